Source: an optimization exercise on an open RTL-to-GDS flow (aim: a short achievable clock period and few clock cycles). Production flows keep margins and buffers that such runs may drop.
Function was checked by simulation only, so behaviour that the tests miss may differ from the original.
The runs stand in the order in which they began. Some may have run side by side, so a run need not build on the results above it, and the first need not be the original design.
Some runs may be left out. An edit can pass the tests and still lose a function that they never use.

`flow/config.mk`:
```
export PLATFORM = sky130hd
export DESIGN_NAME = vexriscv_core
export DESIGN_NICKNAME = vexriscv_core
export VERILOG_FILES = /design/flow/design.v
export SDC_FILE = /design/flow/constraint.sdc
export NUM_CORES = 4
export LEC_CHECK = 0
export CAP_MARGIN = 30
export CORE_MARGIN = 2
export CORE_UTILIZATION = 30
export PLACE_DENSITY = 0.5
export SLEW_MARGIN = 40
```
`flow/constraint.sdc`:
```
create_clock -name core_clock -period 10.0 [get_ports {clk}]
set_input_delay 2.0000 -clock core_clock [delete_from_list [all_inputs] [get_ports {clk}]]
set_output_delay 2.0000 -clock core_clock [all_outputs]
set_load 0.01 [all_outputs]
```
`flow/design.v`:
```
module VexRiscv (
  output              iBus_cmd_valid,
  input               iBus_cmd_ready,
  output     [31:0]   iBus_cmd_payload_pc,
  input               iBus_rsp_valid,
  input               iBus_rsp_payload_error,
  input      [31:0]   iBus_rsp_payload_inst,
  input               timerInterrupt,
  input               externalInterrupt,
  input               softwareInterrupt,
  input               debug_bus_cmd_valid,
  output reg          debug_bus_cmd_ready,
  input               debug_bus_cmd_payload_wr,
  input      [7:0]    debug_bus_cmd_payload_address,
  input      [31:0]   debug_bus_cmd_payload_data,
  output reg [31:0]   debug_bus_rsp_data,
  output              debug_resetOut,
  output              dBus_cmd_valid,
  input               dBus_cmd_ready,
  output              dBus_cmd_payload_wr,
  output     [31:0]   dBus_cmd_payload_address,
  output     [31:0]   dBus_cmd_payload_data,
  output     [1:0]    dBus_cmd_payload_size,
  input               dBus_rsp_ready,
  input               dBus_rsp_error,
  input      [31:0]   dBus_rsp_data,
  input               clk,
  input               reset
);
  wire                _zz_VexRiscv_145;
  wire                _zz_VexRiscv_146;
  reg        [31:0]   _zz_VexRiscv_147;
  reg        [31:0]   _zz_VexRiscv_148;
  wire                IBusSimplePlugin_rspJoin_rspBuffer_c_io_push_ready;
  wire                IBusSimplePlugin_rspJoin_rspBuffer_c_io_pop_valid;
  wire                IBusSimplePlugin_rspJoin_rspBuffer_c_io_pop_payload_error;
  wire       [31:0]   IBusSimplePlugin_rspJoin_rspBuffer_c_io_pop_payload_inst;
  wire       [0:0]    IBusSimplePlugin_rspJoin_rspBuffer_c_io_occupancy;
  wire                _zz_VexRiscv_149;
  wire                _zz_VexRiscv_150;
  wire                _zz_VexRiscv_151;
  wire                _zz_VexRiscv_152;
  wire                _zz_VexRiscv_153;
  wire                _zz_VexRiscv_154;
  wire                _zz_VexRiscv_155;
  wire                _zz_VexRiscv_156;
  wire                _zz_VexRiscv_157;
  wire                _zz_VexRiscv_158;
  wire                _zz_VexRiscv_159;
  wire       [1:0]    _zz_VexRiscv_160;
  wire                _zz_VexRiscv_161;
  wire                _zz_VexRiscv_162;
  wire                _zz_VexRiscv_163;
  wire                _zz_VexRiscv_164;
  wire                _zz_VexRiscv_165;
  wire                _zz_VexRiscv_166;
  wire                _zz_VexRiscv_167;
  wire                _zz_VexRiscv_168;
  wire                _zz_VexRiscv_169;
  wire       [5:0]    _zz_VexRiscv_170;
  wire                _zz_VexRiscv_171;
  wire                _zz_VexRiscv_172;
  wire                _zz_VexRiscv_173;
  wire                _zz_VexRiscv_174;
  wire                _zz_VexRiscv_175;
  wire                _zz_VexRiscv_176;
  wire       [4:0]    _zz_VexRiscv_177;
  wire       [1:0]    _zz_VexRiscv_178;
  wire       [1:0]    _zz_VexRiscv_179;
  wire       [1:0]    _zz_VexRiscv_180;
  wire                _zz_VexRiscv_181;
  wire       [0:0]    _zz_VexRiscv_182;
  wire       [0:0]    _zz_VexRiscv_183;
  wire       [0:0]    _zz_VexRiscv_184;
  wire       [0:0]    _zz_VexRiscv_185;
  wire       [0:0]    _zz_VexRiscv_186;
  wire       [0:0]    _zz_VexRiscv_187;
  wire       [2:0]    _zz_VexRiscv_188;
  wire       [31:0]   _zz_VexRiscv_189;
  wire       [0:0]    _zz_VexRiscv_190;
  wire       [0:0]    _zz_VexRiscv_191;
  wire       [0:0]    _zz_VexRiscv_192;
  wire       [0:0]    _zz_VexRiscv_193;
  wire       [0:0]    _zz_VexRiscv_194;
  wire       [0:0]    _zz_VexRiscv_195;
  wire       [1:0]    _zz_VexRiscv_196;
  wire       [1:0]    _zz_VexRiscv_197;
  wire       [2:0]    _zz_VexRiscv_198;
  wire       [31:0]   _zz_VexRiscv_199;
  wire       [2:0]    _zz_VexRiscv_200;
  wire       [31:0]   _zz_VexRiscv_201;
  wire       [31:0]   _zz_VexRiscv_202;
  wire       [11:0]   _zz_VexRiscv_203;
  wire       [11:0]   _zz_VexRiscv_204;
  wire       [2:0]    _zz_VexRiscv_205;
  wire       [0:0]    _zz_VexRiscv_206;
  wire       [2:0]    _zz_VexRiscv_207;
  wire       [0:0]    _zz_VexRiscv_208;
  wire       [2:0]    _zz_VexRiscv_209;
  wire       [0:0]    _zz_VexRiscv_210;
  wire       [2:0]    _zz_VexRiscv_211;
  wire       [0:0]    _zz_VexRiscv_212;
  wire       [2:0]    _zz_VexRiscv_213;
  wire       [0:0]    _zz_VexRiscv_214;
  wire       [2:0]    _zz_VexRiscv_215;
  wire       [4:0]    _zz_VexRiscv_216;
  wire       [11:0]   _zz_VexRiscv_217;
  wire       [11:0]   _zz_VexRiscv_218;
  wire       [31:0]   _zz_VexRiscv_219;
  wire       [31:0]   _zz_VexRiscv_220;
  wire       [31:0]   _zz_VexRiscv_221;
  wire       [31:0]   _zz_VexRiscv_222;
  wire       [31:0]   _zz_VexRiscv_223;
  wire       [31:0]   _zz_VexRiscv_224;
  wire       [31:0]   _zz_VexRiscv_225;
  wire       [31:0]   _zz_VexRiscv_226;
  wire       [32:0]   _zz_VexRiscv_227;
  wire       [19:0]   _zz_VexRiscv_228;
  wire       [11:0]   _zz_VexRiscv_229;
  wire       [11:0]   _zz_VexRiscv_230;
  wire       [0:0]    _zz_VexRiscv_231;
  wire       [0:0]    _zz_VexRiscv_232;
  wire       [0:0]    _zz_VexRiscv_233;
  wire       [0:0]    _zz_VexRiscv_234;
  wire       [0:0]    _zz_VexRiscv_235;
  wire       [0:0]    _zz_VexRiscv_236;
  wire                _zz_VexRiscv_237;
  wire                _zz_VexRiscv_238;
  wire                _zz_VexRiscv_239;
  wire                _zz_VexRiscv_240;
  wire       [6:0]    _zz_VexRiscv_241;
  wire       [4:0]    _zz_VexRiscv_242;
  wire                _zz_VexRiscv_243;
  wire       [4:0]    _zz_VexRiscv_244;
  wire       [31:0]   _zz_VexRiscv_245;
  wire       [31:0]   _zz_VexRiscv_246;
  wire       [31:0]   _zz_VexRiscv_247;
  wire       [31:0]   _zz_VexRiscv_248;
  wire                _zz_VexRiscv_249;
  wire       [1:0]    _zz_VexRiscv_250;
  wire       [1:0]    _zz_VexRiscv_251;
  wire                _zz_VexRiscv_252;
  wire       [0:0]    _zz_VexRiscv_253;
  wire       [20:0]   _zz_VexRiscv_254;
  wire       [31:0]   _zz_VexRiscv_255;
  wire       [31:0]   _zz_VexRiscv_256;
  wire       [31:0]   _zz_VexRiscv_257;
  wire       [31:0]   _zz_VexRiscv_258;
  wire                _zz_VexRiscv_259;
  wire                _zz_VexRiscv_260;
  wire                _zz_VexRiscv_261;
  wire       [0:0]    _zz_VexRiscv_262;
  wire       [0:0]    _zz_VexRiscv_263;
  wire                _zz_VexRiscv_264;
  wire       [0:0]    _zz_VexRiscv_265;
  wire       [17:0]   _zz_VexRiscv_266;
  wire       [31:0]   _zz_VexRiscv_267;
  wire                _zz_VexRiscv_268;
  wire                _zz_VexRiscv_269;
  wire       [0:0]    _zz_VexRiscv_270;
  wire       [0:0]    _zz_VexRiscv_271;
  wire       [0:0]    _zz_VexRiscv_272;
  wire       [0:0]    _zz_VexRiscv_273;
  wire                _zz_VexRiscv_274;
  wire       [0:0]    _zz_VexRiscv_275;
  wire       [14:0]   _zz_VexRiscv_276;
  wire       [31:0]   _zz_VexRiscv_277;
  wire       [31:0]   _zz_VexRiscv_278;
  wire       [0:0]    _zz_VexRiscv_279;
  wire       [0:0]    _zz_VexRiscv_280;
  wire       [0:0]    _zz_VexRiscv_281;
  wire       [0:0]    _zz_VexRiscv_282;
  wire                _zz_VexRiscv_283;
  wire       [0:0]    _zz_VexRiscv_284;
  wire       [11:0]   _zz_VexRiscv_285;
  wire       [31:0]   _zz_VexRiscv_286;
  wire                _zz_VexRiscv_287;
  wire                _zz_VexRiscv_288;
  wire       [0:0]    _zz_VexRiscv_289;
  wire       [0:0]    _zz_VexRiscv_290;
  wire       [0:0]    _zz_VexRiscv_291;
  wire       [0:0]    _zz_VexRiscv_292;
  wire                _zz_VexRiscv_293;
  wire       [0:0]    _zz_VexRiscv_294;
  wire       [7:0]    _zz_VexRiscv_295;
  wire       [31:0]   _zz_VexRiscv_296;
  wire       [31:0]   _zz_VexRiscv_297;
  wire       [31:0]   _zz_VexRiscv_298;
  wire       [31:0]   _zz_VexRiscv_299;
  wire       [31:0]   _zz_VexRiscv_300;
  wire       [5:0]    _zz_VexRiscv_301;
  wire       [5:0]    _zz_VexRiscv_302;
  wire                _zz_VexRiscv_303;
  wire       [0:0]    _zz_VexRiscv_304;
  wire       [4:0]    _zz_VexRiscv_305;
  wire       [31:0]   _zz_VexRiscv_306;
  wire       [31:0]   _zz_VexRiscv_307;
  wire                _zz_VexRiscv_308;
  wire       [0:0]    _zz_VexRiscv_309;
  wire       [1:0]    _zz_VexRiscv_310;
  wire       [31:0]   _zz_VexRiscv_311;
  wire       [31:0]   _zz_VexRiscv_312;
  wire                _zz_VexRiscv_313;
  wire       [0:0]    _zz_VexRiscv_314;
  wire       [2:0]    _zz_VexRiscv_315;
  wire       [0:0]    _zz_VexRiscv_316;
  wire       [0:0]    _zz_VexRiscv_317;
  wire                _zz_VexRiscv_318;
  wire       [0:0]    _zz_VexRiscv_319;
  wire       [0:0]    _zz_VexRiscv_320;
  wire       [31:0]   _zz_VexRiscv_321;
  wire                _zz_VexRiscv_322;
  wire                _zz_VexRiscv_323;
  wire       [31:0]   _zz_VexRiscv_324;
  wire       [31:0]   _zz_VexRiscv_325;
  wire       [31:0]   _zz_VexRiscv_326;
  wire                _zz_VexRiscv_327;
  wire       [0:0]    _zz_VexRiscv_328;
  wire       [0:0]    _zz_VexRiscv_329;
  wire       [31:0]   _zz_VexRiscv_330;
  wire       [31:0]   _zz_VexRiscv_331;
  wire       [0:0]    _zz_VexRiscv_332;
  wire       [1:0]    _zz_VexRiscv_333;
  wire       [1:0]    _zz_VexRiscv_334;
  wire       [1:0]    _zz_VexRiscv_335;
  wire       [1:0]    _zz_VexRiscv_336;
  wire       [1:0]    _zz_VexRiscv_337;
  wire       [31:0]   _zz_VexRiscv_338;
  wire       [31:0]   _zz_VexRiscv_339;
  wire       [31:0]   _zz_VexRiscv_340;
  wire       [31:0]   _zz_VexRiscv_341;
  wire       [31:0]   _zz_VexRiscv_342;
  wire       [31:0]   _zz_VexRiscv_343;
  wire       [31:0]   _zz_VexRiscv_344;
  wire       [31:0]   _zz_VexRiscv_345;
  wire       [31:0]   _zz_VexRiscv_346;
  wire       [31:0]   _zz_VexRiscv_347;
  wire       [31:0]   memory_MEMORY_READ_DATA;
  wire       [31:0]   execute_BRANCH_CALC;
  wire                execute_BRANCH_DO;
  wire       [31:0]   writeBack_REGFILE_WRITE_DATA;
  wire       [31:0]   execute_REGFILE_WRITE_DATA;
  wire       [1:0]    memory_MEMORY_ADDRESS_LOW;
  wire       [1:0]    execute_MEMORY_ADDRESS_LOW;
  wire                decode_DO_EBREAK;
  wire       [31:0]   decode_SRC2;
  wire       [31:0]   decode_SRC1;
  wire                decode_SRC2_FORCE_ZERO;
  wire       [1:0] decode_BRANCH_CTRL;
  wire       [1:0] _zz_VexRiscv_1;
  wire       [1:0] _zz_VexRiscv_2;
  wire       [1:0] _zz_VexRiscv_3;
  wire       [1:0] decode_SHIFT_CTRL;
  wire       [1:0] _zz_VexRiscv_4;
  wire       [1:0] _zz_VexRiscv_5;
  wire       [1:0] _zz_VexRiscv_6;
  wire       [1:0] decode_ALU_BITWISE_CTRL;
  wire       [1:0] _zz_VexRiscv_7;
  wire       [1:0] _zz_VexRiscv_8;
  wire       [1:0] _zz_VexRiscv_9;
  wire                decode_SRC_LESS_UNSIGNED;
  wire       [1:0] decode_ALU_CTRL;
  wire       [1:0] _zz_VexRiscv_10;
  wire       [1:0] _zz_VexRiscv_11;
  wire       [1:0] _zz_VexRiscv_12;
  wire       [1:0] _zz_VexRiscv_13;
  wire       [1:0] _zz_VexRiscv_14;
  wire       [1:0] _zz_VexRiscv_15;
  wire       [1:0] _zz_VexRiscv_16;
  wire       [1:0] decode_ENV_CTRL;
  wire       [1:0] _zz_VexRiscv_17;
  wire       [1:0] _zz_VexRiscv_18;
  wire       [1:0] _zz_VexRiscv_19;
  wire                decode_IS_CSR;
  wire                decode_MEMORY_STORE;
  wire                execute_BYPASSABLE_MEMORY_STAGE;
  wire                decode_BYPASSABLE_MEMORY_STAGE;
  wire                decode_BYPASSABLE_EXECUTE_STAGE;
  wire                decode_MEMORY_ENABLE;
  wire                decode_CSR_READ_OPCODE;
  wire                decode_CSR_WRITE_OPCODE;
  wire       [31:0]   writeBack_FORMAL_PC_NEXT;
  wire       [31:0]   memory_FORMAL_PC_NEXT;
  wire       [31:0]   execute_FORMAL_PC_NEXT;
  wire       [31:0]   decode_FORMAL_PC_NEXT;
  wire       [31:0]   memory_PC;
  wire                execute_DO_EBREAK;
  wire                decode_IS_EBREAK;
  wire       [31:0]   memory_BRANCH_CALC;
  wire                memory_BRANCH_DO;
  wire       [31:0]   execute_PC;
  wire       [31:0]   execute_RS1;
  wire       [1:0] execute_BRANCH_CTRL;
  wire       [1:0] _zz_VexRiscv_20;
  wire                decode_RS2_USE;
  wire                decode_RS1_USE;
  wire                execute_REGFILE_WRITE_VALID;
  wire                execute_BYPASSABLE_EXECUTE_STAGE;
  wire       [31:0]   _zz_VexRiscv_21;
  wire                memory_REGFILE_WRITE_VALID;
  wire       [31:0]   memory_INSTRUCTION;
  wire                memory_BYPASSABLE_MEMORY_STAGE;
  wire                writeBack_REGFILE_WRITE_VALID;
  reg        [31:0]   decode_RS2;
  reg        [31:0]   decode_RS1;
  wire       [31:0]   memory_REGFILE_WRITE_DATA;
  wire       [1:0] execute_SHIFT_CTRL;
  wire       [1:0] _zz_VexRiscv_22;
  wire                execute_SRC_LESS_UNSIGNED;
  wire                execute_SRC2_FORCE_ZERO;
  wire                execute_SRC_USE_SUB_LESS;
  wire       [31:0]   _zz_VexRiscv_23;
  wire       [31:0]   _zz_VexRiscv_24;
  wire       [1:0] decode_SRC2_CTRL;
  wire       [1:0] _zz_VexRiscv_25;
  wire       [31:0]   _zz_VexRiscv_26;
  wire       [1:0] decode_SRC1_CTRL;
  wire       [1:0] _zz_VexRiscv_27;
  wire                decode_SRC_USE_SUB_LESS;
  wire                decode_SRC_ADD_ZERO;
  wire       [31:0]   execute_SRC_ADD_SUB;
  wire                execute_SRC_LESS;
  wire       [1:0] execute_ALU_CTRL;
  wire       [1:0] _zz_VexRiscv_28;
  wire       [31:0]   execute_SRC2;
  wire       [1:0] execute_ALU_BITWISE_CTRL;
  wire       [1:0] _zz_VexRiscv_29;
  wire       [31:0]   _zz_VexRiscv_30;
  wire                _zz_VexRiscv_31;
  reg                 _zz_VexRiscv_32;
  wire       [31:0]   decode_INSTRUCTION_ANTICIPATED;
  reg                 decode_REGFILE_WRITE_VALID;
  wire       [1:0] _zz_VexRiscv_33;
  wire       [1:0] _zz_VexRiscv_34;
  wire       [1:0] _zz_VexRiscv_35;
  wire       [1:0] _zz_VexRiscv_36;
  wire       [1:0] _zz_VexRiscv_37;
  wire       [1:0] _zz_VexRiscv_38;
  wire       [1:0] _zz_VexRiscv_39;
  reg        [31:0]   _zz_VexRiscv_40;
  wire       [31:0]   execute_SRC1;
  wire                execute_CSR_READ_OPCODE;
  wire                execute_CSR_WRITE_OPCODE;
  wire                execute_IS_CSR;
  wire       [1:0] memory_ENV_CTRL;
  wire       [1:0] _zz_VexRiscv_41;
  wire       [1:0] execute_ENV_CTRL;
  wire       [1:0] _zz_VexRiscv_42;
  wire       [1:0] writeBack_ENV_CTRL;
  wire       [1:0] _zz_VexRiscv_43;
  wire                writeBack_MEMORY_STORE;
  reg        [31:0]   _zz_VexRiscv_44;
  wire                writeBack_MEMORY_ENABLE;
  wire       [1:0]    writeBack_MEMORY_ADDRESS_LOW;
  wire       [31:0]   writeBack_MEMORY_READ_DATA;
  wire                memory_MEMORY_STORE;
  wire                memory_MEMORY_ENABLE;
  wire       [31:0]   execute_SRC_ADD;
  wire       [31:0]   execute_RS2;
  wire       [31:0]   execute_INSTRUCTION;
  wire                execute_MEMORY_STORE;
  wire                execute_MEMORY_ENABLE;
  wire                execute_ALIGNEMENT_FAULT;
  reg        [31:0]   _zz_VexRiscv_45;
  wire       [31:0]   decode_PC;
  wire       [31:0]   decode_INSTRUCTION;
  wire                decode_IS_RVC;
  wire       [31:0]   writeBack_PC;
  wire       [31:0]   writeBack_INSTRUCTION;
  reg                 decode_arbitration_haltItself;
  reg                 decode_arbitration_haltByOther;
  reg                 decode_arbitration_removeIt;
  wire                decode_arbitration_flushIt;
  wire                decode_arbitration_flushNext;
  reg                 decode_arbitration_isValid;
  wire                decode_arbitration_isStuck;
  wire                decode_arbitration_isStuckByOthers;
  wire                decode_arbitration_isFlushed;
  wire                decode_arbitration_isMoving;
  wire                decode_arbitration_isFiring;
  reg                 execute_arbitration_haltItself;
  reg                 execute_arbitration_haltByOther;
  reg                 execute_arbitration_removeIt;
  reg                 execute_arbitration_flushIt;
  reg                 execute_arbitration_flushNext;
  reg                 execute_arbitration_isValid;
  wire                execute_arbitration_isStuck;
  wire                execute_arbitration_isStuckByOthers;
  wire                execute_arbitration_isFlushed;
  wire                execute_arbitration_isMoving;
  wire                execute_arbitration_isFiring;
  reg                 memory_arbitration_haltItself;
  wire                memory_arbitration_haltByOther;
  reg                 memory_arbitration_removeIt;
  wire                memory_arbitration_flushIt;
  reg                 memory_arbitration_flushNext;
  reg                 memory_arbitration_isValid;
  wire                memory_arbitration_isStuck;
  wire                memory_arbitration_isStuckByOthers;
  wire                memory_arbitration_isFlushed;
  wire                memory_arbitration_isMoving;
  wire                memory_arbitration_isFiring;
  wire                writeBack_arbitration_haltItself;
  wire                writeBack_arbitration_haltByOther;
  reg                 writeBack_arbitration_removeIt;
  wire                writeBack_arbitration_flushIt;
  reg                 writeBack_arbitration_flushNext;
  reg                 writeBack_arbitration_isValid;
  wire                writeBack_arbitration_isStuck;
  wire                writeBack_arbitration_isStuckByOthers;
  wire                writeBack_arbitration_isFlushed;
  wire                writeBack_arbitration_isMoving;
  wire                writeBack_arbitration_isFiring;
  wire       [31:0]   lastStageInstruction ;
  wire       [31:0]   lastStagePc ;
  wire                lastStageIsValid ;
  wire                lastStageIsFiring ;
  reg                 IBusSimplePlugin_fetcherHalt;
  reg                 IBusSimplePlugin_incomingInstruction;
  wire                IBusSimplePlugin_pcValids_0;
  wire                IBusSimplePlugin_pcValids_1;
  wire                IBusSimplePlugin_pcValids_2;
  wire                IBusSimplePlugin_pcValids_3;
  wire                CsrPlugin_inWfi ;
  reg                 CsrPlugin_thirdPartyWake;
  reg                 CsrPlugin_jumpInterface_valid;
  reg        [31:0]   CsrPlugin_jumpInterface_payload;
  wire                CsrPlugin_exceptionPendings_0;
  wire                CsrPlugin_exceptionPendings_1;
  wire                CsrPlugin_exceptionPendings_2;
  wire                CsrPlugin_exceptionPendings_3;
  wire                contextSwitching;
  reg        [1:0]    CsrPlugin_privilege;
  reg                 CsrPlugin_forceMachineWire;
  reg                 CsrPlugin_selfException_valid;
  reg        [3:0]    CsrPlugin_selfException_payload_code;
  wire       [31:0]   CsrPlugin_selfException_payload_badAddr;
  reg                 CsrPlugin_allowInterrupts;
  reg                 CsrPlugin_allowException;
  reg                 CsrPlugin_allowEbreakException;
  wire                BranchPlugin_jumpInterface_valid;
  wire       [31:0]   BranchPlugin_jumpInterface_payload;
  reg                 IBusSimplePlugin_injectionPort_valid;
  reg                 IBusSimplePlugin_injectionPort_ready;
  wire       [31:0]   IBusSimplePlugin_injectionPort_payload;
  wire                IBusSimplePlugin_externalFlush;
  wire                IBusSimplePlugin_jump_pcLoad_valid;
  wire       [31:0]   IBusSimplePlugin_jump_pcLoad_payload;
  wire       [1:0]    _zz_VexRiscv_46;
  wire                IBusSimplePlugin_fetchPc_output_valid;
  wire                IBusSimplePlugin_fetchPc_output_ready;
  wire       [31:0]   IBusSimplePlugin_fetchPc_output_payload;
  reg        [31:0]   IBusSimplePlugin_fetchPc_pcReg ;
  reg                 IBusSimplePlugin_fetchPc_correction;
  reg                 IBusSimplePlugin_fetchPc_correctionReg;
  wire                IBusSimplePlugin_fetchPc_corrected;
  reg                 IBusSimplePlugin_fetchPc_pcRegPropagate;
  reg                 IBusSimplePlugin_fetchPc_booted;
  reg                 IBusSimplePlugin_fetchPc_inc;
  reg        [31:0]   IBusSimplePlugin_fetchPc_pc;
  reg                 IBusSimplePlugin_fetchPc_flushed;
  reg                 IBusSimplePlugin_decodePc_flushed;
  reg        [31:0]   IBusSimplePlugin_decodePc_pcReg ;
  wire       [31:0]   IBusSimplePlugin_decodePc_pcPlus;
  reg                 IBusSimplePlugin_decodePc_injectedDecode;
  wire                IBusSimplePlugin_iBusRsp_redoFetch;
  wire                IBusSimplePlugin_iBusRsp_stages_0_input_valid;
  wire                IBusSimplePlugin_iBusRsp_stages_0_input_ready;
  wire       [31:0]   IBusSimplePlugin_iBusRsp_stages_0_input_payload;
  wire                IBusSimplePlugin_iBusRsp_stages_0_output_valid;
  wire                IBusSimplePlugin_iBusRsp_stages_0_output_ready;
  wire       [31:0]   IBusSimplePlugin_iBusRsp_stages_0_output_payload;
  reg                 IBusSimplePlugin_iBusRsp_stages_0_halt;
  wire                IBusSimplePlugin_iBusRsp_stages_1_input_valid;
  wire                IBusSimplePlugin_iBusRsp_stages_1_input_ready;
  wire       [31:0]   IBusSimplePlugin_iBusRsp_stages_1_input_payload;
  wire                IBusSimplePlugin_iBusRsp_stages_1_output_valid;
  wire                IBusSimplePlugin_iBusRsp_stages_1_output_ready;
  wire       [31:0]   IBusSimplePlugin_iBusRsp_stages_1_output_payload;
  wire                IBusSimplePlugin_iBusRsp_stages_1_halt;
  wire                _zz_VexRiscv_47;
  wire                _zz_VexRiscv_48;
  wire                IBusSimplePlugin_iBusRsp_flush;
  wire                _zz_VexRiscv_49;
  wire                _zz_VexRiscv_50;
  reg                 _zz_VexRiscv_51;
  reg                 IBusSimplePlugin_iBusRsp_readyForError;
  wire                IBusSimplePlugin_iBusRsp_output_valid;
  wire                IBusSimplePlugin_iBusRsp_output_ready;
  wire       [31:0]   IBusSimplePlugin_iBusRsp_output_payload_pc;
  wire                IBusSimplePlugin_iBusRsp_output_payload_rsp_error;
  wire       [31:0]   IBusSimplePlugin_iBusRsp_output_payload_rsp_inst;
  wire                IBusSimplePlugin_iBusRsp_output_payload_isRvc;
  wire                IBusSimplePlugin_decompressor_input_valid;
  wire                IBusSimplePlugin_decompressor_input_ready;
  wire       [31:0]   IBusSimplePlugin_decompressor_input_payload_pc;
  wire                IBusSimplePlugin_decompressor_input_payload_rsp_error;
  wire       [31:0]   IBusSimplePlugin_decompressor_input_payload_rsp_inst;
  wire                IBusSimplePlugin_decompressor_input_payload_isRvc;
  wire                IBusSimplePlugin_decompressor_output_valid;
  wire                IBusSimplePlugin_decompressor_output_ready;
  wire       [31:0]   IBusSimplePlugin_decompressor_output_payload_pc;
  wire                IBusSimplePlugin_decompressor_output_payload_rsp_error;
  wire       [31:0]   IBusSimplePlugin_decompressor_output_payload_rsp_inst;
  wire                IBusSimplePlugin_decompressor_output_payload_isRvc;
  wire                IBusSimplePlugin_decompressor_flushNext;
  wire                IBusSimplePlugin_decompressor_consumeCurrent;
  reg                 IBusSimplePlugin_decompressor_bufferValid;
  reg        [15:0]   IBusSimplePlugin_decompressor_bufferData;
  wire                IBusSimplePlugin_decompressor_isInputLowRvc;
  wire                IBusSimplePlugin_decompressor_isInputHighRvc;
  reg                 IBusSimplePlugin_decompressor_throw2BytesReg;
  wire                IBusSimplePlugin_decompressor_throw2Bytes;
  wire                IBusSimplePlugin_decompressor_unaligned;
  reg                 IBusSimplePlugin_decompressor_bufferValidLatch;
  reg                 IBusSimplePlugin_decompressor_throw2BytesLatch;
  wire                IBusSimplePlugin_decompressor_bufferValidPatched;
  wire                IBusSimplePlugin_decompressor_throw2BytesPatched;
  wire       [31:0]   IBusSimplePlugin_decompressor_raw;
  wire                IBusSimplePlugin_decompressor_isRvc;
  wire       [15:0]   _zz_VexRiscv_52;
  reg        [31:0]   IBusSimplePlugin_decompressor_decompressed;
  wire       [4:0]    _zz_VexRiscv_53;
  wire       [4:0]    _zz_VexRiscv_54;
  wire       [11:0]   _zz_VexRiscv_55;
  wire                _zz_VexRiscv_56;
  reg        [11:0]   _zz_VexRiscv_57;
  wire                _zz_VexRiscv_58;
  reg        [9:0]    _zz_VexRiscv_59;
  wire       [20:0]   _zz_VexRiscv_60;
  wire                _zz_VexRiscv_61;
  reg        [14:0]   _zz_VexRiscv_62;
  wire                _zz_VexRiscv_63;
  reg        [2:0]    _zz_VexRiscv_64;
  wire                _zz_VexRiscv_65;
  reg        [9:0]    _zz_VexRiscv_66;
  wire       [20:0]   _zz_VexRiscv_67;
  wire                _zz_VexRiscv_68;
  reg        [4:0]    _zz_VexRiscv_69;
  wire       [12:0]   _zz_VexRiscv_70;
  wire       [4:0]    _zz_VexRiscv_71;
  wire       [4:0]    _zz_VexRiscv_72;
  wire       [4:0]    _zz_VexRiscv_73;
  wire                _zz_VexRiscv_74;
  reg        [2:0]    _zz_VexRiscv_75;
  reg        [2:0]    _zz_VexRiscv_76;
  wire                _zz_VexRiscv_77;
  reg        [6:0]    _zz_VexRiscv_78;
  wire                IBusSimplePlugin_decompressor_bufferFill;
  wire                IBusSimplePlugin_injector_decodeInput_valid;
  wire                IBusSimplePlugin_injector_decodeInput_ready;
  wire       [31:0]   IBusSimplePlugin_injector_decodeInput_payload_pc;
  wire                IBusSimplePlugin_injector_decodeInput_payload_rsp_error;
  wire       [31:0]   IBusSimplePlugin_injector_decodeInput_payload_rsp_inst;
  wire                IBusSimplePlugin_injector_decodeInput_payload_isRvc;
  reg                 _zz_VexRiscv_79;
  reg        [31:0]   _zz_VexRiscv_80;
  reg                 _zz_VexRiscv_81;
  reg        [31:0]   _zz_VexRiscv_82;
  reg                 _zz_VexRiscv_83;
  reg                 IBusSimplePlugin_injector_nextPcCalc_valids_0;
  reg                 IBusSimplePlugin_injector_nextPcCalc_valids_1;
  reg                 IBusSimplePlugin_injector_nextPcCalc_valids_2;
  reg                 IBusSimplePlugin_injector_nextPcCalc_valids_3;
  reg        [31:0]   IBusSimplePlugin_injector_formal_rawInDecode;
  wire                IBusSimplePlugin_cmd_valid;
  wire                IBusSimplePlugin_cmd_ready;
  wire       [31:0]   IBusSimplePlugin_cmd_payload_pc;
  wire                IBusSimplePlugin_pending_inc;
  wire                IBusSimplePlugin_pending_dec;
  reg        [2:0]    IBusSimplePlugin_pending_value;
  wire       [2:0]    IBusSimplePlugin_pending_next;
  wire                IBusSimplePlugin_cmdFork_canEmit;
  wire                IBusSimplePlugin_rspJoin_rspBuffer_output_valid;
  wire                IBusSimplePlugin_rspJoin_rspBuffer_output_ready;
  wire                IBusSimplePlugin_rspJoin_rspBuffer_output_payload_error;
  wire       [31:0]   IBusSimplePlugin_rspJoin_rspBuffer_output_payload_inst;
  reg        [2:0]    IBusSimplePlugin_rspJoin_rspBuffer_discardCounter;
  wire                IBusSimplePlugin_rspJoin_rspBuffer_flush;
  wire       [31:0]   IBusSimplePlugin_rspJoin_fetchRsp_pc;
  reg                 IBusSimplePlugin_rspJoin_fetchRsp_rsp_error;
  wire       [31:0]   IBusSimplePlugin_rspJoin_fetchRsp_rsp_inst;
  wire                IBusSimplePlugin_rspJoin_fetchRsp_isRvc;
  wire                IBusSimplePlugin_rspJoin_join_valid;
  wire                IBusSimplePlugin_rspJoin_join_ready;
  wire       [31:0]   IBusSimplePlugin_rspJoin_join_payload_pc;
  wire                IBusSimplePlugin_rspJoin_join_payload_rsp_error;
  wire       [31:0]   IBusSimplePlugin_rspJoin_join_payload_rsp_inst;
  wire                IBusSimplePlugin_rspJoin_join_payload_isRvc;
  wire                IBusSimplePlugin_rspJoin_exceptionDetected;
  wire                _zz_VexRiscv_84;
  wire                _zz_VexRiscv_85;
  reg                 execute_DBusSimplePlugin_skipCmd;
  reg        [31:0]   _zz_VexRiscv_86;
  reg        [3:0]    _zz_VexRiscv_87;
  wire       [3:0]    execute_DBusSimplePlugin_formalMask;
  reg        [31:0]   writeBack_DBusSimplePlugin_rspShifted;
  wire                _zz_VexRiscv_88;
  reg        [31:0]   _zz_VexRiscv_89;
  wire                _zz_VexRiscv_90;
  reg        [31:0]   _zz_VexRiscv_91;
  reg        [31:0]   writeBack_DBusSimplePlugin_rspFormated;
  wire       [1:0]    CsrPlugin_misa_base;
  wire       [25:0]   CsrPlugin_misa_extensions;
  wire       [1:0]    CsrPlugin_mtvec_mode;
  wire       [29:0]   CsrPlugin_mtvec_base;
  reg        [31:0]   CsrPlugin_mepc;
  reg                 CsrPlugin_mstatus_MIE;
  reg                 CsrPlugin_mstatus_MPIE;
  reg        [1:0]    CsrPlugin_mstatus_MPP;
  reg                 CsrPlugin_mip_MEIP;
  reg                 CsrPlugin_mip_MTIP;
  reg                 CsrPlugin_mip_MSIP;
  reg                 CsrPlugin_mie_MEIE;
  reg                 CsrPlugin_mie_MTIE;
  reg                 CsrPlugin_mie_MSIE;
  reg                 CsrPlugin_mcause_interrupt;
  reg        [3:0]    CsrPlugin_mcause_exceptionCode;
  reg        [31:0]   CsrPlugin_mtval;
  reg        [63:0]   CsrPlugin_mcycle;
  reg        [63:0]   CsrPlugin_minstret;
  wire                _zz_VexRiscv_92;
  wire                _zz_VexRiscv_93;
  wire                _zz_VexRiscv_94;
  wire                CsrPlugin_exceptionPortCtrl_exceptionValids_decode;
  reg                 CsrPlugin_exceptionPortCtrl_exceptionValids_execute;
  reg                 CsrPlugin_exceptionPortCtrl_exceptionValids_memory;
  reg                 CsrPlugin_exceptionPortCtrl_exceptionValids_writeBack;
  wire                CsrPlugin_exceptionPortCtrl_exceptionValidsRegs_decode;
  reg                 CsrPlugin_exceptionPortCtrl_exceptionValidsRegs_execute;
  reg                 CsrPlugin_exceptionPortCtrl_exceptionValidsRegs_memory;
  reg                 CsrPlugin_exceptionPortCtrl_exceptionValidsRegs_writeBack;
  reg        [3:0]    CsrPlugin_exceptionPortCtrl_exceptionContext_code;
  reg        [31:0]   CsrPlugin_exceptionPortCtrl_exceptionContext_badAddr;
  wire       [1:0]    CsrPlugin_exceptionPortCtrl_exceptionTargetPrivilegeUncapped;
  wire       [1:0]    CsrPlugin_exceptionPortCtrl_exceptionTargetPrivilege;
  reg                 CsrPlugin_interrupt_valid;
  reg        [3:0]    CsrPlugin_interrupt_code ;
  reg        [1:0]    CsrPlugin_interrupt_targetPrivilege;
  wire                CsrPlugin_exception;
  wire                CsrPlugin_lastStageWasWfi;
  reg                 CsrPlugin_pipelineLiberator_pcValids_0;
  reg                 CsrPlugin_pipelineLiberator_pcValids_1;
  reg                 CsrPlugin_pipelineLiberator_pcValids_2;
  wire                CsrPlugin_pipelineLiberator_active;
  reg                 CsrPlugin_pipelineLiberator_done;
  wire                CsrPlugin_interruptJump ;
  reg                 CsrPlugin_hadException ;
  reg        [1:0]    CsrPlugin_targetPrivilege;
  reg        [3:0]    CsrPlugin_trapCause;
  reg        [1:0]    CsrPlugin_xtvec_mode;
  reg        [29:0]   CsrPlugin_xtvec_base;
  reg                 execute_CsrPlugin_wfiWake;
  wire                execute_CsrPlugin_blockedBySideEffects;
  reg                 execute_CsrPlugin_illegalAccess;
  reg                 execute_CsrPlugin_illegalInstruction;
  wire       [31:0]   execute_CsrPlugin_readData;
  reg                 execute_CsrPlugin_writeInstruction;
  reg                 execute_CsrPlugin_readInstruction;
  wire                execute_CsrPlugin_writeEnable;
  wire                execute_CsrPlugin_readEnable;
  wire       [31:0]   execute_CsrPlugin_readToWriteData;
  reg        [31:0]   execute_CsrPlugin_writeData;
  wire       [11:0]   execute_CsrPlugin_csrAddress;
  wire       [26:0]   _zz_VexRiscv_95;
  wire                _zz_VexRiscv_96;
  wire                _zz_VexRiscv_97;
  wire                _zz_VexRiscv_98;
  wire                _zz_VexRiscv_99;
  wire                _zz_VexRiscv_100;
  wire                _zz_VexRiscv_101;
  wire       [1:0] _zz_VexRiscv_102;
  wire       [1:0] _zz_VexRiscv_103;
  wire       [1:0] _zz_VexRiscv_104;
  wire       [1:0] _zz_VexRiscv_105;
  wire       [1:0] _zz_VexRiscv_106;
  wire       [1:0] _zz_VexRiscv_107;
  wire       [1:0] _zz_VexRiscv_108;
  wire       [4:0]    decode_RegFilePlugin_regFileReadAddress1;
  wire       [4:0]    decode_RegFilePlugin_regFileReadAddress2;
  wire       [31:0]   decode_RegFilePlugin_rs1Data;
  wire       [31:0]   decode_RegFilePlugin_rs2Data;
  reg                 lastStageRegFileWrite_valid ;
  reg        [4:0]    lastStageRegFileWrite_payload_address ;
  reg        [31:0]   lastStageRegFileWrite_payload_data ;
  reg                 _zz_VexRiscv_109;
  reg        [31:0]   execute_IntAluPlugin_bitwise;
  reg        [31:0]   _zz_VexRiscv_110;
  reg        [31:0]   _zz_VexRiscv_111;
  wire                _zz_VexRiscv_112;
  reg        [19:0]   _zz_VexRiscv_113;
  wire                _zz_VexRiscv_114;
  reg        [19:0]   _zz_VexRiscv_115;
  reg        [31:0]   _zz_VexRiscv_116;
  reg        [31:0]   execute_SrcPlugin_addSub;
  wire                execute_SrcPlugin_less;
  reg                 execute_LightShifterPlugin_isActive;
  wire                execute_LightShifterPlugin_isShift;
  reg        [4:0]    execute_LightShifterPlugin_amplitudeReg;
  wire       [4:0]    execute_LightShifterPlugin_amplitude;
  wire       [31:0]   execute_LightShifterPlugin_shiftInput;
  wire                execute_LightShifterPlugin_done;
  reg        [31:0]   _zz_VexRiscv_117;
  reg                 HazardSimplePlugin_src0Hazard;
  reg                 HazardSimplePlugin_src1Hazard;
  wire                HazardSimplePlugin_writeBackWrites_valid;
  wire       [4:0]    HazardSimplePlugin_writeBackWrites_payload_address;
  wire       [31:0]   HazardSimplePlugin_writeBackWrites_payload_data;
  reg                 HazardSimplePlugin_writeBackBuffer_valid;
  reg        [4:0]    HazardSimplePlugin_writeBackBuffer_payload_address;
  reg        [31:0]   HazardSimplePlugin_writeBackBuffer_payload_data;
  wire                HazardSimplePlugin_addr0Match;
  wire                HazardSimplePlugin_addr1Match;
  wire                _zz_VexRiscv_118;
  wire                _zz_VexRiscv_119;
  wire                _zz_VexRiscv_120;
  wire                _zz_VexRiscv_121;
  wire                _zz_VexRiscv_122;
  wire                _zz_VexRiscv_123;
  wire                execute_BranchPlugin_eq;
  wire       [2:0]    _zz_VexRiscv_124;
  reg                 _zz_VexRiscv_125;
  reg                 _zz_VexRiscv_126;
  wire       [31:0]   execute_BranchPlugin_branch_src1;
  wire                _zz_VexRiscv_127;
  reg        [10:0]   _zz_VexRiscv_128;
  wire                _zz_VexRiscv_129;
  reg        [19:0]   _zz_VexRiscv_130;
  wire                _zz_VexRiscv_131;
  reg        [18:0]   _zz_VexRiscv_132;
  reg        [31:0]   _zz_VexRiscv_133;
  wire       [31:0]   execute_BranchPlugin_branch_src2;
  wire       [31:0]   execute_BranchPlugin_branchAdder;
  reg                 DebugPlugin_firstCycle;
  reg                 DebugPlugin_secondCycle;
  reg                 DebugPlugin_resetIt;
  reg                 DebugPlugin_haltIt;
  reg                 DebugPlugin_stepIt;
  reg                 DebugPlugin_isPipBusy;
  reg                 DebugPlugin_godmode;
  reg                 DebugPlugin_haltedByBreak;
  reg                 DebugPlugin_debugUsed ;
  reg                 DebugPlugin_disableEbreak;
  wire                DebugPlugin_allowEBreak;
  reg        [31:0]   DebugPlugin_busReadDataReg;
  reg                 _zz_VexRiscv_134;
  reg                 _zz_VexRiscv_135;
  reg                 DebugPlugin_resetIt_regNext;
  reg        [31:0]   decode_to_execute_PC;
  reg        [31:0]   execute_to_memory_PC;
  reg        [31:0]   memory_to_writeBack_PC;
  reg        [31:0]   decode_to_execute_INSTRUCTION;
  reg        [31:0]   execute_to_memory_INSTRUCTION;
  reg        [31:0]   memory_to_writeBack_INSTRUCTION;
  reg        [31:0]   decode_to_execute_FORMAL_PC_NEXT;
  reg        [31:0]   execute_to_memory_FORMAL_PC_NEXT;
  reg        [31:0]   memory_to_writeBack_FORMAL_PC_NEXT;
  reg                 decode_to_execute_CSR_WRITE_OPCODE;
  reg                 decode_to_execute_CSR_READ_OPCODE;
  reg                 decode_to_execute_SRC_USE_SUB_LESS;
  reg                 decode_to_execute_MEMORY_ENABLE;
  reg                 execute_to_memory_MEMORY_ENABLE;
  reg                 memory_to_writeBack_MEMORY_ENABLE;
  reg                 decode_to_execute_REGFILE_WRITE_VALID;
  reg                 execute_to_memory_REGFILE_WRITE_VALID;
  reg                 memory_to_writeBack_REGFILE_WRITE_VALID;
  reg                 decode_to_execute_BYPASSABLE_EXECUTE_STAGE;
  reg                 decode_to_execute_BYPASSABLE_MEMORY_STAGE;
  reg                 execute_to_memory_BYPASSABLE_MEMORY_STAGE;
  reg                 decode_to_execute_MEMORY_STORE;
  reg                 execute_to_memory_MEMORY_STORE;
  reg                 memory_to_writeBack_MEMORY_STORE;
  reg                 decode_to_execute_IS_CSR;
  reg        [1:0] decode_to_execute_ENV_CTRL;
  reg        [1:0] execute_to_memory_ENV_CTRL;
  reg        [1:0] memory_to_writeBack_ENV_CTRL;
  reg        [1:0] decode_to_execute_ALU_CTRL;
  reg                 decode_to_execute_SRC_LESS_UNSIGNED;
  reg        [1:0] decode_to_execute_ALU_BITWISE_CTRL;
  reg        [1:0] decode_to_execute_SHIFT_CTRL;
  reg        [1:0] decode_to_execute_BRANCH_CTRL;
  reg        [31:0]   decode_to_execute_RS1;
  reg        [31:0]   decode_to_execute_RS2;
  reg                 decode_to_execute_SRC2_FORCE_ZERO;
  reg        [31:0]   decode_to_execute_SRC1;
  reg        [31:0]   decode_to_execute_SRC2;
  reg                 decode_to_execute_DO_EBREAK;
  reg        [1:0]    execute_to_memory_MEMORY_ADDRESS_LOW;
  reg        [1:0]    memory_to_writeBack_MEMORY_ADDRESS_LOW;
  reg        [31:0]   execute_to_memory_REGFILE_WRITE_DATA;
  reg        [31:0]   memory_to_writeBack_REGFILE_WRITE_DATA;
  reg                 execute_to_memory_BRANCH_DO;
  reg        [31:0]   execute_to_memory_BRANCH_CALC;
  reg        [31:0]   memory_to_writeBack_MEMORY_READ_DATA;
  reg        [2:0]    _zz_VexRiscv_136;
  reg                 execute_CsrPlugin_csr_768;
  reg                 execute_CsrPlugin_csr_836;
  reg                 execute_CsrPlugin_csr_772;
  reg                 execute_CsrPlugin_csr_833;
  reg                 execute_CsrPlugin_csr_834;
  reg                 execute_CsrPlugin_csr_835;
  reg                 execute_CsrPlugin_csr_3072;
  reg                 execute_CsrPlugin_csr_3200;
  reg        [31:0]   _zz_VexRiscv_137;
  reg        [31:0]   _zz_VexRiscv_138;
  reg        [31:0]   _zz_VexRiscv_139;
  reg        [31:0]   _zz_VexRiscv_140;
  reg        [31:0]   _zz_VexRiscv_141;
  reg        [31:0]   _zz_VexRiscv_142;
  reg        [31:0]   _zz_VexRiscv_143;
  reg        [31:0]   _zz_VexRiscv_144;
  reg [31:0] RegFilePlugin_regFile [0:31] ;
  assign _zz_VexRiscv_149 = (writeBack_arbitration_isValid && writeBack_REGFILE_WRITE_VALID);
  assign _zz_VexRiscv_150 = 1'b1;
  assign _zz_VexRiscv_151 = (memory_arbitration_isValid && memory_REGFILE_WRITE_VALID);
  assign _zz_VexRiscv_152 = (execute_arbitration_isValid && execute_REGFILE_WRITE_VALID);
  assign _zz_VexRiscv_153 = (execute_arbitration_isValid && execute_IS_CSR);
  assign _zz_VexRiscv_154 = ((execute_arbitration_isValid && execute_LightShifterPlugin_isShift) && (execute_SRC2[4 : 0] != 5'h0));
  assign _zz_VexRiscv_155 = (execute_arbitration_isValid && execute_DO_EBREAK);
  assign _zz_VexRiscv_156 = (({writeBack_arbitration_isValid,memory_arbitration_isValid} != 2'b00) == 1'b0);
  assign _zz_VexRiscv_157 = (CsrPlugin_hadException || CsrPlugin_interruptJump);
  assign _zz_VexRiscv_158 = (writeBack_arbitration_isValid && (writeBack_ENV_CTRL == 2'b01));
  assign _zz_VexRiscv_159 = (DebugPlugin_stepIt && IBusSimplePlugin_incomingInstruction);
  assign _zz_VexRiscv_160 = writeBack_INSTRUCTION[29 : 28];
  assign _zz_VexRiscv_161 = (IBusSimplePlugin_jump_pcLoad_valid && ((! decode_arbitration_isStuck) || decode_arbitration_removeIt));
  assign _zz_VexRiscv_162 = (CsrPlugin_privilege < execute_CsrPlugin_csrAddress[9 : 8]);
  assign _zz_VexRiscv_163 = ((execute_arbitration_isValid && (execute_ENV_CTRL == 2'b10)) && CsrPlugin_allowEbreakException);
  assign _zz_VexRiscv_164 = (writeBack_arbitration_isValid && writeBack_REGFILE_WRITE_VALID);
  assign _zz_VexRiscv_165 = (1'b0 || (! 1'b1));
  assign _zz_VexRiscv_166 = (memory_arbitration_isValid && memory_REGFILE_WRITE_VALID);
  assign _zz_VexRiscv_167 = (1'b0 || (! memory_BYPASSABLE_MEMORY_STAGE));
  assign _zz_VexRiscv_168 = (execute_arbitration_isValid && execute_REGFILE_WRITE_VALID);
  assign _zz_VexRiscv_169 = (1'b0 || (! execute_BYPASSABLE_EXECUTE_STAGE));
  assign _zz_VexRiscv_170 = debug_bus_cmd_payload_address[7 : 2];
  assign _zz_VexRiscv_171 = (IBusSimplePlugin_decompressor_output_ready && IBusSimplePlugin_decompressor_input_valid);
  assign _zz_VexRiscv_172 = (CsrPlugin_mstatus_MIE || (CsrPlugin_privilege < 2'b11));
  assign _zz_VexRiscv_173 = ((_zz_VexRiscv_92 && 1'b1) && (! 1'b0));
  assign _zz_VexRiscv_174 = ((_zz_VexRiscv_93 && 1'b1) && (! 1'b0));
  assign _zz_VexRiscv_175 = ((_zz_VexRiscv_94 && 1'b1) && (! 1'b0));
  assign _zz_VexRiscv_176 = (! execute_arbitration_isStuckByOthers);
  assign _zz_VexRiscv_177 = {_zz_VexRiscv_52[1 : 0],_zz_VexRiscv_52[15 : 13]};
  assign _zz_VexRiscv_178 = _zz_VexRiscv_52[6 : 5];
  assign _zz_VexRiscv_179 = _zz_VexRiscv_52[11 : 10];
  assign _zz_VexRiscv_180 = writeBack_INSTRUCTION[13 : 12];
  assign _zz_VexRiscv_181 = execute_INSTRUCTION[13];
  assign _zz_VexRiscv_182 = _zz_VexRiscv_95[19 : 19];
  assign _zz_VexRiscv_183 = _zz_VexRiscv_95[12 : 12];
  assign _zz_VexRiscv_184 = _zz_VexRiscv_95[10 : 10];
  assign _zz_VexRiscv_185 = _zz_VexRiscv_95[9 : 9];
  assign _zz_VexRiscv_186 = _zz_VexRiscv_95[8 : 8];
  assign _zz_VexRiscv_187 = _zz_VexRiscv_95[3 : 3];
  assign _zz_VexRiscv_188 = (decode_IS_RVC ? 3'b010 : 3'b100);
  assign _zz_VexRiscv_189 = {29'd0, _zz_VexRiscv_188};
  assign _zz_VexRiscv_190 = _zz_VexRiscv_95[16 : 16];
  assign _zz_VexRiscv_191 = _zz_VexRiscv_95[11 : 11];
  assign _zz_VexRiscv_192 = _zz_VexRiscv_95[4 : 4];
  assign _zz_VexRiscv_193 = _zz_VexRiscv_95[2 : 2];
  assign _zz_VexRiscv_194 = _zz_VexRiscv_95[22 : 22];
  assign _zz_VexRiscv_195 = _zz_VexRiscv_95[7 : 7];
  assign _zz_VexRiscv_196 = (_zz_VexRiscv_46 & (~ _zz_VexRiscv_197));
  assign _zz_VexRiscv_197 = (_zz_VexRiscv_46 - 2'b01);
  assign _zz_VexRiscv_198 = {IBusSimplePlugin_fetchPc_inc,2'b00};
  assign _zz_VexRiscv_199 = {29'd0, _zz_VexRiscv_198};
  assign _zz_VexRiscv_200 = (decode_IS_RVC ? 3'b010 : 3'b100);
  assign _zz_VexRiscv_201 = {29'd0, _zz_VexRiscv_200};
  assign _zz_VexRiscv_202 = {{_zz_VexRiscv_62,_zz_VexRiscv_52[6 : 2]},12'h0};
  assign _zz_VexRiscv_203 = {{{4'b0000,_zz_VexRiscv_52[8 : 7]},_zz_VexRiscv_52[12 : 9]},2'b00};
  assign _zz_VexRiscv_204 = {{{4'b0000,_zz_VexRiscv_52[8 : 7]},_zz_VexRiscv_52[12 : 9]},2'b00};
  assign _zz_VexRiscv_205 = (IBusSimplePlugin_pending_value + _zz_VexRiscv_207);
  assign _zz_VexRiscv_206 = IBusSimplePlugin_pending_inc;
  assign _zz_VexRiscv_207 = {2'd0, _zz_VexRiscv_206};
  assign _zz_VexRiscv_208 = IBusSimplePlugin_pending_dec;
  assign _zz_VexRiscv_209 = {2'd0, _zz_VexRiscv_208};
  assign _zz_VexRiscv_210 = (IBusSimplePlugin_rspJoin_rspBuffer_c_io_pop_valid && (IBusSimplePlugin_rspJoin_rspBuffer_discardCounter != 3'b000));
  assign _zz_VexRiscv_211 = {2'd0, _zz_VexRiscv_210};
  assign _zz_VexRiscv_212 = IBusSimplePlugin_pending_dec;
  assign _zz_VexRiscv_213 = {2'd0, _zz_VexRiscv_212};
  assign _zz_VexRiscv_214 = execute_SRC_LESS;
  assign _zz_VexRiscv_215 = (decode_IS_RVC ? 3'b010 : 3'b100);
  assign _zz_VexRiscv_216 = decode_INSTRUCTION[19 : 15];
  assign _zz_VexRiscv_217 = decode_INSTRUCTION[31 : 20];
  assign _zz_VexRiscv_218 = {decode_INSTRUCTION[31 : 25],decode_INSTRUCTION[11 : 7]};
  assign _zz_VexRiscv_219 = ($signed(_zz_VexRiscv_220) + $signed(_zz_VexRiscv_223));
  assign _zz_VexRiscv_220 = ($signed(_zz_VexRiscv_221) + $signed(_zz_VexRiscv_222));
  assign _zz_VexRiscv_221 = execute_SRC1;
  assign _zz_VexRiscv_222 = (execute_SRC_USE_SUB_LESS ? (~ execute_SRC2) : execute_SRC2);
  assign _zz_VexRiscv_223 = (execute_SRC_USE_SUB_LESS ? _zz_VexRiscv_224 : _zz_VexRiscv_225);
  assign _zz_VexRiscv_224 = 32'h00000001;
  assign _zz_VexRiscv_225 = 32'h0;
  assign _zz_VexRiscv_226 = (_zz_VexRiscv_227 >>> 1);
  assign _zz_VexRiscv_227 = {((execute_SHIFT_CTRL == 2'b11) && execute_LightShifterPlugin_shiftInput[31]),execute_LightShifterPlugin_shiftInput};
  assign _zz_VexRiscv_228 = {{{execute_INSTRUCTION[31],execute_INSTRUCTION[19 : 12]},execute_INSTRUCTION[20]},execute_INSTRUCTION[30 : 21]};
  assign _zz_VexRiscv_229 = execute_INSTRUCTION[31 : 20];
  assign _zz_VexRiscv_230 = {{{execute_INSTRUCTION[31],execute_INSTRUCTION[7]},execute_INSTRUCTION[30 : 25]},execute_INSTRUCTION[11 : 8]};
  assign _zz_VexRiscv_231 = execute_CsrPlugin_writeData[7 : 7];
  assign _zz_VexRiscv_232 = execute_CsrPlugin_writeData[3 : 3];
  assign _zz_VexRiscv_233 = execute_CsrPlugin_writeData[3 : 3];
  assign _zz_VexRiscv_234 = execute_CsrPlugin_writeData[11 : 11];
  assign _zz_VexRiscv_235 = execute_CsrPlugin_writeData[7 : 7];
  assign _zz_VexRiscv_236 = execute_CsrPlugin_writeData[3 : 3];
  assign _zz_VexRiscv_237 = 1'b1;
  assign _zz_VexRiscv_238 = 1'b1;
  assign _zz_VexRiscv_239 = (_zz_VexRiscv_52[11 : 10] == 2'b01);
  assign _zz_VexRiscv_240 = ((_zz_VexRiscv_52[11 : 10] == 2'b11) && (_zz_VexRiscv_52[6 : 5] == 2'b00));
  assign _zz_VexRiscv_241 = 7'h0;
  assign _zz_VexRiscv_242 = _zz_VexRiscv_52[6 : 2];
  assign _zz_VexRiscv_243 = _zz_VexRiscv_52[12];
  assign _zz_VexRiscv_244 = _zz_VexRiscv_52[11 : 7];
  assign _zz_VexRiscv_245 = (decode_INSTRUCTION & 32'h0000001c);
  assign _zz_VexRiscv_246 = 32'h00000004;
  assign _zz_VexRiscv_247 = (decode_INSTRUCTION & 32'h00000058);
  assign _zz_VexRiscv_248 = 32'h00000040;
  assign _zz_VexRiscv_249 = ((decode_INSTRUCTION & 32'h00007054) == 32'h00005010);
  assign _zz_VexRiscv_250 = {(_zz_VexRiscv_255 == _zz_VexRiscv_256),(_zz_VexRiscv_257 == _zz_VexRiscv_258)};
  assign _zz_VexRiscv_251 = 2'b00;
  assign _zz_VexRiscv_252 = ({_zz_VexRiscv_259,_zz_VexRiscv_260} != 2'b00);
  assign _zz_VexRiscv_253 = (_zz_VexRiscv_261 != 1'b0);
  assign _zz_VexRiscv_254 = {(_zz_VexRiscv_262 != _zz_VexRiscv_263),{_zz_VexRiscv_264,{_zz_VexRiscv_265,_zz_VexRiscv_266}}};
  assign _zz_VexRiscv_255 = (decode_INSTRUCTION & 32'h40003054);
  assign _zz_VexRiscv_256 = 32'h40001010;
  assign _zz_VexRiscv_257 = (decode_INSTRUCTION & 32'h00007054);
  assign _zz_VexRiscv_258 = 32'h00001010;
  assign _zz_VexRiscv_259 = ((decode_INSTRUCTION & 32'h00000064) == 32'h00000024);
  assign _zz_VexRiscv_260 = ((decode_INSTRUCTION & 32'h00003054) == 32'h00001010);
  assign _zz_VexRiscv_261 = ((decode_INSTRUCTION & 32'h00001000) == 32'h00001000);
  assign _zz_VexRiscv_262 = ((decode_INSTRUCTION & _zz_VexRiscv_267) == 32'h00002000);
  assign _zz_VexRiscv_263 = 1'b0;
  assign _zz_VexRiscv_264 = ({_zz_VexRiscv_268,_zz_VexRiscv_269} != 2'b00);
  assign _zz_VexRiscv_265 = ({_zz_VexRiscv_270,_zz_VexRiscv_271} != 2'b00);
  assign _zz_VexRiscv_266 = {(_zz_VexRiscv_272 != _zz_VexRiscv_273),{_zz_VexRiscv_274,{_zz_VexRiscv_275,_zz_VexRiscv_276}}};
  assign _zz_VexRiscv_267 = 32'h00003000;
  assign _zz_VexRiscv_268 = ((decode_INSTRUCTION & 32'h00002010) == 32'h00002000);
  assign _zz_VexRiscv_269 = ((decode_INSTRUCTION & 32'h00005000) == 32'h00001000);
  assign _zz_VexRiscv_270 = ((decode_INSTRUCTION & _zz_VexRiscv_277) == 32'h00006000);
  assign _zz_VexRiscv_271 = ((decode_INSTRUCTION & _zz_VexRiscv_278) == 32'h00004000);
  assign _zz_VexRiscv_272 = _zz_VexRiscv_97;
  assign _zz_VexRiscv_273 = 1'b0;
  assign _zz_VexRiscv_274 = (_zz_VexRiscv_101 != 1'b0);
  assign _zz_VexRiscv_275 = ({_zz_VexRiscv_279,_zz_VexRiscv_280} != 2'b00);
  assign _zz_VexRiscv_276 = {(_zz_VexRiscv_281 != _zz_VexRiscv_282),{_zz_VexRiscv_283,{_zz_VexRiscv_284,_zz_VexRiscv_285}}};
  assign _zz_VexRiscv_277 = 32'h00006004;
  assign _zz_VexRiscv_278 = 32'h00005004;
  assign _zz_VexRiscv_279 = ((decode_INSTRUCTION & 32'h00000050) == 32'h00000040);
  assign _zz_VexRiscv_280 = ((decode_INSTRUCTION & 32'h00003040) == 32'h00000040);
  assign _zz_VexRiscv_281 = _zz_VexRiscv_101;
  assign _zz_VexRiscv_282 = 1'b0;
  assign _zz_VexRiscv_283 = (((decode_INSTRUCTION & _zz_VexRiscv_286) == 32'h00000050) != 1'b0);
  assign _zz_VexRiscv_284 = ({_zz_VexRiscv_287,_zz_VexRiscv_288} != 2'b00);
  assign _zz_VexRiscv_285 = {({_zz_VexRiscv_289,_zz_VexRiscv_290} != 2'b00),{(_zz_VexRiscv_291 != _zz_VexRiscv_292),{_zz_VexRiscv_293,{_zz_VexRiscv_294,_zz_VexRiscv_295}}}};
  assign _zz_VexRiscv_286 = 32'h00103050;
  assign _zz_VexRiscv_287 = ((decode_INSTRUCTION & 32'h00001050) == 32'h00001050);
  assign _zz_VexRiscv_288 = ((decode_INSTRUCTION & 32'h00002050) == 32'h00002050);
  assign _zz_VexRiscv_289 = ((decode_INSTRUCTION & _zz_VexRiscv_296) == 32'h00000020);
  assign _zz_VexRiscv_290 = ((decode_INSTRUCTION & _zz_VexRiscv_297) == 32'h00000020);
  assign _zz_VexRiscv_291 = ((decode_INSTRUCTION & _zz_VexRiscv_298) == 32'h00000020);
  assign _zz_VexRiscv_292 = 1'b0;
  assign _zz_VexRiscv_293 = ((_zz_VexRiscv_299 == _zz_VexRiscv_300) != 1'b0);
  assign _zz_VexRiscv_294 = (_zz_VexRiscv_99 != 1'b0);
  assign _zz_VexRiscv_295 = {(_zz_VexRiscv_301 != _zz_VexRiscv_302),{_zz_VexRiscv_303,{_zz_VexRiscv_304,_zz_VexRiscv_305}}};
  assign _zz_VexRiscv_296 = 32'h00000034;
  assign _zz_VexRiscv_297 = 32'h00000064;
  assign _zz_VexRiscv_298 = 32'h00000020;
  assign _zz_VexRiscv_299 = (decode_INSTRUCTION & 32'h00000010);
  assign _zz_VexRiscv_300 = 32'h00000010;
  assign _zz_VexRiscv_301 = {_zz_VexRiscv_100,{(_zz_VexRiscv_306 == _zz_VexRiscv_307),{_zz_VexRiscv_308,{_zz_VexRiscv_309,_zz_VexRiscv_310}}}};
  assign _zz_VexRiscv_302 = 6'h0;
  assign _zz_VexRiscv_303 = ({_zz_VexRiscv_98,(_zz_VexRiscv_311 == _zz_VexRiscv_312)} != 2'b00);
  assign _zz_VexRiscv_304 = ({_zz_VexRiscv_98,_zz_VexRiscv_313} != 2'b00);
  assign _zz_VexRiscv_305 = {({_zz_VexRiscv_314,_zz_VexRiscv_315} != 4'b0000),{(_zz_VexRiscv_316 != _zz_VexRiscv_317),{_zz_VexRiscv_318,{_zz_VexRiscv_319,_zz_VexRiscv_320}}}};
  assign _zz_VexRiscv_306 = (decode_INSTRUCTION & 32'h00001010);
  assign _zz_VexRiscv_307 = 32'h00001010;
  assign _zz_VexRiscv_308 = ((decode_INSTRUCTION & _zz_VexRiscv_321) == 32'h00002010);
  assign _zz_VexRiscv_309 = _zz_VexRiscv_99;
  assign _zz_VexRiscv_310 = {_zz_VexRiscv_322,_zz_VexRiscv_323};
  assign _zz_VexRiscv_311 = (decode_INSTRUCTION & 32'h00000070);
  assign _zz_VexRiscv_312 = 32'h00000020;
  assign _zz_VexRiscv_313 = ((decode_INSTRUCTION & _zz_VexRiscv_324) == 32'h0);
  assign _zz_VexRiscv_314 = (_zz_VexRiscv_325 == _zz_VexRiscv_326);
  assign _zz_VexRiscv_315 = {_zz_VexRiscv_327,{_zz_VexRiscv_328,_zz_VexRiscv_329}};
  assign _zz_VexRiscv_316 = (_zz_VexRiscv_330 == _zz_VexRiscv_331);
  assign _zz_VexRiscv_317 = 1'b0;
  assign _zz_VexRiscv_318 = ({_zz_VexRiscv_332,_zz_VexRiscv_333} != 3'b000);
  assign _zz_VexRiscv_319 = (_zz_VexRiscv_334 != _zz_VexRiscv_335);
  assign _zz_VexRiscv_320 = (_zz_VexRiscv_336 != _zz_VexRiscv_337);
  assign _zz_VexRiscv_321 = 32'h00002010;
  assign _zz_VexRiscv_322 = ((decode_INSTRUCTION & 32'h0000000c) == 32'h00000004);
  assign _zz_VexRiscv_323 = ((decode_INSTRUCTION & 32'h00000028) == 32'h0);
  assign _zz_VexRiscv_324 = 32'h00000020;
  assign _zz_VexRiscv_325 = (decode_INSTRUCTION & 32'h00000044);
  assign _zz_VexRiscv_326 = 32'h0;
  assign _zz_VexRiscv_327 = ((decode_INSTRUCTION & 32'h00000018) == 32'h0);
  assign _zz_VexRiscv_328 = _zz_VexRiscv_97;
  assign _zz_VexRiscv_329 = ((decode_INSTRUCTION & _zz_VexRiscv_338) == 32'h00001000);
  assign _zz_VexRiscv_330 = (decode_INSTRUCTION & 32'h00000058);
  assign _zz_VexRiscv_331 = 32'h0;
  assign _zz_VexRiscv_332 = ((decode_INSTRUCTION & _zz_VexRiscv_339) == 32'h00000040);
  assign _zz_VexRiscv_333 = {(_zz_VexRiscv_340 == _zz_VexRiscv_341),(_zz_VexRiscv_342 == _zz_VexRiscv_343)};
  assign _zz_VexRiscv_334 = {(_zz_VexRiscv_344 == _zz_VexRiscv_345),_zz_VexRiscv_96};
  assign _zz_VexRiscv_335 = 2'b00;
  assign _zz_VexRiscv_336 = {(_zz_VexRiscv_346 == _zz_VexRiscv_347),_zz_VexRiscv_96};
  assign _zz_VexRiscv_337 = 2'b00;
  assign _zz_VexRiscv_338 = 32'h00005004;
  assign _zz_VexRiscv_339 = 32'h00000044;
  assign _zz_VexRiscv_340 = (decode_INSTRUCTION & 32'h00002014);
  assign _zz_VexRiscv_341 = 32'h00002010;
  assign _zz_VexRiscv_342 = (decode_INSTRUCTION & 32'h40004034);
  assign _zz_VexRiscv_343 = 32'h40000030;
  assign _zz_VexRiscv_344 = (decode_INSTRUCTION & 32'h00000014);
  assign _zz_VexRiscv_345 = 32'h00000004;
  assign _zz_VexRiscv_346 = (decode_INSTRUCTION & 32'h00000044);
  assign _zz_VexRiscv_347 = 32'h00000004;
  always @ (posedge clk) begin
    if(_zz_VexRiscv_237) begin
      _zz_VexRiscv_147 <= RegFilePlugin_regFile[decode_RegFilePlugin_regFileReadAddress1];
    end
  end
  always @ (posedge clk) begin
    if(_zz_VexRiscv_238) begin
      _zz_VexRiscv_148 <= RegFilePlugin_regFile[decode_RegFilePlugin_regFileReadAddress2];
    end
  end
  always @ (posedge clk) begin
    if(_zz_VexRiscv_32) begin
      RegFilePlugin_regFile[lastStageRegFileWrite_payload_address] <= lastStageRegFileWrite_payload_data;
    end
  end
  StreamFifoLowLatency IBusSimplePlugin_rspJoin_rspBuffer_c (
    .io_push_valid            (iBus_rsp_valid                                                  ),  
    .io_push_ready            (IBusSimplePlugin_rspJoin_rspBuffer_c_io_push_ready              ),  
    .io_push_payload_error    (iBus_rsp_payload_error                                          ),  
    .io_push_payload_inst     (iBus_rsp_payload_inst[31:0]                                     ),  
    .io_pop_valid             (IBusSimplePlugin_rspJoin_rspBuffer_c_io_pop_valid               ),  
    .io_pop_ready             (_zz_VexRiscv_145                                                ),  
    .io_pop_payload_error     (IBusSimplePlugin_rspJoin_rspBuffer_c_io_pop_payload_error       ),  
    .io_pop_payload_inst      (IBusSimplePlugin_rspJoin_rspBuffer_c_io_pop_payload_inst[31:0]  ),  
    .io_flush                 (_zz_VexRiscv_146                                                ),  
    .io_occupancy             (IBusSimplePlugin_rspJoin_rspBuffer_c_io_occupancy               ),  
    .clk                      (clk                                                             ),  
    .reset                    (reset                                                           )   
  );
  assign memory_MEMORY_READ_DATA = dBus_rsp_data;
  assign execute_BRANCH_CALC = {execute_BranchPlugin_branchAdder[31 : 1],1'b0};
  assign execute_BRANCH_DO = _zz_VexRiscv_126;
  assign writeBack_REGFILE_WRITE_DATA = memory_to_writeBack_REGFILE_WRITE_DATA;
  assign execute_REGFILE_WRITE_DATA = _zz_VexRiscv_110;
  assign memory_MEMORY_ADDRESS_LOW = execute_to_memory_MEMORY_ADDRESS_LOW;
  assign execute_MEMORY_ADDRESS_LOW = dBus_cmd_payload_address[1 : 0];
  assign decode_DO_EBREAK = (((! DebugPlugin_haltIt) && (decode_IS_EBREAK || 1'b0)) && DebugPlugin_allowEBreak);
  assign decode_SRC2 = _zz_VexRiscv_116;
  assign decode_SRC1 = _zz_VexRiscv_111;
  assign decode_SRC2_FORCE_ZERO = (decode_SRC_ADD_ZERO && (! decode_SRC_USE_SUB_LESS));
  assign decode_BRANCH_CTRL = _zz_VexRiscv_1;
  assign _zz_VexRiscv_2 = _zz_VexRiscv_3;
  assign decode_SHIFT_CTRL = _zz_VexRiscv_4;
  assign _zz_VexRiscv_5 = _zz_VexRiscv_6;
  assign decode_ALU_BITWISE_CTRL = _zz_VexRiscv_7;
  assign _zz_VexRiscv_8 = _zz_VexRiscv_9;
  assign decode_SRC_LESS_UNSIGNED = _zz_VexRiscv_182[0];
  assign decode_ALU_CTRL = _zz_VexRiscv_10;
  assign _zz_VexRiscv_11 = _zz_VexRiscv_12;
  assign _zz_VexRiscv_13 = _zz_VexRiscv_14;
  assign _zz_VexRiscv_15 = _zz_VexRiscv_16;
  assign decode_ENV_CTRL = _zz_VexRiscv_17;
  assign _zz_VexRiscv_18 = _zz_VexRiscv_19;
  assign decode_IS_CSR = _zz_VexRiscv_183[0];
  assign decode_MEMORY_STORE = _zz_VexRiscv_184[0];
  assign execute_BYPASSABLE_MEMORY_STAGE = decode_to_execute_BYPASSABLE_MEMORY_STAGE;
  assign decode_BYPASSABLE_MEMORY_STAGE = _zz_VexRiscv_185[0];
  assign decode_BYPASSABLE_EXECUTE_STAGE = _zz_VexRiscv_186[0];
  assign decode_MEMORY_ENABLE = _zz_VexRiscv_187[0];
  assign decode_CSR_READ_OPCODE = (decode_INSTRUCTION[13 : 7] != 7'h20);
  assign decode_CSR_WRITE_OPCODE = (! (((decode_INSTRUCTION[14 : 13] == 2'b01) && (decode_INSTRUCTION[19 : 15] == 5'h0)) || ((decode_INSTRUCTION[14 : 13] == 2'b11) && (decode_INSTRUCTION[19 : 15] == 5'h0))));
  assign writeBack_FORMAL_PC_NEXT = memory_to_writeBack_FORMAL_PC_NEXT;
  assign memory_FORMAL_PC_NEXT = execute_to_memory_FORMAL_PC_NEXT;
  assign execute_FORMAL_PC_NEXT = decode_to_execute_FORMAL_PC_NEXT;
  assign decode_FORMAL_PC_NEXT = (decode_PC + _zz_VexRiscv_189);
  assign memory_PC = execute_to_memory_PC;
  assign execute_DO_EBREAK = decode_to_execute_DO_EBREAK;
  assign decode_IS_EBREAK = _zz_VexRiscv_190[0];
  assign memory_BRANCH_CALC = execute_to_memory_BRANCH_CALC;
  assign memory_BRANCH_DO = execute_to_memory_BRANCH_DO;
  assign execute_PC = decode_to_execute_PC;
  assign execute_RS1 = decode_to_execute_RS1;
  assign execute_BRANCH_CTRL = _zz_VexRiscv_20;
  assign decode_RS2_USE = _zz_VexRiscv_191[0];
  assign decode_RS1_USE = _zz_VexRiscv_192[0];
  assign execute_REGFILE_WRITE_VALID = decode_to_execute_REGFILE_WRITE_VALID;
  assign execute_BYPASSABLE_EXECUTE_STAGE = decode_to_execute_BYPASSABLE_EXECUTE_STAGE;
  assign _zz_VexRiscv_21 = memory_REGFILE_WRITE_DATA;
  assign memory_REGFILE_WRITE_VALID = execute_to_memory_REGFILE_WRITE_VALID;
  assign memory_INSTRUCTION = execute_to_memory_INSTRUCTION;
  assign memory_BYPASSABLE_MEMORY_STAGE = execute_to_memory_BYPASSABLE_MEMORY_STAGE;
  assign writeBack_REGFILE_WRITE_VALID = memory_to_writeBack_REGFILE_WRITE_VALID;
  always @ (*) begin
    decode_RS2 = decode_RegFilePlugin_rs2Data;
    if(HazardSimplePlugin_writeBackBuffer_valid)begin
      if(HazardSimplePlugin_addr1Match)begin
        decode_RS2 = HazardSimplePlugin_writeBackBuffer_payload_data;
      end
    end
    if(_zz_VexRiscv_149)begin
      if(_zz_VexRiscv_150)begin
        if(_zz_VexRiscv_119)begin
          decode_RS2 = _zz_VexRiscv_44;
        end
      end
    end
    if(_zz_VexRiscv_151)begin
      if(memory_BYPASSABLE_MEMORY_STAGE)begin
        if(_zz_VexRiscv_121)begin
          decode_RS2 = _zz_VexRiscv_21;
        end
      end
    end
    if(_zz_VexRiscv_152)begin
      if(execute_BYPASSABLE_EXECUTE_STAGE)begin
        if(_zz_VexRiscv_123)begin
          decode_RS2 = _zz_VexRiscv_40;
        end
      end
    end
  end
  always @ (*) begin
    decode_RS1 = decode_RegFilePlugin_rs1Data;
    if(HazardSimplePlugin_writeBackBuffer_valid)begin
      if(HazardSimplePlugin_addr0Match)begin
        decode_RS1 = HazardSimplePlugin_writeBackBuffer_payload_data;
      end
    end
    if(_zz_VexRiscv_149)begin
      if(_zz_VexRiscv_150)begin
        if(_zz_VexRiscv_118)begin
          decode_RS1 = _zz_VexRiscv_44;
        end
      end
    end
    if(_zz_VexRiscv_151)begin
      if(memory_BYPASSABLE_MEMORY_STAGE)begin
        if(_zz_VexRiscv_120)begin
          decode_RS1 = _zz_VexRiscv_21;
        end
      end
    end
    if(_zz_VexRiscv_152)begin
      if(execute_BYPASSABLE_EXECUTE_STAGE)begin
        if(_zz_VexRiscv_122)begin
          decode_RS1 = _zz_VexRiscv_40;
        end
      end
    end
  end
  assign memory_REGFILE_WRITE_DATA = execute_to_memory_REGFILE_WRITE_DATA;
  assign execute_SHIFT_CTRL = _zz_VexRiscv_22;
  assign execute_SRC_LESS_UNSIGNED = decode_to_execute_SRC_LESS_UNSIGNED;
  assign execute_SRC2_FORCE_ZERO = decode_to_execute_SRC2_FORCE_ZERO;
  assign execute_SRC_USE_SUB_LESS = decode_to_execute_SRC_USE_SUB_LESS;
  assign _zz_VexRiscv_23 = decode_PC;
  assign _zz_VexRiscv_24 = decode_RS2;
  assign decode_SRC2_CTRL = _zz_VexRiscv_25;
  assign _zz_VexRiscv_26 = decode_RS1;
  assign decode_SRC1_CTRL = _zz_VexRiscv_27;
  assign decode_SRC_USE_SUB_LESS = _zz_VexRiscv_193[0];
  assign decode_SRC_ADD_ZERO = _zz_VexRiscv_194[0];
  assign execute_SRC_ADD_SUB = execute_SrcPlugin_addSub;
  assign execute_SRC_LESS = execute_SrcPlugin_less;
  assign execute_ALU_CTRL = _zz_VexRiscv_28;
  assign execute_SRC2 = decode_to_execute_SRC2;
  assign execute_ALU_BITWISE_CTRL = _zz_VexRiscv_29;
  assign _zz_VexRiscv_30 = writeBack_INSTRUCTION;
  assign _zz_VexRiscv_31 = writeBack_REGFILE_WRITE_VALID;
  always @ (*) begin
    _zz_VexRiscv_32 = 1'b0;
    if(lastStageRegFileWrite_valid)begin
      _zz_VexRiscv_32 = 1'b1;
    end
  end
  assign decode_INSTRUCTION_ANTICIPATED = (decode_arbitration_isStuck ? decode_INSTRUCTION : IBusSimplePlugin_decompressor_output_payload_rsp_inst);
  always @ (*) begin
    decode_REGFILE_WRITE_VALID = _zz_VexRiscv_195[0];
    if((decode_INSTRUCTION[11 : 7] == 5'h0))begin
      decode_REGFILE_WRITE_VALID = 1'b0;
    end
  end
  always @ (*) begin
    _zz_VexRiscv_40 = execute_REGFILE_WRITE_DATA;
    if(_zz_VexRiscv_153)begin
      _zz_VexRiscv_40 = execute_CsrPlugin_readData;
    end
    if(_zz_VexRiscv_154)begin
      _zz_VexRiscv_40 = _zz_VexRiscv_117;
    end
  end
  assign execute_SRC1 = decode_to_execute_SRC1;
  assign execute_CSR_READ_OPCODE = decode_to_execute_CSR_READ_OPCODE;
  assign execute_CSR_WRITE_OPCODE = decode_to_execute_CSR_WRITE_OPCODE;
  assign execute_IS_CSR = decode_to_execute_IS_CSR;
  assign memory_ENV_CTRL = _zz_VexRiscv_41;
  assign execute_ENV_CTRL = _zz_VexRiscv_42;
  assign writeBack_ENV_CTRL = _zz_VexRiscv_43;
  assign writeBack_MEMORY_STORE = memory_to_writeBack_MEMORY_STORE;
  always @ (*) begin
    _zz_VexRiscv_44 = writeBack_REGFILE_WRITE_DATA;
    if((writeBack_arbitration_isValid && writeBack_MEMORY_ENABLE))begin
      _zz_VexRiscv_44 = writeBack_DBusSimplePlugin_rspFormated;
    end
  end
  assign writeBack_MEMORY_ENABLE = memory_to_writeBack_MEMORY_ENABLE;
  assign writeBack_MEMORY_ADDRESS_LOW = memory_to_writeBack_MEMORY_ADDRESS_LOW;
  assign writeBack_MEMORY_READ_DATA = memory_to_writeBack_MEMORY_READ_DATA;
  assign memory_MEMORY_STORE = execute_to_memory_MEMORY_STORE;
  assign memory_MEMORY_ENABLE = execute_to_memory_MEMORY_ENABLE;
  assign execute_SRC_ADD = execute_SrcPlugin_addSub;
  assign execute_RS2 = decode_to_execute_RS2;
  assign execute_INSTRUCTION = decode_to_execute_INSTRUCTION;
  assign execute_MEMORY_STORE = decode_to_execute_MEMORY_STORE;
  assign execute_MEMORY_ENABLE = decode_to_execute_MEMORY_ENABLE;
  assign execute_ALIGNEMENT_FAULT = 1'b0;
  always @ (*) begin
    _zz_VexRiscv_45 = memory_FORMAL_PC_NEXT;
    if(BranchPlugin_jumpInterface_valid)begin
      _zz_VexRiscv_45 = BranchPlugin_jumpInterface_payload;
    end
  end
  assign decode_PC = IBusSimplePlugin_decodePc_pcReg;
  assign decode_INSTRUCTION = IBusSimplePlugin_injector_decodeInput_payload_rsp_inst;
  assign decode_IS_RVC = IBusSimplePlugin_injector_decodeInput_payload_isRvc;
  assign writeBack_PC = memory_to_writeBack_PC;
  assign writeBack_INSTRUCTION = memory_to_writeBack_INSTRUCTION;
  always @ (*) begin
    decode_arbitration_haltItself = 1'b0;
    case(_zz_VexRiscv_136)
      3'b010 : begin
        decode_arbitration_haltItself = 1'b1;
      end
      default : begin
      end
    endcase
  end
  always @ (*) begin
    decode_arbitration_haltByOther = 1'b0;
    if(CsrPlugin_pipelineLiberator_active)begin
      decode_arbitration_haltByOther = 1'b1;
    end
    if(({(writeBack_arbitration_isValid && (writeBack_ENV_CTRL == 2'b01)),{(memory_arbitration_isValid && (memory_ENV_CTRL == 2'b01)),(execute_arbitration_isValid && (execute_ENV_CTRL == 2'b01))}} != 3'b000))begin
      decode_arbitration_haltByOther = 1'b1;
    end
    if((decode_arbitration_isValid && (HazardSimplePlugin_src0Hazard || HazardSimplePlugin_src1Hazard)))begin
      decode_arbitration_haltByOther = 1'b1;
    end
  end
  always @ (*) begin
    decode_arbitration_removeIt = 1'b0;
    if(decode_arbitration_isFlushed)begin
      decode_arbitration_removeIt = 1'b1;
    end
  end
  assign decode_arbitration_flushIt = 1'b0;
  assign decode_arbitration_flushNext = 1'b0;
  always @ (*) begin
    execute_arbitration_haltItself = 1'b0;
    if(((((execute_arbitration_isValid && execute_MEMORY_ENABLE) && (! dBus_cmd_ready)) && (! execute_DBusSimplePlugin_skipCmd)) && (! _zz_VexRiscv_85)))begin
      execute_arbitration_haltItself = 1'b1;
    end
    if(_zz_VexRiscv_153)begin
      if(execute_CsrPlugin_blockedBySideEffects)begin
        execute_arbitration_haltItself = 1'b1;
      end
    end
    if(_zz_VexRiscv_154)begin
      if((! execute_LightShifterPlugin_done))begin
        execute_arbitration_haltItself = 1'b1;
      end
    end
  end
  always @ (*) begin
    execute_arbitration_haltByOther = 1'b0;
    if(_zz_VexRiscv_155)begin
      execute_arbitration_haltByOther = 1'b1;
    end
  end
  always @ (*) begin
    execute_arbitration_removeIt = 1'b0;
    if(CsrPlugin_selfException_valid)begin
      execute_arbitration_removeIt = 1'b1;
    end
    if(execute_arbitration_isFlushed)begin
      execute_arbitration_removeIt = 1'b1;
    end
  end
  always @ (*) begin
    execute_arbitration_flushIt = 1'b0;
    if(_zz_VexRiscv_155)begin
      if(_zz_VexRiscv_156)begin
        execute_arbitration_flushIt = 1'b1;
      end
    end
  end
  always @ (*) begin
    execute_arbitration_flushNext = 1'b0;
    if(CsrPlugin_selfException_valid)begin
      execute_arbitration_flushNext = 1'b1;
    end
    if(_zz_VexRiscv_155)begin
      if(_zz_VexRiscv_156)begin
        execute_arbitration_flushNext = 1'b1;
      end
    end
    if(_zz_VexRiscv_135)begin
      execute_arbitration_flushNext = 1'b1;
    end
  end
  always @ (*) begin
    memory_arbitration_haltItself = 1'b0;
    if((((memory_arbitration_isValid && memory_MEMORY_ENABLE) && (! memory_MEMORY_STORE)) && ((! dBus_rsp_ready) || 1'b0)))begin
      memory_arbitration_haltItself = 1'b1;
    end
  end
  assign memory_arbitration_haltByOther = 1'b0;
  always @ (*) begin
    memory_arbitration_removeIt = 1'b0;
    if(memory_arbitration_isFlushed)begin
      memory_arbitration_removeIt = 1'b1;
    end
  end
  assign memory_arbitration_flushIt = 1'b0;
  always @ (*) begin
    memory_arbitration_flushNext = 1'b0;
    if(BranchPlugin_jumpInterface_valid)begin
      memory_arbitration_flushNext = 1'b1;
    end
  end
  assign writeBack_arbitration_haltItself = 1'b0;
  assign writeBack_arbitration_haltByOther = 1'b0;
  always @ (*) begin
    writeBack_arbitration_removeIt = 1'b0;
    if(writeBack_arbitration_isFlushed)begin
      writeBack_arbitration_removeIt = 1'b1;
    end
  end
  assign writeBack_arbitration_flushIt = 1'b0;
  always @ (*) begin
    writeBack_arbitration_flushNext = 1'b0;
    if(_zz_VexRiscv_157)begin
      writeBack_arbitration_flushNext = 1'b1;
    end
    if(_zz_VexRiscv_158)begin
      writeBack_arbitration_flushNext = 1'b1;
    end
  end
  assign lastStageInstruction = writeBack_INSTRUCTION;
  assign lastStagePc = writeBack_PC;
  assign lastStageIsValid = writeBack_arbitration_isValid;
  assign lastStageIsFiring = writeBack_arbitration_isFiring;
  always @ (*) begin
    IBusSimplePlugin_fetcherHalt = 1'b0;
    if(({CsrPlugin_exceptionPortCtrl_exceptionValids_writeBack,{CsrPlugin_exceptionPortCtrl_exceptionValids_memory,{CsrPlugin_exceptionPortCtrl_exceptionValids_execute,CsrPlugin_exceptionPortCtrl_exceptionValids_decode}}} != 4'b0000))begin
      IBusSimplePlugin_fetcherHalt = 1'b1;
    end
    if(_zz_VexRiscv_157)begin
      IBusSimplePlugin_fetcherHalt = 1'b1;
    end
    if(_zz_VexRiscv_158)begin
      IBusSimplePlugin_fetcherHalt = 1'b1;
    end
    if(_zz_VexRiscv_155)begin
      if(_zz_VexRiscv_156)begin
        IBusSimplePlugin_fetcherHalt = 1'b1;
      end
    end
    if(DebugPlugin_haltIt)begin
      IBusSimplePlugin_fetcherHalt = 1'b1;
    end
    if(_zz_VexRiscv_159)begin
      IBusSimplePlugin_fetcherHalt = 1'b1;
    end
  end
  always @ (*) begin
    IBusSimplePlugin_incomingInstruction = 1'b0;
    if(IBusSimplePlugin_iBusRsp_stages_1_input_valid)begin
      IBusSimplePlugin_incomingInstruction = 1'b1;
    end
    if(IBusSimplePlugin_injector_decodeInput_valid)begin
      IBusSimplePlugin_incomingInstruction = 1'b1;
    end
  end
  assign CsrPlugin_inWfi = 1'b0;
  always @ (*) begin
    CsrPlugin_thirdPartyWake = 1'b0;
    if(DebugPlugin_haltIt)begin
      CsrPlugin_thirdPartyWake = 1'b1;
    end
  end
  always @ (*) begin
    CsrPlugin_jumpInterface_valid = 1'b0;
    if(_zz_VexRiscv_157)begin
      CsrPlugin_jumpInterface_valid = 1'b1;
    end
    if(_zz_VexRiscv_158)begin
      CsrPlugin_jumpInterface_valid = 1'b1;
    end
  end
  always @ (*) begin
    CsrPlugin_jumpInterface_payload = 32'bxxxxxxxxxxxxxxxxxxxxxxxxxxxxxxxx;
    if(_zz_VexRiscv_157)begin
      CsrPlugin_jumpInterface_payload = {CsrPlugin_xtvec_base,2'b00};
    end
    if(_zz_VexRiscv_158)begin
      case(_zz_VexRiscv_160)
        2'b11 : begin
          CsrPlugin_jumpInterface_payload = CsrPlugin_mepc;
        end
        default : begin
        end
      endcase
    end
  end
  always @ (*) begin
    CsrPlugin_forceMachineWire = 1'b0;
    if(DebugPlugin_godmode)begin
      CsrPlugin_forceMachineWire = 1'b1;
    end
  end
  always @ (*) begin
    CsrPlugin_allowInterrupts = 1'b1;
    if((DebugPlugin_haltIt || DebugPlugin_stepIt))begin
      CsrPlugin_allowInterrupts = 1'b0;
    end
  end
  always @ (*) begin
    CsrPlugin_allowException = 1'b1;
    if(DebugPlugin_godmode)begin
      CsrPlugin_allowException = 1'b0;
    end
  end
  always @ (*) begin
    CsrPlugin_allowEbreakException = 1'b1;
    if(DebugPlugin_allowEBreak)begin
      CsrPlugin_allowEbreakException = 1'b0;
    end
  end
  assign IBusSimplePlugin_externalFlush = ({writeBack_arbitration_flushNext,{memory_arbitration_flushNext,{execute_arbitration_flushNext,decode_arbitration_flushNext}}} != 4'b0000);
  assign IBusSimplePlugin_jump_pcLoad_valid = ({BranchPlugin_jumpInterface_valid,CsrPlugin_jumpInterface_valid} != 2'b00);
  assign _zz_VexRiscv_46 = {BranchPlugin_jumpInterface_valid,CsrPlugin_jumpInterface_valid};
  assign IBusSimplePlugin_jump_pcLoad_payload = (_zz_VexRiscv_196[0] ? CsrPlugin_jumpInterface_payload : BranchPlugin_jumpInterface_payload);
  always @ (*) begin
    IBusSimplePlugin_fetchPc_correction = 1'b0;
    if(IBusSimplePlugin_jump_pcLoad_valid)begin
      IBusSimplePlugin_fetchPc_correction = 1'b1;
    end
  end
  assign IBusSimplePlugin_fetchPc_corrected = (IBusSimplePlugin_fetchPc_correction || IBusSimplePlugin_fetchPc_correctionReg);
  always @ (*) begin
    IBusSimplePlugin_fetchPc_pcRegPropagate = 1'b0;
    if(IBusSimplePlugin_iBusRsp_stages_1_input_ready)begin
      IBusSimplePlugin_fetchPc_pcRegPropagate = 1'b1;
    end
  end
  always @ (*) begin
    IBusSimplePlugin_fetchPc_pc = (IBusSimplePlugin_fetchPc_pcReg + _zz_VexRiscv_199);
    if(IBusSimplePlugin_fetchPc_inc)begin
      IBusSimplePlugin_fetchPc_pc[1] = 1'b0;
    end
    if(IBusSimplePlugin_jump_pcLoad_valid)begin
      IBusSimplePlugin_fetchPc_pc = IBusSimplePlugin_jump_pcLoad_payload;
    end
    IBusSimplePlugin_fetchPc_pc[0] = 1'b0;
  end
  always @ (*) begin
    IBusSimplePlugin_fetchPc_flushed = 1'b0;
    if(IBusSimplePlugin_jump_pcLoad_valid)begin
      IBusSimplePlugin_fetchPc_flushed = 1'b1;
    end
  end
  assign IBusSimplePlugin_fetchPc_output_valid = ((! IBusSimplePlugin_fetcherHalt) && IBusSimplePlugin_fetchPc_booted);
  assign IBusSimplePlugin_fetchPc_output_payload = IBusSimplePlugin_fetchPc_pc;
  always @ (*) begin
    IBusSimplePlugin_decodePc_flushed = 1'b0;
    if(_zz_VexRiscv_161)begin
      IBusSimplePlugin_decodePc_flushed = 1'b1;
    end
  end
  assign IBusSimplePlugin_decodePc_pcPlus = (IBusSimplePlugin_decodePc_pcReg + _zz_VexRiscv_201);
  always @ (*) begin
    IBusSimplePlugin_decodePc_injectedDecode = 1'b0;
    if((_zz_VexRiscv_136 != 3'b000))begin
      IBusSimplePlugin_decodePc_injectedDecode = 1'b1;
    end
  end
  assign IBusSimplePlugin_iBusRsp_redoFetch = 1'b0;
  assign IBusSimplePlugin_iBusRsp_stages_0_input_valid = IBusSimplePlugin_fetchPc_output_valid;
  assign IBusSimplePlugin_fetchPc_output_ready = IBusSimplePlugin_iBusRsp_stages_0_input_ready;
  assign IBusSimplePlugin_iBusRsp_stages_0_input_payload = IBusSimplePlugin_fetchPc_output_payload;
  always @ (*) begin
    IBusSimplePlugin_iBusRsp_stages_0_halt = 1'b0;
    if((IBusSimplePlugin_iBusRsp_stages_0_input_valid && ((! IBusSimplePlugin_cmdFork_canEmit) || (! IBusSimplePlugin_cmd_ready))))begin
      IBusSimplePlugin_iBusRsp_stages_0_halt = 1'b1;
    end
  end
  assign _zz_VexRiscv_47 = (! IBusSimplePlugin_iBusRsp_stages_0_halt);
  assign IBusSimplePlugin_iBusRsp_stages_0_input_ready = (IBusSimplePlugin_iBusRsp_stages_0_output_ready && _zz_VexRiscv_47);
  assign IBusSimplePlugin_iBusRsp_stages_0_output_valid = (IBusSimplePlugin_iBusRsp_stages_0_input_valid && _zz_VexRiscv_47);
  assign IBusSimplePlugin_iBusRsp_stages_0_output_payload = IBusSimplePlugin_iBusRsp_stages_0_input_payload;
  assign IBusSimplePlugin_iBusRsp_stages_1_halt = 1'b0;
  assign _zz_VexRiscv_48 = (! IBusSimplePlugin_iBusRsp_stages_1_halt);
  assign IBusSimplePlugin_iBusRsp_stages_1_input_ready = (IBusSimplePlugin_iBusRsp_stages_1_output_ready && _zz_VexRiscv_48);
  assign IBusSimplePlugin_iBusRsp_stages_1_output_valid = (IBusSimplePlugin_iBusRsp_stages_1_input_valid && _zz_VexRiscv_48);
  assign IBusSimplePlugin_iBusRsp_stages_1_output_payload = IBusSimplePlugin_iBusRsp_stages_1_input_payload;
  assign IBusSimplePlugin_iBusRsp_flush = (IBusSimplePlugin_externalFlush || IBusSimplePlugin_iBusRsp_redoFetch);
  assign IBusSimplePlugin_iBusRsp_stages_0_output_ready = _zz_VexRiscv_49;
  assign _zz_VexRiscv_49 = ((1'b0 && (! _zz_VexRiscv_50)) || IBusSimplePlugin_iBusRsp_stages_1_input_ready);
  assign _zz_VexRiscv_50 = _zz_VexRiscv_51;
  assign IBusSimplePlugin_iBusRsp_stages_1_input_valid = _zz_VexRiscv_50;
  assign IBusSimplePlugin_iBusRsp_stages_1_input_payload = IBusSimplePlugin_fetchPc_pcReg;
  always @ (*) begin
    IBusSimplePlugin_iBusRsp_readyForError = 1'b1;
    if(IBusSimplePlugin_injector_decodeInput_valid)begin
      IBusSimplePlugin_iBusRsp_readyForError = 1'b0;
    end
  end
  assign IBusSimplePlugin_decompressor_input_valid = (IBusSimplePlugin_iBusRsp_output_valid && (! IBusSimplePlugin_iBusRsp_redoFetch));
  assign IBusSimplePlugin_decompressor_input_payload_pc = IBusSimplePlugin_iBusRsp_output_payload_pc;
  assign IBusSimplePlugin_decompressor_input_payload_rsp_error = IBusSimplePlugin_iBusRsp_output_payload_rsp_error;
  assign IBusSimplePlugin_decompressor_input_payload_rsp_inst = IBusSimplePlugin_iBusRsp_output_payload_rsp_inst;
  assign IBusSimplePlugin_decompressor_input_payload_isRvc = IBusSimplePlugin_iBusRsp_output_payload_isRvc;
  assign IBusSimplePlugin_iBusRsp_output_ready = IBusSimplePlugin_decompressor_input_ready;
  assign IBusSimplePlugin_decompressor_flushNext = 1'b0;
  assign IBusSimplePlugin_decompressor_consumeCurrent = 1'b0;
  assign IBusSimplePlugin_decompressor_isInputLowRvc = (IBusSimplePlugin_decompressor_input_payload_rsp_inst[1 : 0] != 2'b11);
  assign IBusSimplePlugin_decompressor_isInputHighRvc = (IBusSimplePlugin_decompressor_input_payload_rsp_inst[17 : 16] != 2'b11);
  assign IBusSimplePlugin_decompressor_throw2Bytes = (IBusSimplePlugin_decompressor_throw2BytesReg || IBusSimplePlugin_decompressor_input_payload_pc[1]);
  assign IBusSimplePlugin_decompressor_unaligned = (IBusSimplePlugin_decompressor_throw2Bytes || IBusSimplePlugin_decompressor_bufferValid);
  assign IBusSimplePlugin_decompressor_bufferValidPatched = (IBusSimplePlugin_decompressor_input_valid ? IBusSimplePlugin_decompressor_bufferValid : IBusSimplePlugin_decompressor_bufferValidLatch);
  assign IBusSimplePlugin_decompressor_throw2BytesPatched = (IBusSimplePlugin_decompressor_input_valid ? IBusSimplePlugin_decompressor_throw2Bytes : IBusSimplePlugin_decompressor_throw2BytesLatch);
  assign IBusSimplePlugin_decompressor_raw = (IBusSimplePlugin_decompressor_bufferValidPatched ? {IBusSimplePlugin_decompressor_input_payload_rsp_inst[15 : 0],IBusSimplePlugin_decompressor_bufferData} : {IBusSimplePlugin_decompressor_input_payload_rsp_inst[31 : 16],(IBusSimplePlugin_decompressor_throw2BytesPatched ? IBusSimplePlugin_decompressor_input_payload_rsp_inst[31 : 16] : IBusSimplePlugin_decompressor_input_payload_rsp_inst[15 : 0])});
  assign IBusSimplePlugin_decompressor_isRvc = (IBusSimplePlugin_decompressor_raw[1 : 0] != 2'b11);
  assign _zz_VexRiscv_52 = IBusSimplePlugin_decompressor_raw[15 : 0];
  always @ (*) begin
    IBusSimplePlugin_decompressor_decompressed = 32'bxxxxxxxxxxxxxxxxxxxxxxxxxxxxxxxx;
    case(_zz_VexRiscv_177)
      5'h0 : begin
        IBusSimplePlugin_decompressor_decompressed = {{{{{{{{{2'b00,_zz_VexRiscv_52[10 : 7]},_zz_VexRiscv_52[12 : 11]},_zz_VexRiscv_52[5]},_zz_VexRiscv_52[6]},2'b00},5'h02},3'b000},_zz_VexRiscv_54},7'h13};
      end
      5'h02 : begin
        IBusSimplePlugin_decompressor_decompressed = {{{{_zz_VexRiscv_55,_zz_VexRiscv_53},3'b010},_zz_VexRiscv_54},7'h03};
      end
      5'h06 : begin
        IBusSimplePlugin_decompressor_decompressed = {{{{{_zz_VexRiscv_55[11 : 5],_zz_VexRiscv_54},_zz_VexRiscv_53},3'b010},_zz_VexRiscv_55[4 : 0]},7'h23};
      end
      5'h08 : begin
        IBusSimplePlugin_decompressor_decompressed = {{{{_zz_VexRiscv_57,_zz_VexRiscv_52[11 : 7]},3'b000},_zz_VexRiscv_52[11 : 7]},7'h13};
      end
      5'h09 : begin
        IBusSimplePlugin_decompressor_decompressed = {{{{{_zz_VexRiscv_60[20],_zz_VexRiscv_60[10 : 1]},_zz_VexRiscv_60[11]},_zz_VexRiscv_60[19 : 12]},_zz_VexRiscv_72},7'h6f};
      end
      5'h0a : begin
        IBusSimplePlugin_decompressor_decompressed = {{{{_zz_VexRiscv_57,5'h0},3'b000},_zz_VexRiscv_52[11 : 7]},7'h13};
      end
      5'h0b : begin
        IBusSimplePlugin_decompressor_decompressed = ((_zz_VexRiscv_52[11 : 7] == 5'h02) ? {{{{{{{{{_zz_VexRiscv_64,_zz_VexRiscv_52[4 : 3]},_zz_VexRiscv_52[5]},_zz_VexRiscv_52[2]},_zz_VexRiscv_52[6]},4'b0000},_zz_VexRiscv_52[11 : 7]},3'b000},_zz_VexRiscv_52[11 : 7]},7'h13} : {{_zz_VexRiscv_202[31 : 12],_zz_VexRiscv_52[11 : 7]},7'h37});
      end
      5'h0c : begin
        IBusSimplePlugin_decompressor_decompressed = {{{{{((_zz_VexRiscv_52[11 : 10] == 2'b10) ? _zz_VexRiscv_78 : {{1'b0,(_zz_VexRiscv_239 || _zz_VexRiscv_240)},5'h0}),(((! _zz_VexRiscv_52[11]) || _zz_VexRiscv_74) ? _zz_VexRiscv_52[6 : 2] : _zz_VexRiscv_54)},_zz_VexRiscv_53},_zz_VexRiscv_76},_zz_VexRiscv_53},(_zz_VexRiscv_74 ? 7'h13 : 7'h33)};
      end
      5'h0d : begin
        IBusSimplePlugin_decompressor_decompressed = {{{{{_zz_VexRiscv_67[20],_zz_VexRiscv_67[10 : 1]},_zz_VexRiscv_67[11]},_zz_VexRiscv_67[19 : 12]},_zz_VexRiscv_71},7'h6f};
      end
      5'h0e : begin
        IBusSimplePlugin_decompressor_decompressed = {{{{{{{_zz_VexRiscv_70[12],_zz_VexRiscv_70[10 : 5]},_zz_VexRiscv_71},_zz_VexRiscv_53},3'b000},_zz_VexRiscv_70[4 : 1]},_zz_VexRiscv_70[11]},7'h63};
      end
      5'h0f : begin
        IBusSimplePlugin_decompressor_decompressed = {{{{{{{_zz_VexRiscv_70[12],_zz_VexRiscv_70[10 : 5]},_zz_VexRiscv_71},_zz_VexRiscv_53},3'b001},_zz_VexRiscv_70[4 : 1]},_zz_VexRiscv_70[11]},7'h63};
      end
      5'h10 : begin
        IBusSimplePlugin_decompressor_decompressed = {{{{{7'h0,_zz_VexRiscv_52[6 : 2]},_zz_VexRiscv_52[11 : 7]},3'b001},_zz_VexRiscv_52[11 : 7]},7'h13};
      end
      5'h12 : begin
        IBusSimplePlugin_decompressor_decompressed = {{{{{{{{4'b0000,_zz_VexRiscv_52[3 : 2]},_zz_VexRiscv_52[12]},_zz_VexRiscv_52[6 : 4]},2'b00},_zz_VexRiscv_73},3'b010},_zz_VexRiscv_52[11 : 7]},7'h03};
      end
      5'h14 : begin
        IBusSimplePlugin_decompressor_decompressed = ((_zz_VexRiscv_52[12 : 2] == 11'h400) ? 32'h00100073 : ((_zz_VexRiscv_52[6 : 2] == 5'h0) ? {{{{12'h0,_zz_VexRiscv_52[11 : 7]},3'b000},(_zz_VexRiscv_52[12] ? _zz_VexRiscv_72 : _zz_VexRiscv_71)},7'h67} : {{{{{_zz_VexRiscv_241,_zz_VexRiscv_242},(_zz_VexRiscv_243 ? _zz_VexRiscv_244 : _zz_VexRiscv_71)},3'b000},_zz_VexRiscv_52[11 : 7]},7'h33}));
      end
      5'h16 : begin
        IBusSimplePlugin_decompressor_decompressed = {{{{{_zz_VexRiscv_203[11 : 5],_zz_VexRiscv_52[6 : 2]},_zz_VexRiscv_73},3'b010},_zz_VexRiscv_204[4 : 0]},7'h23};
      end
      default : begin
      end
    endcase
  end
  assign _zz_VexRiscv_53 = {2'b01,_zz_VexRiscv_52[9 : 7]};
  assign _zz_VexRiscv_54 = {2'b01,_zz_VexRiscv_52[4 : 2]};
  assign _zz_VexRiscv_55 = {{{{5'h0,_zz_VexRiscv_52[5]},_zz_VexRiscv_52[12 : 10]},_zz_VexRiscv_52[6]},2'b00};
  assign _zz_VexRiscv_56 = _zz_VexRiscv_52[12];
  always @ (*) begin
    _zz_VexRiscv_57[11] = _zz_VexRiscv_56;
    _zz_VexRiscv_57[10] = _zz_VexRiscv_56;
    _zz_VexRiscv_57[9] = _zz_VexRiscv_56;
    _zz_VexRiscv_57[8] = _zz_VexRiscv_56;
    _zz_VexRiscv_57[7] = _zz_VexRiscv_56;
    _zz_VexRiscv_57[6] = _zz_VexRiscv_56;
    _zz_VexRiscv_57[5] = _zz_VexRiscv_56;
    _zz_VexRiscv_57[4 : 0] = _zz_VexRiscv_52[6 : 2];
  end
  assign _zz_VexRiscv_58 = _zz_VexRiscv_52[12];
  always @ (*) begin
    _zz_VexRiscv_59[9] = _zz_VexRiscv_58;
    _zz_VexRiscv_59[8] = _zz_VexRiscv_58;
    _zz_VexRiscv_59[7] = _zz_VexRiscv_58;
    _zz_VexRiscv_59[6] = _zz_VexRiscv_58;
    _zz_VexRiscv_59[5] = _zz_VexRiscv_58;
    _zz_VexRiscv_59[4] = _zz_VexRiscv_58;
    _zz_VexRiscv_59[3] = _zz_VexRiscv_58;
    _zz_VexRiscv_59[2] = _zz_VexRiscv_58;
    _zz_VexRiscv_59[1] = _zz_VexRiscv_58;
    _zz_VexRiscv_59[0] = _zz_VexRiscv_58;
  end
  assign _zz_VexRiscv_60 = {{{{{{{{_zz_VexRiscv_59,_zz_VexRiscv_52[8]},_zz_VexRiscv_52[10 : 9]},_zz_VexRiscv_52[6]},_zz_VexRiscv_52[7]},_zz_VexRiscv_52[2]},_zz_VexRiscv_52[11]},_zz_VexRiscv_52[5 : 3]},1'b0};
  assign _zz_VexRiscv_61 = _zz_VexRiscv_52[12];
  always @ (*) begin
    _zz_VexRiscv_62[14] = _zz_VexRiscv_61;
    _zz_VexRiscv_62[13] = _zz_VexRiscv_61;
    _zz_VexRiscv_62[12] = _zz_VexRiscv_61;
    _zz_VexRiscv_62[11] = _zz_VexRiscv_61;
    _zz_VexRiscv_62[10] = _zz_VexRiscv_61;
    _zz_VexRiscv_62[9] = _zz_VexRiscv_61;
    _zz_VexRiscv_62[8] = _zz_VexRiscv_61;
    _zz_VexRiscv_62[7] = _zz_VexRiscv_61;
    _zz_VexRiscv_62[6] = _zz_VexRiscv_61;
    _zz_VexRiscv_62[5] = _zz_VexRiscv_61;
    _zz_VexRiscv_62[4] = _zz_VexRiscv_61;
    _zz_VexRiscv_62[3] = _zz_VexRiscv_61;
    _zz_VexRiscv_62[2] = _zz_VexRiscv_61;
    _zz_VexRiscv_62[1] = _zz_VexRiscv_61;
    _zz_VexRiscv_62[0] = _zz_VexRiscv_61;
  end
  assign _zz_VexRiscv_63 = _zz_VexRiscv_52[12];
  always @ (*) begin
    _zz_VexRiscv_64[2] = _zz_VexRiscv_63;
    _zz_VexRiscv_64[1] = _zz_VexRiscv_63;
    _zz_VexRiscv_64[0] = _zz_VexRiscv_63;
  end
  assign _zz_VexRiscv_65 = _zz_VexRiscv_52[12];
  always @ (*) begin
    _zz_VexRiscv_66[9] = _zz_VexRiscv_65;
    _zz_VexRiscv_66[8] = _zz_VexRiscv_65;
    _zz_VexRiscv_66[7] = _zz_VexRiscv_65;
    _zz_VexRiscv_66[6] = _zz_VexRiscv_65;
    _zz_VexRiscv_66[5] = _zz_VexRiscv_65;
    _zz_VexRiscv_66[4] = _zz_VexRiscv_65;
    _zz_VexRiscv_66[3] = _zz_VexRiscv_65;
    _zz_VexRiscv_66[2] = _zz_VexRiscv_65;
    _zz_VexRiscv_66[1] = _zz_VexRiscv_65;
    _zz_VexRiscv_66[0] = _zz_VexRiscv_65;
  end
  assign _zz_VexRiscv_67 = {{{{{{{{_zz_VexRiscv_66,_zz_VexRiscv_52[8]},_zz_VexRiscv_52[10 : 9]},_zz_VexRiscv_52[6]},_zz_VexRiscv_52[7]},_zz_VexRiscv_52[2]},_zz_VexRiscv_52[11]},_zz_VexRiscv_52[5 : 3]},1'b0};
  assign _zz_VexRiscv_68 = _zz_VexRiscv_52[12];
  always @ (*) begin
    _zz_VexRiscv_69[4] = _zz_VexRiscv_68;
    _zz_VexRiscv_69[3] = _zz_VexRiscv_68;
    _zz_VexRiscv_69[2] = _zz_VexRiscv_68;
    _zz_VexRiscv_69[1] = _zz_VexRiscv_68;
    _zz_VexRiscv_69[0] = _zz_VexRiscv_68;
  end
  assign _zz_VexRiscv_70 = {{{{{_zz_VexRiscv_69,_zz_VexRiscv_52[6 : 5]},_zz_VexRiscv_52[2]},_zz_VexRiscv_52[11 : 10]},_zz_VexRiscv_52[4 : 3]},1'b0};
  assign _zz_VexRiscv_71 = 5'h0;
  assign _zz_VexRiscv_72 = 5'h01;
  assign _zz_VexRiscv_73 = 5'h02;
  assign _zz_VexRiscv_74 = (_zz_VexRiscv_52[11 : 10] != 2'b11);
  always @ (*) begin
    case(_zz_VexRiscv_178)
      2'b00 : begin
        _zz_VexRiscv_75 = 3'b000;
      end
      2'b01 : begin
        _zz_VexRiscv_75 = 3'b100;
      end
      2'b10 : begin
        _zz_VexRiscv_75 = 3'b110;
      end
      default : begin
        _zz_VexRiscv_75 = 3'b111;
      end
    endcase
  end
  always @ (*) begin
    case(_zz_VexRiscv_179)
      2'b00 : begin
        _zz_VexRiscv_76 = 3'b101;
      end
      2'b01 : begin
        _zz_VexRiscv_76 = 3'b101;
      end
      2'b10 : begin
        _zz_VexRiscv_76 = 3'b111;
      end
      default : begin
        _zz_VexRiscv_76 = _zz_VexRiscv_75;
      end
    endcase
  end
  assign _zz_VexRiscv_77 = _zz_VexRiscv_52[12];
  always @ (*) begin
    _zz_VexRiscv_78[6] = _zz_VexRiscv_77;
    _zz_VexRiscv_78[5] = _zz_VexRiscv_77;
    _zz_VexRiscv_78[4] = _zz_VexRiscv_77;
    _zz_VexRiscv_78[3] = _zz_VexRiscv_77;
    _zz_VexRiscv_78[2] = _zz_VexRiscv_77;
    _zz_VexRiscv_78[1] = _zz_VexRiscv_77;
    _zz_VexRiscv_78[0] = _zz_VexRiscv_77;
  end
  assign IBusSimplePlugin_decompressor_output_valid = (IBusSimplePlugin_decompressor_input_valid && (! ((IBusSimplePlugin_decompressor_throw2Bytes && (! IBusSimplePlugin_decompressor_bufferValid)) && (! IBusSimplePlugin_decompressor_isInputHighRvc))));
  assign IBusSimplePlugin_decompressor_output_payload_pc = IBusSimplePlugin_decompressor_input_payload_pc;
  assign IBusSimplePlugin_decompressor_output_payload_isRvc = IBusSimplePlugin_decompressor_isRvc;
  assign IBusSimplePlugin_decompressor_output_payload_rsp_inst = (IBusSimplePlugin_decompressor_isRvc ? IBusSimplePlugin_decompressor_decompressed : IBusSimplePlugin_decompressor_raw);
  assign IBusSimplePlugin_decompressor_input_ready = (IBusSimplePlugin_decompressor_output_ready && (((! IBusSimplePlugin_iBusRsp_stages_1_input_valid) || IBusSimplePlugin_decompressor_flushNext) || ((! (IBusSimplePlugin_decompressor_bufferValid && IBusSimplePlugin_decompressor_isInputHighRvc)) && (! (((! IBusSimplePlugin_decompressor_unaligned) && IBusSimplePlugin_decompressor_isInputLowRvc) && IBusSimplePlugin_decompressor_isInputHighRvc)))));
  assign IBusSimplePlugin_decompressor_bufferFill = (((((! IBusSimplePlugin_decompressor_unaligned) && IBusSimplePlugin_decompressor_isInputLowRvc) && (! IBusSimplePlugin_decompressor_isInputHighRvc)) || (IBusSimplePlugin_decompressor_bufferValid && (! IBusSimplePlugin_decompressor_isInputHighRvc))) || ((IBusSimplePlugin_decompressor_throw2Bytes && (! IBusSimplePlugin_decompressor_isRvc)) && (! IBusSimplePlugin_decompressor_isInputHighRvc)));
  assign IBusSimplePlugin_decompressor_output_ready = ((1'b0 && (! IBusSimplePlugin_injector_decodeInput_valid)) || IBusSimplePlugin_injector_decodeInput_ready);
  assign IBusSimplePlugin_injector_decodeInput_valid = _zz_VexRiscv_79;
  assign IBusSimplePlugin_injector_decodeInput_payload_pc = _zz_VexRiscv_80;
  assign IBusSimplePlugin_injector_decodeInput_payload_rsp_error = _zz_VexRiscv_81;
  assign IBusSimplePlugin_injector_decodeInput_payload_rsp_inst = _zz_VexRiscv_82;
  assign IBusSimplePlugin_injector_decodeInput_payload_isRvc = _zz_VexRiscv_83;
  assign IBusSimplePlugin_pcValids_0 = IBusSimplePlugin_injector_nextPcCalc_valids_0;
  assign IBusSimplePlugin_pcValids_1 = IBusSimplePlugin_injector_nextPcCalc_valids_1;
  assign IBusSimplePlugin_pcValids_2 = IBusSimplePlugin_injector_nextPcCalc_valids_2;
  assign IBusSimplePlugin_pcValids_3 = IBusSimplePlugin_injector_nextPcCalc_valids_3;
  assign IBusSimplePlugin_injector_decodeInput_ready = (! decode_arbitration_isStuck);
  always @ (*) begin
    decode_arbitration_isValid = IBusSimplePlugin_injector_decodeInput_valid;
    case(_zz_VexRiscv_136)
      3'b010 : begin
        decode_arbitration_isValid = 1'b1;
      end
      3'b011 : begin
        decode_arbitration_isValid = 1'b1;
      end
      default : begin
      end
    endcase
  end
  assign iBus_cmd_valid = IBusSimplePlugin_cmd_valid;
  assign IBusSimplePlugin_cmd_ready = iBus_cmd_ready;
  assign iBus_cmd_payload_pc = IBusSimplePlugin_cmd_payload_pc;
  assign IBusSimplePlugin_pending_next = (_zz_VexRiscv_205 - _zz_VexRiscv_209);
  assign IBusSimplePlugin_cmdFork_canEmit = (IBusSimplePlugin_iBusRsp_stages_0_output_ready && (IBusSimplePlugin_pending_value != 3'b111));
  assign IBusSimplePlugin_cmd_valid = (IBusSimplePlugin_iBusRsp_stages_0_input_valid && IBusSimplePlugin_cmdFork_canEmit);
  assign IBusSimplePlugin_pending_inc = (IBusSimplePlugin_cmd_valid && IBusSimplePlugin_cmd_ready);
  assign IBusSimplePlugin_cmd_payload_pc = {IBusSimplePlugin_iBusRsp_stages_0_input_payload[31 : 2],2'b00};
  assign IBusSimplePlugin_rspJoin_rspBuffer_flush = ((IBusSimplePlugin_rspJoin_rspBuffer_discardCounter != 3'b000) || IBusSimplePlugin_iBusRsp_flush);
  assign IBusSimplePlugin_rspJoin_rspBuffer_output_valid = (IBusSimplePlugin_rspJoin_rspBuffer_c_io_pop_valid && (IBusSimplePlugin_rspJoin_rspBuffer_discardCounter == 3'b000));
  assign IBusSimplePlugin_rspJoin_rspBuffer_output_payload_error = IBusSimplePlugin_rspJoin_rspBuffer_c_io_pop_payload_error;
  assign IBusSimplePlugin_rspJoin_rspBuffer_output_payload_inst = IBusSimplePlugin_rspJoin_rspBuffer_c_io_pop_payload_inst;
  assign _zz_VexRiscv_145 = (IBusSimplePlugin_rspJoin_rspBuffer_output_ready || IBusSimplePlugin_rspJoin_rspBuffer_flush);
  assign IBusSimplePlugin_pending_dec = (IBusSimplePlugin_rspJoin_rspBuffer_c_io_pop_valid && _zz_VexRiscv_145);
  assign IBusSimplePlugin_rspJoin_fetchRsp_pc = IBusSimplePlugin_iBusRsp_stages_1_output_payload;
  always @ (*) begin
    IBusSimplePlugin_rspJoin_fetchRsp_rsp_error = IBusSimplePlugin_rspJoin_rspBuffer_output_payload_error;
    if((! IBusSimplePlugin_rspJoin_rspBuffer_output_valid))begin
      IBusSimplePlugin_rspJoin_fetchRsp_rsp_error = 1'b0;
    end
  end
  assign IBusSimplePlugin_rspJoin_fetchRsp_rsp_inst = IBusSimplePlugin_rspJoin_rspBuffer_output_payload_inst;
  assign IBusSimplePlugin_rspJoin_exceptionDetected = 1'b0;
  assign IBusSimplePlugin_rspJoin_join_valid = (IBusSimplePlugin_iBusRsp_stages_1_output_valid && IBusSimplePlugin_rspJoin_rspBuffer_output_valid);
  assign IBusSimplePlugin_rspJoin_join_payload_pc = IBusSimplePlugin_rspJoin_fetchRsp_pc;
  assign IBusSimplePlugin_rspJoin_join_payload_rsp_error = IBusSimplePlugin_rspJoin_fetchRsp_rsp_error;
  assign IBusSimplePlugin_rspJoin_join_payload_rsp_inst = IBusSimplePlugin_rspJoin_fetchRsp_rsp_inst;
  assign IBusSimplePlugin_rspJoin_join_payload_isRvc = IBusSimplePlugin_rspJoin_fetchRsp_isRvc;
  assign IBusSimplePlugin_iBusRsp_stages_1_output_ready = (IBusSimplePlugin_iBusRsp_stages_1_output_valid ? (IBusSimplePlugin_rspJoin_join_valid && IBusSimplePlugin_rspJoin_join_ready) : IBusSimplePlugin_rspJoin_join_ready);
  assign IBusSimplePlugin_rspJoin_rspBuffer_output_ready = (IBusSimplePlugin_rspJoin_join_valid && IBusSimplePlugin_rspJoin_join_ready);
  assign _zz_VexRiscv_84 = (! IBusSimplePlugin_rspJoin_exceptionDetected);
  assign IBusSimplePlugin_rspJoin_join_ready = (IBusSimplePlugin_iBusRsp_output_ready && _zz_VexRiscv_84);
  assign IBusSimplePlugin_iBusRsp_output_valid = (IBusSimplePlugin_rspJoin_join_valid && _zz_VexRiscv_84);
  assign IBusSimplePlugin_iBusRsp_output_payload_pc = IBusSimplePlugin_rspJoin_join_payload_pc;
  assign IBusSimplePlugin_iBusRsp_output_payload_rsp_error = IBusSimplePlugin_rspJoin_join_payload_rsp_error;
  assign IBusSimplePlugin_iBusRsp_output_payload_rsp_inst = IBusSimplePlugin_rspJoin_join_payload_rsp_inst;
  assign IBusSimplePlugin_iBusRsp_output_payload_isRvc = IBusSimplePlugin_rspJoin_join_payload_isRvc;
  assign _zz_VexRiscv_85 = 1'b0;
  always @ (*) begin
    execute_DBusSimplePlugin_skipCmd = 1'b0;
    if(execute_ALIGNEMENT_FAULT)begin
      execute_DBusSimplePlugin_skipCmd = 1'b1;
    end
  end
  assign dBus_cmd_valid = (((((execute_arbitration_isValid && execute_MEMORY_ENABLE) && (! execute_arbitration_isStuckByOthers)) && (! execute_arbitration_isFlushed)) && (! execute_DBusSimplePlugin_skipCmd)) && (! _zz_VexRiscv_85));
  assign dBus_cmd_payload_wr = execute_MEMORY_STORE;
  assign dBus_cmd_payload_size = execute_INSTRUCTION[13 : 12];
  always @ (*) begin
    case(dBus_cmd_payload_size)
      2'b00 : begin
        _zz_VexRiscv_86 = {{{execute_RS2[7 : 0],execute_RS2[7 : 0]},execute_RS2[7 : 0]},execute_RS2[7 : 0]};
      end
      2'b01 : begin
        _zz_VexRiscv_86 = {execute_RS2[15 : 0],execute_RS2[15 : 0]};
      end
      default : begin
        _zz_VexRiscv_86 = execute_RS2[31 : 0];
      end
    endcase
  end
  assign dBus_cmd_payload_data = _zz_VexRiscv_86;
  always @ (*) begin
    case(dBus_cmd_payload_size)
      2'b00 : begin
        _zz_VexRiscv_87 = 4'b0001;
      end
      2'b01 : begin
        _zz_VexRiscv_87 = 4'b0011;
      end
      default : begin
        _zz_VexRiscv_87 = 4'b1111;
      end
    endcase
  end
  assign execute_DBusSimplePlugin_formalMask = (_zz_VexRiscv_87 <<< dBus_cmd_payload_address[1 : 0]);
  assign dBus_cmd_payload_address = execute_SRC_ADD;
  always @ (*) begin
    writeBack_DBusSimplePlugin_rspShifted = writeBack_MEMORY_READ_DATA;
    case(writeBack_MEMORY_ADDRESS_LOW)
      2'b01 : begin
        writeBack_DBusSimplePlugin_rspShifted[7 : 0] = writeBack_MEMORY_READ_DATA[15 : 8];
      end
      2'b10 : begin
        writeBack_DBusSimplePlugin_rspShifted[15 : 0] = writeBack_MEMORY_READ_DATA[31 : 16];
      end
      2'b11 : begin
        writeBack_DBusSimplePlugin_rspShifted[7 : 0] = writeBack_MEMORY_READ_DATA[31 : 24];
      end
      default : begin
      end
    endcase
  end
  assign _zz_VexRiscv_88 = (writeBack_DBusSimplePlugin_rspShifted[7] && (! writeBack_INSTRUCTION[14]));
  always @ (*) begin
    _zz_VexRiscv_89[31] = _zz_VexRiscv_88;
    _zz_VexRiscv_89[30] = _zz_VexRiscv_88;
    _zz_VexRiscv_89[29] = _zz_VexRiscv_88;
    _zz_VexRiscv_89[28] = _zz_VexRiscv_88;
    _zz_VexRiscv_89[27] = _zz_VexRiscv_88;
    _zz_VexRiscv_89[26] = _zz_VexRiscv_88;
    _zz_VexRiscv_89[25] = _zz_VexRiscv_88;
    _zz_VexRiscv_89[24] = _zz_VexRiscv_88;
    _zz_VexRiscv_89[23] = _zz_VexRiscv_88;
    _zz_VexRiscv_89[22] = _zz_VexRiscv_88;
    _zz_VexRiscv_89[21] = _zz_VexRiscv_88;
    _zz_VexRiscv_89[20] = _zz_VexRiscv_88;
    _zz_VexRiscv_89[19] = _zz_VexRiscv_88;
    _zz_VexRiscv_89[18] = _zz_VexRiscv_88;
    _zz_VexRiscv_89[17] = _zz_VexRiscv_88;
    _zz_VexRiscv_89[16] = _zz_VexRiscv_88;
    _zz_VexRiscv_89[15] = _zz_VexRiscv_88;
    _zz_VexRiscv_89[14] = _zz_VexRiscv_88;
    _zz_VexRiscv_89[13] = _zz_VexRiscv_88;
    _zz_VexRiscv_89[12] = _zz_VexRiscv_88;
    _zz_VexRiscv_89[11] = _zz_VexRiscv_88;
    _zz_VexRiscv_89[10] = _zz_VexRiscv_88;
    _zz_VexRiscv_89[9] = _zz_VexRiscv_88;
    _zz_VexRiscv_89[8] = _zz_VexRiscv_88;
    _zz_VexRiscv_89[7 : 0] = writeBack_DBusSimplePlugin_rspShifted[7 : 0];
  end
  assign _zz_VexRiscv_90 = (writeBack_DBusSimplePlugin_rspShifted[15] && (! writeBack_INSTRUCTION[14]));
  always @ (*) begin
    _zz_VexRiscv_91[31] = _zz_VexRiscv_90;
    _zz_VexRiscv_91[30] = _zz_VexRiscv_90;
    _zz_VexRiscv_91[29] = _zz_VexRiscv_90;
    _zz_VexRiscv_91[28] = _zz_VexRiscv_90;
    _zz_VexRiscv_91[27] = _zz_VexRiscv_90;
    _zz_VexRiscv_91[26] = _zz_VexRiscv_90;
    _zz_VexRiscv_91[25] = _zz_VexRiscv_90;
    _zz_VexRiscv_91[24] = _zz_VexRiscv_90;
    _zz_VexRiscv_91[23] = _zz_VexRiscv_90;
    _zz_VexRiscv_91[22] = _zz_VexRiscv_90;
    _zz_VexRiscv_91[21] = _zz_VexRiscv_90;
    _zz_VexRiscv_91[20] = _zz_VexRiscv_90;
    _zz_VexRiscv_91[19] = _zz_VexRiscv_90;
    _zz_VexRiscv_91[18] = _zz_VexRiscv_90;
    _zz_VexRiscv_91[17] = _zz_VexRiscv_90;
    _zz_VexRiscv_91[16] = _zz_VexRiscv_90;
    _zz_VexRiscv_91[15 : 0] = writeBack_DBusSimplePlugin_rspShifted[15 : 0];
  end
  always @ (*) begin
    case(_zz_VexRiscv_180)
      2'b00 : begin
        writeBack_DBusSimplePlugin_rspFormated = _zz_VexRiscv_89;
      end
      2'b01 : begin
        writeBack_DBusSimplePlugin_rspFormated = _zz_VexRiscv_91;
      end
      default : begin
        writeBack_DBusSimplePlugin_rspFormated = writeBack_DBusSimplePlugin_rspShifted;
      end
    endcase
  end
  always @ (*) begin
    CsrPlugin_privilege = 2'b11;
    if(CsrPlugin_forceMachineWire)begin
      CsrPlugin_privilege = 2'b11;
    end
  end
  assign CsrPlugin_misa_base = 2'b01;
  assign CsrPlugin_misa_extensions = 26'h0000042;
  assign CsrPlugin_mtvec_mode = 2'b00;
  assign CsrPlugin_mtvec_base = 30'h00000008;
  assign _zz_VexRiscv_92 = (CsrPlugin_mip_MTIP && CsrPlugin_mie_MTIE);
  assign _zz_VexRiscv_93 = (CsrPlugin_mip_MSIP && CsrPlugin_mie_MSIE);
  assign _zz_VexRiscv_94 = (CsrPlugin_mip_MEIP && CsrPlugin_mie_MEIE);
  assign CsrPlugin_exceptionPortCtrl_exceptionValidsRegs_decode = 1'b0;
  assign CsrPlugin_exceptionPortCtrl_exceptionTargetPrivilegeUncapped = 2'b11;
  assign CsrPlugin_exceptionPortCtrl_exceptionTargetPrivilege = ((CsrPlugin_privilege < CsrPlugin_exceptionPortCtrl_exceptionTargetPrivilegeUncapped) ? CsrPlugin_exceptionPortCtrl_exceptionTargetPrivilegeUncapped : CsrPlugin_privilege);
  assign CsrPlugin_exceptionPortCtrl_exceptionValids_decode = CsrPlugin_exceptionPortCtrl_exceptionValidsRegs_decode;
  always @ (*) begin
    CsrPlugin_exceptionPortCtrl_exceptionValids_execute = CsrPlugin_exceptionPortCtrl_exceptionValidsRegs_execute;
    if(CsrPlugin_selfException_valid)begin
      CsrPlugin_exceptionPortCtrl_exceptionValids_execute = 1'b1;
    end
    if(execute_arbitration_isFlushed)begin
      CsrPlugin_exceptionPortCtrl_exceptionValids_execute = 1'b0;
    end
  end
  always @ (*) begin
    CsrPlugin_exceptionPortCtrl_exceptionValids_memory = CsrPlugin_exceptionPortCtrl_exceptionValidsRegs_memory;
    if(memory_arbitration_isFlushed)begin
      CsrPlugin_exceptionPortCtrl_exceptionValids_memory = 1'b0;
    end
  end
  always @ (*) begin
    CsrPlugin_exceptionPortCtrl_exceptionValids_writeBack = CsrPlugin_exceptionPortCtrl_exceptionValidsRegs_writeBack;
    if(writeBack_arbitration_isFlushed)begin
      CsrPlugin_exceptionPortCtrl_exceptionValids_writeBack = 1'b0;
    end
  end
  assign CsrPlugin_exceptionPendings_0 = CsrPlugin_exceptionPortCtrl_exceptionValidsRegs_decode;
  assign CsrPlugin_exceptionPendings_1 = CsrPlugin_exceptionPortCtrl_exceptionValidsRegs_execute;
  assign CsrPlugin_exceptionPendings_2 = CsrPlugin_exceptionPortCtrl_exceptionValidsRegs_memory;
  assign CsrPlugin_exceptionPendings_3 = CsrPlugin_exceptionPortCtrl_exceptionValidsRegs_writeBack;
  assign CsrPlugin_exception = (CsrPlugin_exceptionPortCtrl_exceptionValids_writeBack && CsrPlugin_allowException);
  assign CsrPlugin_lastStageWasWfi = 1'b0;
  assign CsrPlugin_pipelineLiberator_active = ((CsrPlugin_interrupt_valid && CsrPlugin_allowInterrupts) && decode_arbitration_isValid);
  always @ (*) begin
    CsrPlugin_pipelineLiberator_done = CsrPlugin_pipelineLiberator_pcValids_2;
    if(({CsrPlugin_exceptionPortCtrl_exceptionValidsRegs_writeBack,{CsrPlugin_exceptionPortCtrl_exceptionValidsRegs_memory,CsrPlugin_exceptionPortCtrl_exceptionValidsRegs_execute}} != 3'b000))begin
      CsrPlugin_pipelineLiberator_done = 1'b0;
    end
    if(CsrPlugin_hadException)begin
      CsrPlugin_pipelineLiberator_done = 1'b0;
    end
  end
  assign CsrPlugin_interruptJump = ((CsrPlugin_interrupt_valid && CsrPlugin_pipelineLiberator_done) && CsrPlugin_allowInterrupts);
  always @ (*) begin
    CsrPlugin_targetPrivilege = CsrPlugin_interrupt_targetPrivilege;
    if(CsrPlugin_hadException)begin
      CsrPlugin_targetPrivilege = CsrPlugin_exceptionPortCtrl_exceptionTargetPrivilege;
    end
  end
  always @ (*) begin
    CsrPlugin_trapCause = CsrPlugin_interrupt_code;
    if(CsrPlugin_hadException)begin
      CsrPlugin_trapCause = CsrPlugin_exceptionPortCtrl_exceptionContext_code;
    end
  end
  always @ (*) begin
    CsrPlugin_xtvec_mode = 2'bxx;
    case(CsrPlugin_targetPrivilege)
      2'b11 : begin
        CsrPlugin_xtvec_mode = CsrPlugin_mtvec_mode;
      end
      default : begin
      end
    endcase
  end
  always @ (*) begin
    CsrPlugin_xtvec_base = 30'bxxxxxxxxxxxxxxxxxxxxxxxxxxxxxx;
    case(CsrPlugin_targetPrivilege)
      2'b11 : begin
        CsrPlugin_xtvec_base = CsrPlugin_mtvec_base;
      end
      default : begin
      end
    endcase
  end
  assign contextSwitching = CsrPlugin_jumpInterface_valid;
  assign execute_CsrPlugin_blockedBySideEffects = (({writeBack_arbitration_isValid,memory_arbitration_isValid} != 2'b00) || 1'b0);
  always @ (*) begin
    execute_CsrPlugin_illegalAccess = 1'b1;
    if(execute_CsrPlugin_csr_768)begin
      execute_CsrPlugin_illegalAccess = 1'b0;
    end
    if(execute_CsrPlugin_csr_836)begin
      execute_CsrPlugin_illegalAccess = 1'b0;
    end
    if(execute_CsrPlugin_csr_772)begin
      execute_CsrPlugin_illegalAccess = 1'b0;
    end
    if(execute_CsrPlugin_csr_833)begin
      execute_CsrPlugin_illegalAccess = 1'b0;
    end
    if(execute_CsrPlugin_csr_834)begin
      if(execute_CSR_READ_OPCODE)begin
        execute_CsrPlugin_illegalAccess = 1'b0;
      end
    end
    if(execute_CsrPlugin_csr_835)begin
      if(execute_CSR_READ_OPCODE)begin
        execute_CsrPlugin_illegalAccess = 1'b0;
      end
    end
    if(execute_CsrPlugin_csr_3072)begin
      if(execute_CSR_READ_OPCODE)begin
        execute_CsrPlugin_illegalAccess = 1'b0;
      end
    end
    if(execute_CsrPlugin_csr_3200)begin
      if(execute_CSR_READ_OPCODE)begin
        execute_CsrPlugin_illegalAccess = 1'b0;
      end
    end
    if(_zz_VexRiscv_162)begin
      execute_CsrPlugin_illegalAccess = 1'b1;
    end
    if(((! execute_arbitration_isValid) || (! execute_IS_CSR)))begin
      execute_CsrPlugin_illegalAccess = 1'b0;
    end
  end
  always @ (*) begin
    execute_CsrPlugin_illegalInstruction = 1'b0;
    if((execute_arbitration_isValid && (execute_ENV_CTRL == 2'b01)))begin
      if((CsrPlugin_privilege < execute_INSTRUCTION[29 : 28]))begin
        execute_CsrPlugin_illegalInstruction = 1'b1;
      end
    end
  end
  always @ (*) begin
    CsrPlugin_selfException_valid = 1'b0;
    if(_zz_VexRiscv_163)begin
      CsrPlugin_selfException_valid = 1'b1;
    end
  end
  always @ (*) begin
    CsrPlugin_selfException_payload_code = 4'bxxxx;
    if(_zz_VexRiscv_163)begin
      CsrPlugin_selfException_payload_code = 4'b0011;
    end
  end
  assign CsrPlugin_selfException_payload_badAddr = execute_INSTRUCTION;
  always @ (*) begin
    execute_CsrPlugin_writeInstruction = ((execute_arbitration_isValid && execute_IS_CSR) && execute_CSR_WRITE_OPCODE);
    if(_zz_VexRiscv_162)begin
      execute_CsrPlugin_writeInstruction = 1'b0;
    end
  end
  always @ (*) begin
    execute_CsrPlugin_readInstruction = ((execute_arbitration_isValid && execute_IS_CSR) && execute_CSR_READ_OPCODE);
    if(_zz_VexRiscv_162)begin
      execute_CsrPlugin_readInstruction = 1'b0;
    end
  end
  assign execute_CsrPlugin_writeEnable = (execute_CsrPlugin_writeInstruction && (! execute_arbitration_isStuck));
  assign execute_CsrPlugin_readEnable = (execute_CsrPlugin_readInstruction && (! execute_arbitration_isStuck));
  assign execute_CsrPlugin_readToWriteData = execute_CsrPlugin_readData;
  always @ (*) begin
    case(_zz_VexRiscv_181)
      1'b0 : begin
        execute_CsrPlugin_writeData = execute_SRC1;
      end
      default : begin
        execute_CsrPlugin_writeData = (execute_INSTRUCTION[12] ? (execute_CsrPlugin_readToWriteData & (~ execute_SRC1)) : (execute_CsrPlugin_readToWriteData | execute_SRC1));
      end
    endcase
  end
  assign execute_CsrPlugin_csrAddress = execute_INSTRUCTION[31 : 20];
  assign _zz_VexRiscv_96 = ((decode_INSTRUCTION & 32'h00004050) == 32'h00004050);
  assign _zz_VexRiscv_97 = ((decode_INSTRUCTION & 32'h00006004) == 32'h00002000);
  assign _zz_VexRiscv_98 = ((decode_INSTRUCTION & 32'h00000004) == 32'h00000004);
  assign _zz_VexRiscv_99 = ((decode_INSTRUCTION & 32'h00000050) == 32'h00000010);
  assign _zz_VexRiscv_100 = ((decode_INSTRUCTION & 32'h00000048) == 32'h00000048);
  assign _zz_VexRiscv_101 = ((decode_INSTRUCTION & 32'h10003050) == 32'h00000050);
  assign _zz_VexRiscv_95 = {({_zz_VexRiscv_100,(_zz_VexRiscv_245 == _zz_VexRiscv_246)} != 2'b00),{((_zz_VexRiscv_247 == _zz_VexRiscv_248) != 1'b0),{(_zz_VexRiscv_249 != 1'b0),{(_zz_VexRiscv_250 != _zz_VexRiscv_251),{_zz_VexRiscv_252,{_zz_VexRiscv_253,_zz_VexRiscv_254}}}}}};
  assign _zz_VexRiscv_102 = _zz_VexRiscv_95[1 : 0];
  assign _zz_VexRiscv_39 = _zz_VexRiscv_102;
  assign _zz_VexRiscv_103 = _zz_VexRiscv_95[6 : 5];
  assign _zz_VexRiscv_38 = _zz_VexRiscv_103;
  assign _zz_VexRiscv_104 = _zz_VexRiscv_95[14 : 13];
  assign _zz_VexRiscv_37 = _zz_VexRiscv_104;
  assign _zz_VexRiscv_105 = _zz_VexRiscv_95[18 : 17];
  assign _zz_VexRiscv_36 = _zz_VexRiscv_105;
  assign _zz_VexRiscv_106 = _zz_VexRiscv_95[21 : 20];
  assign _zz_VexRiscv_35 = _zz_VexRiscv_106;
  assign _zz_VexRiscv_107 = _zz_VexRiscv_95[24 : 23];
  assign _zz_VexRiscv_34 = _zz_VexRiscv_107;
  assign _zz_VexRiscv_108 = _zz_VexRiscv_95[26 : 25];
  assign _zz_VexRiscv_33 = _zz_VexRiscv_108;
  assign decode_RegFilePlugin_regFileReadAddress1 = decode_INSTRUCTION_ANTICIPATED[19 : 15];
  assign decode_RegFilePlugin_regFileReadAddress2 = decode_INSTRUCTION_ANTICIPATED[24 : 20];
  assign decode_RegFilePlugin_rs1Data = _zz_VexRiscv_147;
  assign decode_RegFilePlugin_rs2Data = _zz_VexRiscv_148;
  always @ (*) begin
    lastStageRegFileWrite_valid = (_zz_VexRiscv_31 && writeBack_arbitration_isFiring);
    if(_zz_VexRiscv_109)begin
      lastStageRegFileWrite_valid = 1'b1;
    end
  end
  always @ (*) begin
    lastStageRegFileWrite_payload_address = _zz_VexRiscv_30[11 : 7];
    if(_zz_VexRiscv_109)begin
      lastStageRegFileWrite_payload_address = 5'h0;
    end
  end
  always @ (*) begin
    lastStageRegFileWrite_payload_data = _zz_VexRiscv_44;
    if(_zz_VexRiscv_109)begin
      lastStageRegFileWrite_payload_data = 32'h0;
    end
  end
  always @ (*) begin
    case(execute_ALU_BITWISE_CTRL)
      2'b10 : begin
        execute_IntAluPlugin_bitwise = (execute_SRC1 & execute_SRC2);
      end
      2'b01 : begin
        execute_IntAluPlugin_bitwise = (execute_SRC1 | execute_SRC2);
      end
      default : begin
        execute_IntAluPlugin_bitwise = (execute_SRC1 ^ execute_SRC2);
      end
    endcase
  end
  always @ (*) begin
    case(execute_ALU_CTRL)
      2'b10 : begin
        _zz_VexRiscv_110 = execute_IntAluPlugin_bitwise;
      end
      2'b01 : begin
        _zz_VexRiscv_110 = {31'd0, _zz_VexRiscv_214};
      end
      default : begin
        _zz_VexRiscv_110 = execute_SRC_ADD_SUB;
      end
    endcase
  end
  always @ (*) begin
    case(decode_SRC1_CTRL)
      2'b00 : begin
        _zz_VexRiscv_111 = _zz_VexRiscv_26;
      end
      2'b10 : begin
        _zz_VexRiscv_111 = {29'd0, _zz_VexRiscv_215};
      end
      2'b01 : begin
        _zz_VexRiscv_111 = {decode_INSTRUCTION[31 : 12],12'h0};
      end
      default : begin
        _zz_VexRiscv_111 = {27'd0, _zz_VexRiscv_216};
      end
    endcase
  end
  assign _zz_VexRiscv_112 = _zz_VexRiscv_217[11];
  always @ (*) begin
    _zz_VexRiscv_113[19] = _zz_VexRiscv_112;
    _zz_VexRiscv_113[18] = _zz_VexRiscv_112;
    _zz_VexRiscv_113[17] = _zz_VexRiscv_112;
    _zz_VexRiscv_113[16] = _zz_VexRiscv_112;
    _zz_VexRiscv_113[15] = _zz_VexRiscv_112;
    _zz_VexRiscv_113[14] = _zz_VexRiscv_112;
    _zz_VexRiscv_113[13] = _zz_VexRiscv_112;
    _zz_VexRiscv_113[12] = _zz_VexRiscv_112;
    _zz_VexRiscv_113[11] = _zz_VexRiscv_112;
    _zz_VexRiscv_113[10] = _zz_VexRiscv_112;
    _zz_VexRiscv_113[9] = _zz_VexRiscv_112;
    _zz_VexRiscv_113[8] = _zz_VexRiscv_112;
    _zz_VexRiscv_113[7] = _zz_VexRiscv_112;
    _zz_VexRiscv_113[6] = _zz_VexRiscv_112;
    _zz_VexRiscv_113[5] = _zz_VexRiscv_112;
    _zz_VexRiscv_113[4] = _zz_VexRiscv_112;
    _zz_VexRiscv_113[3] = _zz_VexRiscv_112;
    _zz_VexRiscv_113[2] = _zz_VexRiscv_112;
    _zz_VexRiscv_113[1] = _zz_VexRiscv_112;
    _zz_VexRiscv_113[0] = _zz_VexRiscv_112;
  end
  assign _zz_VexRiscv_114 = _zz_VexRiscv_218[11];
  always @ (*) begin
    _zz_VexRiscv_115[19] = _zz_VexRiscv_114;
    _zz_VexRiscv_115[18] = _zz_VexRiscv_114;
    _zz_VexRiscv_115[17] = _zz_VexRiscv_114;
    _zz_VexRiscv_115[16] = _zz_VexRiscv_114;
    _zz_VexRiscv_115[15] = _zz_VexRiscv_114;
    _zz_VexRiscv_115[14] = _zz_VexRiscv_114;
    _zz_VexRiscv_115[13] = _zz_VexRiscv_114;
    _zz_VexRiscv_115[12] = _zz_VexRiscv_114;
    _zz_VexRiscv_115[11] = _zz_VexRiscv_114;
    _zz_VexRiscv_115[10] = _zz_VexRiscv_114;
    _zz_VexRiscv_115[9] = _zz_VexRiscv_114;
    _zz_VexRiscv_115[8] = _zz_VexRiscv_114;
    _zz_VexRiscv_115[7] = _zz_VexRiscv_114;
    _zz_VexRiscv_115[6] = _zz_VexRiscv_114;
    _zz_VexRiscv_115[5] = _zz_VexRiscv_114;
    _zz_VexRiscv_115[4] = _zz_VexRiscv_114;
    _zz_VexRiscv_115[3] = _zz_VexRiscv_114;
    _zz_VexRiscv_115[2] = _zz_VexRiscv_114;
    _zz_VexRiscv_115[1] = _zz_VexRiscv_114;
    _zz_VexRiscv_115[0] = _zz_VexRiscv_114;
  end
  always @ (*) begin
    case(decode_SRC2_CTRL)
      2'b00 : begin
        _zz_VexRiscv_116 = _zz_VexRiscv_24;
      end
      2'b01 : begin
        _zz_VexRiscv_116 = {_zz_VexRiscv_113,decode_INSTRUCTION[31 : 20]};
      end
      2'b10 : begin
        _zz_VexRiscv_116 = {_zz_VexRiscv_115,{decode_INSTRUCTION[31 : 25],decode_INSTRUCTION[11 : 7]}};
      end
      default : begin
        _zz_VexRiscv_116 = _zz_VexRiscv_23;
      end
    endcase
  end
  always @ (*) begin
    execute_SrcPlugin_addSub = _zz_VexRiscv_219;
    if(execute_SRC2_FORCE_ZERO)begin
      execute_SrcPlugin_addSub = execute_SRC1;
    end
  end
  assign execute_SrcPlugin_less = ((execute_SRC1[31] == execute_SRC2[31]) ? execute_SrcPlugin_addSub[31] : (execute_SRC_LESS_UNSIGNED ? execute_SRC2[31] : execute_SRC1[31]));
  assign execute_LightShifterPlugin_isShift = (execute_SHIFT_CTRL != 2'b00);
  assign execute_LightShifterPlugin_amplitude = (execute_LightShifterPlugin_isActive ? execute_LightShifterPlugin_amplitudeReg : execute_SRC2[4 : 0]);
  assign execute_LightShifterPlugin_shiftInput = (execute_LightShifterPlugin_isActive ? memory_REGFILE_WRITE_DATA : execute_SRC1);
  assign execute_LightShifterPlugin_done = (execute_LightShifterPlugin_amplitude[4 : 1] == 4'b0000);
  always @ (*) begin
    case(execute_SHIFT_CTRL)
      2'b01 : begin
        _zz_VexRiscv_117 = (execute_LightShifterPlugin_shiftInput <<< 1);
      end
      default : begin
        _zz_VexRiscv_117 = _zz_VexRiscv_226;
      end
    endcase
  end
  always @ (*) begin
    HazardSimplePlugin_src0Hazard = 1'b0;
    if(_zz_VexRiscv_164)begin
      if(_zz_VexRiscv_165)begin
        if(_zz_VexRiscv_118)begin
          HazardSimplePlugin_src0Hazard = 1'b1;
        end
      end
    end
    if(_zz_VexRiscv_166)begin
      if(_zz_VexRiscv_167)begin
        if(_zz_VexRiscv_120)begin
          HazardSimplePlugin_src0Hazard = 1'b1;
        end
      end
    end
    if(_zz_VexRiscv_168)begin
      if(_zz_VexRiscv_169)begin
        if(_zz_VexRiscv_122)begin
          HazardSimplePlugin_src0Hazard = 1'b1;
        end
      end
    end
    if((! decode_RS1_USE))begin
      HazardSimplePlugin_src0Hazard = 1'b0;
    end
  end
  always @ (*) begin
    HazardSimplePlugin_src1Hazard = 1'b0;
    if(_zz_VexRiscv_164)begin
      if(_zz_VexRiscv_165)begin
        if(_zz_VexRiscv_119)begin
          HazardSimplePlugin_src1Hazard = 1'b1;
        end
      end
    end
    if(_zz_VexRiscv_166)begin
      if(_zz_VexRiscv_167)begin
        if(_zz_VexRiscv_121)begin
          HazardSimplePlugin_src1Hazard = 1'b1;
        end
      end
    end
    if(_zz_VexRiscv_168)begin
      if(_zz_VexRiscv_169)begin
        if(_zz_VexRiscv_123)begin
          HazardSimplePlugin_src1Hazard = 1'b1;
        end
      end
    end
    if((! decode_RS2_USE))begin
      HazardSimplePlugin_src1Hazard = 1'b0;
    end
  end
  assign HazardSimplePlugin_writeBackWrites_valid = (_zz_VexRiscv_31 && writeBack_arbitration_isFiring);
  assign HazardSimplePlugin_writeBackWrites_payload_address = _zz_VexRiscv_30[11 : 7];
  assign HazardSimplePlugin_writeBackWrites_payload_data = _zz_VexRiscv_44;
  assign HazardSimplePlugin_addr0Match = (HazardSimplePlugin_writeBackBuffer_payload_address == decode_INSTRUCTION[19 : 15]);
  assign HazardSimplePlugin_addr1Match = (HazardSimplePlugin_writeBackBuffer_payload_address == decode_INSTRUCTION[24 : 20]);
  assign _zz_VexRiscv_118 = (writeBack_INSTRUCTION[11 : 7] == decode_INSTRUCTION[19 : 15]);
  assign _zz_VexRiscv_119 = (writeBack_INSTRUCTION[11 : 7] == decode_INSTRUCTION[24 : 20]);
  assign _zz_VexRiscv_120 = (memory_INSTRUCTION[11 : 7] == decode_INSTRUCTION[19 : 15]);
  assign _zz_VexRiscv_121 = (memory_INSTRUCTION[11 : 7] == decode_INSTRUCTION[24 : 20]);
  assign _zz_VexRiscv_122 = (execute_INSTRUCTION[11 : 7] == decode_INSTRUCTION[19 : 15]);
  assign _zz_VexRiscv_123 = (execute_INSTRUCTION[11 : 7] == decode_INSTRUCTION[24 : 20]);
  assign execute_BranchPlugin_eq = (execute_SRC1 == execute_SRC2);
  assign _zz_VexRiscv_124 = execute_INSTRUCTION[14 : 12];
  always @ (*) begin
    if((_zz_VexRiscv_124 == 3'b000)) begin
        _zz_VexRiscv_125 = execute_BranchPlugin_eq;
    end else if((_zz_VexRiscv_124 == 3'b001)) begin
        _zz_VexRiscv_125 = (! execute_BranchPlugin_eq);
    end else if((((_zz_VexRiscv_124 & 3'b101) == 3'b101))) begin
        _zz_VexRiscv_125 = (! execute_SRC_LESS);
    end else begin
        _zz_VexRiscv_125 = execute_SRC_LESS;
    end
  end
  always @ (*) begin
    case(execute_BRANCH_CTRL)
      2'b00 : begin
        _zz_VexRiscv_126 = 1'b0;
      end
      2'b10 : begin
        _zz_VexRiscv_126 = 1'b1;
      end
      2'b11 : begin
        _zz_VexRiscv_126 = 1'b1;
      end
      default : begin
        _zz_VexRiscv_126 = _zz_VexRiscv_125;
      end
    endcase
  end
  assign execute_BranchPlugin_branch_src1 = ((execute_BRANCH_CTRL == 2'b11) ? execute_RS1 : execute_PC);
  assign _zz_VexRiscv_127 = _zz_VexRiscv_228[19];
  always @ (*) begin
    _zz_VexRiscv_128[10] = _zz_VexRiscv_127;
    _zz_VexRiscv_128[9] = _zz_VexRiscv_127;
    _zz_VexRiscv_128[8] = _zz_VexRiscv_127;
    _zz_VexRiscv_128[7] = _zz_VexRiscv_127;
    _zz_VexRiscv_128[6] = _zz_VexRiscv_127;
    _zz_VexRiscv_128[5] = _zz_VexRiscv_127;
    _zz_VexRiscv_128[4] = _zz_VexRiscv_127;
    _zz_VexRiscv_128[3] = _zz_VexRiscv_127;
    _zz_VexRiscv_128[2] = _zz_VexRiscv_127;
    _zz_VexRiscv_128[1] = _zz_VexRiscv_127;
    _zz_VexRiscv_128[0] = _zz_VexRiscv_127;
  end
  assign _zz_VexRiscv_129 = _zz_VexRiscv_229[11];
  always @ (*) begin
    _zz_VexRiscv_130[19] = _zz_VexRiscv_129;
    _zz_VexRiscv_130[18] = _zz_VexRiscv_129;
    _zz_VexRiscv_130[17] = _zz_VexRiscv_129;
    _zz_VexRiscv_130[16] = _zz_VexRiscv_129;
    _zz_VexRiscv_130[15] = _zz_VexRiscv_129;
    _zz_VexRiscv_130[14] = _zz_VexRiscv_129;
    _zz_VexRiscv_130[13] = _zz_VexRiscv_129;
    _zz_VexRiscv_130[12] = _zz_VexRiscv_129;
    _zz_VexRiscv_130[11] = _zz_VexRiscv_129;
    _zz_VexRiscv_130[10] = _zz_VexRiscv_129;
    _zz_VexRiscv_130[9] = _zz_VexRiscv_129;
    _zz_VexRiscv_130[8] = _zz_VexRiscv_129;
    _zz_VexRiscv_130[7] = _zz_VexRiscv_129;
    _zz_VexRiscv_130[6] = _zz_VexRiscv_129;
    _zz_VexRiscv_130[5] = _zz_VexRiscv_129;
    _zz_VexRiscv_130[4] = _zz_VexRiscv_129;
    _zz_VexRiscv_130[3] = _zz_VexRiscv_129;
    _zz_VexRiscv_130[2] = _zz_VexRiscv_129;
    _zz_VexRiscv_130[1] = _zz_VexRiscv_129;
    _zz_VexRiscv_130[0] = _zz_VexRiscv_129;
  end
  assign _zz_VexRiscv_131 = _zz_VexRiscv_230[11];
  always @ (*) begin
    _zz_VexRiscv_132[18] = _zz_VexRiscv_131;
    _zz_VexRiscv_132[17] = _zz_VexRiscv_131;
    _zz_VexRiscv_132[16] = _zz_VexRiscv_131;
    _zz_VexRiscv_132[15] = _zz_VexRiscv_131;
    _zz_VexRiscv_132[14] = _zz_VexRiscv_131;
    _zz_VexRiscv_132[13] = _zz_VexRiscv_131;
    _zz_VexRiscv_132[12] = _zz_VexRiscv_131;
    _zz_VexRiscv_132[11] = _zz_VexRiscv_131;
    _zz_VexRiscv_132[10] = _zz_VexRiscv_131;
    _zz_VexRiscv_132[9] = _zz_VexRiscv_131;
    _zz_VexRiscv_132[8] = _zz_VexRiscv_131;
    _zz_VexRiscv_132[7] = _zz_VexRiscv_131;
    _zz_VexRiscv_132[6] = _zz_VexRiscv_131;
    _zz_VexRiscv_132[5] = _zz_VexRiscv_131;
    _zz_VexRiscv_132[4] = _zz_VexRiscv_131;
    _zz_VexRiscv_132[3] = _zz_VexRiscv_131;
    _zz_VexRiscv_132[2] = _zz_VexRiscv_131;
    _zz_VexRiscv_132[1] = _zz_VexRiscv_131;
    _zz_VexRiscv_132[0] = _zz_VexRiscv_131;
  end
  always @ (*) begin
    case(execute_BRANCH_CTRL)
      2'b10 : begin
        _zz_VexRiscv_133 = {{_zz_VexRiscv_128,{{{execute_INSTRUCTION[31],execute_INSTRUCTION[19 : 12]},execute_INSTRUCTION[20]},execute_INSTRUCTION[30 : 21]}},1'b0};
      end
      2'b11 : begin
        _zz_VexRiscv_133 = {_zz_VexRiscv_130,execute_INSTRUCTION[31 : 20]};
      end
      default : begin
        _zz_VexRiscv_133 = {{_zz_VexRiscv_132,{{{execute_INSTRUCTION[31],execute_INSTRUCTION[7]},execute_INSTRUCTION[30 : 25]},execute_INSTRUCTION[11 : 8]}},1'b0};
      end
    endcase
  end
  assign execute_BranchPlugin_branch_src2 = _zz_VexRiscv_133;
  assign execute_BranchPlugin_branchAdder = (execute_BranchPlugin_branch_src1 + execute_BranchPlugin_branch_src2);
  assign BranchPlugin_jumpInterface_valid = ((memory_arbitration_isValid && memory_BRANCH_DO) && (! 1'b0));
  assign BranchPlugin_jumpInterface_payload = memory_BRANCH_CALC;
  assign DebugPlugin_allowEBreak = (DebugPlugin_debugUsed && (! DebugPlugin_disableEbreak));
  always @ (*) begin
    debug_bus_cmd_ready = 1'b1;
    if(debug_bus_cmd_valid)begin
      case(_zz_VexRiscv_170)
        6'h01 : begin
          if(debug_bus_cmd_payload_wr)begin
            debug_bus_cmd_ready = IBusSimplePlugin_injectionPort_ready;
          end
        end
        default : begin
        end
      endcase
    end
  end
  always @ (*) begin
    debug_bus_rsp_data = DebugPlugin_busReadDataReg;
    if((! _zz_VexRiscv_134))begin
      debug_bus_rsp_data[0] = DebugPlugin_resetIt;
      debug_bus_rsp_data[1] = DebugPlugin_haltIt;
      debug_bus_rsp_data[2] = DebugPlugin_isPipBusy;
      debug_bus_rsp_data[3] = DebugPlugin_haltedByBreak;
      debug_bus_rsp_data[4] = DebugPlugin_stepIt;
    end
  end
  always @ (*) begin
    IBusSimplePlugin_injectionPort_valid = 1'b0;
    if(debug_bus_cmd_valid)begin
      case(_zz_VexRiscv_170)
        6'h01 : begin
          if(debug_bus_cmd_payload_wr)begin
            IBusSimplePlugin_injectionPort_valid = 1'b1;
          end
        end
        default : begin
        end
      endcase
    end
  end
  assign IBusSimplePlugin_injectionPort_payload = debug_bus_cmd_payload_data;
  assign debug_resetOut = DebugPlugin_resetIt_regNext;
  assign _zz_VexRiscv_27 = _zz_VexRiscv_39;
  assign _zz_VexRiscv_25 = _zz_VexRiscv_38;
  assign _zz_VexRiscv_19 = decode_ENV_CTRL;
  assign _zz_VexRiscv_16 = execute_ENV_CTRL;
  assign _zz_VexRiscv_14 = memory_ENV_CTRL;
  assign _zz_VexRiscv_17 = _zz_VexRiscv_37;
  assign _zz_VexRiscv_42 = decode_to_execute_ENV_CTRL;
  assign _zz_VexRiscv_41 = execute_to_memory_ENV_CTRL;
  assign _zz_VexRiscv_43 = memory_to_writeBack_ENV_CTRL;
  assign _zz_VexRiscv_12 = decode_ALU_CTRL;
  assign _zz_VexRiscv_10 = _zz_VexRiscv_36;
  assign _zz_VexRiscv_28 = decode_to_execute_ALU_CTRL;
  assign _zz_VexRiscv_9 = decode_ALU_BITWISE_CTRL;
  assign _zz_VexRiscv_7 = _zz_VexRiscv_35;
  assign _zz_VexRiscv_29 = decode_to_execute_ALU_BITWISE_CTRL;
  assign _zz_VexRiscv_6 = decode_SHIFT_CTRL;
  assign _zz_VexRiscv_4 = _zz_VexRiscv_34;
  assign _zz_VexRiscv_22 = decode_to_execute_SHIFT_CTRL;
  assign _zz_VexRiscv_3 = decode_BRANCH_CTRL;
  assign _zz_VexRiscv_1 = _zz_VexRiscv_33;
  assign _zz_VexRiscv_20 = decode_to_execute_BRANCH_CTRL;
  assign decode_arbitration_isFlushed = (({writeBack_arbitration_flushNext,{memory_arbitration_flushNext,execute_arbitration_flushNext}} != 3'b000) || ({writeBack_arbitration_flushIt,{memory_arbitration_flushIt,{execute_arbitration_flushIt,decode_arbitration_flushIt}}} != 4'b0000));
  assign execute_arbitration_isFlushed = (({writeBack_arbitration_flushNext,memory_arbitration_flushNext} != 2'b00) || ({writeBack_arbitration_flushIt,{memory_arbitration_flushIt,execute_arbitration_flushIt}} != 3'b000));
  assign memory_arbitration_isFlushed = ((writeBack_arbitration_flushNext != 1'b0) || ({writeBack_arbitration_flushIt,memory_arbitration_flushIt} != 2'b00));
  assign writeBack_arbitration_isFlushed = (1'b0 || (writeBack_arbitration_flushIt != 1'b0));
  assign decode_arbitration_isStuckByOthers = (decode_arbitration_haltByOther || (((1'b0 || execute_arbitration_isStuck) || memory_arbitration_isStuck) || writeBack_arbitration_isStuck));
  assign decode_arbitration_isStuck = (decode_arbitration_haltItself || decode_arbitration_isStuckByOthers);
  assign decode_arbitration_isMoving = ((! decode_arbitration_isStuck) && (! decode_arbitration_removeIt));
  assign decode_arbitration_isFiring = ((decode_arbitration_isValid && (! decode_arbitration_isStuck)) && (! decode_arbitration_removeIt));
  assign execute_arbitration_isStuckByOthers = (execute_arbitration_haltByOther || ((1'b0 || memory_arbitration_isStuck) || writeBack_arbitration_isStuck));
  assign execute_arbitration_isStuck = (execute_arbitration_haltItself || execute_arbitration_isStuckByOthers);
  assign execute_arbitration_isMoving = ((! execute_arbitration_isStuck) && (! execute_arbitration_removeIt));
  assign execute_arbitration_isFiring = ((execute_arbitration_isValid && (! execute_arbitration_isStuck)) && (! execute_arbitration_removeIt));
  assign memory_arbitration_isStuckByOthers = (memory_arbitration_haltByOther || (1'b0 || writeBack_arbitration_isStuck));
  assign memory_arbitration_isStuck = (memory_arbitration_haltItself || memory_arbitration_isStuckByOthers);
  assign memory_arbitration_isMoving = ((! memory_arbitration_isStuck) && (! memory_arbitration_removeIt));
  assign memory_arbitration_isFiring = ((memory_arbitration_isValid && (! memory_arbitration_isStuck)) && (! memory_arbitration_removeIt));
  assign writeBack_arbitration_isStuckByOthers = (writeBack_arbitration_haltByOther || 1'b0);
  assign writeBack_arbitration_isStuck = (writeBack_arbitration_haltItself || writeBack_arbitration_isStuckByOthers);
  assign writeBack_arbitration_isMoving = ((! writeBack_arbitration_isStuck) && (! writeBack_arbitration_removeIt));
  assign writeBack_arbitration_isFiring = ((writeBack_arbitration_isValid && (! writeBack_arbitration_isStuck)) && (! writeBack_arbitration_removeIt));
  always @ (*) begin
    IBusSimplePlugin_injectionPort_ready = 1'b0;
    case(_zz_VexRiscv_136)
      3'b100 : begin
        IBusSimplePlugin_injectionPort_ready = 1'b1;
      end
      default : begin
      end
    endcase
  end
  always @ (*) begin
    _zz_VexRiscv_137 = 32'h0;
    if(execute_CsrPlugin_csr_768)begin
      _zz_VexRiscv_137[12 : 11] = CsrPlugin_mstatus_MPP;
      _zz_VexRiscv_137[7 : 7] = CsrPlugin_mstatus_MPIE;
      _zz_VexRiscv_137[3 : 3] = CsrPlugin_mstatus_MIE;
    end
  end
  always @ (*) begin
    _zz_VexRiscv_138 = 32'h0;
    if(execute_CsrPlugin_csr_836)begin
      _zz_VexRiscv_138[11 : 11] = CsrPlugin_mip_MEIP;
      _zz_VexRiscv_138[7 : 7] = CsrPlugin_mip_MTIP;
      _zz_VexRiscv_138[3 : 3] = CsrPlugin_mip_MSIP;
    end
  end
  always @ (*) begin
    _zz_VexRiscv_139 = 32'h0;
    if(execute_CsrPlugin_csr_772)begin
      _zz_VexRiscv_139[11 : 11] = CsrPlugin_mie_MEIE;
      _zz_VexRiscv_139[7 : 7] = CsrPlugin_mie_MTIE;
      _zz_VexRiscv_139[3 : 3] = CsrPlugin_mie_MSIE;
    end
  end
  always @ (*) begin
    _zz_VexRiscv_140 = 32'h0;
    if(execute_CsrPlugin_csr_833)begin
      _zz_VexRiscv_140[31 : 0] = CsrPlugin_mepc;
    end
  end
  always @ (*) begin
    _zz_VexRiscv_141 = 32'h0;
    if(execute_CsrPlugin_csr_834)begin
      _zz_VexRiscv_141[31 : 31] = CsrPlugin_mcause_interrupt;
      _zz_VexRiscv_141[3 : 0] = CsrPlugin_mcause_exceptionCode;
    end
  end
  always @ (*) begin
    _zz_VexRiscv_142 = 32'h0;
    if(execute_CsrPlugin_csr_835)begin
      _zz_VexRiscv_142[31 : 0] = CsrPlugin_mtval;
    end
  end
  always @ (*) begin
    _zz_VexRiscv_143 = 32'h0;
    if(execute_CsrPlugin_csr_3072)begin
      _zz_VexRiscv_143[31 : 0] = CsrPlugin_mcycle[31 : 0];
    end
  end
  always @ (*) begin
    _zz_VexRiscv_144 = 32'h0;
    if(execute_CsrPlugin_csr_3200)begin
      _zz_VexRiscv_144[31 : 0] = CsrPlugin_mcycle[63 : 32];
    end
  end
  assign execute_CsrPlugin_readData = (((_zz_VexRiscv_137 | _zz_VexRiscv_138) | (_zz_VexRiscv_139 | _zz_VexRiscv_140)) | ((_zz_VexRiscv_141 | _zz_VexRiscv_142) | (_zz_VexRiscv_143 | _zz_VexRiscv_144)));
  assign _zz_VexRiscv_146 = 1'b0;
  always @ (posedge clk or posedge reset) begin
    if (reset) begin
      IBusSimplePlugin_fetchPc_pcReg <= 32'h0;
      IBusSimplePlugin_fetchPc_correctionReg <= 1'b0;
      IBusSimplePlugin_fetchPc_booted <= 1'b0;
      IBusSimplePlugin_fetchPc_inc <= 1'b0;
      IBusSimplePlugin_decodePc_pcReg <= 32'h0;
      _zz_VexRiscv_51 <= 1'b0;
      IBusSimplePlugin_decompressor_bufferValid <= 1'b0;
      IBusSimplePlugin_decompressor_throw2BytesReg <= 1'b0;
      _zz_VexRiscv_79 <= 1'b0;
      IBusSimplePlugin_injector_nextPcCalc_valids_0 <= 1'b0;
      IBusSimplePlugin_injector_nextPcCalc_valids_1 <= 1'b0;
      IBusSimplePlugin_injector_nextPcCalc_valids_2 <= 1'b0;
      IBusSimplePlugin_injector_nextPcCalc_valids_3 <= 1'b0;
      IBusSimplePlugin_pending_value <= 3'b000;
      IBusSimplePlugin_rspJoin_rspBuffer_discardCounter <= 3'b000;
      CsrPlugin_mstatus_MIE <= 1'b0;
      CsrPlugin_mstatus_MPIE <= 1'b0;
      CsrPlugin_mstatus_MPP <= 2'b11;
      CsrPlugin_mie_MEIE <= 1'b0;
      CsrPlugin_mie_MTIE <= 1'b0;
      CsrPlugin_mie_MSIE <= 1'b0;
      CsrPlugin_exceptionPortCtrl_exceptionValidsRegs_execute <= 1'b0;
      CsrPlugin_exceptionPortCtrl_exceptionValidsRegs_memory <= 1'b0;
      CsrPlugin_exceptionPortCtrl_exceptionValidsRegs_writeBack <= 1'b0;
      CsrPlugin_interrupt_valid <= 1'b0;
      CsrPlugin_pipelineLiberator_pcValids_0 <= 1'b0;
      CsrPlugin_pipelineLiberator_pcValids_1 <= 1'b0;
      CsrPlugin_pipelineLiberator_pcValids_2 <= 1'b0;
      CsrPlugin_hadException <= 1'b0;
      execute_CsrPlugin_wfiWake <= 1'b0;
      _zz_VexRiscv_109 <= 1'b1;
      execute_LightShifterPlugin_isActive <= 1'b0;
      HazardSimplePlugin_writeBackBuffer_valid <= 1'b0;
      DebugPlugin_resetIt <= 1'b0;
      DebugPlugin_haltIt <= 1'b0;
      DebugPlugin_stepIt <= 1'b0;
      DebugPlugin_godmode <= 1'b0;
      DebugPlugin_haltedByBreak <= 1'b0;
      DebugPlugin_debugUsed <= 1'b0;
      DebugPlugin_disableEbreak <= 1'b0;
      _zz_VexRiscv_135 <= 1'b0;
      execute_arbitration_isValid <= 1'b0;
      memory_arbitration_isValid <= 1'b0;
      writeBack_arbitration_isValid <= 1'b0;
      _zz_VexRiscv_136 <= 3'b000;
      CsrPlugin_mcycle <= 64'h0;
    end else begin
      CsrPlugin_mcycle <= (CsrPlugin_mcycle + 64'h0000000000000001);
      if(IBusSimplePlugin_fetchPc_correction)begin
        IBusSimplePlugin_fetchPc_correctionReg <= 1'b1;
      end
      if((IBusSimplePlugin_fetchPc_output_valid && IBusSimplePlugin_fetchPc_output_ready))begin
        IBusSimplePlugin_fetchPc_correctionReg <= 1'b0;
      end
      IBusSimplePlugin_fetchPc_booted <= 1'b1;
      if((IBusSimplePlugin_fetchPc_correction || IBusSimplePlugin_fetchPc_pcRegPropagate))begin
        IBusSimplePlugin_fetchPc_inc <= 1'b0;
      end
      if((IBusSimplePlugin_fetchPc_output_valid && IBusSimplePlugin_fetchPc_output_ready))begin
        IBusSimplePlugin_fetchPc_inc <= 1'b1;
      end
      if(((! IBusSimplePlugin_fetchPc_output_valid) && IBusSimplePlugin_fetchPc_output_ready))begin
        IBusSimplePlugin_fetchPc_inc <= 1'b0;
      end
      if((IBusSimplePlugin_fetchPc_booted && ((IBusSimplePlugin_fetchPc_output_ready || IBusSimplePlugin_fetchPc_correction) || IBusSimplePlugin_fetchPc_pcRegPropagate)))begin
        IBusSimplePlugin_fetchPc_pcReg <= IBusSimplePlugin_fetchPc_pc;
      end
      if((decode_arbitration_isFiring && (! IBusSimplePlugin_decodePc_injectedDecode)))begin
        IBusSimplePlugin_decodePc_pcReg <= IBusSimplePlugin_decodePc_pcPlus;
      end
      if(_zz_VexRiscv_161)begin
        IBusSimplePlugin_decodePc_pcReg <= IBusSimplePlugin_jump_pcLoad_payload;
      end
      if(IBusSimplePlugin_iBusRsp_flush)begin
        _zz_VexRiscv_51 <= 1'b0;
      end
      if(_zz_VexRiscv_49)begin
        _zz_VexRiscv_51 <= (IBusSimplePlugin_iBusRsp_stages_0_output_valid && (! 1'b0));
      end
      if((IBusSimplePlugin_decompressor_output_valid && IBusSimplePlugin_decompressor_output_ready))begin
        IBusSimplePlugin_decompressor_throw2BytesReg <= ((((! IBusSimplePlugin_decompressor_unaligned) && IBusSimplePlugin_decompressor_isInputLowRvc) && IBusSimplePlugin_decompressor_isInputHighRvc) || (IBusSimplePlugin_decompressor_bufferValid && IBusSimplePlugin_decompressor_isInputHighRvc));
      end
      if((IBusSimplePlugin_decompressor_output_ready && IBusSimplePlugin_decompressor_input_valid))begin
        IBusSimplePlugin_decompressor_bufferValid <= 1'b0;
      end
      if(_zz_VexRiscv_171)begin
        if(IBusSimplePlugin_decompressor_bufferFill)begin
          IBusSimplePlugin_decompressor_bufferValid <= 1'b1;
        end
      end
      if((IBusSimplePlugin_externalFlush || IBusSimplePlugin_decompressor_consumeCurrent))begin
        IBusSimplePlugin_decompressor_throw2BytesReg <= 1'b0;
        IBusSimplePlugin_decompressor_bufferValid <= 1'b0;
      end
      if(decode_arbitration_removeIt)begin
        _zz_VexRiscv_79 <= 1'b0;
      end
      if(IBusSimplePlugin_decompressor_output_ready)begin
        _zz_VexRiscv_79 <= (IBusSimplePlugin_decompressor_output_valid && (! IBusSimplePlugin_externalFlush));
      end
      if((! 1'b0))begin
        IBusSimplePlugin_injector_nextPcCalc_valids_0 <= 1'b1;
      end
      if(IBusSimplePlugin_decodePc_flushed)begin
        IBusSimplePlugin_injector_nextPcCalc_valids_0 <= 1'b0;
      end
      if((! execute_arbitration_isStuck))begin
        IBusSimplePlugin_injector_nextPcCalc_valids_1 <= IBusSimplePlugin_injector_nextPcCalc_valids_0;
      end
      if(IBusSimplePlugin_decodePc_flushed)begin
        IBusSimplePlugin_injector_nextPcCalc_valids_1 <= 1'b0;
      end
      if((! memory_arbitration_isStuck))begin
        IBusSimplePlugin_injector_nextPcCalc_valids_2 <= IBusSimplePlugin_injector_nextPcCalc_valids_1;
      end
      if(IBusSimplePlugin_decodePc_flushed)begin
        IBusSimplePlugin_injector_nextPcCalc_valids_2 <= 1'b0;
      end
      if((! writeBack_arbitration_isStuck))begin
        IBusSimplePlugin_injector_nextPcCalc_valids_3 <= IBusSimplePlugin_injector_nextPcCalc_valids_2;
      end
      if(IBusSimplePlugin_decodePc_flushed)begin
        IBusSimplePlugin_injector_nextPcCalc_valids_3 <= 1'b0;
      end
      IBusSimplePlugin_pending_value <= IBusSimplePlugin_pending_next;
      IBusSimplePlugin_rspJoin_rspBuffer_discardCounter <= (IBusSimplePlugin_rspJoin_rspBuffer_discardCounter - _zz_VexRiscv_211);
      if(IBusSimplePlugin_iBusRsp_flush)begin
        IBusSimplePlugin_rspJoin_rspBuffer_discardCounter <= (IBusSimplePlugin_pending_value - _zz_VexRiscv_213);
      end
      if((! execute_arbitration_isStuck))begin
        CsrPlugin_exceptionPortCtrl_exceptionValidsRegs_execute <= 1'b0;
      end else begin
        CsrPlugin_exceptionPortCtrl_exceptionValidsRegs_execute <= CsrPlugin_exceptionPortCtrl_exceptionValids_execute;
      end
      if((! memory_arbitration_isStuck))begin
        CsrPlugin_exceptionPortCtrl_exceptionValidsRegs_memory <= (CsrPlugin_exceptionPortCtrl_exceptionValids_execute && (! execute_arbitration_isStuck));
      end else begin
        CsrPlugin_exceptionPortCtrl_exceptionValidsRegs_memory <= CsrPlugin_exceptionPortCtrl_exceptionValids_memory;
      end
      if((! writeBack_arbitration_isStuck))begin
        CsrPlugin_exceptionPortCtrl_exceptionValidsRegs_writeBack <= (CsrPlugin_exceptionPortCtrl_exceptionValids_memory && (! memory_arbitration_isStuck));
      end else begin
        CsrPlugin_exceptionPortCtrl_exceptionValidsRegs_writeBack <= 1'b0;
      end
      CsrPlugin_interrupt_valid <= 1'b0;
      if(_zz_VexRiscv_172)begin
        if(_zz_VexRiscv_173)begin
          CsrPlugin_interrupt_valid <= 1'b1;
        end
        if(_zz_VexRiscv_174)begin
          CsrPlugin_interrupt_valid <= 1'b1;
        end
        if(_zz_VexRiscv_175)begin
          CsrPlugin_interrupt_valid <= 1'b1;
        end
      end
      if(CsrPlugin_pipelineLiberator_active)begin
        if((! execute_arbitration_isStuck))begin
          CsrPlugin_pipelineLiberator_pcValids_0 <= 1'b1;
        end
        if((! memory_arbitration_isStuck))begin
          CsrPlugin_pipelineLiberator_pcValids_1 <= CsrPlugin_pipelineLiberator_pcValids_0;
        end
        if((! writeBack_arbitration_isStuck))begin
          CsrPlugin_pipelineLiberator_pcValids_2 <= CsrPlugin_pipelineLiberator_pcValids_1;
        end
      end
      if(((! CsrPlugin_pipelineLiberator_active) || decode_arbitration_removeIt))begin
        CsrPlugin_pipelineLiberator_pcValids_0 <= 1'b0;
        CsrPlugin_pipelineLiberator_pcValids_1 <= 1'b0;
        CsrPlugin_pipelineLiberator_pcValids_2 <= 1'b0;
      end
      if(CsrPlugin_interruptJump)begin
        CsrPlugin_interrupt_valid <= 1'b0;
      end
      CsrPlugin_hadException <= CsrPlugin_exception;
      if(_zz_VexRiscv_157)begin
        case(CsrPlugin_targetPrivilege)
          2'b11 : begin
            CsrPlugin_mstatus_MIE <= 1'b0;
            CsrPlugin_mstatus_MPIE <= CsrPlugin_mstatus_MIE;
            CsrPlugin_mstatus_MPP <= CsrPlugin_privilege;
          end
          default : begin
          end
        endcase
      end
      if(_zz_VexRiscv_158)begin
        case(_zz_VexRiscv_160)
          2'b11 : begin
            CsrPlugin_mstatus_MPP <= 2'b00;
            CsrPlugin_mstatus_MIE <= CsrPlugin_mstatus_MPIE;
            CsrPlugin_mstatus_MPIE <= 1'b1;
          end
          default : begin
          end
        endcase
      end
      execute_CsrPlugin_wfiWake <= (({_zz_VexRiscv_94,{_zz_VexRiscv_93,_zz_VexRiscv_92}} != 3'b000) || CsrPlugin_thirdPartyWake);
      _zz_VexRiscv_109 <= 1'b0;
      if(_zz_VexRiscv_154)begin
        if(_zz_VexRiscv_176)begin
          execute_LightShifterPlugin_isActive <= 1'b1;
          if(execute_LightShifterPlugin_done)begin
            execute_LightShifterPlugin_isActive <= 1'b0;
          end
        end
      end
      if(execute_arbitration_removeIt)begin
        execute_LightShifterPlugin_isActive <= 1'b0;
      end
      HazardSimplePlugin_writeBackBuffer_valid <= HazardSimplePlugin_writeBackWrites_valid;
      if((DebugPlugin_haltIt && (! DebugPlugin_isPipBusy)))begin
        DebugPlugin_godmode <= 1'b1;
      end
      if(debug_bus_cmd_valid)begin
        DebugPlugin_debugUsed <= 1'b1;
      end
      if(debug_bus_cmd_valid)begin
        case(_zz_VexRiscv_170)
          6'h0 : begin
            if(debug_bus_cmd_payload_wr)begin
              DebugPlugin_stepIt <= debug_bus_cmd_payload_data[4];
              if(debug_bus_cmd_payload_data[16])begin
                DebugPlugin_resetIt <= 1'b1;
              end
              if(debug_bus_cmd_payload_data[24])begin
                DebugPlugin_resetIt <= 1'b0;
              end
              if(debug_bus_cmd_payload_data[17])begin
                DebugPlugin_haltIt <= 1'b1;
              end
              if(debug_bus_cmd_payload_data[25])begin
                DebugPlugin_haltIt <= 1'b0;
              end
              if(debug_bus_cmd_payload_data[25])begin
                DebugPlugin_haltedByBreak <= 1'b0;
              end
              if(debug_bus_cmd_payload_data[25])begin
                DebugPlugin_godmode <= 1'b0;
              end
              if(debug_bus_cmd_payload_data[18])begin
                DebugPlugin_disableEbreak <= 1'b1;
              end
              if(debug_bus_cmd_payload_data[26])begin
                DebugPlugin_disableEbreak <= 1'b0;
              end
            end
          end
          default : begin
          end
        endcase
      end
      if(_zz_VexRiscv_155)begin
        if(_zz_VexRiscv_156)begin
          DebugPlugin_haltIt <= 1'b1;
          DebugPlugin_haltedByBreak <= 1'b1;
        end
      end
      if(_zz_VexRiscv_159)begin
        if(decode_arbitration_isValid)begin
          DebugPlugin_haltIt <= 1'b1;
        end
      end
      _zz_VexRiscv_135 <= (DebugPlugin_stepIt && decode_arbitration_isFiring);
      if(((! execute_arbitration_isStuck) || execute_arbitration_removeIt))begin
        execute_arbitration_isValid <= 1'b0;
      end
      if(((! decode_arbitration_isStuck) && (! decode_arbitration_removeIt)))begin
        execute_arbitration_isValid <= decode_arbitration_isValid;
      end
      if(((! memory_arbitration_isStuck) || memory_arbitration_removeIt))begin
        memory_arbitration_isValid <= 1'b0;
      end
      if(((! execute_arbitration_isStuck) && (! execute_arbitration_removeIt)))begin
        memory_arbitration_isValid <= execute_arbitration_isValid;
      end
      if(((! writeBack_arbitration_isStuck) || writeBack_arbitration_removeIt))begin
        writeBack_arbitration_isValid <= 1'b0;
      end
      if(((! memory_arbitration_isStuck) && (! memory_arbitration_removeIt)))begin
        writeBack_arbitration_isValid <= memory_arbitration_isValid;
      end
      case(_zz_VexRiscv_136)
        3'b000 : begin
          if(IBusSimplePlugin_injectionPort_valid)begin
            _zz_VexRiscv_136 <= 3'b001;
          end
        end
        3'b001 : begin
          _zz_VexRiscv_136 <= 3'b010;
        end
        3'b010 : begin
          _zz_VexRiscv_136 <= 3'b011;
        end
        3'b011 : begin
          if((! decode_arbitration_isStuck))begin
            _zz_VexRiscv_136 <= 3'b100;
          end
        end
        3'b100 : begin
          _zz_VexRiscv_136 <= 3'b000;
        end
        default : begin
        end
      endcase
      if(execute_CsrPlugin_csr_768)begin
        if(execute_CsrPlugin_writeEnable)begin
          CsrPlugin_mstatus_MPP <= execute_CsrPlugin_writeData[12 : 11];
          CsrPlugin_mstatus_MPIE <= _zz_VexRiscv_231[0];
          CsrPlugin_mstatus_MIE <= _zz_VexRiscv_232[0];
        end
      end
      if(execute_CsrPlugin_csr_772)begin
        if(execute_CsrPlugin_writeEnable)begin
          CsrPlugin_mie_MEIE <= _zz_VexRiscv_234[0];
          CsrPlugin_mie_MTIE <= _zz_VexRiscv_235[0];
          CsrPlugin_mie_MSIE <= _zz_VexRiscv_236[0];
        end
      end
    end
  end
  always @ (posedge clk) begin
    if(IBusSimplePlugin_decompressor_input_valid)begin
      IBusSimplePlugin_decompressor_bufferValidLatch <= IBusSimplePlugin_decompressor_bufferValid;
    end
    if(IBusSimplePlugin_decompressor_input_valid)begin
      IBusSimplePlugin_decompressor_throw2BytesLatch <= IBusSimplePlugin_decompressor_throw2Bytes;
    end
    if(_zz_VexRiscv_171)begin
      IBusSimplePlugin_decompressor_bufferData <= IBusSimplePlugin_decompressor_input_payload_rsp_inst[31 : 16];
    end
    if(IBusSimplePlugin_decompressor_output_ready)begin
      _zz_VexRiscv_80 <= IBusSimplePlugin_decompressor_output_payload_pc;
      _zz_VexRiscv_81 <= IBusSimplePlugin_decompressor_output_payload_rsp_error;
      _zz_VexRiscv_82 <= IBusSimplePlugin_decompressor_output_payload_rsp_inst;
      _zz_VexRiscv_83 <= IBusSimplePlugin_decompressor_output_payload_isRvc;
    end
    if(IBusSimplePlugin_injector_decodeInput_ready)begin
      IBusSimplePlugin_injector_formal_rawInDecode <= IBusSimplePlugin_decompressor_raw;
    end
    CsrPlugin_mip_MEIP <= externalInterrupt;
    CsrPlugin_mip_MTIP <= timerInterrupt;
    CsrPlugin_mip_MSIP <= softwareInterrupt;
    if(writeBack_arbitration_isFiring)begin
      CsrPlugin_minstret <= (CsrPlugin_minstret + 64'h0000000000000001);
    end
    if(CsrPlugin_selfException_valid)begin
      CsrPlugin_exceptionPortCtrl_exceptionContext_code <= CsrPlugin_selfException_payload_code;
      CsrPlugin_exceptionPortCtrl_exceptionContext_badAddr <= CsrPlugin_selfException_payload_badAddr;
    end
    if(_zz_VexRiscv_172)begin
      if(_zz_VexRiscv_173)begin
        CsrPlugin_interrupt_code <= 4'b0111;
        CsrPlugin_interrupt_targetPrivilege <= 2'b11;
      end
      if(_zz_VexRiscv_174)begin
        CsrPlugin_interrupt_code <= 4'b0011;
        CsrPlugin_interrupt_targetPrivilege <= 2'b11;
      end
      if(_zz_VexRiscv_175)begin
        CsrPlugin_interrupt_code <= 4'b1011;
        CsrPlugin_interrupt_targetPrivilege <= 2'b11;
      end
    end
    if(_zz_VexRiscv_157)begin
      case(CsrPlugin_targetPrivilege)
        2'b11 : begin
          CsrPlugin_mcause_interrupt <= (! CsrPlugin_hadException);
          CsrPlugin_mcause_exceptionCode <= CsrPlugin_trapCause;
          CsrPlugin_mepc <= writeBack_PC;
          if(CsrPlugin_hadException)begin
            CsrPlugin_mtval <= CsrPlugin_exceptionPortCtrl_exceptionContext_badAddr;
          end
        end
        default : begin
        end
      endcase
    end
    if(_zz_VexRiscv_154)begin
      if(_zz_VexRiscv_176)begin
        execute_LightShifterPlugin_amplitudeReg <= (execute_LightShifterPlugin_amplitude - 5'h01);
      end
    end
    HazardSimplePlugin_writeBackBuffer_payload_address <= HazardSimplePlugin_writeBackWrites_payload_address;
    HazardSimplePlugin_writeBackBuffer_payload_data <= HazardSimplePlugin_writeBackWrites_payload_data;
    DebugPlugin_firstCycle <= 1'b0;
    if(debug_bus_cmd_ready)begin
      DebugPlugin_firstCycle <= 1'b1;
    end
    DebugPlugin_secondCycle <= DebugPlugin_firstCycle;
    DebugPlugin_isPipBusy <= (({writeBack_arbitration_isValid,{memory_arbitration_isValid,{execute_arbitration_isValid,decode_arbitration_isValid}}} != 4'b0000) || IBusSimplePlugin_incomingInstruction);
    if(writeBack_arbitration_isValid)begin
      DebugPlugin_busReadDataReg <= _zz_VexRiscv_44;
    end
    _zz_VexRiscv_134 <= debug_bus_cmd_payload_address[2];
    if(_zz_VexRiscv_155)begin
      DebugPlugin_busReadDataReg <= execute_PC;
    end
    DebugPlugin_resetIt_regNext <= DebugPlugin_resetIt;
    if((! execute_arbitration_isStuck))begin
      decode_to_execute_PC <= _zz_VexRiscv_23;
    end
    if((! memory_arbitration_isStuck))begin
      execute_to_memory_PC <= execute_PC;
    end
    if(((! writeBack_arbitration_isStuck) && (! CsrPlugin_exceptionPortCtrl_exceptionValids_writeBack)))begin
      memory_to_writeBack_PC <= memory_PC;
    end
    if((! execute_arbitration_isStuck))begin
      decode_to_execute_INSTRUCTION <= decode_INSTRUCTION;
    end
    if((! memory_arbitration_isStuck))begin
      execute_to_memory_INSTRUCTION <= execute_INSTRUCTION;
    end
    if((! writeBack_arbitration_isStuck))begin
      memory_to_writeBack_INSTRUCTION <= memory_INSTRUCTION;
    end
    if((! execute_arbitration_isStuck))begin
      decode_to_execute_FORMAL_PC_NEXT <= decode_FORMAL_PC_NEXT;
    end
    if((! memory_arbitration_isStuck))begin
      execute_to_memory_FORMAL_PC_NEXT <= execute_FORMAL_PC_NEXT;
    end
    if((! writeBack_arbitration_isStuck))begin
      memory_to_writeBack_FORMAL_PC_NEXT <= _zz_VexRiscv_45;
    end
    if((! execute_arbitration_isStuck))begin
      decode_to_execute_CSR_WRITE_OPCODE <= decode_CSR_WRITE_OPCODE;
    end
    if((! execute_arbitration_isStuck))begin
      decode_to_execute_CSR_READ_OPCODE <= decode_CSR_READ_OPCODE;
    end
    if((! execute_arbitration_isStuck))begin
      decode_to_execute_SRC_USE_SUB_LESS <= decode_SRC_USE_SUB_LESS;
    end
    if((! execute_arbitration_isStuck))begin
      decode_to_execute_MEMORY_ENABLE <= decode_MEMORY_ENABLE;
    end
    if((! memory_arbitration_isStuck))begin
      execute_to_memory_MEMORY_ENABLE <= execute_MEMORY_ENABLE;
    end
    if((! writeBack_arbitration_isStuck))begin
      memory_to_writeBack_MEMORY_ENABLE <= memory_MEMORY_ENABLE;
    end
    if((! execute_arbitration_isStuck))begin
      decode_to_execute_REGFILE_WRITE_VALID <= decode_REGFILE_WRITE_VALID;
    end
    if((! memory_arbitration_isStuck))begin
      execute_to_memory_REGFILE_WRITE_VALID <= execute_REGFILE_WRITE_VALID;
    end
    if((! writeBack_arbitration_isStuck))begin
      memory_to_writeBack_REGFILE_WRITE_VALID <= memory_REGFILE_WRITE_VALID;
    end
    if((! execute_arbitration_isStuck))begin
      decode_to_execute_BYPASSABLE_EXECUTE_STAGE <= decode_BYPASSABLE_EXECUTE_STAGE;
    end
    if((! execute_arbitration_isStuck))begin
      decode_to_execute_BYPASSABLE_MEMORY_STAGE <= decode_BYPASSABLE_MEMORY_STAGE;
    end
    if((! memory_arbitration_isStuck))begin
      execute_to_memory_BYPASSABLE_MEMORY_STAGE <= execute_BYPASSABLE_MEMORY_STAGE;
    end
    if((! execute_arbitration_isStuck))begin
      decode_to_execute_MEMORY_STORE <= decode_MEMORY_STORE;
    end
    if((! memory_arbitration_isStuck))begin
      execute_to_memory_MEMORY_STORE <= execute_MEMORY_STORE;
    end
    if((! writeBack_arbitration_isStuck))begin
      memory_to_writeBack_MEMORY_STORE <= memory_MEMORY_STORE;
    end
    if((! execute_arbitration_isStuck))begin
      decode_to_execute_IS_CSR <= decode_IS_CSR;
    end
    if((! execute_arbitration_isStuck))begin
      decode_to_execute_ENV_CTRL <= _zz_VexRiscv_18;
    end
    if((! memory_arbitration_isStuck))begin
      execute_to_memory_ENV_CTRL <= _zz_VexRiscv_15;
    end
    if((! writeBack_arbitration_isStuck))begin
      memory_to_writeBack_ENV_CTRL <= _zz_VexRiscv_13;
    end
    if((! execute_arbitration_isStuck))begin
      decode_to_execute_ALU_CTRL <= _zz_VexRiscv_11;
    end
    if((! execute_arbitration_isStuck))begin
      decode_to_execute_SRC_LESS_UNSIGNED <= decode_SRC_LESS_UNSIGNED;
    end
    if((! execute_arbitration_isStuck))begin
      decode_to_execute_ALU_BITWISE_CTRL <= _zz_VexRiscv_8;
    end
    if((! execute_arbitration_isStuck))begin
      decode_to_execute_SHIFT_CTRL <= _zz_VexRiscv_5;
    end
    if((! execute_arbitration_isStuck))begin
      decode_to_execute_BRANCH_CTRL <= _zz_VexRiscv_2;
    end
    if((! execute_arbitration_isStuck))begin
      decode_to_execute_RS1 <= _zz_VexRiscv_26;
    end
    if((! execute_arbitration_isStuck))begin
      decode_to_execute_RS2 <= _zz_VexRiscv_24;
    end
    if((! execute_arbitration_isStuck))begin
      decode_to_execute_SRC2_FORCE_ZERO <= decode_SRC2_FORCE_ZERO;
    end
    if((! execute_arbitration_isStuck))begin
      decode_to_execute_SRC1 <= decode_SRC1;
    end
    if((! execute_arbitration_isStuck))begin
      decode_to_execute_SRC2 <= decode_SRC2;
    end
    if((! execute_arbitration_isStuck))begin
      decode_to_execute_DO_EBREAK <= decode_DO_EBREAK;
    end
    if((! memory_arbitration_isStuck))begin
      execute_to_memory_MEMORY_ADDRESS_LOW <= execute_MEMORY_ADDRESS_LOW;
    end
    if((! writeBack_arbitration_isStuck))begin
      memory_to_writeBack_MEMORY_ADDRESS_LOW <= memory_MEMORY_ADDRESS_LOW;
    end
    if(((! memory_arbitration_isStuck) && (! execute_arbitration_isStuckByOthers)))begin
      execute_to_memory_REGFILE_WRITE_DATA <= _zz_VexRiscv_40;
    end
    if((! writeBack_arbitration_isStuck))begin
      memory_to_writeBack_REGFILE_WRITE_DATA <= _zz_VexRiscv_21;
    end
    if((! memory_arbitration_isStuck))begin
      execute_to_memory_BRANCH_DO <= execute_BRANCH_DO;
    end
    if((! memory_arbitration_isStuck))begin
      execute_to_memory_BRANCH_CALC <= execute_BRANCH_CALC;
    end
    if((! writeBack_arbitration_isStuck))begin
      memory_to_writeBack_MEMORY_READ_DATA <= memory_MEMORY_READ_DATA;
    end
    if((_zz_VexRiscv_136 != 3'b000))begin
      _zz_VexRiscv_82 <= IBusSimplePlugin_injectionPort_payload;
    end
    if((! execute_arbitration_isStuck))begin
      execute_CsrPlugin_csr_768 <= (decode_INSTRUCTION[31 : 20] == 12'h300);
    end
    if((! execute_arbitration_isStuck))begin
      execute_CsrPlugin_csr_836 <= (decode_INSTRUCTION[31 : 20] == 12'h344);
    end
    if((! execute_arbitration_isStuck))begin
      execute_CsrPlugin_csr_772 <= (decode_INSTRUCTION[31 : 20] == 12'h304);
    end
    if((! execute_arbitration_isStuck))begin
      execute_CsrPlugin_csr_833 <= (decode_INSTRUCTION[31 : 20] == 12'h341);
    end
    if((! execute_arbitration_isStuck))begin
      execute_CsrPlugin_csr_834 <= (decode_INSTRUCTION[31 : 20] == 12'h342);
    end
    if((! execute_arbitration_isStuck))begin
      execute_CsrPlugin_csr_835 <= (decode_INSTRUCTION[31 : 20] == 12'h343);
    end
    if((! execute_arbitration_isStuck))begin
      execute_CsrPlugin_csr_3072 <= (decode_INSTRUCTION[31 : 20] == 12'hc00);
    end
    if((! execute_arbitration_isStuck))begin
      execute_CsrPlugin_csr_3200 <= (decode_INSTRUCTION[31 : 20] == 12'hc80);
    end
    if(execute_CsrPlugin_csr_836)begin
      if(execute_CsrPlugin_writeEnable)begin
        CsrPlugin_mip_MSIP <= _zz_VexRiscv_233[0];
      end
    end
    if(execute_CsrPlugin_csr_833)begin
      if(execute_CsrPlugin_writeEnable)begin
        CsrPlugin_mepc <= execute_CsrPlugin_writeData[31 : 0];
      end
    end
  end
endmodule
module StreamFifoLowLatency (
  input               io_push_valid,
  output              io_push_ready,
  input               io_push_payload_error,
  input      [31:0]   io_push_payload_inst,
  output reg          io_pop_valid,
  input               io_pop_ready,
  output reg          io_pop_payload_error,
  output reg [31:0]   io_pop_payload_inst,
  input               io_flush,
  output     [0:0]    io_occupancy,
  input               clk,
  input               reset
);
  wire                _zz_StreamFifoLowLatency_4;
  wire       [0:0]    _zz_StreamFifoLowLatency_5;
  reg                 _zz_StreamFifoLowLatency_1;
  reg                 pushPtr_willIncrement;
  reg                 pushPtr_willClear;
  wire                pushPtr_willOverflowIfInc;
  wire                pushPtr_willOverflow;
  reg                 popPtr_willIncrement;
  reg                 popPtr_willClear;
  wire                popPtr_willOverflowIfInc;
  wire                popPtr_willOverflow;
  wire                ptrMatch;
  reg                 risingOccupancy;
  wire                empty;
  wire                full;
  wire                pushing;
  wire                popping;
  wire       [32:0]   _zz_StreamFifoLowLatency_2;
  reg        [32:0]   _zz_StreamFifoLowLatency_3;
  assign _zz_StreamFifoLowLatency_4 = (! empty);
  assign _zz_StreamFifoLowLatency_5 = _zz_StreamFifoLowLatency_2[0 : 0];
  always @ (*) begin
    _zz_StreamFifoLowLatency_1 = 1'b0;
    if(pushing)begin
      _zz_StreamFifoLowLatency_1 = 1'b1;
    end
  end
  always @ (*) begin
    pushPtr_willIncrement = 1'b0;
    if(pushing)begin
      pushPtr_willIncrement = 1'b1;
    end
  end
  always @ (*) begin
    pushPtr_willClear = 1'b0;
    if(io_flush)begin
      pushPtr_willClear = 1'b1;
    end
  end
  assign pushPtr_willOverflowIfInc = 1'b1;
  assign pushPtr_willOverflow = (pushPtr_willOverflowIfInc && pushPtr_willIncrement);
  always @ (*) begin
    popPtr_willIncrement = 1'b0;
    if(popping)begin
      popPtr_willIncrement = 1'b1;
    end
  end
  always @ (*) begin
    popPtr_willClear = 1'b0;
    if(io_flush)begin
      popPtr_willClear = 1'b1;
    end
  end
  assign popPtr_willOverflowIfInc = 1'b1;
  assign popPtr_willOverflow = (popPtr_willOverflowIfInc && popPtr_willIncrement);
  assign ptrMatch = 1'b1;
  assign empty = (ptrMatch && (! risingOccupancy));
  assign full = (ptrMatch && risingOccupancy);
  assign pushing = (io_push_valid && io_push_ready);
  assign popping = (io_pop_valid && io_pop_ready);
  assign io_push_ready = (! full);
  always @ (*) begin
    if(_zz_StreamFifoLowLatency_4)begin
      io_pop_valid = 1'b1;
    end else begin
      io_pop_valid = io_push_valid;
    end
  end
  assign _zz_StreamFifoLowLatency_2 = _zz_StreamFifoLowLatency_3;
  always @ (*) begin
    if(_zz_StreamFifoLowLatency_4)begin
      io_pop_payload_error = _zz_StreamFifoLowLatency_5[0];
    end else begin
      io_pop_payload_error = io_push_payload_error;
    end
  end
  always @ (*) begin
    if(_zz_StreamFifoLowLatency_4)begin
      io_pop_payload_inst = _zz_StreamFifoLowLatency_2[32 : 1];
    end else begin
      io_pop_payload_inst = io_push_payload_inst;
    end
  end
  assign io_occupancy = (risingOccupancy && ptrMatch);
  always @ (posedge clk or posedge reset) begin
    if (reset) begin
      risingOccupancy <= 1'b0;
    end else begin
      if((pushing != popping))begin
        risingOccupancy <= pushing;
      end
      if(io_flush)begin
        risingOccupancy <= 1'b0;
      end
    end
  end
  always @ (posedge clk) begin
    if(_zz_StreamFifoLowLatency_1)begin
      _zz_StreamFifoLowLatency_3 <= {io_push_payload_inst,io_push_payload_error};
    end
  end
endmodule
module vexriscv_core (
  input               clk,
  input               reset,
  output              iBus_cmd_valid,
  input               iBus_cmd_ready,
  output     [31:0]   iBus_cmd_payload_pc,
  input               iBus_rsp_valid,
  input      [31:0]   iBus_rsp_payload_inst,
  output              dBus_cmd_valid,
  input               dBus_cmd_ready,
  output              dBus_cmd_payload_wr,
  output     [31:0]   dBus_cmd_payload_address,
  output     [31:0]   dBus_cmd_payload_data,
  output     [1:0]    dBus_cmd_payload_size,
  input               dBus_rsp_ready,
  input      [31:0]   dBus_rsp_data
);
  wire          debug_bus_cmd_ready;
  wire [31:0]   debug_bus_rsp_data;
  wire          debug_resetOut;
  VexRiscv cpu (
    .iBus_cmd_valid                (iBus_cmd_valid),
    .iBus_cmd_ready                (iBus_cmd_ready),
    .iBus_cmd_payload_pc           (iBus_cmd_payload_pc),
    .iBus_rsp_valid                (iBus_rsp_valid),
    .iBus_rsp_payload_error        (1'b0),
    .iBus_rsp_payload_inst         (iBus_rsp_payload_inst),
    .timerInterrupt                (1'b0),
    .externalInterrupt             (1'b0),
    .softwareInterrupt             (1'b0),
    .debug_bus_cmd_valid           (1'b0),
    .debug_bus_cmd_ready           (debug_bus_cmd_ready),
    .debug_bus_cmd_payload_wr      (1'b0),
    .debug_bus_cmd_payload_address (8'h00),
    .debug_bus_cmd_payload_data    (32'h00000000),
    .debug_bus_rsp_data            (debug_bus_rsp_data),
    .debug_resetOut                (debug_resetOut),
    .dBus_cmd_valid                (dBus_cmd_valid),
    .dBus_cmd_ready                (dBus_cmd_ready),
    .dBus_cmd_payload_wr           (dBus_cmd_payload_wr),
    .dBus_cmd_payload_address      (dBus_cmd_payload_address),
    .dBus_cmd_payload_data         (dBus_cmd_payload_data),
    .dBus_cmd_payload_size         (dBus_cmd_payload_size),
    .dBus_rsp_ready                (dBus_rsp_ready),
    .dBus_rsp_error                (1'b0),
    .dBus_rsp_data                 (dBus_rsp_data),
    .clk                           (clk),
    .reset                         (reset)
  );
endmodule
```
`flow/run.sh`:
```
#!/bin/bash
# synth_recipe.tcl (not shown) runs the flow's synth.tcl, then flattens the netlist and writes it again
# the make line also repeats each setting of config.mk as NAME=value (left out here)
make -C /OpenROAD-flow-scripts/flow DESIGN_CONFIG=/design/flow/config.mk WORK_HOME=/design/flow/orfs CLKGATE_MAP_FILE= SYNTH_SCRIPT=/design/flow/synth_recipe.tcl finish
```
==> results by group, run 1 <==
Worst setup path
  – Largest fanout of any net on the critical path: 31
  – Biggest cell delay along the critical path: 680 ps
  – Critical path type: reg -> out
  – Crit path launch: cpu.decode_to_execute_SRC_USE_SUB_LESS
  – RR Endpoint: cpu._zz_VexRiscv_147[27]
  – Crit path cell chain: buf_4 -> xor2_1 -> fa_1 -> a21o_1 -> a21oi_1 -> o21bai_1 -> a2111oi_1 -> o31ai_1 -> buf_4 -> a21oi_1 -> o211ai_1 -> and2_1 -> xnor2_1 -> o21ai_1 -> clkdlybuf4s50_1
  – Data arrival at the endpoint of the critical path: 6540 ps
  – CP Capture Type: primary output
  – Register-to-register setup slack: 3400 ps
  – Setup crit start kind: register
  – Slowest stage cell, crit path: a2111oi_1
  – Critical path data required time: 8000 ps
  – Cell count of the worst reg-to-reg path: 16

Timing
  – Setup tns final: 0 ps
  – Final hold vios: 0
  – Final worst path period need: 8540 ps
  – Setup repair after global routing missed its margin: no
  – Hold WS: 340 ps
  – Actual transition at the worst max-transition pin: 995 ps
  – Highest achievable clock rate: 117 MHz
  – Setup-failing EPs final: 0
  – Worst clock skew on the final layout: 73.3 ps
  – Share of the clock period used by the worst path after layout: 85.4%
  – Final slew viol count: 0
  – Headroom to the max-slew limit: 32.9%

Layout
  – Flip-flop count of the largest register after layout: 1024
  – Top reg by flops: cpu.RegFilePlugin_regFile
  – Number of nets in the layout: 8718
  – Layout Area Growth over Synthesis: 14.6%
  – Fraction of final layout cells sized beyond drive strength 1: 13.1%
  – Number of standard cells in the final layout excluding fillers: 13100
  – Top Registers: cpu.RegFilePlugin_regFile: 1024 flops, cpu.CsrPlugin_mcycle: 64 flops

Clock tree
  – Sinks on the clock net: 1918
  – Number of buffers created by CTS: 213
  – Setup Fix Bufs, Post-CTS: 0
  – CTS resizes: 0
  – Hold buffer count at cts: 0
  – Clk pin slew, worst setup/hold paths: 60 ps
  – Root buffer cell: clkbuf_16
  – TritonCTS clock tree: done
  – Number of levels in the clock H-tree: 4
  – Insertion delay of the later-clocked pin in the worst-skew pair: 920 ps
  – Maximum buffer depth of the clock tree: 4

Synth
  – Leading post-synthesis cells by cell area: edfxtp_1 (45%), dfxtp_1 (5.0%), dfrtp_1 (4.0%), mux4_2 (3.8%), mux2i_1 (3.8%)
  – Most common cell in the synthesized netlist: edfxtp_1
  – Most instantiated flip-flop cell in the synthesis netlist: edfxtp_1
  – YS warnings: 2
  – Distinct cell type count of the synthesized netlist: 105
  – Share of the synthesized area in the top cell type: 45.5%
  – Synthesized instance count: 8622
  – Post-synthesis sequential area ratio: 54.6%
  – Top cell type by total area after synthesis: edfxtp_1
  – Async set-reset flop share out of synthesis: 8.55%
  – Commonest cells post-synth: edfxtp_1 (1506), a21oi_1 (672), nand2_1 (543), clkbuf_1 (530), nand3_1 (386)
  – Area of the mapped netlist: 99500 µm²
  – Mean instance size in the synthesized netlist: 11.5 µm²
  – Flop and latch count out of synthesis: 1918
  – Number of flops mapped to enable cells by yosys: 1506

Route
  – Vias/cell: 6.13
  – Overall via count from detail_route: 80100
  – Wirelength, routed: 426000 µm
  – Count of unresolved DRC violations after routing: 0
  – Detailed router's first-iteration violation count: 11100
  – Number of iterations in the first detailed-routing pass: 7
  – Routed wire per std cell: 32.6 µm
  – Antenna viol nets, final: 0

Die
  – Starting density of the core: 30.1%
  – Placeable Area: 330000 µm²
  – Vert. Die Dim: 580 µm
  – Width of the die: 580 µm
  – Total Die Area: 336000 µm²
  – Cell row count: 211
  – Count of pins on the block boundary: 171

Worst hold path
  – Number of cells traversed by the worst hold path: 0
  – Hold Path End: cpu.memory_to_writeBack_INSTRUCTION[13]
  – Beginning of the worst hold path: cpu.execute_to_memory_INSTRUCTION[13]
  – Hold/Removal Path Class: reg -> reg

Run
  – Number of max-cap violations: 0

Global routing
  – Aggregate global routing overflow: 0
  – Antenna violations before repair: 23
  – Largest net degree at the start of global routing: 135
  – Global-route wire length before repair: 594000 µm
  – Via count of the first global-routing pass: 76300
  – Global Route Usage Sum: 24.3%

Placed design
  – Port Buffer Count: 168
  – DP HPWL: 272000 µm
  – Number of placed cells counting well taps: 12700
  – Placer congestion estimate: 0.944

Run status
  – Status: complete, no violations
==> cell families (layout without fill, tap and decap cells) <==
| kind of cell | count (synthesis) | in the layout | share of synthesized area [%] |
|---|---|---|---|
| and+or+nand+nor | 1903 | 1903 | 8.97 |
| DFF | 1918 | 1918 | 54.6 |
| adders and majority gates | 144 | 144 | 1.84 |
| AOI/OAI and AO/OA | 2627 | 2627 | 18.4 |
| muxes | 722 | 722 | 9.60 |
| xor gates and xnor gates | 252 | 252 | 2.22 |
| buffers and inverters | 1054 | 1118 | 4.42 |
| other | 2 | 17 | 0.00755 |
==> stage by stage <==
step | cell area, µm² | util (%) | setup WS [ps]
floorplan | 99700 | - | -1230
global placement | 106000 | 32.2 | 1610
detailed placement | 107000 | 32.4 | 1770
CTS | 114000 | 34.5 | 1400
global route | 114000 | 34.5 | 1380
finish | 114000 | 34.5 | 1460
==> layout by cell type, fill, tap and decap left out, types with 167 or more instances in the layout <==
master,synthesis,layout
a22oi_1,183,183
dfxtp_1,248,245
a21oi_1,672,664
buf_4,66,178
inv_1,284,281
mux4_2,167,167
nand3_1,386,379
edfxtp_1,1506,1506
mux2i_1,374,374
mux2_2,179,179
clkdlybuf4s50_1,0,168
o21ai_0,283,258
nor3_1,279,274
nand2_1,543,538
nor2_1,363,314
clkbuf_16,0,221
a211oi_1,254,253
==> cell type report <==
cell class / count / area (µm²)
tap: 4366 / 5460
antenna: 13 / 32.5
fill: 32300 / 216000
timing repair buffer: 432 / 4380
multi-input combinational: 5652 / 41800
clock inverter: 110 / 978
inverter: 287 / 1100
clock buffer: 289 / 5980
sequential: 1918 / 54300
==> critical path, delay by kind of cell, from the launching register on <==
kind / cells / cell delay (ps)
AOI/OAI and AO/OA: 8 / 2810
xor gates and xnor gates: 2 / 380
adders and majority gates: 1 / 450
buffers and inverters: 3 / 1360
DFF: 1 / 340
and+or+nand+nor: 1 / 290
==> worst max path at each step <==
stage	endpoint	slack (ps)	depth (start not counted)
global placement	cpu._zz_VexRiscv_148[7]	1610	15
CTS	dBus_cmd_payload_address[26]	1400	15
detailed placement	cpu._zz_VexRiscv_148[3]	1770	16
global route	dBus_cmd_payload_address[26]	1380	15
floorplan	iBus_cmd_valid	-1230	12
finish	dBus_cmd_payload_address[26]	1460	15
==> per-layer routing <==
metal	vias to the layer above	wire length, µm	GRT usage [%]
met4	4	21900	11.2
met1	40600	172000	33.0
met2	5039	188000	37.1
met5	-	23	0
li1	33500	-	-
met3	923	43600	4.91
Testbench counts, summed over its fixed seeds: cycles 308,386.
Power of run 1 is left out: the tool's default activity adds up to more than one toggle a clock period on the data nets, which glitch-free logic cannot reach.
==> run 2: changes to the inputs <==
==> flow/design.v (replaced) <==
module VexRiscv (
  input               clk,
  input               reset,
  output              iBus_cmd_valid,
  input               iBus_cmd_ready,
  output     [31:0]   iBus_cmd_payload_pc,
  input               iBus_rsp_valid,
  input      [31:0]   iBus_rsp_payload_inst,
  output              dBus_cmd_valid,
  input               dBus_cmd_ready,
  output              dBus_cmd_payload_wr,
  output     [31:0]   dBus_cmd_payload_address,
  output     [31:0]   dBus_cmd_payload_data,
  output     [1:0]    dBus_cmd_payload_size,
  input               dBus_rsp_ready,
  input      [31:0]   dBus_rsp_data
);
  localparam BI = 5;               
  localparam NB = 1 << BI;
  localparam TW = 10;              
  localparam R_ADD  = 4'd0;
  localparam R_SLT  = 4'd1;
  localparam R_SLTU = 4'd2;
  localparam R_XOR  = 4'd3;
  localparam R_OR   = 4'd4;
  localparam R_AND  = 4'd5;
  localparam R_SLL  = 4'd6;
  localparam R_SRL  = 4'd7;
  localparam R_SRA  = 4'd8;
  localparam R_LINK = 4'd9;
  localparam R_CSR  = 4'd10;
  function [31:0] cexp;
    input [15:0] c;
    reg [4:0] rdp, rs2p;
    begin
      rdp  = {2'b01, c[4:2]};
      rs2p = {2'b01, c[9:7]};
      cexp = 32'h0;
      case ({c[15:13], c[1:0]})
        5'b000_00: cexp = {2'b0, c[10:7], c[12:11], c[5], c[6], 2'b00, 5'd2, 3'b000, rdp, 7'h13};            
        5'b010_00: cexp = {5'b0, c[5], c[12:10], c[6], 2'b00, rs2p, 3'b010, rdp, 7'h03};                     
        5'b110_00: cexp = {5'b0, c[5], c[12], rdp, rs2p, 3'b010, c[11:10], c[6], 2'b00, 7'h23};              
        5'b000_01: cexp = {{7{c[12]}}, c[6:2], c[11:7], 3'b000, c[11:7], 7'h13};                               
        5'b001_01: cexp = {c[12], c[8], c[10:9], c[6], c[7], c[2], c[11], c[5:3], {9{c[12]}}, 5'd1, 7'h6F};   
        5'b010_01: cexp = {{7{c[12]}}, c[6:2], 5'd0, 3'b000, c[11:7], 7'h13};                                  
        5'b011_01: begin
          if (c[11:7] == 5'd2)
            cexp = {{3{c[12]}}, c[4:3], c[5], c[2], c[6], 4'b0, 5'd2, 3'b000, 5'd2, 7'h13};                    
          else
            cexp = {{15{c[12]}}, c[6:2], c[11:7], 7'h37};                                                      
        end
        5'b100_01: begin
          case (c[11:10])
            2'b00: cexp = {7'b0000000, c[6:2], rs2p, 3'b101, rs2p, 7'h13};                                     
            2'b01: cexp = {7'b0100000, c[6:2], rs2p, 3'b101, rs2p, 7'h13};                                     
            2'b10: cexp = {{7{c[12]}}, c[6:2], rs2p, 3'b111, rs2p, 7'h13};                                     
            default: begin
              case (c[6:5])
                2'b00: cexp = {7'b0100000, rdp, rs2p, 3'b000, rs2p, 7'h33};                                    
                2'b01: cexp = {7'b0000000, rdp, rs2p, 3'b100, rs2p, 7'h33};                                    
                2'b10: cexp = {7'b0000000, rdp, rs2p, 3'b110, rs2p, 7'h33};                                    
                default: cexp = {7'b0000000, rdp, rs2p, 3'b111, rs2p, 7'h33};                                  
              endcase
            end
          endcase
        end
        5'b101_01: cexp = {c[12], c[8], c[10:9], c[6], c[7], c[2], c[11], c[5:3], {9{c[12]}}, 5'd0, 7'h6F};   
        5'b110_01: cexp = {{4{c[12]}}, c[6:5], c[2], 5'd0, rs2p, 3'b000, c[11:10], c[4:3], c[12], 7'h63};     
        5'b111_01: cexp = {{4{c[12]}}, c[6:5], c[2], 5'd0, rs2p, 3'b001, c[11:10], c[4:3], c[12], 7'h63};     
        5'b000_10: cexp = {7'b0000000, c[6:2], c[11:7], 3'b001, c[11:7], 7'h13};                               
        5'b010_10: cexp = {4'b0, c[3:2], c[12], c[6:4], 2'b00, 5'd2, 3'b010, c[11:7], 7'h03};                 
        5'b110_10: cexp = {4'b0, c[8:7], c[12], c[6:2], 5'd2, 3'b010, c[11:9], 2'b00, 7'h23};                 
        5'b100_10: begin
          if (c[12] == 1'b0) begin
            if (c[6:2] == 5'd0) cexp = {12'b0, c[11:7], 3'b000, 5'd0, 7'h67};                                  
            else                cexp = {7'b0, c[6:2], 5'd0, 3'b000, c[11:7], 7'h33};                           
          end else begin
            if (c[11:2] == 10'd0)    cexp = 32'h00100073;                                                      
            else if (c[6:2] == 5'd0) cexp = {12'b0, c[11:7], 3'b000, 5'd1, 7'h67};                             
            else                     cexp = {7'b0, c[6:2], c[11:7], 3'b000, c[11:7], 7'h33};                   
          end
        end
        default: cexp = 32'h00000013;
      endcase
    end
  endfunction
  wire        flush;               
  wire [31:1] rpc;                 
  wire        hold_w, hold_m, hold_e;
  reg  [NB-1:0] btb_v;
  reg  [TW-1:0] btb_tag [0:NB-1];
  reg           btb_e   [0:NB-1];
  reg  [1:0]    btb_ctr [0:NB-1];
  reg  [31:1]   btb_tgt [0:NB-1];
  wire          btb_we;
  wire [BI-1:0] btb_widx;
  wire          btb_wv;
  wire [TW-1:0] btb_wtag;
  wire          btb_we_e;
  wire [1:0]    btb_wctr;
  wire [31:1]   btb_wtgt;
  reg  [31:2] f_pc;
  reg         f_start;             
  reg         f_valid;
  reg  [4:0]  f_live;              
  reg  [4:0]  f_drop;              
  reg  [1:0]  mq_h, mq_t;
  reg         mq_start [0:3];
  reg         mq_hit   [0:3];
  reg         mq_e     [0:3];
  reg  [1:0]  mq_ctr   [0:3];
  reg  [31:1] mq_tgt   [0:3];
  localparam QN = 10;
  localparam QW = 50;
  reg  [QN*QW-1:0] qv;
  reg  [3:0]       q_cnt;
  wire [BI-1:0] f_idx = f_pc[BI+1:2];
  reg           bu_we;
  reg  [BI-1:0] bu_idx;
  reg           bu_v;
  reg  [TW-1:0] bu_tag;
  reg           bu_e;
  reg  [1:0]    bu_ctr;
  reg  [31:1]   bu_tgt;
  wire f_hit  = btb_v[f_idx] && (btb_tag[f_idx] == f_pc[BI+1+TW:BI+2]) && !(!btb_e[f_idx] && f_start) &&
                !(bu_we && (bu_idx == f_idx));
  wire f_take = f_hit && btb_ctr[f_idx][1];
  wire f_acc   = f_valid && iBus_cmd_ready;
  wire r_stale = (f_drop != 5'd0);
  wire r_live  = iBus_rsp_valid && !r_stale;
  assign iBus_cmd_valid      = f_valid;
  assign iBus_cmd_payload_pc = {f_pc, 2'b00};
  wire        m_st  = mq_start[mq_h];
  wire        m_ht  = mq_hit[mq_h];
  wire        m_e   = mq_e[mq_h];
  wire [1:0]  m_ct  = mq_ctr[mq_h];
  wire [31:1] m_tg  = mq_tgt[mq_h];
  wire        m_end = (m_ht && m_ct[1]) ? m_e : 1'b1;
  wire        push  = r_live && !flush;
  wire [1:0]  npush = !push ? 2'd0 : ((m_st || !m_end) ? 2'd1 : 2'd2);
  wire [15:0] p0_hw = m_st ? iBus_rsp_payload_inst[31:16] : iBus_rsp_payload_inst[15:0];
  wire        p0_bh = m_ht && (m_e == m_st);
  wire [15:0] p1_hw = iBus_rsp_payload_inst[31:16];
  wire        p1_bh = m_ht && m_e;
  wire [QW-1:0] qe0 = qv[0 +: QW];
  wire [QW-1:0] qe1 = qv[QW +: QW];
  wire [15:0] hw0 = qe0[15:0];
  wire [15:0] hw1 = qe1[15:0];
  wire        is16 = (hw0[1:0] != 2'b11);
  wire        d_avail = (q_cnt != 4'd0) && (is16 || (q_cnt >= 4'd2));
  wire        d_take;              
  wire        d_go;                
  wire [1:0]  npop = d_take ? (is16 ? 2'd1 : 2'd2) : 2'd0;
  wire [4:0] tot_next  = f_live + f_drop + {4'd0, f_acc} - {4'd0, iBus_rsp_valid};
  wire [4:0] live_next = flush ? 5'd0 : (f_live + {4'd0, f_acc} - {4'd0, r_live});
  wire [4:0] drop_next = flush ? tot_next : (f_drop - {4'd0, (iBus_rsp_valid && r_stale)});
  wire [3:0] qcnt_next = flush ? 4'd0 : (q_cnt + {2'd0, npush} - {2'd0, npop});
  wire [4:0] live_nf   = f_live + {4'd0, f_acc} - {4'd0, r_live};
  wire [6:0] room      = {3'd0, q_cnt} + {5'd0, npush} + {1'b0, live_nf, 1'b0};
  wire       valid_next = (flush || ((room <= QN - 2) && (live_nf < 5'd3))) && (tot_next < 5'd14);
  wire [QW-1:0] pe0 = {m_tg, m_ct, p0_bh, p0_hw};
  wire [QW-1:0] pe1 = {m_tg, m_ct, p1_bh, p1_hw};
  reg  [QN*QW-1:0] qv_n;
  integer qi, qb;
  reg [QW-1:0] c0, c1, c2;
  always @(*) begin
    for (qi = 0; qi < QN; qi = qi + 1) begin
      qb = q_cnt;
      c0 = (qi < qb) ? qv[qi*QW +: QW] : (qi == qb) ? pe0 : pe1;
      c1 = (qi < qb - 1) ? qv[((qi+1 < QN) ? qi+1 : qi)*QW +: QW] : (qi == qb - 1) ? pe0 : pe1;
      c2 = (qi < qb - 2) ? qv[((qi+2 < QN) ? qi+2 : qi)*QW +: QW] : (qi == qb - 2) ? pe0 : pe1;
      qv_n[qi*QW +: QW] = (npop == 2'd0) ? c0 : (npop == 2'd1) ? c1 : c2;
    end
  end
  always @(posedge clk or posedge reset) begin
    if (reset) begin
      f_pc    <= 30'd0;
      f_start <= 1'b0;
      f_valid <= 1'b1;
      f_live  <= 5'd0;
      f_drop  <= 5'd0;
      mq_h    <= 2'd0;
      mq_t    <= 2'd0;
      q_cnt   <= 4'd0;
    end else begin
      f_valid <= valid_next;
      f_live  <= live_next;
      f_drop  <= drop_next;
      q_cnt   <= qcnt_next;
      if (flush) begin
        f_pc    <= rpc[31:2];
        f_start <= rpc[1];
        mq_h    <= 2'd0;
        mq_t    <= 2'd0;
      end else begin
        if (f_acc) begin
          f_pc    <= f_take ? btb_tgt[f_idx][31:2] : (f_pc + 30'd1);
          f_start <= f_take ? btb_tgt[f_idx][1] : 1'b0;
          mq_t    <= mq_t + 2'd1;
        end
        if (r_live) mq_h <= mq_h + 2'd1;
      end
    end
  end
  always @(posedge clk) begin
    if (f_acc && !flush) begin
      mq_start[mq_t] <= f_start;
      mq_hit[mq_t]   <= f_hit;
      mq_e[mq_t]     <= btb_e[f_idx];
      mq_ctr[mq_t]   <= btb_ctr[f_idx];
      mq_tgt[mq_t]   <= btb_tgt[f_idx];
    end
    qv <= qv_n;
  end
  reg  [31:1] d_pc;
  wire [31:0] ins = is16 ? cexp(hw0) : {hw1, hw0};
  wire        x_bh  = is16 ? qe0[16]    : qe1[16];
  wire [1:0]  x_bc  = is16 ? qe0[18:17] : qe1[18:17];
  wire [31:1] x_tgt = is16 ? qe0[49:19] : qe1[49:19];
  wire        x_pt  = x_bh && x_bc[1];
  wire        x_bad = !is16 && qe0[16] && qe0[18];
  wire [6:0] op  = ins[6:0];
  wire [4:0] rd  = ins[11:7];
  wire [2:0] f3  = ins[14:12];
  wire [4:0] rs1 = ins[19:15];
  wire [4:0] rs2 = ins[24:20];
  wire       f7b = ins[30];
  wire i_lui   = (op == 7'h37);
  wire i_auipc = (op == 7'h17);
  wire i_jal   = (op == 7'h6F);
  wire i_jalr  = (op == 7'h67);
  wire i_br    = (op == 7'h63);
  wire i_load  = (op == 7'h03);
  wire i_store = (op == 7'h23);
  wire i_opi   = (op == 7'h13);
  wire i_op    = (op == 7'h33);
  wire i_sys   = (op == 7'h73);
  wire i_csr   = i_sys && (f3 != 3'b000);
  wire i_ebrk  = i_sys && (f3 == 3'b000) && (ins[31:20] == 12'h001);
  wire i_mret  = i_sys && (f3 == 3'b000) && (ins[31:20] == 12'h302);
  wire [31:0] imm_i = {{20{ins[31]}}, ins[31:20]};
  wire [31:0] imm_s = {{20{ins[31]}}, ins[31:25], ins[11:7]};
  wire [31:0] imm_b = {{19{ins[31]}}, ins[31], ins[7], ins[30:25], ins[11:8], 1'b0};
  wire [31:0] imm_u = {ins[31:12], 12'b0};
  wire [31:0] imm_j = {{11{ins[31]}}, ins[31], ins[19:12], ins[20], ins[30:21], 1'b0};
  wire use1 = !(i_lui || i_auipc || i_jal || (i_csr && f3[2]));
  wire use2 = i_br || i_store || i_op;
  wire wr_rd = (i_lui || i_auipc || i_jal || i_jalr || i_load || i_opi || i_op || i_csr) && (rd != 5'd0) && !x_bad;
  reg  [31:0] rf [1:31];
  reg         e_valid, e_we, e_load, e_store, e_br, e_jal, e_jalr, e_csr, e_csrw, e_ebrk, e_mret, e_bad;
  reg         e_sub, e_pt, e_bh;
  reg  [1:0]  e_bc;
  reg  [3:0]  e_rsel;
  reg  [4:0]  e_rd;
  reg  [2:0]  e_f3;
  reg  [31:0] e_a, e_b, e_sd;
  reg  [31:1] e_pc, e_nseq, e_boff, e_poff, e_ptgt;
  reg  [BI-1:0] e_eidx;
  reg  [TW-1:0] e_etag;
  reg         e_ehw;
  reg  [7:0]  e_csel;
  reg         m_valid, m_we, m_load, m_mem, m_wr, m_issued, m_sgn;
  reg  [1:0]  m_size;
  reg  [4:0]  m_rd;
  reg  [31:0] m_res, m_sd;
  reg         w_valid, w_we, w_load, w_sgn;
  reg  [1:0]  w_size, w_alo;
  reg  [4:0]  w_rd;
  reg  [31:0] w_res;
  wire [31:0] e_res;
  wire [31:0] ld_sh = dBus_rsp_data >> {w_alo, 3'b000};
  wire [31:0] ld_val = (w_size == 2'd0) ? {{24{w_sgn && ld_sh[7]}}, ld_sh[7:0]} :
                       (w_size == 2'd1) ? {{16{w_sgn && ld_sh[15]}}, ld_sh[15:0]} : dBus_rsp_data;
  wire [31:0] w_val = w_load ? ld_val : w_res;
  reg [31:0] v1, v2;
  always @(*) begin
    if (rs1 == 5'd0)                              v1 = 32'd0;
    else if (e_valid && e_we && (e_rd == rs1))    v1 = e_res;
    else if (m_valid && m_we && (m_rd == rs1))    v1 = m_res;
    else if (w_valid && w_we && (w_rd == rs1))    v1 = w_val;
    else                                          v1 = rf[rs1];
  end
  always @(*) begin
    if (rs2 == 5'd0)                              v2 = 32'd0;
    else if (e_valid && e_we && (e_rd == rs2))    v2 = e_res;
    else if (m_valid && m_we && (m_rd == rs2))    v2 = m_res;
    else if (w_valid && w_we && (w_rd == rs2))    v2 = w_val;
    else                                          v2 = rf[rs2];
  end
  wire haz = (e_valid && e_load && (e_rd != 5'd0) && ((use1 && e_rd == rs1) || (use2 && e_rd == rs2))) ||
             (m_valid && m_load && (m_rd != 5'd0) && ((use1 && m_rd == rs1) || (use2 && m_rd == rs2)));
  assign d_take = d_avail && !haz && !hold_e;
  assign d_go = d_take && !flush;
  wire [31:1] d_p1 = d_pc + 31'd1;
  wire [31:1] d_p2 = d_pc + 31'd2;
  wire [31:1] d_nseq = is16 ? d_p1 : d_p2;
  wire [31:1] d_end  = is16 ? d_pc : d_p1;       
  wire [31:0] d_boff = i_jal ? imm_j : imm_b;
  wire [31:1] d_poff = x_tgt - d_pc;
  wire [31:0] d_a = (i_auipc) ? {d_pc, 1'b0} : i_lui ? 32'd0 : (i_csr && f3[2]) ? {27'd0, rs1} : v1;
  wire [31:0] d_b = (i_op || i_br) ? v2 : i_store ? imm_s : (i_lui || i_auipc) ? imm_u : imm_i;
  reg [3:0] d_rsel;
  always @(*) begin
    d_rsel = R_ADD;
    if (i_op || i_opi) begin
      case (f3)
        3'b010: d_rsel = R_SLT;
        3'b011: d_rsel = R_SLTU;
        3'b100: d_rsel = R_XOR;
        3'b110: d_rsel = R_OR;
        3'b111: d_rsel = R_AND;
        3'b001: d_rsel = R_SLL;
        3'b101: d_rsel = f7b ? R_SRA : R_SRL;
        default: d_rsel = R_ADD;
      endcase
    end
    if (i_jal || i_jalr) d_rsel = R_LINK;
    if (i_csr) d_rsel = R_CSR;
  end
  wire [11:0] csra = ins[31:20];
  wire [7:0]  d_csel = {csra == 12'hC80, csra == 12'hC00, csra == 12'h343, csra == 12'h342,
                        csra == 12'h341, csra == 12'h344, csra == 12'h304, csra == 12'h300};
  always @(posedge clk or posedge reset) begin
    if (reset) begin
      e_valid <= 1'b0;
      d_pc    <= 31'd0;
    end else begin
      if (flush) d_pc <= rpc;
      else if (d_go) d_pc <= x_pt ? x_tgt : d_nseq;
      if (!hold_e) e_valid <= d_go;
    end
  end
  always @(posedge clk) begin
    if (!hold_e) begin
      e_we    <= wr_rd;
      e_load  <= i_load && !x_bad;
      e_store <= i_store && !x_bad;
      e_br    <= i_br && !x_bad;
      e_jal   <= i_jal && !x_bad;
      e_jalr  <= i_jalr && !x_bad;
      e_csr   <= i_csr && !x_bad;
      e_csrw  <= (f3[1:0] == 2'b01) || (rs1 != 5'd0);
      e_ebrk  <= i_ebrk && !x_bad;
      e_mret  <= i_mret && !x_bad;
      e_bad   <= x_bad;
      e_sub   <= i_op && f7b && (f3 == 3'b000);
      e_pt    <= x_pt;
      e_bh    <= x_bh;
      e_bc    <= x_bc;
      e_rsel  <= d_rsel;
      e_rd    <= rd;
      e_f3    <= f3;
      e_a     <= d_a;
      e_b     <= d_b;
      e_sd    <= v2;
      e_pc    <= d_pc;
      e_nseq  <= d_nseq;
      e_boff  <= d_boff[31:1];
      e_poff  <= d_poff;
      e_ptgt  <= x_tgt;
      e_eidx  <= d_end[BI+1:2];
      e_etag  <= d_end[BI+1+TW:BI+2];
      e_ehw   <= d_end[1];
      e_csel  <= d_csel;
    end
  end
  reg         st_mie, st_mpie;
  reg  [1:0]  st_mpp;
  reg         ie_meie, ie_mtie, ie_msie;
  reg  [31:0] mepc, mtval;
  reg         mc_int;
  reg  [3:0]  mc_code;
  reg  [63:0] mcycle;
  wire [31:0] bx   = e_sub ? ~e_b : e_b;
  wire [31:0] sum  = e_a + bx + {31'd0, e_sub};
  wire        c_eq  = (e_a == e_b);
  wire        c_lt  = ($signed(e_a) < $signed(e_b));
  wire        c_ltu = (e_a < e_b);
  wire [31:0] sll  = e_a << e_b[4:0];
  wire [31:0] srl  = e_a >> e_b[4:0];
  wire [31:0] sra  = $signed(e_a) >>> e_b[4:0];
  wire [31:0] csr_r =
      ({32{e_csel[0]}} & {19'd0, st_mpp, 3'd0, st_mpie, 3'd0, st_mie, 3'd0}) |
      ({32{e_csel[1]}} & {20'd0, ie_meie, 3'd0, ie_mtie, 3'd0, ie_msie, 3'd0}) |
      ({32{e_csel[3]}} & mepc) |
      ({32{e_csel[4]}} & {mc_int, 27'd0, mc_code}) |
      ({32{e_csel[5]}} & mtval) |
      ({32{e_csel[6]}} & mcycle[31:0]) |
      ({32{e_csel[7]}} & mcycle[63:32]);
  wire [31:0] csr_w = (e_f3[1:0] == 2'b01) ? e_a : (e_f3[1:0] == 2'b10) ? (csr_r | e_a) : (csr_r & ~e_a);
  reg [31:0] res;
  always @(*) begin
    case (e_rsel)
      R_SLT:  res = {31'd0, c_lt};
      R_SLTU: res = {31'd0, c_ltu};
      R_XOR:  res = e_a ^ e_b;
      R_OR:   res = e_a | e_b;
      R_AND:  res = e_a & e_b;
      R_SLL:  res = sll;
      R_SRL:  res = srl;
      R_SRA:  res = sra;
      R_LINK: res = {e_nseq, 1'b0};
      R_CSR:  res = csr_r;
      default: res = sum;
    endcase
  end
  assign e_res = res;
  reg cond;
  always @(*) begin
    case (e_f3)
      3'b000: cond = c_eq;
      3'b001: cond = !c_eq;
      3'b100: cond = c_lt;
      3'b101: cond = !c_lt;
      3'b110: cond = c_ltu;
      default: cond = !c_ltu;
    endcase
  end
  wire [31:1] e_btgt = e_pc + e_boff;
  wire tgt_ok = (e_poff == e_boff);
  wire [31:0] jr_p  = {e_ptgt, 1'b0};
  wire [31:0] jr_k  = e_a ^ e_b ^ jr_p;
  wire [31:0] jr_g  = (e_a & e_b) | ((e_a ^ e_b) & ~jr_p);
  wire [31:0] jr_c  = {jr_g[30:1], e_a[0] & e_b[0], 1'b0};
  wire jr_ok  = (jr_k[31:1] == jr_c[31:1]);
  wire is_cti = e_br || e_jal || e_jalr;
  wire mis = (e_br && (cond ? !(e_pt && tgt_ok) : e_pt)) ||
             (e_jal && !(e_pt && tgt_ok)) ||
             (e_jalr && !(e_pt && jr_ok)) ||
             (!is_cti && e_pt) || e_ebrk || e_mret || e_bad;
  wire e_fire = e_valid && !hold_e;
  assign flush = e_valid && mis;
  assign rpc = e_bad ? e_pc :
               e_ebrk ? 31'h10 :
               e_mret ? mepc[31:1] :
               e_jalr ? sum[31:1] :
               ((e_br && cond) || e_jal) ? e_btgt : e_nseq;
  assign btb_we   = e_valid && ((e_br && (e_bh || cond)) || e_jal || e_jalr || (!is_cti && e_bh) || e_bad);
  assign btb_widx = e_bad ? e_pc[BI+1:2] : e_eidx;
  assign btb_wv   = is_cti;
  assign btb_wtag = e_etag;
  assign btb_we_e = e_ehw;
  assign btb_wctr = !e_br ? 2'b11 :
                    !e_bh ? 2'b10 :
                    cond ? ((e_bc == 2'b11) ? 2'b11 : e_bc + 2'd1) :
                           ((e_bc == 2'b00) ? 2'b00 : e_bc - 2'd1);
  assign btb_wtgt = e_jalr ? sum[31:1] : e_btgt;
  always @(posedge clk or posedge reset) begin
    if (reset) begin
      btb_v <= {NB{1'b0}};
      bu_we <= 1'b0;
    end else begin
      bu_we <= btb_we;
      if (bu_we) btb_v[bu_idx] <= bu_v;
    end
  end
  always @(posedge clk) begin
    bu_idx <= btb_widx;
    bu_v   <= btb_wv;
    bu_tag <= btb_wtag;
    bu_e   <= btb_we_e;
    bu_ctr <= btb_wctr;
    bu_tgt <= btb_wtgt;
    if (bu_we) begin
      btb_tag[bu_idx] <= bu_tag;
      btb_e[bu_idx]   <= bu_e;
      btb_ctr[bu_idx] <= bu_ctr;
      btb_tgt[bu_idx] <= bu_tgt;
    end
  end
  always @(posedge clk or posedge reset) begin
    if (reset) begin
      st_mie  <= 1'b0;
      st_mpie <= 1'b0;
      st_mpp  <= 2'b11;
      ie_meie <= 1'b0;
      ie_mtie <= 1'b0;
      ie_msie <= 1'b0;
      mcycle  <= 64'd0;
    end else begin
      mcycle <= mcycle + 64'd1;
      if (e_fire) begin
        if (e_csr && e_csrw && e_csel[0]) begin
          st_mpp  <= csr_w[12:11];
          st_mpie <= csr_w[7];
          st_mie  <= csr_w[3];
        end
        if (e_csr && e_csrw && e_csel[1]) begin
          ie_meie <= csr_w[11];
          ie_mtie <= csr_w[7];
          ie_msie <= csr_w[3];
        end
        if (e_ebrk) begin
          st_mie  <= 1'b0;
          st_mpie <= st_mie;
          st_mpp  <= 2'b11;
        end
        if (e_mret) begin
          st_mpp  <= 2'b00;
          st_mie  <= st_mpie;
          st_mpie <= 1'b1;
        end
      end
    end
  end
  always @(posedge clk) begin
    if (e_fire) begin
      if (e_csr && e_csrw && e_csel[3]) mepc <= csr_w;
      if (e_ebrk) begin
        mepc    <= {e_pc, 1'b0};
        mc_int  <= 1'b0;
        mc_code <= 4'd3;
        mtval   <= 32'h00100073;
      end
    end
  end
  wire m_stall = m_valid && m_mem && !m_issued && !dBus_cmd_ready;
  wire w_stall = w_valid && w_load && !dBus_rsp_ready;
  assign hold_w = w_stall;
  assign hold_m = hold_w || m_stall;
  assign hold_e = hold_m;
  assign dBus_cmd_valid           = m_valid && m_mem && !m_issued;
  assign dBus_cmd_payload_wr      = m_wr;
  assign dBus_cmd_payload_address = m_res;
  assign dBus_cmd_payload_data    = m_sd;
  assign dBus_cmd_payload_size    = m_size;
  always @(posedge clk or posedge reset) begin
    if (reset) begin
      m_valid  <= 1'b0;
      m_issued <= 1'b0;
      w_valid  <= 1'b0;
    end else begin
      if (!hold_m) begin
        m_valid  <= e_valid;
        m_issued <= 1'b0;
      end else if (dBus_cmd_valid && dBus_cmd_ready) begin
        m_issued <= 1'b1;
      end
      if (!hold_w) w_valid <= m_valid && !hold_m;
    end
  end
  always @(posedge clk) begin
    if (!hold_m) begin
      m_we   <= e_we;
      m_load <= e_load;
      m_mem  <= e_load || e_store;
      m_wr   <= e_store;
      m_sgn  <= !e_f3[2];
      m_size <= e_f3[1:0];
      m_rd   <= e_rd;
      m_res  <= e_res;
      m_sd   <= (e_f3[1:0] == 2'd0) ? {4{e_sd[7:0]}} : (e_f3[1:0] == 2'd1) ? {2{e_sd[15:0]}} : e_sd;
    end
    if (!hold_w) begin
      w_we   <= m_we;
      w_load <= m_load;
      w_sgn  <= m_sgn;
      w_size <= m_size;
      w_alo  <= m_res[1:0];
      w_rd   <= m_rd;
      w_res  <= m_res;
    end
    if (w_valid && w_we && !hold_w) rf[w_rd] <= w_val;
  end
endmodule
module vexriscv_core (
  input               clk,
  input               reset,
  output              iBus_cmd_valid,
  input               iBus_cmd_ready,
  output     [31:0]   iBus_cmd_payload_pc,
  input               iBus_rsp_valid,
  input      [31:0]   iBus_rsp_payload_inst,
  output              dBus_cmd_valid,
  input               dBus_cmd_ready,
  output              dBus_cmd_payload_wr,
  output     [31:0]   dBus_cmd_payload_address,
  output     [31:0]   dBus_cmd_payload_data,
  output     [1:0]    dBus_cmd_payload_size,
  input               dBus_rsp_ready,
  input      [31:0]   dBus_rsp_data
);
  VexRiscv cpu (
    .clk                           (clk),
    .reset                         (reset),
    .iBus_cmd_valid                (iBus_cmd_valid),
    .iBus_cmd_ready                (iBus_cmd_ready),
    .iBus_cmd_payload_pc           (iBus_cmd_payload_pc),
    .iBus_rsp_valid                (iBus_rsp_valid),
    .iBus_rsp_payload_inst         (iBus_rsp_payload_inst),
    .dBus_cmd_valid                (dBus_cmd_valid),
    .dBus_cmd_ready                (dBus_cmd_ready),
    .dBus_cmd_payload_wr           (dBus_cmd_payload_wr),
    .dBus_cmd_payload_address      (dBus_cmd_payload_address),
    .dBus_cmd_payload_data         (dBus_cmd_payload_data),
    .dBus_cmd_payload_size         (dBus_cmd_payload_size),
    .dBus_rsp_ready                (dBus_rsp_ready),
    .dBus_rsp_data                 (dBus_rsp_data)
  );
endmodule
--- a/flow/config.mk
+++ b/flow/config.mk
@@ -5,8 +5,10 @@
 export SDC_FILE = /design/flow/constraint.sdc
 export NUM_CORES = 4
 export LEC_CHECK = 0
+export ABC_CLOCK_PERIOD_IN_PS = 4000
 export CAP_MARGIN = 30
 export CORE_MARGIN = 2
 export CORE_UTILIZATION = 30
 export PLACE_DENSITY = 0.5
+export SETUP_SLACK_MARGIN = 5
 export SLEW_MARGIN = 40
==> run 2 against run 1 <==
First-iteration DRC count rose by 96%. Via count rose by 84%. Fmax rose by 58%. Cell count rose by 89%. Area after synthesis rose by 90%. Design area rose by 94%. Clock-buffer cell count rose by 248. Critical endpoint is now cpu.f_valid. Largest cell class unchanged.
==> results by group, run 2 <==
Run status
  – Status: complete, no violations

Route
  – Count of unresolved DRC violations after routing: 0
  – Routed wire per std cell: 33.5 µm
  – Antenna viol nets, final: 0
  – Vias/cell: 5.98
  – Overall via count from detail_route: 147000
  – Number of iterations in the first detailed-routing pass: 10
  – Wirelength, routed: 825000 µm
  – Detailed router's first-iteration violation count: 21800

Worst setup path
  – CP Capture Type: register
  – Gate family responsible for the most delay along the worst path: compound AO/OA/AOI/OAI gates
  – Slowest stage cell, crit path: edfxtp_1
  – Largest fanout of any net on the critical path: 12
  – Worst path bufs/invs: 3
  – Data arrival at the endpoint of the critical path: 6400 ps
  – Crit path cell chain: inv_1 -> ha_1 -> o21bai_1 -> a2111oi_4 -> a2111oi_4 -> nor4_4 -> o21a_1 -> nor2_1 -> o41a_1 -> a31oi_4 -> buf_12 -> and3_4 -> xnor2_2 -> ha_4 -> a21oi_2 -> xnor2_1 -> buf_4 -> ha_4 -> a21oi_2 -> nor2b_1 -> mux2i_1 -> o2111ai_1 -> a21oi_1
  – Biggest cell delay along the critical path: 870 ps
  – Critical path data required time: 11010 ps
  – Setup crit start kind: register
  – Critical path type: reg -> reg

Placed design
  – DP Worst Slack: 3440 ps
  – Post-DP Area: 202000 µm²
  – Placer congestion estimate: 1.00
  – DP HPWL: 510000 µm
  – Port Buffer Count: 168

Die
  – Width of the die: 797 µm
  – Vert. Die Dim: 797 µm
  – Cell row count: 291
  – Count of pins on the block boundary: 171
  – Total Die Area: 635000 µm²
  – Starting density of the core: 30.1%
  – Placeable Area: 627000 µm²

Clock tree
  – Insertion delay of the later-clocked pin in the worst-skew pair: 1100 ps
  – Root buffer cell: clkbuf_16
  – Sinks on the clock net: 3724
  – Number of levels in the clock H-tree: 5
  – Clk pin slew, worst setup/hold paths: 60 ps
  – TritonCTS clock tree: done
  – Maximum buffer depth of the clock tree: 4
  – Number of buffers created by CTS: 417

Layout
  – Layout Area Growth over Synthesis: 17.2%
  – Fraction of final layout cells sized beyond drive strength 1: 15.6%
  – Final Cell Area: 221000 µm²
  – Top Registers: cpu.btb_tgt: 992 flops, cpu.rf: 992 flops, cpu.qv: 500 flops
  – Most frequent cells in the layout: edfxtp_1 (3485), nand2_1 (2325), a21oi_1 (893)
  – Number of nets in the layout: 16200
  – Most common cell after layout, fill and taps aside: edfxtp_1
  – Final core utilization: 35.2%

Timing
  – Setup-failing EPs final: 0
  – Actual transition at the worst max-transition pin: 1020 ps
  – Headroom to the max-slew limit: 31.9%
  – Worst clock skew on the final layout: 187 ps
  – Final slew viol count: 0
  – Setup repair after global routing missed its margin: yes
  – Highest achievable clock rate: 185 MHz
  – Minimum setup slack in the final design: 4610 ps
  – Final hold vios: 0
  – Hold WS: 470 ps
  – Share of the clock period used by the worst path after layout: 53.9%
  – Final worst path period need: 5390 ps

Global routing
  – Largest net degree at the start of global routing: 135
  – Via count of the first global-routing pass: 137000
  – Aggregate global routing overflow: 0
  – Global Route Usage Sum: 24.7%
  – Antenna violations before repair: 61
  – Global-route wire length before repair: 1130000 µm

Synth
  – Async set-reset flop share out of synthesis: 5.08%
  – Synthesized instance count: 15900
  – YS warnings: 1
  – Post-synthesis sequential area ratio: 58.5%
  – Simple logic cell fraction of the synthesized area: 10.6%
  – Top cell type by total area after synthesis: edfxtp_1
  – Share of the synthesized area in the top cell type: 55.5%
  – Number of flops mapped to enable cells by yosys: 3485
  – Mux contribution to synthesized area: 8.49%
  – Distinct cell type count of the synthesized netlist: 116
  – Flop and latch count out of synthesis: 3724
  – Adder-Cell Fraction of Synth Area: 2.02%
  – Most instantiated flip-flop cell in the synthesis netlist: edfxtp_1
  – Mean instance size in the synthesized netlist: 11.9 µm²
  – Commonest cells post-synth: edfxtp_1 (3485), nand2_1 (2355), a21oi_1 (934), clkbuf_1 (927), nor2_1 (881)
  – Post-Synth XOR/XNOR Area: 1.62%
  – Fraction of the mapped netlist area in compound gates: 15.1%
  – Leading post-synthesis cells by cell area: edfxtp_1 (55%), mux4_2 (5.2%), nand2_1 (4.7%), mux2i_1 (2.7%), a211oi_1 (2.5%)
  – Area of the mapped netlist: 189000 µm²
  – Most common cell in the synthesized netlist: edfxtp_1
  – Main combinational cell family by area after synthesis: compound AO/OA/AOI/OAI gates

Run
  – Number of max-cap violations: 0

Worst hold path
  – Hold/Removal Path Class: reg -> reg
-- run 2: area by class of cell --
type                       instances  area (µm²)
fill                           60900      406000
clock buffer                     537       11300
multi-input combinational      10400       74700
antenna                           34        85.1
sequential                      3724      110000
timing repair buffer             955       10300
tap                             8350       10400
clock inverter                   239        2510
inverter                         359        1370
-- run 2: metal layers --
metal / GRT usage [%] / up-vias / wire length [µm]
met1: 33.5 / 75400 / 329000
li1: - / 61500 / -
met3: 5.16 / 1628 / 84200
met2: 38.1 / 8902 / 366000
met4: 11.0 / 24 / 45100
met5: 0 / - / 243
-- run 2: cells by family after synthesis --
family,count (synthesis)
fa+ha+maj,283
buf+inv,1715
mux,1047
simple gates,4608
compound gates,4139
flops,3724
xor+xnor,348
other cells,1
-- run 2: repair_timing --
action                                   CTS  global route
hold buffers                               0             0
endpoints found under the setup margin  1535           620
gates cloned                              30            14
buffers inserted                         124            64
gates resized for setup                  284           145
pin swaps                                 54            31
-- run 2: final timing paths --
check,endpoint,slack (ps),start,depth (start not counted)
setup reg to reg,cpu.f_valid,4610,cpu.e_a[1],23
min in group asynchronous,cpu.mcycle[58],1700,reset,2
setup / recovery,cpu.f_valid,4610,cpu.e_a[1],23
hold / removal,cpu.w_we,470,cpu.m_we,0
hold reg to reg,cpu.w_we,470,cpu.m_we,0
max in group asynchronous,cpu.mq_h[1],6850,reset,3
-- run 2: per-stage QoR --
stage / setup TNS [ps] / cells
2_1_floorplan: -618160 / 15900
3_3_place_gp: 0 / 23500
3_5_place_dp: 0 / 23600
4_1_cts: 0 / 24500
5_1_grt: 0 / 24600
6_report: 0 / 24600
Testbench counts for the RTL of run 2, summed over its fixed seeds: cycles 140,018.
Power of run 2 is left out for the same reason.
==> run 3: changes to the inputs <==
--- a/flow/design.v
+++ b/flow/design.v
@@ -111,8 +111,8 @@
   reg  [1:0]  mq_ctr   [0:3];
   reg  [31:1] mq_tgt   [0:3];
   localparam QN = 10;
-  localparam QW = 50;
-  reg  [QN*QW-1:0] qv;
+  localparam QW = 60;
+  reg  [QN*QW-1:0] qv;               
   reg  [3:0]       q_cnt;
   wire [BI-1:0] f_idx = f_pc[BI+1:2];
   reg           bu_we;
@@ -137,20 +137,23 @@
   wire [31:1] m_tg  = mq_tgt[mq_h];
   wire        m_end = (m_ht && m_ct[1]) ? m_e : 1'b1;
   wire        push  = r_live && !flush;
-  wire [1:0]  npush = !push ? 2'd0 : ((m_st || !m_end) ? 2'd1 : 2'd2);
+  wire [1:0]  npush = !r_live ? 2'd0 : ((m_st || !m_end) ? 2'd1 : 2'd2);    
   wire [15:0] p0_hw = m_st ? iBus_rsp_payload_inst[31:16] : iBus_rsp_payload_inst[15:0];
   wire        p0_bh = m_ht && (m_e == m_st);
   wire [15:0] p1_hw = iBus_rsp_payload_inst[31:16];
   wire        p1_bh = m_ht && m_e;
+  wire [QW-1:0] pe0, pe1;
   wire [QW-1:0] qe0 = qv[0 +: QW];
   wire [QW-1:0] qe1 = qv[QW +: QW];
-  wire [15:0] hw0 = qe0[15:0];
-  wire [15:0] hw1 = qe1[15:0];
+  wire [QW-1:0] h0 = (q_cnt != 4'd0) ? qe0 : pe0;
+  wire [QW-1:0] h1 = (q_cnt >= 4'd2) ? qe1 : (q_cnt == 4'd1) ? pe0 : pe1;
+  wire [4:0]  q_avail = {1'b0, q_cnt} + {3'd0, npush};
+  wire [15:0] hw0 = h0[15:0];
+  wire [15:0] hw1 = h1[15:0];
   wire        is16 = (hw0[1:0] != 2'b11);
-  wire        d_avail = (q_cnt != 4'd0) && (is16 || (q_cnt >= 4'd2));
-  wire        d_take;              
-  wire        d_go;                
-  wire [1:0]  npop = d_take ? (is16 ? 2'd1 : 2'd2) : 2'd0;
+  wire        i_avail = (q_avail != 5'd0) && (is16 || (q_avail >= 5'd2));
+  wire        i_take;              
+  wire [1:0]  npop = i_take ? (is16 ? 2'd1 : 2'd2) : 2'd0;
   wire [4:0] tot_next  = f_live + f_drop + {4'd0, f_acc} - {4'd0, iBus_rsp_valid};
   wire [4:0] live_next = flush ? 5'd0 : (f_live + {4'd0, f_acc} - {4'd0, r_live});
   wire [4:0] drop_next = flush ? tot_next : (f_drop - {4'd0, (iBus_rsp_valid && r_stale)});
@@ -158,8 +161,10 @@
   wire [4:0] live_nf   = f_live + {4'd0, f_acc} - {4'd0, r_live};
   wire [6:0] room      = {3'd0, q_cnt} + {5'd0, npush} + {1'b0, live_nf, 1'b0};
   wire       valid_next = (flush || ((room <= QN - 2) && (live_nf < 5'd3))) && (tot_next < 5'd14);
-  wire [QW-1:0] pe0 = {m_tg, m_ct, p0_bh, p0_hw};
-  wire [QW-1:0] pe1 = {m_tg, m_ct, p1_bh, p1_hw};
+  wire [31:0] p0_x = cexp(p0_hw);
+  wire [31:0] p1_x = cexp(p1_hw);
+  assign pe0 = {p0_x[24:20], p0_x[19:15], m_tg, m_ct, p0_bh, p0_hw};
+  assign pe1 = {p1_x[24:20], p1_x[19:15], m_tg, m_ct, p1_bh, p1_hw};
   reg  [QN*QW-1:0] qv_n;
   integer qi, qb;
   reg [QW-1:0] c0, c1, c2;
@@ -203,7 +208,7 @@
     end
   end
   always @(posedge clk) begin
-    if (f_acc && !flush) begin
+    if (f_acc) begin
       mq_start[mq_t] <= f_start;
       mq_hit[mq_t]   <= f_hit;
       mq_e[mq_t]     <= btb_e[f_idx];
@@ -212,18 +217,18 @@
     end
     qv <= qv_n;
   end
-  reg  [31:1] d_pc;
+  reg  [31:1] i_pc;
   wire [31:0] ins = is16 ? cexp(hw0) : {hw1, hw0};
-  wire        x_bh  = is16 ? qe0[16]    : qe1[16];
-  wire [1:0]  x_bc  = is16 ? qe0[18:17] : qe1[18:17];
-  wire [31:1] x_tgt = is16 ? qe0[49:19] : qe1[49:19];
+  wire        x_bh  = is16 ? h0[16]    : h1[16];
+  wire [1:0]  x_bc  = is16 ? h0[18:17] : h1[18:17];
+  wire [31:1] x_tgt = is16 ? h0[49:19] : h1[49:19];
   wire        x_pt  = x_bh && x_bc[1];
-  wire        x_bad = !is16 && qe0[16] && qe0[18];
+  wire        x_bad = !is16 && h0[16] && h0[18];
   wire [6:0] op  = ins[6:0];
   wire [4:0] rd  = ins[11:7];
   wire [2:0] f3  = ins[14:12];
-  wire [4:0] rs1 = ins[19:15];
-  wire [4:0] rs2 = ins[24:20];
+  wire [4:0] rs1 = is16 ? h0[54:50] : {hw1[3:0], hw0[15]};
+  wire [4:0] rs2 = is16 ? h0[59:55] : hw1[8:4];
   wire       f7b = ins[30];
   wire i_lui   = (op == 7'h37);
   wire i_auipc = (op == 7'h17);
@@ -246,6 +251,101 @@
   wire use1 = !(i_lui || i_auipc || i_jal || (i_csr && f3[2]));
   wire use2 = i_br || i_store || i_op;
   wire wr_rd = (i_lui || i_auipc || i_jal || i_jalr || i_load || i_opi || i_op || i_csr) && (rd != 5'd0) && !x_bad;
+  wire [31:1] i_p1 = i_pc + 31'd1;
+  wire [31:1] i_p2 = i_pc + 31'd2;
+  wire [31:1] i_nseq = is16 ? i_p1 : i_p2;
+  wire [31:1] i_end  = is16 ? i_pc : i_p1;       
+  wire [31:0] i_boff = i_jal ? imm_j : imm_b;
+  wire [31:1] i_poff0 = h0[49:19] - i_pc;
+  wire [31:1] i_poff1 = h1[49:19] - i_pc;
+  wire [31:1] i_poff = is16 ? i_poff0 : i_poff1;   
+  wire [31:0] i_imm  = i_store ? imm_s : (i_lui || i_auipc) ? imm_u : imm_i;
+  wire [1:0]  i_asel = i_auipc ? 2'd1 : i_lui ? 2'd2 : (i_csr && f3[2]) ? 2'd3 : 2'd0;
+  reg [3:0] i_rsel;
+  always @(*) begin
+    i_rsel = R_ADD;
+    if (i_op || i_opi) begin
+      case (f3)
+        3'b010: i_rsel = R_SLT;
+        3'b011: i_rsel = R_SLTU;
+        3'b100: i_rsel = R_XOR;
+        3'b110: i_rsel = R_OR;
+        3'b111: i_rsel = R_AND;
+        3'b001: i_rsel = R_SLL;
+        3'b101: i_rsel = f7b ? R_SRA : R_SRL;
+        default: i_rsel = R_ADD;
+      endcase
+    end
+    if (i_jal || i_jalr) i_rsel = R_LINK;
+    if (i_csr) i_rsel = R_CSR;
+  end
+  wire [11:0] csra = ins[31:20];
+  wire [7:0]  i_csel = {csra == 12'hC80, csra == 12'hC00, csra == 12'h343, csra == 12'h342,
+                        csra == 12'h341, csra == 12'h344, csra == 12'h304, csra == 12'h300};
+  reg         dd_valid, dd_we, dd_load, dd_store, dd_br, dd_jal, dd_jalr, dd_csr, dd_csrw, dd_ebrk, dd_mret, dd_bad;
+  reg         dd_sub, dd_pt, dd_bh, dd_use1, dd_use2, dd_bimm;
+  reg  [1:0]  dd_bc, dd_asel;
+  reg  [3:0]  dd_rsel;
+  reg  [4:0]  dd_rd, dd_rs1, dd_rs2;
+  reg  [2:0]  dd_f3;
+  reg  [31:0] dd_imm;
+  reg  [31:1] dd_pc, dd_nseq, dd_boff, dd_poff, dd_ptgt;
+  reg  [BI-1:0] dd_eidx;
+  reg  [TW-1:0] dd_etag;
+  reg         dd_ehw;
+  reg  [7:0]  dd_csel;
+  wire d_go_nf;                    
+  wire dd_free = !dd_valid || d_go_nf;
+  assign i_take = i_avail && dd_free;
+  always @(posedge clk or posedge reset) begin
+    if (reset) begin
+      i_pc     <= 31'd0;
+      dd_valid <= 1'b0;
+    end else begin
+      if (flush) i_pc <= rpc;
+      else if (i_take) i_pc <= x_pt ? x_tgt : i_nseq;
+      if (flush) dd_valid <= 1'b0;
+      else if (dd_free) dd_valid <= i_avail;
+    end
+  end
+  always @(posedge clk) begin
+    if (dd_free) begin
+      dd_we    <= wr_rd;
+      dd_load  <= i_load && !x_bad;
+      dd_store <= i_store && !x_bad;
+      dd_br    <= i_br && !x_bad;
+      dd_jal   <= i_jal && !x_bad;
+      dd_jalr  <= i_jalr && !x_bad;
+      dd_csr   <= i_csr && !x_bad;
+      dd_csrw  <= (f3[1:0] == 2'b01) || (rs1 != 5'd0);
+      dd_ebrk  <= i_ebrk && !x_bad;
+      dd_mret  <= i_mret && !x_bad;
+      dd_bad   <= x_bad;
+      dd_sub   <= i_op && f7b && (f3 == 3'b000);
+      dd_pt    <= x_pt;
+      dd_bh    <= x_bh;
+      dd_bc    <= x_bc;
+      dd_use1  <= use1;
+      dd_use2  <= use2;
+      dd_bimm  <= !(i_op || i_br);
+      dd_asel  <= i_asel;
+      dd_rsel  <= i_rsel;
+      dd_rd    <= rd;
+      dd_rs1   <= rs1;
+      dd_rs2   <= rs2;
+      dd_f3    <= f3;
+      dd_imm   <= i_imm;
+      dd_pc    <= i_pc;
+      dd_nseq  <= i_nseq;
+      dd_boff  <= i_boff[31:1];
+      dd_poff  <= i_poff;
+      dd_ptgt  <= x_tgt;
+      dd_eidx  <= i_end[BI+1:2];
+      dd_etag  <= i_end[BI+1+TW:BI+2];
+      dd_ehw   <= i_end[1];
+      dd_csel  <= i_csel;
+    end
+  end
   reg  [31:0] rf [1:31];
   reg         e_valid, e_we, e_load, e_store, e_br, e_jal, e_jalr, e_csr, e_csrw, e_ebrk, e_mret, e_bad;
   reg         e_sub, e_pt, e_bh;
@@ -274,94 +374,64 @@
   wire [31:0] w_val = w_load ? ld_val : w_res;
   reg [31:0] v1, v2;
   always @(*) begin
-    if (rs1 == 5'd0)                              v1 = 32'd0;
-    else if (e_valid && e_we && (e_rd == rs1))    v1 = e_res;
-    else if (m_valid && m_we && (m_rd == rs1))    v1 = m_res;
-    else if (w_valid && w_we && (w_rd == rs1))    v1 = w_val;
-    else                                          v1 = rf[rs1];
-  end
-  always @(*) begin
-    if (rs2 == 5'd0)                              v2 = 32'd0;
-    else if (e_valid && e_we && (e_rd == rs2))    v2 = e_res;
-    else if (m_valid && m_we && (m_rd == rs2))    v2 = m_res;
-    else if (w_valid && w_we && (w_rd == rs2))    v2 = w_val;
-    else                                          v2 = rf[rs2];
+    if (dd_rs1 == 5'd0)                              v1 = 32'd0;
+    else if (e_valid && e_we && (e_rd == dd_rs1))    v1 = e_res;
+    else if (m_valid && m_we && (m_rd == dd_rs1))    v1 = m_res;
+    else if (w_valid && w_we && (w_rd == dd_rs1))    v1 = w_val;
+    else                                             v1 = rf[dd_rs1];
   end
-  wire haz = (e_valid && e_load && (e_rd != 5'd0) && ((use1 && e_rd == rs1) || (use2 && e_rd == rs2))) ||
-             (m_valid && m_load && (m_rd != 5'd0) && ((use1 && m_rd == rs1) || (use2 && m_rd == rs2)));
-  assign d_take = d_avail && !haz && !hold_e;
-  assign d_go = d_take && !flush;
-  wire [31:1] d_p1 = d_pc + 31'd1;
-  wire [31:1] d_p2 = d_pc + 31'd2;
-  wire [31:1] d_nseq = is16 ? d_p1 : d_p2;
-  wire [31:1] d_end  = is16 ? d_pc : d_p1;       
-  wire [31:0] d_boff = i_jal ? imm_j : imm_b;
-  wire [31:1] d_poff = x_tgt - d_pc;
-  wire [31:0] d_a = (i_auipc) ? {d_pc, 1'b0} : i_lui ? 32'd0 : (i_csr && f3[2]) ? {27'd0, rs1} : v1;
-  wire [31:0] d_b = (i_op || i_br) ? v2 : i_store ? imm_s : (i_lui || i_auipc) ? imm_u : imm_i;
-  reg [3:0] d_rsel;
   always @(*) begin
-    d_rsel = R_ADD;
-    if (i_op || i_opi) begin
-      case (f3)
-        3'b010: d_rsel = R_SLT;
-        3'b011: d_rsel = R_SLTU;
-        3'b100: d_rsel = R_XOR;
-        3'b110: d_rsel = R_OR;
-        3'b111: d_rsel = R_AND;
-        3'b001: d_rsel = R_SLL;
-        3'b101: d_rsel = f7b ? R_SRA : R_SRL;
-        default: d_rsel = R_ADD;
-      endcase
-    end
-    if (i_jal || i_jalr) d_rsel = R_LINK;
-    if (i_csr) d_rsel = R_CSR;
+    if (dd_rs2 == 5'd0)                              v2 = 32'd0;
+    else if (e_valid && e_we && (e_rd == dd_rs2))    v2 = e_res;
+    else if (m_valid && m_we && (m_rd == dd_rs2))    v2 = m_res;
+    else if (w_valid && w_we && (w_rd == dd_rs2))    v2 = w_val;
+    else                                             v2 = rf[dd_rs2];
   end
-  wire [11:0] csra = ins[31:20];
-  wire [7:0]  d_csel = {csra == 12'hC80, csra == 12'hC00, csra == 12'h343, csra == 12'h342,
-                        csra == 12'h341, csra == 12'h344, csra == 12'h304, csra == 12'h300};
+  wire haz = (e_valid && e_load && (e_rd != 5'd0) && ((dd_use1 && e_rd == dd_rs1) || (dd_use2 && e_rd == dd_rs2))) ||
+             (m_valid && m_load && (m_rd != 5'd0) && ((dd_use1 && m_rd == dd_rs1) || (dd_use2 && m_rd == dd_rs2)));
+  assign d_go_nf = dd_valid && !haz && !hold_e;
+  wire   d_go    = d_go_nf && !flush;
+  wire [31:0] d_a = (dd_asel == 2'd1) ? {dd_pc, 1'b0} : (dd_asel == 2'd2) ? 32'd0 : (dd_asel == 2'd3) ? {27'd0, dd_rs1} : v1;
+  wire [31:0] d_b = dd_bimm ? dd_imm : v2;
   always @(posedge clk or posedge reset) begin
     if (reset) begin
       e_valid <= 1'b0;
-      d_pc    <= 31'd0;
     end else begin
-      if (flush) d_pc <= rpc;
-      else if (d_go) d_pc <= x_pt ? x_tgt : d_nseq;
       if (!hold_e) e_valid <= d_go;
     end
   end
   always @(posedge clk) begin
     if (!hold_e) begin
-      e_we    <= wr_rd;
-      e_load  <= i_load && !x_bad;
-      e_store <= i_store && !x_bad;
-      e_br    <= i_br && !x_bad;
-      e_jal   <= i_jal && !x_bad;
-      e_jalr  <= i_jalr && !x_bad;
-      e_csr   <= i_csr && !x_bad;
-      e_csrw  <= (f3[1:0] == 2'b01) || (rs1 != 5'd0);
-      e_ebrk  <= i_ebrk && !x_bad;
-      e_mret  <= i_mret && !x_bad;
-      e_bad   <= x_bad;
-      e_sub   <= i_op && f7b && (f3 == 3'b000);
-      e_pt    <= x_pt;
-      e_bh    <= x_bh;
-      e_bc    <= x_bc;
-      e_rsel  <= d_rsel;
-      e_rd    <= rd;
-      e_f3    <= f3;
+      e_we    <= dd_we;
+      e_load  <= dd_load;
+      e_store <= dd_store;
+      e_br    <= dd_br;
+      e_jal   <= dd_jal;
+      e_jalr  <= dd_jalr;
+      e_csr   <= dd_csr;
+      e_csrw  <= dd_csrw;
+      e_ebrk  <= dd_ebrk;
+      e_mret  <= dd_mret;
+      e_bad   <= dd_bad;
+      e_sub   <= dd_sub;
+      e_pt    <= dd_pt;
+      e_bh    <= dd_bh;
+      e_bc    <= dd_bc;
+      e_rsel  <= dd_rsel;
+      e_rd    <= dd_rd;
+      e_f3    <= dd_f3;
       e_a     <= d_a;
       e_b     <= d_b;
       e_sd    <= v2;
-      e_pc    <= d_pc;
-      e_nseq  <= d_nseq;
-      e_boff  <= d_boff[31:1];
-      e_poff  <= d_poff;
-      e_ptgt  <= x_tgt;
-      e_eidx  <= d_end[BI+1:2];
-      e_etag  <= d_end[BI+1+TW:BI+2];
-      e_ehw   <= d_end[1];
-      e_csel  <= d_csel;
+      e_pc    <= dd_pc;
+      e_nseq  <= dd_nseq;
+      e_boff  <= dd_boff;
+      e_poff  <= dd_poff;
+      e_ptgt  <= dd_ptgt;
+      e_eidx  <= dd_eidx;
+      e_etag  <= dd_etag;
+      e_ehw   <= dd_ehw;
+      e_csel  <= dd_csel;
     end
   end
   reg         st_mie, st_mpie;
==> run 3 against run 2 <==
Design area is 6.8% higher. Fmax is 5.1% higher. Still clean. Critical path type is now in -> reg. Sequential cell count is 352 higher. Clock skew is 71 ps lower. Hold slack worse by 58 ps.
==> results by group, run 3 <==
Run status
  – Status: complete, no violations

Run
  – Number of max-cap violations: 0

Timing
  – Highest achievable clock rate: 195 MHz
  – Setup-failing EPs final: 0
  – Worst clock skew on the final layout: 116 ps
  – Headroom to the max-slew limit: 36.3%
  – Actual transition at the worst max-transition pin: 950 ps
  – Setup repair after global routing missed its margin: yes
  – Final hold vios: 0
  – Final slew viol count: 0
  – Share of the clock period used by the worst path after layout: 51.3%
  – Hold WS: 412 ps
  – Final worst path period need: 5130 ps

Die
  – Placeable Area: 673000 µm²
  – Count of pins on the block boundary: 171
  – Starting density of the core: 30.1%
  – Total Die Area: 682000 µm²
  – Cell row count: 301
  – Vert. Die Dim: 826 µm
  – Width of the die: 826 µm

Global routing
  – Aggregate global routing overflow: 0
  – Antenna violations before repair: 48
  – Via count of the first global-routing pass: 133000
  – Global Route Usage Sum: 21.5%
  – Largest net degree at the start of global routing: 133
  – Global-route wire length before repair: 1060000 µm

Route
  – Routed wire per std cell: 30.9 µm
  – Wirelength, routed: 762000 µm
  – Detailed router's first-iteration violation count: 17700
  – Count of unresolved DRC violations after routing: 0
  – Vias/cell: 5.70
  – Antenna viol nets, final: 0
  – Overall via count from detail_route: 141000
  – Number of iterations in the first detailed-routing pass: 8

Clock tree
  – Number of buffers created by CTS: 433
  – Clk pin slew, worst setup/hold paths: 70 ps
  – Insertion delay of the later-clocked pin in the worst-skew pair: 1110 ps
  – Sinks on the clock net: 4076
  – TritonCTS clock tree: done
  – Maximum buffer depth of the clock tree: 4
  – Root buffer cell: clkbuf_16
  – Number of levels in the clock H-tree: 5

Synth
  – Commonest cells post-synth: edfxtp_1 (3826), nand2_1 (1605), nor2_1 (1177), mux4_2 (1063), clkbuf_1 (1019)
  – Leading post-synthesis cells by cell area: edfxtp_1 (57%), mux4_2 (12%), nand2_1 (3.0%), a21oi_1 (2.5%), dfrtp_1 (2.3%)
  – Post-synthesis sequential area ratio: 59.6%
  – Most common cell in the synthesized netlist: edfxtp_1
  – Top cell type by total area after synthesis: edfxtp_1
  – YS warnings: 1
  – Mean instance size in the synthesized netlist: 13.3 µm²
  – Most instantiated flip-flop cell in the synthesis netlist: edfxtp_1
  – Distinct cell type count of the synthesized netlist: 111
  – Flop and latch count out of synthesis: 4076
  – Area of the mapped netlist: 203000 µm²
  – Number of flops mapped to enable cells by yosys: 3826
  – Share of the synthesized area in the top cell type: 56.7%
  – Synthesized instance count: 15300
  – Async set-reset flop share out of synthesis: 4.66%

Layout
  – Number of nets in the layout: 15700
  – Final Cell Area: 236000 µm²
  – Most frequent cells in the layout: edfxtp_1 (3826), nand2_1 (1569), nor2_1 (1075)
  – Top Registers: cpu.btb_tgt: 992 flops, cpu.rf: 992 flops, cpu.qv: 600 flops
  – # fillers: 64900
  – Combined flip-flop and latch cell area: 121000 µm²
  – Final core utilization: 35.1%
  – Most common cell after layout, fill and taps aside: edfxtp_1
  – Multi-input gate area: 78900 µm²
  – Layout Area Growth over Synthesis: 16.5%
  – Fraction of final layout cells sized beyond drive strength 1: 20.3%

Worst setup path
  – CP Capture Type: register
  – Slowest stage cell, crit path: clkdlybuf4s50_1
  – Critical path type: in -> reg
  – Biggest cell delay along the critical path: 580 ps
  – Critical path data required time: 10740 ps
  – Setup crit start kind: input pin
  – Crit path cell chain: clkdlybuf4s50_1 -> buf_6 -> nand2b_1 -> mux2i_1 -> nand4_1 -> o31ai_2 -> buf_4 -> a31oi_2 -> buf_6 -> nand2_1 -> o211ai_1 -> nand2_1 -> or3_1 -> or4_1
  – Data arrival at the endpoint of the critical path: 5870 ps
  – Largest fanout of any net on the critical path: 31

Placed design
  – Post-DP Area: 217000 µm²
  – DP HPWL: 495000 µm
  – Placer congestion estimate: 0.945
  – Port Buffer Count: 168

Worst hold path
  – Hold/Removal Path Class: reg -> reg
[run 3: cell types whose count changed in the layout (fill, tap and decap cells not counted), sizes merged, moves of 208 or more]
cell    before   now
nand2     2361  1611
mux4       433  1063
edfxtp    3485  3826
nand3      504   202
o221ai     374    79
nor2       891  1177
a22oi       80   288
[run 3: cells by family after synthesis]
family,share of synthesized area (%)
flip-flops,59.6
AO/OA/AOI/OAI,11.9
AND/OR/NAND/NOR,7.85
buffers and inverters,3.01
multiplexers,14.3
XOR/XNOR,1.50
adder cells (fa/ha/maj),1.89
other,0.00185
[run 3: worst max-delay path: cells and delay by family]
kind | cells | cell delay [ps]
compound gates | 3 | 590
buf+inv | 4 | 1380
mux | 1 | 250
simple gates | 6 | 1610
[run 3: metal layers]
layer / global-route usage, % / wire length [µm]
met1: 29.5 / 314000
met2: 33.9 / 348000
met3: 3.12 / 59900
met4: 9.41 / 40600
met5: 0 / 64
[run 3: worst paths after layout]
| check | from | to | slack, ps | depth (start not counted) |
|---|---|---|---|---|
| max in group asynchronous | reset | cpu.q_cnt[0] | 6980 | 3 |
| min reg2reg | cpu.dd_nseq[10] | cpu.e_nseq[10] | 410 | 0 |
| min in group asynchronous | reset | cpu.btb_v[11] | 1740 | 2 |
| max | iBus_rsp_payload_inst[17] | cpu.dd_csrw | 4870 | 14 |
| max reg2reg | cpu.mq_h[0] | cpu.dd_poff[31] | 4970 | 22 |
| min | cpu.dd_nseq[10] | cpu.e_nseq[10] | 410 | 0 |
[run 3: final cells by class]
class,count,area share [%]
Multi-Input combinational cell,9598,33.4
Timing Repair Buffer,908,3.99
Tap cell,8938,4.74
Sequential cell,4076,51.2
Inverter,328,0.535
Antenna cell,26,0.0276
Clock buffer,556,4.92
Clock inverter,251,1.14
[run 3: through the flow]
stage | std cells | setup WS (ps) | TNS (ps)
after detailed placement | 23600 | 2680 | 0
after CTS | 24600 | 4810 | 0
after global routing | 24700 | 4810 | 0
after global placement | 23600 | 2510 | 0
final | 24700 | 4870 | 0
after floorplan | 15300 | -314 | -3750
[run 3: repair_timing]
| item | CTS | global route |
|---|---|---|
| setup buffers | 92 | 75 |
| endpoints found under the setup margin | 1513 | 956 |
| pin swaps | 44 | 44 |
| hold buffers | 0 | 0 |
| gates resized for setup | 268 | 178 |
| gates cloned | 24 | 8 |
Testbench counts for the RTL of run 3, summed over its fixed seeds: cycles 139,793.
Power of run 3 is not shown: the default activity estimate is doubtful for this run.
==> run 4: changes to the inputs <==
--- a/flow/design.v
+++ b/flow/design.v
@@ -17,7 +17,8 @@
 );
   localparam BI = 5;               
   localparam NB = 1 << BI;
-  localparam TW = 10;              
+  localparam TW = 8;               
+  localparam GW = 16;              
   localparam R_ADD  = 4'd0;
   localparam R_SLT  = 4'd1;
   localparam R_SLTU = 4'd2;
@@ -86,12 +87,12 @@
   endfunction
   wire        flush;               
   wire [31:1] rpc;                 
-  wire        hold_w, hold_m, hold_e;
+  wire        hold_w, hold_x, hold_m, hold_e;
   reg  [NB-1:0] btb_v;
   reg  [TW-1:0] btb_tag [0:NB-1];
   reg           btb_e   [0:NB-1];
   reg  [1:0]    btb_ctr [0:NB-1];
-  reg  [31:1]   btb_tgt [0:NB-1];
+  reg  [GW:1]   btb_tgt [0:NB-1];
   wire          btb_we;
   wire [BI-1:0] btb_widx;
   wire          btb_wv;
@@ -110,7 +111,7 @@
   reg         mq_e     [0:3];
   reg  [1:0]  mq_ctr   [0:3];
   reg  [31:1] mq_tgt   [0:3];
-  localparam QN = 10;
+  localparam QN = 12;
   localparam QW = 60;
   reg  [QN*QW-1:0] qv;               
   reg  [3:0]       q_cnt;
@@ -121,15 +122,17 @@
   reg  [TW-1:0] bu_tag;
   reg           bu_e;
   reg  [1:0]    bu_ctr;
-  reg  [31:1]   bu_tgt;
-  wire f_hit  = btb_v[f_idx] && (btb_tag[f_idx] == f_pc[BI+1+TW:BI+2]) && !(!btb_e[f_idx] && f_start) &&
-                !(bu_we && (bu_idx == f_idx));
+  reg  [GW:1]   bu_tgt;
+  reg  f_nopred;
+  wire f_hit  = btb_v[f_idx] && (btb_tag[f_idx] == f_pc[BI+1+TW:BI+2]) && !(!btb_e[f_idx] && f_start) && !f_nopred;
   wire f_take = f_hit && btb_ctr[f_idx][1];
+  wire [31:1] f_tgt = {f_pc[31:GW+1], btb_tgt[f_idx]};
   wire f_acc   = f_valid && iBus_cmd_ready;
   wire r_stale = (f_drop != 5'd0);
   wire r_live  = iBus_rsp_valid && !r_stale;
   assign iBus_cmd_valid      = f_valid;
-  assign iBus_cmd_payload_pc = {f_pc, 2'b00};
+  reg  [31:2] o_pc;                
+  assign iBus_cmd_payload_pc = {o_pc, 2'b00};
   wire        m_st  = mq_start[mq_h];
   wire        m_ht  = mq_hit[mq_h];
   wire        m_e   = mq_e[mq_h];
@@ -145,22 +148,21 @@
   wire [QW-1:0] pe0, pe1;
   wire [QW-1:0] qe0 = qv[0 +: QW];
   wire [QW-1:0] qe1 = qv[QW +: QW];
-  wire [QW-1:0] h0 = (q_cnt != 4'd0) ? qe0 : pe0;
-  wire [QW-1:0] h1 = (q_cnt >= 4'd2) ? qe1 : (q_cnt == 4'd1) ? pe0 : pe1;
-  wire [4:0]  q_avail = {1'b0, q_cnt} + {3'd0, npush};
+  wire [QW-1:0] h0 = qe0;
+  wire [QW-1:0] h1 = qe1;
   wire [15:0] hw0 = h0[15:0];
   wire [15:0] hw1 = h1[15:0];
   wire        is16 = (hw0[1:0] != 2'b11);
-  wire        i_avail = (q_avail != 5'd0) && (is16 || (q_avail >= 5'd2));
+  wire        i_avail = (q_cnt >= 4'd2) || ((q_cnt == 4'd1) && is16);
   wire        i_take;              
   wire [1:0]  npop = i_take ? (is16 ? 2'd1 : 2'd2) : 2'd0;
   wire [4:0] tot_next  = f_live + f_drop + {4'd0, f_acc} - {4'd0, iBus_rsp_valid};
   wire [4:0] live_next = flush ? 5'd0 : (f_live + {4'd0, f_acc} - {4'd0, r_live});
   wire [4:0] drop_next = flush ? tot_next : (f_drop - {4'd0, (iBus_rsp_valid && r_stale)});
   wire [3:0] qcnt_next = flush ? 4'd0 : (q_cnt + {2'd0, npush} - {2'd0, npop});
-  wire [4:0] live_nf   = f_live + {4'd0, f_acc} - {4'd0, r_live};
-  wire [6:0] room      = {3'd0, q_cnt} + {5'd0, npush} + {1'b0, live_nf, 1'b0};
-  wire       valid_next = (flush || ((room <= QN - 2) && (live_nf < 5'd3))) && (tot_next < 5'd14);
+  wire [4:0] live_w    = f_live + {4'd0, f_valid};
+  wire [6:0] room      = {3'd0, q_cnt} + {1'b0, live_w, 1'b0};
+  wire       valid_next = (flush || ((room <= QN - 2) && (live_w < 5'd3))) && ((live_w + f_drop) < 5'd14);
   wire [31:0] p0_x = cexp(p0_hw);
   wire [31:0] p1_x = cexp(p1_hw);
   assign pe0 = {p0_x[24:20], p0_x[19:15], m_tg, m_ct, p0_bh, p0_hw};
@@ -177,6 +179,16 @@
       qv_n[qi*QW +: QW] = (npop == 2'd0) ? c0 : (npop == 2'd1) ? c1 : c2;
     end
   end
+  wire [31:2] f_pc_n = flush ? rpc[31:2] : f_acc ? (f_take ? f_tgt[31:2] : (f_pc + 30'd1)) : f_pc;
+  always @(posedge clk or posedge reset) begin
+    if (reset) o_pc <= 30'd0;
+    else if (flush || f_acc || !f_valid) o_pc <= f_pc_n;
+  end
+  always @(posedge clk or posedge reset) begin
+    if (reset)      f_nopred <= 1'b1;
+    else if (flush) f_nopred <= 1'b1;
+    else if (f_acc) f_nopred <= 1'b0;
+  end
   always @(posedge clk or posedge reset) begin
     if (reset) begin
       f_pc    <= 30'd0;
@@ -193,14 +205,14 @@
       f_drop  <= drop_next;
       q_cnt   <= qcnt_next;
       if (flush) begin
-        f_pc    <= rpc[31:2];
+        f_pc    <= f_pc_n;
         f_start <= rpc[1];
         mq_h    <= 2'd0;
         mq_t    <= 2'd0;
       end else begin
         if (f_acc) begin
-          f_pc    <= f_take ? btb_tgt[f_idx][31:2] : (f_pc + 30'd1);
-          f_start <= f_take ? btb_tgt[f_idx][1] : 1'b0;
+          f_pc    <= f_pc_n;
+          f_start <= f_take ? f_tgt[1] : 1'b0;
           mq_t    <= mq_t + 2'd1;
         end
         if (r_live) mq_h <= mq_h + 2'd1;
@@ -213,7 +225,7 @@
       mq_hit[mq_t]   <= f_hit;
       mq_e[mq_t]     <= btb_e[f_idx];
       mq_ctr[mq_t]   <= btb_ctr[f_idx];
-      mq_tgt[mq_t]   <= btb_tgt[f_idx];
+      mq_tgt[mq_t]   <= f_tgt;
     end
     qv <= qv_n;
   end
@@ -321,7 +333,7 @@
       dd_ebrk  <= i_ebrk && !x_bad;
       dd_mret  <= i_mret && !x_bad;
       dd_bad   <= x_bad;
-      dd_sub   <= i_op && f7b && (f3 == 3'b000);
+      dd_sub   <= (i_op && f7b && (f3 == 3'b000)) || ((i_op || i_opi) && (f3[2:1] == 2'b01));
       dd_pt    <= x_pt;
       dd_bh    <= x_bh;
       dd_bc    <= x_bc;
@@ -348,35 +360,46 @@
   end
   reg  [31:0] rf [1:31];
   reg         e_valid, e_we, e_load, e_store, e_br, e_jal, e_jalr, e_csr, e_csrw, e_ebrk, e_mret, e_bad;
-  reg         e_sub, e_pt, e_bh;
+  reg         e_sub, e_pt, e_bh, e_mis_t, e_mis_s;
+  reg  [31:0] e_ca, e_cb;          
+  reg  [31:1] e_btgt, e_alt;
   reg  [1:0]  e_bc;
   reg  [3:0]  e_rsel;
   reg  [4:0]  e_rd;
   reg  [2:0]  e_f3;
   reg  [31:0] e_a, e_b, e_sd;
-  reg  [31:1] e_pc, e_nseq, e_boff, e_poff, e_ptgt;
+  reg  [31:1] e_pc, e_nseq, e_ptgt;
   reg  [BI-1:0] e_eidx;
   reg  [TW-1:0] e_etag;
   reg         e_ehw;
   reg  [7:0]  e_csel;
-  reg         m_valid, m_we, m_load, m_mem, m_wr, m_issued, m_sgn;
+  reg         m_valid, m_we, m_load, m_sgn;
   reg  [1:0]  m_size;
   reg  [4:0]  m_rd;
-  reg  [31:0] m_res, m_sd;
+  reg  [31:0] m_res;
+  reg         x_valid, x_we, x_load, x_sgn;
+  reg  [1:0]  x_size, x_alo;
+  reg  [4:0]  x_rd;
+  reg  [31:0] x_res;
   reg         w_valid, w_we, w_load, w_sgn;
   reg  [1:0]  w_size, w_alo;
   reg  [4:0]  w_rd;
   reg  [31:0] w_res;
   wire [31:0] e_res;
-  wire [31:0] ld_sh = dBus_rsp_data >> {w_alo, 3'b000};
+  reg  [31:0] rq_d [0:3];
+  reg  [1:0]  rq_h, rq_t;
+  reg  [2:0]  rq_n;
+  wire [31:0] rq_top = rq_d[rq_h];
+  wire [31:0] ld_sh = rq_top >> {w_alo, 3'b000};
   wire [31:0] ld_val = (w_size == 2'd0) ? {{24{w_sgn && ld_sh[7]}}, ld_sh[7:0]} :
-                       (w_size == 2'd1) ? {{16{w_sgn && ld_sh[15]}}, ld_sh[15:0]} : dBus_rsp_data;
+                       (w_size == 2'd1) ? {{16{w_sgn && ld_sh[15]}}, ld_sh[15:0]} : rq_top;
   wire [31:0] w_val = w_load ? ld_val : w_res;
   reg [31:0] v1, v2;
   always @(*) begin
     if (dd_rs1 == 5'd0)                              v1 = 32'd0;
     else if (e_valid && e_we && (e_rd == dd_rs1))    v1 = e_res;
     else if (m_valid && m_we && (m_rd == dd_rs1))    v1 = m_res;
+    else if (x_valid && x_we && (x_rd == dd_rs1))    v1 = x_res;
     else if (w_valid && w_we && (w_rd == dd_rs1))    v1 = w_val;
     else                                             v1 = rf[dd_rs1];
   end
@@ -384,15 +407,23 @@
     if (dd_rs2 == 5'd0)                              v2 = 32'd0;
     else if (e_valid && e_we && (e_rd == dd_rs2))    v2 = e_res;
     else if (m_valid && m_we && (m_rd == dd_rs2))    v2 = m_res;
+    else if (x_valid && x_we && (x_rd == dd_rs2))    v2 = x_res;
     else if (w_valid && w_we && (w_rd == dd_rs2))    v2 = w_val;
     else                                             v2 = rf[dd_rs2];
   end
   wire haz = (e_valid && e_load && (e_rd != 5'd0) && ((dd_use1 && e_rd == dd_rs1) || (dd_use2 && e_rd == dd_rs2))) ||
-             (m_valid && m_load && (m_rd != 5'd0) && ((dd_use1 && m_rd == dd_rs1) || (dd_use2 && m_rd == dd_rs2)));
+             (m_valid && m_load && (m_rd != 5'd0) && ((dd_use1 && m_rd == dd_rs1) || (dd_use2 && m_rd == dd_rs2))) ||
+             (x_valid && x_load && (x_rd != 5'd0) && ((dd_use1 && x_rd == dd_rs1) || (dd_use2 && x_rd == dd_rs2)));
   assign d_go_nf = dd_valid && !haz && !hold_e;
   wire   d_go    = d_go_nf && !flush;
   wire [31:0] d_a = (dd_asel == 2'd1) ? {dd_pc, 1'b0} : (dd_asel == 2'd2) ? 32'd0 : (dd_asel == 2'd3) ? {27'd0, dd_rs1} : v1;
   wire [31:0] d_b = dd_bimm ? dd_imm : v2;
+  wire        d_tgtok = (dd_poff == dd_boff);
+  wire [31:1] d_btgt  = dd_pc + dd_boff;
+  wire        d_mis_t = !(dd_pt && d_tgtok);
+  wire        d_mis_s = (dd_jal && !(dd_pt && d_tgtok)) || (!(dd_br || dd_jal || dd_jalr) && dd_pt) ||
+                        dd_ebrk || dd_mret || dd_bad;
+  wire [31:1] d_alt   = dd_bad ? dd_pc : dd_ebrk ? 31'h10 : dd_jal ? d_btgt : dd_nseq;
   always @(posedge clk or posedge reset) begin
     if (reset) begin
       e_valid <= 1'b0;
@@ -414,6 +445,14 @@
       e_mret  <= dd_mret;
       e_bad   <= dd_bad;
       e_sub   <= dd_sub;
+      e_mis_t <= d_mis_t;
+      e_mis_s <= d_mis_s;
+      e_btgt  <= d_btgt;
+      e_alt   <= d_alt;
+      if (dd_br) begin
+        e_ca  <= d_a;
+        e_cb  <= d_b;
+      end
       e_pt    <= dd_pt;
       e_bh    <= dd_bh;
       e_bc    <= dd_bc;
@@ -425,8 +464,6 @@
       e_sd    <= v2;
       e_pc    <= dd_pc;
       e_nseq  <= dd_nseq;
-      e_boff  <= dd_boff;
-      e_poff  <= dd_poff;
       e_ptgt  <= dd_ptgt;
       e_eidx  <= dd_eidx;
       e_etag  <= dd_etag;
@@ -442,10 +479,13 @@
   reg  [3:0]  mc_code;
   reg  [63:0] mcycle;
   wire [31:0] bx   = e_sub ? ~e_b : e_b;
-  wire [31:0] sum  = e_a + bx + {31'd0, e_sub};
-  wire        c_eq  = (e_a == e_b);
-  wire        c_lt  = ($signed(e_a) < $signed(e_b));
-  wire        c_ltu = (e_a < e_b);
+  wire [32:0] sum33 = {1'b0, e_a} + {1'b0, bx} + {32'd0, e_sub};
+  wire [31:0] sum  = sum33[31:0];
+  wire        a_lt  = (e_a[31] ^ e_b[31]) ? e_a[31] : sum[31];
+  wire        a_ltu = !sum33[32];
+  wire        c_eq  = (e_ca == e_cb);
+  wire        c_lt  = ($signed(e_ca) < $signed(e_cb));
+  wire        c_ltu = (e_ca < e_cb);
   wire [31:0] sll  = e_a << e_b[4:0];
   wire [31:0] srl  = e_a >> e_b[4:0];
   wire [31:0] sra  = $signed(e_a) >>> e_b[4:0];
@@ -461,8 +501,8 @@
   reg [31:0] res;
   always @(*) begin
     case (e_rsel)
-      R_SLT:  res = {31'd0, c_lt};
-      R_SLTU: res = {31'd0, c_ltu};
+      R_SLT:  res = {31'd0, a_lt};
+      R_SLTU: res = {31'd0, a_ltu};
       R_XOR:  res = e_a ^ e_b;
       R_OR:   res = e_a | e_b;
       R_AND:  res = e_a & e_b;
@@ -486,25 +526,18 @@
       default: cond = !c_ltu;
     endcase
   end
-  wire [31:1] e_btgt = e_pc + e_boff;
-  wire tgt_ok = (e_poff == e_boff);
   wire [31:0] jr_p  = {e_ptgt, 1'b0};
   wire [31:0] jr_k  = e_a ^ e_b ^ jr_p;
   wire [31:0] jr_g  = (e_a & e_b) | ((e_a ^ e_b) & ~jr_p);
   wire [31:0] jr_c  = {jr_g[30:1], e_a[0] & e_b[0], 1'b0};
   wire jr_ok  = (jr_k[31:1] == jr_c[31:1]);
   wire is_cti = e_br || e_jal || e_jalr;
-  wire mis = (e_br && (cond ? !(e_pt && tgt_ok) : e_pt)) ||
-             (e_jal && !(e_pt && tgt_ok)) ||
-             (e_jalr && !(e_pt && jr_ok)) ||
-             (!is_cti && e_pt) || e_ebrk || e_mret || e_bad;
+  wire mis = e_mis_s || (e_br && (cond ? e_mis_t : e_pt)) || (e_jalr && !(e_pt && jr_ok));
   wire e_fire = e_valid && !hold_e;
   assign flush = e_valid && mis;
-  assign rpc = e_bad ? e_pc :
-               e_ebrk ? 31'h10 :
-               e_mret ? mepc[31:1] :
+  assign rpc = e_mret ? mepc[31:1] :
                e_jalr ? sum[31:1] :
-               ((e_br && cond) || e_jal) ? e_btgt : e_nseq;
+               e_br ? (cond ? e_btgt : e_nseq) : e_alt;
   assign btb_we   = e_valid && ((e_br && (e_bh || cond)) || e_jal || e_jalr || (!is_cti && e_bh) || e_bad);
   assign btb_widx = e_bad ? e_pc[BI+1:2] : e_eidx;
   assign btb_wv   = is_cti;
@@ -530,7 +563,7 @@
     bu_tag <= btb_wtag;
     bu_e   <= btb_we_e;
     bu_ctr <= btb_wctr;
-    bu_tgt <= btb_wtgt;
+    bu_tgt <= btb_wtgt[GW:1];
     if (bu_we) begin
       btb_tag[bu_idx] <= bu_tag;
       btb_e[bu_idx]   <= bu_e;
@@ -584,51 +617,94 @@
       end
     end
   end
-  wire m_stall = m_valid && m_mem && !m_issued && !dBus_cmd_ready;
-  wire w_stall = w_valid && w_load && !dBus_rsp_ready;
+  reg         c_v0, c_v1;
+  reg         c0_wr, c1_wr;
+  reg  [1:0]  c0_size, c1_size;
+  reg  [31:0] c0_addr, c0_data, c1_addr, c1_data;
+  assign dBus_cmd_valid           = c_v0;
+  assign dBus_cmd_payload_wr      = c0_wr;
+  assign dBus_cmd_payload_address = c0_addr;
+  assign dBus_cmd_payload_data    = c0_data;
+  assign dBus_cmd_payload_size    = c0_size;
+  wire        e_mem   = e_load || e_store;
+  wire        e_stall = e_valid && e_mem && c_v1;
+  wire        w_stall = w_valid && w_load && (rq_n == 3'd0);
   assign hold_w = w_stall;
-  assign hold_m = hold_w || m_stall;
-  assign hold_e = hold_m;
-  assign dBus_cmd_valid           = m_valid && m_mem && !m_issued;
-  assign dBus_cmd_payload_wr      = m_wr;
-  assign dBus_cmd_payload_address = m_res;
-  assign dBus_cmd_payload_data    = m_sd;
-  assign dBus_cmd_payload_size    = m_size;
+  assign hold_x = hold_w;
+  assign hold_m = hold_x;
+  assign hold_e = hold_m || e_stall;
+  wire        c_pop  = c_v0 && dBus_cmd_ready;
+  wire        c_push = e_valid && e_mem && !hold_e;
+  wire [31:0] c_data = (e_f3[1:0] == 2'd0) ? {4{e_sd[7:0]}} : (e_f3[1:0] == 2'd1) ? {2{e_sd[15:0]}} : e_sd;
+  wire        c0_new = c_push && (c_v1 ? 1'b0 : (!c_v0 || c_pop));
+  wire        c0_sh  = c_pop && c_v1;
+  wire        c1_new = c_push && !c0_new;
+  wire rq_pop = w_valid && w_load && !w_stall;
   always @(posedge clk or posedge reset) begin
     if (reset) begin
       m_valid  <= 1'b0;
-      m_issued <= 1'b0;
+      c_v0     <= 1'b0;
+      c_v1     <= 1'b0;
+      x_valid  <= 1'b0;
       w_valid  <= 1'b0;
+      rq_h     <= 2'd0;
+      rq_t     <= 2'd0;
+      rq_n     <= 3'd0;
     end else begin
-      if (!hold_m) begin
-        m_valid  <= e_valid;
-        m_issued <= 1'b0;
-      end else if (dBus_cmd_valid && dBus_cmd_ready) begin
-        m_issued <= 1'b1;
-      end
-      if (!hold_w) w_valid <= m_valid && !hold_m;
+      if (!hold_m) m_valid <= e_valid && !e_stall;
+      c_v0 <= (c_v0 && !(c_pop && !c_v1)) || c_push;
+      c_v1 <= (c_v1 && !c_pop) || (c_push && c_v0 && !c_pop);
+      if (!hold_x) x_valid <= m_valid && !hold_m;
+      if (!hold_w) w_valid <= x_valid;
+      if (dBus_rsp_ready) rq_t <= rq_t + 2'd1;
+      if (rq_pop) rq_h <= rq_h + 2'd1;
+      rq_n <= rq_n + {2'd0, dBus_rsp_ready} - {2'd0, rq_pop};
     end
   end
   always @(posedge clk) begin
+    if (c0_new) begin
+      c0_wr   <= e_store;
+      c0_size <= e_f3[1:0];
+      c0_addr <= sum;
+      c0_data <= c_data;
+    end else if (c0_sh) begin
+      c0_wr   <= c1_wr;
+      c0_size <= c1_size;
+      c0_addr <= c1_addr;
+      c0_data <= c1_data;
+    end
+    if (c1_new) begin
+      c1_wr   <= e_store;
+      c1_size <= e_f3[1:0];
+      c1_addr <= sum;
+      c1_data <= c_data;
+    end
+    if (dBus_rsp_ready) rq_d[rq_t] <= dBus_rsp_data;
     if (!hold_m) begin
       m_we   <= e_we;
       m_load <= e_load;
-      m_mem  <= e_load || e_store;
-      m_wr   <= e_store;
       m_sgn  <= !e_f3[2];
       m_size <= e_f3[1:0];
       m_rd   <= e_rd;
       m_res  <= e_res;
-      m_sd   <= (e_f3[1:0] == 2'd0) ? {4{e_sd[7:0]}} : (e_f3[1:0] == 2'd1) ? {2{e_sd[15:0]}} : e_sd;
+    end
+    if (!hold_x) begin
+      x_we   <= m_we;
+      x_load <= m_load;
+      x_sgn  <= m_sgn;
+      x_size <= m_size;
+      x_alo  <= m_res[1:0];
+      x_rd   <= m_rd;
+      x_res  <= m_res;
     end
     if (!hold_w) begin
-      w_we   <= m_we;
-      w_load <= m_load;
-      w_sgn  <= m_sgn;
-      w_size <= m_size;
-      w_alo  <= m_res[1:0];
-      w_rd   <= m_rd;
-      w_res  <= m_res;
+      w_we   <= x_we;
+      w_load <= x_load;
+      w_sgn  <= x_sgn;
+      w_size <= x_size;
+      w_alo  <= x_alo;
+      w_rd   <= x_rd;
+      w_res  <= x_res;
     end
     if (w_valid && w_we && !hold_w) rf[w_rd] <= w_val;
   end
==> flow/flow/run.sh (new file) <==
#!/bin/bash
set -euo pipefail
bash standard.sh SETUP_SLACK_MARGIN=6 TNS_END_PERCENT=20 finish > standard_make.log 2>&1
==> flow/standard.sh (new file) <==
#!/bin/bash
# synth_recipe.tcl (not shown) runs the flow's synth.tcl, then flattens the netlist and writes it again
# the make line also repeats each setting of config.mk as NAME=value (left out here)
make -C /OpenROAD-flow-scripts/flow DESIGN_CONFIG=/design/flow/config.mk WORK_HOME=/design/flow/orfs CLKGATE_MAP_FILE= SYNTH_SCRIPT=/design/flow/synth_recipe.tcl "${@:-finish}"
--- a/flow/config.mk
+++ b/flow/config.mk
@@ -10,5 +10,4 @@
 export CORE_MARGIN = 2
 export CORE_UTILIZATION = 30
 export PLACE_DENSITY = 0.5
-export SETUP_SLACK_MARGIN = 5
 export SLEW_MARGIN = 40
removed: flow/run.sh
==> run 4 against run 3 <==
Via count rose by 8.9%. Die area is 1.4% higher. Clock skew increased by 6.0 ps. Clock-buffer cell count shrank 2. Worst setup slack improved by 810 ps. Critical path depth is 3 higher. Global-route usage rose by 1.4 points. Non-clock buffer count is 252 higher. First-iteration DRC count up 12%. Cell count rose by 6.9%. Fmax up 19%. Hold slack lost 81 ps. Largest cell class unchanged.
==> results by group, run 4 <==
Global routing
  – Global-route wire length before repair: 1140000 µm
  – Via count of the first global-routing pass: 143000
  – Aggregate global routing overflow: 0
  – GR peak layer: met2
  – Met3 routing resource usage after global routing: 3.54%
  – Antenna violations before repair: 30
  – Largest net degree at the start of global routing: 118
  – M2 GR Usage: 36.7%
  – Global Route Usage Sum: 22.9%
  – Met1 track demand over resource in global routing: 30.3%

Worst setup path
  – Critical path data required time: 10770 ps
  – Critical path type: reg -> reg
  – Largest fanout of any net on the critical path: 8
  – Setup crit start kind: register
  – Data arrival at the endpoint of the critical path: 5090 ps
  – CP Capture Type: register

Die
  – Count of pins on the block boundary: 171
  – Vert. Die Dim: 832 µm
  – Starting density of the core: 30.1%
  – Total Die Area: 692000 µm²
  – Cell row count: 304
  – Width of the die: 832 µm
  – Placeable Area: 684000 µm²

Run
  – Number of max-cap violations: 0

Route
  – Antenna viol nets, final: 0
  – Number of iterations in the first detailed-routing pass: 9
  – Count of unresolved DRC violations after routing: 0
  – Overall via count from detail_route: 153000
  – Routed wire per std cell: 31.5 µm
  – Detailed router's first-iteration violation count: 19800
  – Vias/cell: 5.81
  – Wirelength, routed: 831000 µm

Synth
  – Leading post-synthesis cells by cell area: edfxtp_1 (55%), mux4_2 (9.9%), a21oi_1 (4.1%), o21ai_0 (3.5%), nand2_1 (3.0%)
  – Mean instance size in the synthesized netlist: 12.2 µm²
  – Most instantiated flip-flop cell in the synthesis netlist: edfxtp_1
  – Top cell type by total area after synthesis: edfxtp_1
  – Synthesized instance count: 16800
  – Number of flops mapped to enable cells by yosys: 3745
  – Most common cell in the synthesized netlist: edfxtp_1
  – Share of the synthesized area in the top cell type: 54.7%
  – Flop and latch count out of synthesis: 4018
  – Post-synthesis sequential area ratio: 57.9%
  – Commonest cells post-synth: edfxtp_1 (3745), a21oi_1 (1701), nand2_1 (1632), o21ai_0 (1444), nor2_1 (1391)
  – Async set-reset flop share out of synthesis: 5.72%
  – Area of the mapped netlist: 206000 µm²
  – Distinct cell type count of the synthesized netlist: 104
  – YS warnings: 1

Clock tree
  – Root buffer cell: clkbuf_16
  – TritonCTS clock tree: done
  – Maximum buffer depth of the clock tree: 4
  – Number of levels in the clock H-tree: 5
  – Clk pin slew, worst setup/hold paths: 60 ps
  – Number of buffers created by CTS: 434
  – Sinks on the clock net: 4018
  – Insertion delay of the later-clocked pin in the worst-skew pair: 1090 ps

Layout
  – Top reg by flops: cpu.rf
  – Flip-flop count of the largest register after layout: 992
  – Most common cell after layout, fill and taps aside: edfxtp_1
  – Most frequent cells in the layout: edfxtp_1 (3745), a21oi_1 (1617), nand2_1 (1582)
  – Top Registers: cpu.rf: 992 flops, cpu.qv: 720 flops, cpu.btb_tgt: 512 flops
  – Layout Area Growth over Synthesis: 18.6%
  – Number of nets in the layout: 17300
  – Fraction of final layout cells sized beyond drive strength 1: 20.4%

Timing
  – Share of the clock period used by the worst path after layout: 43.2%
  – Setup-failing EPs final: 0
  – Final worst path period need: 4320 ps
  – Setup tns final: 0 ps
  – Worst clock skew on the final layout: 122 ps
  – Final slew viol count: 0
  – Actual transition at the worst max-transition pin: 952 ps
  – Final hold vios: 0
  – Headroom to the max-slew limit: 36.3%
  – Setup repair after global routing missed its margin: yes
  – Highest achievable clock rate: 231 MHz

Placed design
  – Placer congestion estimate: 0.968
  – DP HPWL: 511000 µm
  – Port Buffer Count: 168

Run status
  – Status: complete, no violations

Worst hold path
  – Hold/Removal Path Class: reg -> reg
[run 4: cell families after synthesis]
| kind of cell | share of synthesized area (%) |
|---|---|
| fa+ha+maj | 1.93 |
| mux | 12.7 |
| buf+inv | 3.57 |
| compound gates | 14.6 |
| xor+xnor | 1.54 |
| other cells | 0.00182 |
| simple gates | 7.78 |
| flops | 57.9 |
[run 4: cell type report]
type / count / area (µm²)
Clock inverter: 254 / 2660
Sequential cell: 4018 / 119000
Inverter: 419 / 1680
Fill cell: 66200 / 440000
Timing Repair inverter: 5 / 36.3
Antenna cell: 26 / 65.1
Clock buffer: 554 / 11500
Multi-Input combinational cell: 10900 / 84300
Timing Repair Buffer: 1160 / 12800
Tap cell: 9027 / 11300
[run 4: worst paths after layout]
check,start,endpoint,slack [ps],cells past startpoint
worst max register to register,cpu.e_sub,cpu.e_b[0],5680,17
worst min register to register,cpu.e_etag[1],cpu.bu_tag[1],330,0
worst max-delay path,cpu.e_sub,cpu.e_b[0],5680,17
max in group asynchronous,reset,cpu.rq_h[0],7210,5
min in group asynchronous,reset,cpu.btb_v[26],1470,2
worst min-delay path,cpu.e_etag[1],cpu.bu_tag[1],330,0
[run 4: worst max-delay path: stages (launching register included)]
cell      delay [ps]
edfxtp_1         410
buf_12           180
buf_16           160
xor2_4           220
ha_4             310
buf_4            200
nand4_1          230
o211a_1          330
nor3b_4          190
a211oi_4         300
or3_4            200
nor2_2            50
o32a_1           320
a211oi_2         180
buf_4            200
o32ai_2           80
buf_4            180
mux2_4           290
[run 4: metrics by stage]
step	hold slack, ps	worst slack, ps	instance area, µm²	utilization (%)	instances
after global placement	330	3350	219000	32.0	25100
after detailed placement	328	3640	220000	32.1	25100
after floorplan	323	939	206000	-	16800
final	330	5680	244000	35.6	26400
after CTS	342	5740	240000	35.1	26200
after global routing	348	5660	244000	35.6	26400
[run 4: what timing repair did]
item	CTS	global route
endpoints found under the setup margin	2035	1015
resized for setup	685	383
setup buffers	218	155
hold buffers	0	0
pin swaps	111	145
gates cloned	51	19
[run 4: metal layers]
layer	vias up	part of all wire (%)
li1	65000	-
met1	78200	39
met5	-	0.011
met2	8303	46
met3	1721	8.4
met4	14	5.9
Testbench counts for the RTL of run 4, summed over its fixed seeds: cycles 146,027.
Power of run 4 is not shown: the default activity estimate is doubtful for this run.
==> run 5: changes to the inputs <==
--- a/flow/design.v
+++ b/flow/design.v
@@ -193,7 +193,7 @@
     if (reset) begin
       f_pc    <= 30'd0;
       f_start <= 1'b0;
-      f_valid <= 1'b1;
+      f_valid <= 1'b0;
       f_live  <= 5'd0;
       f_drop  <= 5'd0;
       mq_h    <= 2'd0;
==> flow/flow/run.sh (replaced) <==
#!/bin/bash
set -euo pipefail
bash standard.sh SETUP_SLACK_MARGIN=6.5 TNS_END_PERCENT=20 finish > standard_make.log 2>&1
==> run 5 against run 4 <==
Worst setup slack better by 150 ps. Still clean. Die area hardly changed. Area after synthesis is essentially flat. Global-route usage fell by 0.27 points. Core utilization increased by 1.8 points. Synthesized cell count shrank 0.26%. Routed wire length is 0.80% lower.
==> results by group, run 5 <==
Die
  – Width of the die: 832 µm
  – Cell row count: 304
  – Placeable Area: 684000 µm²
  – Vert. Die Dim: 832 µm
  – Total Die Area: 692000 µm²
  – Count of pins on the block boundary: 171
  – Starting density of the core: 30.1%

Worst setup path
  – Setup crit start kind: input pin
  – Most Frequent Cell on Critical Path: buf_6
  – CP Capture Type: register
  – Crit path cell chain: buf_8 -> or4_4 -> or4_4 -> a21o_4 -> buf_6 -> buf_6 -> buf_6 -> o21ai_2 -> a21oi_2 -> nor2_1 -> o21ai_2 -> buf_6 -> clkinvlp_4 -> buf_12 -> o221ai_2 -> o211ai_1 -> nand3_1
  – Critical path data required time: 10760 ps
  – Biggest cell delay along the critical path: 550 ps
  – Largest fanout of any net on the critical path: 6
  – Critical path type: in -> reg
  – R2r startpoint: cpu.f_pc[2]
  – Gate family responsible for the most delay along the worst path: simple AND/OR/NAND/NOR gates
  – Slowest stage cell, crit path: or4_4
  – Crit path launch: iBus_rsp_payload_inst[6]
  – Data arrival at the endpoint of the critical path: 4930 ps
  – Worst path bufs/invs: 7

Synth
  – Async set-reset flop share out of synthesis: 5.72%
  – Distinct cell type count of the synthesized netlist: 108
  – Synthesized instance count: 16800
  – YS warnings: 1
  – Flop and latch count out of synthesis: 4018
  – Share of the synthesized area in the top cell type: 54.7%
  – Most instantiated flip-flop cell in the synthesis netlist: edfxtp_1
  – Commonest cells post-synth: edfxtp_1 (3745), a21oi_1 (1798), nor2_1 (1572), nand2_1 (1383), o21ai_0 (1339)
  – Top cell type by total area after synthesis: edfxtp_1
  – Number of flops mapped to enable cells by yosys: 3745
  – Leading post-synthesis cells by cell area: edfxtp_1 (55%), mux4_2 (9.9%), a21oi_1 (4.4%), o21ai_0 (3.3%), nor2_1 (2.9%)
  – Mean instance size in the synthesized netlist: 12.3 µm²
  – Most common cell in the synthesized netlist: edfxtp_1
  – Post-synthesis sequential area ratio: 57.9%
  – Area of the mapped netlist: 206000 µm²

Global routing
  – Largest net degree at the start of global routing: 145
  – Global Route Usage Sum: 22.6%
  – Via count of the first global-routing pass: 145000
  – Global-route wire length before repair: 1140000 µm
  – Antenna violations before repair: 42
  – Aggregate global routing overflow: 0

Layout
  – Layout Area Growth over Synthesis: 24.5%
  – Most frequent cells in the layout: edfxtp_1 (3745), a21oi_1 (1586), nor2_1 (1381)
  – # fillers: 64900
  – Flip-flop count of the largest register after layout: 992
  – Most common cell after layout, fill and taps aside: edfxtp_1
  – Top reg by flops: cpu.rf
  – Fraction of final layout cells sized beyond drive strength 1: 26.1%
  – Final core utilization: 37.4%
  – Top Registers: cpu.rf: 992 flops, cpu.qv: 720 flops, cpu.btb_tgt: 512 flops
  – Number of nets in the layout: 17800

Route
  – Vias/cell: 5.82
  – Overall via count from detail_route: 156000
  – Count of unresolved DRC violations after routing: 0
  – Antenna viol nets, final: 0
  – Wirelength, routed: 825000 µm
  – Detailed router's first-iteration violation count: 22000
  – Number of iterations in the first detailed-routing pass: 9
  – Routed wire per std cell: 30.7 µm

Clock tree
  – TritonCTS clock tree: done
  – Root buffer cell: clkbuf_16
  – Hold buffer count at cts: 0
  – Number of buffers created by CTS: 450
  – Clk pin slew, worst setup/hold paths: 60 ps
  – Sinks on the clock net: 4018
  – Number of levels in the clock H-tree: 5
  – Insertion delay of the later-clocked pin in the worst-skew pair: 1130 ps
  – Maximum buffer depth of the clock tree: 4

Run
  – Number of max-cap violations: 0

Timing
  – Headroom to the max-slew limit: 32.2%
  – Setup-failing EPs final: 0
  – Worst clock skew on the final layout: 149 ps
  – Actual transition at the worst max-transition pin: 1010 ps
  – Highest achievable clock rate: 240 MHz
  – Setup repair after global routing missed its margin: yes
  – Share of the clock period used by the worst path after layout: 41.7%
  – Minimum setup slack in the final design: 5830 ps
  – Final slew viol count: 0
  – Setup tns final: 0 ps
  – Final worst path period need: 4170 ps
  – Final hold vios: 0

Placed design
  – Placer congestion estimate: 0.928
  – DP HPWL: 491000 µm
  – DP Worst Slack: 3750 ps
  – Port Buffer Count: 168

Run status
  – Status: complete, no violations

Worst hold path
  – Hold/Removal Path Class: reg -> reg
  – Beginning of the worst hold path: cpu.dd_rd[4]
[run 5: changes by cell type in the layout (fill, tap and decap cells not counted), moves of 51 or more]
cell,before,now
nor2_4,89,143
o221ai_1,197,146
a21oi_2,59,146
a211oi_2,9,84
nand2_1,1582,1313
nor2_1,1269,1381
buf_4,633,851
buf_6,128,232
buf_16,43,101
o21ai_0,1332,1080
o21ai_1,85,177
buf_12,108,191
[run 5: final cells by class]
type | instances | area (µm²) | share of cell area, %
antenna | 23 | 57.6 | 0.0225
clock buffer | 576 | 12200 | 4.78
clock inverter | 266 | 2820 | 1.10
inverter | 419 | 1750 | 0.683
multi-input combinational | 10900 | 88000 | 34.4
sequential | 4018 | 119000 | 46.6
tap | 9027 | 11300 | 4.41
timing repair buffer | 1671 | 20500 | 8.00
timing repair inverter | 4 | 31.3 | 0.0122
[run 5: timing repair]
action,CTS,global route
pin swaps,428,310
gates resized for setup,1686,760
buffers inserted,586,245
cloned,153,31
endpoints found under the setup margin,2944,1975
[run 5: worst paths after layout]
check                      depth (start not counted)  slack, ps           end
min reg2reg                                        0        300   cpu.e_rd[4]
max in group asynchronous                          4       7160  cpu.q_cnt[2]
min in group asynchronous                          2       1380   cpu.rq_h[1]
max                                               17       5830   cpu.qv[236]
min                                                0        300   cpu.e_rd[4]
max reg2reg                                       17       5870  cpu.f_pc[27]
[run 5: kinds of logic after synthesis]
group           after synthesis  synth area share [%]
compound gates             5008                  14.6
flops                      4018                  57.9
simple gates               3725                  7.65
buf+inv                    1886                  3.58
mux                        1457                  12.7
xor+xnor                    369                  1.58
fa+ha+maj                   293                  1.93
other cells                   1               0.00182
[run 5: worst register-to-register path: stages, from the launching register on]
cell and delay, ps:
dfrtp_4 530, buf_16 160, buf_16 140, or3b_4 450
o22ai_4 260, o22ai_2 120, a221oi_4 530, xnor2_1 180
nand4_1 220, nor4b_4 330, buf_6 160, buf_12 110
buf_16 140, buf_8 120, buf_6 90, nor3_4 30
xor2_2 180, mux2_4 280
[run 5: routing by layer]
metal | vias up | share of wire, % | track usage, % | routed length (µm)
met3 | 1476 | 10 | 4.44 | 85600
met4 | 20 | 4.3 | 7.97 | 35100
met1 | 80000 | 42 | 32.9 | 349000
met2 | 8970 | 43 | 33.4 | 355000
li1 | 66000 | - | - | -
met5 | - | 0.013 | 0 | 110
[run 5: metrics by stage]
step / std cells / cell area, µm² / hold WS [ps]
3_3_place_gp: 25000 / 218000 / 324
3_5_place_dp: 25000 / 219000 / 328
6_report: 26900 / 256000 / 302
2_1_floorplan: 16800 / 206000 / 323
4_1_cts: 26600 / 250000 / 290
5_1_grt: 26900 / 256000 / 285
Testbench counts for the RTL of run 5, summed over its fixed seeds: cycles 146,027.
Power of run 5 is not shown: the default activity estimate is doubtful for this run.
==> run 6: changes to the inputs <==
==> flow/flow/run.sh (replaced) <==
#!/bin/bash
set -euo pipefail
bash standard.sh SETUP_SLACK_MARGIN=6.5 TNS_END_PERCENT=20 \
  'BUFFER_PORTS_ARGS=-buffer_cell sky130_fd_sc_hd__buf_4' finish > standard_make.log 2>&1
==> run 6 against run 5 <==
Critical endpoint is now cpu.e_cb[24]. Global-route usage is 0.48 points lower. Sequential cell count stayed put. Via count is 0.26% lower. Area after synthesis stayed put. Cell count is 0.14% lower. Critical path depth stayed put. Core utilization is 0.22 points lower.
==> results by group, run 6 <==
Die
  – Count of pins on the block boundary: 171
  – Total Die Area: 692000 µm²
  – Starting density of the core: 30.1%
  – Cell row count: 304
  – Placeable Area: 684000 µm²
  – Width of the die: 832 µm
  – Vert. Die Dim: 832 µm

Timing
  – Final slew viol count: 0
  – Setup repair after global routing missed its margin: yes
  – Highest achievable clock rate: 238 MHz
  – Actual transition at the worst max-transition pin: 1040 ps
  – Share of the clock period used by the worst path after layout: 42.0%
  – Final worst path period need: 4200 ps
  – Worst clock skew on the final layout: 132 ps
  – Setup tns final: 0 ps
  – Headroom to the max-slew limit: 30.7%
  – Final hold vios: 0
  – Setup-failing EPs final: 0

Route
  – Overall via count from detail_route: 156000
  – Wirelength, routed: 824000 µm
  – Number of iterations in the first detailed-routing pass: 9
  – Antenna viol nets, final: 0
  – Vias/cell: 5.81
  – Routed wire per std cell: 30.7 µm
  – Detailed router's first-iteration violation count: 21900
  – Count of unresolved DRC violations after routing: 0

Global routing
  – Global-route wire length before repair: 1120000 µm
  – Via count of the first global-routing pass: 142000
  – Largest net degree at the start of global routing: 120
  – Aggregate global routing overflow: 0
  – Antenna violations before repair: 38
  – Global Route Usage Sum: 22.1%

Layout
  – Most frequent cells in the layout: edfxtp_1 (3745), a21oi_1 (1598), nor2_1 (1382)
  – Most common cell after layout, fill and taps aside: edfxtp_1
  – Top Registers: cpu.rf: 992 flops, cpu.qv: 720 flops, cpu.btb_tgt: 512 flops
  – Fraction of final layout cells sized beyond drive strength 1: 26.1%
  – Layout Area Growth over Synthesis: 23.7%
  – Number of nets in the layout: 17800
  – Top reg by flops: cpu.rf
  – Flip-flop count of the largest register after layout: 992

Synth
  – Synthesized instance count: 16800
  – Flop and latch count out of synthesis: 4018
  – Share of the synthesized area in the top cell type: 54.7%
  – Number of flops mapped to enable cells by yosys: 3745
  – Async set-reset flop share out of synthesis: 5.72%
  – Commonest cells post-synth: edfxtp_1 (3745), a21oi_1 (1798), nor2_1 (1572), nand2_1 (1383), o21ai_0 (1339)
  – Mean instance size in the synthesized netlist: 12.3 µm²
  – Top cell type by total area after synthesis: edfxtp_1
  – Post-synthesis sequential area ratio: 57.9%
  – YS warnings: 1
  – Leading post-synthesis cells by cell area: edfxtp_1 (55%), mux4_2 (9.9%), a21oi_1 (4.4%), o21ai_0 (3.3%), nor2_1 (2.9%)
  – Distinct cell type count of the synthesized netlist: 108
  – Most common cell in the synthesized netlist: edfxtp_1
  – Most instantiated flip-flop cell in the synthesis netlist: edfxtp_1
  – Area of the mapped netlist: 206000 µm²

Worst hold path
  – Number of cells traversed by the worst hold path: 0
  – Hold Path End: cpu.bu_tag[2]
  – Beginning of the worst hold path: cpu.e_etag[2]
  – Hold/Removal Path Class: reg -> reg

Clock tree
  – Insertion delay of the later-clocked pin in the worst-skew pair: 1130 ps
  – Root buffer cell: clkbuf_16
  – TritonCTS clock tree: done
  – Number of levels in the clock H-tree: 5
  – Clk pin slew, worst setup/hold paths: 60 ps
  – Sinks on the clock net: 4018
  – Number of buffers created by CTS: 450
  – Maximum buffer depth of the clock tree: 4

Placed design
  – Port Buffer Count: 168
  – DP HPWL: 492000 µm
  – Placer congestion estimate: 0.945

Worst setup path
  – Largest fanout of any net on the critical path: 5
  – RR Endpoint: cpu.e_cb[24]
  – Most Frequent Cell on Critical Path: a21oi_4
  – Slowest stage cell, crit path: edfxtp_1
  – Crit path cell chain: buf_6 -> buf_16 -> xor2_4 -> fa_2 -> a21o_1 -> a21oi_4 -> o211ai_1 -> buf_4 -> a21oi_4 -> a31oi_4 -> a21oi_4 -> buf_6 -> o21ai_4 -> xnor2_4 -> a32oi_4 -> nor2_4 -> o41ai_2
  – Biggest cell delay along the critical path: 530 ps
  – Setup crit start kind: register
  – R2r startpoint: cpu.e_sub
  – CP Capture Type: register
  – Critical path type: reg -> reg
  – Data arrival at the endpoint of the critical path: 5010 ps
  – Register-to-register setup slack: 5800 ps
  – Cell count of the worst reg-to-reg path: 17
  – Critical path data required time: 10800 ps

Run status
  – Status: complete, no violations

Run
  – Number of max-cap violations: 0
-- run 6: layout make-up --
class | instances | area, µm²
flip-flops and latches | 4018 | 119000
clock buffers | 591 | 12200
multi-input cells | 10900 | 87600
inverters | 419 | 1770
fillers | 65100 | 430000
repair buffers | 1642 | 19700
clock inverters | 254 | 2510
repair inverters | 5 | 43.8
well taps | 9027 | 11300
diodes | 13 | 32.5
-- run 6: stage by stage --
| stage | hold WS, ps | util, % | setup WS [ps] | instances | instance area (µm²) |
|---|---|---|---|---|---|
| after floorplan | 323 | - | 941 | 16800 | 206000 |
| after CTS | 325 | 35.6 | 5880 | 26300 | 244000 |
| after detailed placement | 329 | 32.0 | 3380 | 25000 | 219000 |
| after global routing | 324 | 37.2 | 5740 | 26800 | 254000 |
| after global placement | 327 | 31.9 | 3510 | 25000 | 218000 |
| final | 327 | 37.2 | 5800 | 26800 | 254000 |
-- run 6: layer usage --
layer  track usage (%)  vias to the layer above  wire length, µm  share of wire, %
li1                  -                    65900                -                 -
met1              32.6                    79600           350000                42
met2              32.3                     9058           352000                43
met3              4.29                     1426            86100                10
met4              7.84                       16            35400               4.3
met5                 0                        -              171             0.021
-- run 6: how the worst max path moves through the flow --
| stage | start | endpoint | cells past startpoint |
|---|---|---|---|
| floorplan | cpu.rq_n[0] | cpu.e_ca[0] | 6 |
| global placement | cpu.q_cnt[1] | cpu.qv[629] | 10 |
| detailed placement | cpu.q_cnt[1] | cpu.qv[615] | 13 |
| CTS | cpu.rq_h[0] | cpu.e_cb[11] | 13 |
| global route | cpu.e_sub | cpu.e_cb[24] | 14 |
| finish | cpu.e_sub | cpu.e_cb[24] | 17 |
-- run 6: cells by family (layout without fill, tap and decap cells) --
kind of cell	count (synthesis)	in the layout	share of synthesized area [%]
AOI/OAI and AO/OA	5008	5011	14.6
DFF	4018	4018	57.9
and+or+nand+nor	3725	3742	7.65
buffers and inverters	1886	2911	3.58
muxes	1457	1458	12.7
xor gates and xnor gates	369	369	1.58
adders and majority gates	293	293	1.93
other	1	15	0.00182
-- run 6: timing repair --
item | in CTS | in global routing
hold buffers | 0 | 0
setup endpoints to repair | 3136 | 2134
gates resized for setup | 987 | 1214
pin swaps | 173 | 417
gates cloned | 105 | 79
setup buffers | 371 | 425
-- run 6: worst max-delay path: cells and delay by family (launching register included) --
kind,cells,cell delay (ps)
AOI/OAI and AO/OA,9,1940
adders and majority gates,1,380
buffers and inverters,4,630
xor gates and xnor gates,2,420
DFF,1,530
and+or+nand+nor,1,80
Power of run 6 is not shown: the default activity estimate is doubtful for this run.
==> run 7: changes to the inputs <==
--- a/flow/config.mk
+++ b/flow/config.mk
@@ -8,6 +8,6 @@
 export ABC_CLOCK_PERIOD_IN_PS = 4000
 export CAP_MARGIN = 30
 export CORE_MARGIN = 2
-export CORE_UTILIZATION = 30
-export PLACE_DENSITY = 0.5
+export CORE_UTILIZATION = 40
+export PLACE_DENSITY = 0.6
 export SLEW_MARGIN = 40
==> run 7 against run 6 <==
Synthesized cell count did not move. Routed wire length fell by 7.2%. Highest routed layer unchanged. Core utilization rose by 11 points. Clock-buffer cell count fell by 52. Non-clock buffer count fell by 129. Worst setup slack got worse by 77 ps. Hold slack improved by 50 ps. Still clean. Clock skew fell by 6.5 ps.
==> results by group, run 7 <==
Run status
  – Status: complete, no violations

Layout
  – Number of nets in the layout: 17600
  – Fraction of final layout cells sized beyond drive strength 1: 25.3%
  – Most common cell after layout, fill and taps aside: edfxtp_1
  – Top Registers: cpu.rf: 992 flops, cpu.qv: 720 flops, cpu.btb_tgt: 512 flops
  – Layout Area Growth over Synthesis: 20.9%
  – Most frequent cells in the layout: edfxtp_1 (3745), a21oi_1 (1593), nor2_1 (1404)
  – Top reg by flops: cpu.rf
  – Flip-flop count of the largest register after layout: 992
  – # fillers: 43900

Synth
  – YS warnings: 1
  – Commonest cells post-synth: edfxtp_1 (3745), a21oi_1 (1798), nor2_1 (1572), nand2_1 (1383), o21ai_0 (1339)
  – Async set-reset flop share out of synthesis: 5.72%
  – Number of flops mapped to enable cells by yosys: 3745
  – Post-synthesis sequential area ratio: 57.9%
  – Most common cell in the synthesized netlist: edfxtp_1
  – Mean instance size in the synthesized netlist: 12.3 µm²
  – Share of the synthesized area in the top cell type: 54.7%
  – Top cell type by total area after synthesis: edfxtp_1
  – Synthesized instance count: 16800
  – Area of the mapped netlist: 206000 µm²
  – Leading post-synthesis cells by cell area: edfxtp_1 (55%), mux4_2 (9.9%), a21oi_1 (4.4%), o21ai_0 (3.3%), nor2_1 (2.9%)
  – Most instantiated flip-flop cell in the synthesis netlist: edfxtp_1
  – Flop and latch count out of synthesis: 4018
  – Distinct cell type count of the synthesized netlist: 108

Worst setup path
  – Critical path type: in -> reg
  – CP Capture Type: register
  – Gate family responsible for the most delay along the worst path: simple AND/OR/NAND/NOR gates
  – Register-to-register setup slack: 5830 ps
  – Worst path bufs/invs: 4
  – Crit path depth: 13
  – RR Endpoint: cpu.e_sd[30]
  – Crit path launch: iBus_rsp_payload_inst[2]
  – Largest fanout of any net on the critical path: 7
  – R2r startpoint: cpu.e_sub
  – Slowest stage cell, crit path: or4_4
  – Cell count of the worst reg-to-reg path: 20
  – Setup crit start kind: input pin
  – Data arrival at the endpoint of the critical path: 5040 ps
  – Biggest cell delay along the critical path: 550 ps
  – Setup crit end: cpu.qv[531]
  – Critical path data required time: 10760 ps
  – Crit path cell chain: buf_6 -> or4_4 -> or4_4 -> a21o_4 -> nor3b_4 -> a211oi_2 -> a21oi_2 -> buf_4 -> nor4_4 -> buf_6 -> buf_12 -> a21oi_2 -> or4_1

Timing
  – Actual transition at the worst max-transition pin: 1030 ps
  – Highest achievable clock rate: 234 MHz
  – Setup-failing EPs final: 0
  – Final hold vios: 0
  – Final worst path period need: 4280 ps
  – Worst clock skew on the final layout: 125 ps
  – Final slew viol count: 0
  – Headroom to the max-slew limit: 31.5%
  – Setup repair after global routing missed its margin: yes
  – Setup tns final: 0 ps
  – Share of the clock period used by the worst path after layout: 42.8%

Route
  – Wirelength, routed: 765000 µm
  – Routed wire per std cell: 31.4 µm
  – Number of iterations in the first detailed-routing pass: 8
  – Antenna viol nets, final: 0
  – Detailed router's first-iteration violation count: 24700
  – Vias/cell: 6.38
  – Count of unresolved DRC violations after routing: 0
  – Overall via count from detail_route: 156000

Clock tree
  – Number of buffers created by CTS: 427
  – Maximum buffer depth of the clock tree: 4
  – Insertion delay of the later-clocked pin in the worst-skew pair: 1090 ps
  – TritonCTS clock tree: done
  – Sinks on the clock net: 4018
  – Root buffer cell: clkbuf_16
  – Number of levels in the clock H-tree: 5
  – Clk pin slew, worst setup/hold paths: 70 ps

Global routing
  – Global Route Usage Sum: 26.9%
  – Aggregate global routing overflow: 0
  – Global-route wire length before repair: 1030000 µm
  – Via count of the first global-routing pass: 140000
  – Largest net degree at the start of global routing: 128
  – Antenna violations before repair: 26

Die
  – Total Die Area: 520000 µm²
  – Width of the die: 721 µm
  – Placeable Area: 512000 µm²
  – Starting density of the core: 40.1%
  – Vert. Die Dim: 721 µm
  – Count of pins on the block boundary: 171
  – Cell row count: 263

Worst hold path
  – Hold/Removal Path Class: reg -> reg

Run
  – Number of max-cap violations: 0

Placed design
  – Port Buffer Count: 168
  – DP HPWL: 455000 µm
  – Placer congestion estimate: 0.974
run 7: per-layer routing:
| layer | global-route usage (%) | vias up | wire length [µm] |
|---|---|---|---|
| met5 | 0 | - | 53 |
| met4 | 9.72 | 8 | 36700 |
| met3 | 6.53 | 1663 | 102000 |
| met2 | 39.2 | 10700 | 325000 |
| met1 | 39.2 | 77600 | 301000 |
| li1 | - | 65600 | - |
run 7: cells by family (layout without fill, tap and decap cells):
group                    after synthesis  in the layout  synth area share [%]
AO/OA/AOI/OAI                       5008           5013                  14.6
XOR/XNOR                             369            369                  1.58
adder cells (fa/ha/maj)              293            293                  1.93
buffers and inverters               1886           2736                  3.58
flip-flops                          4018           4018                  57.9
multiplexers                        1457           1459                  12.7
other                                  1             12               0.00182
AND/OR/NAND/NOR                     3725           3734                  7.65
run 7: repair_timing:
item                                     CTS  global route
setup buffers                            182           514
hold buffers                               0             0
cloned                                    60           105
pin swaps                                 69           473
gates resized for setup                  554          1472
endpoints found under the setup margin  2720          1818
run 7: how the worst min path moves through the flow:
stage                     cells after the start  slack [ps]           start            end
after global routing                          0         390       cpu.e_ehw       cpu.bu_e
final                                         0         380  cpu.dd_csel[7]  cpu.e_csel[7]
after floorplan                               0         320       cpu.e_ehw       cpu.bu_e
after global placement                        0         390       cpu.e_ehw       cpu.bu_e
after detailed placement                      0         390       cpu.e_ehw       cpu.bu_e
after CTS                                     0         390  cpu.dd_csel[7]  cpu.e_csel[7]
run 7: stage by stage:
step	instances	setup WS, ps	hold WS, ps	instance area, µm²	utilization (%)
6_report	24400	5720	378	249000	48.5
2_1_floorplan	16800	941	323	206000	-
5_1_grt	24400	5680	387	249000	48.5
3_5_place_dp	22700	4320	386	216000	42.1
4_1_cts	23800	5830	391	235000	45.9
3_3_place_gp	22700	3890	389	215000	42.0
run 7: layout make-up:
type                            count  area (µm²)  share of cell area, %
Clock inverter                    258        2660                   1.07
Antenna cell                       10        25.0                 0.0101
Timing Repair Buffer             1513       18000                   7.22
Timing Repair inverter              7        50.0                 0.0201
Tap cell                         6757        8450                   3.40
Inverter                          419        1750                  0.704
Multi-Input combinational cell  10900       87200                   35.1
Sequential cell                  4018      119000                   47.9
Clock buffer                      539       11300                   4.56
run 7: worst register-to-register path, delay by kind of cell, from the launching register on:
| family | cells | cell delay (ps) |
|---|---|---|
| compound gates | 9 | 1770 |
| mux | 1 | 280 |
| buf+inv | 8 | 1180 |
| simple gates | 1 | 40 |
| flops | 1 | 440 |
| fa+ha+maj | 1 | 380 |
Power of run 7 is not shown: the default activity estimate is doubtful for this run.

port drivers added, routing unchanged:
In the flow no input, the clock included, has a driving cell. The finished layouts below were timed again as built, in two steps. Step 1 (the two cells are an assumption about what drives the block):
set clk [get_ports {clk}]
set_driving_cell -lib_cell sky130_fd_sc_hd__clkbuf_16 $clk
set_driving_cell -lib_cell sky130_fd_sc_hd__buf_2 [delete_from_list [all_inputs] $clk]
Step 2 moves the port delays by t, midway between the first and last clock arrival at a register: inputs arrive t later, outputs are due t later. That takes back most of the time a late clock gives input paths. Slacks: no drivers / after step 1 / after step 2; pairs: no drivers / after step 1.
run	shift t [ns]	setup WS [ns]	clock arrival spread, ns
run 1	0.988	1.460 / 1.358 / 1.592	0.074 / 0.075
run 2	1.149	4.609 / 4.609 / 3.994	0.188 / 0.189
run 3	1.181	4.868 / 4.965 / 3.792	0.120 / 0.120
run 4	1.191	5.676 / 5.603 / 4.808	0.137 / 0.137
run 5	1.205	5.830 / 5.783 / 4.734	0.158 / 0.159
run 6	1.206	5.797 / 5.797 / 4.772	0.136 / 0.136
run 7	1.159	5.720 / 5.811 / 4.651	0.131 / 0.131
After both steps setup and hold are still met in every run listed. The setup slack of run 5, which loses most, moves by -0.047 ns with the drivers and by -1.096 ns with both steps.
